This is an optimization exercise on Yosys and OpenROAD, whose aim is small area, not a production implementation.
At most, simulation tests tie the RTL to the original design; equivalence was not proved.
Order is by start time. A run may have started before the one above it ended, and the first run may already hold edits.
The series may have gaps, and a smaller design here may also do less where the tests do not look.
For runs 1 to 3, 24 to 26 and 28, only the layout was checked, not whether the RTL still works.
No activity file was given, so power comes from the tool's default toggle rates.

--- design/flow/run.sh ---
#!/bin/bash
# synth_recipe.tcl (not shown) runs the flow's synth.tcl, then flattens the netlist and writes it again
# the make line also repeats each setting of config.mk as NAME=value (left out here)
make -C /OpenROAD-flow-scripts/flow DESIGN_CONFIG=/design/flow/config.mk WORK_HOME=/design/flow/orfs CLKGATE_MAP_FILE= SYNTH_SCRIPT=/design/flow/synth_recipe.tcl finish
--- design/flow/config.mk ---
export PLATFORM = sky130hd
export DESIGN_NAME = MAC
export DESIGN_NICKNAME = MAC
export VERILOG_FILES = /design/flow/design.v
export SDC_FILE = /design/flow/constraint.sdc
export NUM_CORES = 4
export LEC_CHECK = 0
export CAP_MARGIN = 20
export CORE_MARGIN = 2
export CORE_UTILIZATION = 40
export PLACE_DENSITY = 0.6
export SLEW_MARGIN = 20
--- design/flow/constraint.sdc ---
create_clock -name core_clock -period 9.0 [get_ports {clk}]
set_input_delay 1.8000 -clock core_clock [delete_from_list [all_inputs] [get_ports {clk}]]
set_output_delay 1.8000 -clock core_clock [all_outputs]
set_load 0.01 [all_outputs]
--- design/flow/design.v ---
`timescale 1ns/1ps
module Delay #(
    parameter NUM_STAGES = 1,
    parameter DATA_WIDTH = 1
)(
    input  wire                  CLK,
    input  wire                  RESET_N,
    input  wire [DATA_WIDTH-1:0] DIN,
    output wire [DATA_WIDTH-1:0] DOUT
);
genvar i;
generate
if (NUM_STAGES == 0)
begin
    assign DOUT = DIN;
end
else if (NUM_STAGES > 0)
begin
    reg [NUM_STAGES*DATA_WIDTH-1:0] din_delay;
    always @(posedge CLK or negedge RESET_N)
    begin
        if(!RESET_N)
        begin
            din_delay[DATA_WIDTH-1:0] <= 0;
        end else
        begin
            din_delay[DATA_WIDTH-1:0] <= DIN;
        end
    end
    for (i=1; i<NUM_STAGES; i=i+1)
	 begin : REGISTER_STAGES
        always @(posedge CLK or negedge RESET_N )
        begin
            if(!RESET_N)
            begin
                din_delay[i*DATA_WIDTH+:DATA_WIDTH] <= 0;
            end else
            begin
                din_delay[i*DATA_WIDTH+:DATA_WIDTH] <= din_delay[(i-1)*DATA_WIDTH+:DATA_WIDTH];
            end
        end
    end
    assign DOUT = din_delay[(NUM_STAGES-1)*DATA_WIDTH+:DATA_WIDTH];
end
endgenerate
endmodule
module FLGOFFSET # (
	parameter DATA_WIDTH = 32)
	(
	input 										clk,
	input  										rst_n,
	input 										I_Sta,  
	input 										I_Pipe, 
	input [ DATA_WIDTH					-1 : 0] I_ActFlag, 
	input [ DATA_WIDTH  				-1 : 0] I_WeiFlag, 
	output reg									O_Offset_val,  
	output reg 									O_OffsetAct_val,
	output reg 									O_OffsetWei_val,
	output reg									O_fnh,  
	output reg[ (
(DATA_WIDTH) <= (1<<0) ? 0 : (DATA_WIDTH) <= (1<<1) ? 1 :
(DATA_WIDTH) <= (1<<2) ? 2 : (DATA_WIDTH) <= (1<<3) ? 3 :
(DATA_WIDTH) <= (1<<4) ? 4 : (DATA_WIDTH) <= (1<<5) ? 5 :
(DATA_WIDTH) <= (1<<6) ? 6 : (DATA_WIDTH) <= (1<<7) ? 7 :
(DATA_WIDTH) <= (1<<8) ? 8 : (DATA_WIDTH) <= (1<<9) ? 9 :
(DATA_WIDTH) <= (1<<10) ? 10 : (DATA_WIDTH) <= (1<<11) ? 11 :
(DATA_WIDTH) <= (1<<12) ? 12 : (DATA_WIDTH) <= (1<<13) ? 13 :
(DATA_WIDTH) <= (1<<14) ? 14 : (DATA_WIDTH) <= (1<<15) ? 15 :
(DATA_WIDTH) <= (1<<16) ? 16 : (DATA_WIDTH) <= (1<<17) ? 17 :
(DATA_WIDTH) <= (1<<18) ? 18 : (DATA_WIDTH) <= (1<<19) ? 19 :
(DATA_WIDTH) <= (1<<20) ? 20 : (DATA_WIDTH) <= (1<<21) ? 21 :
(DATA_WIDTH) <= (1<<22) ? 22 : (DATA_WIDTH) <= (1<<23) ? 23 :
(DATA_WIDTH) <= (1<<24) ? 24 : (DATA_WIDTH) <= (1<<25) ? 25 :
(DATA_WIDTH) <= (1<<26) ? 26 : (DATA_WIDTH) <= (1<<27) ? 27 :
(DATA_WIDTH) <= (1<<28) ? 28 : (DATA_WIDTH) <= (1<<29) ? 29 :
(DATA_WIDTH) <= (1<<30) ? 30 : (DATA_WIDTH) <= (1<<31) ? 31 : 32) 	-1 : 0] O_Offset_Act,  
	output reg[ (
(DATA_WIDTH) <= (1<<0) ? 0 : (DATA_WIDTH) <= (1<<1) ? 1 :
(DATA_WIDTH) <= (1<<2) ? 2 : (DATA_WIDTH) <= (1<<3) ? 3 :
(DATA_WIDTH) <= (1<<4) ? 4 : (DATA_WIDTH) <= (1<<5) ? 5 :
(DATA_WIDTH) <= (1<<6) ? 6 : (DATA_WIDTH) <= (1<<7) ? 7 :
(DATA_WIDTH) <= (1<<8) ? 8 : (DATA_WIDTH) <= (1<<9) ? 9 :
(DATA_WIDTH) <= (1<<10) ? 10 : (DATA_WIDTH) <= (1<<11) ? 11 :
(DATA_WIDTH) <= (1<<12) ? 12 : (DATA_WIDTH) <= (1<<13) ? 13 :
(DATA_WIDTH) <= (1<<14) ? 14 : (DATA_WIDTH) <= (1<<15) ? 15 :
(DATA_WIDTH) <= (1<<16) ? 16 : (DATA_WIDTH) <= (1<<17) ? 17 :
(DATA_WIDTH) <= (1<<18) ? 18 : (DATA_WIDTH) <= (1<<19) ? 19 :
(DATA_WIDTH) <= (1<<20) ? 20 : (DATA_WIDTH) <= (1<<21) ? 21 :
(DATA_WIDTH) <= (1<<22) ? 22 : (DATA_WIDTH) <= (1<<23) ? 23 :
(DATA_WIDTH) <= (1<<24) ? 24 : (DATA_WIDTH) <= (1<<25) ? 25 :
(DATA_WIDTH) <= (1<<26) ? 26 : (DATA_WIDTH) <= (1<<27) ? 27 :
(DATA_WIDTH) <= (1<<28) ? 28 : (DATA_WIDTH) <= (1<<29) ? 29 :
(DATA_WIDTH) <= (1<<30) ? 30 : (DATA_WIDTH) <= (1<<31) ? 31 : 32) 	-1 : 0] O_Offset_Wei
	);
wire 							ValFlag_d;
wire [ DATA_WIDTH	- 1 : 0 ] ActFlag; 
wire [ DATA_WIDTH	- 1 : 0 ] WeiFlag;
wire [ DATA_WIDTH	- 1 : 0 ] AndFlag;
wire [ DATA_WIDTH	- 1 : 0 ] SetFlag;
wire [ DATA_WIDTH	- 1 : 0 ] ActCntFlag;
wire [ DATA_WIDTH	- 1 : 0 ] WeiCntFlag;
wire [ DATA_WIDTH	- 1 : 0 ] wire_ActCntFlag;
wire [ DATA_WIDTH	- 1 : 0 ] wire_WeiCntFlag;
wire [ (
(DATA_WIDTH) <= (1<<0) ? 0 : (DATA_WIDTH) <= (1<<1) ? 1 :
(DATA_WIDTH) <= (1<<2) ? 2 : (DATA_WIDTH) <= (1<<3) ? 3 :
(DATA_WIDTH) <= (1<<4) ? 4 : (DATA_WIDTH) <= (1<<5) ? 5 :
(DATA_WIDTH) <= (1<<6) ? 6 : (DATA_WIDTH) <= (1<<7) ? 7 :
(DATA_WIDTH) <= (1<<8) ? 8 : (DATA_WIDTH) <= (1<<9) ? 9 :
(DATA_WIDTH) <= (1<<10) ? 10 : (DATA_WIDTH) <= (1<<11) ? 11 :
(DATA_WIDTH) <= (1<<12) ? 12 : (DATA_WIDTH) <= (1<<13) ? 13 :
(DATA_WIDTH) <= (1<<14) ? 14 : (DATA_WIDTH) <= (1<<15) ? 15 :
(DATA_WIDTH) <= (1<<16) ? 16 : (DATA_WIDTH) <= (1<<17) ? 17 :
(DATA_WIDTH) <= (1<<18) ? 18 : (DATA_WIDTH) <= (1<<19) ? 19 :
(DATA_WIDTH) <= (1<<20) ? 20 : (DATA_WIDTH) <= (1<<21) ? 21 :
(DATA_WIDTH) <= (1<<22) ? 22 : (DATA_WIDTH) <= (1<<23) ? 23 :
(DATA_WIDTH) <= (1<<24) ? 24 : (DATA_WIDTH) <= (1<<25) ? 25 :
(DATA_WIDTH) <= (1<<26) ? 26 : (DATA_WIDTH) <= (1<<27) ? 27 :
(DATA_WIDTH) <= (1<<28) ? 28 : (DATA_WIDTH) <= (1<<29) ? 29 :
(DATA_WIDTH) <= (1<<30) ? 30 : (DATA_WIDTH) <= (1<<31) ? 31 : 32) -1 : 0 ] Offset_Act;
wire [ (
(DATA_WIDTH) <= (1<<0) ? 0 : (DATA_WIDTH) <= (1<<1) ? 1 :
(DATA_WIDTH) <= (1<<2) ? 2 : (DATA_WIDTH) <= (1<<3) ? 3 :
(DATA_WIDTH) <= (1<<4) ? 4 : (DATA_WIDTH) <= (1<<5) ? 5 :
(DATA_WIDTH) <= (1<<6) ? 6 : (DATA_WIDTH) <= (1<<7) ? 7 :
(DATA_WIDTH) <= (1<<8) ? 8 : (DATA_WIDTH) <= (1<<9) ? 9 :
(DATA_WIDTH) <= (1<<10) ? 10 : (DATA_WIDTH) <= (1<<11) ? 11 :
(DATA_WIDTH) <= (1<<12) ? 12 : (DATA_WIDTH) <= (1<<13) ? 13 :
(DATA_WIDTH) <= (1<<14) ? 14 : (DATA_WIDTH) <= (1<<15) ? 15 :
(DATA_WIDTH) <= (1<<16) ? 16 : (DATA_WIDTH) <= (1<<17) ? 17 :
(DATA_WIDTH) <= (1<<18) ? 18 : (DATA_WIDTH) <= (1<<19) ? 19 :
(DATA_WIDTH) <= (1<<20) ? 20 : (DATA_WIDTH) <= (1<<21) ? 21 :
(DATA_WIDTH) <= (1<<22) ? 22 : (DATA_WIDTH) <= (1<<23) ? 23 :
(DATA_WIDTH) <= (1<<24) ? 24 : (DATA_WIDTH) <= (1<<25) ? 25 :
(DATA_WIDTH) <= (1<<26) ? 26 : (DATA_WIDTH) <= (1<<27) ? 27 :
(DATA_WIDTH) <= (1<<28) ? 28 : (DATA_WIDTH) <= (1<<29) ? 29 :
(DATA_WIDTH) <= (1<<30) ? 30 : (DATA_WIDTH) <= (1<<31) ? 31 : 32) -1 : 0 ] Offset_Wei;
reg [ DATA_WIDTH	- 1 : 0 ] ActFlag_temp;
reg [ DATA_WIDTH	- 1 : 0 ] WeiFlag_temp;
reg [ DATA_WIDTH	- 1 : 0 ] ActCntFlag_temp;
reg [ DATA_WIDTH	- 1 : 0 ] WeiCntFlag_temp;
wire 						ValFlag;
reg 						last_offset;
assign ActFlag = ActFlag_temp; 
assign WeiFlag = WeiFlag_temp;
assign AndFlag = ActFlag & WeiFlag;
generate
	genvar i;
	for(i=1;i<DATA_WIDTH;i=i+1)
		assign SetFlag[i] = AndFlag[i-1] | SetFlag[i-1];
endgenerate
assign SetFlag[0] = 0;
assign ActCntFlag = last_offset ? ActFlag : (~SetFlag & ActFlag); 
assign WeiCntFlag = last_offset ? WeiFlag : (~SetFlag & WeiFlag); 
assign ValFlag = SetFlag[DATA_WIDTH-1];
always @ ( posedge clk or negedge rst_n ) begin
    if ( !rst_n ) begin
		ActFlag_temp    <= 0;
		WeiFlag_temp    <= 0;
		ActCntFlag_temp <= 0;
		WeiCntFlag_temp <= 0;
		O_Offset_Act    <= 0;
		O_Offset_Wei    <= 0;
		O_Offset_val    <= 0;
		O_fnh           <= 1;
		last_offset     <= 0;
		O_OffsetAct_val   <= 0;
		O_OffsetWei_val   <= 0;
	end else if ( I_Sta ) begin
		ActFlag_temp    <= I_ActFlag;
		WeiFlag_temp    <= I_WeiFlag;
		O_Offset_val 	<= 0;
		O_fnh 			<= 0;
		last_offset     <= 0;
		O_OffsetAct_val   <= 0;
		O_OffsetWei_val   <= 0;
    end else if( I_Pipe) begin  
		ActFlag_temp    <= SetFlag  & ActFlag;
		WeiFlag_temp    <= SetFlag  & WeiFlag;
		O_Offset_Act      <= Offset_Act;
		O_Offset_Wei      <= Offset_Wei;
		O_fnh 			  <= ~ValFlag && ~AndFlag[DATA_WIDTH-1];
		O_Offset_val 	  <= ActFlag || WeiFlag;
		O_OffsetAct_val   <= |Offset_Act;
		O_OffsetWei_val   <= |Offset_Wei;
    end
end
assign 	Offset_Act = 
		ActCntFlag[0] +
		ActCntFlag[1] +
		ActCntFlag[2] +
		ActCntFlag[3] +
		ActCntFlag[4] +
		ActCntFlag[5] +
		ActCntFlag[6] +
		ActCntFlag[7] +
		ActCntFlag[8] +
		ActCntFlag[9] +
		ActCntFlag[10] +
		ActCntFlag[11] +
		ActCntFlag[12] +
		ActCntFlag[13] +
		ActCntFlag[14] +
		ActCntFlag[15] +
		ActCntFlag[16] +
		ActCntFlag[17] +
		ActCntFlag[18] +
		ActCntFlag[19] +
		ActCntFlag[20] +
		ActCntFlag[21] +
		ActCntFlag[22] +
		ActCntFlag[23] +
		ActCntFlag[24] +
		ActCntFlag[25] +
		ActCntFlag[26] +
		ActCntFlag[27] +
		ActCntFlag[28] +
		ActCntFlag[29] +
		ActCntFlag[30] +
		ActCntFlag[31] ;
assign Offset_Wei = 
		WeiCntFlag[0] +
		WeiCntFlag[1] +
		WeiCntFlag[2] +
		WeiCntFlag[3] +
		WeiCntFlag[4] +
		WeiCntFlag[5] +
		WeiCntFlag[6] +
		WeiCntFlag[7] +
		WeiCntFlag[8] +
		WeiCntFlag[9] +
		WeiCntFlag[10] +
		WeiCntFlag[11] +
		WeiCntFlag[12] +
		WeiCntFlag[13] +
		WeiCntFlag[14] +
		WeiCntFlag[15] +
		WeiCntFlag[16] +
		WeiCntFlag[17] +
		WeiCntFlag[18] +
		WeiCntFlag[19] +
		WeiCntFlag[20] +
		WeiCntFlag[21] +
		WeiCntFlag[22] +
		WeiCntFlag[23] +
		WeiCntFlag[24] +
		WeiCntFlag[25] +
		WeiCntFlag[26] +
		WeiCntFlag[27] +
		WeiCntFlag[28] +
		WeiCntFlag[29] +
		WeiCntFlag[30] +
		WeiCntFlag[31] ;
endmodule
module MAC
    (
    input                                   clk     ,
    input                                   rst_n   ,
    output                                  MACMUX_Val,
    output reg [4    -1 : 0] MACMUX_Addr,       
    output reg[ 32            -1 : 0] MACMUX_Psum,  
    input                                   MUXMAC_Rdy,
    output                                  MACMUX_Empty,
    output                                  MACARB_ReqHelp,  
    input                                   ARBMAC_Rst,
    input [ 2                       -1 : 0] PEBMAC_WeiCol,  
    input [(
(8192*4*16*16/32) <= (1<<0) ? 0 : (8192*4*16*16/32) <= (1<<1) ? 1 :
(8192*4*16*16/32) <= (1<<2) ? 2 : (8192*4*16*16/32) <= (1<<3) ? 3 :
(8192*4*16*16/32) <= (1<<4) ? 4 : (8192*4*16*16/32) <= (1<<5) ? 5 :
(8192*4*16*16/32) <= (1<<6) ? 6 : (8192*4*16*16/32) <= (1<<7) ? 7 :
(8192*4*16*16/32) <= (1<<8) ? 8 : (8192*4*16*16/32) <= (1<<9) ? 9 :
(8192*4*16*16/32) <= (1<<10) ? 10 : (8192*4*16*16/32) <= (1<<11) ? 11 :
(8192*4*16*16/32) <= (1<<12) ? 12 : (8192*4*16*16/32) <= (1<<13) ? 13 :
(8192*4*16*16/32) <= (1<<14) ? 14 : (8192*4*16*16/32) <= (1<<15) ? 15 :
(8192*4*16*16/32) <= (1<<16) ? 16 : (8192*4*16*16/32) <= (1<<17) ? 17 :
(8192*4*16*16/32) <= (1<<18) ? 18 : (8192*4*16*16/32) <= (1<<19) ? 19 :
(8192*4*16*16/32) <= (1<<20) ? 20 : (8192*4*16*16/32) <= (1<<21) ? 21 :
(8192*4*16*16/32) <= (1<<22) ? 22 : (8192*4*16*16/32) <= (1<<23) ? 23 :
(8192*4*16*16/32) <= (1<<24) ? 24 : (8192*4*16*16/32) <= (1<<25) ? 25 :
(8192*4*16*16/32) <= (1<<26) ? 26 : (8192*4*16*16/32) <= (1<<27) ? 27 :
(8192*4*16*16/32) <= (1<<28) ? 28 : (8192*4*16*16/32) <= (1<<29) ? 29 :
(8192*4*16*16/32) <= (1<<30) ? 30 : (8192*4*16*16/32) <= (1<<31) ? 31 : 32)                        -1 : 0] AddrRowFlgAct,
    input [ (
(8192*4*16*16) <= (1<<0) ? 0 : (8192*4*16*16) <= (1<<1) ? 1 :
(8192*4*16*16) <= (1<<2) ? 2 : (8192*4*16*16) <= (1<<3) ? 3 :
(8192*4*16*16) <= (1<<4) ? 4 : (8192*4*16*16) <= (1<<5) ? 5 :
(8192*4*16*16) <= (1<<6) ? 6 : (8192*4*16*16) <= (1<<7) ? 7 :
(8192*4*16*16) <= (1<<8) ? 8 : (8192*4*16*16) <= (1<<9) ? 9 :
(8192*4*16*16) <= (1<<10) ? 10 : (8192*4*16*16) <= (1<<11) ? 11 :
(8192*4*16*16) <= (1<<12) ? 12 : (8192*4*16*16) <= (1<<13) ? 13 :
(8192*4*16*16) <= (1<<14) ? 14 : (8192*4*16*16) <= (1<<15) ? 15 :
(8192*4*16*16) <= (1<<16) ? 16 : (8192*4*16*16) <= (1<<17) ? 17 :
(8192*4*16*16) <= (1<<18) ? 18 : (8192*4*16*16) <= (1<<19) ? 19 :
(8192*4*16*16) <= (1<<20) ? 20 : (8192*4*16*16) <= (1<<21) ? 21 :
(8192*4*16*16) <= (1<<22) ? 22 : (8192*4*16*16) <= (1<<23) ? 23 :
(8192*4*16*16) <= (1<<24) ? 24 : (8192*4*16*16) <= (1<<25) ? 25 :
(8192*4*16*16) <= (1<<26) ? 26 : (8192*4*16*16) <= (1<<27) ? 27 :
(8192*4*16*16) <= (1<<28) ? 28 : (8192*4*16*16) <= (1<<29) ? 29 :
(8192*4*16*16) <= (1<<30) ? 30 : (8192*4*16*16) <= (1<<31) ? 31 : 32) + 6         -1 : 0] AddrRowAct,
    input [ (
(8192*4) <= (1<<0) ? 0 : (8192*4) <= (1<<1) ? 1 :
(8192*4) <= (1<<2) ? 2 : (8192*4) <= (1<<3) ? 3 :
(8192*4) <= (1<<4) ? 4 : (8192*4) <= (1<<5) ? 5 :
(8192*4) <= (1<<6) ? 6 : (8192*4) <= (1<<7) ? 7 :
(8192*4) <= (1<<8) ? 8 : (8192*4) <= (1<<9) ? 9 :
(8192*4) <= (1<<10) ? 10 : (8192*4) <= (1<<11) ? 11 :
(8192*4) <= (1<<12) ? 12 : (8192*4) <= (1<<13) ? 13 :
(8192*4) <= (1<<14) ? 14 : (8192*4) <= (1<<15) ? 15 :
(8192*4) <= (1<<16) ? 16 : (8192*4) <= (1<<17) ? 17 :
(8192*4) <= (1<<18) ? 18 : (8192*4) <= (1<<19) ? 19 :
(8192*4) <= (1<<20) ? 20 : (8192*4) <= (1<<21) ? 21 :
(8192*4) <= (1<<22) ? 22 : (8192*4) <= (1<<23) ? 23 :
(8192*4) <= (1<<24) ? 24 : (8192*4) <= (1<<25) ? 25 :
(8192*4) <= (1<<26) ? 26 : (8192*4) <= (1<<27) ? 27 :
(8192*4) <= (1<<28) ? 28 : (8192*4) <= (1<<29) ? 29 :
(8192*4) <= (1<<30) ? 30 : (8192*4) <= (1<<31) ? 31 : 32)                                    -1 : 0] AddrBlockWei,
    input [ 32            -1 : 0] MAC_FlgWei,
    input                                   MAC_FlgWei_Val,
    output                                  MAC_AddrFlgAct_Rdy,
    output reg [ (
(8192*4*16*16/32) <= (1<<0) ? 0 : (8192*4*16*16/32) <= (1<<1) ? 1 :
(8192*4*16*16/32) <= (1<<2) ? 2 : (8192*4*16*16/32) <= (1<<3) ? 3 :
(8192*4*16*16/32) <= (1<<4) ? 4 : (8192*4*16*16/32) <= (1<<5) ? 5 :
(8192*4*16*16/32) <= (1<<6) ? 6 : (8192*4*16*16/32) <= (1<<7) ? 7 :
(8192*4*16*16/32) <= (1<<8) ? 8 : (8192*4*16*16/32) <= (1<<9) ? 9 :
(8192*4*16*16/32) <= (1<<10) ? 10 : (8192*4*16*16/32) <= (1<<11) ? 11 :
(8192*4*16*16/32) <= (1<<12) ? 12 : (8192*4*16*16/32) <= (1<<13) ? 13 :
(8192*4*16*16/32) <= (1<<14) ? 14 : (8192*4*16*16/32) <= (1<<15) ? 15 :
(8192*4*16*16/32) <= (1<<16) ? 16 : (8192*4*16*16/32) <= (1<<17) ? 17 :
(8192*4*16*16/32) <= (1<<18) ? 18 : (8192*4*16*16/32) <= (1<<19) ? 19 :
(8192*4*16*16/32) <= (1<<20) ? 20 : (8192*4*16*16/32) <= (1<<21) ? 21 :
(8192*4*16*16/32) <= (1<<22) ? 22 : (8192*4*16*16/32) <= (1<<23) ? 23 :
(8192*4*16*16/32) <= (1<<24) ? 24 : (8192*4*16*16/32) <= (1<<25) ? 25 :
(8192*4*16*16/32) <= (1<<26) ? 26 : (8192*4*16*16/32) <= (1<<27) ? 27 :
(8192*4*16*16/32) <= (1<<28) ? 28 : (8192*4*16*16/32) <= (1<<29) ? 29 :
(8192*4*16*16/32) <= (1<<30) ? 30 : (8192*4*16*16/32) <= (1<<31) ? 31 : 32)-1:0] MAC_AddrFlgAct,
    input                                   MAC_FlgAct_Val,
    input [ 32            -1 : 0] MAC_FlgAct,
    output                                  MAC_AddrAct_Rdy,
    output reg[ (
(8192*4*16*16) <= (1<<0) ? 0 : (8192*4*16*16) <= (1<<1) ? 1 :
(8192*4*16*16) <= (1<<2) ? 2 : (8192*4*16*16) <= (1<<3) ? 3 :
(8192*4*16*16) <= (1<<4) ? 4 : (8192*4*16*16) <= (1<<5) ? 5 :
(8192*4*16*16) <= (1<<6) ? 6 : (8192*4*16*16) <= (1<<7) ? 7 :
(8192*4*16*16) <= (1<<8) ? 8 : (8192*4*16*16) <= (1<<9) ? 9 :
(8192*4*16*16) <= (1<<10) ? 10 : (8192*4*16*16) <= (1<<11) ? 11 :
(8192*4*16*16) <= (1<<12) ? 12 : (8192*4*16*16) <= (1<<13) ? 13 :
(8192*4*16*16) <= (1<<14) ? 14 : (8192*4*16*16) <= (1<<15) ? 15 :
(8192*4*16*16) <= (1<<16) ? 16 : (8192*4*16*16) <= (1<<17) ? 17 :
(8192*4*16*16) <= (1<<18) ? 18 : (8192*4*16*16) <= (1<<19) ? 19 :
(8192*4*16*16) <= (1<<20) ? 20 : (8192*4*16*16) <= (1<<21) ? 21 :
(8192*4*16*16) <= (1<<22) ? 22 : (8192*4*16*16) <= (1<<23) ? 23 :
(8192*4*16*16) <= (1<<24) ? 24 : (8192*4*16*16) <= (1<<25) ? 25 :
(8192*4*16*16) <= (1<<26) ? 26 : (8192*4*16*16) <= (1<<27) ? 27 :
(8192*4*16*16) <= (1<<28) ? 28 : (8192*4*16*16) <= (1<<29) ? 29 :
(8192*4*16*16) <= (1<<30) ? 30 : (8192*4*16*16) <= (1<<31) ? 31 : 32) + 6     -1 : 0] MAC_AddrAct,
    input                                   MAC_Act_Val,
    input [ 8             -1 : 0] MAC_Act,
    output                                  MAC_AddrWei_Rdy,
    output reg[ (
(8192*4) <= (1<<0) ? 0 : (8192*4) <= (1<<1) ? 1 :
(8192*4) <= (1<<2) ? 2 : (8192*4) <= (1<<3) ? 3 :
(8192*4) <= (1<<4) ? 4 : (8192*4) <= (1<<5) ? 5 :
(8192*4) <= (1<<6) ? 6 : (8192*4) <= (1<<7) ? 7 :
(8192*4) <= (1<<8) ? 8 : (8192*4) <= (1<<9) ? 9 :
(8192*4) <= (1<<10) ? 10 : (8192*4) <= (1<<11) ? 11 :
(8192*4) <= (1<<12) ? 12 : (8192*4) <= (1<<13) ? 13 :
(8192*4) <= (1<<14) ? 14 : (8192*4) <= (1<<15) ? 15 :
(8192*4) <= (1<<16) ? 16 : (8192*4) <= (1<<17) ? 17 :
(8192*4) <= (1<<18) ? 18 : (8192*4) <= (1<<19) ? 19 :
(8192*4) <= (1<<20) ? 20 : (8192*4) <= (1<<21) ? 21 :
(8192*4) <= (1<<22) ? 22 : (8192*4) <= (1<<23) ? 23 :
(8192*4) <= (1<<24) ? 24 : (8192*4) <= (1<<25) ? 25 :
(8192*4) <= (1<<26) ? 26 : (8192*4) <= (1<<27) ? 27 :
(8192*4) <= (1<<28) ? 28 : (8192*4) <= (1<<29) ? 29 :
(8192*4) <= (1<<30) ? 30 : (8192*4) <= (1<<31) ? 31 : 32)     -1 : 0] MAC_AddrWei,
    input                                   MAC_Wei_Val,
    input [ 8             -1 : 0] MAC_Wei  
);
wire                                    MAC_Fnh;
wire                                    MAC_Sta;
wire[(
(32) <= (1<<0) ? 0 : (32) <= (1<<1) ? 1 :
(32) <= (1<<2) ? 2 : (32) <= (1<<3) ? 3 :
(32) <= (1<<4) ? 4 : (32) <= (1<<5) ? 5 :
(32) <= (1<<6) ? 6 : (32) <= (1<<7) ? 7 :
(32) <= (1<<8) ? 8 : (32) <= (1<<9) ? 9 :
(32) <= (1<<10) ? 10 : (32) <= (1<<11) ? 11 :
(32) <= (1<<12) ? 12 : (32) <= (1<<13) ? 13 :
(32) <= (1<<14) ? 14 : (32) <= (1<<15) ? 15 :
(32) <= (1<<16) ? 16 : (32) <= (1<<17) ? 17 :
(32) <= (1<<18) ? 18 : (32) <= (1<<19) ? 19 :
(32) <= (1<<20) ? 20 : (32) <= (1<<21) ? 21 :
(32) <= (1<<22) ? 22 : (32) <= (1<<23) ? 23 :
(32) <= (1<<24) ? 24 : (32) <= (1<<25) ? 25 :
(32) <= (1<<26) ? 26 : (32) <= (1<<27) ? 27 :
(32) <= (1<<28) ? 28 : (32) <= (1<<29) ? 29 :
(32) <= (1<<30) ? 30 : (32) <= (1<<31) ? 31 : 32)     -1 : 0] MACAW_OffsetAct;
wire[(
(32) <= (1<<0) ? 0 : (32) <= (1<<1) ? 1 :
(32) <= (1<<2) ? 2 : (32) <= (1<<3) ? 3 :
(32) <= (1<<4) ? 4 : (32) <= (1<<5) ? 5 :
(32) <= (1<<6) ? 6 : (32) <= (1<<7) ? 7 :
(32) <= (1<<8) ? 8 : (32) <= (1<<9) ? 9 :
(32) <= (1<<10) ? 10 : (32) <= (1<<11) ? 11 :
(32) <= (1<<12) ? 12 : (32) <= (1<<13) ? 13 :
(32) <= (1<<14) ? 14 : (32) <= (1<<15) ? 15 :
(32) <= (1<<16) ? 16 : (32) <= (1<<17) ? 17 :
(32) <= (1<<18) ? 18 : (32) <= (1<<19) ? 19 :
(32) <= (1<<20) ? 20 : (32) <= (1<<21) ? 21 :
(32) <= (1<<22) ? 22 : (32) <= (1<<23) ? 23 :
(32) <= (1<<24) ? 24 : (32) <= (1<<25) ? 25 :
(32) <= (1<<26) ? 26 : (32) <= (1<<27) ? 27 :
(32) <= (1<<28) ? 28 : (32) <= (1<<29) ? 29 :
(32) <= (1<<30) ? 30 : (32) <= (1<<31) ? 31 : 32)     -1 : 0] MACAW_OffsetWei;
wire                                    MACAW_ValOffset;
wire                                    MAC_FnhRow;
wire                                    ActWei_Val;
wire                                    pipe;
reg                                     MAC_Addr_val, fnh;
wire                                    MAC_Empty;
reg [4 + 1      -1 : 0]  Cnt_Comp;
reg                                     val_comp; 
wire                                    en_mac;
wire                                    O_OffsetAct_val; reg O_OffsetAct_val_d;
wire                                    O_OffsetWei_val; reg O_OffsetWei_val_d;
localparam IDLE    = 0;
localparam WAITFLG = 1;
localparam COMP    = 2;
localparam WAITMUX = 3;
reg [2 -1 : 0           ] state;
reg [2 -1 : 0           ] next_state;
always @(*) begin
  if(!rst_n) begin
    next_state <= IDLE;
  end else begin
    case (state)
        IDLE  : if ( ARBMAC_Rst )
                    next_state <= WAITFLG;
                else 
                    next_state <= IDLE;
        WAITFLG:   if (MAC_FlgWei_Val&&MAC_FlgAct_Val  )
                    next_state <= COMP;  
                else 
                    next_state <= WAITFLG;
        COMP:   if ( MAC_FnhRow && ( (~val_comp&&en_mac) || ~MAC_Addr_val) )  
                    next_state <= IDLE;
                else if ( MAC_Fnh && ( (~val_comp&&en_mac) || ~MAC_Addr_val))
                    next_state <= WAITFLG;
                else if ( MAC_Fnh && val_comp && en_mac)  
                    next_state <= WAITMUX;
                else 
                    next_state <= COMP;
        WAITMUX:if(MUXMAC_Rdy)
                    if(MAC_FnhRow)
                        next_state <= IDLE;
                    else
                        next_state <= WAITFLG;
                else 
                    next_state <= WAITMUX;
      default: next_state <= IDLE;
    endcase
  end
end
always @ ( posedge clk or negedge rst_n ) begin
    if ( !rst_n ) begin
        state <= IDLE;
    end else begin
        state <= next_state;
    end
end
assign MAC_Sta = state==WAITFLG && next_state==COMP;  
assign MAC_AddrFlgAct_Rdy = state == WAITFLG;
always @ ( posedge clk or negedge rst_n ) begin
    if ( !rst_n ) begin
        MAC_AddrFlgAct <= 0;
    end else if ( ARBMAC_Rst ) begin
        MAC_AddrFlgAct <= AddrRowFlgAct;  
    end else if ( MAC_Sta ) begin
        MAC_AddrFlgAct <= MAC_AddrFlgAct + 1;
    end
end
assign MAC_FnhRow = Cnt_Comp == 16 && MAC_Fnh;  
localparam IDLE_REQ = 0;
localparam CMP_REQ = 1;
reg [1 -1 : 0           ] state_req;
reg [1 -1 : 0           ] next_state_req;
always @(*) begin
    if(!rst_n) begin
        next_state_req <= IDLE_REQ;
    end else begin
        case(state_req)
            IDLE_REQ : if (ARBMAC_Rst)
                            next_state_req <= CMP_REQ;
                        else 
                            next_state_req <= IDLE_REQ;
            CMP_REQ :   if ( MAC_Empty )  
                            next_state_req <= IDLE_REQ;
                        else 
                            next_state_req <= CMP_REQ;
            default :   next_state_req <= IDLE_REQ;
        endcase
    end 
end
always @ ( posedge clk or negedge rst_n ) begin
    if ( !rst_n ) begin
        state_req <= IDLE_REQ;
    end else begin
        state_req <= next_state_req;
    end
end
assign MACARB_ReqHelp = next_state_req == IDLE_REQ; 
always @ ( posedge clk or negedge rst_n ) begin
    if ( !rst_n ) begin
        Cnt_Comp <= 0;
    end else if ( ARBMAC_Rst ) begin
        Cnt_Comp <= 0;
    end else if (MAC_Sta ) begin
        Cnt_Comp <= Cnt_Comp + 1;
    end
end
assign pipe = (~MAC_Addr_val || ActWei_Val) && state ==COMP ; 
always @ ( posedge clk or negedge rst_n ) begin
    if ( !rst_n ) begin
        {MAC_AddrAct, MAC_Addr_val, fnh} <= 0; 
        O_OffsetAct_val_d <= 0;
        O_OffsetWei_val_d <= 0;
    end else if (ARBMAC_Rst) begin
        {MAC_AddrAct, MAC_Addr_val, fnh} <= {AddrRowAct-1,1'b0, 1'b1}; 
        O_OffsetAct_val_d <= 0;
        O_OffsetWei_val_d <= 0;
    end else if ( MAC_Sta) begin
        O_OffsetAct_val_d <= 0;
        O_OffsetWei_val_d <= 0;
        {MAC_AddrAct, MAC_Addr_val, fnh} <= {MAC_AddrAct,1'b0, 1'b1}; 
    end else if ( pipe ) begin  
        {MAC_AddrAct, MAC_Addr_val, fnh} <= {MAC_AddrAct + MACAW_OffsetAct, MACAW_ValOffset,MAC_Fnh};
        O_OffsetAct_val_d <= O_OffsetAct_val;
        O_OffsetWei_val_d <= O_OffsetWei_val;
    end
end
assign MAC_AddrAct_Rdy = MAC_Addr_val && O_OffsetAct_val_d;  
assign MAC_AddrWei_Rdy = MAC_Addr_val && O_OffsetWei_val_d;
always @ ( posedge clk or negedge rst_n ) begin
    if ( !rst_n ) begin
        MAC_AddrWei <= 0;
    end else if (ARBMAC_Rst) begin
        MAC_AddrWei <= AddrBlockWei -1;
    end else if (MAC_Sta) begin
        MAC_AddrWei <= AddrBlockWei -1;
    end else if (pipe  ) begin
        MAC_AddrWei <= MAC_AddrWei + MACAW_OffsetWei;
    end
end
assign ActWei_Val = (MAC_Wei_Val&&MAC_Act_Val) && MAC_Addr_val;
FLGOFFSET #(
        .DATA_WIDTH(32)
    ) inst_FLGOFFSET (
        .clk        (clk),
        .rst_n      (rst_n),
        .I_Sta      (MAC_Sta),
        .I_Pipe (pipe ), 
        .I_ActFlag  (MAC_FlgAct),
        .I_WeiFlag  (MAC_FlgWei),
        .O_Offset_val  (MACAW_ValOffset), 
        .O_OffsetAct_val(O_OffsetAct_val),
        .O_OffsetWei_val(O_OffsetWei_val),
        .O_fnh     (MAC_Fnh),
        .O_Offset_Act (MACAW_OffsetAct),
        .O_Offset_Wei (MACAW_OffsetWei)
    );
assign en_mac = ActWei_Val && MAC_Addr_val && ~fnh;
always @ ( posedge clk or negedge rst_n ) begin
    if ( ~rst_n ) begin
        MACMUX_Psum <= 0;
    end else if ( MAC_Sta ) begin
        MACMUX_Psum <= 0;
    end else if ( en_mac ) begin
        MACMUX_Psum <= $signed(MACMUX_Psum) + $signed(MAC_Act) * $signed(MAC_Wei);
    end
end
always @ ( posedge clk or negedge rst_n ) begin
    if ( !rst_n ) begin
        MACMUX_Addr <= 0;
        val_comp    <= 0;
    end else if (ARBMAC_Rst  ) begin
        MACMUX_Addr <= (0 - PEBMAC_WeiCol); 
        val_comp    <= 0;
    end else if ( MAC_Sta  ) begin 
        MACMUX_Addr <= MACMUX_Addr + 1;  
        val_comp    <=  1 <= (MACMUX_Addr + 1) && (MACMUX_Addr + 1) <= 14;
    end
end
assign MACMUX_Val = state == WAITMUX && ~MUXMAC_Rdy;  
assign MACMUX_Empty = state == IDLE;
Delay #(
    .NUM_STAGES(1),
    .DATA_WIDTH(1)
    )Delay_MAC_FnhRow_d(
    .CLK(clk),
    .RESET_N(rst_n),
    .DIN(next_state==IDLE && state != IDLE),  
    .DOUT(MAC_Empty)
    );
endmodule
==> notes.md, run 1 <==
# TYPE chip_impl_metric gauge
chip_impl_info{name="status",value="timing/DRC/antenna clean"} 1
chip_impl_metric{name="final_cells",unit=""} 2772
chip_impl_metric{name="wl_met1",unit="um"} 20700
chip_impl_metric{name="power.combinational.fraction",unit="%"} 71.8
chip_impl_info{name="r2r-end",value="inst_FLGOFFSET.O_OffsetAct_val"} 1
chip_impl_metric{name="grt_pass1_wl",unit="um"} 79800
chip_impl_metric{name="via_count_of_the_first_global_routing_pass",unit=""} 14800
chip_impl_metric{name="synth_edf_count",unit=""} 0
chip_impl_info{name="rsz0062_at_grt",value="false"} 1
chip_impl_metric{name="pwr-share-clk",unit="%"} 11.5
chip_impl_metric{name="hold-path-cell-count",unit=""} 2
chip_impl_metric{name="portBuffers",unit=""} 255
chip_impl_metric{name="syn-cell-area",unit="sq um"} 17500
chip_impl_metric{name="placed_cells_incl_taps",unit=""} 2739
chip_impl_metric{name="largest_net_degree_at_the_start_of_global_routing",unit=""} 73
chip_impl_metric{name="maxSlewViolCount",unit=""} 0
chip_impl_metric{name="cts_hold_buffers",unit=""} 0
chip_impl_metric{name="synth_adder_area_share",unit="%"} 28.6
chip_impl_metric{name="grt.overflow.total",unit=""} 0
chip_impl_metric{name="synthesis.yosys.warnings",unit=""} 3
chip_impl_metric{name="asyncSetResetFlopFracSynth",unit="%"} 100
chip_impl_metric{name="cp_max_fo",unit=""} 8
chip_impl_metric{name="xor_xnor_cell_area_share_of_the_yosys_netlist",unit="%"} 6.25
chip_impl_info{name="ys.flop_type",value="sky130_fd_sc_hd__dfrtp_1"} 1
chip_impl_info{name="cp-start-kind",value="flop"} 1
chip_impl_info{name="synth_top_family_by_area",value="adder cells"} 1
chip_impl_metric{name="dieHeight",unit="um"} 213
chip_impl_metric{name="clock_sink_count",unit=""} 190
chip_impl_metric{name="cts_repair_resize_count",unit=""} 0
chip_impl_info{name="cts_tree",value="done"} 1
chip_impl_metric{name="dpl_worst_slack",unit="ns"} 0.841
chip_impl_metric{name="sequential_power_share",unit="%"} 16.7
chip_impl_metric{name="grt_use_total",unit="%"} 22.4
chip_impl_metric{name="synthDistinctLibCells",unit=""} 65
chip_impl_metric{name="final-hold-violation-count",unit=""} 0
chip_impl_metric{name="worst_ep_required_time",unit="ns"} 9.31
chip_impl_metric{name="detail_route.first_pass.iterations",unit=""} 6
chip_impl_metric{name="clock.fmax",unit="MHz"} 132
chip_impl_metric{name="detailroute.wirelength.met3",unit="um"} 3230
chip_impl_metric{name="total_switching_power",unit="mW"} 3.46
chip_impl_metric{name="core_area",unit="sq um"} 43200
chip_impl_metric{name="drt.antenna.violating_nets",unit=""} 0
chip_impl_metric{name="via_count",unit=""} 14300
chip_impl_info{name="post_synth_main_area_contributors",value="sky130_fd_sc_hd__dfrtp_1, sky130_fd_sc_hd__fa_1, sky130_fd_sc_hd__ha_1"} 1
chip_impl_metric{name="boundaryPins",unit=""} 256
chip_impl_metric{name="fraction_of_the_mapped_netlist_area_in_compound_gates",unit="%"} 10.7
chip_impl_metric{name="worst-endpoint-arrival",unit="ns"} 7.88
chip_impl_metric{name="design_power_total",unit="mW"} 7.12
chip_impl_metric{name="synth_sequential_area_ratio",unit="%"} 27.1
chip_impl_metric{name="maxCapViolCount",unit=""} 0
chip_impl_info{name="dr.max_layer_used",value="met5"} 1
chip_impl_metric{name="syn2layout_area_growth",unit="%"} 21.7
chip_impl_metric{name="start_util",unit="%"} 40.6
chip_impl_metric{name="fin_setup_tns",unit="ns"} 0
chip_impl_info{name="cell_accounting_for_the_most_synthesized_area",value="sky130_fd_sc_hd__dfrtp_1"} 1
chip_impl_metric{name="routed_via_density",unit=""} 5.14
chip_impl_metric{name="synth_simple_gate_area_share",unit="%"} 19.3
chip_impl_metric{name="routedWlPerCell",unit="um"} 17.3
chip_impl_metric{name="detailed_placer_s_ending_hpwl",unit="um"} 37500
chip_impl_metric{name="nets",unit=""} 2614
chip_impl_metric{name="antenna_found_initial",unit=""} 4
chip_impl_metric{name="drt_iter0_markers",unit=""} 842
chip_impl_metric{name="synthesis.area_per_instance",unit="sq um"} 9.04
chip_impl_metric{name="wl_met2",unit="um"} 23200
chip_impl_info{name="min_to",value="inst_FLGOFFSET.O_Offset_Act[0]"} 1
chip_impl_metric{name="slew-limit-headroom",unit="%"} 30.3
chip_impl_info{name="synth_most_common_cell",value="sky130_fd_sc_hd__nand2_1"} 1
chip_impl_metric{name="min_period_over_period",unit="%"} 84.1
chip_impl_metric{name="die-width",unit="um"} 213
chip_impl_metric{name="drc_errors",unit=""} 0
chip_impl_metric{name="placementRows",unit=""} 76
chip_impl_info{name="holdCritStartpoint",value="inst_FLGOFFSET.O_Offset_Act[0]"} 1
chip_impl_metric{name="worstRegToRegCells",unit=""} 20
chip_impl_metric{name="gp_congestion",unit=""} 0.904
chip_impl_metric{name="netlist_instances",unit=""} 1940
chip_impl_metric{name="clock_path_buffers",unit=""} 2
chip_impl_metric{name="final_critical_path_setup_slack",unit="ns"} 1.44
chip_impl_metric{name="synth.area.mux_share",unit="%"} 1.15
chip_impl_metric{name="postLayoutCoreUtil",unit="%"} 49.4
chip_impl_metric{name="drt-total-wl",unit="um"} 47900
chip_impl_metric{name="fin_worst_skew",unit="ns"} 0.0144
chip_impl_metric{name="power.ir.vdd_worst",unit="V"} 0.000324
chip_impl_metric{name="fp.dieArea",unit="sq um"} 45500
chip_impl_metric{name="synthDominantCellAreaShare",unit="%"} 27.0
chip_impl_info{name="timing.setup.critical_path_class",value="reg2reg"} 1
chip_impl_metric{name="number_of_buffers_inserted_to_repair_setup_after_cts",unit=""} 0
chip_impl_metric{name="final_layout_size_suffix_gt1_share",unit="%"} 3.75
chip_impl_info{name="r2r_path_start",value="inst_FLGOFFSET.ActFlag_temp[15]"} 1
chip_impl_metric{name="switching_share",unit="%"} 48.6
chip_impl_metric{name="clkTransAtPathRegs",unit="ns"} 0.07
chip_impl_metric{name="power-per-cell-area",unit="nW/um^2"} 334
chip_impl_metric{name="tightestPinTransition",unit="ns"} 1.04
chip_impl_info{name="cts.root.buffer_cell",value="sky130_fd_sc_hd__clkbuf_16"} 1
chip_impl_metric{name="clock_latency",unit="ns"} 0.47
chip_impl_metric{name="setup.reg_to_reg.worst_slack",unit="ns"} 1.44
chip_impl_metric{name="yosys_register_bits",unit=""} 190
chip_impl_metric{name="min_period",unit="ns"} 7.56
chip_impl_info{name="ys_top_cells_by_count",value="sky130_fd_sc_hd__nand2_1, sky130_fd_sc_hd__inv_1, sky130_fd_sc_hd__dfrtp_1"} 1
chip_impl_metric{name="setup_viol_count_final",unit=""} 0
chip_impl_metric{name="h-tree-depth",unit=""} 4
chip_impl_info{name="timing.hold.worst.class",value="reg2reg"} 1
chip_impl_info{name="critical_path.endpoint_type",value="flop"} 1
chip_impl_metric{name="p_int",unit="mW"} 3.66
chip_impl_metric{name="power_leakage",unit="nW"} 9.83
chip_impl_metric{name="cts_buffers",unit=""} 17
==> stage by stage <==
stage	hold slack (ns)	area, sq um
after CTS	0.498	21300
after floorplan	0.450	17500
after detailed placement	0.473	20700
final	0.497	21300
after global placement	0.471	20700
after global routing	0.527	21300
==> registers in the layout (all words and copies together), names as in the netlist, 2 cells and up <==
name	cells
MAC_AddrFlgAct	18
state	2
MAC_AddrWei	15
inst_FLGOFFSET.ActFlag_temp	32
MACMUX_Psum	32
inst_FLGOFFSET.WeiFlag_temp	32
inst_FLGOFFSET.O_Offset_Wei	5
Cnt_Comp	5
MAC_AddrAct	29
inst_FLGOFFSET.O_Offset_Act	5
MACMUX_Addr	4
==> power groups by stage <==
stage / Clock (mW) / Sequential [mW] / Combinational (mW)
detailed placement: 0 / 1.20 / 5.09
global route: 0.884 / 1.21 / 5.90
global placement: 0 / 1.20 / 5.05
CTS: 0.848 / 1.19 / 5.18
floorplan: 0 / 1.15 / 3.74
finish: 0.819 / 1.19 / 5.11
==> worst max-delay path by stage <==
stage | start | to | slack [ns]
global placement | MAC_Wei[2] | MACMUX_Psum[31] | 0.98
detailed placement | MAC_Wei[2] | MACMUX_Psum[29] | 0.84
global route | inst_FLGOFFSET.WeiFlag_temp[15] | inst_FLGOFFSET.O_OffsetAct_val | 0.99
finish | inst_FLGOFFSET.ActFlag_temp[15] | inst_FLGOFFSET.O_OffsetAct_val | 1.44
CTS | MAC_Wei[2] | MACMUX_Psum[29] | 1.32
floorplan | MAC_Wei[0] | MACMUX_Psum[24] | 1.75
==> worst max-delay path: stages (launching register included) <==
cell and delay (ns):
sky130_fd_sc_hd__dfrtp_1 0.44, sky130_fd_sc_hd__a222oi_1 0.58, sky130_fd_sc_hd__and3_2 0.34, sky130_fd_sc_hd__nor4b_4 0.46, sky130_fd_sc_hd__nand3_1 0.26, sky130_fd_sc_hd__a21oi_1 0.31, sky130_fd_sc_hd__and2_1 0.19, sky130_fd_sc_hd__fa_1 0.47
sky130_fd_sc_hd__fa_1 0.55, sky130_fd_sc_hd__inv_1 0.05, sky130_fd_sc_hd__fa_1 0.50, sky130_fd_sc_hd__inv_1 0.05, sky130_fd_sc_hd__fa_1 0.48, sky130_fd_sc_hd__fa_1 0.57, sky130_fd_sc_hd__fa_1 0.53, sky130_fd_sc_hd__fa_1 0.50
sky130_fd_sc_hd__fa_1 0.43, sky130_fd_sc_hd__a21o_1 0.17, sky130_fd_sc_hd__a21oi_1 0.17, sky130_fd_sc_hd__xor2_1 0.26, sky130_fd_sc_hd__a31oi_1 0.12
==> layer usage <==
| metal | vias to the layer above | GRT usage (%) |
|---|---|---|
| met4 | 6 | 4.48 |
| li1 | 6860 | - |
| met2 | 312 | 37.0 |
| met3 | 39 | 5.90 |
| met1 | 7035 | 29.8 |
| met5 | - | 0 |
==> layout by cell type (no fill, tap or decap), types with 5 or more instances in the layout <==
| cell type | n |
|---|---|
| sky130_fd_sc_hd__nand2_1 | 322 |
| sky130_fd_sc_hd__inv_1 | 253 |
| sky130_fd_sc_hd__clkdlybuf4s50_1 | 253 |
| sky130_fd_sc_hd__dfrtp_1 | 189 |
| sky130_fd_sc_hd__fa_1 | 184 |
| sky130_fd_sc_hd__ha_1 | 103 |
| sky130_fd_sc_hd__o21ai_0 | 95 |
| sky130_fd_sc_hd__a21oi_1 | 78 |
| sky130_fd_sc_hd__nor2_1 | 77 |
| sky130_fd_sc_hd__xnor2_1 | 69 |
| sky130_fd_sc_hd__nand3_1 | 62 |
| sky130_fd_sc_hd__xor2_1 | 56 |
| sky130_fd_sc_hd__and2_1 | 50 |
| sky130_fd_sc_hd__nor3_1 | 34 |
| sky130_fd_sc_hd__and3_1 | 30 |
| sky130_fd_sc_hd__nor4_1 | 27 |
| sky130_fd_sc_hd__nand4_1 | 21 |
| sky130_fd_sc_hd__mux2i_1 | 19 |
| sky130_fd_sc_hd__nand2b_1 | 18 |
| sky130_fd_sc_hd__a22o_1 | 18 |
| sky130_fd_sc_hd__buf_4 | 18 |
| sky130_fd_sc_hd__clkbuf_16 | 17 |
| sky130_fd_sc_hd__a21o_1 | 15 |
| sky130_fd_sc_hd__a211oi_1 | 13 |
| sky130_fd_sc_hd__nor2b_1 | 11 |
| sky130_fd_sc_hd__and2_2 | 10 |
| sky130_fd_sc_hd__a31oi_1 | 10 |
| sky130_fd_sc_hd__a21boi_0 | 9 |
| sky130_fd_sc_hd__a22oi_1 | 8 |
| sky130_fd_sc_hd__o31ai_1 | 8 |
| sky130_fd_sc_hd__o21a_1 | 8 |
| sky130_fd_sc_hd__or4_1 | 8 |
| sky130_fd_sc_hd__and3_2 | 6 |
| sky130_fd_sc_hd__o22ai_1 | 6 |
| sky130_fd_sc_hd__o211ai_1 | 5 |
| sky130_fd_sc_hd__o21bai_1 | 5 |
==> cell type report <==
type                            count  area [sq um]
Fill cell                        4156         21800
Antenna cell                        1          2.50
Clock buffer                       19           443
Sequential cell                   190          4760
Timing Repair Buffer              272          2680
Clock inverter                     13           170
Inverter                          253           950
Multi-Input combinational cell   1439         11600
Tap cell                          585           732
==> kinds of logic after synthesis <==
logic type,count (synthesis)
xor+xnor,125
simple gates,704
flops,190
fa+ha+maj,289
compound gates,301
buf+inv,311
mux,20
==> run 2, diff against run 1 <==
==> design/flow/design.v (replaced) <==
`timescale 1ns/1ps
module Delay #(
    parameter NUM_STAGES = 1,
    parameter DATA_WIDTH = 1
)(
    input  wire                  CLK,
    input  wire                  RESET_N,
    input  wire [DATA_WIDTH-1:0] DIN,
    output wire [DATA_WIDTH-1:0] DOUT
);
genvar i;
generate
if (NUM_STAGES == 0)
begin
    assign DOUT = DIN;
end
else if (NUM_STAGES > 0)
begin
    reg [NUM_STAGES*DATA_WIDTH-1:0] din_delay;
    always @(posedge CLK or negedge RESET_N)
    begin
        if(!RESET_N)
        begin
            din_delay[DATA_WIDTH-1:0] <= 0;
        end else
        begin
            din_delay[DATA_WIDTH-1:0] <= DIN;
        end
    end
    for (i=1; i<NUM_STAGES; i=i+1)
	 begin : REGISTER_STAGES
        always @(posedge CLK or negedge RESET_N )
        begin
            if(!RESET_N)
            begin
                din_delay[i*DATA_WIDTH+:DATA_WIDTH] <= 0;
            end else
            begin
                din_delay[i*DATA_WIDTH+:DATA_WIDTH] <= din_delay[(i-1)*DATA_WIDTH+:DATA_WIDTH];
            end
        end
    end
    assign DOUT = din_delay[(NUM_STAGES-1)*DATA_WIDTH+:DATA_WIDTH];
end
endgenerate
endmodule
module ADDF (
    input  a,
    input  b,
    input  c,
    output s,
    output co
);
assign {co, s} = a + b + c;
endmodule
module ADDH (
    input  a,
    input  b,
    output s,
    output co
);
assign {co, s} = a + b;
endmodule
module POPC32 (
    input  [31:0] x,
    output [4:0]  y
);
wire pc_1;
wire pc_2;
wire pc_3;
wire pc_4;
wire pc_5;
wire pc_6;
wire pc_7;
wire pc_8;
wire pc_9;
wire pc_10;
wire pc_11;
wire pc_12;
wire pc_13;
wire pc_14;
wire pc_15;
wire pc_16;
wire pc_17;
wire pc_18;
wire pc_19;
wire pc_20;
wire pc_21;
wire pc_22;
wire pc_23;
wire pc_24;
wire pc_25;
wire pc_26;
wire pc_27;
wire pc_28;
wire pc_29;
wire pc_30;
wire pc_31;
wire pc_32;
wire pc_33;
wire pc_34;
wire pc_35;
wire pc_36;
wire pc_37;
wire pc_38;
wire pc_39;
wire pc_40;
wire pc_41;
wire pc_42;
wire pc_43;
wire pc_44;
wire pc_45;
wire pc_46;
wire pc_47;
wire pc_48;
wire pc_49;
wire pc_50;
wire pc_51;
wire pc_52;
wire pc_53;
wire pc_54;
wire pc_55;
wire pc_56;
wire pc_57;
wire pc_58;
wire pc_59;
wire pc_60;
wire pc_61;
wire pc_62;
ADDF pc_f1 (.a(x[0]), .b(x[1]), .c(x[2]), .s(pc_1), .co(pc_2));
ADDF pc_f2 (.a(x[3]), .b(x[4]), .c(x[5]), .s(pc_3), .co(pc_4));
ADDF pc_f3 (.a(x[6]), .b(x[7]), .c(x[8]), .s(pc_5), .co(pc_6));
ADDF pc_f4 (.a(x[9]), .b(x[10]), .c(x[11]), .s(pc_7), .co(pc_8));
ADDF pc_f5 (.a(x[12]), .b(x[13]), .c(x[14]), .s(pc_9), .co(pc_10));
ADDF pc_f6 (.a(x[15]), .b(x[16]), .c(x[17]), .s(pc_11), .co(pc_12));
ADDF pc_f7 (.a(x[18]), .b(x[19]), .c(x[20]), .s(pc_13), .co(pc_14));
ADDF pc_f8 (.a(x[21]), .b(x[22]), .c(x[23]), .s(pc_15), .co(pc_16));
ADDF pc_f9 (.a(x[24]), .b(x[25]), .c(x[26]), .s(pc_17), .co(pc_18));
ADDF pc_f10 (.a(x[27]), .b(x[28]), .c(x[29]), .s(pc_19), .co(pc_20));
ADDF pc_f11 (.a(x[30]), .b(x[31]), .c(pc_1), .s(pc_21), .co(pc_22));
ADDF pc_f12 (.a(pc_3), .b(pc_5), .c(pc_7), .s(pc_23), .co(pc_24));
ADDF pc_f13 (.a(pc_9), .b(pc_11), .c(pc_13), .s(pc_25), .co(pc_26));
ADDF pc_f14 (.a(pc_15), .b(pc_17), .c(pc_19), .s(pc_27), .co(pc_28));
ADDF pc_f15 (.a(pc_21), .b(pc_23), .c(pc_25), .s(pc_29), .co(pc_30));
ADDH pc_h16 (.a(pc_27), .b(pc_29), .s(pc_31), .co(pc_32));
ADDF pc_f17 (.a(pc_2), .b(pc_4), .c(pc_6), .s(pc_33), .co(pc_34));
ADDF pc_f18 (.a(pc_8), .b(pc_10), .c(pc_12), .s(pc_35), .co(pc_36));
ADDF pc_f19 (.a(pc_14), .b(pc_16), .c(pc_18), .s(pc_37), .co(pc_38));
ADDF pc_f20 (.a(pc_20), .b(pc_22), .c(pc_24), .s(pc_39), .co(pc_40));
ADDF pc_f21 (.a(pc_26), .b(pc_28), .c(pc_33), .s(pc_41), .co(pc_42));
ADDF pc_f22 (.a(pc_35), .b(pc_37), .c(pc_30), .s(pc_43), .co(pc_44));
ADDF pc_f23 (.a(pc_39), .b(pc_41), .c(pc_32), .s(pc_45), .co(pc_46));
ADDH pc_h24 (.a(pc_43), .b(pc_45), .s(pc_47), .co(pc_48));
ADDF pc_f25 (.a(pc_34), .b(pc_36), .c(pc_38), .s(pc_49), .co(pc_50));
ADDF pc_f26 (.a(pc_40), .b(pc_42), .c(pc_49), .s(pc_51), .co(pc_52));
ADDF pc_f27 (.a(pc_44), .b(pc_51), .c(pc_46), .s(pc_53), .co(pc_54));
ADDH pc_h28 (.a(pc_48), .b(pc_53), .s(pc_55), .co(pc_56));
ADDF pc_f29 (.a(pc_50), .b(pc_52), .c(pc_54), .s(pc_57), .co(pc_58));
ADDH pc_h30 (.a(pc_56), .b(pc_57), .s(pc_59), .co(pc_60));
ADDH pc_h31 (.a(pc_58), .b(pc_60), .s(pc_61), .co(pc_62));
assign y = {pc_61, pc_59, pc_55, pc_47, pc_31};
endmodule
module MAC
    (
    input                                   clk     ,
    input                                   rst_n   ,
    output                                  MACMUX_Val,
    output reg [4    -1 : 0] MACMUX_Addr,
    output reg[ 32            -1 : 0] MACMUX_Psum,
    input                                   MUXMAC_Rdy,
    output                                  MACMUX_Empty,
    output                                  MACARB_ReqHelp,
    input                                   ARBMAC_Rst,
    input [ 2                       -1 : 0] PEBMAC_WeiCol,
    input [(
(8192*4*16*16/32) <= (1<<0) ? 0 : (8192*4*16*16/32) <= (1<<1) ? 1 :
(8192*4*16*16/32) <= (1<<2) ? 2 : (8192*4*16*16/32) <= (1<<3) ? 3 :
(8192*4*16*16/32) <= (1<<4) ? 4 : (8192*4*16*16/32) <= (1<<5) ? 5 :
(8192*4*16*16/32) <= (1<<6) ? 6 : (8192*4*16*16/32) <= (1<<7) ? 7 :
(8192*4*16*16/32) <= (1<<8) ? 8 : (8192*4*16*16/32) <= (1<<9) ? 9 :
(8192*4*16*16/32) <= (1<<10) ? 10 : (8192*4*16*16/32) <= (1<<11) ? 11 :
(8192*4*16*16/32) <= (1<<12) ? 12 : (8192*4*16*16/32) <= (1<<13) ? 13 :
(8192*4*16*16/32) <= (1<<14) ? 14 : (8192*4*16*16/32) <= (1<<15) ? 15 :
(8192*4*16*16/32) <= (1<<16) ? 16 : (8192*4*16*16/32) <= (1<<17) ? 17 :
(8192*4*16*16/32) <= (1<<18) ? 18 : (8192*4*16*16/32) <= (1<<19) ? 19 :
(8192*4*16*16/32) <= (1<<20) ? 20 : (8192*4*16*16/32) <= (1<<21) ? 21 :
(8192*4*16*16/32) <= (1<<22) ? 22 : (8192*4*16*16/32) <= (1<<23) ? 23 :
(8192*4*16*16/32) <= (1<<24) ? 24 : (8192*4*16*16/32) <= (1<<25) ? 25 :
(8192*4*16*16/32) <= (1<<26) ? 26 : (8192*4*16*16/32) <= (1<<27) ? 27 :
(8192*4*16*16/32) <= (1<<28) ? 28 : (8192*4*16*16/32) <= (1<<29) ? 29 :
(8192*4*16*16/32) <= (1<<30) ? 30 : (8192*4*16*16/32) <= (1<<31) ? 31 : 32)                        -1 : 0] AddrRowFlgAct,
    input [ (
(8192*4*16*16) <= (1<<0) ? 0 : (8192*4*16*16) <= (1<<1) ? 1 :
(8192*4*16*16) <= (1<<2) ? 2 : (8192*4*16*16) <= (1<<3) ? 3 :
(8192*4*16*16) <= (1<<4) ? 4 : (8192*4*16*16) <= (1<<5) ? 5 :
(8192*4*16*16) <= (1<<6) ? 6 : (8192*4*16*16) <= (1<<7) ? 7 :
(8192*4*16*16) <= (1<<8) ? 8 : (8192*4*16*16) <= (1<<9) ? 9 :
(8192*4*16*16) <= (1<<10) ? 10 : (8192*4*16*16) <= (1<<11) ? 11 :
(8192*4*16*16) <= (1<<12) ? 12 : (8192*4*16*16) <= (1<<13) ? 13 :
(8192*4*16*16) <= (1<<14) ? 14 : (8192*4*16*16) <= (1<<15) ? 15 :
(8192*4*16*16) <= (1<<16) ? 16 : (8192*4*16*16) <= (1<<17) ? 17 :
(8192*4*16*16) <= (1<<18) ? 18 : (8192*4*16*16) <= (1<<19) ? 19 :
(8192*4*16*16) <= (1<<20) ? 20 : (8192*4*16*16) <= (1<<21) ? 21 :
(8192*4*16*16) <= (1<<22) ? 22 : (8192*4*16*16) <= (1<<23) ? 23 :
(8192*4*16*16) <= (1<<24) ? 24 : (8192*4*16*16) <= (1<<25) ? 25 :
(8192*4*16*16) <= (1<<26) ? 26 : (8192*4*16*16) <= (1<<27) ? 27 :
(8192*4*16*16) <= (1<<28) ? 28 : (8192*4*16*16) <= (1<<29) ? 29 :
(8192*4*16*16) <= (1<<30) ? 30 : (8192*4*16*16) <= (1<<31) ? 31 : 32) + 6         -1 : 0] AddrRowAct,
    input [ (
(8192*4) <= (1<<0) ? 0 : (8192*4) <= (1<<1) ? 1 :
(8192*4) <= (1<<2) ? 2 : (8192*4) <= (1<<3) ? 3 :
(8192*4) <= (1<<4) ? 4 : (8192*4) <= (1<<5) ? 5 :
(8192*4) <= (1<<6) ? 6 : (8192*4) <= (1<<7) ? 7 :
(8192*4) <= (1<<8) ? 8 : (8192*4) <= (1<<9) ? 9 :
(8192*4) <= (1<<10) ? 10 : (8192*4) <= (1<<11) ? 11 :
(8192*4) <= (1<<12) ? 12 : (8192*4) <= (1<<13) ? 13 :
(8192*4) <= (1<<14) ? 14 : (8192*4) <= (1<<15) ? 15 :
(8192*4) <= (1<<16) ? 16 : (8192*4) <= (1<<17) ? 17 :
(8192*4) <= (1<<18) ? 18 : (8192*4) <= (1<<19) ? 19 :
(8192*4) <= (1<<20) ? 20 : (8192*4) <= (1<<21) ? 21 :
(8192*4) <= (1<<22) ? 22 : (8192*4) <= (1<<23) ? 23 :
(8192*4) <= (1<<24) ? 24 : (8192*4) <= (1<<25) ? 25 :
(8192*4) <= (1<<26) ? 26 : (8192*4) <= (1<<27) ? 27 :
(8192*4) <= (1<<28) ? 28 : (8192*4) <= (1<<29) ? 29 :
(8192*4) <= (1<<30) ? 30 : (8192*4) <= (1<<31) ? 31 : 32)                                    -1 : 0] AddrBlockWei,
    input [ 32            -1 : 0] MAC_FlgWei,
    input                                   MAC_FlgWei_Val,
    output                                  MAC_AddrFlgAct_Rdy,
    output reg [ (
(8192*4*16*16/32) <= (1<<0) ? 0 : (8192*4*16*16/32) <= (1<<1) ? 1 :
(8192*4*16*16/32) <= (1<<2) ? 2 : (8192*4*16*16/32) <= (1<<3) ? 3 :
(8192*4*16*16/32) <= (1<<4) ? 4 : (8192*4*16*16/32) <= (1<<5) ? 5 :
(8192*4*16*16/32) <= (1<<6) ? 6 : (8192*4*16*16/32) <= (1<<7) ? 7 :
(8192*4*16*16/32) <= (1<<8) ? 8 : (8192*4*16*16/32) <= (1<<9) ? 9 :
(8192*4*16*16/32) <= (1<<10) ? 10 : (8192*4*16*16/32) <= (1<<11) ? 11 :
(8192*4*16*16/32) <= (1<<12) ? 12 : (8192*4*16*16/32) <= (1<<13) ? 13 :
(8192*4*16*16/32) <= (1<<14) ? 14 : (8192*4*16*16/32) <= (1<<15) ? 15 :
(8192*4*16*16/32) <= (1<<16) ? 16 : (8192*4*16*16/32) <= (1<<17) ? 17 :
(8192*4*16*16/32) <= (1<<18) ? 18 : (8192*4*16*16/32) <= (1<<19) ? 19 :
(8192*4*16*16/32) <= (1<<20) ? 20 : (8192*4*16*16/32) <= (1<<21) ? 21 :
(8192*4*16*16/32) <= (1<<22) ? 22 : (8192*4*16*16/32) <= (1<<23) ? 23 :
(8192*4*16*16/32) <= (1<<24) ? 24 : (8192*4*16*16/32) <= (1<<25) ? 25 :
(8192*4*16*16/32) <= (1<<26) ? 26 : (8192*4*16*16/32) <= (1<<27) ? 27 :
(8192*4*16*16/32) <= (1<<28) ? 28 : (8192*4*16*16/32) <= (1<<29) ? 29 :
(8192*4*16*16/32) <= (1<<30) ? 30 : (8192*4*16*16/32) <= (1<<31) ? 31 : 32)-1:0] MAC_AddrFlgAct,
    input                                   MAC_FlgAct_Val,
    input [ 32            -1 : 0] MAC_FlgAct,
    output                                  MAC_AddrAct_Rdy,
    output reg[ (
(8192*4*16*16) <= (1<<0) ? 0 : (8192*4*16*16) <= (1<<1) ? 1 :
(8192*4*16*16) <= (1<<2) ? 2 : (8192*4*16*16) <= (1<<3) ? 3 :
(8192*4*16*16) <= (1<<4) ? 4 : (8192*4*16*16) <= (1<<5) ? 5 :
(8192*4*16*16) <= (1<<6) ? 6 : (8192*4*16*16) <= (1<<7) ? 7 :
(8192*4*16*16) <= (1<<8) ? 8 : (8192*4*16*16) <= (1<<9) ? 9 :
(8192*4*16*16) <= (1<<10) ? 10 : (8192*4*16*16) <= (1<<11) ? 11 :
(8192*4*16*16) <= (1<<12) ? 12 : (8192*4*16*16) <= (1<<13) ? 13 :
(8192*4*16*16) <= (1<<14) ? 14 : (8192*4*16*16) <= (1<<15) ? 15 :
(8192*4*16*16) <= (1<<16) ? 16 : (8192*4*16*16) <= (1<<17) ? 17 :
(8192*4*16*16) <= (1<<18) ? 18 : (8192*4*16*16) <= (1<<19) ? 19 :
(8192*4*16*16) <= (1<<20) ? 20 : (8192*4*16*16) <= (1<<21) ? 21 :
(8192*4*16*16) <= (1<<22) ? 22 : (8192*4*16*16) <= (1<<23) ? 23 :
(8192*4*16*16) <= (1<<24) ? 24 : (8192*4*16*16) <= (1<<25) ? 25 :
(8192*4*16*16) <= (1<<26) ? 26 : (8192*4*16*16) <= (1<<27) ? 27 :
(8192*4*16*16) <= (1<<28) ? 28 : (8192*4*16*16) <= (1<<29) ? 29 :
(8192*4*16*16) <= (1<<30) ? 30 : (8192*4*16*16) <= (1<<31) ? 31 : 32) + 6     -1 : 0] MAC_AddrAct,
    input                                   MAC_Act_Val,
    input [ 8             -1 : 0] MAC_Act,
    output                                  MAC_AddrWei_Rdy,
    output reg[ (
(8192*4) <= (1<<0) ? 0 : (8192*4) <= (1<<1) ? 1 :
(8192*4) <= (1<<2) ? 2 : (8192*4) <= (1<<3) ? 3 :
(8192*4) <= (1<<4) ? 4 : (8192*4) <= (1<<5) ? 5 :
(8192*4) <= (1<<6) ? 6 : (8192*4) <= (1<<7) ? 7 :
(8192*4) <= (1<<8) ? 8 : (8192*4) <= (1<<9) ? 9 :
(8192*4) <= (1<<10) ? 10 : (8192*4) <= (1<<11) ? 11 :
(8192*4) <= (1<<12) ? 12 : (8192*4) <= (1<<13) ? 13 :
(8192*4) <= (1<<14) ? 14 : (8192*4) <= (1<<15) ? 15 :
(8192*4) <= (1<<16) ? 16 : (8192*4) <= (1<<17) ? 17 :
(8192*4) <= (1<<18) ? 18 : (8192*4) <= (1<<19) ? 19 :
(8192*4) <= (1<<20) ? 20 : (8192*4) <= (1<<21) ? 21 :
(8192*4) <= (1<<22) ? 22 : (8192*4) <= (1<<23) ? 23 :
(8192*4) <= (1<<24) ? 24 : (8192*4) <= (1<<25) ? 25 :
(8192*4) <= (1<<26) ? 26 : (8192*4) <= (1<<27) ? 27 :
(8192*4) <= (1<<28) ? 28 : (8192*4) <= (1<<29) ? 29 :
(8192*4) <= (1<<30) ? 30 : (8192*4) <= (1<<31) ? 31 : 32)     -1 : 0] MAC_AddrWei,
    input                                   MAC_Wei_Val,
    input [ 8             -1 : 0] MAC_Wei
);
localparam IDLE    = 2'd0;
localparam WAITFLG = 2'd1;
localparam COMP    = 2'd2;
localparam WAITMUX = 2'd3;
reg  [1:0]  state;
reg  [1:0]  next_state;
reg         state_req;
reg         MAC_Empty;
reg  [4:0]  Cnt_Comp;        
reg         val_comp;        
reg         MAC_Addr_val;
reg         fnh;             
reg         OffAct_nz;       
reg         OffWei_nz;
reg  [31:0] ActFlag, WeiFlag;
reg         MACAW_ValOffset;
reg         MAC_Fnh;
reg  [4:0]  MACAW_OffsetAct;
reg  [4:0]  MACAW_OffsetWei;
wire comp     = state == COMP;
wire data_val = MAC_Wei_Val & MAC_Act_Val;
wire en_mac   = MAC_Addr_val & data_val & ~fnh;
wire pipe     = comp & (~MAC_Addr_val | data_val);
wire MAC_FnhRow = (Cnt_Comp == 5'd16) & MAC_Fnh;
wire done     = (~val_comp & en_mac) | ~MAC_Addr_val;
wire MAC_Sta  = (state == WAITFLG) & MAC_FlgWei_Val & MAC_FlgAct_Val;
always @(*) begin
    case (state)
        IDLE    : next_state = ARBMAC_Rst ? WAITFLG : IDLE;
        WAITFLG : next_state = (MAC_FlgWei_Val & MAC_FlgAct_Val) ? COMP : WAITFLG;
        COMP    : if (MAC_Fnh & done)
                      next_state = MAC_FnhRow ? IDLE : WAITFLG;
                  else if (MAC_Fnh & val_comp & en_mac)
                      next_state = WAITMUX;
                  else
                      next_state = COMP;
        default : next_state = MUXMAC_Rdy ? (MAC_FnhRow ? IDLE : WAITFLG) : WAITMUX;
    endcase
end
always @(posedge clk or negedge rst_n) begin
    if (!rst_n) state <= IDLE;
    else        state <= next_state;
end
assign MAC_AddrFlgAct_Rdy = state == WAITFLG;
assign MACMUX_Val   = (state == WAITMUX) & ~MUXMAC_Rdy;
assign MACMUX_Empty = state == IDLE;
wire next_state_req = state_req ? ~MAC_Empty : ARBMAC_Rst;
always @(posedge clk or negedge rst_n) begin
    if (!rst_n) state_req <= 1'b0;
    else        state_req <= next_state_req;
end
assign MACARB_ReqHelp = ~rst_n | ~next_state_req;
always @(posedge clk or negedge rst_n) begin
    if (!rst_n) MAC_Empty <= 1'b0;
    else        MAC_Empty <= (next_state == IDLE) & (state != IDLE);
end
wire [17:0] flg_inc;
INCR #(.W(18)) u_inc_flg (.a(MAC_AddrFlgAct), .ci(MAC_Sta), .y(flg_inc));
always @(posedge clk or negedge rst_n) begin
    if (!rst_n)          MAC_AddrFlgAct <= 0;
    else if (ARBMAC_Rst) MAC_AddrFlgAct <= AddrRowFlgAct;
    else                 MAC_AddrFlgAct <= flg_inc;
end
wire [4:0] cnt_inc;
INCR #(.W(5)) u_inc_cnt (.a(Cnt_Comp), .ci(MAC_Sta), .y(cnt_inc));
always @(posedge clk) begin
    if (ARBMAC_Rst) Cnt_Comp <= 0;
    else            Cnt_Comp <= cnt_inc;
end
wire [3:0] addr_inc;
INCR #(.W(4)) u_inc_addr (.a(MACMUX_Addr), .ci(MAC_Sta), .y(addr_inc));
always @(posedge clk or negedge rst_n) begin
    if (!rst_n)          MACMUX_Addr <= 0;
    else if (ARBMAC_Rst) MACMUX_Addr <= 4'd0 - PEBMAC_WeiCol;
    else                 MACMUX_Addr <= addr_inc;
end
always @(posedge clk) begin
    if (ARBMAC_Rst)   val_comp <= 1'b0;
    else if (MAC_Sta) val_comp <= ~(MACMUX_Addr[3] & MACMUX_Addr[2] & MACMUX_Addr[1]);
end
wire        ld_act = ARBMAC_Rst;
wire [28:0] act_sum;
ADDR5 #(.W(29)) u_add_act (
    .x  (ld_act ? AddrRowAct : MAC_AddrAct),
    .y  ({5{ld_act}} | ({5{pipe}} & MACAW_OffsetAct)),
    .yh (ld_act),
    .s  (act_sum)
);
always @(posedge clk or negedge rst_n) begin
    if (!rst_n) MAC_AddrAct <= 0;
    else        MAC_AddrAct <= act_sum;
end
wire        ld_wei = ARBMAC_Rst | MAC_Sta;
wire [14:0] wei_sum;
ADDR5 #(.W(15)) u_add_wei (
    .x  (ld_wei ? AddrBlockWei : MAC_AddrWei),
    .y  ({5{ld_wei}} | ({5{pipe}} & MACAW_OffsetWei)),
    .yh (ld_wei),
    .s  (wei_sum)
);
always @(posedge clk or negedge rst_n) begin
    if (!rst_n) MAC_AddrWei <= 0;
    else        MAC_AddrWei <= wei_sum;
end
always @(posedge clk or negedge rst_n) begin
    if (!rst_n)                     MAC_Addr_val <= 1'b0;
    else if (ARBMAC_Rst | MAC_Sta)  MAC_Addr_val <= 1'b0;
    else if (pipe)                  MAC_Addr_val <= MACAW_ValOffset;
end
always @(posedge clk) begin
    if (ARBMAC_Rst | MAC_Sta) fnh <= 1'b1;
    else if (pipe)            fnh <= MAC_Fnh;
end
always @(posedge clk) begin
    if (pipe) begin
        OffAct_nz <= |MACAW_OffsetAct;
        OffWei_nz <= |MACAW_OffsetWei;
    end
end
assign MAC_AddrAct_Rdy = MAC_Addr_val & OffAct_nz;
assign MAC_AddrWei_Rdy = MAC_Addr_val & OffWei_nz;
wire [32:0] T;
assign T[0] = ~pipe;
genvar i;
generate
    for (i = 0; i < 32; i = i + 1) begin : g_t
        assign T[i+1] = T[i] | (ActFlag[i] & WeiFlag[i]);
    end
endgenerate
wire [31:0] keep = T[31:0] & {32{~MAC_Sta}};
wire [4:0]  Offset_Act, Offset_Wei;
POPC32 u_pa (.x(ActFlag & ~T[31:0]), .y(Offset_Act));
POPC32 u_pw (.x(WeiFlag & ~T[31:0]), .y(Offset_Wei));
always @(posedge clk) begin
    ActFlag <= ({32{MAC_Sta}} & MAC_FlgAct) | (keep & ActFlag);
    WeiFlag <= ({32{MAC_Sta}} & MAC_FlgWei) | (keep & WeiFlag);
end
always @(posedge clk) begin
    if (MAC_Sta) begin
        MACAW_ValOffset <= 1'b0;
        MAC_Fnh         <= 1'b0;
    end else if (pipe) begin
        MACAW_ValOffset <= (|ActFlag) | (|WeiFlag);
        MAC_Fnh         <= ~T[32];
    end
end
always @(posedge clk or negedge rst_n) begin
    if (!rst_n) begin
        MACAW_OffsetAct <= 0;
        MACAW_OffsetWei <= 0;
    end else if (pipe) begin
        MACAW_OffsetAct <= Offset_Act;
        MACAW_OffsetWei <= Offset_Wei;
    end
end
wire [31:0] psum_sum;
MACC8 u_macc (
    .a (MAC_Act & {8{en_mac}}),
    .w (MAC_Wei),
    .p (MACMUX_Psum),
    .y (psum_sum)
);
always @(posedge clk or negedge rst_n) begin
    if (!rst_n) MACMUX_Psum <= 0;
    else        MACMUX_Psum <= psum_sum & {32{~MAC_Sta}};
end
endmodule
module INCR #(parameter W = 4) (
    input  [W-1:0] a,
    input          ci,
    output [W-1:0] y
);
wire [W:0] c;
assign c[0] = ci;
genvar k;
generate
    for (k = 0; k < W; k = k + 1) begin : g
        ADDH u (.a(a[k]), .b(c[k]), .s(y[k]), .co(c[k+1]));
    end
endgenerate
endmodule
module ADDR5 #(parameter W = 15) (
    input  [W-1:0] x,
    input  [4:0]   y,
    input          yh,
    output [W-1:0] s
);
wire [W:0] c;
assign c[0] = 1'b0;
genvar k;
generate
    for (k = 0; k < W; k = k + 1) begin : g
        if (k == 0)
            ADDH u (.a(x[k]), .b(y[k]), .s(s[k]), .co(c[k+1]));
        else if (k < 5)
            ADDF u (.a(x[k]), .b(y[k]), .c(c[k]), .s(s[k]), .co(c[k+1]));
        else
            ADDF u (.a(x[k]), .b(yh), .c(c[k]), .s(s[k]), .co(c[k+1]));
    end
endgenerate
endmodule
module MACC8 (
    input  [7:0]  a,
    input  [7:0]  w,
    input  [31:0] p,
    output [31:0] y
);
wire mc_1;
wire mc_2;
wire mc_3;
wire mc_4;
wire mc_5;
wire mc_6;
wire mc_7;
wire mc_8;
wire mc_9;
wire mc_10;
wire mc_11;
wire mc_12;
wire mc_13;
wire mc_14;
wire mc_15;
wire mc_16;
wire mc_17;
wire mc_18;
wire mc_19;
wire mc_20;
wire mc_21;
wire mc_22;
wire mc_23;
wire mc_24;
wire mc_25;
wire mc_26;
wire mc_27;
wire mc_28;
wire mc_29;
wire mc_30;
wire mc_31;
wire mc_32;
wire mc_33;
wire mc_34;
wire mc_35;
wire mc_36;
wire mc_37;
wire mc_38;
wire mc_39;
wire mc_40;
wire mc_41;
wire mc_42;
wire mc_43;
wire mc_44;
wire mc_45;
wire mc_46;
wire mc_47;
wire mc_48;
wire mc_49;
wire mc_50;
wire mc_51;
wire mc_52;
wire mc_53;
wire mc_54;
wire mc_55;
wire mc_56;
wire mc_57;
wire mc_58;
wire mc_59;
wire mc_60;
wire mc_61;
wire mc_62;
wire mc_63;
wire mc_64;
wire mc_65;
wire mc_66;
wire mc_67;
wire mc_68;
wire mc_69;
wire mc_70;
wire mc_71;
wire mc_72;
wire mc_73;
wire mc_74;
wire mc_75;
wire mc_76;
wire mc_77;
wire mc_78;
wire mc_79;
wire mc_80;
wire mc_81;
wire mc_82;
wire mc_83;
wire mc_84;
wire mc_85;
wire mc_86;
wire mc_87;
wire mc_88;
wire mc_89;
wire mc_90;
wire mc_91;
wire mc_92;
wire mc_93;
wire mc_94;
wire mc_95;
wire mc_96;
wire mc_97;
wire mc_98;
wire mc_99;
wire mc_100;
wire mc_101;
wire mc_102;
wire mc_103;
wire mc_104;
wire mc_105;
wire mc_106;
wire mc_107;
wire mc_108;
wire mc_109;
wire mc_110;
wire mc_111;
wire mc_112;
wire mc_113;
wire mc_114;
wire mc_115;
wire mc_116;
wire mc_117;
wire mc_118;
wire mc_119;
wire mc_120;
wire mc_121;
wire mc_122;
wire mc_123;
wire mc_124;
wire mc_125;
wire mc_126;
wire mc_127;
wire mc_128;
wire mc_129;
wire mc_130;
wire mc_131;
wire mc_132;
wire mc_133;
wire mc_134;
wire mc_135;
wire mc_136;
wire mc_137;
wire mc_138;
wire mc_139;
wire mc_140;
wire mc_141;
wire mc_142;
wire mc_143;
wire mc_144;
wire mc_145;
wire mc_146;
wire mc_147;
wire mc_148;
wire mc_149;
wire mc_150;
wire mc_151;
wire mc_152;
wire mc_153;
wire mc_154;
wire mc_155;
wire mc_156;
wire mc_157;
wire mc_158;
wire mc_159;
wire mc_160;
wire mc_161;
wire mc_162;
wire mc_163;
wire mc_164;
wire mc_165;
wire mc_166;
wire mc_167;
wire mc_168;
wire mc_169;
wire mc_170;
wire mc_171;
wire mc_172;
wire mc_173;
wire mc_174;
wire mc_175;
wire mc_176;
wire mc_177;
wire mc_178;
wire mc_179;
wire mc_180;
wire mc_181;
wire mc_182;
wire mc_183;
wire mc_184;
wire mc_185;
wire mc_186;
wire mc_187;
wire mc_188;
wire mc_189;
wire mc_190;
wire mc_191;
wire mc_192;
wire mc_193;
wire mc_194;
wire mc_195;
wire mc_196;
wire mc_197;
wire mc_198;
wire mc_199;
wire mc_200;
wire mc_201;
wire mc_202;
wire mc_203;
wire mc_204;
wire mc_205;
wire mc_206;
wire mc_207;
wire mc_208;
wire mc_209;
wire mc_210;
wire mc_211;
wire mc_212;
wire mc_213;
wire mc_214;
wire mc_215;
wire mc_216;
wire mc_217;
wire mc_218;
wire mc_219;
wire mc_220;
wire mc_221;
wire mc_222;
wire mc_223;
wire mc_224;
wire mc_225;
wire mc_226;
wire mc_227;
wire mc_228;
wire mc_229;
wire mc_230;
wire mc_231;
wire mc_232;
wire mc_233;
wire mc_234;
wire mc_235;
wire mc_236;
wire mc_237;
wire mc_238;
wire mc_239;
wire mc_240;
wire mc_241;
wire mc_242;
wire mc_243;
wire mc_244;
wire mc_245;
wire mc_246;
wire mc_247;
wire mc_248;
wire mc_249;
wire mc_250;
wire mc_251;
wire mc_252;
wire mc_253;
wire mc_254;
wire mc_255;
wire mc_256;
wire mc_257;
wire mc_258;
wire mc_259;
wire mc_260;
wire mc_261;
wire mc_262;
wire mc_263;
wire mc_264;
wire mc_265;
wire mc_266;
wire mc_267;
wire mc_268;
wire mc_269;
wire mc_270;
wire mc_271;
wire mc_272;
wire mc_273;
wire mc_274;
assign mc_1 = a[0] & w[0];
assign mc_2 = a[0] & w[1];
assign mc_3 = a[0] & w[2];
assign mc_4 = a[0] & w[3];
assign mc_5 = a[0] & w[4];
assign mc_6 = a[0] & w[5];
assign mc_7 = a[0] & w[6];
assign mc_8 = ~(a[0] & w[7]);
assign mc_9 = a[1] & w[0];
assign mc_10 = a[1] & w[1];
assign mc_11 = a[1] & w[2];
assign mc_12 = a[1] & w[3];
assign mc_13 = a[1] & w[4];
assign mc_14 = a[1] & w[5];
assign mc_15 = a[1] & w[6];
assign mc_16 = ~(a[1] & w[7]);
assign mc_17 = a[2] & w[0];
assign mc_18 = a[2] & w[1];
assign mc_19 = a[2] & w[2];
assign mc_20 = a[2] & w[3];
assign mc_21 = a[2] & w[4];
assign mc_22 = a[2] & w[5];
assign mc_23 = a[2] & w[6];
assign mc_24 = ~(a[2] & w[7]);
assign mc_25 = a[3] & w[0];
assign mc_26 = a[3] & w[1];
assign mc_27 = a[3] & w[2];
assign mc_28 = a[3] & w[3];
assign mc_29 = a[3] & w[4];
assign mc_30 = a[3] & w[5];
assign mc_31 = a[3] & w[6];
assign mc_32 = ~(a[3] & w[7]);
assign mc_33 = a[4] & w[0];
assign mc_34 = a[4] & w[1];
assign mc_35 = a[4] & w[2];
assign mc_36 = a[4] & w[3];
assign mc_37 = a[4] & w[4];
assign mc_38 = a[4] & w[5];
assign mc_39 = a[4] & w[6];
assign mc_40 = ~(a[4] & w[7]);
assign mc_41 = a[5] & w[0];
assign mc_42 = a[5] & w[1];
assign mc_43 = a[5] & w[2];
assign mc_44 = a[5] & w[3];
assign mc_45 = a[5] & w[4];
assign mc_46 = a[5] & w[5];
assign mc_47 = a[5] & w[6];
assign mc_48 = ~(a[5] & w[7]);
assign mc_49 = a[6] & w[0];
assign mc_50 = a[6] & w[1];
assign mc_51 = a[6] & w[2];
assign mc_52 = a[6] & w[3];
assign mc_53 = a[6] & w[4];
assign mc_54 = a[6] & w[5];
assign mc_55 = a[6] & w[6];
assign mc_56 = ~(a[6] & w[7]);
assign mc_57 = ~(a[7] & w[0]);
assign mc_58 = ~(a[7] & w[1]);
assign mc_59 = ~(a[7] & w[2]);
assign mc_60 = ~(a[7] & w[3]);
assign mc_61 = ~(a[7] & w[4]);
assign mc_62 = ~(a[7] & w[5]);
assign mc_63 = ~(a[7] & w[6]);
assign mc_64 = a[7] & w[7];
ADDH mc_h1 (.a(p[0]), .b(mc_1), .s(mc_65), .co(mc_66));
ADDF mc_f2 (.a(p[1]), .b(mc_2), .c(mc_9), .s(mc_67), .co(mc_68));
ADDH mc_h3 (.a(mc_66), .b(mc_67), .s(mc_69), .co(mc_70));
ADDF mc_f4 (.a(p[2]), .b(mc_3), .c(mc_10), .s(mc_71), .co(mc_72));
ADDF mc_f5 (.a(mc_17), .b(mc_68), .c(mc_71), .s(mc_73), .co(mc_74));
ADDH mc_h6 (.a(mc_70), .b(mc_73), .s(mc_75), .co(mc_76));
ADDF mc_f7 (.a(p[3]), .b(mc_4), .c(mc_11), .s(mc_77), .co(mc_78));
ADDF mc_f8 (.a(mc_18), .b(mc_25), .c(mc_72), .s(mc_79), .co(mc_80));
ADDF mc_f9 (.a(mc_77), .b(mc_74), .c(mc_79), .s(mc_81), .co(mc_82));
ADDH mc_h10 (.a(mc_76), .b(mc_81), .s(mc_83), .co(mc_84));
ADDF mc_f11 (.a(p[4]), .b(mc_5), .c(mc_12), .s(mc_85), .co(mc_86));
ADDF mc_f12 (.a(mc_19), .b(mc_26), .c(mc_33), .s(mc_87), .co(mc_88));
ADDF mc_f13 (.a(mc_78), .b(mc_85), .c(mc_87), .s(mc_89), .co(mc_90));
ADDF mc_f14 (.a(mc_80), .b(mc_89), .c(mc_82), .s(mc_91), .co(mc_92));
ADDH mc_h15 (.a(mc_84), .b(mc_91), .s(mc_93), .co(mc_94));
ADDF mc_f16 (.a(p[5]), .b(mc_6), .c(mc_13), .s(mc_95), .co(mc_96));
ADDF mc_f17 (.a(mc_20), .b(mc_27), .c(mc_34), .s(mc_97), .co(mc_98));
ADDF mc_f18 (.a(mc_41), .b(mc_86), .c(mc_88), .s(mc_99), .co(mc_100));
ADDF mc_f19 (.a(mc_95), .b(mc_97), .c(mc_90), .s(mc_101), .co(mc_102));
ADDF mc_f20 (.a(mc_99), .b(mc_101), .c(mc_92), .s(mc_103), .co(mc_104));
ADDH mc_h21 (.a(mc_94), .b(mc_103), .s(mc_105), .co(mc_106));
ADDF mc_f22 (.a(p[6]), .b(mc_7), .c(mc_14), .s(mc_107), .co(mc_108));
ADDF mc_f23 (.a(mc_21), .b(mc_28), .c(mc_35), .s(mc_109), .co(mc_110));
ADDF mc_f24 (.a(mc_42), .b(mc_49), .c(mc_96), .s(mc_111), .co(mc_112));
ADDF mc_f25 (.a(mc_98), .b(mc_107), .c(mc_109), .s(mc_113), .co(mc_114));
ADDF mc_f26 (.a(mc_100), .b(mc_111), .c(mc_113), .s(mc_115), .co(mc_116));
ADDF mc_f27 (.a(mc_102), .b(mc_115), .c(mc_104), .s(mc_117), .co(mc_118));
ADDH mc_h28 (.a(mc_106), .b(mc_117), .s(mc_119), .co(mc_120));
ADDF mc_f29 (.a(p[7]), .b(mc_8), .c(mc_15), .s(mc_121), .co(mc_122));
ADDF mc_f30 (.a(mc_22), .b(mc_29), .c(mc_36), .s(mc_123), .co(mc_124));
ADDF mc_f31 (.a(mc_43), .b(mc_50), .c(mc_57), .s(mc_125), .co(mc_126));
ADDF mc_f32 (.a(mc_108), .b(mc_110), .c(mc_121), .s(mc_127), .co(mc_128));
ADDF mc_f33 (.a(mc_123), .b(mc_125), .c(mc_112), .s(mc_129), .co(mc_130));
ADDF mc_f34 (.a(mc_114), .b(mc_127), .c(mc_116), .s(mc_131), .co(mc_132));
ADDF mc_f35 (.a(mc_129), .b(mc_131), .c(mc_118), .s(mc_133), .co(mc_134));
ADDH mc_h36 (.a(mc_120), .b(mc_133), .s(mc_135), .co(mc_136));
assign mc_137 = ~(p[8] ^ mc_16);
assign mc_138 = p[8] | mc_16;
ADDF mc_f37 (.a(mc_23), .b(mc_30), .c(mc_37), .s(mc_139), .co(mc_140));
ADDF mc_f38 (.a(mc_44), .b(mc_51), .c(mc_58), .s(mc_141), .co(mc_142));
ADDF mc_f39 (.a(mc_122), .b(mc_124), .c(mc_126), .s(mc_143), .co(mc_144));
ADDF mc_f40 (.a(mc_137), .b(mc_139), .c(mc_141), .s(mc_145), .co(mc_146));
ADDF mc_f41 (.a(mc_128), .b(mc_143), .c(mc_145), .s(mc_147), .co(mc_148));
ADDF mc_f42 (.a(mc_130), .b(mc_147), .c(mc_132), .s(mc_149), .co(mc_150));
ADDF mc_f43 (.a(mc_149), .b(mc_134), .c(mc_136), .s(mc_151), .co(mc_152));
ADDF mc_f44 (.a(p[9]), .b(mc_24), .c(mc_31), .s(mc_153), .co(mc_154));
ADDF mc_f45 (.a(mc_38), .b(mc_45), .c(mc_52), .s(mc_155), .co(mc_156));
ADDF mc_f46 (.a(mc_59), .b(mc_138), .c(mc_140), .s(mc_157), .co(mc_158));
ADDF mc_f47 (.a(mc_142), .b(mc_153), .c(mc_155), .s(mc_159), .co(mc_160));
ADDF mc_f48 (.a(mc_144), .b(mc_146), .c(mc_157), .s(mc_161), .co(mc_162));
ADDF mc_f49 (.a(mc_159), .b(mc_148), .c(mc_161), .s(mc_163), .co(mc_164));
ADDF mc_f50 (.a(mc_163), .b(mc_150), .c(mc_152), .s(mc_165), .co(mc_166));
ADDF mc_f51 (.a(p[10]), .b(mc_32), .c(mc_39), .s(mc_167), .co(mc_168));
ADDF mc_f52 (.a(mc_46), .b(mc_53), .c(mc_60), .s(mc_169), .co(mc_170));
ADDF mc_f53 (.a(mc_154), .b(mc_156), .c(mc_167), .s(mc_171), .co(mc_172));
ADDF mc_f54 (.a(mc_169), .b(mc_158), .c(mc_160), .s(mc_173), .co(mc_174));
ADDF mc_f55 (.a(mc_171), .b(mc_162), .c(mc_173), .s(mc_175), .co(mc_176));
ADDF mc_f56 (.a(mc_164), .b(mc_175), .c(mc_166), .s(mc_177), .co(mc_178));
ADDF mc_f57 (.a(p[11]), .b(mc_40), .c(mc_47), .s(mc_179), .co(mc_180));
ADDF mc_f58 (.a(mc_54), .b(mc_61), .c(mc_168), .s(mc_181), .co(mc_182));
ADDF mc_f59 (.a(mc_170), .b(mc_179), .c(mc_172), .s(mc_183), .co(mc_184));
ADDF mc_f60 (.a(mc_181), .b(mc_174), .c(mc_183), .s(mc_185), .co(mc_186));
ADDF mc_f61 (.a(mc_176), .b(mc_185), .c(mc_178), .s(mc_187), .co(mc_188));
ADDF mc_f62 (.a(p[12]), .b(mc_48), .c(mc_55), .s(mc_189), .co(mc_190));
ADDF mc_f63 (.a(mc_62), .b(mc_180), .c(mc_189), .s(mc_191), .co(mc_192));
ADDF mc_f64 (.a(mc_182), .b(mc_191), .c(mc_184), .s(mc_193), .co(mc_194));
ADDF mc_f65 (.a(mc_186), .b(mc_193), .c(mc_188), .s(mc_195), .co(mc_196));
ADDF mc_f66 (.a(p[13]), .b(mc_56), .c(mc_63), .s(mc_197), .co(mc_198));
ADDF mc_f67 (.a(mc_190), .b(mc_197), .c(mc_192), .s(mc_199), .co(mc_200));
ADDF mc_f68 (.a(mc_199), .b(mc_194), .c(mc_196), .s(mc_201), .co(mc_202));
ADDF mc_f69 (.a(p[14]), .b(mc_64), .c(mc_198), .s(mc_203), .co(mc_204));
ADDF mc_f70 (.a(mc_203), .b(mc_200), .c(mc_202), .s(mc_205), .co(mc_206));
assign mc_207 = ~(p[15] ^ mc_204);
assign mc_208 = p[15] | mc_204;
ADDH mc_h71 (.a(mc_207), .b(mc_206), .s(mc_209), .co(mc_210));
assign mc_211 = ~(p[16] ^ mc_208);
assign mc_212 = p[16] | mc_208;
ADDH mc_h72 (.a(mc_211), .b(mc_210), .s(mc_213), .co(mc_214));
assign mc_215 = ~(p[17] ^ mc_212);
assign mc_216 = p[17] | mc_212;
ADDH mc_h73 (.a(mc_215), .b(mc_214), .s(mc_217), .co(mc_218));
assign mc_219 = ~(p[18] ^ mc_216);
assign mc_220 = p[18] | mc_216;
ADDH mc_h74 (.a(mc_219), .b(mc_218), .s(mc_221), .co(mc_222));
assign mc_223 = ~(p[19] ^ mc_220);
assign mc_224 = p[19] | mc_220;
ADDH mc_h75 (.a(mc_223), .b(mc_222), .s(mc_225), .co(mc_226));
assign mc_227 = ~(p[20] ^ mc_224);
assign mc_228 = p[20] | mc_224;
ADDH mc_h76 (.a(mc_227), .b(mc_226), .s(mc_229), .co(mc_230));
assign mc_231 = ~(p[21] ^ mc_228);
assign mc_232 = p[21] | mc_228;
ADDH mc_h77 (.a(mc_231), .b(mc_230), .s(mc_233), .co(mc_234));
assign mc_235 = ~(p[22] ^ mc_232);
assign mc_236 = p[22] | mc_232;
ADDH mc_h78 (.a(mc_235), .b(mc_234), .s(mc_237), .co(mc_238));
assign mc_239 = ~(p[23] ^ mc_236);
assign mc_240 = p[23] | mc_236;
ADDH mc_h79 (.a(mc_239), .b(mc_238), .s(mc_241), .co(mc_242));
assign mc_243 = ~(p[24] ^ mc_240);
assign mc_244 = p[24] | mc_240;
ADDH mc_h80 (.a(mc_243), .b(mc_242), .s(mc_245), .co(mc_246));
assign mc_247 = ~(p[25] ^ mc_244);
assign mc_248 = p[25] | mc_244;
ADDH mc_h81 (.a(mc_247), .b(mc_246), .s(mc_249), .co(mc_250));
assign mc_251 = ~(p[26] ^ mc_248);
assign mc_252 = p[26] | mc_248;
ADDH mc_h82 (.a(mc_251), .b(mc_250), .s(mc_253), .co(mc_254));
assign mc_255 = ~(p[27] ^ mc_252);
assign mc_256 = p[27] | mc_252;
ADDH mc_h83 (.a(mc_255), .b(mc_254), .s(mc_257), .co(mc_258));
assign mc_259 = ~(p[28] ^ mc_256);
assign mc_260 = p[28] | mc_256;
ADDH mc_h84 (.a(mc_259), .b(mc_258), .s(mc_261), .co(mc_262));
assign mc_263 = ~(p[29] ^ mc_260);
assign mc_264 = p[29] | mc_260;
ADDH mc_h85 (.a(mc_263), .b(mc_262), .s(mc_265), .co(mc_266));
assign mc_267 = ~(p[30] ^ mc_264);
assign mc_268 = p[30] | mc_264;
ADDH mc_h86 (.a(mc_267), .b(mc_266), .s(mc_269), .co(mc_270));
assign mc_271 = ~(p[31] ^ mc_268);
assign mc_272 = p[31] | mc_268;
ADDH mc_h87 (.a(mc_271), .b(mc_270), .s(mc_273), .co(mc_274));
assign y = {mc_273, mc_269, mc_265, mc_261, mc_257, mc_253, mc_249, mc_245, mc_241, mc_237, mc_233, mc_229, mc_225, mc_221, mc_217, mc_213, mc_209, mc_205, mc_201, mc_195, mc_187, mc_177, mc_165, mc_151, mc_135, mc_119, mc_105, mc_93, mc_83, mc_75, mc_69, mc_65};
endmodule
--- a/design/flow/config.mk
+++ b/design/flow/config.mk
@@ -6,4 +6,5 @@
 export NUM_CORES = 4
 export LEC_CHECK = 0
+export ABC_AREA = 1
 export CAP_MARGIN = 20
 export CORE_MARGIN = 2
@@ -11,2 +12,4 @@
 export PLACE_DENSITY = 0.6
 export SLEW_MARGIN = 20
+export SYNTH_HIERARCHICAL = 1
+export SYNTH_MINIMUM_KEEP_SIZE = 0
==> run 2 against run 1 <==
Compared with the run above: the layout now fails its checks (negative setup slack); first-iteration DRC count down 50%; clock-buffer cell count up 1; clock skew down 0.0033 ns; final cell count down 24%; synthesized cell count down 25%; register-to-register slack worse by 3.3 ns; clock power down about 10%; critical path depth up 14.
==> notes.md, run 2 <==
# TYPE chip_impl_metric gauge
chip_impl_metric{name="placementRows",unit=""} 65
chip_impl_metric{name="final_critical_path_setup_slack",unit="ns"} -2.91
chip_impl_metric{name="cts_hold_buffers",unit=""} 0
chip_impl_info{name="violations",value="negative setup slack"} 1
chip_impl_info{name="min_to",value="state_req"} 1
chip_impl_metric{name="final_cells",unit=""} 2109
chip_impl_metric{name="hold-path-cell-count",unit=""} 1
chip_impl_metric{name="fin_setup_tns",unit="ns"} -28.76
chip_impl_info{name="crit_path_frequent_cell",value="sky130_fd_sc_hd__fa_2"} 1
chip_impl_metric{name="drt.antenna.violating_nets",unit=""} 0
chip_impl_metric{name="via_count",unit=""} 9589
chip_impl_metric{name="design_power_total",unit="mW"} 4.11
chip_impl_metric{name="clock_sink_count",unit=""} 188
chip_impl_metric{name="cp_max_fo",unit=""} 3
chip_impl_metric{name="clock_latency",unit="ns"} 0.44
chip_impl_metric{name="grt_use_total",unit="%"} 19.1
chip_impl_metric{name="h-tree-depth",unit=""} 4
chip_impl_info{name="rsz0062_at_grt",value="true"} 1
chip_impl_metric{name="maxCapViolCount",unit=""} 0
chip_impl_info{name="holdCritStartpoint",value="MAC_Empty"} 1
chip_impl_metric{name="grt.overflow.total",unit=""} 0
chip_impl_metric{name="grt_pass1_wl",unit="um"} 50400
chip_impl_metric{name="portBuffers",unit=""} 255
chip_impl_metric{name="dpl_worst_slack",unit="ns"} -3.70
chip_impl_metric{name="register_area",unit="sq um"} 4350
chip_impl_metric{name="cts_buffers",unit=""} 17
chip_impl_metric{name="tightestPinTransition",unit="ns"} 0.887
chip_impl_metric{name="synthesis.area_per_instance",unit="sq um"} 8.92
chip_impl_metric{name="drc_errors",unit=""} 0
chip_impl_info{name="slowest_stage",value="sky130_fd_sc_hd__fa_1"} 1
chip_impl_metric{name="synth_sequential_area_ratio",unit="%"} 33.6
chip_impl_metric{name="min_period_over_period",unit="%"} 132
chip_impl_metric{name="synthesis.yosys.warnings",unit=""} 7
chip_impl_metric{name="yosys_register_bits",unit=""} 188
chip_impl_info{name="timing.setup.critical_path_class",value="in2reg"} 1
chip_impl_info{name="timing.hold.worst.class",value="reg2reg"} 1
chip_impl_metric{name="asyncSetResetFlopFracSynth",unit="%"} 60.1
chip_impl_metric{name="final_layout_size_suffix_gt1_share",unit="%"} 11.7
chip_impl_metric{name="dieHeight",unit="um"} 184
chip_impl_info{name="post_synth_main_area_contributors",value="sky130_fd_sc_hd__fa_1, sky130_fd_sc_hd__dfrtp_1, sky130_fd_sc_hd__nand2_1"} 1
chip_impl_metric{name="clock_path_buffers",unit=""} 2
chip_impl_metric{name="routed_via_density",unit=""} 4.55
chip_impl_metric{name="setup.reg_to_reg.worst_slack",unit="ns"} -1.82
chip_impl_info{name="status",value="complete, but fails checks"} 1
chip_impl_metric{name="clkTransAtPathRegs",unit="ns"} 0.07
chip_impl_info{name="ys_top_cells_by_count",value="sky130_fd_sc_hd__nand2_1, sky130_fd_sc_hd__inv_1, sky130_fd_sc_hd__fa_1"} 1
chip_impl_metric{name="placed_cells_incl_taps",unit=""} 2072
chip_impl_metric{name="syn-cell-area",unit="sq um"} 12900
chip_impl_info{name="top_registers",value="ActFlag: 32 flops, MACMUX_Psum: 32 flops, WeiFlag: 32 flops"} 1
chip_impl_metric{name="total_of_fill_cells_in_the_finished_design",unit=""} 2870
chip_impl_metric{name="worst_ep_required_time",unit="ns"} 9.31
chip_impl_metric{name="fp.dieArea",unit="sq um"} 33800
chip_impl_metric{name="syn2layout_area_growth",unit="%"} 30.4
chip_impl_metric{name="largest_net_degree_at_the_start_of_global_routing",unit=""} 104
chip_impl_info{name="layout.cells.most_common",value="sky130_fd_sc_hd__nand2_1"} 1
chip_impl_metric{name="detailed_placer_s_ending_hpwl",unit="um"} 24500
chip_impl_metric{name="worst-endpoint-arrival",unit="ns"} 12.23
chip_impl_metric{name="via_count_of_the_first_global_routing_pass",unit=""} 10000
chip_impl_info{name="critical_path.endpoint_type",value="flop"} 1
chip_impl_info{name="highest_count_cells_in_the_layout_ignoring_fill_and_taps",value="sky130_fd_sc_hd__nand2_1, sky130_fd_sc_hd__clkdlybuf4s50_1, sky130_fd_sc_hd__inv_1, sky130_fd_sc_hd__fa_1, sky130_fd_sc_hd__dfrtp_1"} 1
chip_impl_info{name="r2r_path_start",value="state[1]"} 1
chip_impl_metric{name="gp_congestion",unit=""} 0.849
chip_impl_metric{name="antenna_found_initial",unit=""} 1
chip_impl_metric{name="routedWlPerCell",unit="um"} 14.6
chip_impl_metric{name="netlist_instances",unit=""} 1452
chip_impl_metric{name="die-width",unit="um"} 184
chip_impl_metric{name="maxSlewViolCount",unit=""} 0
chip_impl_metric{name="worstRegToRegCells",unit=""} 33
chip_impl_metric{name="setup_viol_count_final",unit=""} 23
chip_impl_metric{name="nets",unit=""} 2083
chip_impl_info{name="cts.root.buffer_cell",value="sky130_fd_sc_hd__clkbuf_16"} 1
chip_impl_info{name="cell_accounting_for_the_most_synthesized_area",value="sky130_fd_sc_hd__fa_1"} 1
chip_impl_info{name="synth_most_common_cell",value="sky130_fd_sc_hd__nand2_1"} 1
chip_impl_metric{name="area_of_all_placed_cells_without_fillers",unit="sq um"} 16900
chip_impl_info{name="cts_tree",value="done"} 1
chip_impl_info{name="cp-start-kind",value="primary input"} 1
chip_impl_metric{name="multi_input_area",unit="sq um"} 7570
chip_impl_metric{name="slew-limit-headroom",unit="%"} 40.8
chip_impl_metric{name="synth_edf_count",unit=""} 2
chip_impl_metric{name="synthDominantCellAreaShare",unit="%"} 24.1
chip_impl_metric{name="power_leakage",unit="nW"} 8.49
chip_impl_metric{name="start_util",unit="%"} 40.8
chip_impl_metric{name="min_period",unit="ns"} 11.91
chip_impl_metric{name="power-per-cell-area",unit="nW/um^2"} 243
chip_impl_metric{name="power.ir.vdd_worst",unit="V"} 0.000139
chip_impl_info{name="r2r-end",value="MAC_AddrAct[28]"} 1
chip_impl_metric{name="max_stage_delay",unit="ns"} 0.44
chip_impl_metric{name="clock.fmax",unit="MHz"} 83.9
chip_impl_metric{name="fin_worst_skew",unit="ns"} 0.0110
chip_impl_metric{name="synthDistinctLibCells",unit=""} 31
chip_impl_metric{name="detail_route.first_pass.iterations",unit=""} 7
chip_impl_metric{name="drt-total-wl",unit="um"} 30700
chip_impl_metric{name="detailed_place.area",unit="sq um"} 16200
chip_impl_metric{name="core_area",unit="sq um"} 31700
chip_impl_metric{name="final-hold-violation-count",unit=""} 0
chip_impl_info{name="ys.flop_type",value="sky130_fd_sc_hd__dfrtp_1"} 1
chip_impl_metric{name="drt_iter0_markers",unit=""} 419
chip_impl_metric{name="boundaryPins",unit=""} 256
-- run 2: worst max-delay path by stage --
| stage | startpoint | endpoint | slack (ns) | cells past startpoint |
|---|---|---|---|---|
| global placement | MAC_Wei_Val | MAC_AddrAct[28] | -3.61 | 34 |
| detailed placement | MAC_Wei_Val | MAC_AddrAct[28] | -3.70 | 34 |
| floorplan | ARBMAC_Rst | MAC_AddrAct[28] | -3.06 | 33 |
| finish | MAC_Wei_Val | MAC_AddrAct[28] | -2.91 | 34 |
| CTS | MAC_Wei_Val | MAC_AddrAct[28] | -2.87 | 34 |
| global route | MAC_Wei_Val | MAC_AddrAct[28] | -3.10 | 34 |
-- run 2: per-layer routing --
| metal | GRT usage, % | wire length, um | share of wire [%] | vias up |
|---|---|---|---|---|
| met5 | 0 | 0 | 0 | - |
| met4 | 4.96 | 542 | 1.8 | 0 |
| met3 | 3.25 | 1230 | 4.0 | 26 |
| met2 | 33.1 | 15300 | 50 | 200 |
| met1 | 24.8 | 13600 | 44 | 4562 |
| li1 | - | - | - | 4801 |
-- run 2: area by class of cell --
class                      count  area share, %
multi-input combinational    937           44.8
timing repair buffer         313           17.8
inverter                     236           5.28
tap                          402           2.98
sequential                   188           25.8
clock inverter                12          0.689
clock buffer                  20           2.65
antenna                        1         0.0148
-- run 2: Yosys stat by module, one instance, submodules excluded, a selection --
module  area [sq um]  cells  times used  flip-flops and latches
MAC             7830   1001           1                     188
ADDH            12.5      1          64                       0
MACC8           1120    221           1                       0
ADDF            20.0      1         156                       0
POPC32          37.5      5           2                       0
-- run 2: power breakdown --
group | internal (mW) | total [mW] | switching (mW) | leakage [nW]
sequential | 1.19 | 1.40 | 0.211 | 2.03
clock | 0.392 | 0.737 | 0.345 | 0.261
combinational | 0.957 | 1.98 | 1.02 | 6.20
-- run 2: worst max-delay path, delay by kind of cell --
| family | cells | cell delay, ns |
|---|---|---|
| AO/OA/AOI/OAI | 1 | 0.06 |
| adder cells (fa/ha/maj) | 29 | 10.03 |
| buffers and inverters | 1 | 0.09 |
| AND/OR/NAND/NOR | 3 | 0.23 |
-- run 2: metrics by stage --
step	utilization, %	hold slack [ns]
3_3_place_gp	51.2	0.424
6_report	53.2	0.436
3_5_place_dp	51.2	0.428
5_1_grt	53.2	0.470
2_1_floorplan	-	0.409
4_1_cts	53.1	0.444
-- run 2: cell families (layout without fill, tap and decap cells) --
logic type | count (synthesis) | after routing | synth area share, %
compound gates | 86 | 86 | 3.46
flops | 188 | 188 | 33.6
other cells | 0 | 1 | 0
simple gates | 613 | 613 | 20.1
buf+inv | 327 | 581 | 10.9
fa+ha+maj | 238 | 238 | 32.0
-- run 2: repair_timing --
item,CTS,global route
pin swaps,4,36
setup buffers,3,2
endpoints found under the setup margin,24,21
cloned,0,0
gates resized for setup,19,13
==> run 3, diff against run 2 <==
==> design/flow/flow/run.sh (new file) <==
#!/bin/bash
# Standard layout, with plain buf_1 cells as the port buffers.
set -euo pipefail
export BUFFER_PORTS_ARGS="-buffer_cell sky130_fd_sc_hd__buf_1"
bash standard.sh finish > standard_flow.log 2>&1
==> design/flow/standard.sh (new file) <==
#!/bin/bash
# synth_recipe.tcl (not shown) runs the flow's synth.tcl, then flattens the netlist and writes it again
# the make line also repeats each setting of config.mk as NAME=value (left out here)
make -C /OpenROAD-flow-scripts/flow DESIGN_CONFIG=/design/flow/config.mk WORK_HOME=/design/flow/orfs CLKGATE_MAP_FILE= SYNTH_SCRIPT=/design/flow/synth_recipe.tcl "${@:-finish}"
removed: design/flow/run.sh
==> run 3 against run 2 <==
Compared with the run above: still fails the layout checks on negative setup slack; hold slack lost 0.0061 ns; sequential share of layout area grew 2.5 points; synthesized cell count stayed put; sequential cell count unchanged; core utilization down 4.8 points; power decreased by 5.7%; largest cell class unchanged; largest power group unchanged; highest routed layer unchanged.
==> notes.md, run 3 <==
# TYPE chip_impl_metric gauge
chip_impl_metric{name="fin_worst_skew",unit="ns"} 0.0115
chip_impl_info{name="cell_accounting_for_the_most_synthesized_area",value="sky130_fd_sc_hd__fa_1"} 1
chip_impl_info{name="cts.root.buffer_cell",value="sky130_fd_sc_hd__clkbuf_16"} 1
chip_impl_info{name="top_registers",value="ActFlag: 32 flops, MACMUX_Psum: 32 flops, WeiFlag: 32 flops"} 1
chip_impl_metric{name="start_util",unit="%"} 40.8
chip_impl_metric{name="core_area",unit="sq um"} 31700
chip_impl_metric{name="min_period_over_period",unit="%"} 131
chip_impl_info{name="timing.hold.worst.class",value="reg2reg"} 1
chip_impl_metric{name="syn2layout_area_growth",unit="%"} 18.6
chip_impl_metric{name="grt_pass1_wl",unit="um"} 49700
chip_impl_info{name="highest_count_cells_in_the_layout_ignoring_fill_and_taps",value="sky130_fd_sc_hd__nand2_1, sky130_fd_sc_hd__buf_1, sky130_fd_sc_hd__inv_1, sky130_fd_sc_hd__fa_1, sky130_fd_sc_hd__dfrtp_1"} 1
chip_impl_metric{name="detailed_placer_s_ending_hpwl",unit="um"} 23700
chip_impl_info{name="min_to",value="state_req"} 1
chip_impl_metric{name="placed_cells_incl_taps",unit=""} 2071
chip_impl_metric{name="largest_net_degree_at_the_start_of_global_routing",unit=""} 103
chip_impl_metric{name="dpl_worst_slack",unit="ns"} -3.29
chip_impl_metric{name="boundaryPins",unit=""} 256
chip_impl_metric{name="nets",unit=""} 2084
chip_impl_metric{name="fp.dieArea",unit="sq um"} 33800
chip_impl_metric{name="routed_via_density",unit=""} 4.56
chip_impl_metric{name="asyncSetResetFlopFracSynth",unit="%"} 60.1
chip_impl_metric{name="cts_buffers",unit=""} 17
chip_impl_metric{name="h-tree-depth",unit=""} 4
chip_impl_metric{name="via_count",unit=""} 9629
chip_impl_info{name="holdCritStartpoint",value="MAC_Empty"} 1
chip_impl_metric{name="antenna_found_initial",unit=""} 1
chip_impl_metric{name="min_period",unit="ns"} 11.82
chip_impl_metric{name="grt_use_total",unit="%"} 18.9
chip_impl_metric{name="synth_edf_count",unit=""} 2
chip_impl_metric{name="worstRegToRegCells",unit=""} 33
chip_impl_metric{name="cp_max_fo",unit=""} 3
chip_impl_metric{name="routedWlPerCell",unit="um"} 14.2
chip_impl_info{name="critical_path.endpoint_type",value="flop"} 1
chip_impl_metric{name="synthesis.area_per_instance",unit="sq um"} 8.92
chip_impl_info{name="slowest_stage",value="sky130_fd_sc_hd__fa_1"} 1
chip_impl_info{name="cts_tree",value="done"} 1
chip_impl_metric{name="clock_path_buffers",unit=""} 2
chip_impl_info{name="timing.setup.critical_path_class",value="in2reg"} 1
chip_impl_metric{name="worst_ep_required_time",unit="ns"} 9.31
chip_impl_metric{name="maxCapViolCount",unit=""} 0
chip_impl_metric{name="max_stage_delay",unit="ns"} 0.42
chip_impl_metric{name="syn-cell-area",unit="sq um"} 12900
chip_impl_metric{name="clock_sink_count",unit=""} 188
chip_impl_metric{name="drt.antenna.violating_nets",unit=""} 0
chip_impl_metric{name="clock.fmax",unit="MHz"} 84.6
chip_impl_metric{name="dieHeight",unit="um"} 184
chip_impl_metric{name="maxSlewViolCount",unit=""} 0
chip_impl_metric{name="setup.reg_to_reg.worst_slack",unit="ns"} -1.74
chip_impl_info{name="ys.flop_type",value="sky130_fd_sc_hd__dfrtp_1"} 1
chip_impl_metric{name="die-width",unit="um"} 184
chip_impl_metric{name="drc_errors",unit=""} 0
chip_impl_metric{name="grt.overflow.total",unit=""} 0
chip_impl_metric{name="drt-total-wl",unit="um"} 30100
chip_impl_info{name="violations",value="negative setup slack"} 1
chip_impl_metric{name="placementRows",unit=""} 65
chip_impl_info{name="crit_path_frequent_cell",value="sky130_fd_sc_hd__fa_2"} 1
chip_impl_metric{name="final_critical_path_setup_slack",unit="ns"} -2.82
chip_impl_info{name="status",value="complete, but fails checks"} 1
chip_impl_metric{name="synthesis.yosys.warnings",unit=""} 7
chip_impl_metric{name="fin_setup_tns",unit="ns"} -24.93
chip_impl_metric{name="detail_route.first_pass.iterations",unit=""} 4
chip_impl_metric{name="clock_latency",unit="ns"} 0.44
chip_impl_metric{name="clkTransAtPathRegs",unit="ns"} 0.08
chip_impl_metric{name="final-hold-violation-count",unit=""} 0
chip_impl_metric{name="drt_iter0_markers",unit=""} 359
chip_impl_metric{name="hold-path-cell-count",unit=""} 1
chip_impl_metric{name="gp_congestion",unit=""} 0.840
chip_impl_info{name="r2r-end",value="MAC_AddrAct[28]"} 1
chip_impl_metric{name="portBuffers",unit=""} 255
chip_impl_info{name="layout.cells.most_common",value="sky130_fd_sc_hd__nand2_1"} 1
chip_impl_info{name="synth_most_common_cell",value="sky130_fd_sc_hd__nand2_1"} 1
chip_impl_info{name="rsz0062_at_grt",value="true"} 1
chip_impl_metric{name="final_cells",unit=""} 2110
chip_impl_info{name="cp-start-kind",value="primary input"} 1
chip_impl_metric{name="via_count_of_the_first_global_routing_pass",unit=""} 10100
chip_impl_info{name="r2r_path_start",value="state[1]"} 1
chip_impl_metric{name="tightestPinTransition",unit="ns"} 0.924
chip_impl_info{name="post_synth_main_area_contributors",value="sky130_fd_sc_hd__fa_1, sky130_fd_sc_hd__dfrtp_1, sky130_fd_sc_hd__nand2_1"} 1
chip_impl_metric{name="yosys_register_bits",unit=""} 188
chip_impl_metric{name="synthDistinctLibCells",unit=""} 31
chip_impl_metric{name="power-per-cell-area",unit="nW/um^2"} 252
chip_impl_metric{name="synthDominantCellAreaShare",unit="%"} 24.1
chip_impl_metric{name="netlist_instances",unit=""} 1452
chip_impl_metric{name="synth_sequential_area_ratio",unit="%"} 33.6
chip_impl_metric{name="power.ir.vdd_worst",unit="V"} 0.000137
chip_impl_metric{name="design_power_total",unit="mW"} 3.88
chip_impl_metric{name="setup_viol_count_final",unit=""} 21
chip_impl_metric{name="slew-limit-headroom",unit="%"} 38.4
chip_impl_metric{name="final_layout_size_suffix_gt1_share",unit="%"} 12.3
chip_impl_metric{name="worst-endpoint-arrival",unit="ns"} 12.14
chip_impl_metric{name="power_leakage",unit="nW"} 7.83
chip_impl_info{name="ys_top_cells_by_count",value="sky130_fd_sc_hd__nand2_1, sky130_fd_sc_hd__inv_1, sky130_fd_sc_hd__fa_1"} 1
chip_impl_metric{name="postLayoutCoreUtil",unit="%"} 48.4
-- run 3: repair_timing --
| item | in CTS | in global routing |
|---|---|---|
| setup buffers | 4 | 4 |
| endpoints found under the hold margin | 0 | 0 |
| hold buffers | 0 | 0 |
| pin swaps | 36 | 29 |
| resized for setup | 21 | 19 |
| endpoints found under the setup margin | 21 | 24 |
-- run 3: per-layer routing --
layer,vias up,track usage (%),share of wire (%)
li1,4807,-,-
met1,4560,24.7,45
met2,220,31.7,48
met3,42,3.13,4.4
met4,0,6.56,2.5
met5,-,0,0
-- run 3: logic make-up (layout without fill, tap and decap cells) --
kind of cell | count (synthesis) | count (layout) | share of synthesized area, %
and+or+nand+nor | 613 | 613 | 20.1
buffers and inverters | 327 | 582 | 10.9
adders and majority gates | 238 | 238 | 32.0
DFF | 188 | 188 | 33.6
AOI/OAI and AO/OA | 86 | 86 | 3.46
other | 0 | 1 | 0
-- run 3: power by group --
group	total [mW]	internal, mW	switching [mW]
clock network	0.755	0.400	0.355
registers	1.40	1.19	0.211
logic	1.72	0.704	1.02
-- run 3: worst max-delay path, delay by kind of cell --
kind,cells,cell delay [ns]
compound gates,1,0.05
fa+ha+maj,29,9.96
simple gates,3,0.21
buf+inv,1,0.09
-- run 3: worst max-delay path by stage --
stage                      startpoint               to  slack [ns]  cells past startpoint
after floorplan            ARBMAC_Rst  MAC_AddrAct[28]       -3.06                     33
after global placement    MAC_Wei_Val  MAC_AddrAct[28]       -3.24                     34
after detailed placement  MAC_Wei_Val  MAC_AddrAct[28]       -3.29                     34
after CTS                 MAC_Wei_Val  MAC_AddrAct[28]       -2.82                     34
after global routing      MAC_Wei_Val  MAC_AddrAct[28]       -3.00                     34
final                     MAC_Wei_Val  MAC_AddrAct[28]       -2.82                     34
-- run 3: Yosys stat by module (local to each module, per instance), a selection --
| module | cells inside | flip-flops and latches | cell area [sq um] |
|---|---|---|---|
| MACC8 | 221 | 0 | 1120 |
| ADDH | 1 | 0 | 12.5 |
| POPC32 | 5 | 0 | 37.5 |
| MAC | 1001 | 188 | 7830 |
| ADDF | 1 | 0 | 20.0 |
-- run 3: area by class of cell --
type / instances / area (sq um)
timing repair buffer: 314 / 1440
sequential: 188 / 4350
antenna: 1 / 2.50
multi-input combinational: 937 / 7600
tap: 402 / 503
inverter: 236 / 891
clock buffer: 20 / 457
fill: 3046 / 16400
clock inverter: 12 / 115
-- run 3: stage by stage --
| stage | instance area [sq um] | hold WS (ns) |
|---|---|---|
| 6_report | 15400 | 0.430 |
| 4_1_cts | 15300 | 0.432 |
| 3_3_place_gp | 14600 | 0.424 |
| 5_1_grt | 15400 | 0.461 |
| 2_1_floorplan | 13400 | 0.409 |
| 3_5_place_dp | 14600 | 0.421 |
==> run 4, diff against run 3 <==
--- a/design/flow/design.v
+++ b/design/flow/design.v
@@ -474,15 +474,21 @@
     output [W-1:0] s
 );
-wire [W:0] c;
+wire [5:0] c;
 assign c[0] = 1'b0;
 genvar k;
 generate
-    for (k = 0; k < W; k = k + 1) begin : g
+    for (k = 0; k < 5; k = k + 1) begin : g_lo
         if (k == 0)
             ADDH u (.a(x[k]), .b(y[k]), .s(s[k]), .co(c[k+1]));
-        else if (k < 5)
-            ADDF u (.a(x[k]), .b(y[k]), .c(c[k]), .s(s[k]), .co(c[k+1]));
         else
-            ADDF u (.a(x[k]), .b(yh), .c(c[k]), .s(s[k]), .co(c[k+1]));
+            ADDF u (.a(x[k]), .b(y[k]), .c(c[k]), .s(s[k]), .co(c[k+1]));
+    end
+endgenerate
+wire [W:5] t;
+assign t[5] = c[5] ^ yh;
+generate
+    for (k = 5; k < W; k = k + 1) begin : g_hi
+        assign t[k+1] = t[k] & (x[k] ^ yh);
+        assign s[k]   = x[k] ^ t[k];
     end
 endgenerate
@@ -728,44 +734,4 @@
 wire mc_233;
 wire mc_234;
-wire mc_235;
-wire mc_236;
-wire mc_237;
-wire mc_238;
-wire mc_239;
-wire mc_240;
-wire mc_241;
-wire mc_242;
-wire mc_243;
-wire mc_244;
-wire mc_245;
-wire mc_246;
-wire mc_247;
-wire mc_248;
-wire mc_249;
-wire mc_250;
-wire mc_251;
-wire mc_252;
-wire mc_253;
-wire mc_254;
-wire mc_255;
-wire mc_256;
-wire mc_257;
-wire mc_258;
-wire mc_259;
-wire mc_260;
-wire mc_261;
-wire mc_262;
-wire mc_263;
-wire mc_264;
-wire mc_265;
-wire mc_266;
-wire mc_267;
-wire mc_268;
-wire mc_269;
-wire mc_270;
-wire mc_271;
-wire mc_272;
-wire mc_273;
-wire mc_274;
 assign mc_1 = a[0] & w[0];
 assign mc_2 = a[0] & w[1];
@@ -832,127 +798,106 @@
 assign mc_63 = ~(a[7] & w[6]);
 assign mc_64 = a[7] & w[7];
-ADDH mc_h1 (.a(p[0]), .b(mc_1), .s(mc_65), .co(mc_66));
-ADDF mc_f2 (.a(p[1]), .b(mc_2), .c(mc_9), .s(mc_67), .co(mc_68));
-ADDH mc_h3 (.a(mc_66), .b(mc_67), .s(mc_69), .co(mc_70));
-ADDF mc_f4 (.a(p[2]), .b(mc_3), .c(mc_10), .s(mc_71), .co(mc_72));
-ADDF mc_f5 (.a(mc_17), .b(mc_68), .c(mc_71), .s(mc_73), .co(mc_74));
-ADDH mc_h6 (.a(mc_70), .b(mc_73), .s(mc_75), .co(mc_76));
-ADDF mc_f7 (.a(p[3]), .b(mc_4), .c(mc_11), .s(mc_77), .co(mc_78));
-ADDF mc_f8 (.a(mc_18), .b(mc_25), .c(mc_72), .s(mc_79), .co(mc_80));
-ADDF mc_f9 (.a(mc_77), .b(mc_74), .c(mc_79), .s(mc_81), .co(mc_82));
-ADDH mc_h10 (.a(mc_76), .b(mc_81), .s(mc_83), .co(mc_84));
-ADDF mc_f11 (.a(p[4]), .b(mc_5), .c(mc_12), .s(mc_85), .co(mc_86));
-ADDF mc_f12 (.a(mc_19), .b(mc_26), .c(mc_33), .s(mc_87), .co(mc_88));
-ADDF mc_f13 (.a(mc_78), .b(mc_85), .c(mc_87), .s(mc_89), .co(mc_90));
-ADDF mc_f14 (.a(mc_80), .b(mc_89), .c(mc_82), .s(mc_91), .co(mc_92));
-ADDH mc_h15 (.a(mc_84), .b(mc_91), .s(mc_93), .co(mc_94));
-ADDF mc_f16 (.a(p[5]), .b(mc_6), .c(mc_13), .s(mc_95), .co(mc_96));
-ADDF mc_f17 (.a(mc_20), .b(mc_27), .c(mc_34), .s(mc_97), .co(mc_98));
-ADDF mc_f18 (.a(mc_41), .b(mc_86), .c(mc_88), .s(mc_99), .co(mc_100));
-ADDF mc_f19 (.a(mc_95), .b(mc_97), .c(mc_90), .s(mc_101), .co(mc_102));
-ADDF mc_f20 (.a(mc_99), .b(mc_101), .c(mc_92), .s(mc_103), .co(mc_104));
-ADDH mc_h21 (.a(mc_94), .b(mc_103), .s(mc_105), .co(mc_106));
-ADDF mc_f22 (.a(p[6]), .b(mc_7), .c(mc_14), .s(mc_107), .co(mc_108));
-ADDF mc_f23 (.a(mc_21), .b(mc_28), .c(mc_35), .s(mc_109), .co(mc_110));
-ADDF mc_f24 (.a(mc_42), .b(mc_49), .c(mc_96), .s(mc_111), .co(mc_112));
-ADDF mc_f25 (.a(mc_98), .b(mc_107), .c(mc_109), .s(mc_113), .co(mc_114));
-ADDF mc_f26 (.a(mc_100), .b(mc_111), .c(mc_113), .s(mc_115), .co(mc_116));
-ADDF mc_f27 (.a(mc_102), .b(mc_115), .c(mc_104), .s(mc_117), .co(mc_118));
-ADDH mc_h28 (.a(mc_106), .b(mc_117), .s(mc_119), .co(mc_120));
-ADDF mc_f29 (.a(p[7]), .b(mc_8), .c(mc_15), .s(mc_121), .co(mc_122));
-ADDF mc_f30 (.a(mc_22), .b(mc_29), .c(mc_36), .s(mc_123), .co(mc_124));
-ADDF mc_f31 (.a(mc_43), .b(mc_50), .c(mc_57), .s(mc_125), .co(mc_126));
-ADDF mc_f32 (.a(mc_108), .b(mc_110), .c(mc_121), .s(mc_127), .co(mc_128));
-ADDF mc_f33 (.a(mc_123), .b(mc_125), .c(mc_112), .s(mc_129), .co(mc_130));
-ADDF mc_f34 (.a(mc_114), .b(mc_127), .c(mc_116), .s(mc_131), .co(mc_132));
-ADDF mc_f35 (.a(mc_129), .b(mc_131), .c(mc_118), .s(mc_133), .co(mc_134));
-ADDH mc_h36 (.a(mc_120), .b(mc_133), .s(mc_135), .co(mc_136));
-assign mc_137 = ~(p[8] ^ mc_16);
-assign mc_138 = p[8] | mc_16;
-ADDF mc_f37 (.a(mc_23), .b(mc_30), .c(mc_37), .s(mc_139), .co(mc_140));
-ADDF mc_f38 (.a(mc_44), .b(mc_51), .c(mc_58), .s(mc_141), .co(mc_142));
-ADDF mc_f39 (.a(mc_122), .b(mc_124), .c(mc_126), .s(mc_143), .co(mc_144));
-ADDF mc_f40 (.a(mc_137), .b(mc_139), .c(mc_141), .s(mc_145), .co(mc_146));
-ADDF mc_f41 (.a(mc_128), .b(mc_143), .c(mc_145), .s(mc_147), .co(mc_148));
-ADDF mc_f42 (.a(mc_130), .b(mc_147), .c(mc_132), .s(mc_149), .co(mc_150));
-ADDF mc_f43 (.a(mc_149), .b(mc_134), .c(mc_136), .s(mc_151), .co(mc_152));
-ADDF mc_f44 (.a(p[9]), .b(mc_24), .c(mc_31), .s(mc_153), .co(mc_154));
-ADDF mc_f45 (.a(mc_38), .b(mc_45), .c(mc_52), .s(mc_155), .co(mc_156));
-ADDF mc_f46 (.a(mc_59), .b(mc_138), .c(mc_140), .s(mc_157), .co(mc_158));
-ADDF mc_f47 (.a(mc_142), .b(mc_153), .c(mc_155), .s(mc_159), .co(mc_160));
-ADDF mc_f48 (.a(mc_144), .b(mc_146), .c(mc_157), .s(mc_161), .co(mc_162));
-ADDF mc_f49 (.a(mc_159), .b(mc_148), .c(mc_161), .s(mc_163), .co(mc_164));
-ADDF mc_f50 (.a(mc_163), .b(mc_150), .c(mc_152), .s(mc_165), .co(mc_166));
-ADDF mc_f51 (.a(p[10]), .b(mc_32), .c(mc_39), .s(mc_167), .co(mc_168));
-ADDF mc_f52 (.a(mc_46), .b(mc_53), .c(mc_60), .s(mc_169), .co(mc_170));
-ADDF mc_f53 (.a(mc_154), .b(mc_156), .c(mc_167), .s(mc_171), .co(mc_172));
-ADDF mc_f54 (.a(mc_169), .b(mc_158), .c(mc_160), .s(mc_173), .co(mc_174));
-ADDF mc_f55 (.a(mc_171), .b(mc_162), .c(mc_173), .s(mc_175), .co(mc_176));
-ADDF mc_f56 (.a(mc_164), .b(mc_175), .c(mc_166), .s(mc_177), .co(mc_178));
-ADDF mc_f57 (.a(p[11]), .b(mc_40), .c(mc_47), .s(mc_179), .co(mc_180));
-ADDF mc_f58 (.a(mc_54), .b(mc_61), .c(mc_168), .s(mc_181), .co(mc_182));
-ADDF mc_f59 (.a(mc_170), .b(mc_179), .c(mc_172), .s(mc_183), .co(mc_184));
-ADDF mc_f60 (.a(mc_181), .b(mc_174), .c(mc_183), .s(mc_185), .co(mc_186));
-ADDF mc_f61 (.a(mc_176), .b(mc_185), .c(mc_178), .s(mc_187), .co(mc_188));
-ADDF mc_f62 (.a(p[12]), .b(mc_48), .c(mc_55), .s(mc_189), .co(mc_190));
-ADDF mc_f63 (.a(mc_62), .b(mc_180), .c(mc_189), .s(mc_191), .co(mc_192));
-ADDF mc_f64 (.a(mc_182), .b(mc_191), .c(mc_184), .s(mc_193), .co(mc_194));
-ADDF mc_f65 (.a(mc_186), .b(mc_193), .c(mc_188), .s(mc_195), .co(mc_196));
-ADDF mc_f66 (.a(p[13]), .b(mc_56), .c(mc_63), .s(mc_197), .co(mc_198));
-ADDF mc_f67 (.a(mc_190), .b(mc_197), .c(mc_192), .s(mc_199), .co(mc_200));
-ADDF mc_f68 (.a(mc_199), .b(mc_194), .c(mc_196), .s(mc_201), .co(mc_202));
-ADDF mc_f69 (.a(p[14]), .b(mc_64), .c(mc_198), .s(mc_203), .co(mc_204));
-ADDF mc_f70 (.a(mc_203), .b(mc_200), .c(mc_202), .s(mc_205), .co(mc_206));
-assign mc_207 = ~(p[15] ^ mc_204);
-assign mc_208 = p[15] | mc_204;
-ADDH mc_h71 (.a(mc_207), .b(mc_206), .s(mc_209), .co(mc_210));
-assign mc_211 = ~(p[16] ^ mc_208);
-assign mc_212 = p[16] | mc_208;
-ADDH mc_h72 (.a(mc_211), .b(mc_210), .s(mc_213), .co(mc_214));
-assign mc_215 = ~(p[17] ^ mc_212);
-assign mc_216 = p[17] | mc_212;
-ADDH mc_h73 (.a(mc_215), .b(mc_214), .s(mc_217), .co(mc_218));
-assign mc_219 = ~(p[18] ^ mc_216);
-assign mc_220 = p[18] | mc_216;
-ADDH mc_h74 (.a(mc_219), .b(mc_218), .s(mc_221), .co(mc_222));
-assign mc_223 = ~(p[19] ^ mc_220);
-assign mc_224 = p[19] | mc_220;
-ADDH mc_h75 (.a(mc_223), .b(mc_222), .s(mc_225), .co(mc_226));
-assign mc_227 = ~(p[20] ^ mc_224);
-assign mc_228 = p[20] | mc_224;
-ADDH mc_h76 (.a(mc_227), .b(mc_226), .s(mc_229), .co(mc_230));
-assign mc_231 = ~(p[21] ^ mc_228);
-assign mc_232 = p[21] | mc_228;
-ADDH mc_h77 (.a(mc_231), .b(mc_230), .s(mc_233), .co(mc_234));
-assign mc_235 = ~(p[22] ^ mc_232);
-assign mc_236 = p[22] | mc_232;
-ADDH mc_h78 (.a(mc_235), .b(mc_234), .s(mc_237), .co(mc_238));
-assign mc_239 = ~(p[23] ^ mc_236);
-assign mc_240 = p[23] | mc_236;
-ADDH mc_h79 (.a(mc_239), .b(mc_238), .s(mc_241), .co(mc_242));
-assign mc_243 = ~(p[24] ^ mc_240);
-assign mc_244 = p[24] | mc_240;
-ADDH mc_h80 (.a(mc_243), .b(mc_242), .s(mc_245), .co(mc_246));
-assign mc_247 = ~(p[25] ^ mc_244);
-assign mc_248 = p[25] | mc_244;
-ADDH mc_h81 (.a(mc_247), .b(mc_246), .s(mc_249), .co(mc_250));
-assign mc_251 = ~(p[26] ^ mc_248);
-assign mc_252 = p[26] | mc_248;
-ADDH mc_h82 (.a(mc_251), .b(mc_250), .s(mc_253), .co(mc_254));
-assign mc_255 = ~(p[27] ^ mc_252);
-assign mc_256 = p[27] | mc_252;
-ADDH mc_h83 (.a(mc_255), .b(mc_254), .s(mc_257), .co(mc_258));
-assign mc_259 = ~(p[28] ^ mc_256);
-assign mc_260 = p[28] | mc_256;
-ADDH mc_h84 (.a(mc_259), .b(mc_258), .s(mc_261), .co(mc_262));
-assign mc_263 = ~(p[29] ^ mc_260);
-assign mc_264 = p[29] | mc_260;
-ADDH mc_h85 (.a(mc_263), .b(mc_262), .s(mc_265), .co(mc_266));
-assign mc_267 = ~(p[30] ^ mc_264);
-assign mc_268 = p[30] | mc_264;
-ADDH mc_h86 (.a(mc_267), .b(mc_266), .s(mc_269), .co(mc_270));
-assign mc_271 = ~(p[31] ^ mc_268);
-assign mc_272 = p[31] | mc_268;
-ADDH mc_h87 (.a(mc_271), .b(mc_270), .s(mc_273), .co(mc_274));
-assign y = {mc_273, mc_269, mc_265, mc_261, mc_257, mc_253, mc_249, mc_245, mc_241, mc_237, mc_233, mc_229, mc_225, mc_221, mc_217, mc_213, mc_209, mc_205, mc_201, mc_195, mc_187, mc_177, mc_165, mc_151, mc_135, mc_119, mc_105, mc_93, mc_83, mc_75, mc_69, mc_65};
+ADDF mc_f1 (.a(p[1]), .b(mc_2), .c(mc_9), .s(mc_65), .co(mc_66));
+ADDF mc_f2 (.a(p[2]), .b(mc_3), .c(mc_10), .s(mc_67), .co(mc_68));
+ADDF mc_f3 (.a(mc_17), .b(mc_66), .c(mc_67), .s(mc_69), .co(mc_70));
+ADDF mc_f4 (.a(p[3]), .b(mc_4), .c(mc_11), .s(mc_71), .co(mc_72));
+ADDF mc_f5 (.a(mc_18), .b(mc_25), .c(mc_68), .s(mc_73), .co(mc_74));
+ADDF mc_f6 (.a(mc_71), .b(mc_70), .c(mc_73), .s(mc_75), .co(mc_76));
+ADDF mc_f7 (.a(p[4]), .b(mc_5), .c(mc_12), .s(mc_77), .co(mc_78));
+ADDF mc_f8 (.a(mc_19), .b(mc_26), .c(mc_33), .s(mc_79), .co(mc_80));
+ADDF mc_f9 (.a(mc_72), .b(mc_77), .c(mc_79), .s(mc_81), .co(mc_82));
+ADDF mc_f10 (.a(mc_74), .b(mc_81), .c(mc_76), .s(mc_83), .co(mc_84));
+ADDF mc_f11 (.a(p[5]), .b(mc_6), .c(mc_13), .s(mc_85), .co(mc_86));
+ADDF mc_f12 (.a(mc_20), .b(mc_27), .c(mc_34), .s(mc_87), .co(mc_88));
+ADDF mc_f13 (.a(mc_41), .b(mc_78), .c(mc_80), .s(mc_89), .co(mc_90));
+ADDF mc_f14 (.a(mc_85), .b(mc_87), .c(mc_82), .s(mc_91), .co(mc_92));
+ADDF mc_f15 (.a(mc_89), .b(mc_91), .c(mc_84), .s(mc_93), .co(mc_94));
+ADDF mc_f16 (.a(p[6]), .b(mc_7), .c(mc_14), .s(mc_95), .co(mc_96));
+ADDF mc_f17 (.a(mc_21), .b(mc_28), .c(mc_35), .s(mc_97), .co(mc_98));
+ADDF mc_f18 (.a(mc_42), .b(mc_49), .c(mc_86), .s(mc_99), .co(mc_100));
+ADDF mc_f19 (.a(mc_88), .b(mc_95), .c(mc_97), .s(mc_101), .co(mc_102));
+ADDF mc_f20 (.a(mc_90), .b(mc_99), .c(mc_101), .s(mc_103), .co(mc_104));
+ADDF mc_f21 (.a(mc_92), .b(mc_103), .c(mc_94), .s(mc_105), .co(mc_106));
+ADDF mc_f22 (.a(p[7]), .b(mc_8), .c(mc_15), .s(mc_107), .co(mc_108));
+ADDF mc_f23 (.a(mc_22), .b(mc_29), .c(mc_36), .s(mc_109), .co(mc_110));
+ADDF mc_f24 (.a(mc_43), .b(mc_50), .c(mc_57), .s(mc_111), .co(mc_112));
+ADDF mc_f25 (.a(mc_96), .b(mc_98), .c(mc_107), .s(mc_113), .co(mc_114));
+ADDF mc_f26 (.a(mc_109), .b(mc_111), .c(mc_100), .s(mc_115), .co(mc_116));
+ADDF mc_f27 (.a(mc_102), .b(mc_113), .c(mc_115), .s(mc_117), .co(mc_118));
+ADDF mc_f28 (.a(mc_104), .b(mc_117), .c(mc_106), .s(mc_119), .co(mc_120));
+assign mc_121 = ~(p[8] ^ mc_16);
+assign mc_122 = p[8] | mc_16;
+ADDF mc_f29 (.a(mc_23), .b(mc_30), .c(mc_37), .s(mc_123), .co(mc_124));
+ADDF mc_f30 (.a(mc_44), .b(mc_51), .c(mc_58), .s(mc_125), .co(mc_126));
+ADDF mc_f31 (.a(mc_108), .b(mc_110), .c(mc_112), .s(mc_127), .co(mc_128));
+ADDF mc_f32 (.a(mc_121), .b(mc_123), .c(mc_125), .s(mc_129), .co(mc_130));
+ADDF mc_f33 (.a(mc_114), .b(mc_127), .c(mc_129), .s(mc_131), .co(mc_132));
+ADDF mc_f34 (.a(mc_116), .b(mc_131), .c(mc_118), .s(mc_133), .co(mc_134));
+ADDF mc_f35 (.a(p[9]), .b(mc_24), .c(mc_31), .s(mc_135), .co(mc_136));
+ADDF mc_f36 (.a(mc_38), .b(mc_45), .c(mc_52), .s(mc_137), .co(mc_138));
+ADDF mc_f37 (.a(mc_59), .b(mc_122), .c(mc_124), .s(mc_139), .co(mc_140));
+ADDF mc_f38 (.a(mc_126), .b(mc_135), .c(mc_137), .s(mc_141), .co(mc_142));
+ADDF mc_f39 (.a(mc_128), .b(mc_130), .c(mc_139), .s(mc_143), .co(mc_144));
+ADDF mc_f40 (.a(mc_141), .b(mc_132), .c(mc_143), .s(mc_145), .co(mc_146));
+ADDF mc_f41 (.a(p[10]), .b(mc_32), .c(mc_39), .s(mc_147), .co(mc_148));
+ADDF mc_f42 (.a(mc_46), .b(mc_53), .c(mc_60), .s(mc_149), .co(mc_150));
+ADDF mc_f43 (.a(mc_136), .b(mc_138), .c(mc_147), .s(mc_151), .co(mc_152));
+ADDF mc_f44 (.a(mc_149), .b(mc_140), .c(mc_142), .s(mc_153), .co(mc_154));
+ADDF mc_f45 (.a(mc_151), .b(mc_144), .c(mc_153), .s(mc_155), .co(mc_156));
+ADDF mc_f46 (.a(p[11]), .b(mc_40), .c(mc_47), .s(mc_157), .co(mc_158));
+ADDF mc_f47 (.a(mc_54), .b(mc_61), .c(mc_148), .s(mc_159), .co(mc_160));
+ADDF mc_f48 (.a(mc_150), .b(mc_157), .c(mc_152), .s(mc_161), .co(mc_162));
+ADDF mc_f49 (.a(mc_159), .b(mc_154), .c(mc_161), .s(mc_163), .co(mc_164));
+ADDF mc_f50 (.a(p[12]), .b(mc_48), .c(mc_55), .s(mc_165), .co(mc_166));
+ADDF mc_f51 (.a(mc_62), .b(mc_158), .c(mc_165), .s(mc_167), .co(mc_168));
+ADDF mc_f52 (.a(mc_160), .b(mc_167), .c(mc_162), .s(mc_169), .co(mc_170));
+ADDF mc_f53 (.a(p[13]), .b(mc_56), .c(mc_63), .s(mc_171), .co(mc_172));
+ADDF mc_f54 (.a(mc_166), .b(mc_171), .c(mc_168), .s(mc_173), .co(mc_174));
+ADDF mc_f55 (.a(p[14]), .b(mc_64), .c(mc_172), .s(mc_175), .co(mc_176));
+assign mc_177 = ~(p[15] ^ mc_176);
+assign mc_178 = p[15] | mc_176;
+ADDH mc_h56 (.a(mc_1), .b(p[0]), .s(mc_179), .co(mc_180));
+ADDH mc_h57 (.a(mc_65), .b(mc_180), .s(mc_181), .co(mc_182));
+ADDH mc_h58 (.a(mc_69), .b(mc_182), .s(mc_183), .co(mc_184));
+ADDH mc_h59 (.a(mc_75), .b(mc_184), .s(mc_185), .co(mc_186));
+ADDH mc_h60 (.a(mc_83), .b(mc_186), .s(mc_187), .co(mc_188));
+ADDH mc_h61 (.a(mc_93), .b(mc_188), .s(mc_189), .co(mc_190));
+ADDH mc_h62 (.a(mc_105), .b(mc_190), .s(mc_191), .co(mc_192));
+ADDH mc_h63 (.a(mc_119), .b(mc_192), .s(mc_193), .co(mc_194));
+ADDF mc_f64 (.a(mc_120), .b(mc_133), .c(mc_194), .s(mc_195), .co(mc_196));
+ADDH mc_h65 (.a(mc_134), .b(mc_145), .s(mc_197), .co(mc_198));
+ADDF mc_f66 (.a(mc_146), .b(mc_155), .c(mc_198), .s(mc_199), .co(mc_200));
+ADDF mc_f67 (.a(mc_156), .b(mc_163), .c(mc_200), .s(mc_201), .co(mc_202));
+ADDF mc_f68 (.a(mc_164), .b(mc_169), .c(mc_202), .s(mc_203), .co(mc_204));
+ADDF mc_f69 (.a(mc_170), .b(mc_173), .c(mc_204), .s(mc_205), .co(mc_206));
+ADDF mc_f70 (.a(mc_174), .b(mc_175), .c(mc_206), .s(mc_207), .co(mc_208));
+ADDH mc_h71 (.a(mc_177), .b(mc_208), .s(mc_209), .co(mc_210));
+assign mc_211 = ~(mc_134 ^ mc_145);
+assign mc_212 = mc_134 | mc_145;
+ADDF mc_f72 (.a(mc_146), .b(mc_155), .c(mc_212), .s(mc_213), .co(mc_214));
+ADDF mc_f73 (.a(mc_156), .b(mc_163), .c(mc_214), .s(mc_215), .co(mc_216));
+ADDF mc_f74 (.a(mc_164), .b(mc_169), .c(mc_216), .s(mc_217), .co(mc_218));
+ADDF mc_f75 (.a(mc_170), .b(mc_173), .c(mc_218), .s(mc_219), .co(mc_220));
+ADDF mc_f76 (.a(mc_174), .b(mc_175), .c(mc_220), .s(mc_221), .co(mc_222));
+ADDH mc_h77 (.a(mc_177), .b(mc_222), .s(mc_223), .co(mc_224));
+assign mc_225 = mc_196 ? mc_211 : mc_197;
+assign mc_226 = mc_196 ? mc_213 : mc_199;
+assign mc_227 = mc_196 ? mc_215 : mc_201;
+assign mc_228 = mc_196 ? mc_217 : mc_203;
+assign mc_229 = mc_196 ? mc_219 : mc_205;
+assign mc_230 = mc_196 ? mc_221 : mc_207;
+assign mc_231 = mc_196 ? mc_223 : mc_209;
+assign mc_232 = mc_196 ? mc_224 : mc_210;
+assign mc_233 = mc_178 & mc_232;
+assign mc_234 = ~(mc_178 | mc_232);
+wire [16:0] ones, zeros;
+assign ones[0] = 1'b1;
+assign zeros[0] = 1'b1;
+genvar k;
+generate for (k = 0; k < 16; k = k + 1) begin : g_hi
+    assign ones[k+1]  = ones[k] & p[16+k];
+    assign zeros[k+1] = zeros[k] & ~p[16+k];
+    assign y[16+k] = p[16+k] ^ ((mc_233 & ones[k]) | (mc_234 & zeros[k]));
+end endgenerate
+assign y[15:0] = {mc_231, mc_230, mc_229, mc_228, mc_227, mc_226, mc_225, mc_195, mc_193, mc_191, mc_189, mc_187, mc_185, mc_183, mc_181, mc_179};
 endmodule
==> run 4 against run 3 <==
Compared with the run above: core utilization fell by 2.5 points; clock-buffer cell count is the same; the run now finishes clean; clock power fell by 3.2%; via count increased by 12%; highest routed layer unchanged; die area increased by 4.3%; first-iteration DRC count grew 40%.
==> notes.md, run 4 <==
# TYPE chip_impl_metric gauge
chip_impl_metric{name="final_cells",unit=""} 2331
chip_impl_info{name="status",value="timing/DRC/antenna clean"} 1
chip_impl_metric{name="worst_ep_required_time",unit="ns"} 9.37
chip_impl_metric{name="placed_cells_incl_taps",unit=""} 2299
chip_impl_metric{name="maxCapViolCount",unit=""} 0
chip_impl_metric{name="start_util",unit="%"} 40.5
chip_impl_metric{name="yosys_register_bits",unit=""} 188
chip_impl_metric{name="detailed_placer_s_ending_hpwl",unit="um"} 26100
chip_impl_metric{name="maxSlewViolCount",unit=""} 0
chip_impl_metric{name="routedWlPerCell",unit="um"} 14.2
chip_impl_metric{name="power.ir.vdd_worst",unit="V"} 0.000137
chip_impl_metric{name="antenna_cells",unit=""} 0
chip_impl_metric{name="drc_errors",unit=""} 0
chip_impl_metric{name="cts_hold_buffers",unit=""} 0
chip_impl_info{name="cts_tree",value="done"} 1
chip_impl_metric{name="power-per-cell-area",unit="nW/um^2"} 248
chip_impl_metric{name="synthDistinctLibCells",unit=""} 44
chip_impl_metric{name="postLayoutCoreUtil",unit="%"} 45.9
chip_impl_metric{name="cp_max_fo",unit=""} 9
chip_impl_metric{name="number_of_buffers_inserted_to_repair_setup_after_cts",unit=""} 0
chip_impl_metric{name="netlist_instances",unit=""} 1658
chip_impl_metric{name="drt_iter0_markers",unit=""} 504
chip_impl_metric{name="syn-cell-area",unit="sq um"} 13500
chip_impl_metric{name="syn2layout_area_growth",unit="%"} 13.4
chip_impl_info{name="top_registers",value="ActFlag: 32 flops, MACMUX_Psum: 32 flops, WeiFlag: 32 flops"} 1
chip_impl_metric{name="gp_congestion",unit=""} 0.897
chip_impl_metric{name="final_layout_size_suffix_gt1_share",unit="%"} 6.05
chip_impl_metric{name="routed_via_density",unit=""} 4.64
chip_impl_metric{name="boundaryPins",unit=""} 256
chip_impl_info{name="slowest_stage",value="sky130_fd_sc_hd__fa_1"} 1
chip_impl_metric{name="synthDominantCellAreaShare",unit="%"} 20.9
chip_impl_metric{name="worst-endpoint-arrival",unit="ns"} 8.91
chip_impl_metric{name="tightestPinTransition",unit="ns"} 1.03
chip_impl_metric{name="via_count",unit=""} 10800
chip_impl_metric{name="clock_sink_count",unit=""} 188
chip_impl_metric{name="nets",unit=""} 2204
chip_impl_metric{name="final-hold-violation-count",unit=""} 0
chip_impl_metric{name="fraction_of_the_mapped_netlist_area_in_compound_gates",unit="%"} 4.77
chip_impl_metric{name="clkTransAtPathRegs",unit="ns"} 0.07
chip_impl_info{name="cp-start-kind",value="primary input"} 1
chip_impl_metric{name="die-width",unit="um"} 188
chip_impl_metric{name="asyncSetResetFlopFracSynth",unit="%"} 60.1
chip_impl_metric{name="power_leakage",unit="nW"} 7.99
chip_impl_info{name="ys.flop_type",value="sky130_fd_sc_hd__dfrtp_1"} 1
chip_impl_metric{name="cts_buffers",unit=""} 17
chip_impl_metric{name="portBuffers",unit=""} 255
chip_impl_metric{name="synth_sequential_area_ratio",unit="%"} 32.2
chip_impl_metric{name="grt_use_total",unit="%"} 19.6
chip_impl_metric{name="synth_adder_area_share",unit="%"} 23.8
chip_impl_info{name="cts.root.buffer_cell",value="sky130_fd_sc_hd__clkbuf_16"} 1
chip_impl_metric{name="dieHeight",unit="um"} 188
chip_impl_metric{name="h-tree-depth",unit=""} 4
chip_impl_metric{name="grt_pass1_wl",unit="um"} 55000
chip_impl_metric{name="clock_path_buffers",unit=""} 2
chip_impl_metric{name="synthesis.area_per_instance",unit="sq um"} 8.15
chip_impl_info{name="highest_count_cells_in_the_layout_ignoring_fill_and_taps",value="sky130_fd_sc_hd__nand2_1, sky130_fd_sc_hd__inv_1, sky130_fd_sc_hd__buf_1, sky130_fd_sc_hd__nor2_1, sky130_fd_sc_hd__fa_1"} 1
chip_impl_metric{name="drt.antenna.violating_nets",unit=""} 0
chip_impl_metric{name="grt.overflow.total",unit=""} 0
chip_impl_info{name="post_synth_main_area_contributors",value="sky130_fd_sc_hd__dfrtp_1, sky130_fd_sc_hd__fa_1, sky130_fd_sc_hd__nand2_1"} 1
chip_impl_metric{name="clock_latency",unit="ns"} 0.45
chip_impl_info{name="cell_accounting_for_the_most_synthesized_area",value="sky130_fd_sc_hd__dfrtp_1"} 1
chip_impl_info{name="synth_most_common_cell",value="sky130_fd_sc_hd__nand2_1"} 1
chip_impl_metric{name="min_period_over_period",unit="%"} 94.9
chip_impl_metric{name="largest_net_degree_at_the_start_of_global_routing",unit=""} 71
chip_impl_info{name="critical_path.endpoint_type",value="flop"} 1
chip_impl_metric{name="slew-limit-headroom",unit="%"} 31.3
chip_impl_metric{name="min_period",unit="ns"} 8.54
chip_impl_metric{name="synth_edf_count",unit=""} 2
chip_impl_metric{name="max_stage_delay",unit="ns"} 0.56
chip_impl_metric{name="setup.reg_to_reg.worst_slack",unit="ns"} 1.46
chip_impl_metric{name="core_area",unit="sq um"} 33400
chip_impl_metric{name="setup_viol_count_final",unit=""} 0
chip_impl_metric{name="synth.area.mux_share",unit="%"} 0.0833
chip_impl_metric{name="synth_simple_gate_area_share",unit="%"} 25.7
chip_impl_info{name="timing.setup.critical_path_class",value="in2reg"} 1
chip_impl_metric{name="antenna_found_initial",unit=""} 0
chip_impl_metric{name="fin_worst_skew",unit="ns"} 0.00998
chip_impl_info{name="crit_path_frequent_cell",value="sky130_fd_sc_hd__fa_1"} 1
chip_impl_metric{name="detail_route.first_pass.iterations",unit=""} 5
chip_impl_info{name="timing.hold.worst.class",value="reg2reg"} 1
chip_impl_info{name="layout.cells.most_common",value="sky130_fd_sc_hd__nand2_1"} 1
chip_impl_info{name="rsz0062_at_grt",value="false"} 1
chip_impl_metric{name="via_count_of_the_first_global_routing_pass",unit=""} 11000
chip_impl_info{name="ys_top_cells_by_count",value="sky130_fd_sc_hd__nand2_1, sky130_fd_sc_hd__inv_1, sky130_fd_sc_hd__nor2_1"} 1
chip_impl_metric{name="placementRows",unit=""} 67
chip_impl_metric{name="xor_xnor_cell_area_share_of_the_yosys_netlist",unit="%"} 2.92
chip_impl_info{name="synth_top_family_by_area",value="simple AND/OR/NAND/NOR gates"} 1
chip_impl_metric{name="drt-total-wl",unit="um"} 33100
chip_impl_metric{name="synthesis.yosys.warnings",unit=""} 7
chip_impl_metric{name="clock.fmax",unit="MHz"} 117
chip_impl_metric{name="fp.dieArea",unit="sq um"} 35300
-- run 4: changes by cell type in the layout (fill, tap and decap cells not counted), sizes merged, moves of 29 or more --
cell,previous run,this run
inv,238,267
xor2,0,36
nor2,122,151
nand2,435,511
buf,313,271
fa,156,126
nand3,17,58
-- run 4: path summary, 6_finish.rpt --
path,startpoint,to,cells after the start
hold reg to reg,MAC_Empty,state_req,1
setup / recovery,MAC_Wei_Val,MACMUX_Psum[30],34
max in group asynchronous,rst_n,MAC_AddrAct[4],2
setup reg to reg,MAC_Addr_val,MACMUX_Psum[30],33
hold / removal,MAC_Empty,state_req,1
min in group asynchronous,rst_n,MAC_AddrWei[14],1
-- run 4: stage by stage --
| stage | cell area, sq um | total power, mW | setup slack [ns] | hold WS, ns | setup TNS (ns) |
|---|---|---|---|---|---|
| after global routing | 15300 | 4.17 | 0.0104 | 0.468 | 0 |
| after floorplan | 13500 | 2.76 | 0.615 | 0.409 | 0 |
| after global placement | 14800 | 3.06 | 0.102 | 0.421 | 0 |
| final | 15300 | 3.80 | 0.460 | 0.428 | 0 |
| after detailed placement | 14800 | 3.09 | -0.0784 | 0.425 | -0.164 |
| after CTS | 15300 | 3.85 | 0.391 | 0.434 | 0 |
-- run 4: per-layer routing --
layer / track usage, % / share of wire (%)
met3: 4.88 / 6.3
met4: 5.54 / 1.7
met2: 31.2 / 46
met1: 26.6 / 46
met5: 0 / 0
-- run 4: modules after synthesis (local to each module, per instance), excerpt --
module,cells inside,cell area (sq um),flops+latches,times used
MAC,1001,7830,188,1
MACC8,274,1320,0,1
POPC32,5,37.5,0,2
ADDF,1,20.0,0,126
ADDH,1,12.5,0,50
-- run 4: report_power, final --
part	internal, mW	total (mW)	switching, mW
logic	0.647	1.69	1.05
registers	1.14	1.37	0.238
clock network	0.373	0.731	0.358
-- run 4: cell families (layout without fill, tap and decap cells) --
family                   after synthesis  in the layout
AO/OA/AOI/OAI                        117            117
XOR/XNOR                              45             45
adder cells (fa/ha/maj)              182            182
buffers and inverters                346            571
flip-flops                           188            188
multiplexers                           1              1
AND/OR/NAND/NOR                      779            779
-- run 4: area by class of cell --
type	count	area [sq um]
Sequential cell	188	4350
Multi-Input combinational cell	1124	7760
Clock inverter	12	90.1
Fill cell	3429	18000
Timing Repair Buffer	273	1100
Inverter	266	1000
Clock buffer	20	458
Tap cell	448	561
-- run 4: worst max-delay path, delay by kind of cell --
family / cells / cell delay, ns
buffers and inverters: 7 / 0.43
and+or+nand+nor: 14 / 2.26
AOI/OAI and AO/OA: 1 / 0.12
adders and majority gates: 12 / 4.30
-- run 4: timing repair --
| item | 4_1_cts | 5_1_grt |
|---|---|---|
| gates resized for setup | 0 | 2 |
| setup endpoints to repair | 0 | 3 |
| endpoints found under the hold margin | 0 | 0 |
==> run 5, diff against run 4 <==
==> design/flow/flow/run.sh (replaced) <==
#!/bin/bash
# Layout flow: the standard flow (standard.sh), with two changes.
# 1. After the standard synthesis, the combinational logic of the netlist is
#    mapped again by ABC for area (amap). Registers, full and half adders and
#    tie cells are kept as they are (same instances, names and cell types).
#    The new netlist is proven equivalent to the standard one with Yosys
#    (equiv_make / equiv_simple / equiv_induct); if that proof fails the
#    standard netlist is kept.
# 2. Port buffers are buf_1 cells.
# Each tool writes its full output to a log_*.log file in this folder.
set -euo pipefail
export BUFFER_PORTS_ARGS="-buffer_cell sky130_fd_sc_hd__buf_1"
YOSYS=$FLOW_HOME/../tools/install/yosys/bin/yosys
R=orfs/results/$FLOW_PLATFORM/MAC/base
LIB=$FLOW_HOME/platforms/$FLOW_PLATFORM/lib/sky130_fd_sc_hd__tt_025C_1v80.lib

bash standard.sh synth > log_1_standard_synth.log 2>&1
cp $R/1_2_yosys.v flow_standard.v

KEEP=$(grep -o 'sky130_fd_sc_hd__\(fa\|ha\|df\|edf\|sdf\|dl\|conb\)[a-z0-9_]*' flow_standard.v | sort -u | tr '\n' ' ')
DONT=$(grep -o 'cell *( *"\?sky130_fd_sc_hd__\(lpflow\|probe\)[a-z0-9_]*' $LIB | sed 's/.*(\s*"\?//' | sort -u | sed 's/^/-dont_use /' | tr '\n' ' ')
printf 'strash\ndch -f\namap\n' > remap.abc
cat > remap.ys <<EOF
read_liberty -ignore_miss_func $LIB
read_verilog flow_standard.v
hierarchy -top $FLOW_TOP
setattr -mod -set keep_hierarchy 1 $KEEP
flatten
opt_clean
abc -liberty $LIB -script remap.abc $DONT
opt_clean -purge
hilomap -singleton -hicell sky130_fd_sc_hd__conb_1 HI -locell sky130_fd_sc_hd__conb_1 LO
insbuf -buf sky130_fd_sc_hd__buf_1 A X
splitnets
opt_clean -purge
stat -liberty $LIB
write_verilog -noattr -noexpr -nohex -nodec -selected flow_remap_all.v
EOF
$YOSYS -l log_2_remap.log -q -s remap.ys > /dev/null 2>&1
awk -v top="$FLOW_TOP" '$1=="module" && $2 ~ "^"top"[ (]*" {on=1} on {print} on && /^endmodule/ {on=0}' flow_remap_all.v > flow_remap.v

cat > equiv.ys <<EOF
read_liberty -ignore_miss_func $LIB
read_verilog flow_standard.v
rename $FLOW_TOP gold
read_verilog flow_remap.v
rename $FLOW_TOP gate
flatten gold gate
async2sync
opt_clean
equiv_make gold gate equiv
equiv_simple -undef
equiv_induct -undef
equiv_status -assert
EOF
if $YOSYS -l log_3_equiv.log -q -s equiv.ys > /dev/null 2>&1; then
  echo "remapped netlist proven equivalent; using it"
  cp flow_remap.v $R/1_2_yosys.v
else
  echo "equivalence proof failed; keeping the standard netlist"
fi
touch $R/1_2_yosys.v
bash standard.sh synth > log_4_synth_odb.log 2>&1
bash standard.sh finish > log_5_finish.log 2>&1
==> run 5 against run 4 <==
Compared with the run above: sequential power rose by 3%; final cell count fell by 20%; maximum frequency fell by 0.64%; core utilization rose by 3.0 points; synthesized area fell by 11%; setup slack got worse by 0.055 ns; hold slack improved by 0.015 ns; clock skew rose by 0.0074 ns.
==> notes.md, run 5 <==
# TYPE chip_impl_metric gauge
chip_impl_metric{name="tightestPinTransition",unit="ns"} 0.923
chip_impl_metric{name="final_critical_path_setup_slack",unit="ns"} 0.405
chip_impl_metric{name="pwr-share-clk",unit="%"} 19.9
chip_impl_metric{name="grt_use_total",unit="%"} 20.2
chip_impl_metric{name="worst-endpoint-arrival",unit="ns"} 8.89
chip_impl_metric{name="placed_cells_incl_taps",unit=""} 1833
chip_impl_metric{name="die-width",unit="um"} 177
chip_impl_metric{name="slew-limit-headroom",unit="%"} 38.5
chip_impl_metric{name="multi_input_area",unit="sq um"} 7180
chip_impl_metric{name="worst_ep_required_time",unit="ns"} 9.29
chip_impl_metric{name="final_layout_size_suffix_gt1_share",unit="%"} 12.3
chip_impl_info{name="cts_tree",value="done"} 1
chip_impl_metric{name="setup_viol_count_final",unit=""} 0
chip_impl_metric{name="syn2layout_area_growth",unit="%"} 20.8
chip_impl_info{name="timing.hold.worst.class",value="reg2reg"} 1
chip_impl_metric{name="max_stage_delay",unit="ns"} 0.48
chip_impl_metric{name="routed_via_density",unit=""} 5.17
chip_impl_metric{name="clock.fmax",unit="MHz"} 116
chip_impl_metric{name="detail_route.first_pass.iterations",unit=""} 5
chip_impl_metric{name="drc_errors",unit=""} 0
chip_impl_metric{name="switching_share",unit="%"} 39.9
chip_impl_metric{name="fin_worst_skew",unit="ns"} 0.0174
chip_impl_metric{name="area_of_all_placed_cells_without_fillers",unit="sq um"} 14500
chip_impl_metric{name="clock_latency",unit="ns"} 0.43
chip_impl_metric{name="detailed_place.area",unit="sq um"} 13700
chip_impl_metric{name="power.combinational.fraction",unit="%"} 43.2
chip_impl_metric{name="placementRows",unit=""} 63
chip_impl_metric{name="core_area",unit="sq um"} 29600
chip_impl_metric{name="setup.reg_to_reg.worst_slack",unit="ns"} 1.28
chip_impl_metric{name="min_period",unit="ns"} 8.60
chip_impl_metric{name="h-tree-depth",unit=""} 4
chip_impl_metric{name="netlist_instances",unit=""} 1234
chip_impl_info{name="cp-start-kind",value="primary input"} 1
chip_impl_metric{name="synthesis.area_per_instance",unit="sq um"} 9.73
chip_impl_info{name="layout.cells.most_common",value="sky130_fd_sc_hd__buf_1"} 1
chip_impl_info{name="top_registers",value="ActFlag: 32 flops, MACMUX_Psum: 32 flops, WeiFlag: 32 flops"} 1
chip_impl_metric{name="sequential_power_share",unit="%"} 36.9
chip_impl_metric{name="cts_hold_buffers",unit=""} 0
chip_impl_metric{name="final-hold-violation-count",unit=""} 0
chip_impl_metric{name="cts_buffers",unit=""} 17
chip_impl_metric{name="nets",unit=""} 1806
chip_impl_metric{name="clkTransAtPathRegs",unit="ns"} 0.08
chip_impl_metric{name="min_period_over_period",unit="%"} 95.5
chip_impl_metric{name="design_power_total",unit="mW"} 3.82
chip_impl_metric{name="dpl_worst_slack",unit="ns"} -0.201
chip_impl_metric{name="largest_net_degree_at_the_start_of_global_routing",unit=""} 70
chip_impl_metric{name="clock_sink_count",unit=""} 188
chip_impl_metric{name="cp_max_fo",unit=""} 3
chip_impl_metric{name="power-per-cell-area",unit="nW/um^2"} 263
chip_impl_metric{name="via_count",unit=""} 9706
chip_impl_metric{name="clock_path_buffers",unit=""} 2
chip_impl_metric{name="drt-total-wl",unit="um"} 31300
chip_impl_info{name="rsz0062_at_grt",value="true"} 1
chip_impl_info{name="crit_path_frequent_cell",value="sky130_fd_sc_hd__a21oi_2"} 1
chip_impl_metric{name="grt_pass1_wl",unit="um"} 49900
chip_impl_metric{name="drt.antenna.violating_nets",unit=""} 0
chip_impl_metric{name="p_int",unit="mW"} 2.29
chip_impl_metric{name="maxSlewViolCount",unit=""} 0
chip_impl_metric{name="grt.overflow.total",unit=""} 0
chip_impl_metric{name="gp_congestion",unit=""} 0.887
chip_impl_info{name="timing.critical_path.max_delay_family",value="compound AO/OA/AOI/OAI gates"} 1
chip_impl_metric{name="hold_ws",unit="ns"} 0.443
chip_impl_metric{name="portBuffers",unit=""} 255
chip_impl_metric{name="via_count_of_the_first_global_routing_pass",unit=""} 9717
chip_impl_metric{name="total_switching_power",unit="mW"} 1.52
chip_impl_metric{name="dieHeight",unit="um"} 177
chip_impl_metric{name="antenna_found_initial",unit=""} 1
chip_impl_metric{name="maxCapViolCount",unit=""} 0
chip_impl_metric{name="fp.dieArea",unit="sq um"} 31400
chip_impl_info{name="critical_path.endpoint_type",value="flop"} 1
chip_impl_metric{name="final_cells",unit=""} 1876
chip_impl_metric{name="power_leakage",unit="nW"} 5.95
chip_impl_metric{name="boundaryPins",unit=""} 256
chip_impl_metric{name="detailed_placer_s_ending_hpwl",unit="um"} 24500
chip_impl_metric{name="register_area",unit="sq um"} 4350
chip_impl_metric{name="synthesis.yosys.warnings",unit=""} 7
chip_impl_metric{name="start_util",unit="%"} 40.5
chip_impl_info{name="slowest_stage",value="sky130_fd_sc_hd__fa_1"} 1
chip_impl_metric{name="total_of_fill_cells_in_the_finished_design",unit=""} 2870
chip_impl_info{name="timing.setup.critical_path_class",value="in2reg"} 1
chip_impl_metric{name="power.ir.vdd_worst",unit="V"} 0.000132
chip_impl_metric{name="syn-cell-area",unit="sq um"} 12000
chip_impl_info{name="highest_count_cells_in_the_layout_ignoring_fill_and_taps",value="sky130_fd_sc_hd__buf_1, sky130_fd_sc_hd__nor2_1, sky130_fd_sc_hd__clkinv_1, sky130_fd_sc_hd__dfrtp_1, sky130_fd_sc_hd__fa_1"} 1
chip_impl_metric{name="path_buf_inv",unit=""} 2
chip_impl_metric{name="routedWlPerCell",unit="um"} 16.7
chip_impl_info{name="status",value="timing/DRC/antenna clean"} 1
chip_impl_metric{name="drt_iter0_markers",unit=""} 499
chip_impl_info{name="cts.root.buffer_cell",value="sky130_fd_sc_hd__clkbuf_16"} 1
-- run 5: final timing paths --
check	startpoint	cells after the start	endpoint
worst min-delay path	val_comp	2	val_comp
worst min register to register	val_comp	2	val_comp
worst max-delay path	MAC_Wei_Val	43	MACAW_OffsetWei[4]
min in group asynchronous	rst_n	1	MACMUX_Psum[26]
worst max register to register	MAC_Addr_val	32	MACMUX_Psum[30]
max in group asynchronous	rst_n	2	MACMUX_Addr[2]
-- run 5: metal layers --
| layer | vias up | track usage, % | wire [um] | share of wire, % |
|---|---|---|---|---|
| li1 | 4716 | - | - | - |
| met1 | 4712 | 26.7 | 13700 | 44 |
| met2 | 242 | 34.4 | 15400 | 49 |
| met3 | 36 | 3.45 | 1510 | 4.8 |
| met4 | 0 | 5.29 | 667 | 2.1 |
| met5 | - | 0 | 0 | 0 |
-- run 5: final cells by class --
cell class                      instances  share of cell area [%]
Multi-Input combinational cell        828                    49.5
Sequential cell                       188                    30.0
Timing Repair Buffer                  317                    10.0
Clock buffer                           21                    3.40
Tap cell                              390                    3.36
Inverter                              120                    3.13
Clock inverter                         11                   0.604
Antenna cell                            1                  0.0172
-- run 5: power groups by stage --
stage	Clock, mW	Combinational, mW	Sequential [mW]
floorplan	0	1.23	1.34
global placement	0	1.57	1.42
detailed placement	0	1.62	1.43
CTS	0.784	1.63	1.41
global route	0.814	1.88	1.45
finish	0.760	1.65	1.41
-- run 5: tightest hold or removal path, delay by kind of cell (launching register included) --
family                 cells  cell delay [ns]
buffers and inverters      1             0.05
AO/OA/AOI/OAI              1             0.05
flip-flops                 1             0.30
-- run 5: what timing repair did --
| item | 4_1_cts | 5_1_grt |
|---|---|---|
| gates resized for setup | 0 | 39 |
| setup buffers | 0 | 9 |
| setup endpoints to repair | 0 | 6 |
-- run 5: through the flow --
step,util [%],setup TNS [ns]
2_1_floorplan,-,-0.0680
3_3_place_gp,46.3,-0.134
3_5_place_dp,46.3,-0.593
4_1_cts,48.2,0
5_1_grt,49.0,-0.0524
6_report,49.0,0
==> run 6, diff against run 5 <==
==> design/flow/flow/run.sh (replaced) <==
#!/bin/bash
# Standard layout, with plain buf_1 cells as the port buffers.
set -euo pipefail
export BUFFER_PORTS_ARGS="-buffer_cell sky130_fd_sc_hd__buf_1"
bash standard.sh finish > standard_flow.log 2>&1
--- a/design/flow/config.mk
+++ b/design/flow/config.mk
@@ -10,4 +10,5 @@
 export CORE_MARGIN = 2
 export CORE_UTILIZATION = 40
+export CTS_BUF_LIST = sky130_fd_sc_hd__clkbuf_8
 export PLACE_DENSITY = 0.6
 export SLEW_MARGIN = 20
==> run 6 against run 5 <==
Compared with the run above: still clean on timing, DRC and antenna; final cell count grew 24%; clock power fell by 28%; non-clock buffer count shrank 44; critical endpoint is now MACMUX_Psum[30]; highest routed layer unchanged.
==> notes.md, run 6 <==
# TYPE chip_impl_metric gauge
chip_impl_metric{name="drc_errors",unit=""} 0
chip_impl_info{name="top_registers",value="ActFlag: 32 flops, MACMUX_Psum: 32 flops, WeiFlag: 32 flops"} 1
chip_impl_metric{name="clkTransAtPathRegs",unit="ns"} 0.11
chip_impl_info{name="critical_path.endpoint_type",value="flop"} 1
chip_impl_metric{name="design_power_total",unit="mW"} 3.61
chip_impl_info{name="crit_path_frequent_cell",value="sky130_fd_sc_hd__fa_1"} 1
chip_impl_info{name="ys.flop_type",value="sky130_fd_sc_hd__dfrtp_1"} 1
chip_impl_metric{name="max_stage_delay",unit="ns"} 0.56
chip_impl_metric{name="power.ir.vdd_worst",unit="V"} 0.000116
chip_impl_info{name="cp-start-kind",value="primary input"} 1
chip_impl_metric{name="drt-total-wl",unit="um"} 33100
chip_impl_info{name="cts.root.buffer_cell",value="sky130_fd_sc_hd__clkbuf_8"} 1
chip_impl_metric{name="antenna_cells",unit=""} 0
chip_impl_metric{name="dpl_worst_slack",unit="ns"} -0.0784
chip_impl_info{name="layout.cells.most_common",value="sky130_fd_sc_hd__nand2_1"} 1
chip_impl_metric{name="antenna_found_initial",unit=""} 0
chip_impl_info{name="timing.hold.worst.class",value="reg2reg"} 1
chip_impl_metric{name="synthDistinctLibCells",unit=""} 44
chip_impl_metric{name="synth_edf_count",unit=""} 2
chip_impl_metric{name="syn2layout_area_growth",unit="%"} 12.0
chip_impl_metric{name="min_period",unit="ns"} 8.50
chip_impl_metric{name="cts_buffers",unit=""} 17
chip_impl_metric{name="routedWlPerCell",unit="um"} 14.2
chip_impl_metric{name="boundaryPins",unit=""} 256
chip_impl_info{name="ys_top_cells_by_count",value="sky130_fd_sc_hd__nand2_1, sky130_fd_sc_hd__inv_1, sky130_fd_sc_hd__nor2_1"} 1
chip_impl_metric{name="fin_setup_tns",unit="ns"} 0
chip_impl_info{name="slowest_stage",value="sky130_fd_sc_hd__fa_1"} 1
chip_impl_metric{name="drt.antenna.violating_nets",unit=""} 0
chip_impl_metric{name="die-width",unit="um"} 188
chip_impl_metric{name="maxCapViolCount",unit=""} 0
chip_impl_metric{name="synthDominantCellAreaShare",unit="%"} 20.9
chip_impl_metric{name="via_count_of_the_first_global_routing_pass",unit=""} 11000
chip_impl_metric{name="min_period_over_period",unit="%"} 94.5
chip_impl_metric{name="nets",unit=""} 2204
chip_impl_metric{name="number_of_buffers_inserted_to_repair_setup_after_cts",unit=""} 0
chip_impl_metric{name="cts_hold_buffers",unit=""} 0
chip_impl_metric{name="tightestPinTransition",unit="ns"} 1.03
chip_impl_info{name="synth_most_common_cell",value="sky130_fd_sc_hd__nand2_1"} 1
chip_impl_info{name="status",value="timing/DRC/antenna clean"} 1
chip_impl_metric{name="clock.fmax",unit="MHz"} 118
chip_impl_metric{name="power-per-cell-area",unit="nW/um^2"} 239
chip_impl_metric{name="synthesis.area_per_instance",unit="sq um"} 8.15
chip_impl_metric{name="detailed_placer_s_ending_hpwl",unit="um"} 26100
chip_impl_metric{name="clock_latency",unit="ns"} 0.48
chip_impl_metric{name="final_layout_size_suffix_gt1_share",unit="%"} 6.00
chip_impl_metric{name="netlist_instances",unit=""} 1658
chip_impl_info{name="cell_accounting_for_the_most_synthesized_area",value="sky130_fd_sc_hd__dfrtp_1"} 1
chip_impl_metric{name="final-hold-violation-count",unit=""} 0
chip_impl_info{name="cts_tree",value="done"} 1
chip_impl_metric{name="asyncSetResetFlopFracSynth",unit="%"} 60.1
chip_impl_metric{name="synth_sequential_area_ratio",unit="%"} 32.2
chip_impl_metric{name="fp.dieArea",unit="sq um"} 35300
chip_impl_metric{name="area_of_all_placed_cells_without_fillers",unit="sq um"} 15100
chip_impl_metric{name="synthesis.yosys.warnings",unit=""} 7
chip_impl_metric{name="setup_viol_count_final",unit=""} 0
chip_impl_metric{name="total_of_fill_cells_in_the_finished_design",unit=""} 3443
chip_impl_metric{name="placementRows",unit=""} 67
chip_impl_metric{name="clock_sink_count",unit=""} 188
chip_impl_info{name="post_synth_main_area_contributors",value="sky130_fd_sc_hd__dfrtp_1, sky130_fd_sc_hd__fa_1, sky130_fd_sc_hd__nand2_1"} 1
chip_impl_metric{name="largest_net_degree_at_the_start_of_global_routing",unit=""} 71
chip_impl_metric{name="detailed_place.area",unit="sq um"} 14800
chip_impl_metric{name="detail_route.first_pass.iterations",unit=""} 4
chip_impl_metric{name="worst-endpoint-arrival",unit="ns"} 8.91
chip_impl_metric{name="postLayoutCoreUtil",unit="%"} 45.4
chip_impl_metric{name="start_util",unit="%"} 40.5
chip_impl_metric{name="h-tree-depth",unit=""} 4
chip_impl_metric{name="via_count",unit=""} 10800
chip_impl_metric{name="cts_repair_resize_count",unit=""} 0
chip_impl_metric{name="grt_use_total",unit="%"} 19.5
chip_impl_info{name="rsz0062_at_grt",value="false"} 1
chip_impl_metric{name="setup.reg_to_reg.worst_slack",unit="ns"} 1.46
chip_impl_metric{name="path_buf_inv",unit=""} 7
chip_impl_metric{name="clock_path_buffers",unit=""} 2
chip_impl_info{name="highest_count_cells_in_the_layout_ignoring_fill_and_taps",value="sky130_fd_sc_hd__nand2_1, sky130_fd_sc_hd__inv_1, sky130_fd_sc_hd__buf_1, sky130_fd_sc_hd__nor2_1, sky130_fd_sc_hd__fa_1"} 1
chip_impl_metric{name="yosys_register_bits",unit=""} 188
chip_impl_metric{name="drt_iter0_markers",unit=""} 447
chip_impl_metric{name="cp_max_fo",unit=""} 9
chip_impl_metric{name="grt_pass1_wl",unit="um"} 54900
chip_impl_metric{name="core_area",unit="sq um"} 33400
chip_impl_metric{name="gp_congestion",unit=""} 0.897
chip_impl_metric{name="routed_via_density",unit=""} 4.65
chip_impl_metric{name="portBuffers",unit=""} 255
chip_impl_info{name="timing.critical_path.max_delay_family",value="adder cells"} 1
chip_impl_metric{name="syn-cell-area",unit="sq um"} 13500
chip_impl_metric{name="maxSlewViolCount",unit=""} 0
chip_impl_info{name="timing.setup.critical_path_class",value="in2reg"} 1
chip_impl_metric{name="grt.overflow.total",unit=""} 0
chip_impl_metric{name="power_leakage",unit="nW"} 7.91
chip_impl_metric{name="worst_ep_required_time",unit="ns"} 9.41
chip_impl_metric{name="final_critical_path_setup_slack",unit="ns"} 0.498
chip_impl_metric{name="slew-limit-headroom",unit="%"} 31.1
chip_impl_metric{name="fin_worst_skew",unit="ns"} 0.0157
chip_impl_metric{name="dieHeight",unit="um"} 188
-- run 6: per-stage QoR --
| step | std cells | hold slack [ns] |
|---|---|---|
| after CTS | 2331 | 0.439 |
| after global placement | 2299 | 0.421 |
| final | 2331 | 0.433 |
| after floorplan | 1658 | 0.409 |
| after detailed placement | 2299 | 0.425 |
| after global routing | 2331 | 0.474 |
-- run 6: layout make-up --
type / instances / area (sq um) / share of cell area (%)
timing repair buffer: 273 / 1100 / 7.25
inverter: 266 / 1000 / 6.64
multi-input combinational: 1124 / 7760 / 51.3
sequential: 188 / 4350 / 28.7
clock buffer: 17 / 234 / 1.55
tap: 448 / 561 / 3.70
clock inverter: 15 / 128 / 0.843
-- run 6: layer usage --
metal,GRT usage (%),part of all wire (%),up-vias
li1,-,-,5431
met1,26.6,46,5126
met2,31.1,46,261
met3,4.72,6.3,28
met4,5.36,1.6,0
met5,0,0,-
-- run 6: power breakdown --
| part | internal [mW] | total (mW) | switching (mW) |
|---|---|---|---|
| combinational | 0.648 | 1.69 | 1.05 |
| clock | 0.219 | 0.551 | 0.331 |
| sequential | 1.13 | 1.37 | 0.237 |
| total | 2.00 | 3.61 | 1.61 |
-- run 6: worst reg2reg max path: cells and delay by family (launching register included) --
family | cells | cell delay [ns]
fa+ha+maj | 12 | 4.32
simple gates | 13 | 2.15
flops | 1 | 0.46
buf+inv | 7 | 0.43
compound gates | 1 | 0.12
-- run 6: final timing paths --
path	start	to	cells past startpoint
min in group asynchronous	rst_n	MAC_AddrWei[14]	1
setup / recovery	MAC_Wei_Val	MACMUX_Psum[30]	34
setup reg to reg	MAC_Addr_val	MACMUX_Psum[30]	33
hold / removal	MAC_Empty	state_req	1
hold reg to reg	MAC_Empty	state_req	1
max in group asynchronous	rst_n	MAC_AddrAct[4]	2
-- run 6: cell families after synthesis --
logic type               synth area share (%)
XOR/XNOR                                 2.92
AO/OA/AOI/OAI                            4.77
buffers and inverters                    10.5
flip-flops                               32.2
AND/OR/NAND/NOR                          25.7
multiplexers                           0.0833
adder cells (fa/ha/maj)                  23.8
-- run 6: Yosys stat by module (local to each module, per instance), a selection --
module  cells inside  area, sq um  times used
ADDF               1         20.0         126
ADDH               1         12.5          50
MAC             1001         7830           1
MACC8            274         1320           1
POPC32             5         37.5           2
==> run 7, diff against run 6 <==
--- a/design/flow/design.v
+++ b/design/flow/design.v
@@ -130,28 +130,28 @@
 ADDF pc_f1 (.a(x[0]), .b(x[1]), .c(x[2]), .s(pc_1), .co(pc_2));
 ADDF pc_f2 (.a(x[3]), .b(x[4]), .c(x[5]), .s(pc_3), .co(pc_4));
-ADDF pc_f3 (.a(x[6]), .b(x[7]), .c(x[8]), .s(pc_5), .co(pc_6));
-ADDF pc_f4 (.a(x[9]), .b(x[10]), .c(x[11]), .s(pc_7), .co(pc_8));
-ADDF pc_f5 (.a(x[12]), .b(x[13]), .c(x[14]), .s(pc_9), .co(pc_10));
-ADDF pc_f6 (.a(x[15]), .b(x[16]), .c(x[17]), .s(pc_11), .co(pc_12));
-ADDF pc_f7 (.a(x[18]), .b(x[19]), .c(x[20]), .s(pc_13), .co(pc_14));
-ADDF pc_f8 (.a(x[21]), .b(x[22]), .c(x[23]), .s(pc_15), .co(pc_16));
-ADDF pc_f9 (.a(x[24]), .b(x[25]), .c(x[26]), .s(pc_17), .co(pc_18));
-ADDF pc_f10 (.a(x[27]), .b(x[28]), .c(x[29]), .s(pc_19), .co(pc_20));
-ADDF pc_f11 (.a(x[30]), .b(x[31]), .c(pc_1), .s(pc_21), .co(pc_22));
-ADDF pc_f12 (.a(pc_3), .b(pc_5), .c(pc_7), .s(pc_23), .co(pc_24));
-ADDF pc_f13 (.a(pc_9), .b(pc_11), .c(pc_13), .s(pc_25), .co(pc_26));
-ADDF pc_f14 (.a(pc_15), .b(pc_17), .c(pc_19), .s(pc_27), .co(pc_28));
-ADDF pc_f15 (.a(pc_21), .b(pc_23), .c(pc_25), .s(pc_29), .co(pc_30));
+ADDF pc_f3 (.a(x[6]), .b(pc_1), .c(x[7]), .s(pc_5), .co(pc_6));
+ADDF pc_f4 (.a(x[8]), .b(x[9]), .c(pc_3), .s(pc_7), .co(pc_8));
+ADDF pc_f5 (.a(x[10]), .b(x[11]), .c(pc_5), .s(pc_9), .co(pc_10));
+ADDF pc_f6 (.a(x[12]), .b(x[13]), .c(pc_7), .s(pc_11), .co(pc_12));
+ADDF pc_f7 (.a(x[14]), .b(x[15]), .c(pc_9), .s(pc_13), .co(pc_14));
+ADDF pc_f8 (.a(x[16]), .b(x[17]), .c(pc_11), .s(pc_15), .co(pc_16));
+ADDF pc_f9 (.a(x[18]), .b(x[19]), .c(pc_13), .s(pc_17), .co(pc_18));
+ADDF pc_f10 (.a(x[20]), .b(x[21]), .c(pc_15), .s(pc_19), .co(pc_20));
+ADDF pc_f11 (.a(x[22]), .b(x[23]), .c(pc_17), .s(pc_21), .co(pc_22));
+ADDF pc_f12 (.a(x[24]), .b(x[25]), .c(pc_19), .s(pc_23), .co(pc_24));
+ADDF pc_f13 (.a(x[26]), .b(x[27]), .c(pc_21), .s(pc_25), .co(pc_26));
+ADDF pc_f14 (.a(x[28]), .b(x[29]), .c(pc_23), .s(pc_27), .co(pc_28));
+ADDF pc_f15 (.a(x[30]), .b(x[31]), .c(pc_25), .s(pc_29), .co(pc_30));
 ADDH pc_h16 (.a(pc_27), .b(pc_29), .s(pc_31), .co(pc_32));
 ADDF pc_f17 (.a(pc_2), .b(pc_4), .c(pc_6), .s(pc_33), .co(pc_34));
-ADDF pc_f18 (.a(pc_8), .b(pc_10), .c(pc_12), .s(pc_35), .co(pc_36));
-ADDF pc_f19 (.a(pc_14), .b(pc_16), .c(pc_18), .s(pc_37), .co(pc_38));
-ADDF pc_f20 (.a(pc_20), .b(pc_22), .c(pc_24), .s(pc_39), .co(pc_40));
-ADDF pc_f21 (.a(pc_26), .b(pc_28), .c(pc_33), .s(pc_41), .co(pc_42));
-ADDF pc_f22 (.a(pc_35), .b(pc_37), .c(pc_30), .s(pc_43), .co(pc_44));
-ADDF pc_f23 (.a(pc_39), .b(pc_41), .c(pc_32), .s(pc_45), .co(pc_46));
-ADDH pc_h24 (.a(pc_43), .b(pc_45), .s(pc_47), .co(pc_48));
+ADDF pc_f18 (.a(pc_8), .b(pc_10), .c(pc_33), .s(pc_35), .co(pc_36));
+ADDF pc_f19 (.a(pc_12), .b(pc_14), .c(pc_35), .s(pc_37), .co(pc_38));
+ADDF pc_f20 (.a(pc_16), .b(pc_18), .c(pc_37), .s(pc_39), .co(pc_40));
+ADDF pc_f21 (.a(pc_20), .b(pc_22), .c(pc_39), .s(pc_41), .co(pc_42));
+ADDF pc_f22 (.a(pc_24), .b(pc_26), .c(pc_41), .s(pc_43), .co(pc_44));
+ADDF pc_f23 (.a(pc_28), .b(pc_30), .c(pc_43), .s(pc_45), .co(pc_46));
+ADDH pc_h24 (.a(pc_32), .b(pc_45), .s(pc_47), .co(pc_48));
 ADDF pc_f25 (.a(pc_34), .b(pc_36), .c(pc_38), .s(pc_49), .co(pc_50));
-ADDF pc_f26 (.a(pc_40), .b(pc_42), .c(pc_49), .s(pc_51), .co(pc_52));
+ADDF pc_f26 (.a(pc_40), .b(pc_49), .c(pc_42), .s(pc_51), .co(pc_52));
 ADDF pc_f27 (.a(pc_44), .b(pc_51), .c(pc_46), .s(pc_53), .co(pc_54));
 ADDH pc_h28 (.a(pc_48), .b(pc_53), .s(pc_55), .co(pc_56));
@@ -408,16 +408,16 @@
 assign MAC_AddrAct_Rdy = MAC_Addr_val & OffAct_nz;
 assign MAC_AddrWei_Rdy = MAC_Addr_val & OffWei_nz;
-wire [32:0] T;
-assign T[0] = ~pipe;
+wire [32:0] S;
+assign S[0] = 1'b0;
 genvar i;
 generate
-    for (i = 0; i < 32; i = i + 1) begin : g_t
-        assign T[i+1] = T[i] | (ActFlag[i] & WeiFlag[i]);
+    for (i = 0; i < 32; i = i + 1) begin : g_s
+        assign S[i+1] = S[i] | (ActFlag[i] & WeiFlag[i]);
     end
 endgenerate
-wire [31:0] keep = T[31:0] & {32{~MAC_Sta}};
+wire [31:0] keep = (S[31:0] | {32{~pipe}}) & {32{~MAC_Sta}};
 wire [4:0]  Offset_Act, Offset_Wei;
-POPC32 u_pa (.x(ActFlag & ~T[31:0]), .y(Offset_Act));
-POPC32 u_pw (.x(WeiFlag & ~T[31:0]), .y(Offset_Wei));
+POPC32 u_pa (.x(ActFlag & ~S[31:0]), .y(Offset_Act));
+POPC32 u_pw (.x(WeiFlag & ~S[31:0]), .y(Offset_Wei));
 always @(posedge clk) begin
     ActFlag <= ({32{MAC_Sta}} & MAC_FlgAct) | (keep & ActFlag);
@@ -430,5 +430,5 @@
     end else if (pipe) begin
         MACAW_ValOffset <= (|ActFlag) | (|WeiFlag);
-        MAC_Fnh         <= ~T[32];
+        MAC_Fnh         <= ~S[32];
     end
 end
==> design/flow/flow/run.sh (replaced) <==
#!/bin/bash
# Layout flow: the standard flow (standard.sh), with two changes.
# 1. After the standard synthesis, the combinational logic of the netlist is
#    mapped again by ABC for area (amap). Registers, full and half adders and
#    tie cells are kept as they are (same instances, names and cell types).
#    The new netlist is proven equivalent to the standard one with Yosys
#    (equiv_make / equiv_simple / equiv_induct); if that proof fails the
#    standard netlist is kept.
# 2. Port buffers are buf_1 cells.
# Each tool writes its full output to a log_*.log file in this folder.
set -euo pipefail
export BUFFER_PORTS_ARGS="-buffer_cell sky130_fd_sc_hd__buf_1"
YOSYS=$FLOW_HOME/../tools/install/yosys/bin/yosys
R=orfs/results/$FLOW_PLATFORM/MAC/base
LIB=$FLOW_HOME/platforms/$FLOW_PLATFORM/lib/sky130_fd_sc_hd__tt_025C_1v80.lib

bash standard.sh synth > log_1_standard_synth.log 2>&1
cp $R/1_2_yosys.v flow_standard.v

KEEP=$(grep -o 'sky130_fd_sc_hd__\(fa\|ha\|df\|edf\|sdf\|dl\|conb\)[a-z0-9_]*' flow_standard.v | sort -u | tr '\n' ' ')
DONT=$(grep -o 'cell *( *"\?sky130_fd_sc_hd__\(lpflow\|probe\)[a-z0-9_]*' $LIB | sed 's/.*(\s*"\?//' | sort -u | sed 's/^/-dont_use /' | tr '\n' ' ')
printf 'strash\namap\n' > remap.abc
cat > remap.ys <<EOF
read_liberty -ignore_miss_func $LIB
read_verilog flow_standard.v
hierarchy -top $FLOW_TOP
setattr -mod -set keep_hierarchy 1 $KEEP
flatten
opt_clean
abc -liberty $LIB -script remap.abc $DONT
opt_clean -purge
hilomap -singleton -hicell sky130_fd_sc_hd__conb_1 HI -locell sky130_fd_sc_hd__conb_1 LO
insbuf -buf sky130_fd_sc_hd__buf_1 A X
splitnets
opt_clean -purge
stat -liberty $LIB
write_verilog -noattr -noexpr -nohex -nodec -selected flow_remap_all.v
EOF
$YOSYS -l log_2_remap.log -q -s remap.ys > /dev/null 2>&1
awk -v top="$FLOW_TOP" '$1=="module" && $2 ~ "^"top"[ (]*" {on=1} on {print} on && /^endmodule/ {on=0}' flow_remap_all.v > flow_remap.v

cat > equiv.ys <<EOF
read_liberty -ignore_miss_func $LIB
read_verilog flow_standard.v
rename $FLOW_TOP gold
read_verilog flow_remap.v
rename $FLOW_TOP gate
flatten gold gate
async2sync
opt_clean
equiv_make gold gate equiv
equiv_simple -undef
equiv_induct -undef
equiv_status -assert
EOF
if $YOSYS -l log_3_equiv.log -q -s equiv.ys > /dev/null 2>&1; then
  echo "remapped netlist proven equivalent; using it"
  cp flow_remap.v $R/1_2_yosys.v
else
  echo "equivalence proof failed; keeping the standard netlist"
fi
touch $R/1_2_yosys.v
bash standard.sh synth > log_4_synth_odb.log 2>&1
bash standard.sh finish > log_5_finish.log 2>&1
==> run 7 against run 6 <==
Compared with the run above: hold slack better by 0.052 ns; clock power barely moved; synthesized area is 8.2% lower; synthesized cell count fell by 17%; first-iteration DRC count up 36%; non-clock buffer count increased by 29; maximum frequency is essentially flat; sequential power down 11%; register-to-register slack got worse by 0.61 ns; combinational power up about 40%; via count fell by 5.3%; final cell count is 14% lower; critical path type unchanged; largest power group unchanged.
==> notes.md, run 7 <==
# TYPE chip_impl_metric gauge
chip_impl_info{name="status",value="timing/DRC/antenna clean"} 1
chip_impl_metric{name="worstRegToRegCells",unit=""} 32
chip_impl_metric{name="clock_latency",unit="ns"} 0.51
chip_impl_info{name="holdCritStartpoint",value="MAC_Empty"} 1
chip_impl_metric{name="cp_max_fo",unit=""} 22
chip_impl_metric{name="sequential_power_share",unit="%"} 29.4
chip_impl_metric{name="total_switching_power",unit="mW"} 1.81
chip_impl_metric{name="p_int",unit="mW"} 2.32
chip_impl_metric{name="clock_path_buffers",unit=""} 2
chip_impl_info{name="r2r_path_start",value="WeiFlag[0]"} 1
chip_impl_info{name="critical_path.endpoint_type",value="flop"} 1
chip_impl_metric{name="worst-endpoint-arrival",unit="ns"} 8.92
chip_impl_metric{name="power.ir.vdd_worst",unit="V"} 0.000169
chip_impl_metric{name="detail_route.first_pass.iterations",unit=""} 7
chip_impl_info{name="min_to",value="state_req"} 1
chip_impl_metric{name="fp.dieArea",unit="sq um"} 32400
chip_impl_metric{name="final_layout_size_suffix_gt1_share",unit="%"} 5.47
chip_impl_metric{name="cts_buffers",unit=""} 17
chip_impl_info{name="top_registers",value="ActFlag: 32 flops, MACMUX_Psum: 32 flops, WeiFlag: 32 flops"} 1
chip_impl_metric{name="detailed_place.area",unit="sq um"} 13900
chip_impl_metric{name="setup.reg_to_reg.worst_slack",unit="ns"} 0.85
chip_impl_metric{name="power.combinational.fraction",unit="%"} 57.2
chip_impl_metric{name="via_count",unit=""} 10300
chip_impl_metric{name="setup_viol_count_final",unit=""} 0
chip_impl_metric{name="h-tree-depth",unit=""} 4
chip_impl_metric{name="total_of_fill_cells_in_the_finished_design",unit=""} 3034
chip_impl_metric{name="grt_pass1_wl",unit="um"} 53200
chip_impl_metric{name="routedWlPerCell",unit="um"} 16.0
chip_impl_metric{name="nets",unit=""} 1929
chip_impl_metric{name="detailed_placer_s_ending_hpwl",unit="um"} 24900
chip_impl_metric{name="drc_errors",unit=""} 0
chip_impl_info{name="r2r-end",value="MACAW_OffsetWei[4]"} 1
chip_impl_metric{name="boundaryPins",unit=""} 256
chip_impl_metric{name="synthesis.yosys.warnings",unit=""} 7
chip_impl_info{name="highest_count_cells_in_the_layout_ignoring_fill_and_taps",value="sky130_fd_sc_hd__buf_1, sky130_fd_sc_hd__nor2_1, sky130_fd_sc_hd__clkinv_1, sky130_fd_sc_hd__o21ai_0, sky130_fd_sc_hd__fa_1"} 1
chip_impl_metric{name="drt_iter0_markers",unit=""} 608
chip_impl_metric{name="gp_congestion",unit=""} 0.927
chip_impl_metric{name="syn2layout_area_growth",unit="%"} 15.0
chip_impl_metric{name="syn-cell-area",unit="sq um"} 12400
chip_impl_info{name="cts_tree",value="done"} 1
chip_impl_info{name="slowest_stage",value="sky130_fd_sc_hd__fa_1"} 1
chip_impl_metric{name="slew-limit-headroom",unit="%"} 35.7
chip_impl_metric{name="routed_via_density",unit=""} 5.12
chip_impl_metric{name="power_leakage",unit="nW"} 6.01
chip_impl_metric{name="maxSlewViolCount",unit=""} 0
chip_impl_metric{name="grt_use_total",unit="%"} 20.4
chip_impl_metric{name="clock.fmax",unit="MHz"} 118
chip_impl_metric{name="via_count_of_the_first_global_routing_pass",unit=""} 10500
chip_impl_info{name="timing.hold.worst.class",value="reg2reg"} 1
chip_impl_metric{name="switching_share",unit="%"} 43.8
chip_impl_info{name="layout.cells.most_common",value="sky130_fd_sc_hd__buf_1"} 1
chip_impl_metric{name="clkTransAtPathRegs",unit="ns"} 0.11
chip_impl_metric{name="largest_net_degree_at_the_start_of_global_routing",unit=""} 96
chip_impl_metric{name="final-hold-violation-count",unit=""} 0
chip_impl_metric{name="placementRows",unit=""} 64
chip_impl_metric{name="fin_worst_skew",unit="ns"} 0.0232
chip_impl_metric{name="pwr-share-clk",unit="%"} 13.3
chip_impl_metric{name="hold-path-cell-count",unit=""} 1
chip_impl_metric{name="area_of_all_placed_cells_without_fillers",unit="sq um"} 14300
chip_impl_metric{name="start_util",unit="%"} 40.6
chip_impl_metric{name="die-width",unit="um"} 180
chip_impl_metric{name="number_of_buffers_inserted_to_repair_setup_after_cts",unit=""} 0
chip_impl_metric{name="grt.overflow.total",unit=""} 0
chip_impl_metric{name="netlist_instances",unit=""} 1372
chip_impl_metric{name="min_period",unit="ns"} 8.50
chip_impl_metric{name="worst_ep_required_time",unit="ns"} 9.43
chip_impl_metric{name="portBuffers",unit=""} 255
chip_impl_metric{name="drt.antenna.violating_nets",unit=""} 0
chip_impl_metric{name="core_area",unit="sq um"} 30600
chip_impl_metric{name="synthesis.area_per_instance",unit="sq um"} 9.04
chip_impl_info{name="rsz0062_at_grt",value="false"} 1
chip_impl_metric{name="hold_ws",unit="ns"} 0.485
chip_impl_metric{name="max_stage_delay",unit="ns"} 0.54
chip_impl_info{name="cp-start-kind",value="primary input"} 1
chip_impl_metric{name="maxCapViolCount",unit=""} 0
chip_impl_metric{name="antenna_found_initial",unit=""} 1
chip_impl_metric{name="drt-total-wl",unit="um"} 32000
chip_impl_metric{name="dieHeight",unit="um"} 180
chip_impl_metric{name="min_period_over_period",unit="%"} 94.4
chip_impl_metric{name="clock_sink_count",unit=""} 188
chip_impl_info{name="timing.setup.critical_path_class",value="in2reg"} 1
chip_impl_metric{name="power-per-cell-area",unit="nW/um^2"} 290
chip_impl_metric{name="tightestPinTransition",unit="ns"} 0.965
chip_impl_info{name="crit_path_frequent_cell",value="sky130_fd_sc_hd__fa_1"} 1
chip_impl_info{name="cts.root.buffer_cell",value="sky130_fd_sc_hd__clkbuf_8"} 1
run 7: how the worst max path moves through the flow:
| stage | startpoint | endpoint | slack, ns | depth (start not counted) |
|---|---|---|---|---|
| after global placement | MAC_Act_Val | MACMUX_Psum[31] | 0.04 | 34 |
| after CTS | MAC_Act_Val | MACMUX_Psum[31] | 0.39 | 32 |
| final | MAC_Act_Val | MACMUX_Psum[31] | 0.50 | 32 |
| after floorplan | MAC_Act_Val | MACMUX_Psum[31] | 0.05 | 30 |
| after detailed placement | MAC_Act_Val | MACMUX_Psum[31] | -0.14 | 32 |
| after global routing | MAC_Wei_Val | MACMUX_Psum[30] | 0.04 | 31 |
run 7: routing by layer:
layer | track usage, % | part of all wire [%] | wire (um)
met1 | 27.4 | 45 | 14300
met4 | 5.48 | 1.4 | 441
met3 | 4.14 | 5.7 | 1840
met5 | 0 | 0 | 0
met2 | 33.6 | 48 | 15400
run 7: metrics by stage:
step	utilization [%]	worst slack (ns)	power [mW]	TNS (ns)	instances
final	46.6	0.504	4.13	0	2005
after CTS	46.6	0.392	4.19	0	2004
after global routing	46.6	0.0404	4.60	0	2004
after floorplan	-	0.0506	2.90	0	1372
after global placement	45.4	0.0439	3.55	0	1972
after detailed placement	45.4	-0.137	3.62	-0.225	1972
run 7: worst max-delay path, delay by kind of cell:
kind                       cells  cell delay (ns)
adders and majority gates     12             4.49
and+or+nand+nor               14             1.81
buffers and inverters          4             0.45
AOI/OAI and AO/OA              2             0.38
run 7: repair_timing:
| item | 4_1_cts | 5_1_grt |
|---|---|---|
| gates resized for setup | 0 | 3 |
| hold buffers | 0 | 0 |
| setup endpoints to repair | 0 | 2 |
run 7: cell type report:
| class | instances | area, sq um | share of cell area [%] |
|---|---|---|---|
| inverter | 158 | 594 | 4.17 |
| sequential | 188 | 4350 | 30.5 |
| clock buffer | 20 | 275 | 1.93 |
| tap | 396 | 495 | 3.47 |
| antenna | 1 | 2.50 | 0.0175 |
| clock inverter | 12 | 88.8 | 0.623 |
| multi-input combinational | 928 | 7130 | 50.0 |
| timing repair buffer | 302 | 1330 | 9.31 |
run 7: power groups by stage:
| stage | sequential (mW) | combinational, mW | clock [mW] |
|---|---|---|---|
| 3_3_place_gp | 1.23 | 2.32 | 0 |
| 2_1_floorplan | 1.19 | 1.71 | 0 |
| 5_1_grt | 1.25 | 2.75 | 0.605 |
| 4_1_cts | 1.21 | 2.40 | 0.572 |
| 3_5_place_dp | 1.23 | 2.39 | 0 |
| 6_report | 1.22 | 2.37 | 0.552 |
==> run 8, diff against run 7 <==
--- a/design/flow/flow/run.sh
+++ b/design/flow/flow/run.sh
@@ -20,5 +20,5 @@
 KEEP=$(grep -o 'sky130_fd_sc_hd__\(fa\|ha\|df\|edf\|sdf\|dl\|conb\)[a-z0-9_]*' flow_standard.v | sort -u | tr '\n' ' ')
 DONT=$(grep -o 'cell *( *"\?sky130_fd_sc_hd__\(lpflow\|probe\)[a-z0-9_]*' $LIB | sed 's/.*(\s*"\?//' | sort -u | sed 's/^/-dont_use /' | tr '\n' ' ')
-printf 'strash\namap\n' > remap.abc
+printf 'strash\ndch -f\namap\n' > remap.abc
 cat > remap.ys <<EOF
 read_liberty -ignore_miss_func $LIB
==> run 8 against run 7 <==
Compared with the run above: non-clock buffer count rose by 1; combinational power grew 58%; clock skew is 0.0048 ns lower; global-route usage is 0.19 points lower; clock power increased by 11%; die area is 2.3% lower; cell area is 0.75% lower; critical path type unchanged; largest cell class unchanged.
==> notes.md, run 8 <==
# TYPE chip_impl_metric gauge
chip_impl_info{name="status",value="timing/DRC/antenna clean"} 1
chip_impl_metric{name="worstRegToRegCells",unit=""} 38
chip_impl_metric{name="dieHeight",unit="um"} 178
chip_impl_metric{name="h-tree-depth",unit=""} 4
chip_impl_metric{name="min_period",unit="ns"} 8.64
chip_impl_metric{name="fp.dieArea",unit="sq um"} 31700
chip_impl_info{name="crit_path_frequent_cell",value="sky130_fd_sc_hd__fa_1"} 1
chip_impl_metric{name="register_area",unit="sq um"} 4350
chip_impl_metric{name="routedWlPerCell",unit="um"} 15.8
chip_impl_metric{name="postLayoutCoreUtil",unit="%"} 47.6
chip_impl_metric{name="final-hold-violation-count",unit=""} 0
chip_impl_metric{name="clock_latency",unit="ns"} 0.48
chip_impl_info{name="holdCritStartpoint",value="MAC_Empty"} 1
chip_impl_info{name="min_to",value="state_req"} 1
chip_impl_metric{name="boundaryPins",unit=""} 256
chip_impl_metric{name="start_util",unit="%"} 40.8
chip_impl_metric{name="largest_net_degree_at_the_start_of_global_routing",unit=""} 70
chip_impl_metric{name="clock_path_buffers",unit=""} 2
chip_impl_metric{name="setup.reg_to_reg.worst_slack",unit="ns"} 0.76
chip_impl_info{name="critical_path.endpoint_type",value="flop"} 1
chip_impl_metric{name="final_cells",unit=""} 1964
chip_impl_metric{name="portBuffers",unit=""} 255
chip_impl_metric{name="drc_errors",unit=""} 0
chip_impl_metric{name="min_period_over_period",unit="%"} 96.0
chip_impl_metric{name="fin_worst_skew",unit="ns"} 0.0184
chip_impl_metric{name="clock_sink_count",unit=""} 188
chip_impl_metric{name="final_critical_path_setup_slack",unit="ns"} 0.359
chip_impl_metric{name="detail_route.first_pass.iterations",unit=""} 5
chip_impl_metric{name="nets",unit=""} 1893
chip_impl_info{name="cp-start-kind",value="primary input"} 1
chip_impl_info{name="r2r_path_start",value="ActFlag[0]"} 1
chip_impl_metric{name="gp_congestion",unit=""} 0.859
chip_impl_metric{name="power_leakage",unit="nW"} 5.83
chip_impl_metric{name="total_of_fill_cells_in_the_finished_design",unit=""} 2858
chip_impl_metric{name="grt_pass1_wl",unit="um"} 49800
chip_impl_metric{name="via_count",unit=""} 9901
chip_impl_metric{name="placementRows",unit=""} 63
chip_impl_metric{name="clock.fmax",unit="MHz"} 116
chip_impl_metric{name="grt.overflow.total",unit=""} 0
chip_impl_info{name="cts_tree",value="done"} 1
chip_impl_metric{name="netlist_instances",unit=""} 1335
chip_impl_metric{name="grt_use_total",unit="%"} 20.2
chip_impl_info{name="slowest_stage",value="sky130_fd_sc_hd__fa_1"} 1
chip_impl_metric{name="slew-limit-headroom",unit="%"} 36.9
chip_impl_info{name="layout.cells.most_common",value="sky130_fd_sc_hd__buf_1"} 1
chip_impl_metric{name="power.ir.vdd_worst",unit="V"} 0.000290
chip_impl_metric{name="syn-cell-area",unit="sq um"} 12100
chip_impl_info{name="top_registers",value="ActFlag: 32 flops, MACMUX_Psum: 32 flops, WeiFlag: 32 flops"} 1
chip_impl_metric{name="synthesis.area_per_instance",unit="sq um"} 9.08
chip_impl_metric{name="die-width",unit="um"} 178
chip_impl_metric{name="dpl_worst_slack",unit="ns"} -0.228
chip_impl_metric{name="cp_max_fo",unit=""} 7
chip_impl_metric{name="hold_ws",unit="ns"} 0.454
chip_impl_info{name="r2r-end",value="MACAW_OffsetAct[4]"} 1
chip_impl_metric{name="clkTransAtPathRegs",unit="ns"} 0.11
chip_impl_metric{name="max_stage_delay",unit="ns"} 0.51
chip_impl_info{name="cts.root.buffer_cell",value="sky130_fd_sc_hd__clkbuf_8"} 1
chip_impl_info{name="timing.setup.critical_path_class",value="in2reg"} 1
chip_impl_metric{name="drt_iter0_markers",unit=""} 481
chip_impl_metric{name="worst_ep_required_time",unit="ns"} 9.40
chip_impl_metric{name="hold-path-cell-count",unit=""} 1
chip_impl_metric{name="worst-endpoint-arrival",unit="ns"} 9.04
chip_impl_metric{name="design_power_total",unit="mW"} 5.71
chip_impl_metric{name="detailed_placer_s_ending_hpwl",unit="um"} 24500
chip_impl_metric{name="drt.antenna.violating_nets",unit=""} 0
chip_impl_metric{name="setup_viol_count_final",unit=""} 0
chip_impl_metric{name="multi_input_area",unit="sq um"} 7030
chip_impl_metric{name="routed_via_density",unit=""} 5.04
chip_impl_metric{name="placed_cells_incl_taps",unit=""} 1926
chip_impl_metric{name="cts_buffers",unit=""} 17
chip_impl_metric{name="antenna_found_initial",unit=""} 4
chip_impl_info{name="timing.hold.worst.class",value="reg2reg"} 1
chip_impl_metric{name="final_layout_size_suffix_gt1_share",unit="%"} 7.63
chip_impl_metric{name="power-per-cell-area",unit="nW/um^2"} 403
chip_impl_metric{name="maxCapViolCount",unit=""} 0
chip_impl_metric{name="maxSlewViolCount",unit=""} 0
chip_impl_metric{name="via_count_of_the_first_global_routing_pass",unit=""} 9905
chip_impl_info{name="highest_count_cells_in_the_layout_ignoring_fill_and_taps",value="sky130_fd_sc_hd__buf_1, sky130_fd_sc_hd__nor2_1, sky130_fd_sc_hd__o21ai_0, sky130_fd_sc_hd__clkinv_1, sky130_fd_sc_hd__fa_1"} 1
chip_impl_metric{name="tightestPinTransition",unit="ns"} 0.946
chip_impl_metric{name="synthesis.yosys.warnings",unit=""} 7
chip_impl_metric{name="syn2layout_area_growth",unit="%"} 16.9
chip_impl_metric{name="core_area",unit="sq um"} 29700
chip_impl_metric{name="drt-total-wl",unit="um"} 31100
==> run 8: report_power, final <==
group / leakage, nW / internal (mW) / switching, mW
Combinational: 3.65 / 1.67 / 2.07
Clock: 0.212 / 0.267 / 0.344
Sequential: 1.97 / 1.15 / 0.210
Total: 5.83 / 3.09 / 2.62
==> run 8: area by class of cell <==
| type | count | area share (%) |
|---|---|---|
| multi-input cells | 913 | 49.6 |
| flip-flops and latches | 188 | 30.7 |
| repair buffers | 303 | 9.55 |
| inverters | 136 | 3.61 |
| well taps | 390 | 3.45 |
| clock buffers | 18 | 1.75 |
| clock inverters | 14 | 1.26 |
| diodes | 2 | 0.0353 |
==> run 8: repair_timing <==
action	CTS	global route
hold buffers	0	0
resized for setup	0	30
endpoints found under the setup margin	0	9
setup buffers	0	3
endpoints found under the hold margin	0	0
==> run 8: worst max-delay path by stage <==
stage,startpoint,depth (start not counted),slack [ns],end
after global placement,MAC_Act_Val,36,-0.05,MACMUX_Psum[31]
after detailed placement,MAC_Act_Val,36,-0.23,MACMUX_Psum[31]
after CTS,ActFlag[0],38,0.17,MACAW_OffsetAct[4]
after floorplan,MAC_Act_Val,31,-0.03,MACMUX_Psum[31]
after global routing,MAC_Wei_Val,33,-0.03,MACMUX_Psum[31]
final,MAC_Act_Val,33,0.36,MACMUX_Psum[31]
==> run 8: routing by layer <==
layer | GRT usage [%] | wire [um]
met1 | 26.4 | 13600
met5 | 0 | 49
met2 | 33.0 | 14800
met3 | 4.84 | 1910
met4 | 6.56 | 695
==> run 8: worst max-delay path, delay by kind of cell <==
family	cells	cell delay, ns
fa+ha+maj	11	4.19
simple gates	14	2.01
compound gates	4	0.54
buf+inv	4	0.48
==> run 8: metrics by stage <==
| stage | area [sq um] | setup TNS, ns |
|---|---|---|
| floorplan | 12200 | -0.0279 |
| global placement | 13600 | -0.0576 |
| detailed placement | 13600 | -0.510 |
| CTS | 14000 | 0 |
| global route | 14200 | -0.0613 |
| finish | 14200 | 0 |
==> run 9, diff against run 8 <==
--- a/design/flow/flow/run.sh
+++ b/design/flow/flow/run.sh
@@ -11,4 +11,5 @@
 set -euo pipefail
 export BUFFER_PORTS_ARGS="-buffer_cell sky130_fd_sc_hd__buf_1"
+export CTS_ARGS="-sink_clustering_enable -repair_clock_nets -buf_list sky130_fd_sc_hd__clkbuf_8 -dont_use_dummy_load"
 YOSYS=$FLOW_HOME/../tools/install/yosys/bin/yosys
 R=orfs/results/$FLOW_PLATFORM/MAC/base
==> run 9 against run 8 <==
Compared with the run above: still clean on timing, DRC and antenna; sequential share of layout area increased by 0.42 points; combinational power about the same; power decreased by 3.2%; sequential cell count unchanged; global-route usage decreased by 0.14 points; critical path type unchanged; largest power group unchanged.
==> notes.md, run 9 <==
# TYPE chip_impl_metric gauge
chip_impl_metric{name="placementRows",unit=""} 63
chip_impl_metric{name="clkTransAtPathRegs",unit="ns"} 0.11
chip_impl_metric{name="final_layout_size_suffix_gt1_share",unit="%"} 6.87
chip_impl_metric{name="setup_viol_count_final",unit=""} 0
chip_impl_metric{name="syn2layout_area_growth",unit="%"} 15.3
chip_impl_info{name="top_registers",value="ActFlag: 32 flops, MACMUX_Psum: 32 flops, WeiFlag: 32 flops"} 1
chip_impl_metric{name="grt_pass1_wl",unit="um"} 49500
chip_impl_info{name="timing.critical_path.max_delay_family",value="adder cells"} 1
chip_impl_metric{name="max_stage_delay",unit="ns"} 0.51
chip_impl_metric{name="final-hold-violation-count",unit=""} 0
chip_impl_metric{name="routedWlPerCell",unit="um"} 15.9
chip_impl_metric{name="gp_congestion",unit=""} 0.859
chip_impl_info{name="critical_path.endpoint_type",value="flop"} 1
chip_impl_metric{name="postLayoutCoreUtil",unit="%"} 47.0
chip_impl_metric{name="detail_route.first_pass.iterations",unit=""} 7
chip_impl_info{name="crit_path_frequent_cell",value="sky130_fd_sc_hd__fa_1"} 1
chip_impl_metric{name="worst_ep_required_time",unit="ns"} 9.31
chip_impl_metric{name="detailed_place.area",unit="sq um"} 13600
chip_impl_info{name="cts_tree",value="done"} 1
chip_impl_metric{name="via_count",unit=""} 9889
chip_impl_metric{name="fin_setup_tns",unit="ns"} 0
chip_impl_metric{name="final_critical_path_setup_slack",unit="ns"} 0.338
chip_impl_info{name="cts.root.buffer_cell",value="sky130_fd_sc_hd__clkbuf_8"} 1
chip_impl_metric{name="power.ir.vdd_worst",unit="V"} 0.000297
chip_impl_metric{name="setup.reg_to_reg.worst_slack",unit="ns"} 0.74
chip_impl_metric{name="min_period_over_period",unit="%"} 96.2
chip_impl_metric{name="area_of_all_placed_cells_without_fillers",unit="sq um"} 14000
chip_impl_metric{name="grt.overflow.total",unit=""} 0
chip_impl_metric{name="power-per-cell-area",unit="nW/um^2"} 396
chip_impl_info{name="timing.hold.worst.class",value="reg2reg"} 1
chip_impl_metric{name="via_count_of_the_first_global_routing_pass",unit=""} 9878
chip_impl_metric{name="nets",unit=""} 1893
chip_impl_metric{name="drt_iter0_markers",unit=""} 460
chip_impl_metric{name="drt-total-wl",unit="um"} 31000
chip_impl_metric{name="syn-cell-area",unit="sq um"} 12100
chip_impl_metric{name="design_power_total",unit="mW"} 5.53
chip_impl_metric{name="die-width",unit="um"} 178
chip_impl_metric{name="dpl_worst_slack",unit="ns"} -0.228
chip_impl_metric{name="routed_via_density",unit=""} 5.08
chip_impl_metric{name="detailed_placer_s_ending_hpwl",unit="um"} 24500
chip_impl_metric{name="placed_cells_incl_taps",unit=""} 1926
chip_impl_metric{name="boundaryPins",unit=""} 256
chip_impl_metric{name="clock_sink_count",unit=""} 188
chip_impl_metric{name="drt.antenna.violating_nets",unit=""} 0
chip_impl_metric{name="fp.dieArea",unit="sq um"} 31700
chip_impl_metric{name="start_util",unit="%"} 40.8
chip_impl_info{name="cp-start-kind",value="primary input"} 1
chip_impl_metric{name="clock.fmax",unit="MHz"} 115
chip_impl_info{name="status",value="timing/DRC/antenna clean"} 1
chip_impl_metric{name="maxSlewViolCount",unit=""} 0
chip_impl_metric{name="power_leakage",unit="nW"} 5.74
chip_impl_metric{name="netlist_instances",unit=""} 1335
chip_impl_info{name="timing.setup.critical_path_class",value="in2reg"} 1
chip_impl_metric{name="cp_max_fo",unit=""} 7
chip_impl_metric{name="hold_ws",unit="ns"} 0.420
chip_impl_metric{name="path_buf_inv",unit=""} 4
chip_impl_metric{name="h-tree-depth",unit=""} 4
chip_impl_metric{name="worst-endpoint-arrival",unit="ns"} 8.97
chip_impl_metric{name="antenna_found_initial",unit=""} 4
chip_impl_metric{name="cts_hold_buffers",unit=""} 0
chip_impl_metric{name="largest_net_degree_at_the_start_of_global_routing",unit=""} 70
chip_impl_metric{name="synthesis.area_per_instance",unit="sq um"} 9.08
chip_impl_metric{name="drc_errors",unit=""} 0
chip_impl_info{name="highest_count_cells_in_the_layout_ignoring_fill_and_taps",value="sky130_fd_sc_hd__buf_1, sky130_fd_sc_hd__nor2_1, sky130_fd_sc_hd__o21ai_0, sky130_fd_sc_hd__clkinv_1, sky130_fd_sc_hd__fa_1"} 1
chip_impl_metric{name="portBuffers",unit=""} 255
chip_impl_metric{name="tightestPinTransition",unit="ns"} 0.931
chip_impl_metric{name="cts_buffers",unit=""} 17
chip_impl_metric{name="maxCapViolCount",unit=""} 0
chip_impl_metric{name="grt_use_total",unit="%"} 20.1
chip_impl_metric{name="core_area",unit="sq um"} 29700
chip_impl_info{name="layout.cells.most_common",value="sky130_fd_sc_hd__buf_1"} 1
chip_impl_info{name="slowest_stage",value="sky130_fd_sc_hd__fa_1"} 1
chip_impl_metric{name="clock_path_buffers",unit=""} 2
chip_impl_metric{name="clock_latency",unit="ns"} 0.47
chip_impl_metric{name="min_period",unit="ns"} 8.66
chip_impl_metric{name="slew-limit-headroom",unit="%"} 37.9
chip_impl_metric{name="synthesis.yosys.warnings",unit=""} 7
chip_impl_metric{name="dieHeight",unit="um"} 178
chip_impl_metric{name="final_cells",unit=""} 1948
chip_impl_metric{name="fin_worst_skew",unit="ns"} 0.0450
-- run 9: cell count changes in the layout (fill, tap and decap cells not counted), sizes merged --
cell      delta
clkinv       -4
diode        -1
bufinv       -2
inv          -7
clkinvlp     -1
clkbuf       -1
-- run 9: area by class of cell --
type / instances / area, sq um
Antenna cell: 1 / 2.50
Clock buffer: 17 / 234
Fill cell: 2864 / 15700
Inverter: 136 / 512
Multi-Input combinational cell: 913 / 7030
Sequential cell: 188 / 4350
Tap cell: 390 / 488
Timing Repair Buffer: 303 / 1350
-- run 9: metal layers --
| layer | GRT usage [%] | wire, um | up-vias |
|---|---|---|---|
| li1 | - | - | 4875 |
| met1 | 26.2 | 13600 | 4722 |
| met2 | 33.0 | 14800 | 243 |
| met3 | 5.03 | 1910 | 43 |
| met4 | 5.87 | 685 | 6 |
| met5 | 0 | 30 | - |
-- run 9: path summary, 6_finish.rpt --
check,start,endpoint,cells after the start
min in group asynchronous,rst_n,MAC_AddrAct[18],1
worst max-delay path,MAC_Act_Val,MACMUX_Psum[30],32
worst min-delay path,MAC_Empty,state_req,1
worst max register to register,ActFlag[0],MACAW_OffsetWei[4],38
max in group asynchronous,rst_n,MAC_AddrWei[6],2
worst min register to register,MAC_Empty,state_req,1
-- run 9: timing repair --
item,CTS,global route
hold endpoints to repair,0,0
setup buffers,0,3
endpoints found under the setup margin,0,9
gates resized for setup,0,31
-- run 9: power by group --
part	internal, mW	switching, mW	total (mW)
combinational	1.67	2.06	3.73
clock	0.168	0.273	0.441
sequential	1.15	0.211	1.36
==> run 10, diff against run 9 <==
--- a/design/flow/flow/run.sh
+++ b/design/flow/flow/run.sh
@@ -11,5 +11,4 @@
 set -euo pipefail
 export BUFFER_PORTS_ARGS="-buffer_cell sky130_fd_sc_hd__buf_1"
-export CTS_ARGS="-sink_clustering_enable -repair_clock_nets -buf_list sky130_fd_sc_hd__clkbuf_8 -dont_use_dummy_load"
 YOSYS=$FLOW_HOME/../tools/install/yosys/bin/yosys
 R=orfs/results/$FLOW_PLATFORM/MAC/base
--- a/design/flow/config.mk
+++ b/design/flow/config.mk
@@ -11,4 +11,5 @@
 export CORE_UTILIZATION = 40
 export CTS_BUF_LIST = sky130_fd_sc_hd__clkbuf_8
+export GPL_TIMING_DRIVEN = 0
 export PLACE_DENSITY = 0.6
 export SLEW_MARGIN = 20
==> run 10 against run 9 <==
Compared with the run above: still clean on timing, DRC and antenna; register-to-register slack lost 0.17 ns; cell area grew 4.1%; synthesized area stayed put; largest cell class unchanged; highest routed layer unchanged.
==> notes.md, run 10 <==
# TYPE chip_impl_metric gauge
chip_impl_metric{name="power_leakage",unit="nW"} 5.91
chip_impl_info{name="cts_tree",value="done"} 1
chip_impl_metric{name="clkTransAtPathRegs",unit="ns"} 0.10
chip_impl_metric{name="clock_latency",unit="ns"} 0.48
chip_impl_metric{name="h-tree-depth",unit=""} 4
chip_impl_metric{name="max_stage_delay",unit="ns"} 0.49
chip_impl_metric{name="cts_buffers",unit=""} 17
chip_impl_metric{name="grt_pass1_wl",unit="um"} 50400
chip_impl_info{name="crit_path_frequent_cell",value="sky130_fd_sc_hd__fa_2"} 1
chip_impl_metric{name="routed_via_density",unit=""} 5.02
chip_impl_metric{name="antenna_found_initial",unit=""} 3
chip_impl_metric{name="min_period",unit="ns"} 8.63
chip_impl_metric{name="dpl_worst_slack",unit="ns"} -1.17
chip_impl_metric{name="netlist_instances",unit=""} 1335
chip_impl_metric{name="postLayoutCoreUtil",unit="%"} 48.9
chip_impl_metric{name="cts_hold_buffers",unit=""} 0
chip_impl_metric{name="syn-cell-area",unit="sq um"} 12100
chip_impl_metric{name="fin_setup_tns",unit="ns"} 0
chip_impl_metric{name="start_util",unit="%"} 40.8
chip_impl_metric{name="synthesis.yosys.warnings",unit=""} 7
chip_impl_metric{name="placementRows",unit=""} 63
chip_impl_metric{name="detailed_place.area",unit="sq um"} 13800
chip_impl_metric{name="clock_path_buffers",unit=""} 2
chip_impl_metric{name="worst-endpoint-arrival",unit="ns"} 9.03
chip_impl_metric{name="min_period_over_period",unit="%"} 95.8
chip_impl_metric{name="power-per-cell-area",unit="nW/um^2"} 395
chip_impl_metric{name="area_of_all_placed_cells_without_fillers",unit="sq um"} 14500
chip_impl_metric{name="worst_ep_required_time",unit="ns"} 9.41
chip_impl_metric{name="placed_cells_incl_taps",unit=""} 1990
chip_impl_metric{name="final_critical_path_setup_slack",unit="ns"} 0.374
chip_impl_info{name="cts.root.buffer_cell",value="sky130_fd_sc_hd__clkbuf_8"} 1
chip_impl_info{name="timing.hold.worst.class",value="reg2reg"} 1
chip_impl_metric{name="boundaryPins",unit=""} 256
chip_impl_metric{name="drt-total-wl",unit="um"} 31500
chip_impl_metric{name="nets",unit=""} 1962
chip_impl_metric{name="gp_congestion",unit=""} 0.818
chip_impl_metric{name="largest_net_degree_at_the_start_of_global_routing",unit=""} 73
chip_impl_metric{name="final_layout_size_suffix_gt1_share",unit="%"} 6.34
chip_impl_metric{name="drc_errors",unit=""} 0
chip_impl_metric{name="die-width",unit="um"} 178
chip_impl_info{name="top_registers",value="ActFlag: 32 flops, MACMUX_Psum: 32 flops, WeiFlag: 32 flops"} 1
chip_impl_metric{name="slew-limit-headroom",unit="%"} 44.1
chip_impl_metric{name="synthesis.area_per_instance",unit="sq um"} 9.08
chip_impl_info{name="timing.setup.critical_path_class",value="in2reg"} 1
chip_impl_metric{name="design_power_total",unit="mW"} 5.74
chip_impl_metric{name="grt_use_total",unit="%"} 20.3
chip_impl_metric{name="routedWlPerCell",unit="um"} 15.5
chip_impl_metric{name="dieHeight",unit="um"} 178
chip_impl_info{name="critical_path.endpoint_type",value="flop"} 1
chip_impl_metric{name="final-hold-violation-count",unit=""} 0
chip_impl_metric{name="core_area",unit="sq um"} 29700
chip_impl_metric{name="fp.dieArea",unit="sq um"} 31700
chip_impl_info{name="highest_count_cells_in_the_layout_ignoring_fill_and_taps",value="sky130_fd_sc_hd__buf_1, sky130_fd_sc_hd__nor2_1, sky130_fd_sc_hd__o21ai_0, sky130_fd_sc_hd__clkinv_1, sky130_fd_sc_hd__fa_1"} 1
chip_impl_metric{name="maxSlewViolCount",unit=""} 0
chip_impl_metric{name="via_count",unit=""} 10200
chip_impl_metric{name="hold_ws",unit="ns"} 0.467
chip_impl_metric{name="cp_max_fo",unit=""} 7
chip_impl_metric{name="portBuffers",unit=""} 255
chip_impl_metric{name="fin_worst_skew",unit="ns"} 0.0153
chip_impl_metric{name="power.ir.vdd_worst",unit="V"} 0.000298
chip_impl_metric{name="clock_sink_count",unit=""} 188
chip_impl_metric{name="clock.fmax",unit="MHz"} 116
chip_impl_metric{name="drt.antenna.violating_nets",unit=""} 0
chip_impl_metric{name="final_cells",unit=""} 2033
chip_impl_metric{name="via_count_of_the_first_global_routing_pass",unit=""} 10100
chip_impl_metric{name="tightestPinTransition",unit="ns"} 0.834
chip_impl_metric{name="syn2layout_area_growth",unit="%"} 20.0
chip_impl_metric{name="drt_iter0_markers",unit=""} 552
chip_impl_metric{name="detailed_placer_s_ending_hpwl",unit="um"} 24600
chip_impl_metric{name="maxCapViolCount",unit=""} 0
chip_impl_metric{name="grt.overflow.total",unit=""} 0
chip_impl_info{name="layout.cells.most_common",value="sky130_fd_sc_hd__buf_1"} 1
chip_impl_metric{name="detail_route.first_pass.iterations",unit=""} 5
chip_impl_metric{name="setup_viol_count_final",unit=""} 0
chip_impl_info{name="slowest_stage",value="sky130_fd_sc_hd__fa_1"} 1
chip_impl_info{name="cp-start-kind",value="primary input"} 1
chip_impl_info{name="status",value="timing/DRC/antenna clean"} 1
run 10: cell count changes in the layout (fill, tap and decap cells not counted), sizes merged:
cell / before / now
buf: 300 / 369
bufinv: 0 / 2
clkinv: 134 / 136
clkinvlp: 0 / 4
diode: 1 / 2
inv: 2 / 8
nor3: 16 / 17
run 10: layout make-up:
| class | count | area [sq um] |
|---|---|---|
| Fill cell | 2956 | 15200 |
| Multi-Input combinational cell | 914 | 7130 |
| Sequential cell | 188 | 4350 |
| Timing Repair Buffer | 273 | 1260 |
| Inverter | 136 | 522 |
| Tap cell | 390 | 488 |
| Buffer | 98 | 368 |
| Clock buffer | 18 | 248 |
| Clock inverter | 14 | 161 |
| Antenna cell | 2 | 5.00 |
run 10: repair_timing:
action | in CTS | in global routing
endpoints found under the setup margin | 10 | 13
pin swaps | 1 | 14
resized for setup | 7 | 51
gates cloned | 1 | 1
buffers inserted | 1 | 6
run 10: path summary, 6_finish.rpt:
path | from | end | slack, ns | depth (start not counted)
worst max-delay path | MAC_Wei_Val | MACMUX_Psum[31] | 0.37 | 35
worst min-delay path | MACMUX_Psum[31] | MACMUX_Psum[31] | 0.47 | 1
worst max register to register | ActFlag[0] | MACAW_OffsetAct[4] | 0.57 | 38
worst min register to register | MACMUX_Psum[31] | MACMUX_Psum[31] | 0.47 | 1
max in group asynchronous | rst_n | MACMUX_Psum[21] | 6.87 | 4
min in group asynchronous | rst_n | MAC_AddrFlgAct[2] | 1.21 | 1
run 10: critical path, delay by kind of cell:
family | cells | cell delay [ns]
adders and majority gates | 13 | 4.47
and+or+nand+nor | 14 | 1.76
AOI/OAI and AO/OA | 4 | 0.51
buffers and inverters | 4 | 0.50
run 10: metal layers:
layer / track usage [%] / routed length (um) / vias up
met1: 27.0 / 13900 / 4871
met3: 3.82 / 1910 / 39
met5: 0 / 27 / -
li1: - / - / 5019
met2: 34.0 / 15200 / 281
met4: 5.77 / 484 / 4
run 10: power breakdown:
part	internal, mW	total (mW)	switching [mW]	leakage, nW
clock network	0.260	0.595	0.335	0.204
registers	1.15	1.36	0.213	1.97
logic	1.69	3.78	2.09	3.74
total	3.09	5.74	2.64	5.91
==> run 11, diff against run 10 <==
--- a/design/flow/design.v
+++ b/design/flow/design.v
@@ -339,7 +339,6 @@
 end
 assign MACARB_ReqHelp = ~rst_n | ~next_state_req;
-always @(posedge clk or negedge rst_n) begin
-    if (!rst_n) MAC_Empty <= 1'b0;
-    else        MAC_Empty <= (next_state == IDLE) & (state != IDLE);
+always @(posedge clk) begin
+    MAC_Empty <= (next_state == IDLE) & (state != IDLE);
 end
 wire [17:0] flg_inc;
@@ -416,14 +415,15 @@
     end
 endgenerate
-wire [31:0] keep = (S[31:0] | {32{~pipe}}) & {32{~MAC_Sta}};
+wire        wf   = state == WAITFLG;
+wire [31:0] keep = (S[31:0] | {32{~pipe}}) & {32{~wf}};
 wire [4:0]  Offset_Act, Offset_Wei;
 POPC32 u_pa (.x(ActFlag & ~S[31:0]), .y(Offset_Act));
 POPC32 u_pw (.x(WeiFlag & ~S[31:0]), .y(Offset_Wei));
 always @(posedge clk) begin
-    ActFlag <= ({32{MAC_Sta}} & MAC_FlgAct) | (keep & ActFlag);
-    WeiFlag <= ({32{MAC_Sta}} & MAC_FlgWei) | (keep & WeiFlag);
+    ActFlag <= ({32{wf}} & MAC_FlgAct) | (keep & ActFlag);
+    WeiFlag <= ({32{wf}} & MAC_FlgWei) | (keep & WeiFlag);
 end
 always @(posedge clk) begin
-    if (MAC_Sta) begin
+    if (wf) begin
         MACAW_ValOffset <= 1'b0;
         MAC_Fnh         <= 1'b0;
--- a/design/flow/flow/run.sh
+++ b/design/flow/flow/run.sh
@@ -11,4 +11,5 @@
 set -euo pipefail
 export BUFFER_PORTS_ARGS="-buffer_cell sky130_fd_sc_hd__buf_1"
+export CTS_ARGS="-sink_clustering_enable -repair_clock_nets -buf_list sky130_fd_sc_hd__clkbuf_8 -dont_use_dummy_load"
 YOSYS=$FLOW_HOME/../tools/install/yosys/bin/yosys
 R=orfs/results/$FLOW_PLATFORM/MAC/base
--- a/design/flow/config.mk
+++ b/design/flow/config.mk
@@ -9,8 +9,7 @@
 export CAP_MARGIN = 20
 export CORE_MARGIN = 2
-export CORE_UTILIZATION = 40
+export CORE_UTILIZATION = 60
 export CTS_BUF_LIST = sky130_fd_sc_hd__clkbuf_8
-export GPL_TIMING_DRIVEN = 0
-export PLACE_DENSITY = 0.6
+export PLACE_DENSITY = 0.75
 export SLEW_MARGIN = 20
 export SYNTH_HIERARCHICAL = 1
==> run 11 against run 10 <==
Compared with the run above: still clean; hold slack worse by 0.0040 ns; core utilization is 20 points higher; clock-buffer cell count is 1 lower; sequential share of layout area is 1.7 points higher; final cell count is 10% lower; critical path type unchanged.
==> notes.md, run 11 <==
# TYPE chip_impl_metric gauge
chip_impl_info{name="status",value="timing/DRC/antenna clean"} 1
chip_impl_metric{name="syn2layout_area_growth",unit="%"} 13.2
chip_impl_metric{name="gp_congestion",unit=""} 0.878
chip_impl_metric{name="start_util",unit="%"} 60.5
chip_impl_info{name="r2r_path_start",value="ActFlag[0]"} 1
chip_impl_metric{name="grt_pass1_wl",unit="um"} 46600
chip_impl_metric{name="worst-endpoint-arrival",unit="ns"} 8.96
chip_impl_metric{name="fin_worst_skew",unit="ns"} 0.0443
chip_impl_metric{name="clock_latency",unit="ns"} 0.48
chip_impl_metric{name="portBuffers",unit=""} 255
chip_impl_metric{name="max_stage_delay",unit="ns"} 0.46
chip_impl_metric{name="clkTransAtPathRegs",unit="ns"} 0.09
chip_impl_metric{name="via_count_of_the_first_global_routing_pass",unit=""} 9882
chip_impl_metric{name="grt.overflow.total",unit=""} 0
chip_impl_info{name="layout.cells.most_common",value="sky130_fd_sc_hd__buf_1"} 1
chip_impl_info{name="holdCritStartpoint",value="MAC_Empty"} 1
chip_impl_metric{name="maxSlewViolCount",unit=""} 0
chip_impl_metric{name="routed_via_density",unit=""} 5.50
chip_impl_info{name="slowest_stage",value="sky130_fd_sc_hd__fa_1"} 1
chip_impl_metric{name="min_period",unit="ns"} 8.60
chip_impl_metric{name="cts_hold_buffers",unit=""} 0
chip_impl_metric{name="fin_setup_tns",unit="ns"} 0
chip_impl_info{name="top_registers",value="ActFlag: 32 flops, MACMUX_Psum: 32 flops, WeiFlag: 32 flops"} 1
chip_impl_info{name="worstSetupStartpoint",value="MAC_Act_Val"} 1
chip_impl_metric{name="core_area",unit="sq um"} 20000
chip_impl_metric{name="power.ir.vdd_worst",unit="V"} 0.000275
chip_impl_info{name="cts_tree",value="done"} 1
chip_impl_metric{name="routedWlPerCell",unit="um"} 15.5
chip_impl_metric{name="netlist_instances",unit=""} 1345
chip_impl_info{name="cp-start-kind",value="primary input"} 1
chip_impl_metric{name="cp_max_fo",unit=""} 7
chip_impl_metric{name="power-per-cell-area",unit="nW/um^2"} 368
chip_impl_metric{name="drt.antenna.violating_nets",unit=""} 0
chip_impl_metric{name="detailroute.wirelength.met3",unit="um"} 1350
chip_impl_metric{name="drc_errors",unit=""} 0
chip_impl_info{name="highest_count_cells_in_the_layout_ignoring_fill_and_taps",value="sky130_fd_sc_hd__buf_1, sky130_fd_sc_hd__nor2_1, sky130_fd_sc_hd__o21ai_0, sky130_fd_sc_hd__clkinv_1, sky130_fd_sc_hd__fa_1"} 1
chip_impl_info{name="dr.max_layer_used",value="met5"} 1
chip_impl_info{name="crit_path_frequent_cell",value="sky130_fd_sc_hd__fa_1"} 1
chip_impl_info{name="timing.hold.worst.class",value="reg2reg"} 1
chip_impl_metric{name="tightestPinTransition",unit="ns"} 1.02
chip_impl_metric{name="clock_path_buffers",unit=""} 2
chip_impl_metric{name="postLayoutCoreUtil",unit="%"} 68.5
chip_impl_metric{name="boundaryPins",unit=""} 256
chip_impl_metric{name="detailed_place.area",unit="sq um"} 13400
chip_impl_metric{name="placed_cells_incl_taps",unit=""} 1801
chip_impl_metric{name="dieHeight",unit="um"} 146
chip_impl_metric{name="syn-cell-area",unit="sq um"} 12100
chip_impl_metric{name="die-width",unit="um"} 146
chip_impl_metric{name="clock.fmax",unit="MHz"} 116
chip_impl_metric{name="detailed_placer_s_ending_hpwl",unit="um"} 22000
chip_impl_metric{name="wl_met1",unit="um"} 11400
chip_impl_metric{name="area_of_all_placed_cells_without_fillers",unit="sq um"} 13700
chip_impl_metric{name="via_count",unit=""} 10000
chip_impl_metric{name="hold-path-cell-count",unit=""} 1
chip_impl_metric{name="synthesis.yosys.warnings",unit=""} 7
chip_impl_metric{name="worstRegToRegCells",unit=""} 38
chip_impl_metric{name="final-hold-violation-count",unit=""} 0
chip_impl_metric{name="nets",unit=""} 1888
chip_impl_info{name="critical_path.endpoint_type",value="flop"} 1
chip_impl_metric{name="maxCapViolCount",unit=""} 0
chip_impl_info{name="timing.setup.critical_path_class",value="in2reg"} 1
chip_impl_metric{name="largest_net_degree_at_the_start_of_global_routing",unit=""} 72
chip_impl_metric{name="wl_met2",unit="um"} 14500
chip_impl_metric{name="worst_ep_required_time",unit="ns"} 9.36
chip_impl_metric{name="cts_buffers",unit=""} 17
chip_impl_metric{name="antenna_found_initial",unit=""} 2
chip_impl_metric{name="synthesis.area_per_instance",unit="sq um"} 9.02
chip_impl_info{name="cts.root.buffer_cell",value="sky130_fd_sc_hd__clkbuf_8"} 1
chip_impl_metric{name="min_period_over_period",unit="%"} 95.6
chip_impl_metric{name="slew-limit-headroom",unit="%"} 31.7
chip_impl_metric{name="drt_iter0_markers",unit=""} 562
chip_impl_metric{name="grt_use_total",unit="%"} 27.2
chip_impl_metric{name="h-tree-depth",unit=""} 4
chip_impl_metric{name="drt-total-wl",unit="um"} 28200
chip_impl_metric{name="final_layout_size_suffix_gt1_share",unit="%"} 5.93
chip_impl_metric{name="placementRows",unit=""} 52
chip_impl_metric{name="detail_route.first_pass.iterations",unit=""} 4
chip_impl_metric{name="clock_sink_count",unit=""} 188
chip_impl_metric{name="hold_ws",unit="ns"} 0.463
chip_impl_metric{name="power_leakage",unit="nW"} 5.73
chip_impl_metric{name="setup_viol_count_final",unit=""} 0
chip_impl_metric{name="final_cells",unit=""} 1823
chip_impl_metric{name="fp.dieArea",unit="sq um"} 21400
-- run 11: changes by cell type in the layout (fill, tap and decap cells not counted), sizes merged, moves of 3 or more --
cell | before | now
buf | 369 | 285
nand2 | 84 | 97
inv | 8 | 1
a211oi | 13 | 7
clkinvlp | 4 | 0
nand3 | 22 | 18
nor3 | 17 | 13
and3 | 8 | 5
clkinv | 136 | 139
-- run 11: timing repair --
| item | 4_1_cts | 5_1_grt |
|---|---|---|
| gates resized for setup | 0 | 23 |
| setup endpoints to repair | 0 | 8 |
| buffers inserted | 0 | 3 |
-- run 11: critical path, delay by kind of cell --
| family | cells | cell delay [ns] |
|---|---|---|
| AND/OR/NAND/NOR | 15 | 1.67 |
| buffers and inverters | 6 | 0.62 |
| AO/OA/AOI/OAI | 3 | 0.48 |
| adder cells (fa/ha/maj) | 13 | 4.36 |
-- run 11: final timing paths --
path	end	slack, ns
max	MACMUX_Psum[31]	0.40
max reg2reg	MACAW_OffsetAct[4]	0.68
min in group asynchronous	MAC_AddrFlgAct[17]	1.33
min	state_req	0.46
min reg2reg	state_req	0.46
max in group asynchronous	MACMUX_Psum[13]	6.23
-- run 11: routing by layer --
layer | track usage [%] | up-vias
li1 | - | 4860
met1 | 34.0 | 4798
met2 | 47.7 | 296
met3 | 4.97 | 63
met4 | 9.81 | 2
met5 | 0 | -
-- run 11: power breakdown --
group,leakage (nW),internal [mW],total [mW],switching [mW]
combinational,3.64,1.38,3.24,1.85
clock,0.122,0.167,0.435,0.267
sequential,1.96,1.16,1.38,0.219
total,5.73,2.71,5.05,2.34
-- run 11: final cells by class --
cell class                 count  area (sq um)
inverter                     140           527
multi-input combinational    919          7040
clock buffer                  17           234
sequential                   188          4340
antenna                        1          2.50
tap                          270           338
fill                        1697          6320
timing repair buffer         288          1240
-- run 11: metrics by stage --
stage                     setup slack, ns  total power [mW]
after floorplan                    0.0108              3.71
after CTS                           0.107              5.11
final                               0.400              5.05
after detailed placement          -0.0923              4.66
after global placement              0.105              4.50
after global routing             -0.00630              5.64
==> run 12, diff against run 11 <==
--- a/design/flow/config.mk
+++ b/design/flow/config.mk
@@ -9,7 +9,7 @@
 export CAP_MARGIN = 20
 export CORE_MARGIN = 2
-export CORE_UTILIZATION = 60
+export CORE_UTILIZATION = 40
 export CTS_BUF_LIST = sky130_fd_sc_hd__clkbuf_8
-export PLACE_DENSITY = 0.75
+export PLACE_DENSITY = 0.6
 export SLEW_MARGIN = 20
 export SYNTH_HIERARCHICAL = 1
==> run 12 against run 11 <==
Compared with the run above: setup slack improved by 0.047 ns; cell area rose by 1.0%; first-iteration DRC count fell by 6.0%; final cell count rose by 6.9%; critical path type unchanged; highest routed layer is now met4.
==> notes.md, run 12 <==
# TYPE chip_impl_metric gauge
chip_impl_info{name="timing.setup.critical_path_class",value="in2reg"} 1
chip_impl_metric{name="setup_viol_count_final",unit=""} 0
chip_impl_metric{name="area_of_all_placed_cells_without_fillers",unit="sq um"} 13900
chip_impl_metric{name="total_of_fill_cells_in_the_finished_design",unit=""} 2900
chip_impl_metric{name="placementRows",unit=""} 63
chip_impl_metric{name="grt_use_total",unit="%"} 19.2
chip_impl_metric{name="power-per-cell-area",unit="nW/um^2"} 366
chip_impl_metric{name="cts_buffers",unit=""} 17
chip_impl_info{name="layout.cells.most_common",value="sky130_fd_sc_hd__buf_1"} 1
chip_impl_metric{name="register_area",unit="sq um"} 4340
chip_impl_metric{name="h-tree-depth",unit=""} 4
chip_impl_metric{name="power.ir.vdd_worst",unit="V"} 0.000201
chip_impl_metric{name="slew-limit-headroom",unit="%"} 52.8
chip_impl_info{name="crit_path_frequent_cell",value="sky130_fd_sc_hd__fa_1"} 1
chip_impl_metric{name="final-hold-violation-count",unit=""} 0
chip_impl_metric{name="boundaryPins",unit=""} 256
chip_impl_metric{name="fp.dieArea",unit="sq um"} 31700
chip_impl_metric{name="via_count_of_the_first_global_routing_pass",unit=""} 9672
chip_impl_metric{name="synthesis.area_per_instance",unit="sq um"} 9.02
chip_impl_metric{name="portBuffers",unit=""} 255
chip_impl_metric{name="min_period_over_period",unit="%"} 95.0
chip_impl_metric{name="core_area",unit="sq um"} 29700
chip_impl_metric{name="gp_congestion",unit=""} 0.825
chip_impl_metric{name="detailed_placer_s_ending_hpwl",unit="um"} 23400
chip_impl_metric{name="grt_pass1_wl",unit="um"} 47800
chip_impl_metric{name="max_stage_delay",unit="ns"} 0.50
chip_impl_metric{name="cts_hold_buffers",unit=""} 0
chip_impl_metric{name="final_layout_size_suffix_gt1_share",unit="%"} 5.91
chip_impl_metric{name="fin_worst_skew",unit="ns"} 0.0527
chip_impl_metric{name="p_int",unit="mW"} 2.73
chip_impl_info{name="rsz0062_at_grt",value="false"} 1
chip_impl_info{name="cp-start-kind",value="primary input"} 1
chip_impl_metric{name="antenna_found_initial",unit=""} 1
chip_impl_info{name="r2r-end",value="MACAW_OffsetAct[4]"} 1
chip_impl_metric{name="pwr-share-clk",unit="%"} 8.8
chip_impl_metric{name="routedWlPerCell",unit="um"} 15.2
chip_impl_metric{name="dieHeight",unit="um"} 178
chip_impl_info{name="critical_path_capture_point",value="MACMUX_Psum[31]"} 1
chip_impl_info{name="worstSetupStartpoint",value="MAC_Act_Val"} 1
chip_impl_metric{name="worst_ep_required_time",unit="ns"} 9.41
chip_impl_metric{name="sequential_power_share",unit="%"} 27.1
chip_impl_info{name="status",value="timing/DRC/antenna clean"} 1
chip_impl_metric{name="worstRegToRegCells",unit=""} 38
chip_impl_metric{name="grt.overflow.total",unit=""} 0
chip_impl_metric{name="via_count",unit=""} 9779
chip_impl_metric{name="worst-endpoint-arrival",unit="ns"} 8.96
chip_impl_info{name="top_registers",value="ActFlag: 32 flops, MACMUX_Psum: 32 flops, WeiFlag: 32 flops"} 1
chip_impl_metric{name="die-width",unit="um"} 178
chip_impl_metric{name="detailed_place.area",unit="sq um"} 13600
chip_impl_metric{name="start_util",unit="%"} 40.8
chip_impl_metric{name="synthesis.yosys.warnings",unit=""} 7
chip_impl_metric{name="tightestPinTransition",unit="ns"} 0.709
chip_impl_metric{name="power.combinational.fraction",unit="%"} 64.1
chip_impl_metric{name="syn-cell-area",unit="sq um"} 12100
chip_impl_info{name="cts_tree",value="done"} 1
chip_impl_info{name="critical_path.endpoint_type",value="flop"} 1
chip_impl_metric{name="largest_net_degree_at_the_start_of_global_routing",unit=""} 70
chip_impl_metric{name="cp_max_fo",unit=""} 14
chip_impl_metric{name="multi_input_area",unit="sq um"} 7000
chip_impl_metric{name="switching_share",unit="%"} 46.3
chip_impl_metric{name="nets",unit=""} 1893
chip_impl_metric{name="drt-total-wl",unit="um"} 29600
chip_impl_metric{name="clock_path_buffers",unit=""} 2
chip_impl_metric{name="syn2layout_area_growth",unit="%"} 14.3
chip_impl_metric{name="maxSlewViolCount",unit=""} 0
chip_impl_metric{name="routed_via_density",unit=""} 5.02
chip_impl_info{name="r2r_path_start",value="WeiFlag[0]"} 1
chip_impl_metric{name="total_switching_power",unit="mW"} 2.35
chip_impl_metric{name="drc_errors",unit=""} 0
chip_impl_metric{name="drt_iter0_markers",unit=""} 528
chip_impl_metric{name="drt.antenna.violating_nets",unit=""} 0
chip_impl_info{name="timing.hold.worst.class",value="reg2reg"} 1
chip_impl_metric{name="clkTransAtPathRegs",unit="ns"} 0.11
chip_impl_metric{name="clock_sink_count",unit=""} 188
chip_impl_metric{name="clock.fmax",unit="MHz"} 117
chip_impl_metric{name="maxCapViolCount",unit=""} 0
chip_impl_info{name="cts.root.buffer_cell",value="sky130_fd_sc_hd__clkbuf_8"} 1
chip_impl_metric{name="min_period",unit="ns"} 8.55
chip_impl_info{name="slowest_stage",value="sky130_fd_sc_hd__fa_1"} 1
chip_impl_metric{name="setup.reg_to_reg.worst_slack",unit="ns"} 0.84
chip_impl_metric{name="netlist_instances",unit=""} 1345
chip_impl_metric{name="fin_setup_tns",unit="ns"} 0
chip_impl_metric{name="power_leakage",unit="nW"} 5.74
chip_impl_metric{name="detail_route.first_pass.iterations",unit=""} 5
chip_impl_info{name="highest_count_cells_in_the_layout_ignoring_fill_and_taps",value="sky130_fd_sc_hd__buf_1, sky130_fd_sc_hd__nor2_1, sky130_fd_sc_hd__o21ai_0, sky130_fd_sc_hd__clkinv_1, sky130_fd_sc_hd__fa_1"} 1
chip_impl_metric{name="clock_latency",unit="ns"} 0.49
-- run 12: cell types whose count changed in the layout (fill, tap and decap cells not counted), sizes merged --
| cell | previous run | this run |
|---|---|---|
| buf | 285 | 291 |
| clkbuf | 20 | 19 |
| clkinv | 139 | 138 |
| inv | 1 | 2 |
-- run 12: repair_timing --
action / 4_1_cts / 5_1_grt
setup buffers: 0 / 0
gates resized for setup: 0 / 13
endpoints found under the setup margin: 0 / 6
-- run 12: layer usage --
metal  part of all wire, %  track usage [%]
met1                    44             25.1
met2                    49             32.5
met3                   4.5             3.07
met4                   2.4             6.52
met5                     0                0
-- run 12: worst min path at each step --
stage                    from   endpoint  slack [ns]  cells past startpoint
CTS                 MAC_Empty  state_req        0.42                      1
floorplan           MAC_Empty  state_req        0.41                      1
finish              MAC_Empty  state_req        0.42                      1
global placement    MAC_Empty  state_req        0.43                      1
detailed placement  MAC_Empty  state_req        0.43                      1
global route        MAC_Empty  state_req        0.42                      1
-- run 12: power by group through the flow --
stage	clock network (mW)	logic (mW)	registers, mW
finish	0.445	3.26	1.38
global route	0.495	3.76	1.42
CTS	0.469	3.30	1.37
detailed placement	0	3.29	1.39
global placement	0	3.23	1.38
floorplan	0	2.37	1.33
-- run 12: worst max-delay path, delay by kind of cell --
kind                     cells  cell delay, ns
adder cells (fa/ha/maj)     12            4.22
AND/OR/NAND/NOR             15            1.97
buffers and inverters        5            0.49
AO/OA/AOI/OAI                3            0.50
-- run 12: final cells by class --
type / instances / share of cell area [%]
antenna: 1 / 0.0180
clock buffer: 17 / 1.69
inverter: 140 / 3.80
multi-input combinational: 919 / 50.5
sequential: 188 / 31.3
tap: 390 / 3.52
timing repair buffer: 293 / 9.14
-- run 12: per-stage QoR --
step | power [mW] | instances | worst slack [ns] | hold slack (ns) | utilization [%]
final | 5.08 | 1948 | 0.447 | 0.419 | 46.7
after global placement | 4.62 | 1929 | 0.0473 | 0.429 | 45.7
after global routing | 5.67 | 1948 | 0.0121 | 0.422 | 46.7
after detailed placement | 4.68 | 1930 | -0.0996 | 0.431 | 45.8
after CTS | 5.15 | 1947 | 0.261 | 0.419 | 46.5
after floorplan | 3.71 | 1345 | 0.0108 | 0.414 | -
==> run 13, diff against run 12 <==
--- a/design/flow/flow/run.sh
+++ b/design/flow/flow/run.sh
@@ -11,5 +11,5 @@
 set -euo pipefail
 export BUFFER_PORTS_ARGS="-buffer_cell sky130_fd_sc_hd__buf_1"
-export CTS_ARGS="-sink_clustering_enable -repair_clock_nets -buf_list sky130_fd_sc_hd__clkbuf_8 -dont_use_dummy_load"
+export CTS_ARGS="-sink_clustering_enable -repair_clock_nets -buf_list {sky130_fd_sc_hd__clkbuf_4 sky130_fd_sc_hd__clkbuf_8} -dont_use_dummy_load"
 YOSYS=$FLOW_HOME/../tools/install/yosys/bin/yosys
 R=orfs/results/$FLOW_PLATFORM/MAC/base
==> run 13 against run 12 <==
Compared with the run above: combinational power about the same; still clean on timing, DRC and antenna; sequential power is essentially flat; clock power barely moved; non-clock buffer count unchanged; critical endpoint unchanged.
==> notes.md, run 13 <==
# TYPE chip_impl_metric gauge
chip_impl_metric{name="detailed_placer_s_ending_hpwl",unit="um"} 23400
chip_impl_metric{name="cts_buffers",unit=""} 17
chip_impl_metric{name="min_period",unit="ns"} 8.55
chip_impl_metric{name="drt-total-wl",unit="um"} 29600
chip_impl_metric{name="gp_congestion",unit=""} 0.825
chip_impl_metric{name="fin_setup_tns",unit="ns"} 0
chip_impl_metric{name="antenna_found_initial",unit=""} 1
chip_impl_metric{name="netlist_instances",unit=""} 1345
chip_impl_metric{name="largest_net_degree_at_the_start_of_global_routing",unit=""} 70
chip_impl_metric{name="clock_sink_count",unit=""} 188
chip_impl_info{name="timing.setup.critical_path_class",value="in2reg"} 1
chip_impl_metric{name="clock_latency",unit="ns"} 0.49
chip_impl_metric{name="maxCapViolCount",unit=""} 0
chip_impl_metric{name="detail_route.first_pass.iterations",unit=""} 5
chip_impl_metric{name="syn2layout_area_growth",unit="%"} 14.3
chip_impl_metric{name="drc_errors",unit=""} 0
chip_impl_metric{name="grt.overflow.total",unit=""} 0
chip_impl_metric{name="hold_ws",unit="ns"} 0.419
chip_impl_metric{name="clock_path_buffers",unit=""} 2
chip_impl_info{name="status",value="timing/DRC/antenna clean"} 1
chip_impl_metric{name="via_count",unit=""} 9779
chip_impl_metric{name="fin_worst_skew",unit="ns"} 0.0527
chip_impl_metric{name="routedWlPerCell",unit="um"} 15.2
chip_impl_metric{name="postLayoutCoreUtil",unit="%"} 46.7
chip_impl_metric{name="final-hold-violation-count",unit=""} 0
chip_impl_metric{name="worst-endpoint-arrival",unit="ns"} 8.96
chip_impl_metric{name="dieHeight",unit="um"} 178
chip_impl_info{name="rsz0062_at_grt",value="false"} 1
chip_impl_metric{name="synthesis.area_per_instance",unit="sq um"} 9.02
chip_impl_info{name="highest_count_cells_in_the_layout_ignoring_fill_and_taps",value="sky130_fd_sc_hd__buf_1, sky130_fd_sc_hd__nor2_1, sky130_fd_sc_hd__o21ai_0, sky130_fd_sc_hd__clkinv_1, sky130_fd_sc_hd__fa_1"} 1
chip_impl_metric{name="min_period_over_period",unit="%"} 95.0
chip_impl_metric{name="grt_use_total",unit="%"} 19.2
chip_impl_info{name="layout.cells.most_common",value="sky130_fd_sc_hd__buf_1"} 1
chip_impl_metric{name="routed_via_density",unit=""} 5.02
chip_impl_info{name="slowest_stage",value="sky130_fd_sc_hd__fa_1"} 1
chip_impl_metric{name="placementRows",unit=""} 63
chip_impl_metric{name="number_of_buffers_inserted_to_repair_setup_after_cts",unit=""} 0
chip_impl_metric{name="synthesis.yosys.warnings",unit=""} 7
chip_impl_metric{name="tightestPinTransition",unit="ns"} 0.709
chip_impl_info{name="critical_path.endpoint_type",value="flop"} 1
chip_impl_metric{name="final_layout_size_suffix_gt1_share",unit="%"} 5.91
chip_impl_metric{name="start_util",unit="%"} 40.8
chip_impl_metric{name="boundaryPins",unit=""} 256
chip_impl_info{name="cp-start-kind",value="primary input"} 1
chip_impl_metric{name="portBuffers",unit=""} 255
chip_impl_metric{name="clock.fmax",unit="MHz"} 117
chip_impl_info{name="cts.root.buffer_cell",value="sky130_fd_sc_hd__clkbuf_8"} 1
chip_impl_metric{name="max_stage_delay",unit="ns"} 0.50
chip_impl_metric{name="power_leakage",unit="nW"} 5.74
chip_impl_metric{name="fp.dieArea",unit="sq um"} 31700
chip_impl_metric{name="power.ir.vdd_worst",unit="V"} 0.000201
chip_impl_metric{name="cp_max_fo",unit=""} 14
chip_impl_metric{name="power-per-cell-area",unit="nW/um^2"} 366
chip_impl_metric{name="worst_ep_required_time",unit="ns"} 9.41
chip_impl_metric{name="h-tree-depth",unit=""} 4
chip_impl_metric{name="drt.antenna.violating_nets",unit=""} 0
chip_impl_metric{name="syn-cell-area",unit="sq um"} 12100
chip_impl_metric{name="grt_pass1_wl",unit="um"} 47800
chip_impl_metric{name="maxSlewViolCount",unit=""} 0
chip_impl_metric{name="nets",unit=""} 1893
chip_impl_metric{name="drt_iter0_markers",unit=""} 528
chip_impl_metric{name="clkTransAtPathRegs",unit="ns"} 0.11
chip_impl_metric{name="design_power_total",unit="mW"} 5.08
chip_impl_metric{name="core_area",unit="sq um"} 29700
chip_impl_info{name="cts_tree",value="done"} 1
chip_impl_metric{name="via_count_of_the_first_global_routing_pass",unit=""} 9672
chip_impl_info{name="top_registers",value="ActFlag: 32 flops, MACMUX_Psum: 32 flops, WeiFlag: 32 flops"} 1
chip_impl_info{name="timing.hold.worst.class",value="reg2reg"} 1
chip_impl_info{name="crit_path_frequent_cell",value="sky130_fd_sc_hd__fa_1"} 1
chip_impl_metric{name="setup_viol_count_final",unit=""} 0
chip_impl_metric{name="slew-limit-headroom",unit="%"} 52.8
chip_impl_metric{name="die-width",unit="um"} 178
-- run 13: area by class of cell --
cell class | count | area (sq um)
diodes | 1 | 2.50
clock buffers | 17 | 234
fillers | 2900 | 15900
inverters | 140 | 527
multi-input cells | 919 | 7000
flip-flops and latches | 188 | 4340
well taps | 390 | 488
repair buffers | 293 | 1270
-- run 13: stage by stage --
step | setup WS [ns] | area (sq um) | instances
final | 0.447 | 13900 | 1948
after global routing | 0.0121 | 13900 | 1948
after CTS | 0.261 | 13800 | 1947
after detailed placement | -0.0996 | 13600 | 1930
after global placement | 0.0473 | 13600 | 1929
after floorplan | 0.0108 | 12200 | 1345
-- run 13: what timing repair did --
action,4_1_cts,5_1_grt
hold buffers,0,0
setup endpoints to repair,0,6
hold endpoints to repair,0,0
gates resized for setup,0,13
-- run 13: worst paths after layout --
check | from | endpoint | slack, ns | depth (start not counted)
hold reg to reg | MAC_Empty | state_req | 0.42 | 1
setup reg to reg | WeiFlag[0] | MACAW_OffsetAct[4] | 0.84 | 38
setup / recovery | MAC_Act_Val | MACMUX_Psum[31] | 0.45 | 35
max in group asynchronous | rst_n | MACMUX_Psum[2] | 6.62 | 2
hold / removal | MAC_Empty | state_req | 0.42 | 1
min in group asynchronous | rst_n | state_req | 1.34 | 1
-- run 13: critical path: cells and delay by family --
family	cells	cell delay (ns)
compound gates	3	0.50
simple gates	15	1.97
fa+ha+maj	12	4.22
buf+inv	5	0.49
-- run 13: layer usage --
layer | up-vias | wire length [um] | global-route usage [%] | share of wire (%)
met4 | 0 | 723 | 6.52 | 2.4
met5 | - | 0 | 0 | 0
met2 | 245 | 14500 | 32.5 | 49
li1 | 4863 | - | - | -
met3 | 45 | 1320 | 3.07 | 4.5
met1 | 4626 | 13000 | 25.1 | 44
-- run 13: report_power, final --
part	leakage [nW]	internal, mW	switching [mW]
registers	1.96	1.16	0.215
clock network	0.122	0.168	0.277
logic	3.65	1.40	1.86
total	5.74	2.73	2.35
==> run 14, diff against run 13 <==
--- a/design/flow/design.v
+++ b/design/flow/design.v
@@ -295,6 +295,6 @@
 reg         state_req;
 reg         MAC_Empty;
-reg  [4:0]  Cnt_Comp;        
-reg         val_comp;        
+reg  [1:0]  wei_col;         
+reg         cnt_any;         
 reg         MAC_Addr_val;
 reg         fnh;             
@@ -310,5 +310,6 @@
 wire en_mac   = MAC_Addr_val & data_val & ~fnh;
 wire pipe     = comp & (~MAC_Addr_val | data_val);
-wire MAC_FnhRow = (Cnt_Comp == 5'd16) & MAC_Fnh;
+wire MAC_FnhRow = (MACMUX_Addr == 4'd0 - {2'b00, wei_col}) & cnt_any & MAC_Fnh;
+wire val_comp = cnt_any & (MACMUX_Addr != 4'd0) & (MACMUX_Addr != 4'd15);
 wire done     = (~val_comp & en_mac) | ~MAC_Addr_val;
 wire MAC_Sta  = (state == WAITFLG) & MAC_FlgWei_Val & MAC_FlgAct_Val;
@@ -349,9 +350,11 @@
     else                 MAC_AddrFlgAct <= flg_inc;
 end
-wire [4:0] cnt_inc;
-INCR #(.W(5)) u_inc_cnt (.a(Cnt_Comp), .ci(MAC_Sta), .y(cnt_inc));
 always @(posedge clk) begin
-    if (ARBMAC_Rst) Cnt_Comp <= 0;
-    else            Cnt_Comp <= cnt_inc;
+    if (ARBMAC_Rst) begin
+        wei_col <= PEBMAC_WeiCol;
+        cnt_any <= 1'b0;
+    end else if (MAC_Sta) begin
+        cnt_any <= 1'b1;
+    end
 end
 wire [3:0] addr_inc;
@@ -362,8 +365,4 @@
     else                 MACMUX_Addr <= addr_inc;
 end
-always @(posedge clk) begin
-    if (ARBMAC_Rst)   val_comp <= 1'b0;
-    else if (MAC_Sta) val_comp <= ~(MACMUX_Addr[3] & MACMUX_Addr[2] & MACMUX_Addr[1]);
-end
 wire        ld_act = ARBMAC_Rst;
 wire [28:0] act_sum;
--- a/design/flow/flow/run.sh
+++ b/design/flow/flow/run.sh
@@ -11,5 +11,5 @@
 set -euo pipefail
 export BUFFER_PORTS_ARGS="-buffer_cell sky130_fd_sc_hd__buf_1"
-export CTS_ARGS="-sink_clustering_enable -repair_clock_nets -buf_list {sky130_fd_sc_hd__clkbuf_4 sky130_fd_sc_hd__clkbuf_8} -dont_use_dummy_load"
+export CTS_ARGS="-sink_clustering_enable -repair_clock_nets -buf_list sky130_fd_sc_hd__clkbuf_8 -dont_use_dummy_load"
 YOSYS=$FLOW_HOME/../tools/install/yosys/bin/yosys
 R=orfs/results/$FLOW_PLATFORM/MAC/base
==> run 14 against run 13 <==
Compared with the run above: synthesized area fell by 0.70%; still clean on timing, DRC and antenna; setup slack got worse by 0.00077 ns; global-route usage rose by 1.1 points; combinational power fell by 6.7%; wire length increased by 4.2%; highest routed layer unchanged; largest power group unchanged; via count is 1.2% higher; clock skew fell by 0.0030 ns; register-to-register slack worse by 0.19 ns; power down 4.5%; hold slack better by 0.048 ns.
==> notes.md, run 14 <==
# TYPE chip_impl_metric gauge
chip_impl_info{name="critical_path.endpoint_type",value="flop"} 1
chip_impl_info{name="min_to",value="state_req"} 1
chip_impl_metric{name="power.combinational.fraction",unit="%"} 62.7
chip_impl_metric{name="setup.reg_to_reg.worst_slack",unit="ns"} 0.65
chip_impl_metric{name="grt.overflow.total",unit=""} 0
chip_impl_metric{name="power-per-cell-area",unit="nW/um^2"} 350
chip_impl_metric{name="clock_path_buffers",unit=""} 2
chip_impl_metric{name="drc_errors",unit=""} 0
chip_impl_info{name="r2r-end",value="MACAW_OffsetWei[4]"} 1
chip_impl_metric{name="cp_max_fo",unit=""} 14
chip_impl_metric{name="tightestPinTransition",unit="ns"} 1.07
chip_impl_metric{name="synthesis.yosys.warnings",unit=""} 7
chip_impl_metric{name="hold-path-cell-count",unit=""} 1
chip_impl_info{name="slowest_stage",value="sky130_fd_sc_hd__fa_1"} 1
chip_impl_info{name="highest_count_cells_in_the_layout_ignoring_fill_and_taps",value="sky130_fd_sc_hd__buf_1, sky130_fd_sc_hd__nor2_1, sky130_fd_sc_hd__clkinv_1, sky130_fd_sc_hd__o21ai_0, sky130_fd_sc_hd__fa_1"} 1
chip_impl_info{name="status",value="timing/DRC/antenna clean"} 1
chip_impl_metric{name="max_stage_delay",unit="ns"} 0.48
chip_impl_metric{name="cts_buffers",unit=""} 17
chip_impl_metric{name="worstRegToRegCells",unit=""} 38
chip_impl_metric{name="grt_pass1_wl",unit="um"} 49800
chip_impl_info{name="layout.cells.most_common",value="sky130_fd_sc_hd__buf_1"} 1
chip_impl_metric{name="clock_sink_count",unit=""} 185
chip_impl_metric{name="via_count_of_the_first_global_routing_pass",unit=""} 9920
chip_impl_metric{name="antenna_cells",unit=""} 0
chip_impl_metric{name="path_buf_inv",unit=""} 2
chip_impl_metric{name="fin_worst_skew",unit="ns"} 0.0497
chip_impl_metric{name="total_of_fill_cells_in_the_finished_design",unit=""} 2979
chip_impl_metric{name="setup_viol_count_final",unit=""} 0
chip_impl_metric{name="syn-cell-area",unit="sq um"} 12000
chip_impl_metric{name="clkTransAtPathRegs",unit="ns"} 0.10
chip_impl_metric{name="final-hold-violation-count",unit=""} 0
chip_impl_info{name="cts.root.buffer_cell",value="sky130_fd_sc_hd__clkbuf_8"} 1
chip_impl_metric{name="design_power_total",unit="mW"} 4.85
chip_impl_metric{name="switching_share",unit="%"} 45.8
chip_impl_metric{name="nets",unit=""} 1899
chip_impl_metric{name="netlist_instances",unit=""} 1337
chip_impl_metric{name="dieHeight",unit="um"} 178
chip_impl_metric{name="drt_iter0_markers",unit=""} 539
chip_impl_metric{name="antenna_found_initial",unit=""} 0
chip_impl_metric{name="gp_congestion",unit=""} 0.867
chip_impl_metric{name="worst-endpoint-arrival",unit="ns"} 8.93
chip_impl_metric{name="detail_route.first_pass.iterations",unit=""} 5
chip_impl_metric{name="clock.fmax",unit="MHz"} 117
chip_impl_metric{name="placementRows",unit=""} 63
chip_impl_metric{name="boundaryPins",unit=""} 256
chip_impl_metric{name="h-tree-depth",unit=""} 4
chip_impl_metric{name="maxSlewViolCount",unit=""} 0
chip_impl_metric{name="portBuffers",unit=""} 255
chip_impl_metric{name="slew-limit-headroom",unit="%"} 28.3
chip_impl_metric{name="pwr-share-clk",unit="%"} 9.3
chip_impl_metric{name="placed_cells_incl_taps",unit=""} 1939
chip_impl_metric{name="grt_use_total",unit="%"} 20.3
chip_impl_metric{name="final_cells",unit=""} 1957
chip_impl_info{name="crit_path_frequent_cell",value="sky130_fd_sc_hd__fa_1"} 1
chip_impl_metric{name="die-width",unit="um"} 178
chip_impl_metric{name="p_int",unit="mW"} 2.63
chip_impl_info{name="timing.critical_path.max_delay_family",value="adder cells"} 1
chip_impl_info{name="top_registers",value="ActFlag: 32 flops, MACMUX_Psum: 32 flops, WeiFlag: 32 flops"} 1
chip_impl_metric{name="maxCapViolCount",unit=""} 0
chip_impl_metric{name="min_period",unit="ns"} 8.55
chip_impl_metric{name="cts_hold_buffers",unit=""} 0
chip_impl_metric{name="core_area",unit="sq um"} 29600
chip_impl_metric{name="detailed_placer_s_ending_hpwl",unit="um"} 24400
chip_impl_metric{name="worst_ep_required_time",unit="ns"} 9.38
chip_impl_metric{name="largest_net_degree_at_the_start_of_global_routing",unit=""} 70
chip_impl_metric{name="fp.dieArea",unit="sq um"} 31500
chip_impl_info{name="timing.setup.critical_path_class",value="in2reg"} 1
chip_impl_info{name="holdCritStartpoint",value="MAC_Empty"} 1
chip_impl_metric{name="drt-total-wl",unit="um"} 30800
chip_impl_info{name="r2r_path_start",value="WeiFlag[0]"} 1
chip_impl_metric{name="power.ir.vdd_worst",unit="V"} 0.000209
chip_impl_metric{name="start_util",unit="%"} 40.6
chip_impl_metric{name="via_count",unit=""} 9896
chip_impl_info{name="timing.hold.worst.class",value="reg2reg"} 1
chip_impl_metric{name="routed_via_density",unit=""} 5.06
chip_impl_metric{name="drt.antenna.violating_nets",unit=""} 0
chip_impl_info{name="cp-start-kind",value="primary input"} 1
chip_impl_metric{name="power_leakage",unit="nW"} 5.75
chip_impl_metric{name="final_layout_size_suffix_gt1_share",unit="%"} 5.68
chip_impl_metric{name="clock_latency",unit="ns"} 0.49
chip_impl_metric{name="sequential_power_share",unit="%"} 28.1
chip_impl_metric{name="syn2layout_area_growth",unit="%"} 15.0
chip_impl_info{name="cts_tree",value="done"} 1
chip_impl_metric{name="min_period_over_period",unit="%"} 95.0
chip_impl_metric{name="routedWlPerCell",unit="um"} 15.8
chip_impl_metric{name="synthesis.area_per_instance",unit="sq um"} 9.01
chip_impl_metric{name="total_switching_power",unit="mW"} 2.22
## run 14: layout make-up
cell class | instances | area [sq um] | area share, %
clock buffers | 17 | 234 | 1.69
inverters | 144 | 541 | 3.90
flip-flops and latches | 185 | 4300 | 31.1
repair buffers | 311 | 1400 | 10.1
multi-input cells | 910 | 6880 | 49.7
well taps | 390 | 488 | 3.52
## run 14: per-layer routing
| layer | vias to the layer above | GRT usage (%) | wire, um |
|---|---|---|---|
| met5 | - | 0 | 0 |
| met4 | 0 | 5.87 | 465 |
| met3 | 29 | 3.47 | 1440 |
| met2 | 235 | 34.6 | 15300 |
| met1 | 4753 | 26.5 | 13700 |
| li1 | 4879 | - | - |
## run 14: power groups by stage
stage	Combinational (mW)	Clock [mW]	Sequential, mW
floorplan	2.17	0	1.31
global placement	2.98	0	1.37
detailed placement	3.06	0	1.38
CTS	3.08	0.474	1.36
global route	3.52	0.505	1.41
finish	3.04	0.449	1.36
## run 14: worst max-delay path by stage
stage	from	end	slack, ns	cells past startpoint
after detailed placement	MAC_Act_Val	MACMUX_Psum[31]	-0.25	34
after global placement	MAC_Act_Val	MACMUX_Psum[31]	0.02	35
after CTS	MAC_Act_Val	MACMUX_Psum[31]	0.32	34
after global routing	MAC_Wei_Val	MACMUX_Psum[31]	-0.02	33
after floorplan	MAC_Act_Val	MACMUX_Psum[31]	0.02	31
final	MAC_Act_Val	MACMUX_Psum[31]	0.45	34
## run 14: through the flow
stage          utilization (%)  TNS, ns  hold slack, ns  setup WS, ns  cell area (sq um)
2_1_floorplan                -        0           0.414        0.0202              12100
3_3_place_gp              45.8        0           0.452        0.0239              13600
3_5_place_dp              45.8   -0.681           0.454        -0.246              13600
4_1_cts                   46.6        0           0.470         0.316              13800
5_1_grt                   46.7  -0.0464           0.494       -0.0243              13800
6_report                  46.7        0           0.467         0.446              13800
## run 14: repair_timing
item | in CTS | in global routing
resized for setup | 0 | 13
endpoints found under the hold margin | 0 | 0
buffers inserted | 0 | 1
setup endpoints to repair | 0 | 8
==> run 15, diff against run 14 <==
--- a/design/flow/flow/run.sh
+++ b/design/flow/flow/run.sh
@@ -63,3 +63,5 @@
 touch $R/1_2_yosys.v
 bash standard.sh synth > log_4_synth_odb.log 2>&1
-bash standard.sh finish > log_5_finish.log 2>&1
+PLAT_DONT=$(sed -n '/^export DONT_USE_CELLS/,/^#/p' $FLOW_HOME/platforms/$FLOW_PLATFORM/config.mk | grep -o 'sky130_fd_sc_hd__[a-z0-9_]*' | tr '\n' ' ')
+MORE="sky130_fd_sc_hd__buf_4 sky130_fd_sc_hd__buf_6 sky130_fd_sc_hd__buf_8 sky130_fd_sc_hd__buf_12 sky130_fd_sc_hd__buf_16 sky130_fd_sc_hd__bufbuf_8 sky130_fd_sc_hd__bufbuf_16"
+bash standard.sh "DONT_USE_CELLS=$PLAT_DONT $MORE" finish > log_5_finish.log 2>&1
==> run 15 against run 14 <==
Compared with the run above: highest routed layer unchanged; largest cell class unchanged; setup slack worse by 0.00076 ns; critical endpoint unchanged; synthesized area did not move; via count rose by 0.20%; global-route usage up 0.30 points; critical path type unchanged; die area stayed put; clock-buffer cell count unchanged; register-to-register slack better by 0.02 ns; largest power group unchanged.
==> notes.md, run 15 <==
# TYPE chip_impl_metric gauge
chip_impl_metric{name="detailed_placer_s_ending_hpwl",unit="um"} 25000
chip_impl_metric{name="core_area",unit="sq um"} 29600
chip_impl_info{name="critical_path.endpoint_type",value="flop"} 1
chip_impl_metric{name="start_util",unit="%"} 40.6
chip_impl_metric{name="placementRows",unit=""} 63
chip_impl_metric{name="clock_path_buffers",unit=""} 2
chip_impl_metric{name="portBuffers",unit=""} 255
chip_impl_metric{name="fin_worst_skew",unit="ns"} 0.0402
chip_impl_metric{name="max_stage_delay",unit="ns"} 0.46
chip_impl_metric{name="boundaryPins",unit=""} 256
chip_impl_metric{name="final_cells",unit=""} 1976
chip_impl_metric{name="cts_hold_buffers",unit=""} 0
chip_impl_info{name="rsz0062_at_grt",value="false"} 1
chip_impl_metric{name="final_layout_size_suffix_gt1_share",unit="%"} 5.11
chip_impl_metric{name="syn2layout_area_growth",unit="%"} 14.2
chip_impl_metric{name="clock_latency",unit="ns"} 0.47
chip_impl_metric{name="die-width",unit="um"} 178
chip_impl_metric{name="grt.overflow.total",unit=""} 0
chip_impl_info{name="highest_count_cells_in_the_layout_ignoring_fill_and_taps",value="sky130_fd_sc_hd__buf_1, sky130_fd_sc_hd__nor2_1, sky130_fd_sc_hd__clkinv_1, sky130_fd_sc_hd__o21ai_0, sky130_fd_sc_hd__fa_1"} 1
chip_impl_metric{name="final-hold-violation-count",unit=""} 0
chip_impl_metric{name="netlist_instances",unit=""} 1337
chip_impl_metric{name="dieHeight",unit="um"} 178
chip_impl_info{name="cts_tree",value="done"} 1
chip_impl_metric{name="hold_ws",unit="ns"} 0.453
chip_impl_metric{name="grt_pass1_wl",unit="um"} 50800
chip_impl_metric{name="h-tree-depth",unit=""} 4
chip_impl_metric{name="clock_sink_count",unit=""} 185
chip_impl_metric{name="synthesis.area_per_instance",unit="sq um"} 9.01
chip_impl_metric{name="worst_ep_required_time",unit="ns"} 9.30
chip_impl_metric{name="clkTransAtPathRegs",unit="ns"} 0.11
chip_impl_metric{name="gp_congestion",unit=""} 0.883
chip_impl_info{name="status",value="timing/DRC/antenna clean"} 1
chip_impl_metric{name="slew-limit-headroom",unit="%"} 31.9
chip_impl_metric{name="worst-endpoint-arrival",unit="ns"} 8.86
chip_impl_metric{name="routed_via_density",unit=""} 5.02
chip_impl_metric{name="largest_net_degree_at_the_start_of_global_routing",unit=""} 47
chip_impl_metric{name="min_period_over_period",unit="%"} 95.1
chip_impl_metric{name="maxCapViolCount",unit=""} 0
chip_impl_metric{name="drt_iter0_markers",unit=""} 484
chip_impl_metric{name="detail_route.first_pass.iterations",unit=""} 4
chip_impl_metric{name="power.ir.vdd_worst",unit="V"} 0.000231
chip_impl_metric{name="placed_cells_incl_taps",unit=""} 1955
chip_impl_info{name="layout.cells.most_common",value="sky130_fd_sc_hd__buf_1"} 1
chip_impl_metric{name="antenna_found_initial",unit=""} 2
chip_impl_metric{name="power-per-cell-area",unit="nW/um^2"} 351
chip_impl_metric{name="syn-cell-area",unit="sq um"} 12000
chip_impl_metric{name="cp_max_fo",unit=""} 9
chip_impl_info{name="timing.setup.critical_path_class",value="in2reg"} 1
chip_impl_metric{name="drc_errors",unit=""} 0
chip_impl_metric{name="via_count",unit=""} 9916
chip_impl_info{name="cts.root.buffer_cell",value="sky130_fd_sc_hd__clkbuf_8"} 1
chip_impl_metric{name="setup_viol_count_final",unit=""} 0
chip_impl_metric{name="cts_buffers",unit=""} 17
chip_impl_info{name="slowest_stage",value="sky130_fd_sc_hd__fa_1"} 1
chip_impl_metric{name="power_leakage",unit="nW"} 5.70
chip_impl_metric{name="routedWlPerCell",unit="um"} 15.9
chip_impl_metric{name="design_power_total",unit="mW"} 4.83
chip_impl_metric{name="min_period",unit="ns"} 8.55
chip_impl_info{name="cp-start-kind",value="primary input"} 1
chip_impl_info{name="timing.hold.worst.class",value="reg2reg"} 1
chip_impl_metric{name="drt-total-wl",unit="um"} 31300
chip_impl_metric{name="tightestPinTransition",unit="ns"} 1.02
chip_impl_metric{name="synthesis.yosys.warnings",unit=""} 7
chip_impl_metric{name="drt.antenna.violating_nets",unit=""} 0
chip_impl_metric{name="via_count_of_the_first_global_routing_pass",unit=""} 10200
chip_impl_info{name="crit_path_frequent_cell",value="sky130_fd_sc_hd__fa_1"} 1
chip_impl_metric{name="grt_use_total",unit="%"} 20.6
chip_impl_metric{name="fp.dieArea",unit="sq um"} 31500
chip_impl_info{name="top_registers",value="ActFlag: 32 flops, MACMUX_Psum: 32 flops, WeiFlag: 32 flops"} 1
chip_impl_metric{name="clock.fmax",unit="MHz"} 117
chip_impl_metric{name="nets",unit=""} 1916
chip_impl_metric{name="maxSlewViolCount",unit=""} 0
[run 15: worst max-delay path, delay by kind of cell]
kind | cells | cell delay (ns)
fa+ha+maj | 13 | 4.53
simple gates | 17 | 1.71
buf+inv | 5 | 0.57
compound gates | 2 | 0.27
[run 15: metrics by stage]
| step | setup slack (ns) | util, % | TNS [ns] | area (sq um) |
|---|---|---|---|---|
| after detailed placement | -0.268 | 45.5 | -0.853 | 13500 |
| after floorplan | 0.0202 | - | 0 | 12100 |
| after global routing | 0.00354 | 46.4 | 0 | 13800 |
| final | 0.445 | 46.4 | 0 | 13800 |
| after CTS | 0.245 | 46.3 | 0 | 13700 |
| after global placement | -0.00223 | 45.5 | -0.00223 | 13500 |
[run 15: area by class of cell]
type                    count  area [sq um]
diodes                      2          5.00
multi-input cells         910          6880
well taps                 390           488
repair buffers            328          1300
fillers                  2975         15900
clock buffers              17           234
flip-flops and latches    185          4300
inverters                 144           541
[run 15: final timing paths]
| path | slack [ns] | startpoint | cells past startpoint | endpoint |
|---|---|---|---|---|
| worst min-delay path | 0.45 | MAC_Empty | 1 | state_req |
| worst max register to register | 0.67 | WeiFlag[0] | 38 | MACAW_OffsetAct[4] |
| worst max-delay path | 0.45 | MAC_Act_Val | 37 | MACMUX_Psum[31] |
| max in group asynchronous | 5.87 | rst_n | 3 | MAC_AddrWei[5] |
| worst min register to register | 0.45 | MAC_Empty | 1 | state_req |
| min in group asynchronous | 1.19 | rst_n | 1 | MAC_AddrAct[26] |
[run 15: where the power goes]
part,leakage [nW],switching (mW),internal (mW)
Clock,0.122,0.273,0.168
Combinational,3.64,1.74,1.28
Sequential,1.94,0.221,1.14
Total,5.70,2.23,2.59
[run 15: routing by layer]
metal	share of wire, %	GRT usage [%]	wire length, um
met2	48	34.5	15200
met1	44	26.7	13600
met4	2.5	7.00	781
met3	5.5	4.05	1730
met5	0	0	0
[run 15: repair_timing]
item / in CTS / in global routing
setup endpoints to repair: 0 / 8
resized for setup: 0 / 9
buffers inserted: 0 / 1
==> run 16, diff against run 15 <==
--- a/design/flow/flow/run.sh
+++ b/design/flow/flow/run.sh
@@ -7,5 +7,7 @@
 #    (equiv_make / equiv_simple / equiv_induct); if that proof fails the
 #    standard netlist is kept.
-# 2. Port buffers are buf_1 cells.
+# 2. Port buffers are buf_1 cells; clock tree: clkbuf_8, no dummy loads;
+#    after synthesis the buffers buf_4 and larger are not used (smaller
+#    buffers instead), on top of the platform's own dont-use list.
 # Each tool writes its full output to a log_*.log file in this folder.
 set -euo pipefail
==> run 16 against run 15 <==
Compared with the run above: via count is the same; non-clock buffer count is the same; clock power is essentially flat; synthesized cell count unchanged; combinational power is essentially flat; sequential cell count is the same; sequential share of layout area unchanged; first-iteration DRC count unchanged.
==> notes.md, run 16 <==
# TYPE chip_impl_metric gauge
chip_impl_metric{name="placementRows",unit=""} 63
chip_impl_metric{name="synthesis.yosys.warnings",unit=""} 7
chip_impl_metric{name="multi_input_area",unit="sq um"} 6880
chip_impl_metric{name="max_stage_delay",unit="ns"} 0.46
chip_impl_metric{name="final-hold-violation-count",unit=""} 0
chip_impl_info{name="timing.setup.critical_path_class",value="in2reg"} 1
chip_impl_metric{name="register_area",unit="sq um"} 4300
chip_impl_metric{name="final_cells",unit=""} 1976
chip_impl_info{name="status",value="timing/DRC/antenna clean"} 1
chip_impl_metric{name="die-width",unit="um"} 178
chip_impl_metric{name="dpl_worst_slack",unit="ns"} -0.268
chip_impl_metric{name="routedWlPerCell",unit="um"} 15.9
chip_impl_info{name="slowest_stage",value="sky130_fd_sc_hd__fa_1"} 1
chip_impl_metric{name="min_period_over_period",unit="%"} 95.1
chip_impl_metric{name="total_of_fill_cells_in_the_finished_design",unit=""} 2975
chip_impl_metric{name="core_area",unit="sq um"} 29600
chip_impl_metric{name="grt_use_total",unit="%"} 20.6
chip_impl_metric{name="detailed_placer_s_ending_hpwl",unit="um"} 25000
chip_impl_metric{name="portBuffers",unit=""} 255
chip_impl_metric{name="design_power_total",unit="mW"} 4.83
chip_impl_metric{name="worst_ep_required_time",unit="ns"} 9.30
chip_impl_metric{name="slew-limit-headroom",unit="%"} 31.9
chip_impl_metric{name="syn2layout_area_growth",unit="%"} 14.2
chip_impl_metric{name="clock.fmax",unit="MHz"} 117
chip_impl_metric{name="worst-endpoint-arrival",unit="ns"} 8.86
chip_impl_metric{name="drt_iter0_markers",unit=""} 484
chip_impl_metric{name="netlist_instances",unit=""} 1337
chip_impl_metric{name="drt-total-wl",unit="um"} 31300
chip_impl_metric{name="clock_path_buffers",unit=""} 2
chip_impl_metric{name="maxSlewViolCount",unit=""} 0
chip_impl_metric{name="detailed_place.area",unit="sq um"} 13500
chip_impl_metric{name="area_of_all_placed_cells_without_fillers",unit="sq um"} 13800
chip_impl_info{name="critical_path.endpoint_type",value="flop"} 1
chip_impl_metric{name="cp_max_fo",unit=""} 9
chip_impl_metric{name="clock_sink_count",unit=""} 185
chip_impl_metric{name="final_layout_size_suffix_gt1_share",unit="%"} 5.11
chip_impl_info{name="r2r_path_start",value="WeiFlag[0]"} 1
chip_impl_metric{name="h-tree-depth",unit=""} 4
chip_impl_info{name="cts_tree",value="done"} 1
chip_impl_metric{name="syn-cell-area",unit="sq um"} 12000
chip_impl_metric{name="power.ir.vdd_worst",unit="V"} 0.000231
chip_impl_metric{name="via_count",unit=""} 9916
chip_impl_metric{name="largest_net_degree_at_the_start_of_global_routing",unit=""} 47
chip_impl_metric{name="grt.overflow.total",unit=""} 0
chip_impl_info{name="crit_path_frequent_cell",value="sky130_fd_sc_hd__fa_1"} 1
chip_impl_metric{name="cts_buffers",unit=""} 17
chip_impl_metric{name="nets",unit=""} 1916
chip_impl_metric{name="tightestPinTransition",unit="ns"} 1.02
chip_impl_metric{name="detail_route.first_pass.iterations",unit=""} 4
chip_impl_metric{name="start_util",unit="%"} 40.6
chip_impl_metric{name="final_critical_path_setup_slack",unit="ns"} 0.445
chip_impl_metric{name="maxCapViolCount",unit=""} 0
chip_impl_metric{name="via_count_of_the_first_global_routing_pass",unit=""} 10200
chip_impl_metric{name="setup_viol_count_final",unit=""} 0
chip_impl_metric{name="routed_via_density",unit=""} 5.02
chip_impl_metric{name="power_leakage",unit="nW"} 5.70
chip_impl_info{name="timing.hold.worst.class",value="reg2reg"} 1
chip_impl_info{name="layout.cells.most_common",value="sky130_fd_sc_hd__buf_1"} 1
chip_impl_info{name="rsz0062_at_grt",value="false"} 1
chip_impl_metric{name="power-per-cell-area",unit="nW/um^2"} 351
chip_impl_metric{name="placed_cells_incl_taps",unit=""} 1955
chip_impl_info{name="highest_count_cells_in_the_layout_ignoring_fill_and_taps",value="sky130_fd_sc_hd__buf_1, sky130_fd_sc_hd__nor2_1, sky130_fd_sc_hd__clkinv_1, sky130_fd_sc_hd__o21ai_0, sky130_fd_sc_hd__fa_1"} 1
chip_impl_metric{name="dieHeight",unit="um"} 178
chip_impl_metric{name="boundaryPins",unit=""} 256
chip_impl_metric{name="min_period",unit="ns"} 8.55
chip_impl_metric{name="gp_congestion",unit=""} 0.883
chip_impl_info{name="cts.root.buffer_cell",value="sky130_fd_sc_hd__clkbuf_8"} 1
chip_impl_info{name="top_registers",value="ActFlag: 32 flops, MACMUX_Psum: 32 flops, WeiFlag: 32 flops"} 1
chip_impl_metric{name="fp.dieArea",unit="sq um"} 31500
chip_impl_metric{name="drc_errors",unit=""} 0
chip_impl_metric{name="clock_latency",unit="ns"} 0.47
chip_impl_metric{name="drt.antenna.violating_nets",unit=""} 0
chip_impl_metric{name="fin_worst_skew",unit="ns"} 0.0402
chip_impl_metric{name="synthesis.area_per_instance",unit="sq um"} 9.01
chip_impl_info{name="worstSetupStartpoint",value="MAC_Act_Val"} 1
chip_impl_metric{name="clkTransAtPathRegs",unit="ns"} 0.11
chip_impl_info{name="holdCritStartpoint",value="MAC_Empty"} 1
chip_impl_metric{name="grt_pass1_wl",unit="um"} 50800
chip_impl_metric{name="antenna_found_initial",unit=""} 2
chip_impl_info{name="cp-start-kind",value="primary input"} 1
==> run 16: final cells by class <==
cell class | count | share of cell area, %
Antenna cell | 2 | 0.0364
Clock buffer | 17 | 1.70
Inverter | 144 | 3.93
Multi-Input combinational cell | 910 | 50.0
Sequential cell | 185 | 31.3
Tap cell | 390 | 3.55
Timing Repair Buffer | 328 | 9.47
==> run 16: metrics by stage <==
step | setup TNS, ns | hold WS [ns] | utilization, %
final | 0 | 0.453 | 46.4
after CTS | 0 | 0.457 | 46.3
after global routing | 0 | 0.484 | 46.4
after floorplan | 0 | 0.414 | -
after global placement | -0.00223 | 0.426 | 45.5
after detailed placement | -0.853 | 0.440 | 45.5
==> run 16: worst max-delay path, delay by kind of cell <==
kind	cells	cell delay, ns
fa+ha+maj	13	4.53
simple gates	17	1.71
compound gates	2	0.27
buf+inv	5	0.57
==> run 16: metal layers <==
layer	GRT usage (%)	share of wire (%)	vias up	wire, um
met3	4.05	5.5	42	1730
met5	0	0	-	0
li1	-	-	4907	-
met4	7.00	2.5	0	781
met1	26.7	44	4701	13600
met2	34.5	48	266	15200
==> run 16: worst paths after layout <==
kind | to | slack, ns | depth (start not counted)
setup / recovery | MACMUX_Psum[31] | 0.45 | 37
hold / removal | state_req | 0.45 | 1
setup reg to reg | MACAW_OffsetAct[4] | 0.67 | 38
hold reg to reg | state_req | 0.45 | 1
max in group asynchronous | MAC_AddrWei[5] | 5.87 | 3
min in group asynchronous | MAC_AddrAct[26] | 1.19 | 1
==> run 16: repair_timing <==
item | in CTS | in global routing
endpoints found under the setup margin | 0 | 8
resized for setup | 0 | 9
hold buffers | 0 | 0
buffers inserted | 0 | 1
==> run 16: power by group <==
group          internal (mW)  total [mW]  switching, mW
sequential              1.14        1.36          0.221
combinational           1.28        3.02           1.74
clock                  0.168       0.441          0.273
==> run 17, diff against run 16 <==
--- a/design/flow/config.mk
+++ b/design/flow/config.mk
@@ -9,7 +9,7 @@
 export CAP_MARGIN = 20
 export CORE_MARGIN = 2
-export CORE_UTILIZATION = 40
+export CORE_UTILIZATION = 55
 export CTS_BUF_LIST = sky130_fd_sc_hd__clkbuf_8
-export PLACE_DENSITY = 0.6
+export PLACE_DENSITY = 0.7
 export SLEW_MARGIN = 20
 export SYNTH_HIERARCHICAL = 1
==> run 17 against run 16 <==
Compared with the run above: setup slack better by 0.070 ns; largest cell class unchanged; sequential cell count stayed put; via count is 0.32% higher; power is 1.8% lower; die area is 27% lower; clock skew is 0.00058 ns higher; wire length is 8.1% lower; sequential share of layout area is 0.42 points higher; sequential power hardly changed; combinational power is 3% lower; critical endpoint unchanged; critical path type unchanged; synthesized area stayed put.
==> notes.md, run 17 <==
# TYPE chip_impl_metric gauge
chip_impl_metric{name="cts_buffers",unit=""} 17
chip_impl_metric{name="h-tree-depth",unit=""} 4
chip_impl_metric{name="clock_path_buffers",unit=""} 2
chip_impl_metric{name="routedWlPerCell",unit="um"} 15.5
chip_impl_metric{name="clkTransAtPathRegs",unit="ns"} 0.09
chip_impl_metric{name="clock.fmax",unit="MHz"} 118
chip_impl_metric{name="dieHeight",unit="um"} 152
chip_impl_metric{name="postLayoutCoreUtil",unit="%"} 62.6
chip_impl_metric{name="clock_latency",unit="ns"} 0.47
chip_impl_metric{name="fp.dieArea",unit="sq um"} 23100
chip_impl_info{name="status",value="timing/DRC/antenna clean"} 1
chip_impl_info{name="slowest_stage",value="sky130_fd_sc_hd__fa_1"} 1
chip_impl_metric{name="drt.antenna.violating_nets",unit=""} 0
chip_impl_info{name="cp-start-kind",value="primary input"} 1
chip_impl_metric{name="portBuffers",unit=""} 255
chip_impl_metric{name="design_power_total",unit="mW"} 4.74
chip_impl_metric{name="grt_pass1_wl",unit="um"} 47800
chip_impl_metric{name="max_stage_delay",unit="ns"} 0.54
chip_impl_metric{name="final_layout_size_suffix_gt1_share",unit="%"} 4.20
chip_impl_info{name="highest_count_cells_in_the_layout_ignoring_fill_and_taps",value="sky130_fd_sc_hd__buf_1, sky130_fd_sc_hd__nor2_1, sky130_fd_sc_hd__clkinv_1, sky130_fd_sc_hd__o21ai_0, sky130_fd_sc_hd__fa_1"} 1
chip_impl_metric{name="detailed_placer_s_ending_hpwl",unit="um"} 22800
chip_impl_metric{name="start_util",unit="%"} 55.5
chip_impl_info{name="timing.hold.worst.class",value="reg2reg"} 1
chip_impl_metric{name="power-per-cell-area",unit="nW/um^2"} 349
chip_impl_metric{name="min_period_over_period",unit="%"} 94.3
chip_impl_metric{name="boundaryPins",unit=""} 256
chip_impl_metric{name="hold-path-cell-count",unit=""} 1
chip_impl_metric{name="tightestPinTransition",unit="ns"} 1.04
chip_impl_metric{name="syn-cell-area",unit="sq um"} 12000
chip_impl_metric{name="drc_errors",unit=""} 0
chip_impl_metric{name="min_period",unit="ns"} 8.49
chip_impl_metric{name="slew-limit-headroom",unit="%"} 30.1
chip_impl_metric{name="clock_sink_count",unit=""} 185
chip_impl_metric{name="synthesis.yosys.warnings",unit=""} 7
chip_impl_metric{name="via_count",unit=""} 9948
chip_impl_metric{name="maxCapViolCount",unit=""} 0
chip_impl_metric{name="setup_viol_count_final",unit=""} 0
chip_impl_metric{name="detail_route.first_pass.iterations",unit=""} 4
chip_impl_metric{name="drt_iter0_markers",unit=""} 527
chip_impl_metric{name="nets",unit=""} 1905
chip_impl_metric{name="worst-endpoint-arrival",unit="ns"} 8.81
chip_impl_metric{name="netlist_instances",unit=""} 1337
chip_impl_info{name="timing.setup.critical_path_class",value="in2reg"} 1
chip_impl_metric{name="hold_ws",unit="ns"} 0.440
chip_impl_metric{name="synthesis.area_per_instance",unit="sq um"} 9.01
chip_impl_metric{name="cp_max_fo",unit=""} 5
chip_impl_metric{name="worstRegToRegCells",unit=""} 38
chip_impl_metric{name="antenna_found_initial",unit=""} 2
chip_impl_metric{name="largest_net_degree_at_the_start_of_global_routing",unit=""} 50
chip_impl_metric{name="core_area",unit="sq um"} 21700
chip_impl_metric{name="grt.overflow.total",unit=""} 0
chip_impl_info{name="crit_path_frequent_cell",value="sky130_fd_sc_hd__fa_1"} 1
chip_impl_metric{name="fin_setup_tns",unit="ns"} 0
chip_impl_metric{name="register_area",unit="sq um"} 4300
chip_impl_metric{name="worst_ep_required_time",unit="ns"} 9.32
chip_impl_metric{name="routed_via_density",unit=""} 5.36
chip_impl_metric{name="gp_congestion",unit=""} 0.913
chip_impl_metric{name="multi_input_area",unit="sq um"} 6910
chip_impl_metric{name="power.ir.vdd_worst",unit="V"} 0.000206
chip_impl_info{name="cts.root.buffer_cell",value="sky130_fd_sc_hd__clkbuf_8"} 1
chip_impl_metric{name="grt_use_total",unit="%"} 25.6
chip_impl_info{name="cts_tree",value="done"} 1
chip_impl_metric{name="die-width",unit="um"} 152
chip_impl_metric{name="power_leakage",unit="nW"} 5.64
chip_impl_info{name="critical_path.endpoint_type",value="flop"} 1
chip_impl_metric{name="via_count_of_the_first_global_routing_pass",unit=""} 9867
chip_impl_metric{name="final-hold-violation-count",unit=""} 0
chip_impl_info{name="layout.cells.most_common",value="sky130_fd_sc_hd__buf_1"} 1
chip_impl_metric{name="placed_cells_incl_taps",unit=""} 1832
chip_impl_metric{name="total_of_fill_cells_in_the_finished_design",unit=""} 2001
chip_impl_metric{name="maxSlewViolCount",unit=""} 0
chip_impl_info{name="top_registers",value="ActFlag: 32 flops, MACMUX_Psum: 32 flops, WeiFlag: 32 flops"} 1
chip_impl_metric{name="syn2layout_area_growth",unit="%"} 12.7
chip_impl_metric{name="drt-total-wl",unit="um"} 28800
chip_impl_metric{name="final_cells",unit=""} 1855
chip_impl_metric{name="fin_worst_skew",unit="ns"} 0.0408
chip_impl_metric{name="placementRows",unit=""} 54
-- run 17: layout make-up --
| cell class | count | area share [%] |
|---|---|---|
| Sequential cell | 185 | 31.7 |
| Timing Repair Buffer | 316 | 9.05 |
| Tap cell | 280 | 2.58 |
| Multi-Input combinational cell | 911 | 50.9 |
| Antenna cell | 2 | 0.0369 |
| Inverter | 144 | 3.98 |
| Clock buffer | 17 | 1.72 |
-- run 17: worst max-delay path, delay by kind of cell --
| kind | cells | cell delay (ns) |
|---|---|---|
| compound gates | 2 | 0.36 |
| fa+ha+maj | 12 | 4.41 |
| buf+inv | 1 | 0.10 |
| simple gates | 17 | 2.13 |
-- run 17: repair_timing --
action,in CTS,in global routing
buffers inserted,0,3
setup endpoints to repair,0,9
hold buffers,0,0
resized for setup,0,15
-- run 17: worst paths after layout --
kind	startpoint	end	slack (ns)
max	MAC_Act_Val	MACMUX_Psum[31]	0.51
min	MAC_Empty	state_req	0.44
max reg2reg	ActFlag[0]	MACAW_OffsetAct[4]	0.67
min reg2reg	MAC_Empty	state_req	0.44
max in group asynchronous	rst_n	MACMUX_Psum[14]	6.49
min in group asynchronous	rst_n	MAC_AddrFlgAct[10]	1.27
-- run 17: through the flow --
| stage | setup WS [ns] | area [sq um] |
|---|---|---|
| 2_1_floorplan | 0.0202 | 12100 |
| 3_3_place_gp | 0.0116 | 13300 |
| 3_5_place_dp | -0.193 | 13300 |
| 4_1_cts | 0.289 | 13500 |
| 5_1_grt | -0.00544 | 13600 |
| 6_report | 0.515 | 13600 |
-- run 17: per-layer routing --
layer / GRT usage (%) / vias to the layer above / routed length [um]
met4: 10.1 / 0 / 880
met1: 34.4 / 4695 / 12900
li1: - / 4899 / -
met2: 42.3 / 300 / 13600
met3: 3.76 / 54 / 1380
met5: 0 / - / 0
-- run 17: report_power, final --
group          switching, mW  internal (mW)  leakage, nW  total, mW
Sequential             0.222           1.14         1.94       1.37
Combinational           1.70           1.25         3.58       2.94
Clock                  0.264          0.168        0.122      0.431
Total                   2.18           2.56         5.64       4.74
==> run 18, diff against run 17 <==
--- a/design/flow/flow/run.sh
+++ b/design/flow/flow/run.sh
@@ -13,5 +13,5 @@
 set -euo pipefail
 export BUFFER_PORTS_ARGS="-buffer_cell sky130_fd_sc_hd__buf_1"
-export CTS_ARGS="-sink_clustering_enable -repair_clock_nets -buf_list sky130_fd_sc_hd__clkbuf_8 -dont_use_dummy_load"
+export CTS_ARGS="-sink_clustering_enable -repair_clock_nets -buf_list sky130_fd_sc_hd__clkbuf_8 -sink_clustering_size 24 -dont_use_dummy_load"
 YOSYS=$FLOW_HOME/../tools/install/yosys/bin/yosys
 R=orfs/results/$FLOW_PLATFORM/MAC/base
--- a/design/flow/config.mk
+++ b/design/flow/config.mk
@@ -9,7 +9,7 @@
 export CAP_MARGIN = 20
 export CORE_MARGIN = 2
-export CORE_UTILIZATION = 55
+export CORE_UTILIZATION = 40
 export CTS_BUF_LIST = sky130_fd_sc_hd__clkbuf_8
-export PLACE_DENSITY = 0.7
+export PLACE_DENSITY = 0.6
 export SLEW_MARGIN = 20
 export SYNTH_HIERARCHICAL = 1
==> run 18 against run 17 <==
Compared with the run above: maximum frequency shrank 0.81%; critical endpoint unchanged; combinational power grew 3%; non-clock buffer count grew 12; still clean; critical path type unchanged; sequential share of layout area shrank 0.42 points; die area grew 36%; register-to-register slack is essentially flat; global-route usage shrank 5.0 points.
==> notes.md, run 18 <==
# TYPE chip_impl_metric gauge
chip_impl_metric{name="slew-limit-headroom",unit="%"} 31.9
chip_impl_metric{name="drc_errors",unit=""} 0
chip_impl_metric{name="boundaryPins",unit=""} 256
chip_impl_metric{name="power.combinational.fraction",unit="%"} 62.6
chip_impl_metric{name="portBuffers",unit=""} 255
chip_impl_metric{name="clock_latency",unit="ns"} 0.47
chip_impl_info{name="cts_tree",value="done"} 1
chip_impl_info{name="min_to",value="state_req"} 1
chip_impl_metric{name="min_period_over_period",unit="%"} 95.1
chip_impl_metric{name="pwr-share-clk",unit="%"} 9.1
chip_impl_metric{name="clock_path_buffers",unit=""} 2
chip_impl_info{name="cp-start-kind",value="primary input"} 1
chip_impl_metric{name="area_of_all_placed_cells_without_fillers",unit="sq um"} 13800
chip_impl_metric{name="drt_iter0_markers",unit=""} 484
chip_impl_info{name="status",value="timing/DRC/antenna clean"} 1
chip_impl_info{name="timing.setup.critical_path_class",value="in2reg"} 1
chip_impl_metric{name="final_layout_size_suffix_gt1_share",unit="%"} 5.11
chip_impl_info{name="cts.root.buffer_cell",value="sky130_fd_sc_hd__clkbuf_8"} 1
chip_impl_metric{name="netlist_instances",unit=""} 1337
chip_impl_metric{name="power.ir.vdd_worst",unit="V"} 0.000231
chip_impl_metric{name="switching_share",unit="%"} 46.3
chip_impl_info{name="timing.hold.worst.class",value="reg2reg"} 1
chip_impl_metric{name="tightestPinTransition",unit="ns"} 1.02
chip_impl_info{name="r2r-end",value="MACAW_OffsetAct[4]"} 1
chip_impl_metric{name="p_int",unit="mW"} 2.59
chip_impl_metric{name="drt.antenna.violating_nets",unit=""} 0
chip_impl_metric{name="drt-total-wl",unit="um"} 31300
chip_impl_metric{name="worst-endpoint-arrival",unit="ns"} 8.86
chip_impl_info{name="layout.cells.most_common",value="sky130_fd_sc_hd__buf_1"} 1
chip_impl_metric{name="setup.reg_to_reg.worst_slack",unit="ns"} 0.67
chip_impl_metric{name="via_count_of_the_first_global_routing_pass",unit=""} 10200
chip_impl_metric{name="detailed_place.area",unit="sq um"} 13500
chip_impl_metric{name="via_count",unit=""} 9916
chip_impl_metric{name="dieHeight",unit="um"} 178
chip_impl_metric{name="cp_max_fo",unit=""} 9
chip_impl_metric{name="final-hold-violation-count",unit=""} 0
chip_impl_metric{name="clkTransAtPathRegs",unit="ns"} 0.11
chip_impl_metric{name="placementRows",unit=""} 63
chip_impl_metric{name="fin_worst_skew",unit="ns"} 0.0402
chip_impl_metric{name="clock_sink_count",unit=""} 185
chip_impl_metric{name="grt.overflow.total",unit=""} 0
chip_impl_metric{name="worst_ep_required_time",unit="ns"} 9.30
chip_impl_metric{name="min_period",unit="ns"} 8.55
chip_impl_metric{name="detailed_placer_s_ending_hpwl",unit="um"} 25000
chip_impl_metric{name="power-per-cell-area",unit="nW/um^2"} 351
chip_impl_metric{name="grt_use_total",unit="%"} 20.6
chip_impl_metric{name="clock.fmax",unit="MHz"} 117
chip_impl_info{name="crit_path_frequent_cell",value="sky130_fd_sc_hd__fa_1"} 1
chip_impl_metric{name="die-width",unit="um"} 178
chip_impl_info{name="r2r_path_start",value="WeiFlag[0]"} 1
chip_impl_metric{name="fp.dieArea",unit="sq um"} 31500
chip_impl_metric{name="setup_viol_count_final",unit=""} 0
chip_impl_metric{name="synthesis.area_per_instance",unit="sq um"} 9.01
chip_impl_info{name="rsz0062_at_grt",value="false"} 1
chip_impl_info{name="highest_count_cells_in_the_layout_ignoring_fill_and_taps",value="sky130_fd_sc_hd__buf_1, sky130_fd_sc_hd__nor2_1, sky130_fd_sc_hd__clkinv_1, sky130_fd_sc_hd__o21ai_0, sky130_fd_sc_hd__fa_1"} 1
chip_impl_metric{name="cts_buffers",unit=""} 17
chip_impl_info{name="slowest_stage",value="sky130_fd_sc_hd__fa_1"} 1
chip_impl_metric{name="hold-path-cell-count",unit=""} 1
chip_impl_info{name="holdCritStartpoint",value="MAC_Empty"} 1
chip_impl_metric{name="grt_pass1_wl",unit="um"} 50800
chip_impl_metric{name="core_area",unit="sq um"} 29600
chip_impl_metric{name="total_switching_power",unit="mW"} 2.23
chip_impl_metric{name="max_stage_delay",unit="ns"} 0.46
chip_impl_metric{name="hold_ws",unit="ns"} 0.453
chip_impl_info{name="critical_path.endpoint_type",value="flop"} 1
chip_impl_metric{name="largest_net_degree_at_the_start_of_global_routing",unit=""} 47
chip_impl_metric{name="detail_route.first_pass.iterations",unit=""} 4
chip_impl_metric{name="nets",unit=""} 1916
chip_impl_metric{name="fin_setup_tns",unit="ns"} 0
chip_impl_metric{name="routed_via_density",unit=""} 5.02
chip_impl_metric{name="synthesis.yosys.warnings",unit=""} 7
chip_impl_metric{name="h-tree-depth",unit=""} 4
chip_impl_metric{name="start_util",unit="%"} 40.6
chip_impl_metric{name="syn2layout_area_growth",unit="%"} 14.2
chip_impl_info{name="top_registers",value="ActFlag: 32 flops, MACMUX_Psum: 32 flops, WeiFlag: 32 flops"} 1
chip_impl_metric{name="maxCapViolCount",unit=""} 0
chip_impl_metric{name="syn-cell-area",unit="sq um"} 12000
chip_impl_metric{name="maxSlewViolCount",unit=""} 0
chip_impl_metric{name="power_leakage",unit="nW"} 5.70
chip_impl_metric{name="gp_congestion",unit=""} 0.883
chip_impl_metric{name="antenna_found_initial",unit=""} 2
chip_impl_metric{name="routedWlPerCell",unit="um"} 15.9
chip_impl_metric{name="worstRegToRegCells",unit=""} 38
chip_impl_metric{name="sequential_power_share",unit="%"} 28.3
run 18: final cells by class:
type,instances,area (sq um)
inverter,144,541
clock buffer,17,234
antenna,2,5.00
sequential,185,4300
tap,390,488
timing repair buffer,328,1300
fill,2975,15900
multi-input combinational,910,6880
run 18: per-stage QoR:
step	util, %	cells	setup slack (ns)	total power, mW
floorplan	-	1337	0.0202	3.48
global placement	45.5	1955	-0.00223	4.31
detailed placement	45.5	1955	-0.268	4.40
CTS	46.3	1972	0.245	4.86
global route	46.4	1976	0.00354	5.37
finish	46.4	1976	0.445	4.83
run 18: routing by layer:
| metal | global-route usage (%) | vias to the layer above | share of wire, % |
|---|---|---|---|
| li1 | - | 4907 | - |
| met1 | 26.7 | 4701 | 44 |
| met2 | 34.5 | 266 | 48 |
| met3 | 4.05 | 42 | 5.5 |
| met4 | 7.00 | 0 | 2.5 |
| met5 | 0 | - | 0 |
run 18: worst max path at each step:
stage	end	slack (ns)	depth (start not counted)	from
after detailed placement	MACMUX_Psum[31]	-0.27	37	MAC_Act_Val
after floorplan	MACMUX_Psum[31]	0.02	31	MAC_Act_Val
final	MACMUX_Psum[31]	0.45	37	MAC_Act_Val
after global placement	MACMUX_Psum[31]	-0.002	35	MAC_Act_Val
after global routing	MACAW_OffsetAct[4]	0.004	38	WeiFlag[0]
after CTS	MACMUX_Psum[31]	0.24	37	MAC_Act_Val
run 18: what timing repair did:
item,CTS,global route
gates resized for setup,0,9
hold buffers,0,0
setup endpoints to repair,0,8
endpoints found under the hold margin,0,0
setup buffers,0,1
run 18: power by group through the flow:
| stage | Clock [mW] | Sequential (mW) | Combinational (mW) |
|---|---|---|---|
| CTS | 0.466 | 1.36 | 3.03 |
| global placement | 0 | 1.38 | 2.93 |
| global route | 0.494 | 1.41 | 3.46 |
| floorplan | 0 | 1.31 | 2.17 |
| finish | 0.441 | 1.36 | 3.02 |
| detailed placement | 0 | 1.38 | 3.02 |
run 18: worst max-delay path, delay by kind of cell:
kind / cells / cell delay, ns
compound gates: 2 / 0.27
buf+inv: 5 / 0.57
simple gates: 17 / 1.71
fa+ha+maj: 13 / 4.53
==> run 19, diff against run 18 <==
--- a/design/flow/design.v
+++ b/design/flow/design.v
@@ -301,5 +301,7 @@
 reg         OffAct_nz;       
 reg         OffWei_nz;
-reg  [31:0] ActFlag, WeiFlag;
+reg  [31:0] nActFlag, nWeiFlag;
+wire [31:0] ActFlag = ~nActFlag;
+wire [31:0] WeiFlag = ~nWeiFlag;
 reg         MACAW_ValOffset;
 reg         MAC_Fnh;
@@ -420,6 +422,6 @@
 POPC32 u_pw (.x(WeiFlag & ~S[31:0]), .y(Offset_Wei));
 always @(posedge clk) begin
-    ActFlag <= ({32{wf}} & MAC_FlgAct) | (keep & ActFlag);
-    WeiFlag <= ({32{wf}} & MAC_FlgWei) | (keep & WeiFlag);
+    nActFlag <= ~(({32{wf}} & MAC_FlgAct) | (keep & ActFlag));
+    nWeiFlag <= ~(({32{wf}} & MAC_FlgWei) | (keep & WeiFlag));
 end
 always @(posedge clk) begin
--- a/design/flow/flow/run.sh
+++ b/design/flow/flow/run.sh
@@ -13,5 +13,5 @@
 set -euo pipefail
 export BUFFER_PORTS_ARGS="-buffer_cell sky130_fd_sc_hd__buf_1"
-export CTS_ARGS="-sink_clustering_enable -repair_clock_nets -buf_list sky130_fd_sc_hd__clkbuf_8 -sink_clustering_size 24 -dont_use_dummy_load"
+export CTS_ARGS="-sink_clustering_enable -repair_clock_nets -buf_list sky130_fd_sc_hd__clkbuf_8 -dont_use_dummy_load"
 YOSYS=$FLOW_HOME/../tools/install/yosys/bin/yosys
 R=orfs/results/$FLOW_PLATFORM/MAC/base
--- a/design/flow/config.mk
+++ b/design/flow/config.mk
@@ -9,7 +9,7 @@
 export CAP_MARGIN = 20
 export CORE_MARGIN = 2
-export CORE_UTILIZATION = 40
+export CORE_UTILIZATION = 55
 export CTS_BUF_LIST = sky130_fd_sc_hd__clkbuf_8
-export PLACE_DENSITY = 0.6
+export PLACE_DENSITY = 0.7
 export SLEW_MARGIN = 20
 export SYNTH_HIERARCHICAL = 1
==> run 19 against run 18 <==
Compared with the run above: synthesized cell count is 3.0% lower; setup slack better by 0.011 ns; clock-buffer cell count stayed put; largest power group unchanged.
==> notes.md, run 19 <==
# TYPE chip_impl_metric gauge
chip_impl_metric{name="final_critical_path_setup_slack",unit="ns"} 0.456
chip_impl_metric{name="die-width",unit="um"} 151
chip_impl_info{name="cp-start-kind",value="primary input"} 1
chip_impl_info{name="cts.root.buffer_cell",value="sky130_fd_sc_hd__clkbuf_8"} 1
chip_impl_metric{name="worstRegToRegCells",unit=""} 34
chip_impl_metric{name="drt.antenna.violating_nets",unit=""} 0
chip_impl_metric{name="final-hold-violation-count",unit=""} 0
chip_impl_metric{name="via_count_of_the_first_global_routing_pass",unit=""} 9653
chip_impl_metric{name="power-per-cell-area",unit="nW/um^2"} 354
chip_impl_metric{name="power.combinational.fraction",unit="%"} 60.9
chip_impl_info{name="layout.cells.most_common",value="sky130_fd_sc_hd__nor2_1"} 1
chip_impl_metric{name="pwr-share-clk",unit="%"} 9.1
chip_impl_metric{name="routed_via_density",unit=""} 5.44
chip_impl_metric{name="total_switching_power",unit="mW"} 2.19
chip_impl_metric{name="grt_pass1_wl",unit="um"} 46800
chip_impl_metric{name="max_stage_delay",unit="ns"} 0.55
chip_impl_metric{name="placementRows",unit=""} 53
chip_impl_info{name="r2r-end",value="MACAW_OffsetAct[4]"} 1
chip_impl_metric{name="fin_worst_skew",unit="ns"} 0.0463
chip_impl_info{name="top_registers",value="MACMUX_Psum: 32 flops, nActFlag: 32 flops, nWeiFlag: 32 flops"} 1
chip_impl_metric{name="drc_errors",unit=""} 0
chip_impl_metric{name="final_cells",unit=""} 1799
chip_impl_metric{name="worst-endpoint-arrival",unit="ns"} 8.93
chip_impl_metric{name="dieHeight",unit="um"} 151
chip_impl_metric{name="clock_sink_count",unit=""} 185
chip_impl_metric{name="power_leakage",unit="nW"} 5.61
chip_impl_metric{name="portBuffers",unit=""} 255
chip_impl_info{name="holdCritStartpoint",value="MAC_Empty"} 1
chip_impl_metric{name="core_area",unit="sq um"} 21200
chip_impl_metric{name="detailed_placer_s_ending_hpwl",unit="um"} 23200
chip_impl_metric{name="fin_setup_tns",unit="ns"} 0
chip_impl_metric{name="worst_ep_required_time",unit="ns"} 9.38
chip_impl_metric{name="grt.overflow.total",unit=""} 0
chip_impl_metric{name="clock.fmax",unit="MHz"} 117
chip_impl_metric{name="drt-total-wl",unit="um"} 29200
chip_impl_info{name="rsz0062_at_grt",value="false"} 1
chip_impl_info{name="cts_tree",value="done"} 1
chip_impl_metric{name="largest_net_degree_at_the_start_of_global_routing",unit=""} 45
chip_impl_metric{name="clkTransAtPathRegs",unit="ns"} 0.11
chip_impl_metric{name="placed_cells_incl_taps",unit=""} 1777
chip_impl_metric{name="netlist_instances",unit=""} 1297
chip_impl_info{name="slowest_stage",value="sky130_fd_sc_hd__fa_1"} 1
chip_impl_metric{name="cp_max_fo",unit=""} 6
chip_impl_info{name="crit_path_frequent_cell",value="sky130_fd_sc_hd__fa_1"} 1
chip_impl_info{name="highest_count_cells_in_the_layout_ignoring_fill_and_taps",value="sky130_fd_sc_hd__nor2_1, sky130_fd_sc_hd__buf_1, sky130_fd_sc_hd__fa_1, sky130_fd_sc_hd__dfrtp_1, sky130_fd_sc_hd__a21oi_1"} 1
chip_impl_metric{name="switching_share",unit="%"} 46.0
chip_impl_metric{name="start_util",unit="%"} 56.3
chip_impl_metric{name="slew-limit-headroom",unit="%"} 34.1
chip_impl_metric{name="cts_buffers",unit=""} 17
chip_impl_metric{name="via_count",unit=""} 9790
chip_impl_metric{name="final_layout_size_suffix_gt1_share",unit="%"} 5.26
chip_impl_metric{name="clock_path_buffers",unit=""} 2
chip_impl_metric{name="syn2layout_area_growth",unit="%"} 12.7
chip_impl_info{name="timing.setup.critical_path_class",value="in2reg"} 1
chip_impl_metric{name="boundaryPins",unit=""} 256
chip_impl_metric{name="power.ir.vdd_worst",unit="V"} 0.000232
chip_impl_metric{name="grt_use_total",unit="%"} 26.4
chip_impl_metric{name="syn-cell-area",unit="sq um"} 11900
chip_impl_info{name="critical_path.endpoint_type",value="flop"} 1
chip_impl_info{name="r2r_path_start",value="nWeiFlag[0]"} 1
chip_impl_metric{name="multi_input_area",unit="sq um"} 6950
chip_impl_metric{name="fp.dieArea",unit="sq um"} 22800
chip_impl_metric{name="maxSlewViolCount",unit=""} 0
chip_impl_metric{name="synthesis.yosys.warnings",unit=""} 7
chip_impl_metric{name="min_period",unit="ns"} 8.54
chip_impl_info{name="min_to",value="state_req"} 1
chip_impl_metric{name="routedWlPerCell",unit="um"} 16.2
chip_impl_metric{name="clock_latency",unit="ns"} 0.48
chip_impl_metric{name="total_of_fill_cells_in_the_finished_design",unit=""} 1855
chip_impl_metric{name="setup.reg_to_reg.worst_slack",unit="ns"} 0.60
chip_impl_metric{name="h-tree-depth",unit=""} 4
chip_impl_metric{name="register_area",unit="sq um"} 4310
chip_impl_info{name="status",value="timing/DRC/antenna clean"} 1
chip_impl_metric{name="gp_congestion",unit=""} 0.916
chip_impl_metric{name="cts_hold_buffers",unit=""} 0
chip_impl_metric{name="min_period_over_period",unit="%"} 94.9
chip_impl_metric{name="antenna_found_initial",unit=""} 1
chip_impl_info{name="timing.hold.worst.class",value="reg2reg"} 1
chip_impl_metric{name="tightestPinTransition",unit="ns"} 0.989
chip_impl_metric{name="hold-path-cell-count",unit=""} 1
chip_impl_metric{name="detail_route.first_pass.iterations",unit=""} 5
chip_impl_metric{name="maxCapViolCount",unit=""} 0
chip_impl_metric{name="sequential_power_share",unit="%"} 30.0
chip_impl_metric{name="synthesis.area_per_instance",unit="sq um"} 9.18
chip_impl_metric{name="setup_viol_count_final",unit=""} 0
chip_impl_metric{name="nets",unit=""} 1854
chip_impl_metric{name="dpl_worst_slack",unit="ns"} -0.354
chip_impl_metric{name="p_int",unit="mW"} 2.57
chip_impl_metric{name="drt_iter0_markers",unit=""} 466
[run 19: worst max-delay path: cells and delay by family]
kind            cells  cell delay, ns
compound gates      1            0.19
fa+ha+maj          12            4.45
simple gates       15            1.93
buf+inv             5            0.54
[run 19: power by group through the flow]
stage	registers (mW)	clock network [mW]	logic (mW)
2_1_floorplan	1.35	0	2.10
3_3_place_gp	1.43	0	2.79
3_5_place_dp	1.44	0	2.87
4_1_cts	1.42	0.446	2.92
5_1_grt	1.47	0.484	3.30
6_report	1.43	0.432	2.89
[run 19: metrics by stage]
| stage | total power, mW | cell area, sq um | hold slack [ns] | util (%) |
|---|---|---|---|---|
| 2_1_floorplan | 3.45 | 12000 | 0.414 | - |
| 3_3_place_gp | 4.22 | 13100 | 0.430 | 62.0 |
| 6_report | 4.75 | 13400 | 0.422 | 63.4 |
| 5_1_grt | 5.26 | 13400 | 0.429 | 63.4 |
| 4_1_cts | 4.78 | 13300 | 0.423 | 63.1 |
| 3_5_place_dp | 4.31 | 13100 | 0.436 | 62.0 |
[run 19: what timing repair did]
action	CTS	global route
endpoints found under the setup margin	0	10
endpoints found under the hold margin	0	0
resized for setup	0	19
setup buffers	0	3
[run 19: layer usage]
metal	up-vias	share of wire, %	global-route usage, %
li1	4804	-	-
met1	4659	44	35.2
met2	275	49	43.2
met3	52	4.5	4.94
met4	0	2.9	10.3
met5	-	0	0
[run 19: cell type report]
| cell class | count | area share [%] |
|---|---|---|
| Multi-Input combinational cell | 914 | 51.8 |
| Sequential cell | 185 | 32.1 |
| Timing Repair Buffer | 306 | 8.97 |
| Inverter | 100 | 2.80 |
| Tap cell | 275 | 2.56 |
| Clock buffer | 17 | 1.74 |
| Antenna cell | 2 | 0.0373 |
[run 19: how the worst max path moves through the flow]
stage,from,to,cells past startpoint
final,MAC_Act_Val,MACMUX_Psum[31],33
after global routing,MAC_Act_Val,MACMUX_Psum[31],33
after CTS,MAC_Act_Val,MACMUX_Psum[31],33
after detailed placement,MAC_Act_Val,MACMUX_Psum[31],33
after global placement,MAC_Act_Val,MACMUX_Psum[31],35
after floorplan,MAC_Act_Val,MACMUX_Psum[31],31
==> run 20, diff against run 19 <==
--- a/design/flow/flow/run.sh
+++ b/design/flow/flow/run.sh
@@ -67,3 +67,3 @@
 PLAT_DONT=$(sed -n '/^export DONT_USE_CELLS/,/^#/p' $FLOW_HOME/platforms/$FLOW_PLATFORM/config.mk | grep -o 'sky130_fd_sc_hd__[a-z0-9_]*' | tr '\n' ' ')
 MORE="sky130_fd_sc_hd__buf_4 sky130_fd_sc_hd__buf_6 sky130_fd_sc_hd__buf_8 sky130_fd_sc_hd__buf_12 sky130_fd_sc_hd__buf_16 sky130_fd_sc_hd__bufbuf_8 sky130_fd_sc_hd__bufbuf_16"
-bash standard.sh "DONT_USE_CELLS=$PLAT_DONT $MORE" finish > log_5_finish.log 2>&1
+bash standard.sh "DONT_USE_CELLS=$PLAT_DONT $MORE" REMOVE_ABC_BUFFERS=1 finish > log_5_finish.log 2>&1
==> run 20 against run 19 <==
Compared with the run above: still clean on timing, DRC and antenna; setup slack worse by 0.22 ns; wire length is essentially flat; power fell by 0.69%; via count rose by 0.81%; final cell count rose by 0.39%; die area unchanged; largest power group unchanged; highest routed layer is now met5.
==> notes.md, run 20 <==
# TYPE chip_impl_metric gauge
chip_impl_metric{name="design_power_total",unit="mW"} 4.72
chip_impl_metric{name="h-tree-depth",unit=""} 4
chip_impl_metric{name="final-hold-violation-count",unit=""} 0
chip_impl_metric{name="setup_viol_count_final",unit=""} 0
chip_impl_metric{name="power.ir.vdd_worst",unit="V"} 0.000233
chip_impl_metric{name="detailed_place.area",unit="sq um"} 13100
chip_impl_metric{name="cts_buffers",unit=""} 17
chip_impl_metric{name="worst_ep_required_time",unit="ns"} 9.37
chip_impl_metric{name="min_period_over_period",unit="%"} 97.4
chip_impl_metric{name="largest_net_degree_at_the_start_of_global_routing",unit=""} 54
chip_impl_metric{name="power-per-cell-area",unit="nW/um^2"} 352
chip_impl_metric{name="clock_sink_count",unit=""} 185
chip_impl_metric{name="core_area",unit="sq um"} 21200
chip_impl_metric{name="hold-path-cell-count",unit=""} 1
chip_impl_info{name="layout.cells.most_common",value="sky130_fd_sc_hd__nor2_1"} 1
chip_impl_metric{name="tightestPinTransition",unit="ns"} 0.981
chip_impl_metric{name="power_leakage",unit="nW"} 5.62
chip_impl_metric{name="worstRegToRegCells",unit=""} 34
chip_impl_metric{name="syn2layout_area_growth",unit="%"} 12.7
chip_impl_metric{name="die-width",unit="um"} 151
chip_impl_info{name="cts_tree",value="done"} 1
chip_impl_metric{name="antenna_found_initial",unit=""} 1
chip_impl_metric{name="drt.antenna.violating_nets",unit=""} 0
chip_impl_info{name="status",value="timing/DRC/antenna clean"} 1
chip_impl_info{name="r2r-end",value="MACAW_OffsetAct[4]"} 1
chip_impl_metric{name="syn-cell-area",unit="sq um"} 11900
chip_impl_metric{name="drc_errors",unit=""} 0
chip_impl_metric{name="placementRows",unit=""} 53
chip_impl_metric{name="placed_cells_incl_taps",unit=""} 1783
chip_impl_metric{name="maxSlewViolCount",unit=""} 0
chip_impl_metric{name="portBuffers",unit=""} 255
chip_impl_info{name="critical_path.endpoint_type",value="flop"} 1
chip_impl_info{name="cp-start-kind",value="primary input"} 1
chip_impl_metric{name="nets",unit=""} 1863
chip_impl_metric{name="drt_iter0_markers",unit=""} 350
chip_impl_metric{name="drt-total-wl",unit="um"} 29200
chip_impl_metric{name="detailed_placer_s_ending_hpwl",unit="um"} 23300
chip_impl_info{name="slowest_stage",value="sky130_fd_sc_hd__fa_1"} 1
chip_impl_metric{name="setup.reg_to_reg.worst_slack",unit="ns"} 0.78
chip_impl_info{name="timing.hold.worst.class",value="reg2reg"} 1
chip_impl_metric{name="clkTransAtPathRegs",unit="ns"} 0.10
chip_impl_metric{name="clock_latency",unit="ns"} 0.46
chip_impl_metric{name="routed_via_density",unit=""} 5.46
chip_impl_info{name="cts.root.buffer_cell",value="sky130_fd_sc_hd__clkbuf_8"} 1
chip_impl_metric{name="cp_max_fo",unit=""} 6
chip_impl_metric{name="fp.dieArea",unit="sq um"} 22800
chip_impl_metric{name="via_count",unit=""} 9869
chip_impl_info{name="top_registers",value="MACMUX_Psum: 32 flops, nActFlag: 32 flops, nWeiFlag: 32 flops"} 1
chip_impl_metric{name="maxCapViolCount",unit=""} 0
chip_impl_metric{name="synthesis.yosys.warnings",unit=""} 7
chip_impl_info{name="timing.critical_path.max_delay_family",value="adder cells"} 1
chip_impl_metric{name="antenna_cells",unit=""} 0
chip_impl_info{name="timing.setup.critical_path_class",value="in2reg"} 1
chip_impl_metric{name="min_period",unit="ns"} 8.77
chip_impl_metric{name="multi_input_area",unit="sq um"} 6920
chip_impl_metric{name="worst-endpoint-arrival",unit="ns"} 9.14
chip_impl_metric{name="grt_use_total",unit="%"} 26.1
chip_impl_metric{name="start_util",unit="%"} 56.3
chip_impl_metric{name="slew-limit-headroom",unit="%"} 34.6
chip_impl_metric{name="fin_worst_skew",unit="ns"} 0.0414
chip_impl_metric{name="via_count_of_the_first_global_routing_pass",unit=""} 9547
chip_impl_info{name="min_to",value="state_req"} 1
chip_impl_metric{name="routedWlPerCell",unit="um"} 16.2
chip_impl_metric{name="fin_setup_tns",unit="ns"} 0
chip_impl_info{name="crit_path_frequent_cell",value="sky130_fd_sc_hd__fa_1"} 1
chip_impl_metric{name="path_buf_inv",unit=""} 6
chip_impl_metric{name="cts_hold_buffers",unit=""} 0
chip_impl_metric{name="gp_congestion",unit=""} 0.914
chip_impl_metric{name="register_area",unit="sq um"} 4300
chip_impl_metric{name="clock.fmax",unit="MHz"} 114
chip_impl_info{name="holdCritStartpoint",value="MAC_Empty"} 1
chip_impl_metric{name="grt.overflow.total",unit=""} 0
chip_impl_metric{name="clock_path_buffers",unit=""} 2
chip_impl_metric{name="final_layout_size_suffix_gt1_share",unit="%"} 4.77
chip_impl_metric{name="netlist_instances",unit=""} 1297
chip_impl_info{name="highest_count_cells_in_the_layout_ignoring_fill_and_taps",value="sky130_fd_sc_hd__nor2_1, sky130_fd_sc_hd__buf_1, sky130_fd_sc_hd__fa_1, sky130_fd_sc_hd__dfrtp_1, sky130_fd_sc_hd__a21oi_1"} 1
chip_impl_metric{name="synthesis.area_per_instance",unit="sq um"} 9.18
chip_impl_metric{name="total_of_fill_cells_in_the_finished_design",unit=""} 1855
chip_impl_metric{name="detail_route.first_pass.iterations",unit=""} 5
chip_impl_metric{name="dieHeight",unit="um"} 151
chip_impl_metric{name="boundaryPins",unit=""} 256
chip_impl_metric{name="final_cells",unit=""} 1806
chip_impl_info{name="r2r_path_start",value="nActFlag[0]"} 1
chip_impl_metric{name="max_stage_delay",unit="ns"} 0.51
chip_impl_metric{name="grt_pass1_wl",unit="um"} 46500
chip_impl_metric{name="area_of_all_placed_cells_without_fillers",unit="sq um"} 13400
run 20: worst max-delay path by stage:
stage / start / to / slack (ns) / cells past startpoint
2_1_floorplan: MAC_Act_Val / MACMUX_Psum[31] / -0.85 / 31
3_3_place_gp: MAC_Act_Val / MACMUX_Psum[31] / -0.13 / 33
3_5_place_dp: MAC_Act_Val / MACMUX_Psum[31] / -0.47 / 34
4_1_cts: MAC_Act_Val / MACMUX_Psum[31] / 0.01 / 34
5_1_grt: MAC_Act_Val / MACMUX_Psum[31] / -0.11 / 33
6_report: MAC_Act_Val / MACMUX_Psum[31] / 0.23 / 34
run 20: report_power, final:
part           switching, mW  total, mW  internal (mW)
registers              0.279       1.42           1.14
logic                   1.62       2.86           1.24
clock network          0.269      0.437          0.168
total                   2.17       4.72           2.55
run 20: repair_timing:
item | 4_1_cts | 5_1_grt
setup endpoints to repair | 0 | 12
setup buffers | 0 | 3
endpoints found under the hold margin | 0 | 0
gates resized for setup | 0 | 21
run 20: routing by layer:
metal	vias to the layer above	track usage, %	routed length [um]
met5	-	0	10
met4	2	9.35	860
met3	64	4.55	1510
met2	284	43.8	14400
met1	4714	34.2	12400
li1	4805	-	-
run 20: per-stage QoR:
stage | hold slack, ns | util (%) | setup slack [ns]
3_5_place_dp | 0.444 | 61.9 | -0.468
5_1_grt | 0.480 | 63.5 | -0.106
2_1_floorplan | 0.414 | - | -0.850
6_report | 0.444 | 63.5 | 0.234
4_1_cts | 0.449 | 63.0 | 0.0146
3_3_place_gp | 0.433 | 61.9 | -0.135
run 20: area by class of cell:
type	count	area share, %
Inverter	100	2.80
Multi-Input combinational cell	914	51.5
Tap cell	275	2.56
Timing Repair Buffer	315	9.29
Clock buffer	17	1.74
Sequential cell	185	32.1
==> run 21, diff against run 20 <==
--- a/design/flow/flow/run.sh
+++ b/design/flow/flow/run.sh
@@ -67,3 +67,3 @@
 PLAT_DONT=$(sed -n '/^export DONT_USE_CELLS/,/^#/p' $FLOW_HOME/platforms/$FLOW_PLATFORM/config.mk | grep -o 'sky130_fd_sc_hd__[a-z0-9_]*' | tr '\n' ' ')
 MORE="sky130_fd_sc_hd__buf_4 sky130_fd_sc_hd__buf_6 sky130_fd_sc_hd__buf_8 sky130_fd_sc_hd__buf_12 sky130_fd_sc_hd__buf_16 sky130_fd_sc_hd__bufbuf_8 sky130_fd_sc_hd__bufbuf_16"
-bash standard.sh "DONT_USE_CELLS=$PLAT_DONT $MORE" REMOVE_ABC_BUFFERS=1 finish > log_5_finish.log 2>&1
+bash standard.sh "DONT_USE_CELLS=$PLAT_DONT $MORE" finish > log_5_finish.log 2>&1
--- a/design/flow/config.mk
+++ b/design/flow/config.mk
@@ -9,7 +9,7 @@
 export CAP_MARGIN = 20
 export CORE_MARGIN = 2
-export CORE_UTILIZATION = 55
+export CORE_UTILIZATION = 40
 export CTS_BUF_LIST = sky130_fd_sc_hd__clkbuf_8
-export PLACE_DENSITY = 0.7
+export PLACE_DENSITY = 0.6
 export SLEW_MARGIN = 20
 export SYNTH_HIERARCHICAL = 1
==> run 21 against run 20 <==
Compared with the run above: synthesized cell count unchanged; register-to-register slack is essentially flat; clock power grew 0.9%; maximum frequency is 2.8% higher; clock-buffer cell count is the same; sequential cell count is the same; cell area grew 0.92%; critical endpoint is now MACMUX_Psum[30]; largest cell class unchanged; largest power group unchanged.
==> notes.md, run 21 <==
# TYPE chip_impl_metric gauge
chip_impl_metric{name="grt_pass1_wl",unit="um"} 50000
chip_impl_metric{name="placementRows",unit=""} 63
chip_impl_metric{name="drt_iter0_markers",unit=""} 565
chip_impl_info{name="slowest_stage",value="sky130_fd_sc_hd__fa_1"} 1
chip_impl_metric{name="placed_cells_incl_taps",unit=""} 1891
chip_impl_metric{name="routed_via_density",unit=""} 5.05
chip_impl_metric{name="detailed_placer_s_ending_hpwl",unit="um"} 25000
chip_impl_metric{name="drc_errors",unit=""} 0
chip_impl_metric{name="cp_max_fo",unit=""} 9
chip_impl_metric{name="nets",unit=""} 1851
chip_impl_metric{name="syn2layout_area_growth",unit="%"} 13.8
chip_impl_metric{name="via_count_of_the_first_global_routing_pass",unit=""} 9622
chip_impl_metric{name="fin_worst_skew",unit="ns"} 0.0264
chip_impl_info{name="critical_path.endpoint_type",value="flop"} 1
chip_impl_metric{name="worst_ep_required_time",unit="ns"} 9.39
chip_impl_info{name="cts_tree",value="done"} 1
chip_impl_metric{name="netlist_instances",unit=""} 1297
chip_impl_info{name="timing.setup.critical_path_class",value="in2reg"} 1
chip_impl_metric{name="tightestPinTransition",unit="ns"} 1.06
chip_impl_metric{name="synthesis.area_per_instance",unit="sq um"} 9.18
chip_impl_metric{name="drt.antenna.violating_nets",unit=""} 0
chip_impl_info{name="timing.critical_path.max_delay_family",value="adder cells"} 1
chip_impl_metric{name="cts_hold_buffers",unit=""} 0
chip_impl_metric{name="start_util",unit="%"} 40.4
chip_impl_metric{name="dpl_worst_slack",unit="ns"} -0.213
chip_impl_metric{name="fin_setup_tns",unit="ns"} 0
chip_impl_metric{name="final_layout_size_suffix_gt1_share",unit="%"} 4.67
chip_impl_metric{name="dieHeight",unit="um"} 177
chip_impl_metric{name="die-width",unit="um"} 177
chip_impl_metric{name="power_leakage",unit="nW"} 5.59
chip_impl_metric{name="gp_congestion",unit=""} 0.892
chip_impl_metric{name="total_of_fill_cells_in_the_finished_design",unit=""} 2958
chip_impl_metric{name="synthesis.yosys.warnings",unit=""} 7
chip_impl_metric{name="syn-cell-area",unit="sq um"} 11900
chip_impl_info{name="layout.cells.most_common",value="sky130_fd_sc_hd__nor2_1"} 1
chip_impl_metric{name="largest_net_degree_at_the_start_of_global_routing",unit=""} 51
chip_impl_info{name="crit_path_frequent_cell",value="sky130_fd_sc_hd__fa_1"} 1
chip_impl_info{name="timing.hold.worst.class",value="reg2reg"} 1
chip_impl_metric{name="maxSlewViolCount",unit=""} 0
chip_impl_metric{name="clock_latency",unit="ns"} 0.47
chip_impl_metric{name="path_buf_inv",unit=""} 5
chip_impl_metric{name="clock_path_buffers",unit=""} 2
chip_impl_metric{name="detail_route.first_pass.iterations",unit=""} 4
chip_impl_metric{name="routedWlPerCell",unit="um"} 16.4
chip_impl_info{name="cp-start-kind",value="primary input"} 1
chip_impl_metric{name="h-tree-depth",unit=""} 4
chip_impl_metric{name="antenna_found_initial",unit=""} 6
chip_impl_info{name="r2r_path_start",value="nActFlag[0]"} 1
chip_impl_metric{name="final_cells",unit=""} 1915
chip_impl_metric{name="grt_use_total",unit="%"} 20.5
chip_impl_metric{name="portBuffers",unit=""} 255
chip_impl_metric{name="fp.dieArea",unit="sq um"} 31200
chip_impl_metric{name="boundaryPins",unit=""} 256
chip_impl_metric{name="setup_viol_count_final",unit=""} 0
chip_impl_metric{name="power.ir.vdd_worst",unit="V"} 0.000204
chip_impl_info{name="highest_count_cells_in_the_layout_ignoring_fill_and_taps",value="sky130_fd_sc_hd__nor2_1, sky130_fd_sc_hd__buf_1, sky130_fd_sc_hd__fa_1, sky130_fd_sc_hd__dfrtp_1"} 1
chip_impl_info{name="cts.root.buffer_cell",value="sky130_fd_sc_hd__clkbuf_8"} 1
chip_impl_info{name="worstSetupStartpoint",value="MAC_Act_Val"} 1
chip_impl_metric{name="max_stage_delay",unit="ns"} 0.53
chip_impl_metric{name="min_period",unit="ns"} 8.53
chip_impl_metric{name="power-per-cell-area",unit="nW/um^2"} 349
chip_impl_info{name="top_registers",value="MACMUX_Psum: 32 flops, nActFlag: 32 flops, nWeiFlag: 32 flops"} 1
chip_impl_metric{name="drt-total-wl",unit="um"} 31300
chip_impl_metric{name="clock.fmax",unit="MHz"} 117
chip_impl_metric{name="clock_sink_count",unit=""} 185
chip_impl_metric{name="clkTransAtPathRegs",unit="ns"} 0.10
chip_impl_metric{name="hold_ws",unit="ns"} 0.444
chip_impl_metric{name="via_count",unit=""} 9678
chip_impl_info{name="status",value="timing/DRC/antenna clean"} 1
chip_impl_metric{name="cts_buffers",unit=""} 17
chip_impl_metric{name="final-hold-violation-count",unit=""} 0
chip_impl_metric{name="core_area",unit="sq um"} 29500
chip_impl_metric{name="final_critical_path_setup_slack",unit="ns"} 0.475
chip_impl_metric{name="maxCapViolCount",unit=""} 0
chip_impl_metric{name="grt.overflow.total",unit=""} 0
chip_impl_metric{name="min_period_over_period",unit="%"} 94.7
chip_impl_info{name="holdCritStartpoint",value="MAC_Empty"} 1
chip_impl_metric{name="worst-endpoint-arrival",unit="ns"} 8.92
chip_impl_metric{name="slew-limit-headroom",unit="%"} 29.6
## run 21: final timing paths
check / depth (start not counted) / endpoint / slack, ns
max in group asynchronous: 3 / MACMUX_Psum[8] / 5.96
setup reg to reg: 34 / MACAW_OffsetAct[4] / 0.77
min in group asynchronous: 1 / MAC_AddrAct[16] / 1.20
hold / removal: 1 / state_req / 0.44
setup / recovery: 32 / MACMUX_Psum[30] / 0.47
hold reg to reg: 1 / state_req / 0.44
## run 21: layout make-up
cell class	count	area [sq um]	area share [%]
well taps	390	488	3.60
clock buffers	17	234	1.73
diodes	6	15.0	0.111
flip-flops and latches	185	4300	31.8
inverters	100	375	2.77
repair buffers	303	1190	8.77
multi-input cells	914	6940	51.2
## run 21: routing by layer
layer	vias to the layer above	global-route usage (%)	routed length (um)	share of wire (%)
met1	4617	27.3	13700	44
met3	35	3.96	1620	5.2
li1	4781	-	-	-
met4	0	6.27	584	1.9
met2	245	34.0	15400	49
met5	-	0	0	0
## run 21: repair_timing
item / 4_1_cts / 5_1_grt
setup endpoints to repair: 0 / 8
resized for setup: 0 / 14
setup buffers: 0 / 1
## run 21: stage by stage
stage	power (mW)	cell area, sq um	util (%)
2_1_floorplan	3.45	12000	-
3_3_place_gp	4.24	13200	44.9
3_5_place_dp	4.30	13200	44.9
4_1_cts	4.75	13500	45.7
5_1_grt	5.26	13500	45.9
6_report	4.72	13500	46.0
## run 21: power breakdown
group / internal (mW) / switching [mW] / total, mW
clock network: 0.168 / 0.274 / 0.441
logic: 1.23 / 1.63 / 2.86
registers: 1.14 / 0.278 / 1.42
==> run 22, diff against run 21 <==
--- a/design/flow/flow/run.sh
+++ b/design/flow/flow/run.sh
@@ -23,5 +23,5 @@
 KEEP=$(grep -o 'sky130_fd_sc_hd__\(fa\|ha\|df\|edf\|sdf\|dl\|conb\)[a-z0-9_]*' flow_standard.v | sort -u | tr '\n' ' ')
 DONT=$(grep -o 'cell *( *"\?sky130_fd_sc_hd__\(lpflow\|probe\)[a-z0-9_]*' $LIB | sed 's/.*(\s*"\?//' | sort -u | sed 's/^/-dont_use /' | tr '\n' ' ')
-printf 'strash\ndch -f\namap\n' > remap.abc
+printf 'strash\ndch -f\namap\nstrash\ndch -f\namap\n' > remap.abc
 cat > remap.ys <<EOF
 read_liberty -ignore_miss_func $LIB
==> run 22 against run 21 <==
Compared with the run above: synthesized cell count shrank 0.46%; first-iteration DRC count fell by 2.8%; critical path depth rose by 5; power fell by 0.73%; critical path type unchanged; largest cell class unchanged.
==> notes.md, run 22 <==
# TYPE chip_impl_metric gauge
chip_impl_metric{name="detail_route.first_pass.iterations",unit=""} 5
chip_impl_metric{name="portBuffers",unit=""} 255
chip_impl_info{name="cts.root.buffer_cell",value="sky130_fd_sc_hd__clkbuf_8"} 1
chip_impl_metric{name="drt_iter0_markers",unit=""} 549
chip_impl_metric{name="wl_met2",unit="um"} 15400
chip_impl_info{name="timing.setup.critical_path_class",value="in2reg"} 1
chip_impl_info{name="dr.max_layer_used",value="met4"} 1
chip_impl_metric{name="detailroute.wirelength.met3",unit="um"} 1470
chip_impl_metric{name="clkTransAtPathRegs",unit="ns"} 0.10
chip_impl_metric{name="slew-limit-headroom",unit="%"} 34.9
chip_impl_metric{name="grt_pass1_wl",unit="um"} 50200
chip_impl_metric{name="placementRows",unit=""} 63
chip_impl_metric{name="hold_ws",unit="ns"} 0.434
chip_impl_info{name="worstSetupStartpoint",value="MAC_Act_Val"} 1
chip_impl_metric{name="cts_buffers",unit=""} 17
chip_impl_metric{name="drc_errors",unit=""} 0
chip_impl_metric{name="clock_latency",unit="ns"} 0.47
chip_impl_metric{name="design_power_total",unit="mW"} 4.69
chip_impl_metric{name="power_leakage",unit="nW"} 5.63
chip_impl_metric{name="cts_hold_buffers",unit=""} 0
chip_impl_metric{name="wl_met1",unit="um"} 13800
chip_impl_metric{name="drt-total-wl",unit="um"} 31300
chip_impl_metric{name="core_area",unit="sq um"} 29400
chip_impl_metric{name="maxSlewViolCount",unit=""} 0
chip_impl_metric{name="start_util",unit="%"} 40.3
chip_impl_metric{name="synthesis.area_per_instance",unit="sq um"} 9.19
chip_impl_metric{name="routedWlPerCell",unit="um"} 16.4
chip_impl_metric{name="drt.antenna.violating_nets",unit=""} 0
chip_impl_metric{name="max_stage_delay",unit="ns"} 0.54
chip_impl_info{name="highest_count_cells_in_the_layout_ignoring_fill_and_taps",value="sky130_fd_sc_hd__nor2_1, sky130_fd_sc_hd__buf_1, sky130_fd_sc_hd__fa_1, sky130_fd_sc_hd__dfrtp_1, sky130_fd_sc_hd__clkinv_1"} 1
chip_impl_metric{name="clock.fmax",unit="MHz"} 117
chip_impl_metric{name="clock_sink_count",unit=""} 185
chip_impl_metric{name="final-hold-violation-count",unit=""} 0
chip_impl_metric{name="nets",unit=""} 1846
chip_impl_info{name="critical_path.endpoint_type",value="flop"} 1
chip_impl_metric{name="fp.dieArea",unit="sq um"} 31100
chip_impl_metric{name="via_count_of_the_first_global_routing_pass",unit=""} 9769
chip_impl_metric{name="fin_worst_skew",unit="ns"} 0.0315
chip_impl_metric{name="tightestPinTransition",unit="ns"} 0.976
chip_impl_metric{name="total_of_fill_cells_in_the_finished_design",unit=""} 2933
chip_impl_metric{name="syn2layout_area_growth",unit="%"} 13.7
chip_impl_metric{name="detailed_place.area",unit="sq um"} 13200
chip_impl_metric{name="gp_congestion",unit=""} 0.874
chip_impl_metric{name="worst-endpoint-arrival",unit="ns"} 8.92
chip_impl_metric{name="syn-cell-area",unit="sq um"} 11900
chip_impl_metric{name="grt_use_total",unit="%"} 20.5
chip_impl_info{name="timing.hold.worst.class",value="reg2reg"} 1
chip_impl_metric{name="worst_ep_required_time",unit="ns"} 9.39
chip_impl_metric{name="routed_via_density",unit=""} 5.16
chip_impl_metric{name="antenna_found_initial",unit=""} 2
chip_impl_metric{name="final_layout_size_suffix_gt1_share",unit="%"} 4.62
chip_impl_metric{name="setup_viol_count_final",unit=""} 0
chip_impl_info{name="status",value="timing/DRC/antenna clean"} 1
chip_impl_info{name="r2r_path_start",value="nActFlag[0]"} 1
chip_impl_info{name="holdCritStartpoint",value="MAC_Empty"} 1
chip_impl_metric{name="via_count",unit=""} 9821
chip_impl_metric{name="power.ir.vdd_worst",unit="V"} 0.000209
chip_impl_info{name="cts_tree",value="done"} 1
chip_impl_metric{name="synthesis.yosys.warnings",unit=""} 7
chip_impl_metric{name="die-width",unit="um"} 176
chip_impl_metric{name="min_period_over_period",unit="%"} 94.8
chip_impl_metric{name="h-tree-depth",unit=""} 4
chip_impl_metric{name="maxCapViolCount",unit=""} 0
chip_impl_metric{name="netlist_instances",unit=""} 1291
chip_impl_metric{name="min_period",unit="ns"} 8.53
chip_impl_info{name="cp-start-kind",value="primary input"} 1
chip_impl_metric{name="grt.overflow.total",unit=""} 0
chip_impl_metric{name="power-per-cell-area",unit="nW/um^2"} 348
chip_impl_info{name="rsz0062_at_grt",value="false"} 1
chip_impl_info{name="slowest_stage",value="sky130_fd_sc_hd__fa_1"} 1
chip_impl_metric{name="boundaryPins",unit=""} 256
chip_impl_metric{name="area_of_all_placed_cells_without_fillers",unit="sq um"} 13500
chip_impl_metric{name="detailed_placer_s_ending_hpwl",unit="um"} 25000
chip_impl_metric{name="largest_net_degree_at_the_start_of_global_routing",unit=""} 37
chip_impl_info{name="top_registers",value="MACMUX_Psum: 32 flops, nActFlag: 32 flops, nWeiFlag: 32 flops"} 1
chip_impl_metric{name="final_cells",unit=""} 1905
chip_impl_metric{name="cp_max_fo",unit=""} 8
chip_impl_metric{name="clock_path_buffers",unit=""} 2
chip_impl_metric{name="dieHeight",unit="um"} 176
chip_impl_metric{name="placed_cells_incl_taps",unit=""} 1886
## run 22: report_power, final
part / switching, mW / internal (mW)
clock network: 0.275 / 0.168
registers: 0.280 / 1.14
logic: 1.60 / 1.22
## run 22: worst paths after layout
| kind | end | slack [ns] | cells past startpoint |
|---|---|---|---|
| min reg2reg | state_req | 0.43 | 1 |
| min in group asynchronous | MACMUX_Psum[31] | 1.22 | 1 |
| max | MACMUX_Psum[31] | 0.47 | 37 |
| min | state_req | 0.43 | 1 |
| max in group asynchronous | MACMUX_Psum[11] | 6.66 | 2 |
| max reg2reg | MACAW_OffsetWei[4] | 0.88 | 34 |
## run 22: timing repair
action,CTS,global route
resized for setup,0,14
hold endpoints to repair,0,0
endpoints found under the setup margin,0,7
buffers inserted,0,1
## run 22: cell type report
| type | instances | area [sq um] | share of cell area, % |
|---|---|---|---|
| Inverter | 98 | 368 | 2.73 |
| Antenna cell | 1 | 2.50 | 0.0186 |
| Multi-Input combinational cell | 910 | 6900 | 51.2 |
| Timing Repair Buffer | 304 | 1190 | 8.80 |
| Sequential cell | 185 | 4310 | 31.9 |
| Clock buffer | 17 | 234 | 1.74 |
| Tap cell | 390 | 488 | 3.62 |
## run 22: layer usage
metal  vias up  global-route usage (%)
met2       258                    34.3
met4         0                    6.03
li1       4774                       -
met5         -                       0
met3        36                    3.66
met1      4753                    27.4
## run 22: worst max-delay path: cells and delay by family
family                     cells  cell delay [ns]
AOI/OAI and AO/OA              1             0.18
buffers and inverters          4             0.41
adders and majority gates     12             4.26
and+or+nand+nor               20             2.25
## run 22: through the flow
step | util (%) | worst slack (ns) | setup TNS (ns)
2_1_floorplan | - | 0.00137 | 0
3_3_place_gp | 44.9 | -0.0549 | -0.0795
3_5_place_dp | 44.9 | -0.160 | -0.332
4_1_cts | 45.7 | 0.352 | 0
5_1_grt | 45.8 | 0.00688 | 0
6_report | 45.9 | 0.469 | 0
==> run 23, diff against run 22 <==
--- a/design/flow/flow/run.sh
+++ b/design/flow/flow/run.sh
@@ -2,5 +2,5 @@
 # Layout flow: the standard flow (standard.sh), with two changes.
 # 1. After the standard synthesis, the combinational logic of the netlist is
-#    mapped again by ABC for area (amap). Registers, full and half adders and
+#    mapped again by ABC for area (amap, twice). Registers, full and half adders and
 #    tie cells are kept as they are (same instances, names and cell types).
 #    The new netlist is proven equivalent to the standard one with Yosys
==> run 23 against run 22 <==
Compared with the run above: still clean on timing, DRC and antenna; critical endpoint unchanged; via count is the same; final cell count did not move; non-clock buffer count is the same; core utilization unchanged; synthesized cell count stayed put; hold slack is the same; global-route usage unchanged; setup slack unchanged; clock power about the same.
==> notes.md, run 23 <==
# TYPE chip_impl_metric gauge
chip_impl_info{name="status",value="timing/DRC/antenna clean"} 1
chip_impl_metric{name="largest_net_degree_at_the_start_of_global_routing",unit=""} 37
chip_impl_metric{name="portBuffers",unit=""} 255
chip_impl_metric{name="syn-cell-area",unit="sq um"} 11900
chip_impl_metric{name="power.ir.vdd_worst",unit="V"} 0.000209
chip_impl_metric{name="start_util",unit="%"} 40.3
chip_impl_metric{name="clock_sink_count",unit=""} 185
chip_impl_info{name="rsz0062_at_grt",value="false"} 1
chip_impl_info{name="timing.hold.worst.class",value="reg2reg"} 1
chip_impl_metric{name="drc_errors",unit=""} 0
chip_impl_metric{name="cp_max_fo",unit=""} 8
chip_impl_metric{name="clock.fmax",unit="MHz"} 117
chip_impl_metric{name="tightestPinTransition",unit="ns"} 0.976
chip_impl_metric{name="drt.antenna.violating_nets",unit=""} 0
chip_impl_metric{name="detailed_placer_s_ending_hpwl",unit="um"} 25000
chip_impl_metric{name="via_count",unit=""} 9821
chip_impl_info{name="highest_count_cells_in_the_layout_ignoring_fill_and_taps",value="sky130_fd_sc_hd__nor2_1, sky130_fd_sc_hd__buf_1, sky130_fd_sc_hd__fa_1, sky130_fd_sc_hd__dfrtp_1, sky130_fd_sc_hd__clkinv_1"} 1
chip_impl_metric{name="drt_iter0_markers",unit=""} 549
chip_impl_metric{name="worst_ep_required_time",unit="ns"} 9.39
chip_impl_metric{name="p_int",unit="mW"} 2.53
chip_impl_metric{name="netlist_instances",unit=""} 1291
chip_impl_metric{name="boundaryPins",unit=""} 256
chip_impl_metric{name="antenna_found_initial",unit=""} 2
chip_impl_metric{name="gp_congestion",unit=""} 0.874
chip_impl_metric{name="design_power_total",unit="mW"} 4.69
chip_impl_metric{name="final_layout_size_suffix_gt1_share",unit="%"} 4.62
chip_impl_info{name="top_registers",value="MACMUX_Psum: 32 flops, nActFlag: 32 flops, nWeiFlag: 32 flops"} 1
chip_impl_metric{name="final_critical_path_setup_slack",unit="ns"} 0.469
chip_impl_metric{name="power_leakage",unit="nW"} 5.63
chip_impl_metric{name="max_stage_delay",unit="ns"} 0.54
chip_impl_metric{name="maxCapViolCount",unit=""} 0
chip_impl_metric{name="total_switching_power",unit="mW"} 2.16
chip_impl_metric{name="dpl_worst_slack",unit="ns"} -0.160
chip_impl_metric{name="min_period",unit="ns"} 8.53
chip_impl_metric{name="placed_cells_incl_taps",unit=""} 1886
chip_impl_info{name="r2r_path_start",value="nActFlag[0]"} 1
chip_impl_metric{name="sequential_power_share",unit="%"} 30.2
chip_impl_metric{name="grt_use_total",unit="%"} 20.5
chip_impl_info{name="worstSetupStartpoint",value="MAC_Act_Val"} 1
chip_impl_metric{name="maxSlewViolCount",unit=""} 0
chip_impl_metric{name="min_period_over_period",unit="%"} 94.8
chip_impl_metric{name="clkTransAtPathRegs",unit="ns"} 0.10
chip_impl_metric{name="routedWlPerCell",unit="um"} 16.4
chip_impl_metric{name="pwr-share-clk",unit="%"} 9.4
chip_impl_metric{name="cts_buffers",unit=""} 17
chip_impl_metric{name="synthesis.yosys.warnings",unit=""} 7
chip_impl_metric{name="slew-limit-headroom",unit="%"} 34.9
chip_impl_metric{name="h-tree-depth",unit=""} 4
chip_impl_metric{name="detail_route.first_pass.iterations",unit=""} 5
chip_impl_metric{name="postLayoutCoreUtil",unit="%"} 45.9
chip_impl_metric{name="area_of_all_placed_cells_without_fillers",unit="sq um"} 13500
chip_impl_metric{name="clock_path_buffers",unit=""} 2
chip_impl_info{name="cts.root.buffer_cell",value="sky130_fd_sc_hd__clkbuf_8"} 1
chip_impl_metric{name="synthesis.area_per_instance",unit="sq um"} 9.19
chip_impl_metric{name="clock_latency",unit="ns"} 0.47
chip_impl_info{name="cp-start-kind",value="primary input"} 1
chip_impl_metric{name="total_of_fill_cells_in_the_finished_design",unit=""} 2933
chip_impl_metric{name="die-width",unit="um"} 176
chip_impl_metric{name="syn2layout_area_growth",unit="%"} 13.7
chip_impl_metric{name="power-per-cell-area",unit="nW/um^2"} 348
chip_impl_metric{name="via_count_of_the_first_global_routing_pass",unit=""} 9769
chip_impl_metric{name="grt.overflow.total",unit=""} 0
chip_impl_metric{name="routed_via_density",unit=""} 5.16
chip_impl_metric{name="worst-endpoint-arrival",unit="ns"} 8.92
chip_impl_metric{name="power.combinational.fraction",unit="%"} 60.3
chip_impl_metric{name="fp.dieArea",unit="sq um"} 31100
chip_impl_metric{name="core_area",unit="sq um"} 29400
chip_impl_metric{name="grt_pass1_wl",unit="um"} 50200
chip_impl_info{name="critical_path.endpoint_type",value="flop"} 1
chip_impl_info{name="holdCritStartpoint",value="MAC_Empty"} 1
chip_impl_metric{name="fin_worst_skew",unit="ns"} 0.0315
chip_impl_metric{name="hold_ws",unit="ns"} 0.434
chip_impl_metric{name="final-hold-violation-count",unit=""} 0
chip_impl_metric{name="setup_viol_count_final",unit=""} 0
chip_impl_info{name="cts_tree",value="done"} 1
chip_impl_metric{name="detailed_place.area",unit="sq um"} 13200
chip_impl_metric{name="nets",unit=""} 1846
chip_impl_metric{name="final_cells",unit=""} 1905
chip_impl_metric{name="switching_share",unit="%"} 46.0
chip_impl_info{name="timing.setup.critical_path_class",value="in2reg"} 1
chip_impl_metric{name="drt-total-wl",unit="um"} 31300
chip_impl_metric{name="placementRows",unit=""} 63
chip_impl_metric{name="fin_setup_tns",unit="ns"} 0
chip_impl_info{name="slowest_stage",value="sky130_fd_sc_hd__fa_1"} 1
chip_impl_metric{name="dieHeight",unit="um"} 176
chip_impl_metric{name="cts_hold_buffers",unit=""} 0
==> run 23: repair_timing <==
item | 4_1_cts | 5_1_grt
endpoints found under the setup margin | 0 | 7
buffers inserted | 0 | 1
resized for setup | 0 | 14
endpoints found under the hold margin | 0 | 0
==> run 23: power groups by stage <==
stage               Sequential [mW]  Combinational [mW]  Clock, mW
finish                         1.42                2.83      0.442
global placement               1.43                2.79          0
CTS                            1.41                2.85      0.463
detailed placement             1.43                2.84          0
global route                   1.46                3.28      0.491
floorplan                      1.33                2.11          0
==> run 23: critical path: cells and delay by family <==
| family | cells | cell delay (ns) |
|---|---|---|
| compound gates | 1 | 0.18 |
| buf+inv | 4 | 0.41 |
| simple gates | 20 | 2.25 |
| fa+ha+maj | 12 | 4.26 |
==> run 23: final cells by class <==
class	count	area (sq um)	area share [%]
diodes	1	2.50	0.0186
clock buffers	17	234	1.74
inverters	98	368	2.73
multi-input cells	910	6900	51.2
flip-flops and latches	185	4310	31.9
well taps	390	488	3.62
repair buffers	304	1190	8.80
==> run 23: path summary, 6_finish.rpt <==
check	cells past startpoint	slack [ns]	end
setup / recovery	37	0.47	MACMUX_Psum[31]
hold / removal	1	0.43	state_req
setup reg to reg	34	0.88	MACAW_OffsetWei[4]
hold reg to reg	1	0.43	state_req
max in group asynchronous	2	6.66	MACMUX_Psum[11]
min in group asynchronous	1	1.22	MACMUX_Psum[31]
==> run 23: routing by layer <==
metal | GRT usage [%] | vias up | share of wire [%]
met5 | 0 | - | 0
met3 | 3.66 | 36 | 4.7
li1 | - | 4774 | -
met1 | 27.4 | 4753 | 44
met2 | 34.3 | 258 | 49
met4 | 6.03 | 0 | 2.1
==> run 24, diff against run 23 <==
--- a/design/flow/design.v
+++ b/design/flow/design.v
@@ -732,7 +732,4 @@
 wire mc_230;
 wire mc_231;
-wire mc_232;
-wire mc_233;
-wire mc_234;
 assign mc_1 = a[0] & w[0];
 assign mc_2 = a[0] & w[1];
@@ -867,6 +864,6 @@
 ADDH mc_h63 (.a(mc_119), .b(mc_192), .s(mc_193), .co(mc_194));
 ADDF mc_f64 (.a(mc_120), .b(mc_133), .c(mc_194), .s(mc_195), .co(mc_196));
-ADDH mc_h65 (.a(mc_134), .b(mc_145), .s(mc_197), .co(mc_198));
-ADDF mc_f66 (.a(mc_146), .b(mc_155), .c(mc_198), .s(mc_199), .co(mc_200));
+ADDF mc_f65 (.a(mc_134), .b(mc_145), .c(mc_196), .s(mc_197), .co(mc_198));
+ADDH mc_h66 (.a(mc_146), .b(mc_155), .s(mc_199), .co(mc_200));
 ADDF mc_f67 (.a(mc_156), .b(mc_163), .c(mc_200), .s(mc_201), .co(mc_202));
 ADDF mc_f68 (.a(mc_164), .b(mc_169), .c(mc_202), .s(mc_203), .co(mc_204));
@@ -874,22 +871,20 @@
 ADDF mc_f70 (.a(mc_174), .b(mc_175), .c(mc_206), .s(mc_207), .co(mc_208));
 ADDH mc_h71 (.a(mc_177), .b(mc_208), .s(mc_209), .co(mc_210));
-assign mc_211 = ~(mc_134 ^ mc_145);
-assign mc_212 = mc_134 | mc_145;
-ADDF mc_f72 (.a(mc_146), .b(mc_155), .c(mc_212), .s(mc_213), .co(mc_214));
-ADDF mc_f73 (.a(mc_156), .b(mc_163), .c(mc_214), .s(mc_215), .co(mc_216));
-ADDF mc_f74 (.a(mc_164), .b(mc_169), .c(mc_216), .s(mc_217), .co(mc_218));
-ADDF mc_f75 (.a(mc_170), .b(mc_173), .c(mc_218), .s(mc_219), .co(mc_220));
-ADDF mc_f76 (.a(mc_174), .b(mc_175), .c(mc_220), .s(mc_221), .co(mc_222));
-ADDH mc_h77 (.a(mc_177), .b(mc_222), .s(mc_223), .co(mc_224));
-assign mc_225 = mc_196 ? mc_211 : mc_197;
-assign mc_226 = mc_196 ? mc_213 : mc_199;
-assign mc_227 = mc_196 ? mc_215 : mc_201;
-assign mc_228 = mc_196 ? mc_217 : mc_203;
-assign mc_229 = mc_196 ? mc_219 : mc_205;
-assign mc_230 = mc_196 ? mc_221 : mc_207;
-assign mc_231 = mc_196 ? mc_223 : mc_209;
-assign mc_232 = mc_196 ? mc_224 : mc_210;
-assign mc_233 = mc_178 & mc_232;
-assign mc_234 = ~(mc_178 | mc_232);
+assign mc_211 = ~(mc_146 ^ mc_155);
+assign mc_212 = mc_146 | mc_155;
+ADDF mc_f72 (.a(mc_156), .b(mc_163), .c(mc_212), .s(mc_213), .co(mc_214));
+ADDF mc_f73 (.a(mc_164), .b(mc_169), .c(mc_214), .s(mc_215), .co(mc_216));
+ADDF mc_f74 (.a(mc_170), .b(mc_173), .c(mc_216), .s(mc_217), .co(mc_218));
+ADDF mc_f75 (.a(mc_174), .b(mc_175), .c(mc_218), .s(mc_219), .co(mc_220));
+ADDH mc_h76 (.a(mc_177), .b(mc_220), .s(mc_221), .co(mc_222));
+assign mc_223 = mc_198 ? mc_211 : mc_199;
+assign mc_224 = mc_198 ? mc_213 : mc_201;
+assign mc_225 = mc_198 ? mc_215 : mc_203;
+assign mc_226 = mc_198 ? mc_217 : mc_205;
+assign mc_227 = mc_198 ? mc_219 : mc_207;
+assign mc_228 = mc_198 ? mc_221 : mc_209;
+assign mc_229 = mc_198 ? mc_222 : mc_210;
+assign mc_230 = mc_178 & mc_229;
+assign mc_231 = ~(mc_178 | mc_229);
 wire [16:0] ones, zeros;
 assign ones[0] = 1'b1;
@@ -899,6 +894,6 @@
     assign ones[k+1]  = ones[k] & p[16+k];
     assign zeros[k+1] = zeros[k] & ~p[16+k];
-    assign y[16+k] = p[16+k] ^ ((mc_233 & ones[k]) | (mc_234 & zeros[k]));
+    assign y[16+k] = p[16+k] ^ ((mc_230 & ones[k]) | (mc_231 & zeros[k]));
 end endgenerate
-assign y[15:0] = {mc_231, mc_230, mc_229, mc_228, mc_227, mc_226, mc_225, mc_195, mc_193, mc_191, mc_189, mc_187, mc_185, mc_183, mc_181, mc_179};
+assign y[15:0] = {mc_228, mc_227, mc_226, mc_225, mc_224, mc_223, mc_197, mc_195, mc_193, mc_191, mc_189, mc_187, mc_185, mc_183, mc_181, mc_179};
 endmodule
==> run 24 against run 23 <==
Compared with the run above: first-iteration DRC count grew 17%; hold slack improved by 0.023 ns; cell area decreased by 0.44%; die area fell by 0.25%; clock power about the same; via count is 0.11% higher; final cell count down 0.37%; critical path depth did not move; synthesized area fell by 0.25%; clock-buffer cell count unchanged; largest power group unchanged.
==> notes.md, run 24 <==
# TYPE chip_impl_metric gauge
chip_impl_info{name="cts.root.buffer_cell",value="sky130_fd_sc_hd__clkbuf_8"} 1
chip_impl_metric{name="total_switching_power",unit="mW"} 2.13
chip_impl_metric{name="grt.overflow.total",unit=""} 0
chip_impl_info{name="worstSetupStartpoint",value="MAC_Act_Val"} 1
chip_impl_metric{name="worst_ep_required_time",unit="ns"} 9.38
chip_impl_metric{name="setup.reg_to_reg.worst_slack",unit="ns"} 0.85
chip_impl_metric{name="routed_via_density",unit=""} 5.18
chip_impl_info{name="holdCritStartpoint",value="MAC_Empty"} 1
chip_impl_metric{name="drt-total-wl",unit="um"} 31300
chip_impl_metric{name="clock.fmax",unit="MHz"} 117
chip_impl_metric{name="power.ir.vdd_worst",unit="V"} 0.000184
chip_impl_metric{name="nets",unit=""} 1845
chip_impl_metric{name="syn-cell-area",unit="sq um"} 11800
chip_impl_metric{name="hold_ws",unit="ns"} 0.457
chip_impl_metric{name="p_int",unit="mW"} 2.47
chip_impl_metric{name="core_area",unit="sq um"} 28900
chip_impl_info{name="status",value="timing/DRC/antenna clean"} 1
chip_impl_metric{name="final-hold-violation-count",unit=""} 0
chip_impl_metric{name="min_period_over_period",unit="%"} 95.1
chip_impl_metric{name="tightestPinTransition",unit="ns"} 1.06
chip_impl_metric{name="setup_viol_count_final",unit=""} 0
chip_impl_metric{name="die-width",unit="um"} 176
chip_impl_metric{name="drt.antenna.violating_nets",unit=""} 0
chip_impl_info{name="cp-start-kind",value="primary input"} 1
chip_impl_metric{name="multi_input_area",unit="sq um"} 6850
chip_impl_metric{name="via_count_of_the_first_global_routing_pass",unit=""} 9549
chip_impl_metric{name="clkTransAtPathRegs",unit="ns"} 0.10
chip_impl_metric{name="routedWlPerCell",unit="um"} 16.5
chip_impl_metric{name="synthesis.area_per_instance",unit="sq um"} 9.17
chip_impl_metric{name="syn2layout_area_growth",unit="%"} 13.5
chip_impl_metric{name="h-tree-depth",unit=""} 4
chip_impl_metric{name="cts_hold_buffers",unit=""} 0
chip_impl_metric{name="area_of_all_placed_cells_without_fillers",unit="sq um"} 13400
chip_impl_metric{name="slew-limit-headroom",unit="%"} 29.2
chip_impl_metric{name="dieHeight",unit="um"} 176
chip_impl_metric{name="pwr-share-clk",unit="%"} 9.6
chip_impl_metric{name="worst-endpoint-arrival",unit="ns"} 8.94
chip_impl_info{name="critical_path.endpoint_type",value="flop"} 1
chip_impl_info{name="layout.cells.most_common",value="sky130_fd_sc_hd__nor2_1"} 1
chip_impl_metric{name="clock_sink_count",unit=""} 185
chip_impl_info{name="r2r_path_start",value="nActFlag[0]"} 1
chip_impl_metric{name="gp_congestion",unit=""} 0.900
chip_impl_metric{name="power_leakage",unit="nW"} 5.62
chip_impl_info{name="slowest_stage",value="sky130_fd_sc_hd__fa_1"} 1
chip_impl_metric{name="sequential_power_share",unit="%"} 30.3
chip_impl_metric{name="grt_use_total",unit="%"} 20.4
chip_impl_metric{name="total_of_fill_cells_in_the_finished_design",unit=""} 2893
chip_impl_info{name="timing.setup.critical_path_class",value="in2reg"} 1
chip_impl_metric{name="cts_buffers",unit=""} 17
chip_impl_metric{name="drc_errors",unit=""} 0
chip_impl_metric{name="drt_iter0_markers",unit=""} 643
chip_impl_metric{name="largest_net_degree_at_the_start_of_global_routing",unit=""} 47
chip_impl_metric{name="fin_worst_skew",unit="ns"} 0.0226
chip_impl_metric{name="final_critical_path_setup_slack",unit="ns"} 0.439
chip_impl_metric{name="maxSlewViolCount",unit=""} 0
chip_impl_metric{name="via_count",unit=""} 9832
chip_impl_metric{name="placementRows",unit=""} 62
chip_impl_info{name="crit_path_frequent_cell",value="sky130_fd_sc_hd__nand2_1"} 1
chip_impl_metric{name="power-per-cell-area",unit="nW/um^2"} 343
chip_impl_info{name="highest_count_cells_in_the_layout_ignoring_fill_and_taps",value="sky130_fd_sc_hd__nor2_1, sky130_fd_sc_hd__buf_1, sky130_fd_sc_hd__fa_1, sky130_fd_sc_hd__dfrtp_1, sky130_fd_sc_hd__clkinv_1"} 1
chip_impl_metric{name="switching_share",unit="%"} 46.3
chip_impl_metric{name="clock_latency",unit="ns"} 0.47
chip_impl_metric{name="min_period",unit="ns"} 8.56
chip_impl_metric{name="synthesis.yosys.warnings",unit=""} 7
chip_impl_metric{name="power.combinational.fraction",unit="%"} 60.1
chip_impl_metric{name="detailed_place.area",unit="sq um"} 13100
chip_impl_info{name="top_registers",value="MACMUX_Psum: 32 flops, nActFlag: 32 flops, nWeiFlag: 32 flops"} 1
chip_impl_metric{name="detail_route.first_pass.iterations",unit=""} 6
chip_impl_metric{name="cp_max_fo",unit=""} 7
chip_impl_metric{name="antenna_cells",unit=""} 0
chip_impl_metric{name="dpl_worst_slack",unit="ns"} -0.226
chip_impl_info{name="cts_tree",value="done"} 1
chip_impl_metric{name="register_area",unit="sq um"} 4300
chip_impl_metric{name="start_util",unit="%"} 40.9
chip_impl_metric{name="fin_setup_tns",unit="ns"} 0
chip_impl_metric{name="final_layout_size_suffix_gt1_share",unit="%"} 3.96
chip_impl_metric{name="clock_path_buffers",unit=""} 2
chip_impl_metric{name="netlist_instances",unit=""} 1291
chip_impl_metric{name="max_stage_delay",unit="ns"} 0.47
chip_impl_metric{name="detailed_placer_s_ending_hpwl",unit="um"} 24800
chip_impl_metric{name="grt_pass1_wl",unit="um"} 49400
chip_impl_metric{name="maxCapViolCount",unit=""} 0
chip_impl_metric{name="postLayoutCoreUtil",unit="%"} 46.4
chip_impl_metric{name="antenna_found_initial",unit=""} 0
chip_impl_metric{name="fp.dieArea",unit="sq um"} 31000
chip_impl_info{name="timing.hold.worst.class",value="reg2reg"} 1
chip_impl_metric{name="portBuffers",unit=""} 255
chip_impl_metric{name="boundaryPins",unit=""} 256
-- run 24: cell types whose count changed in the layout (fill, tap and decap cells not counted), moves of 3 or more --
cell                      before  now
sky130_fd_sc_hd__a21oi_1      85   89
sky130_fd_sc_hd__nor2_2        9    3
sky130_fd_sc_hd__buf_2        24   27
sky130_fd_sc_hd__nor2_1      277  285
sky130_fd_sc_hd__nand2_1      52   55
sky130_fd_sc_hd__nand2_2       6    0
sky130_fd_sc_hd__o21ai_0      88   84
-- run 24: worst paths after layout --
| check | cells after the start | endpoint |
|---|---|---|
| max | 37 | MACMUX_Psum[30] |
| min in group asynchronous | 1 | MAC_AddrAct[13] |
| min reg2reg | 1 | state_req |
| max reg2reg | 35 | MACAW_OffsetAct[4] |
| min | 1 | state_req |
| max in group asynchronous | 4 | MACMUX_Psum[17] |
-- run 24: area by class of cell --
cell class	count	area share, %
Multi-Input combinational cell	908	51.0
Sequential cell	185	32.1
Timing Repair Buffer	304	8.79
Tap cell	384	3.58
Inverter	100	2.80
Clock buffer	17	1.74
-- run 24: critical path, delay by kind of cell --
family / cells / cell delay (ns)
fa+ha+maj: 11 / 3.84
compound gates: 1 / 0.17
simple gates: 20 / 2.57
buf+inv: 5 / 0.55
-- run 24: power by group through the flow --
stage / Sequential, mW / Combinational, mW / Clock (mW)
after floorplan: 1.32 / 2.04 / 0
after global placement: 1.41 / 2.74 / 0
after detailed placement: 1.41 / 2.79 / 0
after CTS: 1.39 / 2.81 / 0.459
after global routing: 1.44 / 3.21 / 0.490
final: 1.40 / 2.76 / 0.443
-- run 24: per-stage QoR --
stage	std cells	total power, mW
2_1_floorplan	1291	3.36
3_3_place_gp	1876	4.14
3_5_place_dp	1876	4.20
4_1_cts	1893	4.66
5_1_grt	1898	5.13
6_report	1898	4.60
-- run 24: metal layers --
metal,track usage (%),wire length (um),vias up
met5,0,0,-
met4,5.92,646,0
met3,3.01,1450,37
li1,-,-,4777
met1,28.4,14200,4720
met2,33.4,15000,298
-- run 24: what timing repair did --
item	4_1_cts	5_1_grt
endpoints found under the setup margin	0	6
buffers inserted	0	5
gates resized for setup	0	11
==> run 25, diff against run 24 <==
--- a/design/flow/design.v
+++ b/design/flow/design.v
@@ -723,13 +723,4 @@
 wire mc_221;
 wire mc_222;
-wire mc_223;
-wire mc_224;
-wire mc_225;
-wire mc_226;
-wire mc_227;
-wire mc_228;
-wire mc_229;
-wire mc_230;
-wire mc_231;
 assign mc_1 = a[0] & w[0];
 assign mc_2 = a[0] & w[1];
@@ -865,26 +856,20 @@
 ADDF mc_f64 (.a(mc_120), .b(mc_133), .c(mc_194), .s(mc_195), .co(mc_196));
 ADDF mc_f65 (.a(mc_134), .b(mc_145), .c(mc_196), .s(mc_197), .co(mc_198));
-ADDH mc_h66 (.a(mc_146), .b(mc_155), .s(mc_199), .co(mc_200));
+ADDF mc_f66 (.a(mc_146), .b(mc_155), .c(mc_198), .s(mc_199), .co(mc_200));
 ADDF mc_f67 (.a(mc_156), .b(mc_163), .c(mc_200), .s(mc_201), .co(mc_202));
 ADDF mc_f68 (.a(mc_164), .b(mc_169), .c(mc_202), .s(mc_203), .co(mc_204));
-ADDF mc_f69 (.a(mc_170), .b(mc_173), .c(mc_204), .s(mc_205), .co(mc_206));
+ADDH mc_h69 (.a(mc_170), .b(mc_173), .s(mc_205), .co(mc_206));
 ADDF mc_f70 (.a(mc_174), .b(mc_175), .c(mc_206), .s(mc_207), .co(mc_208));
 ADDH mc_h71 (.a(mc_177), .b(mc_208), .s(mc_209), .co(mc_210));
-assign mc_211 = ~(mc_146 ^ mc_155);
-assign mc_212 = mc_146 | mc_155;
-ADDF mc_f72 (.a(mc_156), .b(mc_163), .c(mc_212), .s(mc_213), .co(mc_214));
-ADDF mc_f73 (.a(mc_164), .b(mc_169), .c(mc_214), .s(mc_215), .co(mc_216));
-ADDF mc_f74 (.a(mc_170), .b(mc_173), .c(mc_216), .s(mc_217), .co(mc_218));
-ADDF mc_f75 (.a(mc_174), .b(mc_175), .c(mc_218), .s(mc_219), .co(mc_220));
-ADDH mc_h76 (.a(mc_177), .b(mc_220), .s(mc_221), .co(mc_222));
-assign mc_223 = mc_198 ? mc_211 : mc_199;
-assign mc_224 = mc_198 ? mc_213 : mc_201;
-assign mc_225 = mc_198 ? mc_215 : mc_203;
-assign mc_226 = mc_198 ? mc_217 : mc_205;
-assign mc_227 = mc_198 ? mc_219 : mc_207;
-assign mc_228 = mc_198 ? mc_221 : mc_209;
-assign mc_229 = mc_198 ? mc_222 : mc_210;
-assign mc_230 = mc_178 & mc_229;
-assign mc_231 = ~(mc_178 | mc_229);
+assign mc_211 = ~(mc_170 ^ mc_173);
+assign mc_212 = mc_170 | mc_173;
+ADDF mc_f72 (.a(mc_174), .b(mc_175), .c(mc_212), .s(mc_213), .co(mc_214));
+ADDH mc_h73 (.a(mc_177), .b(mc_214), .s(mc_215), .co(mc_216));
+assign mc_217 = mc_204 ? mc_211 : mc_205;
+assign mc_218 = mc_204 ? mc_213 : mc_207;
+assign mc_219 = mc_204 ? mc_215 : mc_209;
+assign mc_220 = mc_204 ? mc_216 : mc_210;
+assign mc_221 = mc_178 & mc_220;
+assign mc_222 = ~(mc_178 | mc_220);
 wire [16:0] ones, zeros;
 assign ones[0] = 1'b1;
@@ -894,6 +879,6 @@
     assign ones[k+1]  = ones[k] & p[16+k];
     assign zeros[k+1] = zeros[k] & ~p[16+k];
-    assign y[16+k] = p[16+k] ^ ((mc_230 & ones[k]) | (mc_231 & zeros[k]));
+    assign y[16+k] = p[16+k] ^ ((mc_221 & ones[k]) | (mc_222 & zeros[k]));
 end endgenerate
-assign y[15:0] = {mc_228, mc_227, mc_226, mc_225, mc_224, mc_223, mc_197, mc_195, mc_193, mc_191, mc_189, mc_187, mc_185, mc_183, mc_181, mc_179};
+assign y[15:0] = {mc_219, mc_218, mc_217, mc_203, mc_201, mc_199, mc_197, mc_195, mc_193, mc_191, mc_189, mc_187, mc_185, mc_183, mc_181, mc_179};
 endmodule
==> run 25 against run 24 <==
Compared with the run above: setup slack worse by 0.52 ns; non-clock buffer count is 33 higher; die area is 0.44% lower; cell area is 2.6% higher; the layout now fails its checks (negative setup slack); highest routed layer is now met5; combinational power is 5% higher; synthesized area is 0.45% lower; critical path depth is 4 higher; maximum frequency is 5.7% lower; first-iteration DRC count is 2.8% lower; register-to-register slack worse by 0.13 ns; final cell count is 1.6% higher; power is 3.5% higher.
==> notes.md, run 25 <==
# TYPE chip_impl_metric gauge
chip_impl_metric{name="boundaryPins",unit=""} 256
chip_impl_metric{name="pwr-share-clk",unit="%"} 9.3
chip_impl_metric{name="tightestPinTransition",unit="ns"} 0.999
chip_impl_metric{name="drt-total-wl",unit="um"} 31900
chip_impl_metric{name="cp_max_fo",unit=""} 4
chip_impl_info{name="violations",value="negative setup slack"} 1
chip_impl_metric{name="maxCapViolCount",unit=""} 0
chip_impl_info{name="slowest_stage",value="sky130_fd_sc_hd__fa_1"} 1
chip_impl_metric{name="start_util",unit="%"} 40.8
chip_impl_info{name="cts_tree",value="done"} 1
chip_impl_metric{name="routed_via_density",unit=""} 5.13
chip_impl_info{name="cts.root.buffer_cell",value="sky130_fd_sc_hd__clkbuf_8"} 1
chip_impl_metric{name="drc_errors",unit=""} 0
chip_impl_metric{name="placed_cells_incl_taps",unit=""} 1894
chip_impl_info{name="rsz0062_at_grt",value="true"} 1
chip_impl_metric{name="postLayoutCoreUtil",unit="%"} 47.7
chip_impl_metric{name="detailed_placer_s_ending_hpwl",unit="um"} 25300
chip_impl_info{name="dr.max_layer_used",value="met5"} 1
chip_impl_metric{name="antenna_found_initial",unit=""} 5
chip_impl_metric{name="synthesis.yosys.warnings",unit=""} 7
chip_impl_metric{name="core_area",unit="sq um"} 28900
chip_impl_metric{name="slew-limit-headroom",unit="%"} 33.4
chip_impl_metric{name="final_cells",unit=""} 1929
chip_impl_metric{name="min_period",unit="ns"} 9.08
chip_impl_metric{name="via_count",unit=""} 9900
chip_impl_metric{name="clkTransAtPathRegs",unit="ns"} 0.08
chip_impl_info{name="top_registers",value="MACMUX_Psum: 32 flops, nActFlag: 32 flops, nWeiFlag: 32 flops"} 1
chip_impl_metric{name="min_period_over_period",unit="%"} 101
chip_impl_metric{name="syn2layout_area_growth",unit="%"} 16.9
chip_impl_metric{name="power.ir.vdd_worst",unit="V"} 0.000238
chip_impl_metric{name="dieHeight",unit="um"} 176
chip_impl_metric{name="sequential_power_share",unit="%"} 29.7
chip_impl_metric{name="cts_buffers",unit=""} 17
chip_impl_info{name="cp-start-kind",value="primary input"} 1
chip_impl_metric{name="detailroute.wirelength.met3",unit="um"} 1720
chip_impl_metric{name="grt_use_total",unit="%"} 21.0
chip_impl_metric{name="final-hold-violation-count",unit=""} 0
chip_impl_info{name="crit_path_frequent_cell",value="sky130_fd_sc_hd__fa_2"} 1
chip_impl_metric{name="p_int",unit="mW"} 2.57
chip_impl_metric{name="design_power_total",unit="mW"} 4.77
chip_impl_metric{name="switching_share",unit="%"} 46.1
chip_impl_metric{name="syn-cell-area",unit="sq um"} 11800
chip_impl_metric{name="drt.antenna.violating_nets",unit=""} 0
chip_impl_info{name="critical_path.endpoint_type",value="flop"} 1
chip_impl_metric{name="power.combinational.fraction",unit="%"} 61.0
chip_impl_metric{name="clock_path_buffers",unit=""} 2
chip_impl_info{name="layout.cells.most_common",value="sky130_fd_sc_hd__buf_1"} 1
chip_impl_metric{name="netlist_instances",unit=""} 1286
chip_impl_info{name="highest_count_cells_in_the_layout_ignoring_fill_and_taps",value="sky130_fd_sc_hd__buf_1, sky130_fd_sc_hd__nor2_1, sky130_fd_sc_hd__dfrtp_1, sky130_fd_sc_hd__fa_1, sky130_fd_sc_hd__clkinv_1"} 1
chip_impl_metric{name="fin_setup_tns",unit="ns"} -0.144
chip_impl_metric{name="largest_net_degree_at_the_start_of_global_routing",unit=""} 40
chip_impl_metric{name="worst-endpoint-arrival",unit="ns"} 9.44
chip_impl_metric{name="gp_congestion",unit=""} 0.893
chip_impl_metric{name="clock_latency",unit="ns"} 0.46
chip_impl_metric{name="wl_met1",unit="um"} 14000
chip_impl_metric{name="clock_sink_count",unit=""} 185
chip_impl_metric{name="detail_route.first_pass.iterations",unit=""} 5
chip_impl_metric{name="total_switching_power",unit="mW"} 2.20
chip_impl_metric{name="synthesis.area_per_instance",unit="sq um"} 9.16
chip_impl_metric{name="final_critical_path_setup_slack",unit="ns"} -0.0811
chip_impl_info{name="status",value="complete, but fails checks"} 1
chip_impl_metric{name="wl_met2",unit="um"} 15200
chip_impl_info{name="timing.hold.worst.class",value="reg2reg"} 1
chip_impl_metric{name="fp.dieArea",unit="sq um"} 30800
chip_impl_metric{name="setup_viol_count_final",unit=""} 2
chip_impl_metric{name="fin_worst_skew",unit="ns"} 0.0331
chip_impl_info{name="timing.setup.critical_path_class",value="in2reg"} 1
chip_impl_metric{name="clock.fmax",unit="MHz"} 110
chip_impl_metric{name="drt_iter0_markers",unit=""} 625
chip_impl_metric{name="grt_pass1_wl",unit="um"} 51100
chip_impl_metric{name="max_stage_delay",unit="ns"} 0.47
chip_impl_metric{name="routedWlPerCell",unit="um"} 16.5
chip_impl_metric{name="power_leakage",unit="nW"} 5.74
chip_impl_metric{name="cts_hold_buffers",unit=""} 0
chip_impl_metric{name="worst_ep_required_time",unit="ns"} 9.36
chip_impl_metric{name="h-tree-depth",unit=""} 4
chip_impl_metric{name="die-width",unit="um"} 176
chip_impl_metric{name="grt.overflow.total",unit=""} 0
chip_impl_metric{name="placementRows",unit=""} 62
chip_impl_metric{name="via_count_of_the_first_global_routing_pass",unit=""} 9909
chip_impl_metric{name="portBuffers",unit=""} 255
chip_impl_metric{name="maxSlewViolCount",unit=""} 0
chip_impl_metric{name="nets",unit=""} 1870
chip_impl_metric{name="power-per-cell-area",unit="nW/um^2"} 346
chip_impl_metric{name="final_layout_size_suffix_gt1_share",unit="%"} 8.37
-- run 25: layout make-up --
cell class                      instances  area [sq um]
Clock buffer                           17           234
Timing Repair Buffer                  337          1380
Multi-Input combinational cell        904          6990
Fill cell                            2881         15100
Inverter                               99           378
Tap cell                              384           480
Sequential cell                       185          4300
Antenna cell                            3          7.51
-- run 25: power groups by stage --
stage          clock network (mW)  logic, mW  registers, mW
2_1_floorplan                   0       2.09           1.33
3_3_place_gp                    0       2.80           1.42
3_5_place_dp                    0       2.86           1.42
4_1_cts                     0.464       2.88           1.41
5_1_grt                     0.492       3.35           1.46
6_report                    0.445       2.91           1.41
-- run 25: critical path, delay by kind of cell --
family,cells,cell delay (ns)
and+or+nand+nor,19,1.78
AOI/OAI and AO/OA,1,0.08
adders and majority gates,14,4.99
buffers and inverters,7,0.76
-- run 25: metal layers --
layer  vias to the layer above  GRT usage (%)
met3                        50           4.48
met1                      4757           28.2
met4                         4           7.27
met5                         -              0
li1                       4816              -
met2                       273           33.9
-- run 25: through the flow --
stage / setup WS [ns] / instance area, sq um / hold WS, ns
6_report: -0.0811 / 13800 / 0.457
5_1_grt: -0.387 / 13800 / 0.490
4_1_cts: 0.0173 / 13500 / 0.461
3_5_place_dp: -0.611 / 13300 / 0.451
3_3_place_gp: -0.470 / 13300 / 0.446
2_1_floorplan: -0.398 / 11900 / 0.414
-- run 25: worst paths after layout --
check | startpoint | to | slack, ns | cells past startpoint
worst max-delay path | MAC_Act_Val | MACMUX_Psum[30] | -0.08 | 41
worst min-delay path | cnt_any | cnt_any | 0.46 | 2
worst max register to register | MAC_Addr_val | MACMUX_Psum[30] | 0.72 | 38
worst min register to register | cnt_any | cnt_any | 0.46 | 2
max in group asynchronous | rst_n | MAC_AddrWei[1] | 5.93 | 3
min in group asynchronous | rst_n | MAC_AddrFlgAct[3] | 1.20 | 1
-- run 25: what timing repair did --
action | 4_1_cts | 5_1_grt
pin swaps | 6 | 50
setup buffers | 3 | 12
setup endpoints to repair | 2 | 10
gates resized for setup | 9 | 40
==> run 26, diff against run 25 <==
--- a/design/flow/design.v
+++ b/design/flow/design.v
@@ -713,14 +713,4 @@
 wire mc_211;
 wire mc_212;
-wire mc_213;
-wire mc_214;
-wire mc_215;
-wire mc_216;
-wire mc_217;
-wire mc_218;
-wire mc_219;
-wire mc_220;
-wire mc_221;
-wire mc_222;
 assign mc_1 = a[0] & w[0];
 assign mc_2 = a[0] & w[1];
@@ -859,17 +849,9 @@
 ADDF mc_f67 (.a(mc_156), .b(mc_163), .c(mc_200), .s(mc_201), .co(mc_202));
 ADDF mc_f68 (.a(mc_164), .b(mc_169), .c(mc_202), .s(mc_203), .co(mc_204));
-ADDH mc_h69 (.a(mc_170), .b(mc_173), .s(mc_205), .co(mc_206));
+ADDF mc_f69 (.a(mc_170), .b(mc_173), .c(mc_204), .s(mc_205), .co(mc_206));
 ADDF mc_f70 (.a(mc_174), .b(mc_175), .c(mc_206), .s(mc_207), .co(mc_208));
 ADDH mc_h71 (.a(mc_177), .b(mc_208), .s(mc_209), .co(mc_210));
-assign mc_211 = ~(mc_170 ^ mc_173);
-assign mc_212 = mc_170 | mc_173;
-ADDF mc_f72 (.a(mc_174), .b(mc_175), .c(mc_212), .s(mc_213), .co(mc_214));
-ADDH mc_h73 (.a(mc_177), .b(mc_214), .s(mc_215), .co(mc_216));
-assign mc_217 = mc_204 ? mc_211 : mc_205;
-assign mc_218 = mc_204 ? mc_213 : mc_207;
-assign mc_219 = mc_204 ? mc_215 : mc_209;
-assign mc_220 = mc_204 ? mc_216 : mc_210;
-assign mc_221 = mc_178 & mc_220;
-assign mc_222 = ~(mc_178 | mc_220);
+assign mc_211 = mc_178 & mc_210;
+assign mc_212 = ~(mc_178 | mc_210);
 wire [16:0] ones, zeros;
 assign ones[0] = 1'b1;
@@ -879,6 +861,6 @@
     assign ones[k+1]  = ones[k] & p[16+k];
     assign zeros[k+1] = zeros[k] & ~p[16+k];
-    assign y[16+k] = p[16+k] ^ ((mc_221 & ones[k]) | (mc_222 & zeros[k]));
+    assign y[16+k] = p[16+k] ^ ((mc_211 & ones[k]) | (mc_212 & zeros[k]));
 end endgenerate
-assign y[15:0] = {mc_219, mc_218, mc_217, mc_203, mc_201, mc_199, mc_197, mc_195, mc_193, mc_191, mc_189, mc_187, mc_185, mc_183, mc_181, mc_179};
+assign y[15:0] = {mc_209, mc_207, mc_205, mc_203, mc_201, mc_199, mc_197, mc_195, mc_193, mc_191, mc_189, mc_187, mc_185, mc_183, mc_181, mc_179};
 endmodule
==> run 26 against run 25 <==
Compared with the run above: global-route usage decreased by 0.14 points; clock-buffer cell count unchanged; register-to-register slack got worse by 0.48 ns; hold slack better by 0.00052 ns; still fails the layout checks on negative setup slack; sequential cell count stayed put; clock skew grew 0.0059 ns; setup slack worse by 0.56 ns; non-clock buffer count increased by 30.
==> notes.md, run 26 <==
# TYPE chip_impl_metric gauge
chip_impl_metric{name="final-hold-violation-count",unit=""} 0
chip_impl_metric{name="fin_worst_skew",unit="ns"} 0.0391
chip_impl_info{name="status",value="complete, but fails checks"} 1
chip_impl_metric{name="clock_latency",unit="ns"} 0.46
chip_impl_metric{name="maxCapViolCount",unit=""} 0
chip_impl_info{name="cts_tree",value="done"} 1
chip_impl_metric{name="dieHeight",unit="um"} 175
chip_impl_metric{name="grt_use_total",unit="%"} 20.9
chip_impl_metric{name="area_of_all_placed_cells_without_fillers",unit="sq um"} 13800
chip_impl_metric{name="syn2layout_area_growth",unit="%"} 18.0
chip_impl_info{name="slowest_stage",value="sky130_fd_sc_hd__fa_1"} 1
chip_impl_metric{name="antenna_found_initial",unit=""} 3
chip_impl_metric{name="max_stage_delay",unit="ns"} 0.44
chip_impl_metric{name="netlist_instances",unit=""} 1270
chip_impl_metric{name="worstRegToRegCells",unit=""} 42
chip_impl_metric{name="drt.antenna.violating_nets",unit=""} 0
chip_impl_metric{name="via_count_of_the_first_global_routing_pass",unit=""} 9821
chip_impl_metric{name="boundaryPins",unit=""} 256
chip_impl_metric{name="nets",unit=""} 1881
chip_impl_metric{name="via_count",unit=""} 9794
chip_impl_info{name="cts.root.buffer_cell",value="sky130_fd_sc_hd__clkbuf_8"} 1
chip_impl_metric{name="routed_via_density",unit=""} 5.04
chip_impl_metric{name="power.ir.vdd_worst",unit="V"} 0.000219
chip_impl_info{name="critical_path.endpoint_type",value="flop"} 1
chip_impl_metric{name="detailed_placer_s_ending_hpwl",unit="um"} 24600
chip_impl_info{name="cp-start-kind",value="primary input"} 1
chip_impl_metric{name="grt_pass1_wl",unit="um"} 50900
chip_impl_metric{name="core_area",unit="sq um"} 28700
chip_impl_info{name="top_registers",value="MACMUX_Psum: 32 flops, nActFlag: 32 flops, nWeiFlag: 32 flops"} 1
chip_impl_info{name="crit_path_frequent_cell",value="sky130_fd_sc_hd__fa_2"} 1
chip_impl_metric{name="detailed_place.area",unit="sq um"} 13300
chip_impl_metric{name="setup_viol_count_final",unit=""} 9
chip_impl_metric{name="h-tree-depth",unit=""} 4
chip_impl_metric{name="min_period",unit="ns"} 9.64
chip_impl_metric{name="worst-endpoint-arrival",unit="ns"} 9.92
chip_impl_metric{name="die-width",unit="um"} 175
chip_impl_metric{name="slew-limit-headroom",unit="%"} 36.7
chip_impl_metric{name="start_util",unit="%"} 40.7
chip_impl_metric{name="gp_congestion",unit=""} 0.902
chip_impl_metric{name="final_critical_path_setup_slack",unit="ns"} -0.636
chip_impl_metric{name="drt-total-wl",unit="um"} 31200
chip_impl_metric{name="drc_errors",unit=""} 0
chip_impl_info{name="holdCritStartpoint",value="MAC_Empty"} 1
chip_impl_metric{name="portBuffers",unit=""} 255
chip_impl_metric{name="final_layout_size_suffix_gt1_share",unit="%"} 9.90
chip_impl_info{name="layout.cells.most_common",value="sky130_fd_sc_hd__buf_1"} 1
chip_impl_metric{name="power_leakage",unit="nW"} 5.81
chip_impl_metric{name="cts_hold_buffers",unit=""} 0
chip_impl_metric{name="clkTransAtPathRegs",unit="ns"} 0.09
chip_impl_info{name="timing.setup.critical_path_class",value="in2reg"} 1
chip_impl_metric{name="maxSlewViolCount",unit=""} 0
chip_impl_info{name="timing.hold.worst.class",value="reg2reg"} 1
chip_impl_metric{name="cp_max_fo",unit=""} 5
chip_impl_metric{name="design_power_total",unit="mW"} 4.57
chip_impl_metric{name="detail_route.first_pass.iterations",unit=""} 5
chip_impl_info{name="highest_count_cells_in_the_layout_ignoring_fill_and_taps",value="sky130_fd_sc_hd__buf_1, sky130_fd_sc_hd__nor2_1, sky130_fd_sc_hd__dfrtp_1, sky130_fd_sc_hd__fa_1, sky130_fd_sc_hd__clkinv_1"} 1
chip_impl_metric{name="placementRows",unit=""} 62
chip_impl_metric{name="cts_buffers",unit=""} 17
chip_impl_info{name="rsz0062_at_grt",value="true"} 1
chip_impl_info{name="violations",value="negative setup slack"} 1
chip_impl_metric{name="fp.dieArea",unit="sq um"} 30600
chip_impl_metric{name="clock.fmax",unit="MHz"} 104
chip_impl_info{name="r2r_path_start",value="MAC_Addr_val"} 1
chip_impl_metric{name="syn-cell-area",unit="sq um"} 11700
chip_impl_metric{name="synthesis.area_per_instance",unit="sq um"} 9.19
chip_impl_metric{name="hold-path-cell-count",unit=""} 1
chip_impl_metric{name="clock_sink_count",unit=""} 185
chip_impl_metric{name="worst_ep_required_time",unit="ns"} 9.28
chip_impl_metric{name="grt.overflow.total",unit=""} 0
chip_impl_info{name="worstSetupStartpoint",value="MAC_Act_Val"} 1
chip_impl_metric{name="clock_path_buffers",unit=""} 2
chip_impl_metric{name="largest_net_degree_at_the_start_of_global_routing",unit=""} 43
chip_impl_metric{name="tightestPinTransition",unit="ns"} 0.950
chip_impl_metric{name="routedWlPerCell",unit="um"} 16.1
chip_impl_metric{name="synthesis.yosys.warnings",unit=""} 7
chip_impl_metric{name="power-per-cell-area",unit="nW/um^2"} 332
chip_impl_metric{name="min_period_over_period",unit="%"} 107
chip_impl_metric{name="drt_iter0_markers",unit=""} 507
## run 26: power by group
| part | total [mW] | switching (mW) | internal (mW) |
|---|---|---|---|
| Sequential | 1.42 | 0.283 | 1.13 |
| Clock | 0.439 | 0.271 | 0.168 |
| Combinational | 2.72 | 1.53 | 1.19 |
| Total | 4.57 | 2.09 | 2.49 |
## run 26: critical path, delay by kind of cell
kind	cells	cell delay, ns
adder cells (fa/ha/maj)	17	5.65
AND/OR/NAND/NOR	14	1.32
buffers and inverters	11	1.05
AO/OA/AOI/OAI	1	0.05
## run 26: per-stage QoR
stage	utilization, %	setup TNS, ns	hold WS (ns)	cells	setup slack, ns
finish	48.0	-3.39	0.458	1942	-0.636
global route	48.0	-6.91	0.500	1940	-0.992
CTS	47.6	-4.14	0.461	1941	-0.669
detailed placement	46.2	-9.53	0.451	1893	-1.21
global placement	46.2	-8.02	0.444	1892	-1.09
floorplan	-	-5.47	0.414	1270	-0.952
## run 26: final timing paths
check | end | slack, ns
worst max-delay path | MACMUX_Psum[24] | -0.64
worst min-delay path | state_req | 0.46
worst max register to register | MACMUX_Psum[24] | 0.24
worst min register to register | state_req | 0.46
max in group asynchronous | MACAW_OffsetAct[4] | 6.49
min in group asynchronous | MAC_AddrFlgAct[17] | 1.26
## run 26: per-layer routing
| layer | global-route usage (%) | routed length, um |
|---|---|---|
| met1 | 28.6 | 14100 |
| met5 | 0 | 16 |
| met3 | 4.03 | 1410 |
| met4 | 5.07 | 571 |
| met2 | 34.4 | 15200 |
## run 26: cell type report
type,count,area [sq um]
Fill cell,2863,14900
Sequential cell,185,4300
Antenna cell,2,5.00
Multi-Input combinational cell,894,6870
Timing Repair Buffer,367,1530
Clock buffer,17,234
Inverter,93,354
Tap cell,384,480
## run 26: timing repair
item / in CTS / in global routing
buffers inserted: 32 / 7
pin swaps: 15 / 16
resized for setup: 7 / 30
setup endpoints to repair: 9 / 18
==> run 27, diff against run 26 <==
--- a/design/flow/design.v
+++ b/design/flow/design.v
@@ -713,4 +713,20 @@
 wire mc_211;
 wire mc_212;
+wire mc_213;
+wire mc_214;
+wire mc_215;
+wire mc_216;
+wire mc_217;
+wire mc_218;
+wire mc_219;
+wire mc_220;
+wire mc_221;
+wire mc_222;
+wire mc_223;
+wire mc_224;
+wire mc_225;
+wire mc_226;
+wire mc_227;
+wire mc_228;
 assign mc_1 = a[0] & w[0];
 assign mc_2 = a[0] & w[1];
@@ -847,11 +863,23 @@
 ADDF mc_f65 (.a(mc_134), .b(mc_145), .c(mc_196), .s(mc_197), .co(mc_198));
 ADDF mc_f66 (.a(mc_146), .b(mc_155), .c(mc_198), .s(mc_199), .co(mc_200));
-ADDF mc_f67 (.a(mc_156), .b(mc_163), .c(mc_200), .s(mc_201), .co(mc_202));
+ADDH mc_h67 (.a(mc_156), .b(mc_163), .s(mc_201), .co(mc_202));
 ADDF mc_f68 (.a(mc_164), .b(mc_169), .c(mc_202), .s(mc_203), .co(mc_204));
 ADDF mc_f69 (.a(mc_170), .b(mc_173), .c(mc_204), .s(mc_205), .co(mc_206));
 ADDF mc_f70 (.a(mc_174), .b(mc_175), .c(mc_206), .s(mc_207), .co(mc_208));
 ADDH mc_h71 (.a(mc_177), .b(mc_208), .s(mc_209), .co(mc_210));
-assign mc_211 = mc_178 & mc_210;
-assign mc_212 = ~(mc_178 | mc_210);
+assign mc_211 = ~(mc_156 ^ mc_163);
+assign mc_212 = mc_156 | mc_163;
+ADDF mc_f72 (.a(mc_164), .b(mc_169), .c(mc_212), .s(mc_213), .co(mc_214));
+ADDF mc_f73 (.a(mc_170), .b(mc_173), .c(mc_214), .s(mc_215), .co(mc_216));
+ADDF mc_f74 (.a(mc_174), .b(mc_175), .c(mc_216), .s(mc_217), .co(mc_218));
+ADDH mc_h75 (.a(mc_177), .b(mc_218), .s(mc_219), .co(mc_220));
+assign mc_221 = mc_200 ? mc_211 : mc_201;
+assign mc_222 = mc_200 ? mc_213 : mc_203;
+assign mc_223 = mc_200 ? mc_215 : mc_205;
+assign mc_224 = mc_200 ? mc_217 : mc_207;
+assign mc_225 = mc_200 ? mc_219 : mc_209;
+assign mc_226 = mc_200 ? mc_220 : mc_210;
+assign mc_227 = mc_178 & mc_226;
+assign mc_228 = ~(mc_178 | mc_226);
 wire [16:0] ones, zeros;
 assign ones[0] = 1'b1;
@@ -861,6 +889,6 @@
     assign ones[k+1]  = ones[k] & p[16+k];
     assign zeros[k+1] = zeros[k] & ~p[16+k];
-    assign y[16+k] = p[16+k] ^ ((mc_211 & ones[k]) | (mc_212 & zeros[k]));
+    assign y[16+k] = p[16+k] ^ ((mc_227 & ones[k]) | (mc_228 & zeros[k]));
 end endgenerate
-assign y[15:0] = {mc_209, mc_207, mc_205, mc_203, mc_201, mc_199, mc_197, mc_195, mc_193, mc_191, mc_189, mc_187, mc_185, mc_183, mc_181, mc_179};
+assign y[15:0] = {mc_225, mc_224, mc_223, mc_222, mc_221, mc_199, mc_197, mc_195, mc_193, mc_191, mc_189, mc_187, mc_185, mc_183, mc_181, mc_179};
 endmodule
==> run 27 against run 26 <==
Compared with the run above: now clean on timing, DRC and antenna; synthesized cell count up 0.94%; final cell count down 3.1%; clock-buffer cell count unchanged; setup slack better by 1.1 ns; critical path type unchanged.
==> notes.md, run 27 <==
# TYPE chip_impl_metric gauge
chip_impl_info{name="status",value="timing/DRC/antenna clean"} 1
chip_impl_metric{name="detailed_placer_s_ending_hpwl",unit="um"} 25100
chip_impl_metric{name="final_critical_path_setup_slack",unit="ns"} 0.449
chip_impl_metric{name="antenna_found_initial",unit=""} 3
chip_impl_metric{name="clock.fmax",unit="MHz"} 117
chip_impl_metric{name="power.combinational.fraction",unit="%"} 59.9
chip_impl_metric{name="p_int",unit="mW"} 2.50
chip_impl_info{name="critical_path.endpoint_type",value="flop"} 1
chip_impl_metric{name="clock_sink_count",unit=""} 185
chip_impl_metric{name="nets",unit=""} 1825
chip_impl_metric{name="syn-cell-area",unit="sq um"} 11800
chip_impl_metric{name="maxCapViolCount",unit=""} 0
chip_impl_metric{name="total_switching_power",unit="mW"} 2.15
chip_impl_metric{name="hold-path-cell-count",unit=""} 1
chip_impl_metric{name="final-hold-violation-count",unit=""} 0
chip_impl_metric{name="synthesis.area_per_instance",unit="sq um"} 9.20
chip_impl_metric{name="dieHeight",unit="um"} 176
chip_impl_metric{name="start_util",unit="%"} 40.9
chip_impl_metric{name="syn2layout_area_growth",unit="%"} 13.4
chip_impl_metric{name="setup_viol_count_final",unit=""} 0
chip_impl_metric{name="portBuffers",unit=""} 255
chip_impl_metric{name="multi_input_area",unit="sq um"} 6880
chip_impl_metric{name="clock_path_buffers",unit=""} 2
chip_impl_metric{name="die-width",unit="um"} 176
chip_impl_metric{name="final_layout_size_suffix_gt1_share",unit="%"} 4.48
chip_impl_metric{name="max_stage_delay",unit="ns"} 0.44
chip_impl_metric{name="drt.antenna.violating_nets",unit=""} 0
chip_impl_info{name="top_registers",value="MACMUX_Psum: 32 flops, nActFlag: 32 flops, nWeiFlag: 32 flops"} 1
chip_impl_metric{name="via_count",unit=""} 9810
chip_impl_metric{name="boundaryPins",unit=""} 256
chip_impl_info{name="timing.setup.critical_path_class",value="in2reg"} 1
chip_impl_metric{name="area_of_all_placed_cells_without_fillers",unit="sq um"} 13400
chip_impl_metric{name="maxSlewViolCount",unit=""} 0
chip_impl_metric{name="via_count_of_the_first_global_routing_pass",unit=""} 9773
chip_impl_metric{name="cts_hold_buffers",unit=""} 0
chip_impl_info{name="highest_count_cells_in_the_layout_ignoring_fill_and_taps",value="sky130_fd_sc_hd__nor2_1, sky130_fd_sc_hd__buf_1, sky130_fd_sc_hd__fa_1, sky130_fd_sc_hd__dfrtp_1, sky130_fd_sc_hd__o21ai_0"} 1
chip_impl_metric{name="grt.overflow.total",unit=""} 0
chip_impl_info{name="slowest_stage",value="sky130_fd_sc_hd__fa_1"} 1
chip_impl_metric{name="drt-total-wl",unit="um"} 31400
chip_impl_metric{name="grt_pass1_wl",unit="um"} 50600
chip_impl_metric{name="setup.reg_to_reg.worst_slack",unit="ns"} 0.81
chip_impl_metric{name="dpl_worst_slack",unit="ns"} -0.189
chip_impl_metric{name="core_area",unit="sq um"} 28900
chip_impl_metric{name="routedWlPerCell",unit="um"} 16.7
chip_impl_metric{name="largest_net_degree_at_the_start_of_global_routing",unit=""} 49
chip_impl_metric{name="min_period_over_period",unit="%"} 95.0
chip_impl_metric{name="clock_latency",unit="ns"} 0.47
chip_impl_metric{name="design_power_total",unit="mW"} 4.66
chip_impl_metric{name="fin_worst_skew",unit="ns"} 0.0395
chip_impl_info{name="timing.critical_path.max_delay_family",value="adder cells"} 1
chip_impl_info{name="timing.hold.worst.class",value="reg2reg"} 1
chip_impl_metric{name="placementRows",unit=""} 62
chip_impl_metric{name="cp_max_fo",unit=""} 5
chip_impl_metric{name="detail_route.first_pass.iterations",unit=""} 5
chip_impl_metric{name="register_area",unit="sq um"} 4300
chip_impl_info{name="min_to",value="state_req"} 1
chip_impl_metric{name="cts_buffers",unit=""} 17
chip_impl_info{name="r2r-end",value="MACAW_OffsetWei[4]"} 1
chip_impl_info{name="holdCritStartpoint",value="MAC_Empty"} 1
chip_impl_info{name="cts.root.buffer_cell",value="sky130_fd_sc_hd__clkbuf_8"} 1
chip_impl_info{name="cp-start-kind",value="primary input"} 1
chip_impl_metric{name="total_of_fill_cells_in_the_finished_design",unit=""} 3022
chip_impl_metric{name="h-tree-depth",unit=""} 4
chip_impl_metric{name="power_leakage",unit="nW"} 5.59
chip_impl_metric{name="worst-path-stages",unit=""} 33
chip_impl_metric{name="clkTransAtPathRegs",unit="ns"} 0.12
chip_impl_metric{name="pwr-share-clk",unit="%"} 9.5
chip_impl_metric{name="worst-endpoint-arrival",unit="ns"} 8.94
chip_impl_metric{name="min_period",unit="ns"} 8.55
chip_impl_metric{name="gp_congestion",unit=""} 0.857
chip_impl_metric{name="sequential_power_share",unit="%"} 30.6
chip_impl_metric{name="grt_use_total",unit="%"} 20.7
chip_impl_metric{name="tightestPinTransition",unit="ns"} 0.867
chip_impl_metric{name="detailed_place.area",unit="sq um"} 13100
chip_impl_info{name="cts_tree",value="done"} 1
chip_impl_metric{name="worst_ep_required_time",unit="ns"} 9.39
chip_impl_metric{name="worstRegToRegCells",unit=""} 34
chip_impl_info{name="r2r_path_start",value="nActFlag[0]"} 1
chip_impl_metric{name="netlist_instances",unit=""} 1282
chip_impl_metric{name="synthesis.yosys.warnings",unit=""} 7
chip_impl_info{name="layout.cells.most_common",value="sky130_fd_sc_hd__nor2_1"} 1
chip_impl_metric{name="slew-limit-headroom",unit="%"} 42.2
chip_impl_metric{name="switching_share",unit="%"} 46.2
chip_impl_metric{name="drc_errors",unit=""} 0
chip_impl_metric{name="drt_iter0_markers",unit=""} 491
chip_impl_metric{name="fp.dieArea",unit="sq um"} 30900
chip_impl_metric{name="power.ir.vdd_worst",unit="V"} 0.000186
chip_impl_metric{name="path_buf_inv",unit=""} 2
chip_impl_metric{name="power-per-cell-area",unit="nW/um^2"} 348
chip_impl_metric{name="routed_via_density",unit=""} 5.22
run 27: repair_timing:
item	4_1_cts	5_1_grt
hold endpoints to repair	0	0
setup buffers	0	2
endpoints found under the setup margin	0	7
resized for setup	0	11
run 27: layer usage:
layer	track usage, %	share of wire [%]
met1	27.6	44
met2	34.7	50
met3	3.27	4.0
met4	6.51	2.0
met5	0	0.041
run 27: layout make-up:
| class | count | area share (%) |
|---|---|---|
| Tap cell | 384 | 3.59 |
| Inverter | 90 | 2.53 |
| Antenna cell | 2 | 0.0374 |
| Clock buffer | 17 | 1.75 |
| Timing Repair Buffer | 294 | 8.52 |
| Multi-Input combinational cell | 909 | 51.4 |
| Sequential cell | 185 | 32.2 |
run 27: worst max path at each step:
stage	slack, ns	start	end
5_1_grt	-0.02	MAC_Wei_Val	MACMUX_Psum[30]
3_5_place_dp	-0.19	MAC_Act_Val	MACMUX_Psum[30]
6_report	0.45	MAC_Act_Val	MACMUX_Psum[30]
2_1_floorplan	0.03	MAC_Act_Val	MACMUX_Psum[30]
3_3_place_gp	-0.02	MAC_Act_Val	MACMUX_Psum[30]
4_1_cts	0.33	MAC_Act_Val	MACMUX_Psum[30]
run 27: metrics by stage:
step | std cells | setup TNS, ns | hold slack [ns] | utilization (%)
floorplan | 1282 | 0 | 0.414 | -
global placement | 1860 | -0.0299 | 0.438 | 45.4
detailed placement | 1860 | -0.423 | 0.436 | 45.4
CTS | 1877 | 0 | 0.410 | 46.2
global route | 1881 | -0.0170 | 0.427 | 46.4
finish | 1881 | 0 | 0.406 | 46.4
run 27: power by group through the flow:
stage	clock, mW	sequential [mW]	combinational (mW)
global route	0.493	1.48	3.22
finish	0.442	1.43	2.79
detailed placement	0	1.44	2.82
CTS	0.465	1.43	2.83
floorplan	0	1.34	2.08
global placement	0	1.44	2.74
==> run 28, diff against run 27 <==
--- a/design/flow/design.v
+++ b/design/flow/design.v
@@ -726,7 +726,4 @@
 wire mc_224;
 wire mc_225;
-wire mc_226;
-wire mc_227;
-wire mc_228;
 assign mc_1 = a[0] & w[0];
 assign mc_2 = a[0] & w[1];
@@ -863,23 +860,21 @@
 ADDF mc_f65 (.a(mc_134), .b(mc_145), .c(mc_196), .s(mc_197), .co(mc_198));
 ADDF mc_f66 (.a(mc_146), .b(mc_155), .c(mc_198), .s(mc_199), .co(mc_200));
-ADDH mc_h67 (.a(mc_156), .b(mc_163), .s(mc_201), .co(mc_202));
-ADDF mc_f68 (.a(mc_164), .b(mc_169), .c(mc_202), .s(mc_203), .co(mc_204));
+ADDF mc_f67 (.a(mc_156), .b(mc_163), .c(mc_200), .s(mc_201), .co(mc_202));
+ADDH mc_h68 (.a(mc_164), .b(mc_169), .s(mc_203), .co(mc_204));
 ADDF mc_f69 (.a(mc_170), .b(mc_173), .c(mc_204), .s(mc_205), .co(mc_206));
 ADDF mc_f70 (.a(mc_174), .b(mc_175), .c(mc_206), .s(mc_207), .co(mc_208));
 ADDH mc_h71 (.a(mc_177), .b(mc_208), .s(mc_209), .co(mc_210));
-assign mc_211 = ~(mc_156 ^ mc_163);
-assign mc_212 = mc_156 | mc_163;
-ADDF mc_f72 (.a(mc_164), .b(mc_169), .c(mc_212), .s(mc_213), .co(mc_214));
-ADDF mc_f73 (.a(mc_170), .b(mc_173), .c(mc_214), .s(mc_215), .co(mc_216));
-ADDF mc_f74 (.a(mc_174), .b(mc_175), .c(mc_216), .s(mc_217), .co(mc_218));
-ADDH mc_h75 (.a(mc_177), .b(mc_218), .s(mc_219), .co(mc_220));
-assign mc_221 = mc_200 ? mc_211 : mc_201;
-assign mc_222 = mc_200 ? mc_213 : mc_203;
-assign mc_223 = mc_200 ? mc_215 : mc_205;
-assign mc_224 = mc_200 ? mc_217 : mc_207;
-assign mc_225 = mc_200 ? mc_219 : mc_209;
-assign mc_226 = mc_200 ? mc_220 : mc_210;
-assign mc_227 = mc_178 & mc_226;
-assign mc_228 = ~(mc_178 | mc_226);
+assign mc_211 = ~(mc_164 ^ mc_169);
+assign mc_212 = mc_164 | mc_169;
+ADDF mc_f72 (.a(mc_170), .b(mc_173), .c(mc_212), .s(mc_213), .co(mc_214));
+ADDF mc_f73 (.a(mc_174), .b(mc_175), .c(mc_214), .s(mc_215), .co(mc_216));
+ADDH mc_h74 (.a(mc_177), .b(mc_216), .s(mc_217), .co(mc_218));
+assign mc_219 = mc_202 ? mc_211 : mc_203;
+assign mc_220 = mc_202 ? mc_213 : mc_205;
+assign mc_221 = mc_202 ? mc_215 : mc_207;
+assign mc_222 = mc_202 ? mc_217 : mc_209;
+assign mc_223 = mc_202 ? mc_218 : mc_210;
+assign mc_224 = mc_178 & mc_223;
+assign mc_225 = ~(mc_178 | mc_223);
 wire [16:0] ones, zeros;
 assign ones[0] = 1'b1;
@@ -889,6 +884,6 @@
     assign ones[k+1]  = ones[k] & p[16+k];
     assign zeros[k+1] = zeros[k] & ~p[16+k];
-    assign y[16+k] = p[16+k] ^ ((mc_227 & ones[k]) | (mc_228 & zeros[k]));
+    assign y[16+k] = p[16+k] ^ ((mc_224 & ones[k]) | (mc_225 & zeros[k]));
 end endgenerate
-assign y[15:0] = {mc_225, mc_224, mc_223, mc_222, mc_221, mc_199, mc_197, mc_195, mc_193, mc_191, mc_189, mc_187, mc_185, mc_183, mc_181, mc_179};
+assign y[15:0] = {mc_222, mc_221, mc_220, mc_219, mc_201, mc_199, mc_197, mc_195, mc_193, mc_191, mc_189, mc_187, mc_185, mc_183, mc_181, mc_179};
 endmodule
==> run 28 against run 27 <==
Compared with the run above: synthesized area grew 0.16%; sequential share of layout area shrank 0.19 points; die area grew 0.15%; critical endpoint is now MACMUX_Psum[27]; first-iteration DRC count shrank 1.2%; final cell count grew 1.1%; sequential power is essentially flat; hold slack gained 0.036 ns.
==> notes.md, run 28 <==
# TYPE chip_impl_metric gauge
chip_impl_metric{name="grt_use_total",unit="%"} 20.8
chip_impl_metric{name="maxCapViolCount",unit=""} 0
chip_impl_metric{name="cp_max_fo",unit=""} 6
chip_impl_metric{name="final_critical_path_setup_slack",unit="ns"} 0.417
chip_impl_metric{name="boundaryPins",unit=""} 256
chip_impl_info{name="cp-start-kind",value="primary input"} 1
chip_impl_metric{name="register_area",unit="sq um"} 4300
chip_impl_metric{name="portBuffers",unit=""} 255
chip_impl_metric{name="setup_viol_count_final",unit=""} 0
chip_impl_metric{name="clkTransAtPathRegs",unit="ns"} 0.08
chip_impl_metric{name="maxSlewViolCount",unit=""} 0
chip_impl_metric{name="worst-endpoint-arrival",unit="ns"} 8.94
chip_impl_info{name="slowest_stage",value="sky130_fd_sc_hd__fa_1"} 1
chip_impl_metric{name="final_layout_size_suffix_gt1_share",unit="%"} 4.42
chip_impl_metric{name="drt-total-wl",unit="um"} 31400
chip_impl_metric{name="fin_worst_skew",unit="ns"} 0.0351
chip_impl_metric{name="final-hold-violation-count",unit=""} 0
chip_impl_metric{name="grt_pass1_wl",unit="um"} 50500
chip_impl_metric{name="largest_net_degree_at_the_start_of_global_routing",unit=""} 43
chip_impl_metric{name="worst_ep_required_time",unit="ns"} 9.36
chip_impl_metric{name="clock_sink_count",unit=""} 185
chip_impl_metric{name="drc_errors",unit=""} 0
chip_impl_metric{name="nets",unit=""} 1845
chip_impl_metric{name="via_count_of_the_first_global_routing_pass",unit=""} 9716
chip_impl_metric{name="routed_via_density",unit=""} 5.15
chip_impl_metric{name="dieHeight",unit="um"} 176
chip_impl_metric{name="synthesis.yosys.warnings",unit=""} 7
chip_impl_metric{name="power.ir.vdd_worst",unit="V"} 0.000200
chip_impl_info{name="top_registers",value="MACMUX_Psum: 32 flops, nActFlag: 32 flops, nWeiFlag: 32 flops"} 1
chip_impl_info{name="crit_path_frequent_cell",value="sky130_fd_sc_hd__fa_2"} 1
chip_impl_metric{name="synthesis.area_per_instance",unit="sq um"} 9.14
chip_impl_metric{name="die-width",unit="um"} 176
chip_impl_metric{name="routedWlPerCell",unit="um"} 16.5
chip_impl_metric{name="power_leakage",unit="nW"} 5.57
chip_impl_info{name="layout.cells.most_common",value="sky130_fd_sc_hd__buf_1"} 1
chip_impl_metric{name="antenna_found_initial",unit=""} 5
chip_impl_metric{name="min_period",unit="ns"} 8.58
chip_impl_metric{name="core_area",unit="sq um"} 28900
chip_impl_metric{name="drt_iter0_markers",unit=""} 485
chip_impl_metric{name="syn2layout_area_growth",unit="%"} 13.9
chip_impl_metric{name="via_count",unit=""} 9793
chip_impl_metric{name="syn-cell-area",unit="sq um"} 11800
chip_impl_metric{name="h-tree-depth",unit=""} 4
chip_impl_metric{name="drt.antenna.violating_nets",unit=""} 0
chip_impl_info{name="critical_path.endpoint_type",value="flop"} 1
chip_impl_metric{name="dpl_worst_slack",unit="ns"} -0.147
chip_impl_info{name="cts.root.buffer_cell",value="sky130_fd_sc_hd__clkbuf_8"} 1
chip_impl_metric{name="netlist_instances",unit=""} 1293
chip_impl_metric{name="total_of_fill_cells_in_the_finished_design",unit=""} 2880
chip_impl_metric{name="power-per-cell-area",unit="nW/um^2"} 342
chip_impl_metric{name="clock_path_buffers",unit=""} 2
chip_impl_metric{name="placementRows",unit=""} 62
chip_impl_metric{name="detailed_placer_s_ending_hpwl",unit="um"} 25300
chip_impl_metric{name="cts_hold_buffers",unit=""} 0
chip_impl_info{name="status",value="timing/DRC/antenna clean"} 1
chip_impl_info{name="timing.setup.critical_path_class",value="in2reg"} 1
chip_impl_metric{name="detail_route.first_pass.iterations",unit=""} 5
chip_impl_metric{name="start_util",unit="%"} 40.9
chip_impl_metric{name="max_stage_delay",unit="ns"} 0.45
chip_impl_metric{name="min_period_over_period",unit="%"} 95.4
chip_impl_metric{name="cts_buffers",unit=""} 17
chip_impl_metric{name="fp.dieArea",unit="sq um"} 30900
chip_impl_metric{name="tightestPinTransition",unit="ns"} 1.04
chip_impl_metric{name="clock_latency",unit="ns"} 0.48
chip_impl_info{name="rsz0062_at_grt",value="false"} 1
chip_impl_metric{name="clock.fmax",unit="MHz"} 117
chip_impl_metric{name="hold_ws",unit="ns"} 0.441
chip_impl_info{name="cts_tree",value="done"} 1
chip_impl_metric{name="gp_congestion",unit=""} 0.901
chip_impl_metric{name="multi_input_area",unit="sq um"} 6920
chip_impl_info{name="highest_count_cells_in_the_layout_ignoring_fill_and_taps",value="sky130_fd_sc_hd__buf_1, sky130_fd_sc_hd__nor2_1, sky130_fd_sc_hd__fa_1, sky130_fd_sc_hd__dfrtp_1, sky130_fd_sc_hd__clkinv_1"} 1
chip_impl_metric{name="grt.overflow.total",unit=""} 0
chip_impl_metric{name="slew-limit-headroom",unit="%"} 30.4
chip_impl_info{name="timing.hold.worst.class",value="reg2reg"} 1
[run 28: power breakdown]
part / internal, mW / switching [mW]
sequential: 1.13 / 0.287
combinational: 1.18 / 1.57
clock: 0.168 / 0.272
total: 2.47 / 2.13
[run 28: worst max-delay path: cells and delay by family]
family | cells | cell delay (ns)
AO/OA/AOI/OAI | 2 | 0.32
adder cells (fa/ha/maj) | 13 | 4.49
buffers and inverters | 5 | 0.43
AND/OR/NAND/NOR | 14 | 1.90
[run 28: worst paths after layout]
path	depth (start not counted)	to	start	slack, ns
min reg2reg	1	state_req	MAC_Empty	0.44
min	1	state_req	MAC_Empty	0.44
max reg2reg	34	MACAW_OffsetAct[4]	nWeiFlag[0]	0.86
max in group asynchronous	4	MACAW_OffsetWei[0]	rst_n	5.21
max	34	MACMUX_Psum[27]	MAC_Act_Val	0.42
min in group asynchronous	1	MACMUX_Psum[21]	rst_n	1.28
[run 28: metal layers]
metal  wire (um)  GRT usage, %  vias up
met1       13900          27.5     4696
met5          47             0        -
met3        1850          4.78       51
met4         787          6.40        8
met2       14800          34.0      250
li1            -             -     4788
[run 28: through the flow]
stage                     instances  power [mW]  instance area [sq um]  utilization, %  TNS, ns
after detailed placement       1880        4.17                  13200            45.6   -0.279
after global routing           1900        5.14                  13500            46.6        0
after global placement         1880        4.12                  13200            45.6        0
after floorplan                1293        3.37                  11900               -        0
final                          1901        4.60                  13500            46.6        0
after CTS                      1897        4.64                  13400            46.4        0
[run 28: area by class of cell]
type | instances | share of cell area [%]
antenna | 1 | 0.0186
clock buffer | 17 | 1.74
inverter | 95 | 2.66
multi-input combinational | 915 | 51.4
sequential | 185 | 32.0
tap | 384 | 3.57
timing repair buffer | 304 | 8.64
[run 28: repair_timing]
| action | 4_1_cts | 5_1_grt |
|---|---|---|
| setup endpoints to repair | 0 | 7 |
| resized for setup | 0 | 12 |
| setup buffers | 0 | 3 |
==> run 29, diff against run 28 <==
==> design/flow/design.v: back to that of run 27 <==
--- a/design/flow/config.mk
+++ b/design/flow/config.mk
@@ -11,5 +11,5 @@
 export CORE_UTILIZATION = 40
 export CTS_BUF_LIST = sky130_fd_sc_hd__clkbuf_8
-export PLACE_DENSITY = 0.6
+export PLACE_DENSITY = 0.5
 export SLEW_MARGIN = 20
 export SYNTH_HIERARCHICAL = 1
==> run 29 against run 28 <==
Compared with the run above: still clean on timing, DRC and antenna; synthesized area decreased by 0.16%; critical path depth decreased by 1; global-route usage increased by 0.12 points; synthesized cell count decreased by 0.85%; register-to-register slack about the same; maximum frequency decreased by 0.32%; hold slack improved by 0.011 ns; combinational power increased by 4%; largest cell class unchanged; largest power group unchanged.
==> notes.md, run 29 <==
# TYPE chip_impl_metric gauge
chip_impl_info{name="status",value="timing/DRC/antenna clean"} 1
chip_impl_metric{name="power.ir.vdd_worst",unit="V"} 0.000191
chip_impl_metric{name="via_count",unit=""} 9669
chip_impl_metric{name="final_layout_size_suffix_gt1_share",unit="%"} 4.58
chip_impl_metric{name="synthesis.area_per_instance",unit="sq um"} 9.20
chip_impl_info{name="worstSetupStartpoint",value="MAC_Act_Val"} 1
chip_impl_info{name="top_registers",value="MACMUX_Psum: 32 flops, nActFlag: 32 flops, nWeiFlag: 32 flops"} 1
chip_impl_info{name="timing.setup.critical_path_class",value="in2reg"} 1
chip_impl_metric{name="maxSlewViolCount",unit=""} 0
chip_impl_metric{name="fp.dieArea",unit="sq um"} 30900
chip_impl_metric{name="power_leakage",unit="nW"} 5.60
chip_impl_metric{name="syn-cell-area",unit="sq um"} 11800
chip_impl_metric{name="start_util",unit="%"} 40.9
chip_impl_metric{name="placementRows",unit=""} 62
chip_impl_metric{name="portBuffers",unit=""} 255
chip_impl_info{name="r2r_path_start",value="nActFlag[0]"} 1
chip_impl_info{name="crit_path_frequent_cell",value="sky130_fd_sc_hd__nand2_1"} 1
chip_impl_metric{name="worst-endpoint-arrival",unit="ns"} 8.99
chip_impl_metric{name="boundaryPins",unit=""} 256
chip_impl_metric{name="slew-limit-headroom",unit="%"} 36.1
chip_impl_metric{name="antenna_found_initial",unit=""} 2
chip_impl_metric{name="cp_max_fo",unit=""} 4
chip_impl_metric{name="fin_worst_skew",unit="ns"} 0.0311
chip_impl_metric{name="fin_setup_tns",unit="ns"} 0
chip_impl_metric{name="die-width",unit="um"} 176
chip_impl_metric{name="maxCapViolCount",unit=""} 0
chip_impl_info{name="rsz0062_at_grt",value="false"} 1
chip_impl_metric{name="grt_pass1_wl",unit="um"} 50600
chip_impl_metric{name="detailed_place.area",unit="sq um"} 13200
chip_impl_info{name="cp-start-kind",value="primary input"} 1
chip_impl_metric{name="final_cells",unit=""} 1892
chip_impl_metric{name="clock_path_buffers",unit=""} 2
chip_impl_metric{name="core_area",unit="sq um"} 28900
chip_impl_metric{name="routedWlPerCell",unit="um"} 16.6
chip_impl_info{name="cts_tree",value="done"} 1
chip_impl_metric{name="syn2layout_area_growth",unit="%"} 14.0
chip_impl_metric{name="design_power_total",unit="mW"} 4.74
chip_impl_metric{name="placed_cells_incl_taps",unit=""} 1873
chip_impl_metric{name="drt.antenna.violating_nets",unit=""} 0
chip_impl_metric{name="clkTransAtPathRegs",unit="ns"} 0.10
chip_impl_metric{name="cts_hold_buffers",unit=""} 0
chip_impl_info{name="slowest_stage",value="sky130_fd_sc_hd__fa_1"} 1
chip_impl_metric{name="gp_congestion",unit=""} 0.886
chip_impl_metric{name="dpl_worst_slack",unit="ns"} -0.121
chip_impl_metric{name="netlist_instances",unit=""} 1282
chip_impl_metric{name="detailed_placer_s_ending_hpwl",unit="um"} 25000
chip_impl_metric{name="drt-total-wl",unit="um"} 31500
chip_impl_info{name="critical_path.endpoint_type",value="flop"} 1
chip_impl_metric{name="min_period",unit="ns"} 8.61
chip_impl_info{name="timing.hold.worst.class",value="reg2reg"} 1
chip_impl_metric{name="cts_buffers",unit=""} 17
chip_impl_metric{name="via_count_of_the_first_global_routing_pass",unit=""} 9605
chip_impl_metric{name="dieHeight",unit="um"} 176
chip_impl_metric{name="power-per-cell-area",unit="nW/um^2"} 352
chip_impl_metric{name="drt_iter0_markers",unit=""} 480
chip_impl_metric{name="largest_net_degree_at_the_start_of_global_routing",unit=""} 53
chip_impl_metric{name="tightestPinTransition",unit="ns"} 0.959
chip_impl_info{name="highest_count_cells_in_the_layout_ignoring_fill_and_taps",value="sky130_fd_sc_hd__buf_1, sky130_fd_sc_hd__nor2_1, sky130_fd_sc_hd__fa_1, sky130_fd_sc_hd__dfrtp_1, sky130_fd_sc_hd__o21ai_0"} 1
chip_impl_info{name="cts.root.buffer_cell",value="sky130_fd_sc_hd__clkbuf_8"} 1
chip_impl_metric{name="grt.overflow.total",unit=""} 0
chip_impl_metric{name="path_buf_inv",unit=""} 2
chip_impl_metric{name="final-hold-violation-count",unit=""} 0
chip_impl_info{name="holdCritStartpoint",value="MAC_Empty"} 1
chip_impl_metric{name="clock_latency",unit="ns"} 0.47
chip_impl_metric{name="detail_route.first_pass.iterations",unit=""} 7
chip_impl_metric{name="clock.fmax",unit="MHz"} 116
chip_impl_metric{name="setup_viol_count_final",unit=""} 0
chip_impl_metric{name="final_critical_path_setup_slack",unit="ns"} 0.390
chip_impl_metric{name="min_period_over_period",unit="%"} 95.7
chip_impl_metric{name="h-tree-depth",unit=""} 4
chip_impl_metric{name="worst_ep_required_time",unit="ns"} 9.38
chip_impl_info{name="timing.critical_path.max_delay_family",value="adder cells"} 1
chip_impl_info{name="layout.cells.most_common",value="sky130_fd_sc_hd__buf_1"} 1
chip_impl_metric{name="grt_use_total",unit="%"} 20.9
chip_impl_metric{name="nets",unit=""} 1837
chip_impl_metric{name="area_of_all_placed_cells_without_fillers",unit="sq um"} 13400
chip_impl_metric{name="drc_errors",unit=""} 0
chip_impl_metric{name="max_stage_delay",unit="ns"} 0.44
chip_impl_metric{name="clock_sink_count",unit=""} 185
chip_impl_metric{name="routed_via_density",unit=""} 5.11
chip_impl_metric{name="synthesis.yosys.warnings",unit=""} 7
-- run 29: routing by layer --
layer	wire, um	vias to the layer above	GRT usage (%)
li1	-	4753	-
met1	14200	4653	27.8
met2	15400	228	35.4
met3	1430	33	3.79
met4	467	2	4.99
met5	10	-	0
-- run 29: repair_timing --
action	CTS	global route
buffers inserted	0	1
endpoints found under the setup margin	0	6
resized for setup	0	10
-- run 29: report_power, final --
part,internal (mW),switching (mW),total [mW],leakage [nW]
registers,1.14,0.295,1.43,1.98
clock network,0.168,0.275,0.443,0.122
logic,1.23,1.63,2.86,3.50
-- run 29: final timing paths --
kind | depth (start not counted) | to | slack (ns)
worst max-delay path | 33 | MACMUX_Psum[30] | 0.39
worst min-delay path | 1 | state_req | 0.45
worst max register to register | 34 | MACAW_OffsetWei[4] | 0.85
worst min register to register | 1 | state_req | 0.45
max in group asynchronous | 3 | MAC_AddrAct[20] | 5.75
min in group asynchronous | 1 | MAC_AddrFlgAct[13] | 1.26
-- run 29: worst reg2reg max path: cells and delay by family (launching register included) --
family	cells	cell delay [ns]
AOI/OAI and AO/OA	15	2.82
adders and majority gates	7	2.63
DFF	1	0.45
and+or+nand+nor	12	2.06
-- run 29: final cells by class --
cell class                 count  area, sq um
multi-input combinational    909         6890
antenna                        1         2.50
fill                        2927        15400
sequential                   185         4300
timing repair buffer         306         1190
inverter                      90          338
tap                          384          480
clock buffer                  17          234
-- run 29: through the flow --
step	hold WS (ns)	utilization, %
after floorplan	0.414	-
after global placement	0.427	45.6
after detailed placement	0.428	45.6
after CTS	0.455	46.4
after global routing	0.495	46.6
final	0.453	46.6
==> run 30, diff against run 29 <==
--- a/design/flow/config.mk
+++ b/design/flow/config.mk
@@ -11,5 +11,5 @@
 export CORE_UTILIZATION = 40
 export CTS_BUF_LIST = sky130_fd_sc_hd__clkbuf_8
-export PLACE_DENSITY = 0.5
+export PLACE_DENSITY = 0.8
 export SLEW_MARGIN = 20
 export SYNTH_HIERARCHICAL = 1
==> run 30 against run 29 <==
Compared with the run above: wire length grew 2.0%; critical endpoint unchanged; sequential power barely moved; core utilization is 0.35 points lower; still clean; first-iteration DRC count rose by 36%; hold slack lost 0.015 ns; combinational power barely moved; setup slack better by 0.037 ns; final cell count down 1.1%; sequential cell count is the same; maximum frequency is 0.43% higher; die area unchanged; synthesized area unchanged.
==> notes.md, run 30 <==
# TYPE chip_impl_metric gauge
chip_impl_info{name="status",value="timing/DRC/antenna clean"} 1
chip_impl_metric{name="hold_ws",unit="ns"} 0.438
chip_impl_metric{name="core_area",unit="sq um"} 28900
chip_impl_metric{name="routedWlPerCell",unit="um"} 17.2
chip_impl_metric{name="via_count",unit=""} 10000
chip_impl_metric{name="cp_max_fo",unit=""} 5
chip_impl_metric{name="multi_input_area",unit="sq um"} 6890
chip_impl_info{name="worstSetupStartpoint",value="MAC_Act_Val"} 1
chip_impl_info{name="cp-start-kind",value="primary input"} 1
chip_impl_metric{name="final_critical_path_setup_slack",unit="ns"} 0.427
chip_impl_metric{name="synthesis.yosys.warnings",unit=""} 7
chip_impl_metric{name="register_area",unit="sq um"} 4300
chip_impl_metric{name="postLayoutCoreUtil",unit="%"} 46.2
chip_impl_metric{name="cts_hold_buffers",unit=""} 0
chip_impl_metric{name="detail_route.first_pass.iterations",unit=""} 7
chip_impl_metric{name="grt_use_total",unit="%"} 21.2
chip_impl_metric{name="final_cells",unit=""} 1872
chip_impl_info{name="r2r_path_start",value="nWeiFlag[0]"} 1
chip_impl_metric{name="dieHeight",unit="um"} 176
chip_impl_info{name="timing.setup.critical_path_class",value="in2reg"} 1
chip_impl_metric{name="detailed_place.area",unit="sq um"} 13100
chip_impl_info{name="r2r-end",value="MACAW_OffsetWei[4]"} 1
chip_impl_metric{name="groute.layer.met1.usage",unit="%"} 27.1
chip_impl_metric{name="max_stage_delay",unit="ns"} 0.44
chip_impl_metric{name="dpl_worst_slack",unit="ns"} -0.0636
chip_impl_metric{name="h-tree-depth",unit=""} 4
chip_impl_metric{name="drc_errors",unit=""} 0
chip_impl_metric{name="met3_usage",unit="%"} 5.04
chip_impl_metric{name="clock_path_buffers",unit=""} 2
chip_impl_info{name="critical_path.endpoint_type",value="flop"} 1
chip_impl_info{name="crit_path_frequent_cell",value="sky130_fd_sc_hd__nand2_1"} 1
chip_impl_metric{name="drt-total-wl",unit="um"} 32100
chip_impl_metric{name="antenna_found_initial",unit=""} 1
chip_impl_info{name="critical_path_capture_point",value="MACMUX_Psum[30]"} 1
chip_impl_metric{name="worst_ep_required_time",unit="ns"} 9.36
chip_impl_info{name="cts.root.buffer_cell",value="sky130_fd_sc_hd__clkbuf_8"} 1
chip_impl_metric{name="final-hold-violation-count",unit=""} 0
chip_impl_metric{name="area_of_all_placed_cells_without_fillers",unit="sq um"} 13300
chip_impl_metric{name="worst-endpoint-arrival",unit="ns"} 8.94
chip_impl_metric{name="maxSlewViolCount",unit=""} 0
chip_impl_metric{name="drt.antenna.violating_nets",unit=""} 0
chip_impl_metric{name="synthesis.area_per_instance",unit="sq um"} 9.20
chip_impl_metric{name="grt.met2_usage",unit="%"} 36.0
chip_impl_metric{name="setup.reg_to_reg.worst_slack",unit="ns"} 0.73
chip_impl_info{name="highest_count_cells_in_the_layout_ignoring_fill_and_taps",value="sky130_fd_sc_hd__nor2_1, sky130_fd_sc_hd__buf_1, sky130_fd_sc_hd__fa_1, sky130_fd_sc_hd__dfrtp_1, sky130_fd_sc_hd__o21ai_0"} 1
chip_impl_metric{name="syn2layout_area_growth",unit="%"} 13.1
chip_impl_metric{name="clock.fmax",unit="MHz"} 117
chip_impl_metric{name="grt.overflow.total",unit=""} 0
chip_impl_metric{name="final_layout_size_suffix_gt1_share",unit="%"} 3.63
chip_impl_metric{name="boundaryPins",unit=""} 256
chip_impl_metric{name="power_leakage",unit="nW"} 5.55
chip_impl_metric{name="fin_setup_tns",unit="ns"} 0
chip_impl_info{name="rsz0062_at_grt",value="false"} 1
chip_impl_metric{name="setup_viol_count_final",unit=""} 0
chip_impl_info{name="globalRoute.busiestLayer",value="met2"} 1
chip_impl_metric{name="fin_worst_skew",unit="ns"} 0.0451
chip_impl_metric{name="die-width",unit="um"} 176
chip_impl_metric{name="netlist_instances",unit=""} 1282
chip_impl_metric{name="power-per-cell-area",unit="nW/um^2"} 356
chip_impl_metric{name="slew-limit-headroom",unit="%"} 36.8
chip_impl_metric{name="fp.dieArea",unit="sq um"} 30900
chip_impl_metric{name="cts_buffers",unit=""} 17
chip_impl_metric{name="design_power_total",unit="mW"} 4.75
chip_impl_info{name="slowest_stage",value="sky130_fd_sc_hd__fa_1"} 1
chip_impl_metric{name="tightestPinTransition",unit="ns"} 0.948
chip_impl_metric{name="clock_latency",unit="ns"} 0.48
chip_impl_metric{name="power.ir.vdd_worst",unit="V"} 0.000250
chip_impl_metric{name="grt_pass1_wl",unit="um"} 51300
chip_impl_metric{name="antenna_cells",unit=""} 0
chip_impl_metric{name="gp_congestion",unit=""} 0.960
chip_impl_metric{name="drt_iter0_markers",unit=""} 651
chip_impl_metric{name="placed_cells_incl_taps",unit=""} 1855
chip_impl_metric{name="min_period",unit="ns"} 8.57
chip_impl_metric{name="maxCapViolCount",unit=""} 0
chip_impl_info{name="cts_tree",value="done"} 1
chip_impl_metric{name="total_of_fill_cells_in_the_finished_design",unit=""} 2788
chip_impl_metric{name="largest_net_degree_at_the_start_of_global_routing",unit=""} 57
chip_impl_metric{name="placementRows",unit=""} 62
chip_impl_info{name="top_registers",value="MACMUX_Psum: 32 flops, nActFlag: 32 flops, nWeiFlag: 32 flops"} 1
chip_impl_metric{name="syn-cell-area",unit="sq um"} 11800
chip_impl_metric{name="worstRegToRegCells",unit=""} 34
chip_impl_info{name="timing.hold.worst.class",value="reg2reg"} 1
chip_impl_metric{name="min_period_over_period",unit="%"} 95.3
chip_impl_metric{name="clock_sink_count",unit=""} 185
chip_impl_metric{name="detailed_placer_s_ending_hpwl",unit="um"} 25700
chip_impl_metric{name="number_of_buffers_inserted_to_repair_setup_after_cts",unit=""} 0
chip_impl_metric{name="routed_via_density",unit=""} 5.34
chip_impl_metric{name="via_count_of_the_first_global_routing_pass",unit=""} 10200
chip_impl_metric{name="start_util",unit="%"} 40.9
chip_impl_metric{name="clkTransAtPathRegs",unit="ns"} 0.08
chip_impl_metric{name="portBuffers",unit=""} 255
chip_impl_metric{name="nets",unit=""} 1818
run 30: cell types whose count changed in the layout (fill, tap and decap cells not counted):
cell	previous run	this run
sky130_fd_sc_hd__buf_2	25	10
sky130_fd_sc_hd__diode_2	1	0
sky130_fd_sc_hd__buf_1	278	274
sky130_fd_sc_hd__clkbuf_8	18	17
sky130_fd_sc_hd__clkbuf_2	1	2
run 30: how the worst min path moves through the flow:
| stage | start | end | slack (ns) | cells after the start |
|---|---|---|---|---|
| floorplan | MAC_Empty | state_req | 0.41 | 1 |
| global placement | MAC_Empty | state_req | 0.43 | 1 |
| detailed placement | MAC_Empty | state_req | 0.43 | 1 |
| CTS | MAC_Empty | state_req | 0.44 | 1 |
| global route | MAC_Empty | state_req | 0.46 | 1 |
| finish | MAC_Empty | state_req | 0.44 | 1 |
run 30: report_power, final:
part	leakage, nW	internal [mW]	switching (mW)
Combinational	3.44	1.22	1.64
Sequential	1.98	1.14	0.307
Clock	0.122	0.168	0.270
run 30: layer usage:
metal	part of all wire (%)	wire, um	up-vias
met2	49	15700	396
met5	0.040	13	-
li1	-	-	4721
met3	7.4	2370	50
met4	1.9	624	2
met1	42	13400	4831
run 30: worst max-delay path: cells and delay by family:
kind	cells	cell delay (ns)
AOI/OAI and AO/OA	3	0.44
adders and majority gates	12	4.26
buffers and inverters	2	0.15
and+or+nand+nor	16	2.26
run 30: layout make-up:
cell class | instances | area share [%]
inverter | 90 | 2.53
sequential | 185 | 32.3
timing repair buffer | 287 | 8.22
clock buffer | 17 | 1.75
multi-input combinational | 909 | 51.6
tap | 384 | 3.60
run 30: timing repair:
action | CTS | global route
setup endpoints to repair | 0 | 6
hold endpoints to repair | 0 | 0
gates resized for setup | 0 | 9
==> run 31, diff against run 30 <==
--- a/design/flow/config.mk
+++ b/design/flow/config.mk
@@ -11,5 +11,5 @@
 export CORE_UTILIZATION = 40
 export CTS_BUF_LIST = sky130_fd_sc_hd__clkbuf_8
-export PLACE_DENSITY = 0.8
+export PLACE_DENSITY = 0.75
 export SLEW_MARGIN = 20
 export SYNTH_HIERARCHICAL = 1
==> run 31 against run 30 <==
Compared with the run above: largest cell class unchanged; sequential power about the same; setup slack got worse by 0.0079 ns; highest routed layer unchanged; sequential share of layout area is essentially flat; largest power group unchanged.
==> notes.md, run 31 <==
# TYPE chip_impl_metric gauge
chip_impl_metric{name="clock_path_buffers",unit=""} 2
chip_impl_metric{name="total_of_fill_cells_in_the_finished_design",unit=""} 2819
chip_impl_metric{name="clock_sink_count",unit=""} 185
chip_impl_metric{name="synthesis.area_per_instance",unit="sq um"} 9.20
chip_impl_info{name="timing.setup.critical_path_class",value="in2reg"} 1
chip_impl_metric{name="start_util",unit="%"} 40.9
chip_impl_metric{name="worst_ep_required_time",unit="ns"} 9.39
chip_impl_metric{name="grt_pass1_wl",unit="um"} 51000
chip_impl_metric{name="maxCapViolCount",unit=""} 0
chip_impl_metric{name="via_count_of_the_first_global_routing_pass",unit=""} 10100
chip_impl_metric{name="final-hold-violation-count",unit=""} 0
chip_impl_metric{name="routed_via_density",unit=""} 5.28
chip_impl_metric{name="syn2layout_area_growth",unit="%"} 13.3
chip_impl_metric{name="grt.overflow.total",unit=""} 0
chip_impl_info{name="layout.cells.most_common",value="sky130_fd_sc_hd__nor2_1"} 1
chip_impl_metric{name="cts_hold_buffers",unit=""} 0
chip_impl_metric{name="power-per-cell-area",unit="nW/um^2"} 353
chip_impl_metric{name="power.ir.vdd_worst",unit="V"} 0.000238
chip_impl_info{name="cts.root.buffer_cell",value="sky130_fd_sc_hd__clkbuf_8"} 1
chip_impl_metric{name="fin_setup_tns",unit="ns"} 0
chip_impl_metric{name="antenna_found_initial",unit=""} 2
chip_impl_metric{name="drt_iter0_markers",unit=""} 629
chip_impl_info{name="critical_path.endpoint_type",value="flop"} 1
chip_impl_metric{name="path_buf_inv",unit=""} 2
chip_impl_info{name="timing.hold.worst.class",value="reg2reg"} 1
chip_impl_info{name="timing.critical_path.max_delay_family",value="adder cells"} 1
chip_impl_info{name="cp-start-kind",value="primary input"} 1
chip_impl_metric{name="postLayoutCoreUtil",unit="%"} 46.3
chip_impl_metric{name="fp.dieArea",unit="sq um"} 30900
chip_impl_metric{name="syn-cell-area",unit="sq um"} 11800
chip_impl_metric{name="via_count",unit=""} 9878
chip_impl_metric{name="slew-limit-headroom",unit="%"} 28.2
chip_impl_metric{name="boundaryPins",unit=""} 256
chip_impl_metric{name="grt_use_total",unit="%"} 21.0
chip_impl_metric{name="final_layout_size_suffix_gt1_share",unit="%"} 4.11
chip_impl_metric{name="placementRows",unit=""} 62
chip_impl_metric{name="drt-total-wl",unit="um"} 31800
chip_impl_metric{name="detail_route.first_pass.iterations",unit=""} 5
chip_impl_metric{name="max_stage_delay",unit="ns"} 0.45
chip_impl_metric{name="cp_max_fo",unit=""} 3
chip_impl_metric{name="fin_worst_skew",unit="ns"} 0.0372
chip_impl_info{name="top_registers",value="MACMUX_Psum: 32 flops, nActFlag: 32 flops, nWeiFlag: 32 flops"} 1
chip_impl_metric{name="setup_viol_count_final",unit=""} 0
chip_impl_metric{name="power_leakage",unit="nW"} 5.55
chip_impl_metric{name="netlist_instances",unit=""} 1282
chip_impl_metric{name="drt.antenna.violating_nets",unit=""} 0
chip_impl_metric{name="maxSlewViolCount",unit=""} 0
chip_impl_metric{name="h-tree-depth",unit=""} 4
chip_impl_metric{name="die-width",unit="um"} 176
chip_impl_metric{name="synthesis.yosys.warnings",unit=""} 7
chip_impl_metric{name="clock_latency",unit="ns"} 0.48
chip_impl_info{name="cts_tree",value="done"} 1
chip_impl_metric{name="clkTransAtPathRegs",unit="ns"} 0.09
chip_impl_metric{name="min_period_over_period",unit="%"} 95.3
chip_impl_metric{name="gp_congestion",unit=""} 0.956
chip_impl_metric{name="routedWlPerCell",unit="um"} 17.0
chip_impl_metric{name="largest_net_degree_at_the_start_of_global_routing",unit=""} 40
chip_impl_info{name="status",value="timing/DRC/antenna clean"} 1
chip_impl_metric{name="tightestPinTransition",unit="ns"} 1.08
chip_impl_metric{name="clock.fmax",unit="MHz"} 117
chip_impl_metric{name="min_period",unit="ns"} 8.58
chip_impl_info{name="slowest_stage",value="sky130_fd_sc_hd__fa_1"} 1
chip_impl_metric{name="dieHeight",unit="um"} 176
chip_impl_metric{name="nets",unit=""} 1815
chip_impl_metric{name="portBuffers",unit=""} 255
chip_impl_metric{name="detailed_placer_s_ending_hpwl",unit="um"} 25000
chip_impl_metric{name="core_area",unit="sq um"} 28900
chip_impl_info{name="highest_count_cells_in_the_layout_ignoring_fill_and_taps",value="sky130_fd_sc_hd__nor2_1, sky130_fd_sc_hd__buf_1, sky130_fd_sc_hd__fa_1, sky130_fd_sc_hd__dfrtp_1, sky130_fd_sc_hd__o21ai_0"} 1
chip_impl_metric{name="drc_errors",unit=""} 0
chip_impl_metric{name="worst-endpoint-arrival",unit="ns"} 8.97
chip_impl_metric{name="cts_buffers",unit=""} 17
-- run 31: cell type report --
class	instances	area, sq um	area share (%)
antenna	1	2.50	0.0187
clock buffer	17	234	1.75
inverter	90	338	2.53
multi-input combinational	909	6900	51.7
sequential	185	4300	32.2
tap	384	480	3.60
timing repair buffer	284	1100	8.22
-- run 31: power by group --
part	leakage, nW	internal, mW	switching (mW)
sequential	1.98	1.14	0.305
clock	0.122	0.167	0.271
combinational	3.45	1.22	1.62
-- run 31: worst paths after layout --
path	start	endpoint	slack [ns]	depth (start not counted)
setup / recovery	MAC_Act_Val	MACMUX_Psum[30]	0.42	33
hold / removal	MAC_Empty	state_req	0.47	1
setup reg to reg	nActFlag[0]	MACAW_OffsetAct[4]	0.83	34
hold reg to reg	MAC_Empty	state_req	0.47	1
max in group asynchronous	rst_n	MACMUX_Addr[1]	5.80	3
min in group asynchronous	rst_n	MACMUX_Psum[21]	1.20	1
-- run 31: through the flow --
stage / instance area, sq um / hold slack [ns] / total power, mW / worst slack [ns] / cells
after floorplan: 11900 / 0.414 / 3.42 / 0.0344 / 1282
after global placement: 13100 / 0.476 / 4.13 / 0.0890 / 1851
after detailed placement: 13100 / 0.475 / 4.26 / -0.167 / 1851
after CTS: 13300 / 0.492 / 4.71 / 0.353 / 1868
after global routing: 13400 / 0.501 / 5.23 / -0.00703 / 1869
final: 13400 / 0.472 / 4.72 / 0.419 / 1870
-- run 31: what timing repair did --
item	in CTS	in global routing
setup endpoints to repair	0	6
buffers inserted	0	1
gates resized for setup	0	16
-- run 31: layer usage --
metal	share of wire, %	vias up	GRT usage, %
li1	-	4716	-
met3	7.2	56	5.02
met2	48	346	35.0
met5	0.041	-	0
met1	42	4758	27.3
met4	2.4	2	6.34
==> run 32, diff against run 31 <==
--- a/design/flow/config.mk
+++ b/design/flow/config.mk
@@ -11,5 +11,5 @@
 export CORE_UTILIZATION = 40
 export CTS_BUF_LIST = sky130_fd_sc_hd__clkbuf_8
-export PLACE_DENSITY = 0.75
+export PLACE_DENSITY = 0.7
 export SLEW_MARGIN = 20
 export SYNTH_HIERARCHICAL = 1
==> run 32 against run 31 <==
Compared with the run above: critical endpoint unchanged; setup slack improved by 0.0020 ns; first-iteration DRC count decreased by 5.9%; maximum frequency about the same; power decreased by 0.26%; synthesized area unchanged; hold slack got worse by 0.0086 ns.
==> notes.md, run 32 <==
# TYPE chip_impl_metric gauge
chip_impl_metric{name="design_power_total",unit="mW"} 4.71
chip_impl_metric{name="clock_sink_count",unit=""} 185
chip_impl_metric{name="power-per-cell-area",unit="nW/um^2"} 353
chip_impl_metric{name="register_area",unit="sq um"} 4300
chip_impl_info{name="layout.cells.most_common",value="sky130_fd_sc_hd__nor2_1"} 1
chip_impl_metric{name="detail_route.first_pass.iterations",unit=""} 5
chip_impl_metric{name="min_period",unit="ns"} 8.58
chip_impl_info{name="cts_tree",value="done"} 1
chip_impl_metric{name="antenna_found_initial",unit=""} 2
chip_impl_metric{name="cts_buffers",unit=""} 17
chip_impl_metric{name="setup.reg_to_reg.worst_slack",unit="ns"} 0.86
chip_impl_metric{name="clock_latency",unit="ns"} 0.47
chip_impl_metric{name="clock_path_buffers",unit=""} 2
chip_impl_info{name="r2r_path_start",value="nActFlag[0]"} 1
chip_impl_metric{name="max_stage_delay",unit="ns"} 0.47
chip_impl_metric{name="power.ir.vdd_worst",unit="V"} 0.000220
chip_impl_info{name="crit_path_frequent_cell",value="sky130_fd_sc_hd__nand2_1"} 1
chip_impl_metric{name="cts_hold_buffers",unit=""} 0
chip_impl_metric{name="drt-total-wl",unit="um"} 31900
chip_impl_metric{name="final-hold-violation-count",unit=""} 0
chip_impl_metric{name="die-width",unit="um"} 176
chip_impl_metric{name="nets",unit=""} 1818
chip_impl_info{name="critical_path.endpoint_type",value="flop"} 1
chip_impl_metric{name="total_of_fill_cells_in_the_finished_design",unit=""} 2821
chip_impl_metric{name="placed_cells_incl_taps",unit=""} 1855
chip_impl_metric{name="routed_via_density",unit=""} 5.26
chip_impl_metric{name="worst_ep_required_time",unit="ns"} 9.36
chip_impl_metric{name="gp_congestion",unit=""} 0.921
chip_impl_metric{name="syn2layout_area_growth",unit="%"} 13.1
chip_impl_metric{name="synthesis.area_per_instance",unit="sq um"} 9.20
chip_impl_metric{name="final_layout_size_suffix_gt1_share",unit="%"} 3.83
chip_impl_metric{name="routedWlPerCell",unit="um"} 17.0
chip_impl_metric{name="drt.antenna.violating_nets",unit=""} 0
chip_impl_metric{name="syn-cell-area",unit="sq um"} 11800
chip_impl_metric{name="detailed_placer_s_ending_hpwl",unit="um"} 25500
chip_impl_metric{name="worstRegToRegCells",unit=""} 34
chip_impl_metric{name="power_leakage",unit="nW"} 5.56
chip_impl_info{name="top_registers",value="MACMUX_Psum: 32 flops, nActFlag: 32 flops, nWeiFlag: 32 flops"} 1
chip_impl_metric{name="via_count_of_the_first_global_routing_pass",unit=""} 9955
chip_impl_metric{name="start_util",unit="%"} 40.9
chip_impl_metric{name="min_period_over_period",unit="%"} 95.3
chip_impl_metric{name="placementRows",unit=""} 62
chip_impl_metric{name="cp_max_fo",unit=""} 8
chip_impl_metric{name="netlist_instances",unit=""} 1282
chip_impl_metric{name="dieHeight",unit="um"} 176
chip_impl_metric{name="clock.fmax",unit="MHz"} 117
chip_impl_metric{name="worst-endpoint-arrival",unit="ns"} 8.94
chip_impl_metric{name="drc_errors",unit=""} 0
chip_impl_info{name="worstSetupStartpoint",value="MAC_Wei_Val"} 1
chip_impl_metric{name="final_cells",unit=""} 1873
chip_impl_metric{name="core_area",unit="sq um"} 28900
chip_impl_metric{name="h-tree-depth",unit=""} 4
chip_impl_info{name="critical_path_capture_point",value="MACMUX_Psum[30]"} 1
chip_impl_metric{name="grt_use_total",unit="%"} 21.1
chip_impl_metric{name="largest_net_degree_at_the_start_of_global_routing",unit=""} 58
chip_impl_info{name="rsz0062_at_grt",value="false"} 1
chip_impl_metric{name="maxCapViolCount",unit=""} 0
chip_impl_metric{name="fp.dieArea",unit="sq um"} 30900
chip_impl_metric{name="slew-limit-headroom",unit="%"} 32.5
chip_impl_info{name="slowest_stage",value="sky130_fd_sc_hd__fa_1"} 1
chip_impl_info{name="highest_count_cells_in_the_layout_ignoring_fill_and_taps",value="sky130_fd_sc_hd__nor2_1, sky130_fd_sc_hd__buf_1, sky130_fd_sc_hd__fa_1, sky130_fd_sc_hd__dfrtp_1, sky130_fd_sc_hd__o21ai_0"} 1
chip_impl_metric{name="grt.overflow.total",unit=""} 0
chip_impl_metric{name="tightestPinTransition",unit="ns"} 1.01
chip_impl_info{name="status",value="timing/DRC/antenna clean"} 1
chip_impl_metric{name="portBuffers",unit=""} 255
chip_impl_metric{name="multi_input_area",unit="sq um"} 6880
chip_impl_info{name="timing.hold.worst.class",value="reg2reg"} 1
chip_impl_metric{name="synthesis.yosys.warnings",unit=""} 7
chip_impl_metric{name="maxSlewViolCount",unit=""} 0
chip_impl_info{name="cts.root.buffer_cell",value="sky130_fd_sc_hd__clkbuf_8"} 1
chip_impl_info{name="r2r-end",value="MACAW_OffsetWei[4]"} 1
chip_impl_metric{name="postLayoutCoreUtil",unit="%"} 46.2
chip_impl_metric{name="fin_worst_skew",unit="ns"} 0.0405
chip_impl_info{name="cp-start-kind",value="primary input"} 1
chip_impl_metric{name="via_count",unit=""} 9861
chip_impl_metric{name="grt_pass1_wl",unit="um"} 51400
chip_impl_info{name="timing.setup.critical_path_class",value="in2reg"} 1
chip_impl_metric{name="setup_viol_count_final",unit=""} 0
chip_impl_metric{name="drt_iter0_markers",unit=""} 592
chip_impl_metric{name="clkTransAtPathRegs",unit="ns"} 0.09
chip_impl_metric{name="boundaryPins",unit=""} 256
==> run 32: layout make-up <==
cell class	instances	share of cell area, %
Clock buffer	17	1.75
Antenna cell	1	0.0188
Tap cell	384	3.60
Multi-Input combinational cell	909	51.6
Inverter	90	2.53
Sequential cell	185	32.3
Timing Repair Buffer	287	8.26
==> run 32: critical path: cells and delay by family <==
kind,cells,cell delay (ns)
AOI/OAI and AO/OA,3,0.47
adders and majority gates,11,4.06
buffers and inverters,3,0.39
and+or+nand+nor,16,2.21
==> run 32: repair_timing <==
| action | CTS | global route |
|---|---|---|
| setup buffers | 0 | 0 |
| gates resized for setup | 0 | 6 |
| setup endpoints to repair | 0 | 5 |
==> run 32: metrics by stage <==
step           instance area, sq um  hold WS (ns)  worst slack [ns]  TNS, ns
5_1_grt                       13300         0.501           0.00297        0
3_3_place_gp                  13100         0.431            0.0624        0
6_report                      13300         0.464             0.421        0
2_1_floorplan                 11900         0.414            0.0344        0
4_1_cts                       13300         0.466             0.421        0
3_5_place_dp                  13100         0.447           -0.0727  -0.0960
==> run 32: routing by layer <==
metal	share of wire [%]	track usage, %	vias up	wire (um)
met4	2.1	6.54	2	672
met5	0.041	0	-	13
met1	44	28.2	4791	14100
met3	5.3	4.03	39	1700
li1	-	-	4729	-
met2	48	35.0	300	15400
==> run 32: worst min-delay path by stage <==
stage | endpoint | depth (start not counted) | start | slack [ns]
after floorplan | state_req | 1 | MAC_Empty | 0.41
after global placement | state_req | 1 | MAC_Empty | 0.43
after detailed placement | state_req | 1 | MAC_Empty | 0.45
after CTS | state_req | 1 | MAC_Empty | 0.47
after global routing | state_req | 1 | MAC_Empty | 0.50
final | state_req | 1 | MAC_Empty | 0.46
==> run 32: where the power goes <==
part,internal [mW],leakage (nW),switching [mW]
sequential,1.14,1.98,0.300
combinational,1.21,3.45,1.63
clock,0.168,0.122,0.267
total,2.51,5.56,2.19

-- what the ideal ports hide --
The flow's constraints put no driver on any port. The routed layouts listed below were extracted and timed again, unchanged, in two steps.
Step 1, drivers: a clkbuf_16 drives clk and a buf_2 each remaining input, both assumed.
Step 2 moves the port delays by t, midway between the first and last clock arrival at a register: inputs arrive t later, outputs are due t later. That takes back most of the time a late clock gives input paths.
Three values: no drivers, after step 1, after step 2; two values: the first two.
run | t (ns) | setup slack, ns | clock arrival spread, ns
run 1 | 0.518 | 1.435 / 1.435 / 0.971 | 0.015 / 0.015
run 2 | 0.481 | -2.915 / -2.896 / -3.378 | 0.011 / 0.011
run 3 | 0.485 | -2.823 / -2.808 / -3.293 | 0.014 / 0.015
run 4 | 0.495 | 0.460 / 0.492 / -0.003 | 0.012 / 0.012
run 5 | 0.470 | 0.405 / 0.425 / -0.045 | 0.017 / 0.018
run 6 | 0.524 | 0.498 / 0.526 / 0.001 | 0.017 / 0.017
run 7 | 0.540 | 0.504 / 0.524 / -0.016 | 0.027 / 0.027
run 8 | 0.512 | 0.359 / 0.379 / -0.132 | 0.020 / 0.019
run 9 | 0.496 | 0.338 / 0.357 / -0.139 | 0.045 / 0.045
run 10 | 0.520 | 0.374 / 0.398 / -0.122 | 0.015 / 0.016
run 11 | 0.504 | 0.400 / 0.416 / -0.088 | 0.045 / 0.046
run 12 | 0.510 | 0.447 / 0.466 / -0.043 | 0.052 / 0.053
run 13 | 0.510 | 0.447 / 0.466 / -0.043 | 0.052 / 0.053
run 14 | 0.510 | 0.446 / 0.467 / -0.043 | 0.050 / 0.050
run 15 | 0.502 | 0.445 / 0.470 / -0.032 | 0.040 / 0.040
run 16 | 0.502 | 0.445 / 0.470 / -0.032 | 0.040 / 0.040
run 17 | 0.489 | 0.515 / 0.532 / 0.043 | 0.041 / 0.041
run 18 | 0.502 | 0.445 / 0.470 / -0.032 | 0.040 / 0.040
run 19 | 0.497 | 0.456 / 0.473 / -0.024 | 0.050 / 0.050
run 20 | 0.489 | 0.234 / 0.253 / -0.235 | 0.046 / 0.045
run 21 | 0.508 | 0.475 / 0.494 / -0.014 | 0.032 / 0.032
run 22 | 0.501 | 0.469 / 0.494 / -0.007 | 0.032 / 0.032
run 23 | 0.501 | 0.469 / 0.494 / -0.007 | 0.032 / 0.032
run 24 | 0.504 | 0.439 / 0.462 / -0.042 | 0.024 / 0.024
run 25 | 0.493 | -0.081 / -0.142 / -0.636 | 0.034 / 0.033
run 26 | 0.487 | -0.636 / -0.646 / -1.133 | 0.040 / 0.040
run 27 | 0.494 | 0.449 / 0.469 / -0.025 | 0.040 / 0.040
run 28 | 0.502 | 0.417 / 0.437 / -0.065 | 0.039 / 0.039
run 29 | 0.498 | 0.390 / 0.413 / -0.085 | 0.034 / 0.034
run 30 | 0.503 | 0.427 / 0.444 / -0.059 | 0.045 / 0.046
run 31 | 0.506 | 0.419 / 0.438 / -0.067 | 0.043 / 0.043
run 32 | 0.498 | 0.421 / 0.439 / -0.060 | 0.044 / 0.045
Met with ideal ports but missed after step 2: setup timing in 25 of these runs. The setup slack of run 25, which loses most, moves by -0.061 ns with the drivers and by -0.555 ns with both steps.
